This is an optimization exercise on Yosys and OpenROAD, whose aim is small area, not a production implementation.
Where RTL was checked, it was by simulation tests only, not by an equivalence proof against the original.
The runs stand in the order in which they began. Some may have run side by side, so a run need not build on the results above it, and the first need not be the original design.
Not every run is shown, and edits may drop behaviour that the tests do not exercise.
For runs 6 and 10, only the layout was checked, not whether the RTL still works.

==> design/flow/design.v <==
module dwt_mul_step (
    input  [31:0] a,
    input  [31:0] b,
    input         hi,         
    input  [23:0] acc,        
    input         stk,        
    output [23:0] acc_nxt,
    output        stk_nxt,
    output [31:0] result      
);
    wire [23:0] ma = {|a[30:23], a[22:0]};
    wire [23:0] mb = {|b[30:23], b[22:0]};
    wire [11:0] mbh = hi ? mb[23:12] : mb[11:0];
    wire [23:0] addend = hi ? acc : 24'd0;
    wire [35:0] s = ma * mbh + addend;    
    assign acc_nxt = s[35:12];
    assign stk_nxt = |s[11:0];
    wire        norm   = s[35];
    wire [22:0] mraw   = norm ? s[34:12] : s[33:11];
    wire        guard  = norm ? s[11] : s[10];
    wire        sticky = stk | (|s[9:0]) | (norm & s[10]);
    wire [22:0] mant   = mraw + {22'd0, guard & sticky};
    wire        exc    = (&a[30:23]) | (&b[30:23]);
    wire        sign   = a[31] ^ b[31];
    wire [8:0]  expo   = {1'b0, a[30:23]} + {1'b0, b[30:23]} - 9'd127 + {8'd0, norm};
    wire        zero   = (mant == 23'd0);
    assign result = exc  ? 32'd0 :
                    zero ? {sign, 31'd0} :
                    expo[8] ? (expo[7] ? {sign, 31'd0} : {sign, 8'hff, 23'd0}) :
                    {sign, expo[7:0], mant};
endmodule
module dwt_fadd (
    input  [31:0] x,
    input  [31:0] y,
    output [31:0] z
);
    wire        swap = x[30:0] < y[30:0];
    wire [31:0] A = swap ? y : x;
    wire [31:0] B = swap ? x : y;
    wire        exc = (&x[30:23]) | (&y[30:23]);
    wire        sub = x[31] ^ y[31];
    wire [7:0]  ea = A[30:23];
    wire [7:0]  eb = B[30:23];
    wire [23:0] sa = {|ea, A[22:0]};
    wire [23:0] sb = {|eb, B[22:0]};
    wire [7:0]  d = ea - eb;
    wire [23:0] sbs = sb >> d;
    wire [24:0] S = sa + sbs;
    wire [30:0] radd = S[24] ? {ea + 8'd1, S[23:1]} : {ea, S[22:0]};
    wire [23:0] D = sa - sbs;
    reg  [4:0]  lz;
    integer i;
    always @* begin
        lz = 5'd24;
        for (i = 0; i < 24; i = i + 1)
            if (D[i]) lz = 5'd23 - i[4:0];
    end
    wire [23:0] Dn = D << lz;
    wire [30:0] rsub = (sbs == 24'd0) ? {ea, sa[22:0]} : {ea - {3'd0, lz}, Dn[22:0]};
    assign z = exc ? 32'd0 : {A[31], sub ? rsub : radd};
endmodule
module dwt_pe #(parameter DATA_WIDTH = 32)
(
    input clk,
    input rst,
    input[DATA_WIDTH-1:0] transform1,
    input[DATA_WIDTH-1:0] transform2,
    input[DATA_WIDTH-1:0] transform3,
    input[DATA_WIDTH-1:0] transform4,
    input[DATA_WIDTH-1:0] transform5,
    input[DATA_WIDTH-1:0] transform6,
    input[DATA_WIDTH-1:0] data_in1,
    input[DATA_WIDTH-1:0] data_in2,
    input[DATA_WIDTH-1:0] data_in3,
    input[DATA_WIDTH-1:0] data_in4,
    input[DATA_WIDTH-1:0] data_in5,
    input[DATA_WIDTH-1:0] data_in6,
    output reg [DATA_WIDTH-1:0] data_out
);
    reg [3:0] cnt;
    reg [31:0] U, V, W;
    reg [23:0] acc;
    reg        stk;
    reg [31:0] ta, db;
    always @* begin
        case (cnt[3:1])
            3'd0: begin ta = transform1; db = data_in1; end
            3'd1: begin ta = transform2; db = data_in2; end
            3'd2: begin ta = transform3; db = data_in3; end
            3'd3: begin ta = transform4; db = data_in4; end
            3'd4: begin ta = transform5; db = data_in5; end
            default: begin ta = transform6; db = data_in6; end
        endcase
    end
    wire [23:0] acc_nxt;
    wire        stk_nxt;
    wire [31:0] prod;
    dwt_mul_step mul (
        .a(ta), .b(db), .hi(cnt[0]), .acc(acc), .stk(stk),
        .acc_nxt(acc_nxt), .stk_nxt(stk_nxt), .result(prod)
    );
    wire [31:0] sum;
    dwt_fadd add (.x(U), .y(V), .z(sum));
    always @(posedge clk) begin
        if (rst || cnt == 4'd13) cnt <= 4'd0;
        else cnt <= cnt + 4'd1;
        acc <= acc_nxt;
        stk <= stk_nxt;
        case (cnt)
            4'd1, 4'd5, 4'd9: U <= prod;
            4'd8:             U <= W;
            4'd12:            U <= sum;
            default: ;
        endcase
        case (cnt)
            4'd3, 4'd7, 4'd11: V <= prod;
            4'd8:              V <= sum;
            4'd12:             V <= W;
            default: ;
        endcase
        if (cnt == 4'd4 || cnt == 4'd9) W <= sum;
        if (rst) data_out <= 32'd0;
        else if (cnt == 4'd13) data_out <= sum;
    end
endmodule
==> design/flow/run.sh <==
#!/bin/bash
# synth_recipe.tcl (not shown) runs the flow's synth.tcl, then flattens the netlist and writes it again
# the make line also repeats each setting of config.mk as NAME=value (left out here)
make -C /OpenROAD-flow-scripts/flow DESIGN_CONFIG=/design/flow/config.mk WORK_HOME=/design/flow/orfs CLKGATE_MAP_FILE= SYNTH_SCRIPT=/design/flow/synth_recipe.tcl finish
==> design/flow/config.mk <==
export PLATFORM = sky130hd
export DESIGN_NAME = dwt_pe
export DESIGN_NICKNAME = dwt_pe
export VERILOG_FILES = /design/flow/design.v
export SDC_FILE = /design/flow/constraint.sdc
export NUM_CORES = 4
export LEC_CHECK = 0
export CAP_MARGIN = 20
export CORE_MARGIN = 2
export CORE_UTILIZATION = 40
export PLACE_DENSITY = 0.6
export SLEW_MARGIN = 20
==> design/flow/constraint.sdc <==
create_clock -name core_clock -period 10.0 [get_ports {clk}]
set_input_delay 2.0000 -clock core_clock [delete_from_list [all_inputs] [get_ports {clk}]]
set_output_delay 2.0000 -clock core_clock [all_outputs]
set_load 0.01 [all_outputs]
==> flow_summary.json, run 1 <==
{
  "antenna_found_initial": 0,
  "ff2ff_path_depth": 45,
  "portBuffers": 417,
  "viasPerCell": 5.59,
  "syn_area_um2": 29200,
  "areaGrowthSynthToFinish_pct": 47.5,
  "critPathArrivalTime_ps": 11590,
  "io_pins": 418,
  "finalWirelength_mm": 121,
  "max-slew-margin-rel_pct": 40.7,
  "r2r_end": "V[24]",
  "yosysWarnings": 2,
  "clk_pin_slew_ps": 70,
  "setup_viol": 62,
  "syn_inst": 3628,
  "diodes": 0,
  "crit_top_cell": "fa_1",
  "insertion_delay_ps": 470,
  "clockBufferDepth": 2,
  "rsz0062_at_grt": "yes",
  "final.period_utilization_pct": 114,
  "detailroute.via_count": 31700,
  "crit_required_ps": 10210,
  "setup_ws_ps": -1380,
  "period_minus_slack_ps": 11380,
  "synth_ff_type": "edfxtp_1",
  "cts_tree": "yes",
  "hold_path.class": "reg -> reg",
  "grt_pass1_wl_mm": 183,
  "seq_area_frac_synth_pct": 14.1,
  "min_path_cells": 2,
  "overflow": 0,
  "status": "finished with violations",
  "finish.net_count": 5518,
  "hold_buffers": 0,
  "dr.first_iter.drc_count": 2560,
  "final_hold_viol_count": 0,
  "cp_slowest_cell": "or4_4",
  "ys_ff_latch": 157,
  "rows": 99,
  "drive_above_1_share_pct": 26.8,
  "wl_per_cell_um": 21.4,
  "cts-root-buf": "clkbuf_16",
  "crit_path_max_fanout": 8,
  "worst_pin_slew_ps": 887,
  "max_freq_mhz": 87.9,
  "drtPass1Iterations": 5,
  "avgSynthCellArea_um2": 8.04,
  "syn_nets": 4449,
  "post-dp-hpwl_mm": 98.4,
  "maxCapViolCount": 0,
  "hold_end": "data_out[6]",
  "r2r-start": "cnt[2]",
  "synthTopCellsByArea": "fa_1 (17%), edfxtp_1 (9.9%), ha_1 (8.1%), mux2i_1 (5.6%), nand2_1 (5.4%)",
  "hp-start": "data_out[6]",
  "die_h_um": 274,
  "final.setup_skew_ps": 19.9,
  "finalMaxSlewViolations": 0,
  "so.violations": "setup timing",
  "startpoint_type": "input port",
  "gp_congestion": 0.975,
  "track_usage_pct": 31.5,
  "grt_max_degree": 58,
  "synth_top_area_share_pct": 17.0,
  "core_um2": 72600,
  "reg2reg_slack_ps": -630,
  "synth_cell_types": 102,
  "drc": 0,
  "cts_buffers": 17,
  "cts_sinks": 157,
  "ant_nets": 0,
  "end_kind": "register",
  "cts_max_level": 4,
  "async_reset_ff_share_pct": 0,
  "dieArea_um2": 75100,
  "crit_path_max_incr_delay_ps": 600,
  "die_w_um": 274,
  "crit_type": "in -> reg",
  "n_fill_cell": 6658,
  "synth_area_leader_cell": "fa_1",
  "first_global_vias": 31500,
  "timing.hold.ws_ps": 448,
  "start_util_pct": 40.2,
  "synth-edff-count": 96
}
-- flip-flops by register name, summed over array words and instances, names as in the netlist --
register  count
stk           1
W            32
U            32
acc          24
V            32
cnt           4
data_out     32
-- how the worst max path moves through the flow --
stage / from / endpoint / depth (start not counted)
after detailed placement: transform4[26] / U[25] / 44
after floorplan: data_in4[7] / U[23] / 42
final: transform4[30] / V[24] / 42
after global placement: transform4[26] / U[25] / 44
after CTS: transform3[29] / U[25] / 45
after global routing: data_in2[28] / V[25] / 43
-- worst max-delay path: cells and delay by family --
kind	cells	cell delay, ps
buffers and inverters	9	1430
adders and majority gates	8	2800
and+or+nand+nor	12	2600
AOI/OAI and AO/OA	12	2610
muxes	1	120
-- metrics by stage --
stage	TNS, ps	cells	util, %	setup slack (ps)	area (um2)
global route	-81420	5669	59.3	-1770	43000
global placement	-112640	5584	55.7	-2300	40400
detailed placement	-118350	5584	55.7	-2470	40400
finish	-53580	5669	59.3	-1380	43000
CTS	-54130	5647	57.5	-1270	41700
floorplan	-41240	3628	-	-1380	29500
-- what timing repair did --
item / 4_1_cts / 5_1_grt
endpoints found under the hold margin: 0 / 0
setup endpoints to repair: 63 / 111
resized for setup: 113 / 283
pin swaps: 68 / 170
cloned: 3 / 3
buffers inserted: 29 / 28
-- cells by family after synthesis --
logic type	Yosys count	share of synthesized area (%)
xor gates and xnor gates	102	3.06
DFF	157	14.1
buffers and inverters	564	7.57
and+or+nand+nor	1206	19.7
AOI/OAI and AO/OA	934	21.5
adders and majority gates	435	25.0
muxes	230	9.10
-- routing by layer --
layer	GRT usage, %	wire length (um)
met1	41.1	50200
met2	53.6	57800
met3	2.99	7190
met4	12.7	5940
met5	0	0
-- synth_stat cells, types with 22 or more instances --
master / instances
xnor2_1: 68
mux4_2: 24
a211oi_1: 62
a221oi_1: 30
clkbuf_1: 161
o31ai_1: 29
nand3_1: 61
a31oi_1: 23
mux2_2: 36
xor2_1: 34
inv_1: 344
nor4_1: 22
nor2_1: 279
fa_1: 247
o21bai_1: 24
nand2_1: 423
o21ai_0: 155
a21o_1: 52
a22oi_1: 33
buf_1: 25
edfxtp_1: 96
o211ai_1: 47
or3_1: 24
nor2b_1: 83
ha_1: 188
o21a_1: 24
nand4_1: 30
a21oi_1: 255
nor3_1: 89
dfxtp_1: 61
mux2i_1: 164
and2_1: 71
nand2b_1: 34
o21ai_1: 24
-- cell usage in the layout, fill, tap and decap left out, types with 53 or more instances in the layout --
cell type,instances
fa_1,229
a21oi_1,219
inv_1,323
nor2b_1,73
edfxtp_1,96
nor3_1,73
mux2i_1,160
and2_1,64
nand2_1,397
nor2_1,257
dfxtp_1,57
nand3_1,58
clkdlybuf4s50_1,342
xnor2_1,65
ha_1,166
o21ai_0,117
buf_4,777
o21ai_1,53
-- layout make-up --
class	count	area (um2)	share of cell area [%]
Timing Repair Buffer	1265	11300	26.3
Sequential cell	157	4120	9.57
Multi-Input combinational cell	2907	24500	56.8
Clock inverter	15	180	0.419
Inverter	349	1310	3.05
Tap cell	959	1200	2.79
Clock buffer	17	425	0.989
Power of run 1 is left out: the tool's default activity adds up to more than one toggle a clock period on the data nets, which glitch-free logic cannot reach.
==> inputs of run 2 (changes only) <==
==> design/flow/design.v (replaced) <==
module dwt_mul_array (
    input  [23:0] a,
    input  [11:0] b,
    input  [23:0] c,
    output [35:0] s
);
    wire [23:0] pp [0:11];
    genvar gi;
    generate for (gi = 0; gi < 12; gi = gi + 1) begin : g_pp
        assign pp[gi] = a & {24{b[gi]}};
    end endgenerate
    wire s1;
    wire k2;
    wire s3;
    wire k4;
    wire s5;
    wire k6;
    wire s7;
    wire k8;
    wire s9;
    wire k10;
    wire s11;
    wire k12;
    wire s13;
    wire k14;
    wire s15;
    wire k16;
    wire s17;
    wire k18;
    wire s19;
    wire k20;
    wire s21;
    wire k22;
    wire s23;
    wire k24;
    wire s25;
    wire k26;
    wire s27;
    wire k28;
    wire s29;
    wire k30;
    wire s31;
    wire k32;
    wire s33;
    wire k34;
    wire s35;
    wire k36;
    wire s37;
    wire k38;
    wire s39;
    wire k40;
    wire s41;
    wire k42;
    wire s43;
    wire k44;
    wire s45;
    wire k46;
    wire s47;
    wire k48;
    wire s49;
    wire k50;
    wire s51;
    wire k52;
    wire s53;
    wire k54;
    wire s55;
    wire k56;
    wire s57;
    wire k58;
    wire s59;
    wire k60;
    wire s61;
    wire k62;
    wire s63;
    wire k64;
    wire s65;
    wire k66;
    wire s67;
    wire k68;
    wire s69;
    wire k70;
    wire s71;
    wire k72;
    wire s73;
    wire k74;
    wire s75;
    wire k76;
    wire s77;
    wire k78;
    wire s79;
    wire k80;
    wire s81;
    wire k82;
    wire s83;
    wire k84;
    wire s85;
    wire k86;
    wire s87;
    wire k88;
    wire s89;
    wire k90;
    wire s91;
    wire k92;
    wire s93;
    wire k94;
    wire s95;
    wire k96;
    wire s97;
    wire k98;
    wire s99;
    wire k100;
    wire s101;
    wire k102;
    wire s103;
    wire k104;
    wire s105;
    wire k106;
    wire s107;
    wire k108;
    wire s109;
    wire k110;
    wire s111;
    wire k112;
    wire s113;
    wire k114;
    wire s115;
    wire k116;
    wire s117;
    wire k118;
    wire s119;
    wire k120;
    wire s121;
    wire k122;
    wire s123;
    wire k124;
    wire s125;
    wire k126;
    wire s127;
    wire k128;
    wire s129;
    wire k130;
    wire s131;
    wire k132;
    wire s133;
    wire k134;
    wire s135;
    wire k136;
    wire s137;
    wire k138;
    wire s139;
    wire k140;
    wire s141;
    wire k142;
    wire s143;
    wire k144;
    wire s145;
    wire k146;
    wire s147;
    wire k148;
    wire s149;
    wire k150;
    wire s151;
    wire k152;
    wire s153;
    wire k154;
    wire s155;
    wire k156;
    wire s157;
    wire k158;
    wire s159;
    wire k160;
    wire s161;
    wire k162;
    wire s163;
    wire k164;
    wire s165;
    wire k166;
    wire s167;
    wire k168;
    wire s169;
    wire k170;
    wire s171;
    wire k172;
    wire s173;
    wire k174;
    wire s175;
    wire k176;
    wire s177;
    wire k178;
    wire s179;
    wire k180;
    wire s181;
    wire k182;
    wire s183;
    wire k184;
    wire s185;
    wire k186;
    wire s187;
    wire k188;
    wire s189;
    wire k190;
    wire s191;
    wire k192;
    wire s193;
    wire k194;
    wire s195;
    wire k196;
    wire s197;
    wire k198;
    wire s199;
    wire k200;
    wire s201;
    wire k202;
    wire s203;
    wire k204;
    wire s205;
    wire k206;
    wire s207;
    wire k208;
    wire s209;
    wire k210;
    wire s211;
    wire k212;
    wire s213;
    wire k214;
    wire s215;
    wire k216;
    wire s217;
    wire k218;
    wire s219;
    wire k220;
    wire s221;
    wire k222;
    wire s223;
    wire k224;
    wire s225;
    wire k226;
    wire s227;
    wire k228;
    wire s229;
    wire k230;
    wire s231;
    wire k232;
    wire s233;
    wire k234;
    wire s235;
    wire k236;
    wire s237;
    wire k238;
    wire s239;
    wire k240;
    wire s241;
    wire k242;
    wire s243;
    wire k244;
    wire s245;
    wire k246;
    wire s247;
    wire k248;
    wire s249;
    wire k250;
    wire s251;
    wire k252;
    wire s253;
    wire k254;
    wire s255;
    wire k256;
    wire s257;
    wire k258;
    wire s259;
    wire k260;
    wire s261;
    wire k262;
    wire s263;
    wire k264;
    wire s265;
    wire k266;
    wire s267;
    wire k268;
    wire s269;
    wire k270;
    wire s271;
    wire k272;
    wire s273;
    wire k274;
    wire s275;
    wire k276;
    wire s277;
    wire k278;
    wire s279;
    wire k280;
    wire s281;
    wire k282;
    wire s283;
    wire k284;
    wire s285;
    wire k286;
    wire s287;
    wire k288;
    wire s289;
    wire k290;
    wire s291;
    wire k292;
    wire s293;
    wire k294;
    wire s295;
    wire k296;
    wire s297;
    wire k298;
    wire s299;
    wire k300;
    wire s301;
    wire k302;
    wire s303;
    wire k304;
    wire s305;
    wire k306;
    wire s307;
    wire k308;
    wire s309;
    wire k310;
    wire s311;
    wire k312;
    wire s313;
    wire k314;
    wire s315;
    wire k316;
    wire s317;
    wire k318;
    wire s319;
    wire k320;
    wire s321;
    wire k322;
    wire s323;
    wire k324;
    wire s325;
    wire k326;
    wire s327;
    wire k328;
    wire s329;
    wire k330;
    wire s331;
    wire k332;
    wire s333;
    wire k334;
    wire s335;
    wire k336;
    wire s337;
    wire k338;
    wire s339;
    wire k340;
    wire s341;
    wire k342;
    wire s343;
    wire k344;
    wire s345;
    wire k346;
    wire s347;
    wire k348;
    wire s349;
    wire k350;
    wire s351;
    wire k352;
    wire s353;
    wire k354;
    wire s355;
    wire k356;
    wire s357;
    wire k358;
    wire s359;
    wire k360;
    wire s361;
    wire k362;
    wire s363;
    wire k364;
    wire s365;
    wire k366;
    wire s367;
    wire k368;
    wire s369;
    wire k370;
    wire s371;
    wire k372;
    wire s373;
    wire k374;
    wire s375;
    wire k376;
    wire s377;
    wire k378;
    wire s379;
    wire k380;
    wire s381;
    wire k382;
    wire s383;
    wire k384;
    wire s385;
    wire k386;
    wire s387;
    wire k388;
    wire s389;
    wire k390;
    wire s391;
    wire k392;
    wire s393;
    wire k394;
    wire s395;
    wire k396;
    wire s397;
    wire k398;
    wire s399;
    wire k400;
    wire s401;
    wire k402;
    wire s403;
    wire k404;
    wire s405;
    wire k406;
    wire s407;
    wire k408;
    wire s409;
    wire k410;
    wire s411;
    wire k412;
    wire s413;
    wire k414;
    wire s415;
    wire k416;
    wire s417;
    wire k418;
    wire s419;
    wire k420;
    wire s421;
    wire k422;
    wire s423;
    wire k424;
    wire s425;
    wire k426;
    wire s427;
    wire k428;
    wire s429;
    wire k430;
    wire s431;
    wire k432;
    wire s433;
    wire k434;
    wire s435;
    wire k436;
    wire s437;
    wire k438;
    wire s439;
    wire k440;
    wire s441;
    wire k442;
    wire s443;
    wire k444;
    wire s445;
    wire k446;
    wire s447;
    wire k448;
    wire s449;
    wire k450;
    wire s451;
    wire k452;
    wire s453;
    wire k454;
    wire s455;
    wire k456;
    wire s457;
    wire k458;
    wire s459;
    wire k460;
    wire s461;
    wire k462;
    wire s463;
    wire k464;
    wire s465;
    wire k466;
    wire s467;
    wire k468;
    wire s469;
    wire k470;
    wire s471;
    wire k472;
    wire s473;
    wire k474;
    wire s475;
    wire k476;
    wire s477;
    wire k478;
    wire s479;
    wire k480;
    wire s481;
    wire k482;
    wire s483;
    wire k484;
    wire s485;
    wire k486;
    wire s487;
    wire k488;
    wire s489;
    wire k490;
    wire s491;
    wire k492;
    wire s493;
    wire k494;
    wire s495;
    wire k496;
    wire s497;
    wire k498;
    wire s499;
    wire k500;
    wire s501;
    wire k502;
    wire s503;
    wire k504;
    wire s505;
    wire k506;
    assign s1 = pp[0][8] ^ pp[1][7];
    assign k2 = pp[0][8] & pp[1][7];
    assign s3 = pp[0][9] ^ pp[1][8] ^ pp[2][7];
    assign k4 = (pp[0][9] & pp[1][8]) | (pp[0][9] & pp[2][7]) | (pp[1][8] & pp[2][7]);
    assign s5 = pp[3][6] ^ pp[4][5];
    assign k6 = pp[3][6] & pp[4][5];
    assign s7 = pp[0][10] ^ pp[1][9] ^ pp[2][8];
    assign k8 = (pp[0][10] & pp[1][9]) | (pp[0][10] & pp[2][8]) | (pp[1][9] & pp[2][8]);
    assign s9 = pp[3][7] ^ pp[4][6] ^ pp[5][5];
    assign k10 = (pp[3][7] & pp[4][6]) | (pp[3][7] & pp[5][5]) | (pp[4][6] & pp[5][5]);
    assign s11 = pp[6][4] ^ pp[7][3];
    assign k12 = pp[6][4] & pp[7][3];
    assign s13 = pp[0][11] ^ pp[1][10] ^ pp[2][9];
    assign k14 = (pp[0][11] & pp[1][10]) | (pp[0][11] & pp[2][9]) | (pp[1][10] & pp[2][9]);
    assign s15 = pp[3][8] ^ pp[4][7] ^ pp[5][6];
    assign k16 = (pp[3][8] & pp[4][7]) | (pp[3][8] & pp[5][6]) | (pp[4][7] & pp[5][6]);
    assign s17 = pp[6][5] ^ pp[7][4] ^ pp[8][3];
    assign k18 = (pp[6][5] & pp[7][4]) | (pp[6][5] & pp[8][3]) | (pp[7][4] & pp[8][3]);
    assign s19 = pp[9][2] ^ pp[10][1];
    assign k20 = pp[9][2] & pp[10][1];
    assign s21 = pp[0][12] ^ pp[1][11] ^ pp[2][10];
    assign k22 = (pp[0][12] & pp[1][11]) | (pp[0][12] & pp[2][10]) | (pp[1][11] & pp[2][10]);
    assign s23 = pp[3][9] ^ pp[4][8] ^ pp[5][7];
    assign k24 = (pp[3][9] & pp[4][8]) | (pp[3][9] & pp[5][7]) | (pp[4][8] & pp[5][7]);
    assign s25 = pp[6][6] ^ pp[7][5] ^ pp[8][4];
    assign k26 = (pp[6][6] & pp[7][5]) | (pp[6][6] & pp[8][4]) | (pp[7][5] & pp[8][4]);
    assign s27 = pp[9][3] ^ pp[10][2] ^ pp[11][1];
    assign k28 = (pp[9][3] & pp[10][2]) | (pp[9][3] & pp[11][1]) | (pp[10][2] & pp[11][1]);
    assign s29 = pp[0][13] ^ pp[1][12] ^ pp[2][11];
    assign k30 = (pp[0][13] & pp[1][12]) | (pp[0][13] & pp[2][11]) | (pp[1][12] & pp[2][11]);
    assign s31 = pp[3][10] ^ pp[4][9] ^ pp[5][8];
    assign k32 = (pp[3][10] & pp[4][9]) | (pp[3][10] & pp[5][8]) | (pp[4][9] & pp[5][8]);
    assign s33 = pp[6][7] ^ pp[7][6] ^ pp[8][5];
    assign k34 = (pp[6][7] & pp[7][6]) | (pp[6][7] & pp[8][5]) | (pp[7][6] & pp[8][5]);
    assign s35 = pp[9][4] ^ pp[10][3] ^ pp[11][2];
    assign k36 = (pp[9][4] & pp[10][3]) | (pp[9][4] & pp[11][2]) | (pp[10][3] & pp[11][2]);
    assign s37 = pp[0][14] ^ pp[1][13] ^ pp[2][12];
    assign k38 = (pp[0][14] & pp[1][13]) | (pp[0][14] & pp[2][12]) | (pp[1][13] & pp[2][12]);
    assign s39 = pp[3][11] ^ pp[4][10] ^ pp[5][9];
    assign k40 = (pp[3][11] & pp[4][10]) | (pp[3][11] & pp[5][9]) | (pp[4][10] & pp[5][9]);
    assign s41 = pp[6][8] ^ pp[7][7] ^ pp[8][6];
    assign k42 = (pp[6][8] & pp[7][7]) | (pp[6][8] & pp[8][6]) | (pp[7][7] & pp[8][6]);
    assign s43 = pp[9][5] ^ pp[10][4] ^ pp[11][3];
    assign k44 = (pp[9][5] & pp[10][4]) | (pp[9][5] & pp[11][3]) | (pp[10][4] & pp[11][3]);
    assign s45 = pp[0][15] ^ pp[1][14] ^ pp[2][13];
    assign k46 = (pp[0][15] & pp[1][14]) | (pp[0][15] & pp[2][13]) | (pp[1][14] & pp[2][13]);
    assign s47 = pp[3][12] ^ pp[4][11] ^ pp[5][10];
    assign k48 = (pp[3][12] & pp[4][11]) | (pp[3][12] & pp[5][10]) | (pp[4][11] & pp[5][10]);
    assign s49 = pp[6][9] ^ pp[7][8] ^ pp[8][7];
    assign k50 = (pp[6][9] & pp[7][8]) | (pp[6][9] & pp[8][7]) | (pp[7][8] & pp[8][7]);
    assign s51 = pp[9][6] ^ pp[10][5] ^ pp[11][4];
    assign k52 = (pp[9][6] & pp[10][5]) | (pp[9][6] & pp[11][4]) | (pp[10][5] & pp[11][4]);
    assign s53 = pp[0][16] ^ pp[1][15] ^ pp[2][14];
    assign k54 = (pp[0][16] & pp[1][15]) | (pp[0][16] & pp[2][14]) | (pp[1][15] & pp[2][14]);
    assign s55 = pp[3][13] ^ pp[4][12] ^ pp[5][11];
    assign k56 = (pp[3][13] & pp[4][12]) | (pp[3][13] & pp[5][11]) | (pp[4][12] & pp[5][11]);
    assign s57 = pp[6][10] ^ pp[7][9] ^ pp[8][8];
    assign k58 = (pp[6][10] & pp[7][9]) | (pp[6][10] & pp[8][8]) | (pp[7][9] & pp[8][8]);
    assign s59 = pp[9][7] ^ pp[10][6] ^ pp[11][5];
    assign k60 = (pp[9][7] & pp[10][6]) | (pp[9][7] & pp[11][5]) | (pp[10][6] & pp[11][5]);
    assign s61 = pp[0][17] ^ pp[1][16] ^ pp[2][15];
    assign k62 = (pp[0][17] & pp[1][16]) | (pp[0][17] & pp[2][15]) | (pp[1][16] & pp[2][15]);
    assign s63 = pp[3][14] ^ pp[4][13] ^ pp[5][12];
    assign k64 = (pp[3][14] & pp[4][13]) | (pp[3][14] & pp[5][12]) | (pp[4][13] & pp[5][12]);
    assign s65 = pp[6][11] ^ pp[7][10] ^ pp[8][9];
    assign k66 = (pp[6][11] & pp[7][10]) | (pp[6][11] & pp[8][9]) | (pp[7][10] & pp[8][9]);
    assign s67 = pp[9][8] ^ pp[10][7] ^ pp[11][6];
    assign k68 = (pp[9][8] & pp[10][7]) | (pp[9][8] & pp[11][6]) | (pp[10][7] & pp[11][6]);
    assign s69 = pp[0][18] ^ pp[1][17] ^ pp[2][16];
    assign k70 = (pp[0][18] & pp[1][17]) | (pp[0][18] & pp[2][16]) | (pp[1][17] & pp[2][16]);
    assign s71 = pp[3][15] ^ pp[4][14] ^ pp[5][13];
    assign k72 = (pp[3][15] & pp[4][14]) | (pp[3][15] & pp[5][13]) | (pp[4][14] & pp[5][13]);
    assign s73 = pp[6][12] ^ pp[7][11] ^ pp[8][10];
    assign k74 = (pp[6][12] & pp[7][11]) | (pp[6][12] & pp[8][10]) | (pp[7][11] & pp[8][10]);
    assign s75 = pp[9][9] ^ pp[10][8] ^ pp[11][7];
    assign k76 = (pp[9][9] & pp[10][8]) | (pp[9][9] & pp[11][7]) | (pp[10][8] & pp[11][7]);
    assign s77 = pp[0][19] ^ pp[1][18] ^ pp[2][17];
    assign k78 = (pp[0][19] & pp[1][18]) | (pp[0][19] & pp[2][17]) | (pp[1][18] & pp[2][17]);
    assign s79 = pp[3][16] ^ pp[4][15] ^ pp[5][14];
    assign k80 = (pp[3][16] & pp[4][15]) | (pp[3][16] & pp[5][14]) | (pp[4][15] & pp[5][14]);
    assign s81 = pp[6][13] ^ pp[7][12] ^ pp[8][11];
    assign k82 = (pp[6][13] & pp[7][12]) | (pp[6][13] & pp[8][11]) | (pp[7][12] & pp[8][11]);
    assign s83 = pp[9][10] ^ pp[10][9] ^ pp[11][8];
    assign k84 = (pp[9][10] & pp[10][9]) | (pp[9][10] & pp[11][8]) | (pp[10][9] & pp[11][8]);
    assign s85 = pp[0][20] ^ pp[1][19] ^ pp[2][18];
    assign k86 = (pp[0][20] & pp[1][19]) | (pp[0][20] & pp[2][18]) | (pp[1][19] & pp[2][18]);
    assign s87 = pp[3][17] ^ pp[4][16] ^ pp[5][15];
    assign k88 = (pp[3][17] & pp[4][16]) | (pp[3][17] & pp[5][15]) | (pp[4][16] & pp[5][15]);
    assign s89 = pp[6][14] ^ pp[7][13] ^ pp[8][12];
    assign k90 = (pp[6][14] & pp[7][13]) | (pp[6][14] & pp[8][12]) | (pp[7][13] & pp[8][12]);
    assign s91 = pp[9][11] ^ pp[10][10] ^ pp[11][9];
    assign k92 = (pp[9][11] & pp[10][10]) | (pp[9][11] & pp[11][9]) | (pp[10][10] & pp[11][9]);
    assign s93 = pp[0][21] ^ pp[1][20] ^ pp[2][19];
    assign k94 = (pp[0][21] & pp[1][20]) | (pp[0][21] & pp[2][19]) | (pp[1][20] & pp[2][19]);
    assign s95 = pp[3][18] ^ pp[4][17] ^ pp[5][16];
    assign k96 = (pp[3][18] & pp[4][17]) | (pp[3][18] & pp[5][16]) | (pp[4][17] & pp[5][16]);
    assign s97 = pp[6][15] ^ pp[7][14] ^ pp[8][13];
    assign k98 = (pp[6][15] & pp[7][14]) | (pp[6][15] & pp[8][13]) | (pp[7][14] & pp[8][13]);
    assign s99 = pp[9][12] ^ pp[10][11] ^ pp[11][10];
    assign k100 = (pp[9][12] & pp[10][11]) | (pp[9][12] & pp[11][10]) | (pp[10][11] & pp[11][10]);
    assign s101 = pp[0][22] ^ pp[1][21] ^ pp[2][20];
    assign k102 = (pp[0][22] & pp[1][21]) | (pp[0][22] & pp[2][20]) | (pp[1][21] & pp[2][20]);
    assign s103 = pp[3][19] ^ pp[4][18] ^ pp[5][17];
    assign k104 = (pp[3][19] & pp[4][18]) | (pp[3][19] & pp[5][17]) | (pp[4][18] & pp[5][17]);
    assign s105 = pp[6][16] ^ pp[7][15] ^ pp[8][14];
    assign k106 = (pp[6][16] & pp[7][15]) | (pp[6][16] & pp[8][14]) | (pp[7][15] & pp[8][14]);
    assign s107 = pp[9][13] ^ pp[10][12] ^ pp[11][11];
    assign k108 = (pp[9][13] & pp[10][12]) | (pp[9][13] & pp[11][11]) | (pp[10][12] & pp[11][11]);
    assign s109 = pp[0][23] ^ pp[1][22] ^ pp[2][21];
    assign k110 = (pp[0][23] & pp[1][22]) | (pp[0][23] & pp[2][21]) | (pp[1][22] & pp[2][21]);
    assign s111 = pp[3][20] ^ pp[4][19] ^ pp[5][18];
    assign k112 = (pp[3][20] & pp[4][19]) | (pp[3][20] & pp[5][18]) | (pp[4][19] & pp[5][18]);
    assign s113 = pp[6][17] ^ pp[7][16] ^ pp[8][15];
    assign k114 = (pp[6][17] & pp[7][16]) | (pp[6][17] & pp[8][15]) | (pp[7][16] & pp[8][15]);
    assign s115 = pp[9][14] ^ pp[10][13] ^ pp[11][12];
    assign k116 = (pp[9][14] & pp[10][13]) | (pp[9][14] & pp[11][12]) | (pp[10][13] & pp[11][12]);
    assign s117 = pp[1][23] ^ pp[2][22] ^ pp[3][21];
    assign k118 = (pp[1][23] & pp[2][22]) | (pp[1][23] & pp[3][21]) | (pp[2][22] & pp[3][21]);
    assign s119 = pp[4][20] ^ pp[5][19] ^ pp[6][18];
    assign k120 = (pp[4][20] & pp[5][19]) | (pp[4][20] & pp[6][18]) | (pp[5][19] & pp[6][18]);
    assign s121 = pp[7][17] ^ pp[8][16] ^ pp[9][15];
    assign k122 = (pp[7][17] & pp[8][16]) | (pp[7][17] & pp[9][15]) | (pp[8][16] & pp[9][15]);
    assign s123 = pp[2][23] ^ pp[3][22] ^ pp[4][21];
    assign k124 = (pp[2][23] & pp[3][22]) | (pp[2][23] & pp[4][21]) | (pp[3][22] & pp[4][21]);
    assign s125 = pp[5][20] ^ pp[6][19] ^ pp[7][18];
    assign k126 = (pp[5][20] & pp[6][19]) | (pp[5][20] & pp[7][18]) | (pp[6][19] & pp[7][18]);
    assign s127 = pp[3][23] ^ pp[4][22] ^ pp[5][21];
    assign k128 = (pp[3][23] & pp[4][22]) | (pp[3][23] & pp[5][21]) | (pp[4][22] & pp[5][21]);
    assign s129 = pp[0][5] ^ pp[1][4];
    assign k130 = pp[0][5] & pp[1][4];
    assign s131 = pp[0][6] ^ pp[1][5] ^ pp[2][4];
    assign k132 = (pp[0][6] & pp[1][5]) | (pp[0][6] & pp[2][4]) | (pp[1][5] & pp[2][4]);
    assign s133 = pp[3][3] ^ pp[4][2];
    assign k134 = pp[3][3] & pp[4][2];
    assign s135 = pp[0][7] ^ pp[1][6] ^ pp[2][5];
    assign k136 = (pp[0][7] & pp[1][6]) | (pp[0][7] & pp[2][5]) | (pp[1][6] & pp[2][5]);
    assign s137 = pp[3][4] ^ pp[4][3] ^ pp[5][2];
    assign k138 = (pp[3][4] & pp[4][3]) | (pp[3][4] & pp[5][2]) | (pp[4][3] & pp[5][2]);
    assign s139 = pp[6][1] ^ pp[7][0];
    assign k140 = pp[6][1] & pp[7][0];
    assign s141 = pp[2][6] ^ pp[3][5] ^ pp[4][4];
    assign k142 = (pp[2][6] & pp[3][5]) | (pp[2][6] & pp[4][4]) | (pp[3][5] & pp[4][4]);
    assign s143 = pp[5][3] ^ pp[6][2] ^ pp[7][1];
    assign k144 = (pp[5][3] & pp[6][2]) | (pp[5][3] & pp[7][1]) | (pp[6][2] & pp[7][1]);
    assign s145 = pp[8][0] ^ c[8] ^ s1;
    assign k146 = (pp[8][0] & c[8]) | (pp[8][0] & s1) | (c[8] & s1);
    assign s147 = pp[5][4] ^ pp[6][3] ^ pp[7][2];
    assign k148 = (pp[5][4] & pp[6][3]) | (pp[5][4] & pp[7][2]) | (pp[6][3] & pp[7][2]);
    assign s149 = pp[8][1] ^ pp[9][0] ^ c[9];
    assign k150 = (pp[8][1] & pp[9][0]) | (pp[8][1] & c[9]) | (pp[9][0] & c[9]);
    assign s151 = k2 ^ s3 ^ s5;
    assign k152 = (k2 & s3) | (k2 & s5) | (s3 & s5);
    assign s153 = pp[8][2] ^ pp[9][1] ^ pp[10][0];
    assign k154 = (pp[8][2] & pp[9][1]) | (pp[8][2] & pp[10][0]) | (pp[9][1] & pp[10][0]);
    assign s155 = c[10] ^ k4 ^ k6;
    assign k156 = (c[10] & k4) | (c[10] & k6) | (k4 & k6);
    assign s157 = s7 ^ s9 ^ s11;
    assign k158 = (s7 & s9) | (s7 & s11) | (s9 & s11);
    assign s159 = pp[11][0] ^ c[11] ^ k8;
    assign k160 = (pp[11][0] & c[11]) | (pp[11][0] & k8) | (c[11] & k8);
    assign s161 = k10 ^ k12 ^ s13;
    assign k162 = (k10 & k12) | (k10 & s13) | (k12 & s13);
    assign s163 = s15 ^ s17 ^ s19;
    assign k164 = (s15 & s17) | (s15 & s19) | (s17 & s19);
    assign s165 = c[12] ^ k14 ^ k16;
    assign k166 = (c[12] & k14) | (c[12] & k16) | (k14 & k16);
    assign s167 = k18 ^ k20 ^ s21;
    assign k168 = (k18 & k20) | (k18 & s21) | (k20 & s21);
    assign s169 = s23 ^ s25 ^ s27;
    assign k170 = (s23 & s25) | (s23 & s27) | (s25 & s27);
    assign s171 = c[13] ^ k22 ^ k24;
    assign k172 = (c[13] & k22) | (c[13] & k24) | (k22 & k24);
    assign s173 = k26 ^ k28 ^ s29;
    assign k174 = (k26 & k28) | (k26 & s29) | (k28 & s29);
    assign s175 = s31 ^ s33 ^ s35;
    assign k176 = (s31 & s33) | (s31 & s35) | (s33 & s35);
    assign s177 = c[14] ^ k30 ^ k32;
    assign k178 = (c[14] & k30) | (c[14] & k32) | (k30 & k32);
    assign s179 = k34 ^ k36 ^ s37;
    assign k180 = (k34 & k36) | (k34 & s37) | (k36 & s37);
    assign s181 = s39 ^ s41 ^ s43;
    assign k182 = (s39 & s41) | (s39 & s43) | (s41 & s43);
    assign s183 = c[15] ^ k38 ^ k40;
    assign k184 = (c[15] & k38) | (c[15] & k40) | (k38 & k40);
    assign s185 = k42 ^ k44 ^ s45;
    assign k186 = (k42 & k44) | (k42 & s45) | (k44 & s45);
    assign s187 = s47 ^ s49 ^ s51;
    assign k188 = (s47 & s49) | (s47 & s51) | (s49 & s51);
    assign s189 = c[16] ^ k46 ^ k48;
    assign k190 = (c[16] & k46) | (c[16] & k48) | (k46 & k48);
    assign s191 = k50 ^ k52 ^ s53;
    assign k192 = (k50 & k52) | (k50 & s53) | (k52 & s53);
    assign s193 = s55 ^ s57 ^ s59;
    assign k194 = (s55 & s57) | (s55 & s59) | (s57 & s59);
    assign s195 = c[17] ^ k54 ^ k56;
    assign k196 = (c[17] & k54) | (c[17] & k56) | (k54 & k56);
    assign s197 = k58 ^ k60 ^ s61;
    assign k198 = (k58 & k60) | (k58 & s61) | (k60 & s61);
    assign s199 = s63 ^ s65 ^ s67;
    assign k200 = (s63 & s65) | (s63 & s67) | (s65 & s67);
    assign s201 = c[18] ^ k62 ^ k64;
    assign k202 = (c[18] & k62) | (c[18] & k64) | (k62 & k64);
    assign s203 = k66 ^ k68 ^ s69;
    assign k204 = (k66 & k68) | (k66 & s69) | (k68 & s69);
    assign s205 = s71 ^ s73 ^ s75;
    assign k206 = (s71 & s73) | (s71 & s75) | (s73 & s75);
    assign s207 = c[19] ^ k70 ^ k72;
    assign k208 = (c[19] & k70) | (c[19] & k72) | (k70 & k72);
    assign s209 = k74 ^ k76 ^ s77;
    assign k210 = (k74 & k76) | (k74 & s77) | (k76 & s77);
    assign s211 = s79 ^ s81 ^ s83;
    assign k212 = (s79 & s81) | (s79 & s83) | (s81 & s83);
    assign s213 = c[20] ^ k78 ^ k80;
    assign k214 = (c[20] & k78) | (c[20] & k80) | (k78 & k80);
    assign s215 = k82 ^ k84 ^ s85;
    assign k216 = (k82 & k84) | (k82 & s85) | (k84 & s85);
    assign s217 = s87 ^ s89 ^ s91;
    assign k218 = (s87 & s89) | (s87 & s91) | (s89 & s91);
    assign s219 = c[21] ^ k86 ^ k88;
    assign k220 = (c[21] & k86) | (c[21] & k88) | (k86 & k88);
    assign s221 = k90 ^ k92 ^ s93;
    assign k222 = (k90 & k92) | (k90 & s93) | (k92 & s93);
    assign s223 = s95 ^ s97 ^ s99;
    assign k224 = (s95 & s97) | (s95 & s99) | (s97 & s99);
    assign s225 = c[22] ^ k94 ^ k96;
    assign k226 = (c[22] & k94) | (c[22] & k96) | (k94 & k96);
    assign s227 = k98 ^ k100 ^ s101;
    assign k228 = (k98 & k100) | (k98 & s101) | (k100 & s101);
    assign s229 = s103 ^ s105 ^ s107;
    assign k230 = (s103 & s105) | (s103 & s107) | (s105 & s107);
    assign s231 = c[23] ^ k102 ^ k104;
    assign k232 = (c[23] & k102) | (c[23] & k104) | (k102 & k104);
    assign s233 = k106 ^ k108 ^ s109;
    assign k234 = (k106 & k108) | (k106 & s109) | (k108 & s109);
    assign s235 = s111 ^ s113 ^ s115;
    assign k236 = (s111 & s113) | (s111 & s115) | (s113 & s115);
    assign s237 = pp[10][14] ^ pp[11][13] ^ k110;
    assign k238 = (pp[10][14] & pp[11][13]) | (pp[10][14] & k110) | (pp[11][13] & k110);
    assign s239 = k112 ^ k114 ^ k116;
    assign k240 = (k112 & k114) | (k112 & k116) | (k114 & k116);
    assign s241 = s117 ^ s119 ^ s121;
    assign k242 = (s117 & s119) | (s117 & s121) | (s119 & s121);
    assign s243 = pp[8][17] ^ pp[9][16] ^ pp[10][15];
    assign k244 = (pp[8][17] & pp[9][16]) | (pp[8][17] & pp[10][15]) | (pp[9][16] & pp[10][15]);
    assign s245 = pp[11][14] ^ k118 ^ k120;
    assign k246 = (pp[11][14] & k118) | (pp[11][14] & k120) | (k118 & k120);
    assign s247 = k122 ^ s123 ^ s125;
    assign k248 = (k122 & s123) | (k122 & s125) | (s123 & s125);
    assign s249 = pp[6][20] ^ pp[7][19] ^ pp[8][18];
    assign k250 = (pp[6][20] & pp[7][19]) | (pp[6][20] & pp[8][18]) | (pp[7][19] & pp[8][18]);
    assign s251 = pp[9][17] ^ pp[10][16] ^ pp[11][15];
    assign k252 = (pp[9][17] & pp[10][16]) | (pp[9][17] & pp[11][15]) | (pp[10][16] & pp[11][15]);
    assign s253 = k124 ^ k126 ^ s127;
    assign k254 = (k124 & k126) | (k124 & s127) | (k126 & s127);
    assign s255 = pp[4][23] ^ pp[5][22] ^ pp[6][21];
    assign k256 = (pp[4][23] & pp[5][22]) | (pp[4][23] & pp[6][21]) | (pp[5][22] & pp[6][21]);
    assign s257 = pp[7][20] ^ pp[8][19] ^ pp[9][18];
    assign k258 = (pp[7][20] & pp[8][19]) | (pp[7][20] & pp[9][18]) | (pp[8][19] & pp[9][18]);
    assign s259 = pp[10][17] ^ pp[11][16] ^ k128;
    assign k260 = (pp[10][17] & pp[11][16]) | (pp[10][17] & k128) | (pp[11][16] & k128);
    assign s261 = pp[5][23] ^ pp[6][22] ^ pp[7][21];
    assign k262 = (pp[5][23] & pp[6][22]) | (pp[5][23] & pp[7][21]) | (pp[6][22] & pp[7][21]);
    assign s263 = pp[8][20] ^ pp[9][19] ^ pp[10][18];
    assign k264 = (pp[8][20] & pp[9][19]) | (pp[8][20] & pp[10][18]) | (pp[9][19] & pp[10][18]);
    assign s265 = pp[6][23] ^ pp[7][22] ^ pp[8][21];
    assign k266 = (pp[6][23] & pp[7][22]) | (pp[6][23] & pp[8][21]) | (pp[7][22] & pp[8][21]);
    assign s267 = pp[0][3] ^ pp[1][2];
    assign k268 = pp[0][3] & pp[1][2];
    assign s269 = pp[0][4] ^ pp[1][3] ^ pp[2][2];
    assign k270 = (pp[0][4] & pp[1][3]) | (pp[0][4] & pp[2][2]) | (pp[1][3] & pp[2][2]);
    assign s271 = pp[3][1] ^ pp[4][0];
    assign k272 = pp[3][1] & pp[4][0];
    assign s273 = pp[2][3] ^ pp[3][2] ^ pp[4][1];
    assign k274 = (pp[2][3] & pp[3][2]) | (pp[2][3] & pp[4][1]) | (pp[3][2] & pp[4][1]);
    assign s275 = pp[5][0] ^ c[5] ^ s129;
    assign k276 = (pp[5][0] & c[5]) | (pp[5][0] & s129) | (c[5] & s129);
    assign s277 = pp[5][1] ^ pp[6][0] ^ c[6];
    assign k278 = (pp[5][1] & pp[6][0]) | (pp[5][1] & c[6]) | (pp[6][0] & c[6]);
    assign s279 = k130 ^ s131 ^ s133;
    assign k280 = (k130 & s131) | (k130 & s133) | (s131 & s133);
    assign s281 = c[7] ^ k132 ^ k134;
    assign k282 = (c[7] & k132) | (c[7] & k134) | (k132 & k134);
    assign s283 = s135 ^ s137 ^ s139;
    assign k284 = (s135 & s137) | (s135 & s139) | (s137 & s139);
    assign s285 = k136 ^ k138 ^ k140;
    assign k286 = (k136 & k138) | (k136 & k140) | (k138 & k140);
    assign s287 = s141 ^ s143 ^ s145;
    assign k288 = (s141 & s143) | (s141 & s145) | (s143 & s145);
    assign s289 = k142 ^ k144 ^ k146;
    assign k290 = (k142 & k144) | (k142 & k146) | (k144 & k146);
    assign s291 = s147 ^ s149 ^ s151;
    assign k292 = (s147 & s149) | (s147 & s151) | (s149 & s151);
    assign s293 = k148 ^ k150 ^ k152;
    assign k294 = (k148 & k150) | (k148 & k152) | (k150 & k152);
    assign s295 = s153 ^ s155 ^ s157;
    assign k296 = (s153 & s155) | (s153 & s157) | (s155 & s157);
    assign s297 = k154 ^ k156 ^ k158;
    assign k298 = (k154 & k156) | (k154 & k158) | (k156 & k158);
    assign s299 = s159 ^ s161 ^ s163;
    assign k300 = (s159 & s161) | (s159 & s163) | (s161 & s163);
    assign s301 = k160 ^ k162 ^ k164;
    assign k302 = (k160 & k162) | (k160 & k164) | (k162 & k164);
    assign s303 = s165 ^ s167 ^ s169;
    assign k304 = (s165 & s167) | (s165 & s169) | (s167 & s169);
    assign s305 = k166 ^ k168 ^ k170;
    assign k306 = (k166 & k168) | (k166 & k170) | (k168 & k170);
    assign s307 = s171 ^ s173 ^ s175;
    assign k308 = (s171 & s173) | (s171 & s175) | (s173 & s175);
    assign s309 = k172 ^ k174 ^ k176;
    assign k310 = (k172 & k174) | (k172 & k176) | (k174 & k176);
    assign s311 = s177 ^ s179 ^ s181;
    assign k312 = (s177 & s179) | (s177 & s181) | (s179 & s181);
    assign s313 = k178 ^ k180 ^ k182;
    assign k314 = (k178 & k180) | (k178 & k182) | (k180 & k182);
    assign s315 = s183 ^ s185 ^ s187;
    assign k316 = (s183 & s185) | (s183 & s187) | (s185 & s187);
    assign s317 = k184 ^ k186 ^ k188;
    assign k318 = (k184 & k186) | (k184 & k188) | (k186 & k188);
    assign s319 = s189 ^ s191 ^ s193;
    assign k320 = (s189 & s191) | (s189 & s193) | (s191 & s193);
    assign s321 = k190 ^ k192 ^ k194;
    assign k322 = (k190 & k192) | (k190 & k194) | (k192 & k194);
    assign s323 = s195 ^ s197 ^ s199;
    assign k324 = (s195 & s197) | (s195 & s199) | (s197 & s199);
    assign s325 = k196 ^ k198 ^ k200;
    assign k326 = (k196 & k198) | (k196 & k200) | (k198 & k200);
    assign s327 = s201 ^ s203 ^ s205;
    assign k328 = (s201 & s203) | (s201 & s205) | (s203 & s205);
    assign s329 = k202 ^ k204 ^ k206;
    assign k330 = (k202 & k204) | (k202 & k206) | (k204 & k206);
    assign s331 = s207 ^ s209 ^ s211;
    assign k332 = (s207 & s209) | (s207 & s211) | (s209 & s211);
    assign s333 = k208 ^ k210 ^ k212;
    assign k334 = (k208 & k210) | (k208 & k212) | (k210 & k212);
    assign s335 = s213 ^ s215 ^ s217;
    assign k336 = (s213 & s215) | (s213 & s217) | (s215 & s217);
    assign s337 = k214 ^ k216 ^ k218;
    assign k338 = (k214 & k216) | (k214 & k218) | (k216 & k218);
    assign s339 = s219 ^ s221 ^ s223;
    assign k340 = (s219 & s221) | (s219 & s223) | (s221 & s223);
    assign s341 = k220 ^ k222 ^ k224;
    assign k342 = (k220 & k222) | (k220 & k224) | (k222 & k224);
    assign s343 = s225 ^ s227 ^ s229;
    assign k344 = (s225 & s227) | (s225 & s229) | (s227 & s229);
    assign s345 = k226 ^ k228 ^ k230;
    assign k346 = (k226 & k228) | (k226 & k230) | (k228 & k230);
    assign s347 = s231 ^ s233 ^ s235;
    assign k348 = (s231 & s233) | (s231 & s235) | (s233 & s235);
    assign s349 = k232 ^ k234 ^ k236;
    assign k350 = (k232 & k234) | (k232 & k236) | (k234 & k236);
    assign s351 = s237 ^ s239 ^ s241;
    assign k352 = (s237 & s239) | (s237 & s241) | (s239 & s241);
    assign s353 = k238 ^ k240 ^ k242;
    assign k354 = (k238 & k240) | (k238 & k242) | (k240 & k242);
    assign s355 = s243 ^ s245 ^ s247;
    assign k356 = (s243 & s245) | (s243 & s247) | (s245 & s247);
    assign s357 = k244 ^ k246 ^ k248;
    assign k358 = (k244 & k246) | (k244 & k248) | (k246 & k248);
    assign s359 = s249 ^ s251 ^ s253;
    assign k360 = (s249 & s251) | (s249 & s253) | (s251 & s253);
    assign s361 = k250 ^ k252 ^ k254;
    assign k362 = (k250 & k252) | (k250 & k254) | (k252 & k254);
    assign s363 = s255 ^ s257 ^ s259;
    assign k364 = (s255 & s257) | (s255 & s259) | (s257 & s259);
    assign s365 = pp[11][17] ^ k256 ^ k258;
    assign k366 = (pp[11][17] & k256) | (pp[11][17] & k258) | (k256 & k258);
    assign s367 = k260 ^ s261 ^ s263;
    assign k368 = (k260 & s261) | (k260 & s263) | (s261 & s263);
    assign s369 = pp[9][20] ^ pp[10][19] ^ pp[11][18];
    assign k370 = (pp[9][20] & pp[10][19]) | (pp[9][20] & pp[11][18]) | (pp[10][19] & pp[11][18]);
    assign s371 = k262 ^ k264 ^ s265;
    assign k372 = (k262 & k264) | (k262 & s265) | (k264 & s265);
    assign s373 = pp[7][23] ^ pp[8][22] ^ pp[9][21];
    assign k374 = (pp[7][23] & pp[8][22]) | (pp[7][23] & pp[9][21]) | (pp[8][22] & pp[9][21]);
    assign s375 = pp[10][20] ^ pp[11][19] ^ k266;
    assign k376 = (pp[10][20] & pp[11][19]) | (pp[10][20] & k266) | (pp[11][19] & k266);
    assign s377 = pp[8][23] ^ pp[9][22] ^ pp[10][21];
    assign k378 = (pp[8][23] & pp[9][22]) | (pp[8][23] & pp[10][21]) | (pp[9][22] & pp[10][21]);
    assign s379 = pp[0][2] ^ pp[1][1];
    assign k380 = pp[0][2] & pp[1][1];
    assign s381 = pp[2][1] ^ pp[3][0] ^ c[3];
    assign k382 = (pp[2][1] & pp[3][0]) | (pp[2][1] & c[3]) | (pp[3][0] & c[3]);
    assign s383 = c[4] ^ k268 ^ s269;
    assign k384 = (c[4] & k268) | (c[4] & s269) | (k268 & s269);
    assign s385 = k270 ^ k272 ^ s273;
    assign k386 = (k270 & k272) | (k270 & s273) | (k272 & s273);
    assign s387 = k274 ^ k276 ^ s277;
    assign k388 = (k274 & k276) | (k274 & s277) | (k276 & s277);
    assign s389 = k278 ^ k280 ^ s281;
    assign k390 = (k278 & k280) | (k278 & s281) | (k280 & s281);
    assign s391 = k282 ^ k284 ^ s285;
    assign k392 = (k282 & k284) | (k282 & s285) | (k284 & s285);
    assign s393 = k286 ^ k288 ^ s289;
    assign k394 = (k286 & k288) | (k286 & s289) | (k288 & s289);
    assign s395 = k290 ^ k292 ^ s293;
    assign k396 = (k290 & k292) | (k290 & s293) | (k292 & s293);
    assign s397 = k294 ^ k296 ^ s297;
    assign k398 = (k294 & k296) | (k294 & s297) | (k296 & s297);
    assign s399 = k298 ^ k300 ^ s301;
    assign k400 = (k298 & k300) | (k298 & s301) | (k300 & s301);
    assign s401 = k302 ^ k304 ^ s305;
    assign k402 = (k302 & k304) | (k302 & s305) | (k304 & s305);
    assign s403 = k306 ^ k308 ^ s309;
    assign k404 = (k306 & k308) | (k306 & s309) | (k308 & s309);
    assign s405 = k310 ^ k312 ^ s313;
    assign k406 = (k310 & k312) | (k310 & s313) | (k312 & s313);
    assign s407 = k314 ^ k316 ^ s317;
    assign k408 = (k314 & k316) | (k314 & s317) | (k316 & s317);
    assign s409 = k318 ^ k320 ^ s321;
    assign k410 = (k318 & k320) | (k318 & s321) | (k320 & s321);
    assign s411 = k322 ^ k324 ^ s325;
    assign k412 = (k322 & k324) | (k322 & s325) | (k324 & s325);
    assign s413 = k326 ^ k328 ^ s329;
    assign k414 = (k326 & k328) | (k326 & s329) | (k328 & s329);
    assign s415 = k330 ^ k332 ^ s333;
    assign k416 = (k330 & k332) | (k330 & s333) | (k332 & s333);
    assign s417 = k334 ^ k336 ^ s337;
    assign k418 = (k334 & k336) | (k334 & s337) | (k336 & s337);
    assign s419 = k338 ^ k340 ^ s341;
    assign k420 = (k338 & k340) | (k338 & s341) | (k340 & s341);
    assign s421 = k342 ^ k344 ^ s345;
    assign k422 = (k342 & k344) | (k342 & s345) | (k344 & s345);
    assign s423 = k346 ^ k348 ^ s349;
    assign k424 = (k346 & k348) | (k346 & s349) | (k348 & s349);
    assign s425 = k350 ^ k352 ^ s353;
    assign k426 = (k350 & k352) | (k350 & s353) | (k352 & s353);
    assign s427 = k354 ^ k356 ^ s357;
    assign k428 = (k354 & k356) | (k354 & s357) | (k356 & s357);
    assign s429 = k358 ^ k360 ^ s361;
    assign k430 = (k358 & k360) | (k358 & s361) | (k360 & s361);
    assign s431 = k362 ^ k364 ^ s365;
    assign k432 = (k362 & k364) | (k362 & s365) | (k364 & s365);
    assign s433 = k366 ^ k368 ^ s369;
    assign k434 = (k366 & k368) | (k366 & s369) | (k368 & s369);
    assign s435 = k370 ^ k372 ^ s373;
    assign k436 = (k370 & k372) | (k370 & s373) | (k372 & s373);
    assign s437 = pp[11][20] ^ k374 ^ k376;
    assign k438 = (pp[11][20] & k374) | (pp[11][20] & k376) | (k374 & k376);
    assign s439 = pp[9][23] ^ pp[10][22] ^ pp[11][21];
    assign k440 = (pp[9][23] & pp[10][22]) | (pp[9][23] & pp[11][21]) | (pp[10][22] & pp[11][21]);
    assign s441 = pp[0][1] ^ pp[1][0];
    assign k442 = pp[0][1] & pp[1][0];
    assign s443 = pp[2][0] ^ c[2] ^ s379;
    assign k444 = (pp[2][0] & c[2]) | (pp[2][0] & s379) | (c[2] & s379);
    assign s445 = s267 ^ k380 ^ s381;
    assign k446 = (s267 & k380) | (s267 & s381) | (k380 & s381);
    assign s447 = s271 ^ k382 ^ s383;
    assign k448 = (s271 & k382) | (s271 & s383) | (k382 & s383);
    assign s449 = s275 ^ k384 ^ s385;
    assign k450 = (s275 & k384) | (s275 & s385) | (k384 & s385);
    assign s451 = s279 ^ k386 ^ s387;
    assign k452 = (s279 & k386) | (s279 & s387) | (k386 & s387);
    assign s453 = s283 ^ k388 ^ s389;
    assign k454 = (s283 & k388) | (s283 & s389) | (k388 & s389);
    assign s455 = s287 ^ k390 ^ s391;
    assign k456 = (s287 & k390) | (s287 & s391) | (k390 & s391);
    assign s457 = s291 ^ k392 ^ s393;
    assign k458 = (s291 & k392) | (s291 & s393) | (k392 & s393);
    assign s459 = s295 ^ k394 ^ s395;
    assign k460 = (s295 & k394) | (s295 & s395) | (k394 & s395);
    assign s461 = s299 ^ k396 ^ s397;
    assign k462 = (s299 & k396) | (s299 & s397) | (k396 & s397);
    assign s463 = s303 ^ k398 ^ s399;
    assign k464 = (s303 & k398) | (s303 & s399) | (k398 & s399);
    assign s465 = s307 ^ k400 ^ s401;
    assign k466 = (s307 & k400) | (s307 & s401) | (k400 & s401);
    assign s467 = s311 ^ k402 ^ s403;
    assign k468 = (s311 & k402) | (s311 & s403) | (k402 & s403);
    assign s469 = s315 ^ k404 ^ s405;
    assign k470 = (s315 & k404) | (s315 & s405) | (k404 & s405);
    assign s471 = s319 ^ k406 ^ s407;
    assign k472 = (s319 & k406) | (s319 & s407) | (k406 & s407);
    assign s473 = s323 ^ k408 ^ s409;
    assign k474 = (s323 & k408) | (s323 & s409) | (k408 & s409);
    assign s475 = s327 ^ k410 ^ s411;
    assign k476 = (s327 & k410) | (s327 & s411) | (k410 & s411);
    assign s477 = s331 ^ k412 ^ s413;
    assign k478 = (s331 & k412) | (s331 & s413) | (k412 & s413);
    assign s479 = s335 ^ k414 ^ s415;
    assign k480 = (s335 & k414) | (s335 & s415) | (k414 & s415);
    assign s481 = s339 ^ k416 ^ s417;
    assign k482 = (s339 & k416) | (s339 & s417) | (k416 & s417);
    assign s483 = s343 ^ k418 ^ s419;
    assign k484 = (s343 & k418) | (s343 & s419) | (k418 & s419);
    assign s485 = s347 ^ k420 ^ s421;
    assign k486 = (s347 & k420) | (s347 & s421) | (k420 & s421);
    assign s487 = s351 ^ k422 ^ s423;
    assign k488 = (s351 & k422) | (s351 & s423) | (k422 & s423);
    assign s489 = s355 ^ k424 ^ s425;
    assign k490 = (s355 & k424) | (s355 & s425) | (k424 & s425);
    assign s491 = s359 ^ k426 ^ s427;
    assign k492 = (s359 & k426) | (s359 & s427) | (k426 & s427);
    assign s493 = s363 ^ k428 ^ s429;
    assign k494 = (s363 & k428) | (s363 & s429) | (k428 & s429);
    assign s495 = s367 ^ k430 ^ s431;
    assign k496 = (s367 & k430) | (s367 & s431) | (k430 & s431);
    assign s497 = s371 ^ k432 ^ s433;
    assign k498 = (s371 & k432) | (s371 & s433) | (k432 & s433);
    assign s499 = s375 ^ k434 ^ s435;
    assign k500 = (s375 & k434) | (s375 & s435) | (k434 & s435);
    assign s501 = s377 ^ k436 ^ s437;
    assign k502 = (s377 & k436) | (s377 & s437) | (k436 & s437);
    assign s503 = k378 ^ k438 ^ s439;
    assign k504 = (k378 & k438) | (k378 & s439) | (k438 & s439);
    assign s505 = pp[10][23] ^ pp[11][22] ^ k440;
    assign k506 = (pp[10][23] & pp[11][22]) | (pp[10][23] & k440) | (pp[11][22] & k440);
    wire [35:0] x = {1'b0, pp[11][23], k504, k502, k500, k498, k496, k494, k492, k490, k488, k486, k484, k482, k480, k478, k476, k474, k472, k470, k468, k466, k464, k462, k460, k458, k456, k454, k452, k450, k448, k446, k444, k442, c[1], pp[0][0]};
    wire [35:0] y = {1'b0, k506, s505, s503, s501, s499, s497, s495, s493, s491, s489, s487, s485, s483, s481, s479, s477, s475, s473, s471, s469, s467, s465, s463, s461, s459, s457, s455, s453, s451, s449, s447, s445, s443, s441, c[0]};
    assign s = x + y;
endmodule
module dwt_fadd (
    input  [31:0] x,
    input  [31:0] y,
    output [31:0] z
);
    wire [7:0]  ex = x[30:23];
    wire [7:0]  ey = y[30:23];
    wire        e_lt = ex < ey;
    wire        e_eq = ex == ey;
    wire        m_lt = x[22:0] < y[22:0];
    wire        rev  = e_eq & m_lt;            
    wire        swap = e_lt | rev;             
    wire        exc  = (&ex) | (&ey);
    wire        sub  = x[31] ^ y[31];
    wire [7:0]  dxy  = ex - ey;
    wire [7:0]  dyx  = ey - ex;
    wire [7:0]  d    = e_lt ? dyx : dxy;
    wire [7:0]  ea   = e_lt ? ey : ex;
    wire [23:0] sx   = {|ex, x[22:0]};
    wire [23:0] sy   = {|ey, y[22:0]};
    wire [23:0] sa   = e_lt ? sy : sx;
    wire [23:0] sb   = e_lt ? sx : sy;
    wire [23:0] sbs  = sb >> d;
    wire [24:0] S = {1'b0, sa ^ {24{sub & rev}}} + {1'b0, sbs ^ {24{sub & ~rev}}} + {24'd0, sub};
    wire [30:0] radd = S[24] ? {ea + 8'd1, S[23:1]} : {ea, S[22:0]};
    wire [23:0] D = S[23:0];
    wire        sbz = rev ? ~(|sa) : ~(|sbs);
    reg  [4:0]  lz;
    integer i;
    always @* begin
        lz = 5'd24;
        for (i = 0; i < 24; i = i + 1)
            if (D[i]) lz = 5'd23 - i[4:0];
        if (sbz) lz = 5'd0;
    end
    wire [23:0] Dn = D << lz;
    wire [30:0] rsub = {ea - {3'd0, lz}, Dn[22:0]};
    assign z = exc ? 32'd0 : {swap ? y[31] : x[31], sub ? rsub : radd};
endmodule
module dwt_pe #(parameter DATA_WIDTH = 32)
(
    input clk,
    input rst,
    input[DATA_WIDTH-1:0] transform1,
    input[DATA_WIDTH-1:0] transform2,
    input[DATA_WIDTH-1:0] transform3,
    input[DATA_WIDTH-1:0] transform4,
    input[DATA_WIDTH-1:0] transform5,
    input[DATA_WIDTH-1:0] transform6,
    input[DATA_WIDTH-1:0] data_in1,
    input[DATA_WIDTH-1:0] data_in2,
    input[DATA_WIDTH-1:0] data_in3,
    input[DATA_WIDTH-1:0] data_in4,
    input[DATA_WIDTH-1:0] data_in5,
    input[DATA_WIDTH-1:0] data_in6,
    output reg [DATA_WIDTH-1:0] data_out
);
    reg [3:0] t;
    wire hi = t[0];
    wire [5:0] ks;
    assign ks[0] = (t[3:1] == 3'd0);
    assign ks[1] = (t[3:1] == 3'd1);
    assign ks[2] = (t[3:1] == 3'd2);
    assign ks[3] = (t[3:1] == 3'd3);
    assign ks[4] = (t[3:1] == 3'd4);
    assign ks[5] = (t[3:1] == 3'd5);
    wire [31:0] ta = (transform1 & {32{ks[0]}}) | (transform2 & {32{ks[1]}}) |
                     (transform3 & {32{ks[2]}}) | (transform4 & {32{ks[3]}}) |
                     (transform5 & {32{ks[4]}}) | (transform6 & {32{ks[5]}});
    wire [31:0] db = (data_in1 & {32{ks[0]}}) | (data_in2 & {32{ks[1]}}) |
                     (data_in3 & {32{ks[2]}}) | (data_in4 & {32{ks[3]}}) |
                     (data_in5 & {32{ks[4]}}) | (data_in6 & {32{ks[5]}});
    reg  [23:0] acc;      
    reg         stk;      
    reg         g1, g0;   
    reg  [8:0]  es;       
    reg         sg, ex;   
    wire [23:0] ma = {|ta[30:23], ta[22:0]};
    wire [23:0] mb = {|db[30:23], db[22:0]};
    wire [35:0] s;
    dwt_mul_array mul (
        .a(ma), .b(hi ? mb[23:12] : mb[11:0]), .c(acc & {24{hi}}), .s(s)
    );
    always @(posedge clk) begin
        acc <= s[35:12];
        stk <= hi ? (stk | (|s[9:0])) : (|s[11:0]);
        g1  <= s[11];
        g0  <= s[10];
        es  <= {1'b0, ta[30:23]} + {1'b0, db[30:23]} - 9'd127;
        sg  <= ta[31] ^ db[31];
        ex  <= (&ta[30:23]) | (&db[30:23]);
    end
    wire        norm  = acc[23];
    wire [22:0] mraw  = norm ? acc[22:0] : {acc[21:0], g1};
    wire        rnd   = (norm ? g1 : g0) & (stk | (norm & g0));
    wire [22:0] mant;
    wire [23:0] ic;
    assign ic[0] = rnd;
    genvar gi;
    generate for (gi = 0; gi < 23; gi = gi + 1) begin : g_inc
        assign mant[gi] = mraw[gi] ^ ic[gi];
        assign ic[gi+1] = mraw[gi] & ic[gi];
    end endgenerate
    wire        zero  = rnd ? (&mraw) : ~(|mraw);
    wire [8:0]  expo  = es + {8'd0, norm};
    wire [31:0] prod  = ex   ? 32'd0 :
                        zero ? {sg, 31'd0} :
                        expo[8] ? (expo[7] ? {sg, 31'd0} : {sg, 8'hff, 23'd0}) :
                        {sg, expo[7:0], mant};
    reg  [31:0] U, V, W;
    wire [31:0] sum;
    dwt_fadd add (.x(U), .y(V), .z(sum));
    always @(posedge clk) begin
        if (rst || t == 4'd11) t <= 4'd0;
        else t <= t + 4'd1;
        case (t)
            4'd2, 4'd6, 4'd10: U <= prod;
            4'd9:              U <= W;
            4'd1:              U <= sum;
            default: ;
        endcase
        case (t)
            4'd0, 4'd4, 4'd8:  V <= prod;
            4'd9:              V <= sum;
            4'd1:              V <= W;
            default: ;
        endcase
        if (t == 4'd5 || t == 4'd10) W <= sum;
        if (rst) data_out <= 32'd0;
        else if (t == 4'd2) data_out <= sum;
    end
endmodule
==> flow_summary.json, run 2 <==
{
  "max-slew-margin-rel_pct": 39.2,
  "syn_inst": 3232,
  "drtPass1Iterations": 6,
  "synth-edff-count": 96,
  "crit_top_cell": "ha_1",
  "track_usage_pct": 28.9,
  "die_h_um": 265,
  "synthTopCellsByArea": "fa_1 (18%), edfxtp_1 (11%), ha_1 (7.3%), dfxtp_1 (5.4%), nand2_1 (4.9%)",
  "rows": 95,
  "yosysWarnings": 3,
  "ctsResizeCount": 0,
  "synth_top_family_by_area": "adder cells",
  "synth_area_leader_cell": "fa_1",
  "crit_required_ps": 10210,
  "crit_path_max_incr_delay_ps": 540,
  "drc": 0,
  "final.period_utilization_pct": 94.3,
  "period_minus_slack_ps": 9430,
  "grt_pass1_wl_mm": 159,
  "yosysMostFrequentCell": "nand2_1",
  "io_pins": 418,
  "tns_ps": 0,
  "avgSynthCellArea_um2": 8.44,
  "dr.first_iter.drc_count": 2529,
  "die_w_um": 265,
  "final_common_cell": "clkdlybuf4s50_1",
  "status": "no timing/DRC/antenna violations",
  "ff2ff_path_depth": 36,
  "mostFrequentLayoutCells": "clkdlybuf4s50_1 (417), nand2_1 (359), inv_1 (297)",
  "post-dp-hpwl_mm": 82.6,
  "finalMaxSlewViolations": 0,
  "syn_area_um2": 27300,
  "portBuffers": 417,
  "synthXorXnorAreaFrac_pct": 3.91,
  "synth_ff_type": "edfxtp_1",
  "n_fill_cell": 6555,
  "synth_mux_area_share_pct": 7.93,
  "async_reset_ff_share_pct": 0,
  "start_util_pct": 40.5,
  "r2r_end": "U[30]",
  "finalWirelength_mm": 102,
  "synth_top_area_share_pct": 18.2,
  "end_kind": "register",
  "cts_sinks": 170,
  "reg2reg_slack_ps": 570,
  "critPathArrivalTime_ps": 9640,
  "grtUsageMet1_pct": 38.4,
  "final.setup_skew_ps": 16.0,
  "setup_viol": 0,
  "first_global_vias": 26700,
  "ant_nets": 0,
  "r2r-start": "U[23]",
  "wl_per_cell_um": 22.8,
  "met3_usage_pct": 3.59,
  "cts_max_level": 4,
  "diodes": 0,
  "finish.net_count": 4387,
  "rsz0062_at_grt": "no",
  "dieArea_um2": 70300,
  "overflow": 0,
  "crit_path_max_fanout": 21,
  "hold_path.class": "reg -> reg",
  "synth_common_cells": "nand2_1 (359), inv_1 (297), fa_1 (248), nor2_1 (219), a21oi_1 (176)",
  "synth_compound_area_share_pct": 21.0,
  "gp_congestion": 0.975,
  "hold_buffers": 0,
  "use_met2_pct": 49.0,
  "crit_type": "reg -> reg",
  "cp_slowest_cell": "nor2_4",
  "synth-simple-area-share_pct": 18.4,
  "worst_pin_slew_ps": 913,
  "maxCapViolCount": 0,
  "grt_max_degree": 68,
  "startpoint": "U[23]",
  "crit_path_end": "U[30]",
  "top_usage_layer": "met2",
  "seq_area_frac_synth_pct": 16.0,
  "cts_setup_buffers": 0,
  "core_um2": 67300,
  "startpoint_type": "register",
  "drive_above_1_share_pct": 8.40,
  "cts-root-buf": "clkbuf_16",
  "ys_ff_latch": 170,
  "cts_buffers": 17,
  "clockBufferDepth": 2,
  "areaGrowthSynthToFinish_pct": 22.7,
  "detailroute.via_count": 26500,
  "viasPerCell": 5.92,
  "synth_fa_ha_area_share_pct": 25.5,
  "syn_nets": 4024,
  "antenna_found_initial": 0,
  "final_hold_viol_count": 0,
  "clk_pin_slew_ps": 80,
  "insertion_delay_ps": 450,
  "synth_cell_types": 103,
  "max_freq_mhz": 106,
  "cts_tree": "yes"
}
-- run 2: critical path, delay by kind of cell (launching register included) --
family | cells | cell delay, ps
buffers and inverters | 3 | 790
AOI/OAI and AO/OA | 15 | 3700
muxes | 2 | 510
DFF | 1 | 480
xor gates and xnor gates | 2 | 470
and+or+nand+nor | 10 | 2270
adders and majority gates | 4 | 950
-- run 2: logic make-up after synthesis --
group / after synthesis
buf+inv: 501
mux: 177
flops: 170
xor+xnor: 119
compound gates: 813
fa+ha+maj: 406
simple gates: 1046
-- run 2: worst min-delay path by stage --
stage                  from      endpoint  cells after the start
6_report       data_out[19]  data_out[19]                      2
5_1_grt        data_out[13]  data_out[13]                      2
4_1_cts        data_out[19]  data_out[19]                      2
3_5_place_dp   data_out[19]  data_out[19]                      2
3_3_place_gp   data_out[19]  data_out[19]                      2
2_1_floorplan  data_out[15]  data_out[15]                      2
-- run 2: final cells by class --
cell class	count	area, um2	area share [%]
multi-input cells	2561	21100	62.9
repair buffers	544	5160	15.4
flip-flops and latches	170	4370	13.1
inverters	301	1130	3.38
well taps	873	1090	3.27
clock buffers	17	425	1.27
clock inverters	15	214	0.640
-- run 2: stage by stage --
| stage | util, % | cell area (um2) | hold WS [ps] | std cells | setup slack [ps] |
|---|---|---|---|---|---|
| 3_5_place_dp | 48.7 | 32800 | 444 | 4448 | 274 |
| 6_report | 49.7 | 33500 | 451 | 4481 | 574 |
| 3_3_place_gp | 48.7 | 32800 | 444 | 4448 | 427 |
| 4_1_cts | 49.7 | 33400 | 454 | 4480 | 736 |
| 2_1_floorplan | - | 27300 | 474 | 3232 | 1090 |
| 5_1_grt | 49.7 | 33500 | 476 | 4481 | 32.1 |
-- run 2: per-layer routing --
metal  share of wire (%)  up-vias
li1                    -    12300
met1                  42    12900
met2                  48     1137
met3                 6.6      176
met4                 3.3        0
met5                   0        -
Power of run 2 is left out for the same reason.
==> inputs of run 3 (changes only) <==
==> design/flow/flow/run.sh (new file) <==
#!/bin/bash
# The standard layout, with the smallest buffer (buf_1) as the port
# buffers in place of the resizer's own pick (clkdlybuf4s50_1).
set -euo pipefail
export BUFFER_PORTS_ARGS="-buffer_cell sky130_fd_sc_hd__buf_1"
bash standard.sh > standard.log 2>&1
==> design/flow/standard.sh (new file) <==
#!/bin/bash
# synth_recipe.tcl (not shown) runs the flow's synth.tcl, then flattens the netlist and writes it again
# the make line also repeats each setting of config.mk as NAME=value (left out here)
make -C /OpenROAD-flow-scripts/flow DESIGN_CONFIG=/design/flow/config.mk WORK_HOME=/design/flow/orfs CLKGATE_MAP_FILE= SYNTH_SCRIPT=/design/flow/synth_recipe.tcl "${@:-finish}"
removed: design/flow/run.sh
==> flow_summary.json, run 3 <==
{
  "status": "no timing/DRC/antenna violations",
  "drtPass1Iterations": 6,
  "rsz0062_at_grt": "no",
  "top_layer_used": "met4",
  "finish.net_count": 4362,
  "yosysMostFrequentCell": "nand2_1",
  "finalMaxSlewViolations": 0,
  "grt_max_degree": 47,
  "finalWirelength_mm": 101,
  "cts-root-buf": "clkbuf_16",
  "track_usage_pct": 28.2,
  "avgSynthCellArea_um2": 8.44,
  "finalNonFillerCells": 4457,
  "dp.cells": 4424,
  "portBuffers": 417,
  "areaGrowthSynthToFinish_pct": 12.4,
  "final.period_utilization_pct": 93.5,
  "async_reset_ff_share_pct": 0,
  "final.setup_skew_ps": 17.6,
  "path_buf_inv": 3,
  "critPathArrivalTime_ps": 9570,
  "yosysWarnings": 3,
  "min_path_cells": 2,
  "r2r_end": "U[30]",
  "end_kind": "register",
  "io_pins": 418,
  "ys_ff_latch": 170,
  "crit_path_max_fanout": 20,
  "hold_path.class": "reg -> reg",
  "start_util_pct": 40.5,
  "cts_tree": "yes",
  "grt_pass1_wl_mm": 155,
  "startpoint_type": "register",
  "place_area_um2": 30000,
  "worst_pin_slew_ps": 1090,
  "ff2ff_path_depth": 36,
  "clockBufferDepth": 2,
  "detailroute.via_count": 26700,
  "rows": 95,
  "die_h_um": 265,
  "max_freq_mhz": 107,
  "viasPerCell": 6.00,
  "cp_slowest_cell": "mux4_2",
  "syn_nets": 4024,
  "drc": 0,
  "setup_viol": 0,
  "synthTopCellsByArea": "fa_1 (18%), edfxtp_1 (11%), ha_1 (7.3%), dfxtp_1 (5.4%), nand2_1 (4.9%)",
  "synth-edff-count": 96,
  "final_common_cell": "buf_1",
  "cts_max_level": 4,
  "synth_top_area_share_pct": 18.2,
  "mostFrequentLayoutCells": "buf_1 (417), nand2_1 (359), inv_1 (297)",
  "syn_area_um2": 27300,
  "synth_cell_types": 103,
  "clk_pin_slew_ps": 80,
  "met1_length_mm": 42.5,
  "syn_inst": 3232,
  "seq_area_frac_synth_pct": 16.0,
  "period_minus_slack_ps": 9350,
  "drive_above_1_share_pct": 7.76,
  "crit_family": "compound AO/OA/AOI/OAI gates",
  "insertion_delay_ps": 460,
  "post-dp-hpwl_mm": 80.7,
  "wl_per_cell_um": 22.6,
  "final_hold_viol_count": 0,
  "tns_ps": 0,
  "synth_area_leader_cell": "fa_1",
  "overflow": 0,
  "synth_ff_type": "edfxtp_1",
  "met3_length_mm": 7.59,
  "hold_end": "data_out[0]",
  "final_cell_area_um2": 30600,
  "crit_path_max_incr_delay_ps": 560,
  "reg2reg_slack_ps": 650,
  "cts_buffers": 17,
  "ant_nets": 0,
  "max-slew-margin-rel_pct": 27.4,
  "core_um2": 67300,
  "die_w_um": 265,
  "gp_congestion": 0.984,
  "hp-start": "data_out[0]",
  "maxCapViolCount": 0,
  "r2r-start": "U[23]",
  "synth_common_cells": "nand2_1 (359), inv_1 (297), fa_1 (248), nor2_1 (219), a21oi_1 (176)",
  "dr.first_iter.drc_count": 2795,
  "crit_type": "reg -> reg",
  "routed-wl-met2_mm": 46.3,
  "first_global_vias": 26500,
  "antenna_found_initial": 2,
  "cts_sinks": 170,
  "dieArea_um2": 70300,
  "crit_required_ps": 10220
}
run 3: worst max-delay path by stage:
stage | startpoint | endpoint | slack (ps) | depth (start not counted)
4_1_cts | U[23] | U[30] | 710 | 34
2_1_floorplan | U[23] | U[30] | 1090 | 38
5_1_grt | U[23] | U[30] | 40 | 36
3_3_place_gp | data_in6[14] | acc[21] | 760 | 31
3_5_place_dp | data_in6[14] | acc[21] | 650 | 29
6_report | U[23] | U[30] | 650 | 36
run 3: through the flow:
step | util (%) | setup WS [ps] | hold slack [ps]
floorplan | - | 1090 | 474
global placement | 44.6 | 758 | 443
detailed placement | 44.6 | 651 | 446
CTS | 45.5 | 710 | 461
global route | 45.5 | 40.0 | 479
finish | 45.5 | 648 | 458
run 3: area by class of cell:
| cell class | instances | area (um2) |
|---|---|---|
| Antenna cell | 1 | 2.50 |
| Clock buffer | 17 | 425 |
| Clock inverter | 15 | 204 |
| Fill cell | 6744 | 36600 |
| Inverter | 301 | 1130 |
| Multi-Input combinational cell | 2561 | 21100 |
| Sequential cell | 170 | 4370 |
| Tap cell | 873 | 1090 |
| Timing Repair Buffer | 519 | 2350 |
run 3: repair_timing:
| action | CTS | global route |
|---|---|---|
| endpoints found under the setup margin | 0 | 2 |
| hold endpoints to repair | 0 | 0 |
| hold buffers | 0 | 0 |
| setup buffers | 0 | 0 |
| gates resized for setup | 0 | 2 |
run 3: worst register-to-register path: cells and delay by family (launching register included):
family	cells	cell delay (ps)
AO/OA/AOI/OAI	15	3740
XOR/XNOR	3	480
adder cells (fa/ha/maj)	4	1210
buffers and inverters	3	480
flip-flops	1	440
multiplexers	2	800
AND/OR/NAND/NOR	9	1950
run 3: cell families after synthesis:
| logic type | after synthesis | synth area share, % |
|---|---|---|
| multiplexers | 177 | 7.93 |
| AND/OR/NAND/NOR | 1046 | 18.4 |
| buffers and inverters | 501 | 7.26 |
| AO/OA/AOI/OAI | 813 | 21.0 |
| flip-flops | 170 | 16.0 |
| adder cells (fa/ha/maj) | 406 | 25.5 |
| XOR/XNOR | 119 | 3.91 |
run 3: routing by layer:
layer  GRT usage, %  vias up
li1               -    12200
met1           38.0    13000
met2           46.3     1321
met3           3.20      199
met4           11.6        0
met5              0        -
Power of run 3 is left out for the same reason.
==> inputs of run 4 (changes only) <==
--- a/design/flow/config.mk
+++ b/design/flow/config.mk
@@ -7,6 +7,6 @@
 export LEC_CHECK = 0
 export CAP_MARGIN = 20
 export CORE_MARGIN = 2
-export CORE_UTILIZATION = 40
-export PLACE_DENSITY = 0.6
+export CORE_UTILIZATION = 60
+export PLACE_DENSITY = 0.75
 export SLEW_MARGIN = 20
==> flow_summary.json, run 4 <==
{
  "status": "no timing/DRC/antenna violations",
  "path_buf_inv": 3,
  "crit_family": "compound AO/OA/AOI/OAI gates",
  "cts_sinks": 170,
  "crit_type": "in -> reg",
  "final_hold_viol_count": 0,
  "core_um2": 45100,
  "portBuffers": 417,
  "tns_ps": 0,
  "grt_max_degree": 49,
  "end_kind": "register",
  "finish.net_count": 4355,
  "timing.hold.ws_ps": 458,
  "yosysWarnings": 3,
  "ys_ff_latch": 170,
  "finalWirelength_mm": 107,
  "finalNonFillerCells": 4180,
  "synthTopCellsByArea": "fa_1 (18%), edfxtp_1 (11%), ha_1 (7.3%), dfxtp_1 (5.4%), nand2_1 (4.9%)",
  "rows": 78,
  "cts_setup_buffers": 0,
  "async_reset_ff_share_pct": 0,
  "first_global_vias": 28100,
  "syn_nets": 4024,
  "worst_pin_slew_ps": 1140,
  "start_util_pct": 60.5,
  "crit_top_cell": "fa_1",
  "drtPass1Iterations": 11,
  "synth_top_area_share_pct": 18.2,
  "cp_slowest_cell": "a2111oi_0",
  "max-slew-margin-rel_pct": 21.9,
  "detailroute.via_count": 28500,
  "dieArea_um2": 47200,
  "drc": 0,
  "dp_slack_ps": 133,
  "cts_tree": "yes",
  "rsz0062_at_grt": "no",
  "ant_nets": 0,
  "cts-root-buf": "clkbuf_16",
  "maxCapViolCount": 0,
  "track_usage_pct": 44.6,
  "max_freq_mhz": 104,
  "hold_path.class": "reg -> reg",
  "critPathArrivalTime_ps": 10010,
  "multi_input_area_um2": 21100,
  "final.period_utilization_pct": 96.5,
  "n_fill_cell": 3752,
  "die_w_um": 217,
  "synth_area_leader_cell": "fa_1",
  "grt_pass1_wl_mm": 162,
  "synth_ff_type": "edfxtp_1",
  "syn_area_um2": 27300,
  "setup_ws_ps": 350,
  "drive_above_1_share_pct": 7.63,
  "cts_max_level": 4,
  "finalMaxSlewViolations": 0,
  "cts_buffers": 17,
  "clockBufferDepth": 2,
  "seq_area_frac_synth_pct": 16.0,
  "yosysMostFrequentCell": "nand2_1",
  "viasPerCell": 6.83,
  "setup_viol": 0,
  "io_pins": 418,
  "syn_inst": 3232,
  "startpoint_type": "input port",
  "avgSynthCellArea_um2": 8.44,
  "clk_pin_slew_ps": 70,
  "gp_congestion": 1.07,
  "antenna_found_initial": 5,
  "crit_path_max_fanout": 23,
  "overflow": 0,
  "synth_cell_types": 103,
  "crit_required_ps": 10360,
  "insertion_delay_ps": 450,
  "final_common_cell": "buf_1",
  "die_h_um": 217,
  "synth_common_cells": "nand2_1 (359), inv_1 (297), fa_1 (248), nor2_1 (219), a21oi_1 (176)",
  "register_area_um2": 4370,
  "areaGrowthSynthToFinish_pct": 10.9,
  "synth-edff-count": 96,
  "final.setup_skew_ps": 13.7,
  "period_minus_slack_ps": 9650,
  "crit_path_max_incr_delay_ps": 1000,
  "post-dp-hpwl_mm": 85.6,
  "dp.cells": 4143,
  "wl_per_cell_um": 25.5,
  "mostFrequentLayoutCells": "buf_1 (417), nand2_1 (359), inv_1 (297)",
  "dr.first_iter.drc_count": 3906
}
==> run 4: path summary, 6_finish.rpt <==
| path | startpoint | end | slack (ps) | cells past startpoint |
|---|---|---|---|---|
| max | data_in6[3] | acc[22] | 350 | 29 |
| min | data_out[21] | data_out[21] | 460 | 2 |
| max reg2reg | U[23] | V[30] | 560 | 35 |
| min reg2reg | data_out[21] | data_out[21] | 460 | 2 |
==> run 4: area by class of cell <==
class                   instances  area share [%]
well taps                     600            2.48
clock inverters                15           0.641
inverters                     301            3.74
clock buffers                  17            1.41
flip-flops and latches        170            14.5
repair buffers                512            7.61
diodes                          4          0.0331
multi-input cells            2561            69.6
==> run 4: kinds of logic (layout without fill, tap and decap cells) <==
group	Yosys count	in the layout	share of synthesized area [%]
simple gates	1046	1046	18.4
compound gates	813	813	21.0
buf+inv	501	845	7.26
fa+ha+maj	406	406	25.5
mux	177	177	7.93
flops	170	170	16.0
xor+xnor	119	119	3.91
other cells	0	4	0
==> run 4: tightest hold or removal path, stage by stage, from the launching register on <==
cell	delay, ps
dfxtp_1	310
nand2_1	50
o21ai_1	50
==> run 4: through the flow <==
step	instance area, um2	utilization (%)
6_report	30200	67.1
3_5_place_dp	29600	65.6
2_1_floorplan	27300	-
5_1_grt	30200	67.1
4_1_cts	30200	66.9
3_3_place_gp	29600	65.6
==> run 4: repair_timing <==
action,CTS,global route
endpoints found under the setup margin,0,10
endpoints found under the hold margin,0,0
resized for setup,0,5
hold buffers,0,0
==> run 4: routing by layer <==
layer | routed length [um] | part of all wire [%] | global-route usage [%]
met4 | 7460 | 7.0 | 26.1
met1 | 39300 | 37 | 56.4
met3 | 11700 | 11 | 8.29
met2 | 48200 | 45 | 71.4
met5 | 13 | 0.012 | 0
Power of run 4 is left out for the same reason.
==> inputs of run 5 (changes only) <==
--- a/design/flow/design.v
+++ b/design/flow/design.v
@@ -1049,20 +1049,20 @@
     wire [23:0] sb   = e_lt ? sx : sy;
     wire [23:0] sbs  = sb >> d;
     wire [24:0] S = {1'b0, sa ^ {24{sub & rev}}} + {1'b0, sbs ^ {24{sub & ~rev}}} + {24'd0, sub};
-    wire [30:0] radd = S[24] ? {ea + 8'd1, S[23:1]} : {ea, S[22:0]};
-    wire [23:0] D = S[23:0];
     wire        sbz = rev ? ~(|sa) : ~(|sbs);
-    reg  [4:0]  lz;
+    wire [24:0] T = {S[24] & ~sub, S[23:0]};
+    reg  [4:0]  sh;
     integer i;
     always @* begin
-        lz = 5'd24;
+        sh = 5'd25;
         for (i = 0; i < 24; i = i + 1)
-            if (D[i]) lz = 5'd23 - i[4:0];
-        if (sbz) lz = 5'd0;
+            if (S[i]) sh = 5'd24 - i[4:0];
+        if (sbz) sh = 5'd1;
+        if (~sub) sh = {4'd0, ~S[24]};
     end
-    wire [23:0] Dn = D << lz;
-    wire [30:0] rsub = {ea - {3'd0, lz}, Dn[22:0]};
-    assign z = exc ? 32'd0 : {swap ? y[31] : x[31], sub ? rsub : radd};
+    wire [24:0] N = T << sh;
+    wire [7:0]  en = ea + 8'd1 - {3'd0, sh};
+    assign z = exc ? 32'd0 : {swap ? y[31] : x[31], en, N[23:1]};
 endmodule
 module dwt_pe #(parameter DATA_WIDTH = 32)
 (
@@ -1108,12 +1108,21 @@
     dwt_mul_array mul (
         .a(ma), .b(hi ? mb[23:12] : mb[11:0]), .c(acc & {24{hi}}), .s(s)
     );
+    wire [8:0]  esum;
+    wire [8:0]  ec;
+    assign ec[0] = 1'b0;
+    genvar gi;
+    generate for (gi = 0; gi < 8; gi = gi + 1) begin : g_es
+        assign esum[gi] = ta[23+gi] ^ db[23+gi] ^ ec[gi];
+        assign ec[gi+1] = (ta[23+gi] & db[23+gi]) | (ta[23+gi] & ec[gi]) | (db[23+gi] & ec[gi]);
+    end endgenerate
+    assign esum[8] = ec[8];
     always @(posedge clk) begin
         acc <= s[35:12];
         stk <= hi ? (stk | (|s[9:0])) : (|s[11:0]);
         g1  <= s[11];
         g0  <= s[10];
-        es  <= {1'b0, ta[30:23]} + {1'b0, db[30:23]} - 9'd127;
+        es  <= esum;
         sg  <= ta[31] ^ db[31];
         ex  <= (&ta[30:23]) | (&db[30:23]);
     end
@@ -1123,13 +1132,23 @@
     wire [22:0] mant;
     wire [23:0] ic;
     assign ic[0] = rnd;
-    genvar gi;
     generate for (gi = 0; gi < 23; gi = gi + 1) begin : g_inc
         assign mant[gi] = mraw[gi] ^ ic[gi];
         assign ic[gi+1] = mraw[gi] & ic[gi];
     end endgenerate
     wire        zero  = rnd ? (&mraw) : ~(|mraw);
-    wire [8:0]  expo  = es + {8'd0, norm};
+    wire [8:0]  expo;
+    wire [9:0]  xc;
+    assign xc[0] = norm;
+    generate for (gi = 0; gi < 9; gi = gi + 1) begin : g_ex
+        if (gi == 0 || gi == 7 || gi == 8) begin : g1
+            assign expo[gi] = ~(es[gi] ^ xc[gi]);
+            assign xc[gi+1] = es[gi] | xc[gi];
+        end else begin : g0
+            assign expo[gi] = es[gi] ^ xc[gi];
+            assign xc[gi+1] = es[gi] & xc[gi];
+        end
+    end endgenerate
     wire [31:0] prod  = ex   ? 32'd0 :
                         zero ? {sg, 31'd0} :
                         expo[8] ? (expo[7] ? {sg, 31'd0} : {sg, 8'hff, 23'd0}) :
--- a/design/flow/config.mk
+++ b/design/flow/config.mk
@@ -7,6 +7,6 @@
 export LEC_CHECK = 0
 export CAP_MARGIN = 20
 export CORE_MARGIN = 2
-export CORE_UTILIZATION = 60
-export PLACE_DENSITY = 0.75
+export CORE_UTILIZATION = 40
+export PLACE_DENSITY = 0.6
 export SLEW_MARGIN = 20
==> flow_summary.json, run 5 <==
{
  "status": "no timing/DRC/antenna violations",
  "drtPass1Iterations": 6,
  "synth_area_leader_cell": "fa_1",
  "cts_tree": "yes",
  "tns_ps": 0,
  "cts_max_level": 4,
  "areaGrowthSynthToFinish_pct": 13.6,
  "avgSynthCellArea_um2": 8.46,
  "final.period_utilization_pct": 94.7,
  "portBuffers": 417,
  "detailroute.via_count": 25300,
  "dr.first_iter.drc_count": 2450,
  "reg2reg_slack_ps": 530,
  "cts_buffers": 17,
  "hp-start": "data_out[26]",
  "final_common_cell": "buf_1",
  "seq_area_frac_synth_pct": 16.6,
  "hold_end": "data_out[26]",
  "ff2ff_path_depth": 42,
  "rows": 94,
  "critPathArrivalTime_ps": 9760,
  "cts-root-buf": "clkbuf_16",
  "die_h_um": 261,
  "worst_pin_slew_ps": 1050,
  "startpoint_type": "register",
  "finalWirelength_mm": 94.0,
  "syn_nets": 3907,
  "io_pins": 418,
  "final.setup_skew_ps": 13.8,
  "crit_path_max_incr_delay_ps": 720,
  "core_um2": 65500,
  "finalMaxSlewViolations": 0,
  "crit_required_ps": 10290,
  "clk_pin_slew_ps": 70,
  "hold_path.class": "reg -> reg",
  "final_hold_viol_count": 0,
  "insertion_delay_ps": 450,
  "viasPerCell": 5.81,
  "synth-edff-count": 96,
  "dieArea_um2": 67900,
  "hold_buffers": 0,
  "track_usage_pct": 27.5,
  "yosysMostFrequentCell": "nand2_1",
  "end_kind": "register",
  "wl_per_cell_um": 21.6,
  "grt_max_degree": 63,
  "overflow": 0,
  "final_cell_area_um2": 29900,
  "place_area_um2": 29200,
  "min_path_cells": 2,
  "synthTopCellsByArea": "fa_1 (19%), edfxtp_1 (11%), ha_1 (7.3%), dfxtp_1 (5.6%), mux2i_1 (4.9%)",
  "ant_nets": 0,
  "syn_inst": 3112,
  "drive_above_1_share_pct": 8.06,
  "synth_cell_types": 98,
  "crit_top_cell": "ha_1",
  "ys_ff_latch": 170,
  "crit_path_max_fanout": 11,
  "r2r_end": "V[30]",
  "gp_congestion": 0.969,
  "mostFrequentLayoutCells": "buf_1 (417), nand2_1 (339), inv_1 (302)",
  "cts_sinks": 170,
  "synth_common_cells": "nand2_1 (339), inv_1 (302), fa_1 (255), nor2_1 (189), a21oi_1 (174)",
  "r2r-start": "U[23]",
  "setup_viol": 0,
  "antenna_found_initial": 0,
  "start_util_pct": 40.2,
  "grt_pass1_wl_mm": 145,
  "finish.net_count": 4270,
  "max_freq_mhz": 106,
  "post-dp-hpwl_mm": 76.1,
  "first_global_vias": 25000,
  "clockBufferDepth": 2,
  "max-slew-margin-rel_pct": 29.9,
  "crit_type": "reg -> reg",
  "syn_area_um2": 26300,
  "die_w_um": 261,
  "maxCapViolCount": 0,
  "period_minus_slack_ps": 9470,
  "cp_slowest_cell": "o311ai_0",
  "dp_slack_ps": 327,
  "setup_ws_ps": 527,
  "synth_top_area_share_pct": 19.4,
  "synth_ff_type": "edfxtp_1",
  "final_util_pct": 45.6,
  "yosysWarnings": 3,
  "async_reset_ff_share_pct": 0,
  "drc": 0
}
## run 5: routing by layer
metal	track usage [%]	wire length, um	vias up
li1	-	-	11700
met1	36.1	39400	12300
met2	45.5	43900	1130
met3	3.80	6410	186
met4	11.7	4280	0
met5	0	0	-
## run 5: timing repair
| item | 4_1_cts | 5_1_grt |
|---|---|---|
| endpoints found under the setup margin | 0 | 30 |
| setup buffers | 0 | 4 |
| resized for setup | 0 | 11 |
## run 5: worst max path at each step
stage / startpoint / depth (start not counted) / slack, ps / to
CTS: U[23] / 41 / 270 / V[30]
global placement: U[23] / 43 / 390 / data_out[30]
detailed placement: U[23] / 41 / 330 / V[30]
global route: U[23] / 44 / -70 / data_out[30]
floorplan: U[23] / 42 / 950 / U[30]
finish: U[23] / 42 / 530 / V[30]
## run 5: cells by family (layout without fill, tap and decap cells)
logic type               Yosys count  after routing  synth area share [%]
AO/OA/AOI/OAI                    786            786                  20.2
XOR/XNOR                         112            112                  3.78
adder cells (fa/ha/maj)          409            409                  26.7
buffers and inverters            494            870                  7.37
flip-flops                       170            170                  16.6
multiplexers                     190            190                  8.15
other                              0              1                     0
AND/OR/NAND/NOR                  951            951                  17.2
## run 5: through the flow
stage               std cells  hold slack, ps
global route             4352             482
CTS                      4348             460
global placement         4315             443
detailed placement       4316             450
finish                   4353             457
floorplan                3112             481
## run 5: cell type report
cell class                 instances  area (um2)
antenna                            1        2.50
clock inverter                    14         176
timing repair buffer             529        2480
sequential                       170        4370
tap                              864        1080
fill                            6542       35600
clock buffer                      18         439
inverter                         309        1160
multi-input combinational       2448       20200
## run 5: worst max-delay path, delay by kind of cell, from the launching register on
family,cells,cell delay (ps)
adder cells (fa/ha/maj),6,1840
AND/OR/NAND/NOR,7,1420
flip-flops,1,460
buffers and inverters,6,660
XOR/XNOR,3,580
AO/OA/AOI/OAI,20,4370
Power of run 5 is left out for the same reason.
==> inputs of run 6 (changes only) <==
--- a/design/flow/design.v
+++ b/design/flow/design.v
@@ -1023,7 +1023,189 @@
     assign k506 = (pp[10][23] & pp[11][22]) | (pp[10][23] & k440) | (pp[11][22] & k440);
     wire [35:0] x = {1'b0, pp[11][23], k504, k502, k500, k498, k496, k494, k492, k490, k488, k486, k484, k482, k480, k478, k476, k474, k472, k470, k468, k466, k464, k462, k460, k458, k456, k454, k452, k450, k448, k446, k444, k442, c[1], pp[0][0]};
     wire [35:0] y = {1'b0, k506, s505, s503, s501, s499, s497, s495, s493, s491, s489, s487, s485, s483, s481, s479, s477, s475, s473, s471, s469, s467, s465, s463, s461, s459, s457, s455, s453, s451, s449, s447, s445, s443, s441, c[0]};
-    assign s = x + y;
+    dwt_add36 cpa (.a(x), .b(y), .ci(1'b0), .s(s));
+endmodule
+module dwt_add36 (input [35:0] a, input [35:0] b, input ci, output [35:0] s);
+    wire [35:0] p = a ^ b;
+    wire [35:0] g = a & b;
+    wire G0c = g[0] | (p[0] & ci);
+    wire G1 = g[1] | (p[1] & G0c);
+    wire G2 = g[3] | (p[3] & g[2]);
+    wire P2 = p[3] & p[2];
+    wire G3 = g[5] | (p[5] & g[4]);
+    wire P3 = p[5] & p[4];
+    wire G4 = g[7] | (p[7] & g[6]);
+    wire P4 = p[7] & p[6];
+    wire G5 = g[9] | (p[9] & g[8]);
+    wire P5 = p[9] & p[8];
+    wire G6 = g[11] | (p[11] & g[10]);
+    wire P6 = p[11] & p[10];
+    wire G7 = g[13] | (p[13] & g[12]);
+    wire P7 = p[13] & p[12];
+    wire G8 = g[15] | (p[15] & g[14]);
+    wire P8 = p[15] & p[14];
+    wire G9 = g[17] | (p[17] & g[16]);
+    wire P9 = p[17] & p[16];
+    wire G10 = g[19] | (p[19] & g[18]);
+    wire P10 = p[19] & p[18];
+    wire G11 = g[21] | (p[21] & g[20]);
+    wire P11 = p[21] & p[20];
+    wire G12 = g[23] | (p[23] & g[22]);
+    wire P12 = p[23] & p[22];
+    wire G13 = g[25] | (p[25] & g[24]);
+    wire P13 = p[25] & p[24];
+    wire G14 = g[27] | (p[27] & g[26]);
+    wire P14 = p[27] & p[26];
+    wire G15 = g[29] | (p[29] & g[28]);
+    wire P15 = p[29] & p[28];
+    wire G16 = g[31] | (p[31] & g[30]);
+    wire P16 = p[31] & p[30];
+    wire G17 = g[33] | (p[33] & g[32]);
+    wire P17 = p[33] & p[32];
+    wire G18 = g[35] | (p[35] & g[34]);
+    wire P18 = p[35] & p[34];
+    wire G19 = g[2] | (p[2] & G1);
+    wire G20 = G2 | (P2 & G1);
+    wire G21 = g[6] | (p[6] & G3);
+    wire P21 = p[6] & P3;
+    wire G22 = G4 | (P4 & G3);
+    wire P22 = P4 & P3;
+    wire G23 = g[10] | (p[10] & G5);
+    wire P23 = p[10] & P5;
+    wire G24 = G6 | (P6 & G5);
+    wire P24 = P6 & P5;
+    wire G25 = g[14] | (p[14] & G7);
+    wire P25 = p[14] & P7;
+    wire G26 = G8 | (P8 & G7);
+    wire P26 = P8 & P7;
+    wire G27 = g[18] | (p[18] & G9);
+    wire P27 = p[18] & P9;
+    wire G28 = G10 | (P10 & G9);
+    wire P28 = P10 & P9;
+    wire G29 = g[22] | (p[22] & G11);
+    wire P29 = p[22] & P11;
+    wire G30 = G12 | (P12 & G11);
+    wire P30 = P12 & P11;
+    wire G31 = g[26] | (p[26] & G13);
+    wire P31 = p[26] & P13;
+    wire G32 = G14 | (P14 & G13);
+    wire P32 = P14 & P13;
+    wire G33 = g[30] | (p[30] & G15);
+    wire P33 = p[30] & P15;
+    wire G34 = G16 | (P16 & G15);
+    wire P34 = P16 & P15;
+    wire G35 = g[34] | (p[34] & G17);
+    wire P35 = p[34] & P17;
+    wire G36 = G18 | (P18 & G17);
+    wire P36 = P18 & P17;
+    wire G37 = g[4] | (p[4] & G20);
+    wire G38 = G3 | (P3 & G20);
+    wire G39 = G21 | (P21 & G20);
+    wire G40 = G22 | (P22 & G20);
+    wire G41 = g[12] | (p[12] & G24);
+    wire P41 = p[12] & P24;
+    wire G42 = G7 | (P7 & G24);
+    wire P42 = P7 & P24;
+    wire G43 = G25 | (P25 & G24);
+    wire P43 = P25 & P24;
+    wire G44 = G26 | (P26 & G24);
+    wire P44 = P26 & P24;
+    wire G45 = g[20] | (p[20] & G28);
+    wire P45 = p[20] & P28;
+    wire G46 = G11 | (P11 & G28);
+    wire P46 = P11 & P28;
+    wire G47 = G29 | (P29 & G28);
+    wire P47 = P29 & P28;
+    wire G48 = G30 | (P30 & G28);
+    wire P48 = P30 & P28;
+    wire G49 = g[28] | (p[28] & G32);
+    wire P49 = p[28] & P32;
+    wire G50 = G15 | (P15 & G32);
+    wire P50 = P15 & P32;
+    wire G51 = G33 | (P33 & G32);
+    wire P51 = P33 & P32;
+    wire G52 = G34 | (P34 & G32);
+    wire P52 = P34 & P32;
+    wire G53 = g[8] | (p[8] & G40);
+    wire G54 = G5 | (P5 & G40);
+    wire G55 = G23 | (P23 & G40);
+    wire G56 = G24 | (P24 & G40);
+    wire G57 = G41 | (P41 & G40);
+    wire G58 = G42 | (P42 & G40);
+    wire G59 = G43 | (P43 & G40);
+    wire G60 = G44 | (P44 & G40);
+    wire G61 = g[24] | (p[24] & G48);
+    wire P61 = p[24] & P48;
+    wire G62 = G13 | (P13 & G48);
+    wire P62 = P13 & P48;
+    wire G63 = G31 | (P31 & G48);
+    wire P63 = P31 & P48;
+    wire G64 = G32 | (P32 & G48);
+    wire P64 = P32 & P48;
+    wire G65 = G49 | (P49 & G48);
+    wire P65 = P49 & P48;
+    wire G66 = G50 | (P50 & G48);
+    wire P66 = P50 & P48;
+    wire G67 = G51 | (P51 & G48);
+    wire P67 = P51 & P48;
+    wire G68 = G52 | (P52 & G48);
+    wire P68 = P52 & P48;
+    wire G69 = g[16] | (p[16] & G60);
+    wire G70 = G9 | (P9 & G60);
+    wire G71 = G27 | (P27 & G60);
+    wire G72 = G28 | (P28 & G60);
+    wire G73 = G45 | (P45 & G60);
+    wire G74 = G46 | (P46 & G60);
+    wire G75 = G47 | (P47 & G60);
+    wire G76 = G48 | (P48 & G60);
+    wire G77 = G61 | (P61 & G60);
+    wire G78 = G62 | (P62 & G60);
+    wire G79 = G63 | (P63 & G60);
+    wire G80 = G64 | (P64 & G60);
+    wire G81 = G65 | (P65 & G60);
+    wire G82 = G66 | (P66 & G60);
+    wire G83 = G67 | (P67 & G60);
+    wire G84 = G68 | (P68 & G60);
+    wire G85 = g[32] | (p[32] & G84);
+    wire G86 = G17 | (P17 & G84);
+    wire G87 = G35 | (P35 & G84);
+    wire G88 = G36 | (P36 & G84);
+    assign s[0] = p[0] ^ ci;
+    assign s[1] = p[1] ^ G0c;
+    assign s[2] = p[2] ^ G1;
+    assign s[3] = p[3] ^ G19;
+    assign s[4] = p[4] ^ G20;
+    assign s[5] = p[5] ^ G37;
+    assign s[6] = p[6] ^ G38;
+    assign s[7] = p[7] ^ G39;
+    assign s[8] = p[8] ^ G40;
+    assign s[9] = p[9] ^ G53;
+    assign s[10] = p[10] ^ G54;
+    assign s[11] = p[11] ^ G55;
+    assign s[12] = p[12] ^ G56;
+    assign s[13] = p[13] ^ G57;
+    assign s[14] = p[14] ^ G58;
+    assign s[15] = p[15] ^ G59;
+    assign s[16] = p[16] ^ G60;
+    assign s[17] = p[17] ^ G69;
+    assign s[18] = p[18] ^ G70;
+    assign s[19] = p[19] ^ G71;
+    assign s[20] = p[20] ^ G72;
+    assign s[21] = p[21] ^ G73;
+    assign s[22] = p[22] ^ G74;
+    assign s[23] = p[23] ^ G75;
+    assign s[24] = p[24] ^ G76;
+    assign s[25] = p[25] ^ G77;
+    assign s[26] = p[26] ^ G78;
+    assign s[27] = p[27] ^ G79;
+    assign s[28] = p[28] ^ G80;
+    assign s[29] = p[29] ^ G81;
+    assign s[30] = p[30] ^ G82;
+    assign s[31] = p[31] ^ G83;
+    assign s[32] = p[32] ^ G84;
+    assign s[33] = p[33] ^ G85;
+    assign s[34] = p[34] ^ G86;
+    assign s[35] = p[35] ^ G87;
 endmodule
 module dwt_fadd (
     input  [31:0] x,
==> flow_summary.json, run 6 <==
{
  "post-dp-hpwl_mm": 79.5,
  "final_common_cell": "buf_1",
  "max-slew-margin-rel_pct": 25.1,
  "synth_cell_types": 101,
  "grt_pass1_wl_mm": 148,
  "gp_congestion": 0.974,
  "cp_slowest_cell": "a31oi_2",
  "overflow": 0,
  "drive_above_1_share_pct": 7.52,
  "dieArea_um2": 67300,
  "n_fill_cell": 6589,
  "period_minus_slack_ps": 9340,
  "finish.net_count": 4112,
  "first_global_vias": 24400,
  "cts_max_level": 4,
  "synth_common_cells": "nand2_1 (328), inv_1 (307), fa_1 (260), mux2i_1 (178), nor2_1 (176)",
  "syn_inst": 2967,
  "viasPerCell": 5.78,
  "setup_viol": 0,
  "mostFrequentLayoutCells": "buf_1 (417), nand2_1 (328), inv_1 (307)",
  "startpoint_type": "input port",
  "hold_path.class": "reg -> reg",
  "finalWirelength_mm": 97.4,
  "syn_area_um2": 26100,
  "cts_buffers": 17,
  "critPathArrivalTime_ps": 9670,
  "drtPass1Iterations": 6,
  "portBuffers": 417,
  "synth_ff_type": "edfxtp_1",
  "end_kind": "register",
  "yosysMostFrequentCell": "nand2_1",
  "startpoint": "data_in6[13]",
  "crit_type": "in -> reg",
  "drc": 0,
  "dp.cells": 4148,
  "grt_max_degree": 58,
  "worst_pin_slew_ps": 1120,
  "dr.first_iter.drc_count": 2156,
  "crit_top_cell": "fa_1",
  "tns_ps": 0,
  "final.setup_skew_ps": 12.5,
  "synth_top_area_share_pct": 19.9,
  "yosysWarnings": 3,
  "wl_per_cell_um": 23.3,
  "multi_input_area_um2": 20000,
  "r2r-start": "U[23]",
  "seq_area_frac_synth_pct": 16.7,
  "synth_area_leader_cell": "fa_1",
  "crit_path_max_fanout": 16,
  "hold_buffers": 0,
  "crit_required_ps": 10330,
  "final_hold_viol_count": 0,
  "ant_nets": 0,
  "detailroute.via_count": 24200,
  "clk_pin_slew_ps": 70,
  "synthTopCellsByArea": "fa_1 (20%), edfxtp_1 (11%), ha_1 (7.3%), mux2i_1 (6.8%), dfxtp_1 (5.7%)",
  "async_reset_ff_share_pct": 0,
  "track_usage_pct": 28.9,
  "clockBufferDepth": 2,
  "start_util_pct": 40.5,
  "syn_nets": 3766,
  "io_pins": 418,
  "synth-edff-count": 96,
  "avgSynthCellArea_um2": 8.80,
  "maxCapViolCount": 0,
  "hp-start": "data_out[22]",
  "core_um2": 64500,
  "rsz0062_at_grt": "no",
  "finalMaxSlewViolations": 0,
  "finalNonFillerCells": 4187,
  "final.period_utilization_pct": 93.4,
  "register_area_um2": 4370,
  "areaGrowthSynthToFinish_pct": 12.8,
  "antenna_found_initial": 8,
  "insertion_delay_ps": 440,
  "rows": 93,
  "cts_tree": "yes",
  "status": "no timing/DRC/antenna violations",
  "max_freq_mhz": 107,
  "die_w_um": 259,
  "cts-root-buf": "clkbuf_16",
  "crit_path_max_incr_delay_ps": 910,
  "cts_sinks": 170,
  "ys_ff_latch": 170,
  "die_h_um": 259
}
run 6: logic make-up after synthesis:
family / after synthesis / share of synthesized area, %
adder cells (fa/ha/maj): 413 / 27.3
flip-flops: 170 / 16.7
multiplexers: 244 / 11.0
AO/OA/AOI/OAI: 628 / 17.3
AND/OR/NAND/NOR: 915 / 16.8
buffers and inverters: 490 / 7.33
XOR/XNOR: 107 / 3.59
run 6: timing repair:
action,in CTS,in global routing
endpoints found under the setup margin,0,55
gates resized for setup,0,7
buffers inserted,0,1
run 6: critical path, delay by kind of cell:
kind	cells	cell delay [ps]
AND/OR/NAND/NOR	4	780
buffers and inverters	2	120
AO/OA/AOI/OAI	11	3350
adder cells (fa/ha/maj)	7	3240
XOR/XNOR	1	150
run 6: worst paths after layout:
kind	to	depth (start not counted)	slack, ps
worst min-delay path	data_out[22]	2	450
worst min register to register	data_out[22]	2	450
worst max register to register	U[12]	34	720
worst max-delay path	acc[21]	25	660
run 6: final cells by class:
type / instances / share of cell area [%]
timing repair buffer: 504 / 7.59
multi-input combinational: 2307 / 67.9
clock inverter: 13 / 0.472
clock buffer: 19 / 1.54
tap: 855 / 3.64
inverter: 313 / 3.99
sequential: 170 / 14.9
antenna: 6 / 0.0510
run 6: per-layer routing:
| layer | track usage, % | part of all wire, % | up-vias |
|---|---|---|---|
| li1 | - | - | 11100 |
| met1 | 36.8 | 41 | 11900 |
| met2 | 48.2 | 47 | 1045 |
| met3 | 4.03 | 6.5 | 190 |
| met4 | 14.1 | 5.2 | 2 |
| met5 | 0 | 0.011 | - |
run 6: stage by stage:
stage | setup WS [ps] | hold WS, ps | instance area [um2] | utilization, %
finish | 660 | 450 | 29400 | 45.6
detailed placement | 290 | 446 | 28800 | 44.6
global placement | 425 | 442 | 28800 | 44.6
global route | 33.5 | 477 | 29400 | 45.6
floorplan | 1060 | 474 | 26100 | -
CTS | 317 | 455 | 29400 | 45.6
Power of run 6 is left out for the same reason.
==> inputs of run 7 (changes only) <==
==> design/flow/design.v: back to that of run 5 <==
--- a/design/flow/config.mk
+++ b/design/flow/config.mk
@@ -5,6 +5,7 @@
 export SDC_FILE = /design/flow/constraint.sdc
 export NUM_CORES = 4
 export LEC_CHECK = 0
+export ABC_AREA = 1
 export CAP_MARGIN = 20
 export CORE_MARGIN = 2
 export CORE_UTILIZATION = 40
==> flow_summary.json, run 7 <==
{
  "status": "no timing/DRC/antenna violations",
  "hold_buffers": 0,
  "cts-root-buf": "clkbuf_16",
  "worst_pin_slew_ps": 873,
  "viasPerCell": 5.27,
  "portBuffers": 417,
  "r2r_end": "V[29]",
  "avgSynthCellArea_um2": 7.09,
  "reg2reg_slack_ps": 970,
  "mostFrequentLayoutCells": "nand2_1 (1004), inv_1 (536), buf_1 (417)",
  "synth_area_leader_cell": "fa_1",
  "ff2ff_path_depth": 47,
  "crit_required_ps": 10300,
  "drtPass1Iterations": 6,
  "finalWirelength_mm": 92.8,
  "gp_congestion": 0.959,
  "syn_area_um2": 25400,
  "final.setup_skew_ps": 16.5,
  "areaGrowthSynthToFinish_pct": 12.9,
  "first_global_vias": 25300,
  "cts_sinks": 170,
  "syn_nets": 4383,
  "n_fill_cell": 6596,
  "crit_path_max_fanout": 37,
  "period_minus_slack_ps": 9030,
  "startpoint_type": "register",
  "detailroute.via_count": 25400,
  "dieArea_um2": 65600,
  "ctsResizeCount": 0,
  "finish.net_count": 4746,
  "hold_path.class": "reg -> reg",
  "synth-edff-count": 96,
  "r2r-start": "U[23]",
  "track_usage_pct": 28.1,
  "cts_tree": "yes",
  "syn_inst": 3588,
  "end_kind": "register",
  "critPathArrivalTime_ps": 9330,
  "dr.first_iter.drc_count": 2058,
  "rows": 92,
  "final_hold_viol_count": 0,
  "die_h_um": 256,
  "grt_pass1_wl_mm": 144,
  "tns_ps": 0,
  "post-dp-hpwl_mm": 77.5,
  "finalMaxSlewViolations": 0,
  "min_path_cells": 2,
  "seq_area_frac_synth_pct": 17.2,
  "die_w_um": 256,
  "insertion_delay_ps": 460,
  "crit_type": "reg -> reg",
  "cts_buffers": 17,
  "synthTopCellsByArea": "fa_1 (20%), nand2_1 (15%), edfxtp_1 (11%), inv_1 (7.9%), ha_1 (7.6%)",
  "synth_cell_types": 57,
  "max_freq_mhz": 111,
  "crit_top_cell": "nand2_1",
  "clk_pin_slew_ps": 90,
  "hp-start": "data_out[6]",
  "synth_common_cells": "nand2_1 (1004), inv_1 (536), nand3_1 (332), fa_1 (255), nor2_1 (213)",
  "synth_top_area_share_pct": 20.1,
  "ant_nets": 0,
  "yosysWarnings": 3,
  "ys_ff_latch": 170,
  "clockBufferDepth": 2,
  "yosysMostFrequentCell": "nand2_1",
  "maxCapViolCount": 0,
  "start_util_pct": 40.4,
  "cts_max_level": 4,
  "hold_end": "data_out[6]",
  "cts_setup_buffers": 0,
  "rsz0062_at_grt": "no",
  "grt_max_degree": 64,
  "io_pins": 418,
  "wl_per_cell_um": 19.3,
  "final.period_utilization_pct": 90.3,
  "drc": 0,
  "core_um2": 63000,
  "antenna_found_initial": 4,
  "drive_above_1_share_pct": 3.83,
  "synth_ff_type": "edfxtp_1",
  "max-slew-margin-rel_pct": 41.7,
  "crit_path_max_incr_delay_ps": 490,
  "overflow": 0,
  "async_reset_ff_share_pct": 0,
  "setup_viol": 0,
  "final_common_cell": "nand2_1",
  "cp_slowest_cell": "inv_2"
}
==> run 7: cell types whose count changed after synthesis, moves of 56 or more <==
cell     change
a22oi_1     -82
and2_1      -62
inv_1      +229
mux2i_1    -178
nand2_1    +676
nand3_1    +278
nor2b_1     -78
xnor2_1     -56
==> run 7: cells by family after synthesis <==
logic type | share of synthesized area, %
XOR/XNOR | 3.64
adder cells (fa/ha/maj) | 27.6
AND/OR/NAND/NOR | 27.9
flip-flops | 17.2
AO/OA/AOI/OAI | 12.6
buffers and inverters | 11.1
==> run 7: worst max path at each step <==
stage                  from  endpoint  slack [ps]  cells past startpoint
6_report              U[23]     V[29]         970                     47
5_1_grt               U[23]     V[30]          60                     53
4_1_cts               V[29]     V[30]        1080                     49
3_5_place_dp   data_in1[30]   acc[22]         660                     36
3_3_place_gp   data_in1[30]   acc[21]         830                     26
2_1_floorplan  data_in1[30]   acc[22]        1850                     34
==> run 7: per-stage QoR <==
stage / instances / instance area (um2) / util (%) / setup WS [ps] / hold WS [ps]
final: 4813 / 28700 / 45.6 / 968 / 495
after global routing: 4813 / 28700 / 45.6 / 57.6 / 509
after CTS: 4809 / 28700 / 45.6 / 1080 / 493
after detailed placement: 4777 / 28100 / 44.5 / 657 / 482
after global placement: 4777 / 28100 / 44.5 / 827 / 467
after floorplan: 3588 / 25400 / - / 1850 / 443
==> run 7: worst max-delay path: cells and delay by family (launching register included) <==
kind | cells | cell delay, ps
AOI/OAI and AO/OA | 8 | 1230
xor gates and xnor gates | 2 | 450
adders and majority gates | 6 | 2040
buffers and inverters | 7 | 1160
DFF | 1 | 460
and+or+nand+nor | 24 | 3520
==> run 7: final cells by class <==
| type | instances | area, um2 | share of cell area [%] |
|---|---|---|---|
| Antenna cell | 3 | 7.51 | 0.0261 |
| Clock buffer | 17 | 425 | 1.48 |
| Clock inverter | 15 | 206 | 0.719 |
| Inverter | 566 | 2130 | 7.42 |
| Multi-Input combinational cell | 2706 | 18400 | 63.9 |
| Sequential cell | 170 | 4370 | 15.2 |
| Tap cell | 846 | 1060 | 3.69 |
| Timing Repair Buffer | 490 | 2170 | 7.56 |
==> run 7: metal layers <==
metal	track usage, %	vias up	routed length (um)
met5	0	-	0
met4	15.3	0	5480
met3	3.45	183	5450
met2	47.5	1009	43900
met1	35.0	11800	37900
li1	-	12300	-
Power of run 7 is left out for the same reason.
==> inputs of run 8 (changes only) <==
==> design/flow/flow/run.sh (replaced) <==
#!/bin/bash
# The standard layout (standard.sh) with two changes:
#  - port buffers are buf_1, the smallest buffer, instead of the resizer's
#    own pick (clkdlybuf4s50_1);
#  - synthesis maps the logic with flow/map.abc (one &nf pass with area
#    recovery) in place of ORFS's ABC script. The rest of synthesis is
#    synth_recipe.tcl and ORFS's synth.tcl unchanged, so the registers (their
#    inference, names and cells) are those of the standard synthesis.
set -euo pipefail
W=$PWD
sed "s|^source \$::env(SCRIPTS_DIR)/synth_preamble.tcl\$|&\nlset abc_args 1 $W/flow/map.abc|" \
    "$FLOW_HOME/scripts/synth.tcl" > "$W/synth_map.tcl"
grep -q "^lset abc_args 1 " "$W/synth_map.tcl"
sed "s|source \$::env(SCRIPTS_DIR)/synth.tcl|source $W/synth_map.tcl|" \
    "$W/synth_recipe.tcl" > "$W/synth_recipe_map.tcl"
grep -q "synth_map.tcl" "$W/synth_recipe_map.tcl"
sed "s|SYNTH_SCRIPT=[^ ]*|SYNTH_SCRIPT=$W/synth_recipe_map.tcl|" "$W/standard.sh" > "$W/standard_map.sh"
grep -q "synth_recipe_map.tcl" "$W/standard_map.sh"
export BUFFER_PORTS_ARGS="-buffer_cell sky130_fd_sc_hd__buf_1"
bash "$W/standard_map.sh" > "$W/standard.log" 2>&1
==> design/flow/flow/map.abc (new file) <==
&get -n
&st
&dch
&nf -p -R 20 -F 8
&put
buffer -c
topo
stime -c
upsize -c
dnsize -c
==> flow_summary.json, run 8 <==
{
  "status": "no timing/DRC/antenna violations",
  "end_kind": "register",
  "hold_end": "stk",
  "portBuffers": 417,
  "post-dp-hpwl_mm": 70.3,
  "worst_pin_slew_ps": 1110,
  "die_h_um": 248,
  "dr.first_iter.drc_count": 2317,
  "yosysWarnings": 3,
  "min_path_cells": 2,
  "clk_pin_slew_ps": 70,
  "top_usage_layer": "met2",
  "grtUsageMet1_pct": 35.1,
  "final_hold_viol_count": 0,
  "start_util_pct": 40.5,
  "r2r-start": "t[3]",
  "cp_slowest_cell": "a21oi_2",
  "mostFrequentLayoutCells": "buf_1 (416), nand2_1 (407), inv_1 (280)",
  "drtPass1Iterations": 9,
  "crit_type": "reg -> reg",
  "synth_area_leader_cell": "fa_1",
  "reg2reg_slack_ps": 790,
  "antenna_found_initial": 0,
  "met3_usage_pct": 3.36,
  "max-slew-margin-rel_pct": 25.7,
  "io_pins": 418,
  "maxCapViolCount": 0,
  "hp-start": "stk",
  "synth_common_cells": "nand2_1 (409), inv_1 (280), fa_1 (255), a21oi_1 (190), nor2_1 (165)",
  "synthTopCellsByArea": "fa_1 (21%), edfxtp_1 (12%), ha_1 (8.1%), nand2_1 (6.4%), dfxtp_1 (6.2%)",
  "period_minus_slack_ps": 9210,
  "avgSynthCellArea_um2": 8.49,
  "cts-root-buf": "clkbuf_16",
  "critPathArrivalTime_ps": 9540,
  "r2r_end": "acc[22]",
  "cts_tree": "yes",
  "ys_ff_latch": 170,
  "die_w_um": 248,
  "track_usage_pct": 27.8,
  "core_um2": 58900,
  "seq_area_frac_synth_pct": 18.3,
  "crit_path_max_incr_delay_ps": 790,
  "synth_top_area_share_pct": 21.4,
  "finish.net_count": 3974,
  "drc": 0,
  "rows": 89,
  "grt_max_degree": 65,
  "wl_per_cell_um": 21.5,
  "rsz0062_at_grt": "no",
  "syn_area_um2": 23800,
  "areaGrowthSynthToFinish_pct": 14.0,
  "synth-edff-count": 96,
  "crit_top_cell": "fa_1",
  "final_common_cell": "buf_1",
  "dieArea_um2": 61500,
  "finalMaxSlewViolations": 0,
  "crit_path_max_fanout": 32,
  "drive_above_1_share_pct": 6.80,
  "cts_buffers": 17,
  "synth_ff_type": "edfxtp_1",
  "syn_nets": 3603,
  "hold_path.class": "reg -> reg",
  "final.period_utilization_pct": 92.1,
  "overflow": 0,
  "yosysMostFrequentCell": "nand2_1",
  "syn_inst": 2808,
  "startpoint_type": "register",
  "grt_pass1_wl_mm": 132,
  "diodes": 0,
  "cts_max_level": 4,
  "max_freq_mhz": 109,
  "cts_sinks": 170,
  "first_global_vias": 23200,
  "finalWirelength_mm": 85.4,
  "ant_nets": 0,
  "synth_cell_types": 74,
  "final.setup_skew_ps": 14.5,
  "crit_required_ps": 10330,
  "gp_congestion": 1.00,
  "viasPerCell": 5.78,
  "setup_viol": 0,
  "use_met2_pct": 48.6,
  "tns_ps": 0,
  "async_reset_ff_share_pct": 0,
  "insertion_delay_ps": 460,
  "detailroute.via_count": 22900,
  "clockBufferDepth": 2,
  "n_fill_cell": 5778,
  "ff2ff_path_depth": 31
}
run 8: changes by cell type after synthesis, moves of 68 or more:
cell      before  now
nand2_1     1004  409
nand3_1      332   71
inv_1        536  280
a222oi_1       0  102
mux2i_1        0   70
a22o_1        68    0
run 8: worst max-delay path by stage:
stage	end	slack [ps]	startpoint
after detailed placement	acc[22]	510	data_in3[15]
after CTS	V[30]	540	V[23]
after global placement	acc[22]	610	data_in6[23]
after floorplan	V[30]	950	U[23]
final	acc[22]	790	t[3]
after global routing	V[30]	20	V[23]
run 8: cell families after synthesis:
logic type	share of synthesized area, %
compound gates	18.6
xor+xnor	4.44
fa+ha+maj	29.5
buf+inv	7.34
flops	18.3
mux	3.99
simple gates	17.8
run 8: timing repair:
| item | 4_1_cts | 5_1_grt |
|---|---|---|
| endpoints found under the setup margin | 0 | 68 |
| setup buffers | 0 | 2 |
| resized for setup | 0 | 14 |
| hold buffers | 0 | 0 |
run 8: layout make-up:
type | instances | area, um2 | share of cell area (%)
Clock buffer | 19 | 443 | 1.63
Clock inverter | 13 | 125 | 0.461
Inverter | 281 | 1050 | 3.88
Multi-Input combinational cell | 2194 | 17900 | 65.7
Sequential cell | 170 | 4370 | 16.1
Tap cell | 773 | 967 | 3.56
Timing Repair Buffer | 515 | 2360 | 8.67
run 8: metal layers:
| layer | wire length, um | vias up |
|---|---|---|
| li1 | - | 10600 |
| met1 | 35400 | 11200 |
| met2 | 41500 | 956 |
| met3 | 5220 | 141 |
| met4 | 3260 | 0 |
| met5 | 0 | - |
run 8: critical path, delay by kind of cell, from the launching register on:
kind / cells / cell delay, ps
compound gates: 12 / 3270
simple gates: 11 / 2110
buf+inv: 1 / 60
xor+xnor: 1 / 160
fa+ha+maj: 6 / 2900
flops: 1 / 570
run 8: per-stage QoR:
| stage | setup slack, ps | cell area (um2) | instances | util, % | hold slack [ps] |
|---|---|---|---|---|---|
| after floorplan | 950 | 23800 | 2808 | - | 436 |
| after global placement | 612 | 26500 | 3931 | 45.0 | 452 |
| after detailed placement | 511 | 26500 | 3931 | 45.0 | 456 |
| after CTS | 538 | 27100 | 3963 | 46.0 | 474 |
| after global routing | 25.0 | 27200 | 3965 | 46.1 | 506 |
| final | 794 | 27200 | 3965 | 46.1 | 471 |
Power of run 8 is left out for the same reason.
==> inputs of run 9 (changes only) <==
==> design/flow/flow/map.abc (replaced) <==
&get -n
&st
&dch
&nf -p -R 10
&put
buffer -c
topo
stime -c
upsize -c
dnsize -c
==> flow_summary.json, run 9 <==
{
  "period_minus_slack_ps": 9320,
  "maxCapViolCount": 0,
  "cts_tree": "yes",
  "drtPass1Iterations": 10,
  "final.setup_skew_ps": 15.5,
  "critPathArrivalTime_ps": 9680,
  "start_util_pct": 40.2,
  "crit_family": "compound AO/OA/AOI/OAI gates",
  "dieArea_um2": 62300,
  "syn_area_um2": 24100,
  "seq_area_frac_synth_pct": 18.1,
  "ff2ff_path_depth": 45,
  "async_reset_ff_share_pct": 0,
  "dp.cells": 3920,
  "io_pins": 418,
  "synth-edff-count": 96,
  "dr.first_iter.drc_count": 2032,
  "worst_pin_slew_ps": 977,
  "cts_buffers": 17,
  "synth_top_area_share_pct": 21.1,
  "max-slew-margin-rel_pct": 34.7,
  "drc": 0,
  "core_um2": 60000,
  "areaGrowthSynthToFinish_pct": 13.9,
  "synth_area_leader_cell": "fa_1",
  "track_usage_pct": 29.5,
  "ys_ff_latch": 170,
  "cts_max_level": 4,
  "startpoint_type": "register",
  "overflow": 0,
  "multi_input_area_um2": 18200,
  "avgSynthCellArea_um2": 8.60,
  "grt_pass1_wl_mm": 142,
  "antenna_found_initial": 1,
  "synth_ff_type": "edfxtp_1",
  "final_hold_viol_count": 0,
  "final.period_utilization_pct": 93.2,
  "mostFrequentLayoutCells": "buf_1 (416), nand2_1 (398), inv_1 (274)",
  "register_area_um2": 4370,
  "reg2reg_slack_ps": 680,
  "finalNonFillerCells": 3954,
  "hold_end": "stk",
  "syn_inst": 2806,
  "portBuffers": 417,
  "finalWirelength_mm": 92.8,
  "final_cell_area_um2": 27500,
  "max_freq_mhz": 107,
  "n_fill_cell": 5939,
  "viasPerCell": 5.84,
  "synthTopCellsByArea": "fa_1 (21%), edfxtp_1 (12%), ha_1 (8.0%), nand2_1 (6.2%), dfxtp_1 (6.1%)",
  "cts_sinks": 170,
  "crit_path_max_fanout": 37,
  "cts-root-buf": "clkbuf_16",
  "gp_congestion": 1.07,
  "wl_per_cell_um": 23.5,
  "finish.net_count": 3953,
  "insertion_delay_ps": 450,
  "hp-start": "stk",
  "rows": 90,
  "clk_pin_slew_ps": 70,
  "clockBufferDepth": 2,
  "final_common_cell": "buf_1",
  "yosysMostFrequentCell": "nand2_1",
  "cp_slowest_cell": "ha_1",
  "end_kind": "register",
  "syn_nets": 3601,
  "r2r_end": "data_out[30]",
  "detailroute.via_count": 23100,
  "status": "no timing/DRC/antenna violations",
  "first_global_vias": 23800,
  "setup_viol": 0,
  "ant_nets": 0,
  "synth_cell_types": 90,
  "crit_path_max_incr_delay_ps": 570,
  "crit_required_ps": 10360,
  "grt_max_degree": 65,
  "finalMaxSlewViolations": 0,
  "r2r-start": "V[29]",
  "synth_common_cells": "nand2_1 (398), inv_1 (274), fa_1 (255), a21oi_1 (180), ha_1 (154)",
  "die_w_um": 250,
  "die_h_um": 250,
  "hold_path.class": "reg -> reg",
  "min_path_cells": 2,
  "yosysWarnings": 3,
  "path_buf_inv": 5,
  "place_area_um2": 26700,
  "crit_type": "reg -> reg",
  "drive_above_1_share_pct": 7.57,
  "post-dp-hpwl_mm": 77.2
}
==> run 9: cell count changes in the layout (fill, tap and decap cells not counted), sizes merged, moves of 6 or more <==
cell	before	now
nand4	23	32
xor2	47	56
nor2	165	151
buf	514	505
o21ai	123	117
nor2b	21	29
mux2i	71	84
and3	17	33
a21oi	197	183
inv	291	279
nand2	409	399
==> run 9: worst max-delay path by stage <==
| stage | from | endpoint | cells after the start |
|---|---|---|---|
| after floorplan | U[23] | V[30] | 48 |
| after global placement | data_in4[1] | acc[21] | 30 |
| after detailed placement | data_in4[0] | acc[22] | 30 |
| after CTS | V[23] | data_out[30] | 48 |
| after global routing | U[28] | data_out[30] | 46 |
| final | V[29] | data_out[30] | 45 |
==> run 9: worst min-delay path, cell delays in order, from the launching register on <==
cell     delay (ps)
dfxtp_1         330
a21oi_1          70
nand2_1          50
==> run 9: kinds of logic after synthesis <==
kind of cell / Yosys count / share of synthesized area [%]
multiplexers: 107 / 4.73
AO/OA/AOI/OAI: 633 / 18.2
AND/OR/NAND/NOR: 912 / 17.7
flip-flops: 170 / 18.1
buffers and inverters: 449 / 7.45
XOR/XNOR: 126 / 4.63
adder cells (fa/ha/maj): 409 / 29.1
==> run 9: through the flow <==
stage / util [%] / TNS, ps / setup slack (ps) / hold slack (ps)
2_1_floorplan: - / 0 / 1170 / 436
3_3_place_gp: 44.5 / 0 / 486 / 456
3_5_place_dp: 44.5 / 0 / 402 / 469
4_1_cts: 45.6 / 0 / 552 / 485
5_1_grt: 45.8 / -51.7 / -38.7 / 510
6_report: 45.8 / 0 / 680 / 476
==> run 9: routing by layer <==
layer  up-vias  track usage (%)  wire length [um]
li1      10600                -                 -
met1     11400             36.6             37500
met2       955             51.2             45200
met3       165             3.40              5510
met4         0             14.0              4590
met5         -                0                 0
==> run 9: timing repair <==
item / in CTS / in global routing
hold buffers: 0 / 0
buffers inserted: 0 / 1
endpoints found under the setup margin: 0 / 15
gates resized for setup: 0 / 26
endpoints found under the hold margin: 0 / 0
==> run 9: cell type report <==
type,count,share of cell area (%)
Inverter,276,3.77
Tap cell,782,3.56
Clock buffer,18,1.60
Antenna cell,1,0.00910
Multi-Input combinational cell,2187,66.1
Clock inverter,14,0.678
Timing Repair Buffer,506,8.46
Sequential cell,170,15.9
Power of run 9 is left out for the same reason.
==> inputs of run 10 (changes only) <==
==> design/flow/design.v (replaced) <==
module dwt_mul_booth (
    input  [23:0] a,
    input  [23:0] b,
    input         hi,
    input  [23:0] c,
    output [35:0] s
);
    wire [12:0] w = hi ? b[23:11] : {b[11:0], 1'b0};
    wire [5:0] neg, one, two;
    wire [24:0] q0, q1, q2, q3, q4, q5;
    wire [24:0] ax = {1'b0, a};
    wire [24:0] a2 = {a, 1'b0};
    assign neg[0] = w[2];
    assign one[0] = w[1] ^ w[0];
    assign two[0] = (w[2] & ~w[1] & ~w[0]) | (~w[2] & w[1] & w[0]);
    assign q0 = ((ax & {25{one[0]}}) | (a2 & {25{two[0]}})) ^ {25{neg[0]}};
    assign neg[1] = w[4];
    assign one[1] = w[3] ^ w[2];
    assign two[1] = (w[4] & ~w[3] & ~w[2]) | (~w[4] & w[3] & w[2]);
    assign q1 = ((ax & {25{one[1]}}) | (a2 & {25{two[1]}})) ^ {25{neg[1]}};
    assign neg[2] = w[6];
    assign one[2] = w[5] ^ w[4];
    assign two[2] = (w[6] & ~w[5] & ~w[4]) | (~w[6] & w[5] & w[4]);
    assign q2 = ((ax & {25{one[2]}}) | (a2 & {25{two[2]}})) ^ {25{neg[2]}};
    assign neg[3] = w[8];
    assign one[3] = w[7] ^ w[6];
    assign two[3] = (w[8] & ~w[7] & ~w[6]) | (~w[8] & w[7] & w[6]);
    assign q3 = ((ax & {25{one[3]}}) | (a2 & {25{two[3]}})) ^ {25{neg[3]}};
    assign neg[4] = w[10];
    assign one[4] = w[9] ^ w[8];
    assign two[4] = (w[10] & ~w[9] & ~w[8]) | (~w[10] & w[9] & w[8]);
    assign q4 = ((ax & {25{one[4]}}) | (a2 & {25{two[4]}})) ^ {25{neg[4]}};
    assign neg[5] = w[12];
    assign one[5] = w[11] ^ w[10];
    assign two[5] = (w[12] & ~w[11] & ~w[10]) | (~w[12] & w[11] & w[10]);
    assign q5 = ((ax & {25{one[5]}}) | (a2 & {25{two[5]}})) ^ {25{neg[5]}};
    wire [23:0] r6 = a & {24{hi & b[23]}};
    wire [22:0] cg = c[22:0] & {23{hi}};
    wire cg23n = ~(hi & c[23]);
    wire t1;
    wire t2;
    wire t3;
    wire t4;
    wire t5;
    wire t6;
    wire t7;
    wire s8;
    wire k9;
    wire s10;
    wire k11;
    wire s12;
    wire k13;
    wire s14;
    wire k15;
    wire s16;
    wire k17;
    wire s18;
    wire k19;
    wire s20;
    wire k21;
    wire s22;
    wire k23;
    wire s24;
    wire k25;
    wire s26;
    wire k27;
    wire s28;
    wire k29;
    wire s30;
    wire k31;
    wire s32;
    wire k33;
    wire s34;
    wire k35;
    wire s36;
    wire k37;
    wire s38;
    wire k39;
    wire s40;
    wire k41;
    wire s42;
    wire k43;
    wire s44;
    wire k45;
    wire s46;
    wire k47;
    wire s48;
    wire k49;
    wire s50;
    wire k51;
    wire s52;
    wire k53;
    wire s54;
    wire k55;
    wire s56;
    wire k57;
    wire s58;
    wire k59;
    wire s60;
    wire k61;
    wire s62;
    wire k63;
    wire s64;
    wire k65;
    wire s66;
    wire k67;
    wire s68;
    wire k69;
    wire s70;
    wire k71;
    wire s72;
    wire k73;
    wire s74;
    wire k75;
    wire s76;
    wire k77;
    wire s78;
    wire k79;
    wire s80;
    wire k81;
    wire s82;
    wire k83;
    wire s84;
    wire k85;
    wire s86;
    wire k87;
    wire s88;
    wire k89;
    wire s90;
    wire k91;
    wire s92;
    wire k93;
    wire s94;
    wire k95;
    wire s96;
    wire k97;
    wire s98;
    wire k99;
    wire s100;
    wire k101;
    wire s102;
    wire k103;
    wire s104;
    wire k105;
    wire s106;
    wire k107;
    wire s108;
    wire k109;
    wire s110;
    wire k111;
    wire s112;
    wire k113;
    wire s114;
    wire k115;
    wire s116;
    wire k117;
    wire s118;
    wire k119;
    wire s120;
    wire k121;
    wire s122;
    wire k123;
    wire s124;
    wire k125;
    wire s126;
    wire k127;
    wire s128;
    wire k129;
    wire s130;
    wire k131;
    wire s132;
    wire k133;
    wire s134;
    wire k135;
    wire s136;
    wire k137;
    wire s138;
    wire k139;
    wire s140;
    wire k141;
    wire s142;
    wire k143;
    wire s144;
    wire k145;
    wire s146;
    wire k147;
    wire s148;
    wire k149;
    wire s150;
    wire k151;
    wire s152;
    wire k153;
    wire s154;
    wire k155;
    wire s156;
    wire k157;
    wire s158;
    wire k159;
    wire s160;
    wire k161;
    wire s162;
    wire k163;
    wire s164;
    wire k165;
    wire s166;
    wire k167;
    wire s168;
    wire k169;
    wire s170;
    wire k171;
    wire s172;
    wire k173;
    wire s174;
    wire k175;
    wire s176;
    wire k177;
    wire s178;
    wire k179;
    wire s180;
    wire k181;
    wire s182;
    wire k183;
    wire s184;
    wire k185;
    wire s186;
    wire k187;
    wire s188;
    wire k189;
    wire s190;
    wire k191;
    wire s192;
    wire k193;
    wire s194;
    wire k195;
    wire s196;
    wire k197;
    wire s198;
    wire k199;
    wire s200;
    wire k201;
    wire s202;
    wire k203;
    wire s204;
    wire k205;
    wire s206;
    wire k207;
    wire s208;
    wire k209;
    wire s210;
    wire k211;
    wire s212;
    wire k213;
    wire s214;
    wire k215;
    wire s216;
    wire k217;
    wire s218;
    wire k219;
    wire s220;
    wire k221;
    wire s222;
    wire k223;
    wire s224;
    wire k225;
    wire s226;
    wire k227;
    wire s228;
    wire k229;
    wire s230;
    wire k231;
    wire s232;
    wire k233;
    wire s234;
    wire k235;
    wire s236;
    wire k237;
    wire s238;
    wire k239;
    wire s240;
    wire k241;
    wire s242;
    wire k243;
    wire s244;
    wire k245;
    wire s246;
    wire k247;
    wire s248;
    wire k249;
    wire s250;
    wire k251;
    wire s252;
    wire k253;
    wire s254;
    wire k255;
    wire s256;
    wire k257;
    wire s258;
    wire k259;
    wire s260;
    wire k261;
    wire s262;
    wire k263;
    wire s264;
    wire k265;
    wire s266;
    wire k267;
    wire s268;
    wire k269;
    wire s270;
    wire k271;
    wire s272;
    wire k273;
    wire s274;
    wire k275;
    wire s276;
    wire k277;
    wire s278;
    wire k279;
    wire s280;
    wire k281;
    wire s282;
    wire k283;
    wire s284;
    wire k285;
    wire s286;
    wire k287;
    wire s288;
    wire k289;
    wire s290;
    wire k291;
    wire s292;
    wire k293;
    wire s294;
    wire k295;
    wire s296;
    wire k297;
    wire s298;
    wire k299;
    wire s300;
    wire k301;
    wire s302;
    wire k303;
    wire s304;
    wire k305;
    wire s306;
    wire k307;
    wire s308;
    wire k309;
    wire s310;
    wire k311;
    wire s312;
    wire k313;
    wire s314;
    wire k315;
    wire s316;
    wire k317;
    wire s318;
    wire k319;
    assign t1 = ~(q0[23]);
    assign t2 = ~(q0[24]);
    assign t3 = ~(q1[24]);
    assign t4 = ~(q2[24]);
    assign t5 = ~(q3[24]);
    assign t6 = ~(q4[24]);
    assign t7 = ~(q5[24]);
    assign s8 = q0[8] ^ q1[6];
    assign k9 = q0[8] & q1[6];
    assign s10 = q0[9] ^ q1[7];
    assign k11 = q0[9] & q1[7];
    assign s12 = q0[10] ^ q1[8] ^ q2[6];
    assign k13 = (q0[10] & q1[8]) | (q0[10] & q2[6]) | (q1[8] & q2[6]);
    assign s14 = q3[4] ^ q4[2];
    assign k15 = q3[4] & q4[2];
    assign s16 = q0[11] ^ q1[9] ^ q2[7];
    assign k17 = (q0[11] & q1[9]) | (q0[11] & q2[7]) | (q1[9] & q2[7]);
    assign s18 = q3[5] ^ q4[3];
    assign k19 = q3[5] & q4[3];
    assign s20 = q0[12] ^ q1[10] ^ q2[8];
    assign k21 = (q0[12] & q1[10]) | (q0[12] & q2[8]) | (q1[10] & q2[8]);
    assign s22 = q3[6] ^ q4[4] ^ q5[2];
    assign k23 = (q3[6] & q4[4]) | (q3[6] & q5[2]) | (q4[4] & q5[2]);
    assign s24 = q0[13] ^ q1[11] ^ q2[9];
    assign k25 = (q0[13] & q1[11]) | (q0[13] & q2[9]) | (q1[11] & q2[9]);
    assign s26 = q3[7] ^ q4[5] ^ q5[3];
    assign k27 = (q3[7] & q4[5]) | (q3[7] & q5[3]) | (q4[5] & q5[3]);
    assign s28 = q0[14] ^ q1[12] ^ q2[10];
    assign k29 = (q0[14] & q1[12]) | (q0[14] & q2[10]) | (q1[12] & q2[10]);
    assign s30 = q3[8] ^ q4[6] ^ q5[4];
    assign k31 = (q3[8] & q4[6]) | (q3[8] & q5[4]) | (q4[6] & q5[4]);
    assign s32 = q0[15] ^ q1[13] ^ q2[11];
    assign k33 = (q0[15] & q1[13]) | (q0[15] & q2[11]) | (q1[13] & q2[11]);
    assign s34 = q3[9] ^ q4[7] ^ q5[5];
    assign k35 = (q3[9] & q4[7]) | (q3[9] & q5[5]) | (q4[7] & q5[5]);
    assign s36 = q0[16] ^ q1[14] ^ q2[12];
    assign k37 = (q0[16] & q1[14]) | (q0[16] & q2[12]) | (q1[14] & q2[12]);
    assign s38 = q3[10] ^ q4[8] ^ q5[6];
    assign k39 = (q3[10] & q4[8]) | (q3[10] & q5[6]) | (q4[8] & q5[6]);
    assign s40 = q0[17] ^ q1[15] ^ q2[13];
    assign k41 = (q0[17] & q1[15]) | (q0[17] & q2[13]) | (q1[15] & q2[13]);
    assign s42 = q3[11] ^ q4[9] ^ q5[7];
    assign k43 = (q3[11] & q4[9]) | (q3[11] & q5[7]) | (q4[9] & q5[7]);
    assign s44 = q0[18] ^ q1[16] ^ q2[14];
    assign k45 = (q0[18] & q1[16]) | (q0[18] & q2[14]) | (q1[16] & q2[14]);
    assign s46 = q3[12] ^ q4[10] ^ q5[8];
    assign k47 = (q3[12] & q4[10]) | (q3[12] & q5[8]) | (q4[10] & q5[8]);
    assign s48 = q0[19] ^ q1[17] ^ q2[15];
    assign k49 = (q0[19] & q1[17]) | (q0[19] & q2[15]) | (q1[17] & q2[15]);
    assign s50 = q3[13] ^ q4[11] ^ q5[9];
    assign k51 = (q3[13] & q4[11]) | (q3[13] & q5[9]) | (q4[11] & q5[9]);
    assign s52 = q0[20] ^ q1[18] ^ q2[16];
    assign k53 = (q0[20] & q1[18]) | (q0[20] & q2[16]) | (q1[18] & q2[16]);
    assign s54 = q3[14] ^ q4[12] ^ q5[10];
    assign k55 = (q3[14] & q4[12]) | (q3[14] & q5[10]) | (q4[12] & q5[10]);
    assign s56 = q0[21] ^ q1[19] ^ q2[17];
    assign k57 = (q0[21] & q1[19]) | (q0[21] & q2[17]) | (q1[19] & q2[17]);
    assign s58 = q3[15] ^ q4[13] ^ q5[11];
    assign k59 = (q3[15] & q4[13]) | (q3[15] & q5[11]) | (q4[13] & q5[11]);
    assign s60 = q0[22] ^ q1[20] ^ q2[18];
    assign k61 = (q0[22] & q1[20]) | (q0[22] & q2[18]) | (q1[20] & q2[18]);
    assign s62 = q3[16] ^ q4[14] ^ q5[12];
    assign k63 = (q3[16] & q4[14]) | (q3[16] & q5[12]) | (q4[14] & q5[12]);
    assign s64 = q1[21] ^ q2[19] ^ q3[17];
    assign k65 = (q1[21] & q2[19]) | (q1[21] & q3[17]) | (q2[19] & q3[17]);
    assign s66 = q4[15] ^ q5[13] ^ r6[11];
    assign k67 = (q4[15] & q5[13]) | (q4[15] & r6[11]) | (q5[13] & r6[11]);
    assign s68 = q1[22] ^ q2[20] ^ q3[18];
    assign k69 = (q1[22] & q2[20]) | (q1[22] & q3[18]) | (q2[20] & q3[18]);
    assign s70 = q4[16] ^ q5[14] ^ r6[12];
    assign k71 = (q4[16] & q5[14]) | (q4[16] & r6[12]) | (q5[14] & r6[12]);
    assign s72 = (~neg[0]) ^ q1[23] ^ q2[21];
    assign k73 = ((~neg[0]) & q1[23]) | ((~neg[0]) & q2[21]) | (q1[23] & q2[21]);
    assign s74 = q3[19] ^ q4[17] ^ q5[15];
    assign k75 = (q3[19] & q4[17]) | (q3[19] & q5[15]) | (q4[17] & q5[15]);
    assign s76 = q2[22] ^ q3[20] ^ q4[18];
    assign k77 = (q2[22] & q3[20]) | (q2[22] & q4[18]) | (q3[20] & q4[18]);
    assign s78 = (~neg[1]) ^ q2[23] ^ q3[21];
    assign k79 = ((~neg[1]) & q2[23]) | ((~neg[1]) & q3[21]) | (q2[23] & q3[21]);
    assign s80 = q0[4] ^ q1[2];
    assign k81 = q0[4] & q1[2];
    assign s82 = q0[5] ^ q1[3];
    assign k83 = q0[5] & q1[3];
    assign s84 = q0[6] ^ q1[4] ^ q2[2];
    assign k85 = (q0[6] & q1[4]) | (q0[6] & q2[2]) | (q1[4] & q2[2]);
    assign s86 = q3[0] ^ neg[3];
    assign k87 = q3[0] & neg[3];
    assign s88 = q0[7] ^ q1[5] ^ q2[3];
    assign k89 = (q0[7] & q1[5]) | (q0[7] & q2[3]) | (q1[5] & q2[3]);
    assign s90 = q3[1] ^ cg[7];
    assign k91 = q3[1] & cg[7];
    assign s92 = q2[4] ^ q3[2] ^ q4[0];
    assign k93 = (q2[4] & q3[2]) | (q2[4] & q4[0]) | (q3[2] & q4[0]);
    assign s94 = neg[4] ^ cg[8] ^ s8;
    assign k95 = (neg[4] & cg[8]) | (neg[4] & s8) | (cg[8] & s8);
    assign s96 = q2[5] ^ q3[3] ^ q4[1];
    assign k97 = (q2[5] & q3[3]) | (q2[5] & q4[1]) | (q3[3] & q4[1]);
    assign s98 = cg[9] ^ k9 ^ s10;
    assign k99 = (cg[9] & k9) | (cg[9] & s10) | (k9 & s10);
    assign s100 = q5[0] ^ neg[5] ^ cg[10];
    assign k101 = (q5[0] & neg[5]) | (q5[0] & cg[10]) | (neg[5] & cg[10]);
    assign s102 = k11 ^ s12 ^ s14;
    assign k103 = (k11 & s12) | (k11 & s14) | (s12 & s14);
    assign s104 = q5[1] ^ cg[11] ^ k13;
    assign k105 = (q5[1] & cg[11]) | (q5[1] & k13) | (cg[11] & k13);
    assign s106 = k15 ^ s16 ^ s18;
    assign k107 = (k15 & s16) | (k15 & s18) | (s16 & s18);
    assign s108 = r6[0] ^ cg[12] ^ k17;
    assign k109 = (r6[0] & cg[12]) | (r6[0] & k17) | (cg[12] & k17);
    assign s110 = k19 ^ s20 ^ s22;
    assign k111 = (k19 & s20) | (k19 & s22) | (s20 & s22);
    assign s112 = r6[1] ^ cg[13] ^ k21;
    assign k113 = (r6[1] & cg[13]) | (r6[1] & k21) | (cg[13] & k21);
    assign s114 = k23 ^ s24 ^ s26;
    assign k115 = (k23 & s24) | (k23 & s26) | (s24 & s26);
    assign s116 = r6[2] ^ cg[14] ^ k25;
    assign k117 = (r6[2] & cg[14]) | (r6[2] & k25) | (cg[14] & k25);
    assign s118 = k27 ^ s28 ^ s30;
    assign k119 = (k27 & s28) | (k27 & s30) | (s28 & s30);
    assign s120 = r6[3] ^ cg[15] ^ k29;
    assign k121 = (r6[3] & cg[15]) | (r6[3] & k29) | (cg[15] & k29);
    assign s122 = k31 ^ s32 ^ s34;
    assign k123 = (k31 & s32) | (k31 & s34) | (s32 & s34);
    assign s124 = r6[4] ^ cg[16] ^ k33;
    assign k125 = (r6[4] & cg[16]) | (r6[4] & k33) | (cg[16] & k33);
    assign s126 = k35 ^ s36 ^ s38;
    assign k127 = (k35 & s36) | (k35 & s38) | (s36 & s38);
    assign s128 = r6[5] ^ cg[17] ^ k37;
    assign k129 = (r6[5] & cg[17]) | (r6[5] & k37) | (cg[17] & k37);
    assign s130 = k39 ^ s40 ^ s42;
    assign k131 = (k39 & s40) | (k39 & s42) | (s40 & s42);
    assign s132 = r6[6] ^ cg[18] ^ k41;
    assign k133 = (r6[6] & cg[18]) | (r6[6] & k41) | (cg[18] & k41);
    assign s134 = k43 ^ s44 ^ s46;
    assign k135 = (k43 & s44) | (k43 & s46) | (s44 & s46);
    assign s136 = r6[7] ^ cg[19] ^ k45;
    assign k137 = (r6[7] & cg[19]) | (r6[7] & k45) | (cg[19] & k45);
    assign s138 = k47 ^ s48 ^ s50;
    assign k139 = (k47 & s48) | (k47 & s50) | (s48 & s50);
    assign s140 = r6[8] ^ cg[20] ^ k49;
    assign k141 = (r6[8] & cg[20]) | (r6[8] & k49) | (cg[20] & k49);
    assign s142 = k51 ^ s52 ^ s54;
    assign k143 = (k51 & s52) | (k51 & s54) | (s52 & s54);
    assign s144 = r6[9] ^ cg[21] ^ k53;
    assign k145 = (r6[9] & cg[21]) | (r6[9] & k53) | (cg[21] & k53);
    assign s146 = k55 ^ s56 ^ s58;
    assign k147 = (k55 & s56) | (k55 & s58) | (s56 & s58);
    assign s148 = r6[10] ^ cg[22] ^ k57;
    assign k149 = (r6[10] & cg[22]) | (r6[10] & k57) | (cg[22] & k57);
    assign s150 = k59 ^ s60 ^ s62;
    assign k151 = (k59 & s60) | (k59 & s62) | (s60 & s62);
    assign s152 = cg23n ^ t1 ^ k61;
    assign k153 = (cg23n & t1) | (cg23n & k61) | (t1 & k61);
    assign s154 = k63 ^ s64 ^ s66;
    assign k155 = (k63 & s64) | (k63 & s66) | (s64 & s66);
    assign s156 = q0[23] ^ t2 ^ k65;
    assign k157 = (q0[23] & t2) | (q0[23] & k65) | (t2 & k65);
    assign s158 = k67 ^ s68 ^ s70;
    assign k159 = (k67 & s68) | (k67 & s70) | (s68 & s70);
    assign s160 = r6[13] ^ q0[24] ^ k69;
    assign k161 = (r6[13] & q0[24]) | (r6[13] & k69) | (q0[24] & k69);
    assign s162 = k71 ^ s72 ^ s74;
    assign k163 = (k71 & s72) | (k71 & s74) | (s72 & s74);
    assign s164 = q5[16] ^ r6[14] ^ t3;
    assign k165 = (q5[16] & r6[14]) | (q5[16] & t3) | (r6[14] & t3);
    assign s166 = k73 ^ k75 ^ s76;
    assign k167 = (k73 & k75) | (k73 & s76) | (k75 & s76);
    assign s168 = q4[19] ^ q5[17] ^ r6[15];
    assign k169 = (q4[19] & q5[17]) | (q4[19] & r6[15]) | (q5[17] & r6[15]);
    assign s170 = q1[24] ^ k77 ^ s78;
    assign k171 = (q1[24] & k77) | (q1[24] & s78) | (k77 & s78);
    assign s172 = q3[22] ^ q4[20] ^ q5[18];
    assign k173 = (q3[22] & q4[20]) | (q3[22] & q5[18]) | (q4[20] & q5[18]);
    assign s174 = r6[16] ^ t4 ^ k79;
    assign k175 = (r6[16] & t4) | (r6[16] & k79) | (t4 & k79);
    assign s176 = (~neg[2]) ^ q3[23] ^ q4[21];
    assign k177 = ((~neg[2]) & q3[23]) | ((~neg[2]) & q4[21]) | (q3[23] & q4[21]);
    assign s178 = q5[19] ^ r6[17] ^ q2[24];
    assign k179 = (q5[19] & r6[17]) | (q5[19] & q2[24]) | (r6[17] & q2[24]);
    assign s180 = q4[22] ^ q5[20] ^ r6[18];
    assign k181 = (q4[22] & q5[20]) | (q4[22] & r6[18]) | (q5[20] & r6[18]);
    assign s182 = (~neg[3]) ^ q4[23] ^ q5[21];
    assign k183 = ((~neg[3]) & q4[23]) | ((~neg[3]) & q5[21]) | (q4[23] & q5[21]);
    assign s184 = q0[2] ^ q1[0];
    assign k185 = q0[2] & q1[0];
    assign s186 = q0[3] ^ q1[1];
    assign k187 = q0[3] & q1[1];
    assign s188 = q2[0] ^ neg[2] ^ cg[4];
    assign k189 = (q2[0] & neg[2]) | (q2[0] & cg[4]) | (neg[2] & cg[4]);
    assign s190 = q2[1] ^ cg[5] ^ k81;
    assign k191 = (q2[1] & cg[5]) | (q2[1] & k81) | (cg[5] & k81);
    assign s192 = cg[6] ^ k83 ^ s84;
    assign k193 = (cg[6] & k83) | (cg[6] & s84) | (k83 & s84);
    assign s194 = k85 ^ k87 ^ s88;
    assign k195 = (k85 & k87) | (k85 & s88) | (k87 & s88);
    assign s196 = k89 ^ k91 ^ s92;
    assign k197 = (k89 & k91) | (k89 & s92) | (k91 & s92);
    assign s198 = k93 ^ k95 ^ s96;
    assign k199 = (k93 & k95) | (k93 & s96) | (k95 & s96);
    assign s200 = k97 ^ k99 ^ s100;
    assign k201 = (k97 & k99) | (k97 & s100) | (k99 & s100);
    assign s202 = k101 ^ k103 ^ s104;
    assign k203 = (k101 & k103) | (k101 & s104) | (k103 & s104);
    assign s204 = k105 ^ k107 ^ s108;
    assign k205 = (k105 & k107) | (k105 & s108) | (k107 & s108);
    assign s206 = k109 ^ k111 ^ s112;
    assign k207 = (k109 & k111) | (k109 & s112) | (k111 & s112);
    assign s208 = k113 ^ k115 ^ s116;
    assign k209 = (k113 & k115) | (k113 & s116) | (k115 & s116);
    assign s210 = k117 ^ k119 ^ s120;
    assign k211 = (k117 & k119) | (k117 & s120) | (k119 & s120);
    assign s212 = k121 ^ k123 ^ s124;
    assign k213 = (k121 & k123) | (k121 & s124) | (k123 & s124);
    assign s214 = k125 ^ k127 ^ s128;
    assign k215 = (k125 & k127) | (k125 & s128) | (k127 & s128);
    assign s216 = k129 ^ k131 ^ s132;
    assign k217 = (k129 & k131) | (k129 & s132) | (k131 & s132);
    assign s218 = k133 ^ k135 ^ s136;
    assign k219 = (k133 & k135) | (k133 & s136) | (k135 & s136);
    assign s220 = k137 ^ k139 ^ s140;
    assign k221 = (k137 & k139) | (k137 & s140) | (k139 & s140);
    assign s222 = k141 ^ k143 ^ s144;
    assign k223 = (k141 & k143) | (k141 & s144) | (k143 & s144);
    assign s224 = k145 ^ k147 ^ s148;
    assign k225 = (k145 & k147) | (k145 & s148) | (k147 & s148);
    assign s226 = k149 ^ k151 ^ s152;
    assign k227 = (k149 & k151) | (k149 & s152) | (k151 & s152);
    assign s228 = k153 ^ k155 ^ s156;
    assign k229 = (k153 & k155) | (k153 & s156) | (k155 & s156);
    assign s230 = k157 ^ k159 ^ s160;
    assign k231 = (k157 & k159) | (k157 & s160) | (k159 & s160);
    assign s232 = k161 ^ k163 ^ s164;
    assign k233 = (k161 & k163) | (k161 & s164) | (k163 & s164);
    assign s234 = k165 ^ k167 ^ s168;
    assign k235 = (k165 & k167) | (k165 & s168) | (k167 & s168);
    assign s236 = k169 ^ k171 ^ s172;
    assign k237 = (k169 & k171) | (k169 & s172) | (k171 & s172);
    assign s238 = k173 ^ k175 ^ s176;
    assign k239 = (k173 & k175) | (k173 & s176) | (k175 & s176);
    assign s240 = t5 ^ k177 ^ k179;
    assign k241 = (t5 & k177) | (t5 & k179) | (k177 & k179);
    assign s242 = r6[19] ^ q3[24] ^ k181;
    assign k243 = (r6[19] & q3[24]) | (r6[19] & k181) | (q3[24] & k181);
    assign s244 = q5[22] ^ r6[20] ^ t6;
    assign k245 = (q5[22] & r6[20]) | (q5[22] & t6) | (r6[20] & t6);
    assign s246 = (~neg[4]) ^ q5[23] ^ r6[21];
    assign k247 = ((~neg[4]) & q5[23]) | ((~neg[4]) & r6[21]) | (q5[23] & r6[21]);
    assign s248 = q0[0] ^ neg[0];
    assign k249 = q0[0] & neg[0];
    assign s250 = q0[1] ^ cg[1];
    assign k251 = q0[1] & cg[1];
    assign s252 = neg[1] ^ cg[2] ^ s184;
    assign k253 = (neg[1] & cg[2]) | (neg[1] & s184) | (cg[2] & s184);
    assign s254 = cg[3] ^ k185 ^ s186;
    assign k255 = (cg[3] & k185) | (cg[3] & s186) | (k185 & s186);
    assign s256 = s80 ^ k187 ^ s188;
    assign k257 = (s80 & k187) | (s80 & s188) | (k187 & s188);
    assign s258 = s82 ^ k189 ^ s190;
    assign k259 = (s82 & k189) | (s82 & s190) | (k189 & s190);
    assign s260 = s86 ^ k191 ^ s192;
    assign k261 = (s86 & k191) | (s86 & s192) | (k191 & s192);
    assign s262 = s90 ^ k193 ^ s194;
    assign k263 = (s90 & k193) | (s90 & s194) | (k193 & s194);
    assign s264 = s94 ^ k195 ^ s196;
    assign k265 = (s94 & k195) | (s94 & s196) | (k195 & s196);
    assign s266 = s98 ^ k197 ^ s198;
    assign k267 = (s98 & k197) | (s98 & s198) | (k197 & s198);
    assign s268 = s102 ^ k199 ^ s200;
    assign k269 = (s102 & k199) | (s102 & s200) | (k199 & s200);
    assign s270 = s106 ^ k201 ^ s202;
    assign k271 = (s106 & k201) | (s106 & s202) | (k201 & s202);
    assign s272 = s110 ^ k203 ^ s204;
    assign k273 = (s110 & k203) | (s110 & s204) | (k203 & s204);
    assign s274 = s114 ^ k205 ^ s206;
    assign k275 = (s114 & k205) | (s114 & s206) | (k205 & s206);
    assign s276 = s118 ^ k207 ^ s208;
    assign k277 = (s118 & k207) | (s118 & s208) | (k207 & s208);
    assign s278 = s122 ^ k209 ^ s210;
    assign k279 = (s122 & k209) | (s122 & s210) | (k209 & s210);
    assign s280 = s126 ^ k211 ^ s212;
    assign k281 = (s126 & k211) | (s126 & s212) | (k211 & s212);
    assign s282 = s130 ^ k213 ^ s214;
    assign k283 = (s130 & k213) | (s130 & s214) | (k213 & s214);
    assign s284 = s134 ^ k215 ^ s216;
    assign k285 = (s134 & k215) | (s134 & s216) | (k215 & s216);
    assign s286 = s138 ^ k217 ^ s218;
    assign k287 = (s138 & k217) | (s138 & s218) | (k217 & s218);
    assign s288 = s142 ^ k219 ^ s220;
    assign k289 = (s142 & k219) | (s142 & s220) | (k219 & s220);
    assign s290 = s146 ^ k221 ^ s222;
    assign k291 = (s146 & k221) | (s146 & s222) | (k221 & s222);
    assign s292 = s150 ^ k223 ^ s224;
    assign k293 = (s150 & k223) | (s150 & s224) | (k223 & s224);
    assign s294 = s154 ^ k225 ^ s226;
    assign k295 = (s154 & k225) | (s154 & s226) | (k225 & s226);
    assign s296 = s158 ^ k227 ^ s228;
    assign k297 = (s158 & k227) | (s158 & s228) | (k227 & s228);
    assign s298 = s162 ^ k229 ^ s230;
    assign k299 = (s162 & k229) | (s162 & s230) | (k229 & s230);
    assign s300 = s166 ^ k231 ^ s232;
    assign k301 = (s166 & k231) | (s166 & s232) | (k231 & s232);
    assign s302 = s170 ^ k233 ^ s234;
    assign k303 = (s170 & k233) | (s170 & s234) | (k233 & s234);
    assign s304 = s174 ^ k235 ^ s236;
    assign k305 = (s174 & k235) | (s174 & s236) | (k235 & s236);
    assign s306 = s178 ^ k237 ^ s238;
    assign k307 = (s178 & k237) | (s178 & s238) | (k237 & s238);
    assign s308 = s180 ^ k239 ^ s240;
    assign k309 = (s180 & k239) | (s180 & s240) | (k239 & s240);
    assign s310 = s182 ^ k241 ^ s242;
    assign k311 = (s182 & k241) | (s182 & s242) | (k241 & s242);
    assign s312 = k183 ^ k243 ^ s244;
    assign k313 = (k183 & k243) | (k183 & s244) | (k243 & s244);
    assign s314 = q4[24] ^ k245 ^ s246;
    assign k315 = (q4[24] & k245) | (q4[24] & s246) | (k245 & s246);
    assign s316 = r6[22] ^ t7 ^ k247;
    assign k317 = (r6[22] & t7) | (r6[22] & k247) | (t7 & k247);
    assign s318 = (~neg[5]) ^ r6[23] ^ q5[24];
    assign k319 = ((~neg[5]) & r6[23]) | ((~neg[5]) & q5[24]) | (r6[23] & q5[24]);
    wire [35:0] x = {k317, k315, k313, k311, k309, k307, k305, k303, k301, k299, k297, k295, k293, k291, k289, k287, k285, k283, k281, k279, k277, k275, k273, k271, k269, k267, k265, k263, k261, k259, k257, k255, k253, k251, k249, cg[0]};
    wire [35:0] y = {s318, s316, s314, s312, s310, s308, s306, s304, s302, s300, s298, s296, s294, s292, s290, s288, s286, s284, s282, s280, s278, s276, s274, s272, s270, s268, s266, s264, s262, s260, s258, s256, s254, s252, s250, s248};
    assign s = x + y;
endmodule
module dwt_fadd (
    input  [31:0] x,
    input  [31:0] y,
    output [31:0] z
);
    wire [7:0]  ex = x[30:23];
    wire [7:0]  ey = y[30:23];
    wire        e_lt = ex < ey;
    wire        e_eq = ex == ey;
    wire        m_lt = x[22:0] < y[22:0];
    wire        rev  = e_eq & m_lt;            
    wire        swap = e_lt | rev;             
    wire        exc  = (&ex) | (&ey);
    wire        sub  = x[31] ^ y[31];
    wire [7:0]  dxy  = ex - ey;
    wire [7:0]  dyx  = ey - ex;
    wire [7:0]  d    = e_lt ? dyx : dxy;
    wire [7:0]  ea   = e_lt ? ey : ex;
    wire [23:0] sx   = {|ex, x[22:0]};
    wire [23:0] sy   = {|ey, y[22:0]};
    wire [23:0] sa   = e_lt ? sy : sx;
    wire [23:0] sb   = e_lt ? sx : sy;
    wire [23:0] sbs  = sb >> d;
    wire [24:0] S = {1'b0, sa ^ {24{sub & rev}}} + {1'b0, sbs ^ {24{sub & ~rev}}} + {24'd0, sub};
    wire        sbz = rev ? ~(|sa) : ~(|sbs);
    wire [24:0] T = {S[24] & ~sub, S[23:0]};
    reg  [4:0]  sh;
    integer i;
    always @* begin
        sh = 5'd25;
        for (i = 0; i < 24; i = i + 1)
            if (S[i]) sh = 5'd24 - i[4:0];
        if (sbz) sh = 5'd1;
        if (~sub) sh = {4'd0, ~S[24]};
    end
    wire [24:0] N = T << sh;
    wire [7:0]  en = ea + 8'd1 - {3'd0, sh};
    assign z = exc ? 32'd0 : {swap ? y[31] : x[31], en, N[23:1]};
endmodule
module dwt_pe #(parameter DATA_WIDTH = 32)
(
    input clk,
    input rst,
    input[DATA_WIDTH-1:0] transform1,
    input[DATA_WIDTH-1:0] transform2,
    input[DATA_WIDTH-1:0] transform3,
    input[DATA_WIDTH-1:0] transform4,
    input[DATA_WIDTH-1:0] transform5,
    input[DATA_WIDTH-1:0] transform6,
    input[DATA_WIDTH-1:0] data_in1,
    input[DATA_WIDTH-1:0] data_in2,
    input[DATA_WIDTH-1:0] data_in3,
    input[DATA_WIDTH-1:0] data_in4,
    input[DATA_WIDTH-1:0] data_in5,
    input[DATA_WIDTH-1:0] data_in6,
    output reg [DATA_WIDTH-1:0] data_out
);
    reg [3:0] t;
    wire hi = t[0];
    wire [5:0] ks;
    assign ks[0] = (t[3:1] == 3'd0);
    assign ks[1] = (t[3:1] == 3'd1);
    assign ks[2] = (t[3:1] == 3'd2);
    assign ks[3] = (t[3:1] == 3'd3);
    assign ks[4] = (t[3:1] == 3'd4);
    assign ks[5] = (t[3:1] == 3'd5);
    wire [31:0] ta = (transform1 & {32{ks[0]}}) | (transform2 & {32{ks[1]}}) |
                     (transform3 & {32{ks[2]}}) | (transform4 & {32{ks[3]}}) |
                     (transform5 & {32{ks[4]}}) | (transform6 & {32{ks[5]}});
    wire [31:0] db = (data_in1 & {32{ks[0]}}) | (data_in2 & {32{ks[1]}}) |
                     (data_in3 & {32{ks[2]}}) | (data_in4 & {32{ks[3]}}) |
                     (data_in5 & {32{ks[4]}}) | (data_in6 & {32{ks[5]}});
    reg  [23:0] acc;      
    reg         stk;      
    reg         g1, g0;   
    reg  [8:0]  es;       
    reg         sg, ex;   
    wire [23:0] ma = {|ta[30:23], ta[22:0]};
    wire [23:0] mb = {|db[30:23], db[22:0]};
    wire [35:0] s;
    dwt_mul_booth mul (.a(ma), .b(mb), .hi(hi), .c(acc), .s(s));
    wire [8:0]  esum;
    wire [8:0]  ec;
    assign ec[0] = 1'b0;
    genvar gi;
    generate for (gi = 0; gi < 8; gi = gi + 1) begin : g_es
        assign esum[gi] = ta[23+gi] ^ db[23+gi] ^ ec[gi];
        assign ec[gi+1] = (ta[23+gi] & db[23+gi]) | (ta[23+gi] & ec[gi]) | (db[23+gi] & ec[gi]);
    end endgenerate
    assign esum[8] = ec[8];
    always @(posedge clk) begin
        acc <= s[35:12];
        stk <= hi ? (stk | (|s[9:0])) : (|s[11:0]);
        g1  <= s[11];
        g0  <= s[10];
        es  <= esum;
        sg  <= ta[31] ^ db[31];
        ex  <= (&ta[30:23]) | (&db[30:23]);
    end
    wire        norm  = acc[23];
    wire [22:0] mraw  = norm ? acc[22:0] : {acc[21:0], g1};
    wire        rnd   = (norm ? g1 : g0) & (stk | (norm & g0));
    wire [22:0] mant;
    wire [23:0] ic;
    assign ic[0] = rnd;
    generate for (gi = 0; gi < 23; gi = gi + 1) begin : g_inc
        assign mant[gi] = mraw[gi] ^ ic[gi];
        assign ic[gi+1] = mraw[gi] & ic[gi];
    end endgenerate
    wire        zero  = rnd ? (&mraw) : ~(|mraw);
    wire [8:0]  expo;
    wire [9:0]  xc;
    assign xc[0] = norm;
    generate for (gi = 0; gi < 9; gi = gi + 1) begin : g_ex
        if (gi == 0 || gi == 7 || gi == 8) begin : g1
            assign expo[gi] = ~(es[gi] ^ xc[gi]);
            assign xc[gi+1] = es[gi] | xc[gi];
        end else begin : g0
            assign expo[gi] = es[gi] ^ xc[gi];
            assign xc[gi+1] = es[gi] & xc[gi];
        end
    end endgenerate
    wire [31:0] prod  = ex   ? 32'd0 :
                        zero ? {sg, 31'd0} :
                        expo[8] ? (expo[7] ? {sg, 31'd0} : {sg, 8'hff, 23'd0}) :
                        {sg, expo[7:0], mant};
    reg  [31:0] U, V, W;
    wire [31:0] sum;
    dwt_fadd add (.x(U), .y(V), .z(sum));
    always @(posedge clk) begin
        if (rst || t == 4'd11) t <= 4'd0;
        else t <= t + 4'd1;
        case (t)
            4'd2, 4'd6, 4'd10: U <= prod;
            4'd9:              U <= W;
            4'd1:              U <= sum;
            default: ;
        endcase
        case (t)
            4'd0, 4'd4, 4'd8:  V <= prod;
            4'd9:              V <= sum;
            4'd1:              V <= W;
            default: ;
        endcase
        if (t == 4'd5 || t == 4'd10) W <= sum;
        if (rst) data_out <= 32'd0;
        else if (t == 4'd2) data_out <= sum;
    end
endmodule
==> design/flow/flow/run.sh (replaced) <==
#!/bin/bash
# The standard layout (standard.sh) with three changes:
#  - port buffers are buf_1, the smallest buffer, instead of the resizer's
#    own pick (clkdlybuf4s50_1);
#  - synthesis extracts full adders (extract_fa) before the quick abc pass of
#    yosys's fine step rather than after it, so the explicit full adders of
#    the RTL map to fa_1 cells without inverters between them;
#  - the final technology mapping uses flow/map.abc (one &nf pass with area
#    recovery) in place of ORFS's ABC script.
# The rest of synthesis is synth_recipe.tcl and ORFS's synth.tcl unchanged, so
# the registers (their inference, names and cells) are the standard ones.
set -euo pipefail
W=$PWD
sed -e "s|^source \$::env(SCRIPTS_DIR)/synth_preamble.tcl\$|&\nlset abc_args 1 $W/flow/map.abc|" \
    -e 's|^  synth -top $::env(DESIGN_NAME) -run fine: {\*}$synth_full_args$|  synth -top $::env(DESIGN_NAME) -run fine:check -noabc {*}$synth_full_args\n  extract_fa\n  techmap -map $::env(ADDER_MAP_FILE)\n  techmap\n  opt -fast\n  abc -fast\n  opt -fast\n  synth -top $::env(DESIGN_NAME) -run check: {*}$synth_full_args|' \
    "$FLOW_HOME/scripts/synth.tcl" > "$W/synth_map.tcl"
grep -q "^lset abc_args 1 " "$W/synth_map.tcl"
grep -q "^  extract_fa$" "$W/synth_map.tcl"
sed "s|source \$::env(SCRIPTS_DIR)/synth.tcl|source $W/synth_map.tcl|" \
    "$W/synth_recipe.tcl" > "$W/synth_recipe_map.tcl"
grep -q "synth_map.tcl" "$W/synth_recipe_map.tcl"
sed "s|SYNTH_SCRIPT=[^ ]*|SYNTH_SCRIPT=$W/synth_recipe_map.tcl|" "$W/standard.sh" > "$W/standard_map.sh"
grep -q "synth_recipe_map.tcl" "$W/standard_map.sh"
export BUFFER_PORTS_ARGS="-buffer_cell sky130_fd_sc_hd__buf_1"
bash "$W/standard_map.sh" > "$W/standard.log" 2>&1
==> design/flow/flow/map.abc (replaced) <==
&get -n
&st
&dch
&nf -p -R 20 -F 8
&put
buffer -c
topo
stime -c
upsize -c
dnsize -c
==> flow_summary.json, run 10 <==
{
  "status": "no timing/DRC/antenna violations",
  "hold_path.class": "reg -> reg",
  "r2r_end": "V[29]",
  "syn_area_um2": 23000,
  "cp_slowest_cell": "fa_1",
  "dieArea_um2": 59300,
  "insertion_delay_ps": 460,
  "synth_common_cells": "nand2_1 (278), xnor2_1 (203), nor2_1 (201), ha_1 (164), fa_1 (156)",
  "cts_sinks": 170,
  "syn_inst": 2680,
  "synth_fa_ha_area_share_pct": 22.5,
  "maxCapViolCount": 0,
  "synth_ff_type": "edfxtp_1",
  "synthXorXnorAreaFrac_pct": 10.4,
  "portBuffers": 417,
  "path_buf_inv": 3,
  "io_pins": 418,
  "drc": 0,
  "r2r-start": "V[23]",
  "async_reset_ff_share_pct": 0,
  "yosysMostFrequentCell": "nand2_1",
  "crit_cells": 45,
  "finalWirelength_mm": 94.2,
  "core_um2": 56600,
  "crit_path_max_incr_delay_ps": 480,
  "final.period_utilization_pct": 95.7,
  "yosysWarnings": 2,
  "dp_slack_ps": 296,
  "synth-simple-area-share_pct": 15.8,
  "crit_type": "reg -> reg",
  "synth_area_leader_cell": "fa_1",
  "synth_compound_area_share_pct": 21.4,
  "startpoint_type": "register",
  "grt_pass1_wl_mm": 140,
  "max-slew-margin-rel_pct": 31.3,
  "first_global_vias": 23000,
  "crit_required_ps": 10220,
  "antenna_found_initial": 8,
  "startpoint": "V[23]",
  "crit_path_max_fanout": 22,
  "max_freq_mhz": 105,
  "synth-edff-count": 96,
  "end_kind": "register",
  "critPathArrivalTime_ps": 9780,
  "drive_above_1_share_pct": 8.98,
  "syn_nets": 3386,
  "areaGrowthSynthToFinish_pct": 16.3,
  "clockBufferDepth": 2,
  "finish.net_count": 3778,
  "final_hold_viol_count": 0,
  "die_w_um": 244,
  "setup_ws_ps": 432,
  "rows": 87,
  "avgSynthCellArea_um2": 8.57,
  "wl_per_cell_um": 24.5,
  "crit_top_cell": "nand2_1",
  "hp-start": "data_out[3]",
  "cts_max_level": 4,
  "overflow": 0,
  "worst_pin_slew_ps": 1030,
  "ant_nets": 0,
  "start_util_pct": 40.6,
  "cts_tree": "yes",
  "track_usage_pct": 30.7,
  "seq_area_frac_synth_pct": 19.0,
  "synth_cell_types": 75,
  "ys_ff_latch": 170,
  "crit_path_end": "V[29]",
  "die_h_um": 244,
  "setup_viol": 0,
  "hold_buffers": 0,
  "period_minus_slack_ps": 9570,
  "synth_top_area_share_pct": 13.6,
  "gp_congestion": 1.05,
  "dr.first_iter.drc_count": 2291,
  "grt_max_degree": 68,
  "reg2reg_slack_ps": 430,
  "cts-root-buf": "clkbuf_16",
  "final.setup_skew_ps": 17.5,
  "detailroute.via_count": 23200,
  "finalMaxSlewViolations": 0,
  "clk_pin_slew_ps": 80,
  "viasPerCell": 6.05,
  "final_common_cell": "buf_1",
  "ff2ff_path_depth": 45,
  "synthTopCellsByArea": "fa_1 (14%), edfxtp_1 (13%), ha_1 (8.9%), xnor2_1 (7.7%), dfxtp_1 (6.5%)",
  "crit_family": "compound AO/OA/AOI/OAI gates",
  "synth_top_family_by_area": "adder cells",
  "drtPass1Iterations": 9,
  "cts_buffers": 17,
  "synth_mux_area_share_pct": 5.59,
  "post-dp-hpwl_mm": 76.8,
  "mostFrequentLayoutCells": "buf_1 (416), nand2_1 (276), xnor2_1 (200)"
}
==> run 10: timing repair <==
item                       in CTS  in global routing
setup endpoints to repair       0                103
gates resized for setup         0                 31
setup buffers                   0                 13
==> run 10: worst reg2reg max path, delay by kind of cell (launching register included) <==
kind                       cells  cell delay (ps)
buffers and inverters          3              420
and+or+nand+nor               14             2110
adders and majority gates      6             2160
xor gates and xnor gates       3              600
DFF                            1              470
AOI/OAI and AO/OA             19             3560
==> run 10: layer usage <==
metal	global-route usage, %	vias up	wire length (um)
met5	0	-	68
met1	37.2	11300	37400
met3	4.21	204	6050
met2	53.3	1110	45600
met4	15.2	10	5110
li1	-	10600	-
==> run 10: worst min-delay path by stage <==
| stage | slack (ps) | cells past startpoint | to |
|---|---|---|---|
| 2_1_floorplan | 480 | 2 | stk |
| 3_3_place_gp | 480 | 2 | data_out[20] |
| 3_5_place_dp | 480 | 2 | data_out[2] |
| 4_1_cts | 490 | 2 | data_out[2] |
| 5_1_grt | 510 | 2 | data_out[17] |
| 6_report | 490 | 2 | data_out[3] |
==> run 10: through the flow <==
step           utilization, %  cells  area (um2)  setup TNS (ps)  hold slack, ps
5_1_grt                  47.2   3842       26700            -107             508
6_report                 47.2   3844       26700               0             491
3_3_place_gp             45.7   3793       25900               0             481
2_1_floorplan               -   2680       23000               0             481
3_5_place_dp             45.7   3793       25900               0             479
4_1_cts                  46.7   3825       26500               0             492
==> run 10: logic make-up (layout without fill, tap and decap cells) <==
| kind of cell | after synthesis | after routing |
|---|---|---|
| simple gates | 792 | 792 |
| buf+inv | 307 | 712 |
| mux | 126 | 126 |
| other cells | 0 | 3 |
| compound gates | 692 | 692 |
| flops | 170 | 170 |
| fa+ha+maj | 320 | 320 |
| xor+xnor | 273 | 273 |
==> run 10: area by class of cell <==
cell class / count / area (um2)
Clock buffer: 18 / 450
Fill cell: 5620 / 29900
Antenna cell: 3 / 7.51
Sequential cell: 170 / 4370
Multi-Input combinational cell: 2203 / 17600
Clock inverter: 14 / 151
Tap cell: 756 / 946
Timing Repair Buffer: 568 / 2780
Inverter: 112 / 420
Power of run 10 is left out for the same reason.
==> inputs of run 11 (changes only) <==
==> design/flow/design.v: back to that of run 5 <==
==> flow_summary.json, run 11 <==
{
  "grt_max_degree": 81,
  "synth_common_cells": "nor2_1 (441), nand2_1 (258), fa_1 (255), ha_1 (157), a21oi_1 (152)",
  "avgSynthCellArea_um2": 8.67,
  "viasPerCell": 5.97,
  "startpoint": "U[23]",
  "detailroute.via_count": 22900,
  "wl_per_cell_um": 22.6,
  "crit_top_cell": "fa_1",
  "ys_ff_latch": 170,
  "clockBufferDepth": 2,
  "areaGrowthSynthToFinish_pct": 14.8,
  "synth_cell_types": 81,
  "finalMaxSlewViolations": 0,
  "end_kind": "register",
  "final_hold_viol_count": 0,
  "yosysWarnings": 3,
  "r2r_end": "U[30]",
  "drc": 0,
  "hold_end": "data_out[29]",
  "rows": 88,
  "path_buf_inv": 4,
  "overflow": 0,
  "seq_area_frac_synth_pct": 18.7,
  "place_area_um2": 26000,
  "finalWirelength_mm": 86.8,
  "critPathArrivalTime_ps": 9710,
  "cts_tree": "yes",
  "finish.net_count": 3849,
  "hold_path.class": "reg -> reg",
  "hp-start": "data_out[29]",
  "setup_viol": 0,
  "rsz0062_at_grt": "no",
  "ant_nets": 0,
  "crit_path_max_incr_delay_ps": 490,
  "track_usage_pct": 28.3,
  "ff2ff_path_depth": 45,
  "antenna_found_initial": 9,
  "cts_sinks": 170,
  "crit_type": "reg -> reg",
  "period_minus_slack_ps": 9400,
  "setup_ws_ps": 602,
  "cts_buffers": 17,
  "dr.first_iter.drc_count": 2441,
  "dp_slack_ps": 395,
  "startpoint_type": "register",
  "maxCapViolCount": 0,
  "max-slew-margin-rel_pct": 30.3,
  "post-dp-hpwl_mm": 70.5,
  "register_area_um2": 4360,
  "async_reset_ff_share_pct": 0,
  "syn_nets": 3482,
  "crit_required_ps": 10310,
  "n_fill_cell": 5609,
  "first_global_vias": 22700,
  "final.period_utilization_pct": 94.0,
  "drtPass1Iterations": 14,
  "portBuffers": 417,
  "insertion_delay_ps": 440,
  "crit_family": "compound AO/OA/AOI/OAI gates",
  "tns_ps": 0,
  "drive_above_1_share_pct": 7.21,
  "io_pins": 418,
  "synth_ff_type": "edfxtp_1",
  "die_w_um": 245,
  "synth_top_area_share_pct": 21.9,
  "multi_input_area_um2": 18000,
  "status": "no timing/DRC/antenna violations",
  "gp_congestion": 0.963,
  "min_path_cells": 2,
  "final.setup_skew_ps": 11.2,
  "clk_pin_slew_ps": 80,
  "dieArea_um2": 60100,
  "mostFrequentLayoutCells": "nor2_1 (440), buf_1 (417), nand2_1 (258)",
  "crit_path_max_fanout": 20,
  "cts-root-buf": "clkbuf_16",
  "r2r-start": "U[23]",
  "finalNonFillerCells": 3838,
  "final_cell_area_um2": 26700,
  "grt_pass1_wl_mm": 132,
  "cp_slowest_cell": "fa_1",
  "start_util_pct": 40.4,
  "final_common_cell": "nor2_1",
  "dp.cells": 3788,
  "syn_inst": 2684,
  "hold_buffers": 0,
  "worst_pin_slew_ps": 1040,
  "synth-edff-count": 96,
  "die_h_um": 245,
  "reg2reg_slack_ps": 600,
  "synth_area_leader_cell": "fa_1",
  "cts_max_level": 4,
  "synthTopCellsByArea": "fa_1 (22%), edfxtp_1 (12%), ha_1 (8.4%), nor2_1 (7.1%), dfxtp_1 (6.4%)",
  "yosysMostFrequentCell": "nor2_1",
  "max_freq_mhz": 106,
  "core_um2": 57600,
  "syn_area_um2": 23300
}
## run 11: what timing repair did
item	in CTS	in global routing
gates resized for setup	0	18
buffers inserted	0	5
endpoints found under the setup margin	0	56
## run 11: cell families (layout without fill, tap and decap cells)
group                      after synthesis  after routing  share of synthesized area [%]
DFF                                    170            170                           18.7
adders and majority gates              412            412                           30.4
muxes                                   85             85                           3.79
other                                    0              9                              0
xor gates and xnor gates               122            122                           4.62
and+or+nand+nor                       1004           1004                           19.2
AOI/OAI and AO/OA                      622            622                           18.7
buffers and inverters                  269            649                           4.60
## run 11: worst max-delay path by stage
stage | to | cells past startpoint
final | U[30] | 45
after global routing | U[30] | 45
after CTS | U[30] | 44
after detailed placement | U[30] | 45
after global placement | acc[21] | 30
after floorplan | U[30] | 46
## run 11: worst register-to-register path, delay by kind of cell, from the launching register on
| family | cells | cell delay, ps |
|---|---|---|
| fa+ha+maj | 7 | 2550 |
| buf+inv | 4 | 510 |
| compound gates | 24 | 4540 |
| simple gates | 8 | 830 |
| flops | 1 | 420 |
| xor+xnor | 2 | 430 |
## run 11: cell type report
type                       instances  share of cell area (%)
clock inverter                    14                   0.501
inverter                          86                    1.21
timing repair buffer             531                    9.46
clock buffer                      18                    1.61
multi-input combinational       2245                    67.2
tap                              765                    3.58
antenna                            9                  0.0843
sequential                       170                    16.3
## run 11: per-layer routing
| layer | track usage (%) | share of wire (%) | vias to the layer above |
|---|---|---|---|
| li1 | - | - | 10400 |
| met1 | 38.4 | 42 | 11200 |
| met2 | 45.9 | 46 | 1129 |
| met3 | 3.66 | 7.5 | 158 |
| met4 | 10.9 | 4.1 | 0 |
| met5 | 0 | 0 | - |
## run 11: per-stage QoR
stage / utilization, % / hold WS [ps]
2_1_floorplan: - / 486
3_3_place_gp: 45.1 / 480
3_5_place_dp: 45.1 / 479
4_1_cts: 46.1 / 492
5_1_grt: 46.4 / 518
6_report: 46.4 / 492
Power of run 11 is left out for the same reason.
==> inputs of run 12 (changes only) <==
--- a/design/flow/config.mk
+++ b/design/flow/config.mk
@@ -6,8 +6,8 @@
 export NUM_CORES = 4
 export LEC_CHECK = 0
 export ABC_AREA = 1
-export CAP_MARGIN = 20
+export CAP_MARGIN = 0
 export CORE_MARGIN = 2
 export CORE_UTILIZATION = 40
 export PLACE_DENSITY = 0.6
-export SLEW_MARGIN = 20
+export SLEW_MARGIN = 0
==> flow_summary.json, run 12 <==
{
  "status": "no timing/DRC/antenna violations",
  "areaGrowthSynthToFinish_pct": 14.8,
  "dp.cells": 3788,
  "rsz0062_at_grt": "no",
  "synth_ff_type": "edfxtp_1",
  "dieArea_um2": 60100,
  "hold_path.class": "reg -> reg",
  "final_util_pct": 46.4,
  "crit_required_ps": 10300,
  "synth_common_cells": "nor2_1 (441), nand2_1 (258), fa_1 (255), ha_1 (157), a21oi_1 (152)",
  "grt_max_degree": 81,
  "finish.net_count": 3850,
  "end_kind": "register",
  "cts_tree": "yes",
  "grt_pass1_wl_mm": 132,
  "rows": 88,
  "wl_per_cell_um": 22.6,
  "finalMaxSlewViolations": 0,
  "worst_pin_slew_ps": 1170,
  "period_minus_slack_ps": 9420,
  "n_fill_cell": 5605,
  "crit_type": "reg -> reg",
  "syn_inst": 2684,
  "cts_buffers": 17,
  "synth-edff-count": 96,
  "finalNonFillerCells": 3839,
  "final_hold_viol_count": 0,
  "dr.first_iter.drc_count": 2357,
  "ant_nets": 0,
  "yosysMostFrequentCell": "nor2_1",
  "detailroute.via_count": 22900,
  "io_pins": 418,
  "syn_nets": 3482,
  "avgSynthCellArea_um2": 8.67,
  "register_area_um2": 4360,
  "maxCapViolCount": 0,
  "startpoint_type": "register",
  "max-slew-margin-rel_pct": 21.9,
  "async_reset_ff_share_pct": 0,
  "seq_area_frac_synth_pct": 18.7,
  "multi_input_area_um2": 18000,
  "ys_ff_latch": 170,
  "core_um2": 57600,
  "tns_ps": 0,
  "synth_area_leader_cell": "fa_1",
  "mostFrequentLayoutCells": "nor2_1 (440), buf_1 (417), nand2_1 (258)",
  "final_common_cell": "nor2_1",
  "cp_slowest_cell": "fa_1",
  "final.period_utilization_pct": 94.2,
  "setup_viol": 0,
  "finalWirelength_mm": 86.8,
  "first_global_vias": 22700,
  "max_freq_mhz": 106,
  "yosysWarnings": 3,
  "die_h_um": 245,
  "drive_above_1_share_pct": 7.28,
  "syn_area_um2": 23300,
  "final.setup_skew_ps": 10.8,
  "clk_pin_slew_ps": 70,
  "drtPass1Iterations": 11,
  "start_util_pct": 40.4,
  "synth_top_area_share_pct": 21.9,
  "critPathArrivalTime_ps": 9730,
  "crit_path_max_fanout": 20,
  "cts_sinks": 170,
  "gp_congestion": 0.963,
  "drc": 0,
  "overflow": 0,
  "crit_top_cell": "fa_1",
  "cts_max_level": 4,
  "track_usage_pct": 28.3,
  "insertion_delay_ps": 440,
  "crit_path_max_incr_delay_ps": 480,
  "synth_cell_types": 81,
  "die_w_um": 245,
  "viasPerCell": 5.97,
  "clockBufferDepth": 2,
  "hold_buffers": 0,
  "synthTopCellsByArea": "fa_1 (22%), edfxtp_1 (12%), ha_1 (8.4%), nor2_1 (7.1%), dfxtp_1 (6.4%)",
  "antenna_found_initial": 9,
  "timing.hold.ws_ps": 493,
  "cts-root-buf": "clkbuf_16",
  "portBuffers": 417,
  "post-dp-hpwl_mm": 70.5
}
-- run 12: cell counts after synthesis --
Identical to the previous run, type by type.
-- run 12: critical path, delay by kind of cell (launching register included) --
family                     cells  cell delay, ps
DFF                            1             390
xor gates and xnor gates       2             430
buffers and inverters          4             510
and+or+nand+nor                8             870
AOI/OAI and AO/OA             24            4550
adders and majority gates      7            2540
-- run 12: routing by layer --
metal | vias to the layer above | share of wire (%) | track usage, % | routed length (um)
met5 | - | 0 | 0 | 0
met4 | 0 | 4.1 | 10.9 | 3570
met3 | 156 | 7.1 | 3.66 | 6140
met2 | 1125 | 47 | 45.9 | 40400
met1 | 11300 | 42 | 38.4 | 36700
li1 | 10400 | - | - | -
-- run 12: cell families (layout without fill, tap and decap cells) --
kind of cell               Yosys count  after routing  share of synthesized area (%)
other                                0              9                              0
adders and majority gates          412            412                           30.4
DFF                                170            170                           18.7
xor gates and xnor gates           122            122                           4.62
AOI/OAI and AO/OA                  622            622                           18.7
buffers and inverters              269            650                           4.60
muxes                               85             85                           3.79
and+or+nand+nor                   1004           1004                           19.2
-- run 12: stage by stage --
step	worst slack (ps)	instance area (um2)
final	577	26700
after global placement	430	26000
after floorplan	914	23300
after CTS	349	26500
after detailed placement	395	26000
after global routing	3.31	26700
-- run 12: final cells by class --
cell class                      instances  area share [%]
Timing Repair Buffer                  532            9.48
Clock buffer                           18            1.61
Sequential cell                       170            16.3
Clock inverter                         14           0.501
Inverter                               86            1.21
Tap cell                              765            3.58
Antenna cell                            9          0.0842
Multi-Input combinational cell       2245            67.2
-- run 12: path summary, 6_finish.rpt --
check        cells after the start         start      endpoint  slack (ps)
max                             45         U[23]         U[30]         580
min                              2  data_out[29]  data_out[29]         490
max reg2reg                     45         U[23]         U[30]         580
min reg2reg                      2  data_out[29]  data_out[29]         490
-- run 12: repair_timing --
item / in CTS / in global routing
setup buffers: 0 / 6
setup endpoints to repair: 0 / 58
resized for setup: 0 / 19
Power of run 12 is left out for the same reason.
==> inputs of run 13 (changes only) <==
--- a/design/flow/config.mk
+++ b/design/flow/config.mk
@@ -6,8 +6,10 @@
 export NUM_CORES = 4
 export LEC_CHECK = 0
 export ABC_AREA = 1
-export CAP_MARGIN = 0
+export CAP_MARGIN = 20
 export CORE_MARGIN = 2
 export CORE_UTILIZATION = 40
+export CTS_BUF_LIST = sky130_fd_sc_hd__clkbuf_8
+export CTS_CLUSTER_SIZE = 12
 export PLACE_DENSITY = 0.6
-export SLEW_MARGIN = 0
+export SLEW_MARGIN = 20
==> flow_summary.json, run 13 <==
{
  "track_usage_pct": 28.2,
  "drc": 0,
  "period_minus_slack_ps": 9360,
  "crit_type": "reg -> reg",
  "cts_sinks": 170,
  "die_w_um": 245,
  "ant_nets": 0,
  "cp_slowest_cell": "mux2_2",
  "syn_inst": 2684,
  "dieArea_um2": 60100,
  "crit_path_max_incr_delay_ps": 520,
  "cts-root-buf": "clkbuf_8",
  "finalWirelength_mm": 86.8,
  "clockBufferDepth": 2,
  "synth_top_area_share_pct": 21.9,
  "drive_above_1_share_pct": 7.43,
  "hold_path.class": "reg -> reg",
  "finalNonFillerCells": 3844,
  "grt_pass1_wl_mm": 132,
  "synth_ff_type": "edfxtp_1",
  "rows": 88,
  "maxCapViolCount": 0,
  "detailroute.via_count": 22900,
  "end_kind": "register",
  "insertion_delay_ps": 470,
  "setup_viol": 0,
  "crit_required_ps": 10340,
  "synth_common_cells": "nor2_1 (441), nand2_1 (258), fa_1 (255), ha_1 (157), a21oi_1 (152)",
  "synth-edff-count": 96,
  "areaGrowthSynthToFinish_pct": 14.1,
  "antenna_found_initial": 9,
  "status": "no timing/DRC/antenna violations",
  "core_um2": 57600,
  "cts_buffers": 17,
  "post-dp-hpwl_mm": 70.5,
  "cts_max_level": 4,
  "finish.net_count": 3855,
  "yosysMostFrequentCell": "nor2_1",
  "drtPass1Iterations": 14,
  "startpoint_type": "register",
  "ys_ff_latch": 170,
  "synth_area_leader_cell": "fa_1",
  "portBuffers": 417,
  "setup_ws_ps": 644,
  "grt_max_degree": 81,
  "overflow": 0,
  "final_common_cell": "nor2_1",
  "synth_cell_types": 81,
  "seq_area_frac_synth_pct": 18.7,
  "n_fill_cell": 5641,
  "max_freq_mhz": 107,
  "first_global_vias": 22600,
  "avgSynthCellArea_um2": 8.67,
  "viasPerCell": 5.95,
  "gp_congestion": 0.963,
  "cts_tree": "yes",
  "wl_per_cell_um": 22.6,
  "die_h_um": 245,
  "worst_pin_slew_ps": 1020,
  "syn_area_um2": 23300,
  "synthTopCellsByArea": "fa_1 (22%), edfxtp_1 (12%), ha_1 (8.4%), nor2_1 (7.1%), dfxtp_1 (6.4%)",
  "dp_slack_ps": 395,
  "final_hold_viol_count": 0,
  "dp.cells": 3788,
  "tns_ps": 0,
  "max-slew-margin-rel_pct": 31.5,
  "mostFrequentLayoutCells": "nor2_1 (440), buf_1 (417), nand2_1 (258)",
  "critPathArrivalTime_ps": 9700,
  "async_reset_ff_share_pct": 0,
  "final.period_utilization_pct": 93.6,
  "syn_nets": 3482,
  "dr.first_iter.drc_count": 2436,
  "final.setup_skew_ps": 21.5,
  "finalMaxSlewViolations": 0,
  "start_util_pct": 40.4,
  "io_pins": 418,
  "crit_path_max_fanout": 23,
  "yosysWarnings": 3,
  "clk_pin_slew_ps": 110
}
run 13: cell type report:
class / instances / area (um2) / share of cell area, %
antenna: 9 / 22.5 / 0.0848
clock buffer: 17 / 234 / 0.881
clock inverter: 15 / 138 / 0.518
inverter: 86 / 323 / 1.22
multi-input combinational: 2245 / 18000 / 67.6
sequential: 170 / 4360 / 16.4
tap: 765 / 957 / 3.60
timing repair buffer: 537 / 2560 / 9.63
run 13: path summary, 6_finish.rpt:
| kind | from | to | slack, ps | cells past startpoint |
|---|---|---|---|---|
| worst max register to register | V[28] | U[30] | 640 | 43 |
| worst min register to register | data_out[29] | data_out[29] | 500 | 2 |
| worst min-delay path | data_out[29] | data_out[29] | 500 | 2 |
| worst max-delay path | V[28] | U[30] | 640 | 43 |
run 13: repair_timing:
| action | in CTS | in global routing |
|---|---|---|
| buffers inserted | 0 | 11 |
| hold buffers | 0 | 0 |
| endpoints found under the setup margin | 0 | 57 |
| gates resized for setup | 0 | 18 |
run 13: metrics by stage:
| stage | area (um2) | hold slack (ps) | utilization [%] |
|---|---|---|---|
| finish | 26600 | 496 | 46.1 |
| detailed placement | 26000 | 479 | 45.1 |
| global placement | 26000 | 480 | 45.1 |
| global route | 26600 | 522 | 46.1 |
| CTS | 26300 | 496 | 45.7 |
| floorplan | 23300 | 486 | - |
run 13: worst max-delay path: cells and delay by family (launching register included):
| family | cells | cell delay, ps |
|---|---|---|
| xor gates and xnor gates | 2 | 430 |
| muxes | 3 | 950 |
| AOI/OAI and AO/OA | 20 | 3740 |
| buffers and inverters | 3 | 410 |
| adders and majority gates | 6 | 2140 |
| and+or+nand+nor | 9 | 1090 |
| DFF | 1 | 450 |
run 13: kinds of logic (layout without fill, tap and decap cells):
logic type,after synthesis,after routing,share of synthesized area (%)
AOI/OAI and AO/OA,622,622,18.7
xor gates and xnor gates,122,122,4.62
adders and majority gates,412,412,30.4
buffers and inverters,269,655,4.60
DFF,170,170,18.7
muxes,85,85,3.79
other,0,9,0
and+or+nand+nor,1004,1004,19.2
run 13: routing by layer:
metal	part of all wire (%)	vias up	global-route usage, %
li1	-	10400	-
met2	47	1116	46.0
met4	4.1	0	10.6
met5	0	-	0
met1	42	11200	38.3
met3	7.3	159	3.63
Power of run 13 is left out for the same reason.
==> inputs of run 14 (changes only) <==
==> design/flow/flow/map.abc (replaced) <==
&get -n
&st
&dch
&nf -p -R 50
&put
buffer -c
topo
stime -c
upsize -c
dnsize -c
--- a/design/flow/config.mk
+++ b/design/flow/config.mk
@@ -9,7 +9,5 @@
 export CAP_MARGIN = 20
 export CORE_MARGIN = 2
 export CORE_UTILIZATION = 40
-export CTS_BUF_LIST = sky130_fd_sc_hd__clkbuf_8
-export CTS_CLUSTER_SIZE = 12
 export PLACE_DENSITY = 0.6
 export SLEW_MARGIN = 20
==> flow_summary.json, run 14 <==
{
  "dr.first_iter.drc_count": 2471,
  "gp_congestion": 0.973,
  "wl_per_cell_um": 22.1,
  "end_kind": "register",
  "cts-root-buf": "clkbuf_16",
  "hold_buffers": 0,
  "final_util_pct": 46.3,
  "dieArea_um2": 59800,
  "final_cell_area_um2": 26600,
  "yosysWarnings": 3,
  "insertion_delay_ps": 420,
  "finalNonFillerCells": 3813,
  "grt_pass1_wl_mm": 128,
  "die_h_um": 244,
  "crit_family": "compound AO/OA/AOI/OAI gates",
  "final.setup_skew_ps": 10.8,
  "detailroute.via_count": 22300,
  "first_global_vias": 22200,
  "drc": 0,
  "crit_required_ps": 10310,
  "crit_path_max_incr_delay_ps": 890,
  "dp.cells": 3768,
  "cts_sinks": 170,
  "max_freq_mhz": 106,
  "crit_path_max_fanout": 4,
  "critPathArrivalTime_ps": 9770,
  "startpoint": "data_in2[2]",
  "syn_area_um2": 23100,
  "path_buf_inv": 1,
  "core_um2": 57500,
  "maxCapViolCount": 0,
  "io_pins": 418,
  "ant_nets": 0,
  "final.period_utilization_pct": 94.6,
  "portBuffers": 417,
  "status": "no timing/DRC/antenna violations",
  "post-dp-hpwl_mm": 68.8,
  "setup_viol": 0,
  "cp_slowest_cell": "a222oi_1",
  "finalMaxSlewViolations": 0,
  "mostFrequentLayoutCells": "nor2_1 (504), buf_1 (417), fa_1 (255)",
  "place_area_um2": 25800,
  "grt_max_degree": 76,
  "antenna_found_initial": 8,
  "setup_ws_ps": 536,
  "synth_cell_types": 68,
  "rows": 88,
  "synth_ff_type": "edfxtp_1",
  "crit_type": "in -> reg",
  "clk_pin_slew_ps": 70,
  "areaGrowthSynthToFinish_pct": 15.0,
  "startpoint_type": "input port",
  "hold_path.class": "reg -> reg",
  "worst_pin_slew_ps": 1110,
  "rsz0062_at_grt": "yes",
  "avgSynthCellArea_um2": 8.70,
  "finalWirelength_mm": 84.4,
  "finish.net_count": 3827,
  "die_w_um": 244,
  "start_util_pct": 40.2,
  "synth-edff-count": 96,
  "syn_nets": 3455,
  "final_common_cell": "nor2_1",
  "seq_area_frac_synth_pct": 18.9,
  "syn_inst": 2657,
  "cts_buffers": 17,
  "ys_ff_latch": 170,
  "async_reset_ff_share_pct": 0,
  "dp_slack_ps": 70.5,
  "overflow": 0,
  "cts_max_level": 4,
  "cts_tree": "yes",
  "viasPerCell": 5.85,
  "hp-start": "data_out[30]",
  "drive_above_1_share_pct": 7.00,
  "synthTopCellsByArea": "fa_1 (22%), edfxtp_1 (12%), ha_1 (8.5%), nor2_1 (8.2%), dfxtp_1 (6.4%)",
  "r2r-start": "U[23]",
  "clockBufferDepth": 2,
  "synth_top_area_share_pct": 22.1,
  "period_minus_slack_ps": 9460,
  "drtPass1Iterations": 15,
  "synth_area_leader_cell": "fa_1",
  "yosysMostFrequentCell": "nor2_1",
  "track_usage_pct": 27.6,
  "max-slew-margin-rel_pct": 26.1,
  "final_hold_viol_count": 0,
  "synth_common_cells": "nor2_1 (507), fa_1 (255), nand2_1 (206), a21oi_1 (174), ha_1 (157)"
}
[run 14: worst paths after layout]
kind | end | slack (ps) | depth (start not counted)
max | acc[21] | 540 | 26
min | data_out[30] | 490 | 2
max reg2reg | U[30] | 650 | 47
min reg2reg | data_out[30] | 490 | 2
[run 14: per-layer routing]
| metal | vias to the layer above | GRT usage (%) | routed length (um) |
|---|---|---|---|
| li1 | 10200 | - | - |
| met1 | 10900 | 35.7 | 34500 |
| met2 | 1011 | 46.1 | 39800 |
| met3 | 162 | 3.44 | 5630 |
| met4 | 2 | 12.7 | 4470 |
| met5 | - | 0 | 14 |
[run 14: repair_timing]
item,CTS,global route
setup endpoints to repair,0,94
resized for setup,0,26
buffers inserted,0,6
[run 14: cells by family after synthesis]
kind of cell | Yosys count | share of synthesized area, %
flip-flops | 170 | 18.9
XOR/XNOR | 127 | 4.81
AO/OA/AOI/OAI | 564 | 17.0
buffers and inverters | 258 | 4.40
adder cells (fa/ha/maj) | 412 | 30.6
AND/OR/NAND/NOR | 1003 | 18.9
multiplexers | 123 | 5.49
[run 14: cell type report]
class / instances / area [um2]
Sequential cell: 170 / 4360
Antenna cell: 6 / 15.0
Inverter: 80 / 300
Tap cell: 765 / 957
Clock inverter: 14 / 136
Multi-Input combinational cell: 2229 / 17900
Timing Repair Buffer: 531 / 2480
Fill cell: 5668 / 30900
Clock buffer: 18 / 429
[run 14: stage by stage]
| step | setup TNS [ps] | hold WS (ps) |
|---|---|---|
| after global placement | 0 | 479 |
| after global routing | -423 | 513 |
| after floorplan | 0 | 481 |
| after detailed placement | 0 | 488 |
| final | 0 | 495 |
| after CTS | 0 | 495 |
[run 14: worst reg2reg max path, delay by kind of cell (launching register included)]
kind	cells	cell delay (ps)
and+or+nand+nor	11	1020
DFF	1	440
muxes	3	550
buffers and inverters	3	520
AOI/OAI and AO/OA	20	3770
xor gates and xnor gates	3	470
adders and majority gates	7	2450
Power of run 14 is left out for the same reason.
==> inputs of run 15 (changes only) <==
==> design/flow/flow/map.abc (replaced) <==
&get -n
&st
&dch
&nf -p -R 20 -F 8
&put
topo
stime -c
upsize -c
dnsize -c
==> flow_summary.json, run 15 <==
{
  "ff2ff_path_depth": 43,
  "worst_pin_slew_ps": 1180,
  "r2r-start": "U[23]",
  "syn_inst": 2501,
  "avgSynthCellArea_um2": 9.00,
  "synth-edff-count": 96,
  "antenna_found_initial": 4,
  "yosysMostFrequentCell": "nor2_1",
  "syn_nets": 3299,
  "post-dp-hpwl_mm": 66.4,
  "crit_required_ps": 10350,
  "max_freq_mhz": 107,
  "async_reset_ff_share_pct": 0,
  "final.period_utilization_pct": 93.6,
  "startpoint_type": "register",
  "n_fill_cell": 5340,
  "overflow": 0,
  "ant_nets": 0,
  "max-slew-margin-rel_pct": 21.6,
  "synth_common_cells": "nor2_1 (442), nand2_1 (257), fa_1 (255), ha_1 (157), a21oi_1 (154)",
  "final_common_cell": "nor2_1",
  "cts_max_level": 4,
  "crit_cells": 43,
  "finalMaxSlewViolations": 0,
  "register_area_um2": 4360,
  "crit_family": "compound AO/OA/AOI/OAI gates",
  "path_buf_inv": 4,
  "hold_path.class": "reg -> reg",
  "synth_ff_type": "edfxtp_1",
  "core_um2": 55400,
  "crit_path_end": "data_out[30]",
  "setup_viol": 0,
  "end_kind": "register",
  "startpoint": "U[23]",
  "ys_ff_latch": 170,
  "rows": 86,
  "clk_pin_slew_ps": 70,
  "clockBufferDepth": 2,
  "cts_tree": "yes",
  "synthTopCellsByArea": "fa_1 (23%), edfxtp_1 (13%), ha_1 (8.7%), nor2_1 (7.4%), dfxtp_1 (6.6%)",
  "tns_ps": 0,
  "drtPass1Iterations": 10,
  "areaGrowthSynthToFinish_pct": 18.2,
  "synth_top_area_share_pct": 22.7,
  "die_h_um": 241,
  "yosysWarnings": 3,
  "drc": 0,
  "final.setup_skew_ps": 10.6,
  "seq_area_frac_synth_pct": 19.4,
  "rsz0062_at_grt": "no",
  "synth_cell_types": 75,
  "die_w_um": 241,
  "status": "no timing/DRC/antenna violations",
  "crit_path_max_fanout": 124,
  "crit_type": "reg -> reg",
  "r2r_end": "data_out[30]",
  "crit_path_max_incr_delay_ps": 520,
  "maxCapViolCount": 0,
  "multi_input_area_um2": 18200,
  "dp_slack_ps": 366,
  "cts-root-buf": "clkbuf_16",
  "io_pins": 418,
  "wl_per_cell_um": 21.9,
  "reg2reg_slack_ps": 640,
  "critPathArrivalTime_ps": 9710,
  "period_minus_slack_ps": 9360,
  "gp_congestion": 1.01,
  "portBuffers": 417,
  "finish.net_count": 3814,
  "cts_sinks": 170,
  "track_usage_pct": 28.2,
  "setup_ws_ps": 641,
  "cp_slowest_cell": "mux2_2",
  "insertion_delay_ps": 440,
  "final_cell_area_um2": 26600,
  "detailroute.via_count": 22800,
  "drive_above_1_share_pct": 6.60,
  "final_hold_viol_count": 0,
  "start_util_pct": 40.6,
  "synth_area_leader_cell": "fa_1",
  "mostFrequentLayoutCells": "nor2_1 (440), buf_1 (416), nand2_1 (254)",
  "place_area_um2": 25900,
  "dieArea_um2": 58200,
  "crit_top_cell": "nor2_1",
  "first_global_vias": 22800,
  "finalWirelength_mm": 82.9,
  "dr.first_iter.drc_count": 2433,
  "syn_area_um2": 22500,
  "grt_max_degree": 125,
  "final_util_pct": 48.0,
  "hold_buffers": 0,
  "viasPerCell": 6.04,
  "grt_pass1_wl_mm": 127,
  "cts_buffers": 17
}
## run 15: cell count changes after synthesis, sizes merged, moves of 41 or more
cell    before  now
mux2i      105   60
nand2      206  258
clkinv       1   85
nor2       507  442
clkbuf     146    0
inv         79    1
o21ai       95  136
## run 15: worst register-to-register path, delay by kind of cell (launching register included)
| family | cells | cell delay, ps |
|---|---|---|
| compound gates | 19 | 3660 |
| xor+xnor | 2 | 530 |
| simple gates | 9 | 1320 |
| mux | 3 | 890 |
| flops | 1 | 420 |
| buf+inv | 4 | 570 |
| fa+ha+maj | 6 | 1930 |
## run 15: layout make-up
type	count	share of cell area (%)
Timing Repair Buffer	495	8.23
Antenna cell	4	0.0376
Clock inverter	13	0.517
Clock buffer	19	1.75
Inverter	86	1.26
Multi-Input combinational cell	2246	68.3
Sequential cell	170	16.4
Tap cell	748	3.52
## run 15: logic make-up (layout without fill, tap and decap cells)
kind of cell	count (synthesis)	after routing	share of synthesized area [%]
compound gates	622	622	19.1
xor+xnor	122	123	4.83
fa+ha+maj	412	412	31.4
buf+inv	86	613	1.43
flops	170	170	19.4
mux	85	85	3.95
other cells	0	4	0
simple gates	1004	1004	19.9
## run 15: worst min-delay path by stage
stage | from | endpoint | slack [ps] | cells after the start
after floorplan | sg | U[31] | 490 | 2
after global placement | data_out[20] | data_out[20] | 480 | 2
after detailed placement | data_out[24] | data_out[24] | 480 | 2
after CTS | data_out[24] | data_out[24] | 490 | 2
after global routing | data_out[20] | data_out[20] | 520 | 2
final | data_out[27] | data_out[27] | 500 | 2
## run 15: through the flow
stage,instances,hold slack [ps]
after global routing,3781,520
final,3781,495
after detailed placement,3740,478
after global placement,3740,480
after CTS,3772,494
after floorplan,2501,486
## run 15: per-layer routing
layer,track usage (%),up-vias,share of wire [%]
met5,0,-,0
met4,12.0,0,4.6
met3,4.44,194,7.2
met2,47.2,1112,47
met1,36.3,11200,41
li1,-,10300,-
## run 15: what timing repair did
item                                    in CTS  in global routing
endpoints found under the setup margin       0                 33
resized for setup                            0                  9
setup buffers                                0                  4
Power of run 15 is left out for the same reason.
==> inputs of run 16 (changes only) <==
==> design/flow/flow/map.abc (replaced) <==
&get -n
&st
&dch
&nf -p -R 20 -F 8
&put
==> flow_summary.json, run 16 <==
{
  "path_buf_inv": 6,
  "cts_buffers": 17,
  "end_kind": "register",
  "final_util_pct": 48.5,
  "ant_nets": 0,
  "synth_common_cells": "nor2_1 (442), nand2_1 (258), fa_1 (255), ha_1 (157), a21oi_1 (155)",
  "grt_max_degree": 117,
  "hold_end": "data_out[30]",
  "syn_inst": 2501,
  "detailroute.via_count": 22600,
  "async_reset_ff_share_pct": 0,
  "die_h_um": 241,
  "portBuffers": 417,
  "crit_family": "compound AO/OA/AOI/OAI gates",
  "overflow": 0,
  "syn_nets": 3299,
  "synthXorXnorAreaFrac_pct": 4.77,
  "rsz0062_at_grt": "no",
  "ff2ff_path_depth": 45,
  "max_freq_mhz": 108,
  "period_minus_slack_ps": 9230,
  "avgSynthCellArea_um2": 8.96,
  "crit_path_max_incr_delay_ps": 490,
  "core_um2": 55200,
  "synth_top_family_by_area": "adder cells",
  "final.setup_skew_ps": 9.29,
  "viasPerCell": 5.91,
  "status": "no timing/DRC/antenna violations",
  "yosysWarnings": 3,
  "crit_required_ps": 10320,
  "final.period_utilization_pct": 92.3,
  "cts_sinks": 170,
  "syn_area_um2": 22400,
  "drive_above_1_share_pct": 6.95,
  "io_pins": 418,
  "r2r-start": "U[23]",
  "final_hold_viol_count": 0,
  "crit_type": "reg -> reg",
  "insertion_delay_ps": 460,
  "worst_pin_slew_ps": 1110,
  "final_common_cell": "nor2_1",
  "synth_fa_ha_area_share_pct": 31.6,
  "grt_pass1_wl_mm": 129,
  "synth_ff_type": "edfxtp_1",
  "synth_mux_area_share_pct": 3.94,
  "hold_path.class": "reg -> reg",
  "wl_per_cell_um": 22.1,
  "place_area_um2": 26100,
  "start_util_pct": 40.6,
  "synth-simple-area-share_pct": 19.9,
  "cp_slowest_cell": "mux2_1",
  "areaGrowthSynthToFinish_pct": 19.5,
  "antenna_found_initial": 2,
  "crit_path_max_fanout": 13,
  "cts_max_level": 4,
  "cts-root-buf": "clkbuf_16",
  "clk_pin_slew_ps": 70,
  "synth_top_area_share_pct": 22.8,
  "drc": 0,
  "r2r_end": "U[30]",
  "reg2reg_slack_ps": 770,
  "dr.first_iter.drc_count": 2192,
  "gp_congestion": 1.01,
  "maxCapViolCount": 0,
  "synth_cell_types": 60,
  "post-dp-hpwl_mm": 67.8,
  "cts_tree": "yes",
  "max-slew-margin-rel_pct": 25.8,
  "critPathArrivalTime_ps": 9560,
  "track_usage_pct": 28.9,
  "first_global_vias": 22700,
  "synth_compound_area_share_pct": 18.9,
  "setup_viol": 0,
  "synthTopCellsByArea": "fa_1 (23%), edfxtp_1 (13%), ha_1 (8.8%), nor2_1 (7.4%), dfxtp_1 (6.6%)",
  "n_fill_cell": 5367,
  "die_w_um": 241,
  "drtPass1Iterations": 10,
  "seq_area_frac_synth_pct": 19.5,
  "synth_area_leader_cell": "fa_1",
  "clockBufferDepth": 2,
  "rows": 86,
  "final_cell_area_um2": 26800,
  "min_path_cells": 2,
  "hold_buffers": 0,
  "finalMaxSlewViolations": 0,
  "startpoint_type": "register",
  "hp-start": "data_out[30]",
  "yosysMostFrequentCell": "nor2_1",
  "finish.net_count": 3850,
  "mostFrequentLayoutCells": "nor2_1 (441), buf_1 (416), nand2_1 (253)",
  "synth-edff-count": 96,
  "dieArea_um2": 57900,
  "ys_ff_latch": 170,
  "finalWirelength_mm": 84.2
}
-- run 16: cell types whose count changed in the layout (fill, tap and decap cells not counted), moves of 3 or more --
cell,before,now
a211oi_1,15,20
a211oi_2,9,4
buf_4,75,110
clkbuf_16,18,21
mux2_1,12,23
mux2_2,12,0
o21ai_0,108,112
-- run 16: kinds of logic after synthesis --
family	count (synthesis)
compound gates	622
xor+xnor	122
fa+ha+maj	412
buf+inv	86
flops	170
mux	85
simple gates	1004
-- run 16: how the worst max path moves through the flow --
stage / slack, ps / cells past startpoint / endpoint / startpoint
6_report: 770 / 45 / U[30] / U[23]
3_5_place_dp: 530 / 27 / acc[21] / data_in3[1]
3_3_place_gp: 600 / 27 / acc[21] / data_in3[1]
4_1_cts: 800 / 42 / U[30] / V[29]
2_1_floorplan: -690 / 37 / U[29] / V[27]
5_1_grt: 20 / 43 / U[30] / V[29]
-- run 16: final cells by class --
| type | count | area [um2] | share of cell area, % |
|---|---|---|---|
| clock inverters | 11 | 93.8 | 0.351 |
| inverters | 86 | 330 | 1.23 |
| multi-input cells | 2245 | 18000 | 67.4 |
| clock buffers | 21 | 514 | 1.92 |
| flip-flops and latches | 170 | 4370 | 16.3 |
| repair buffers | 532 | 2490 | 9.30 |
| well taps | 748 | 936 | 3.50 |
| diodes | 3 | 7.51 | 0.0281 |
-- run 16: worst reg2reg max path: cells and delay by family (launching register included) --
| family | cells | cell delay, ps |
|---|---|---|
| AO/OA/AOI/OAI | 21 | 3660 |
| XOR/XNOR | 2 | 630 |
| flip-flops | 1 | 400 |
| AND/OR/NAND/NOR | 7 | 860 |
| buffers and inverters | 6 | 870 |
| multiplexers | 3 | 910 |
| adder cells (fa/ha/maj) | 6 | 1810 |
-- run 16: timing repair --
item                       in CTS  in global routing
setup buffers                   0                  3
gates resized for setup         0                  4
setup endpoints to repair       0                  8
-- run 16: metrics by stage --
stage / setup WS, ps / setup TNS (ps) / hold WS [ps] / std cells
global route: 19.8 / 0 / 503 / 3815
detailed placement: 527 / 0 / 478 / 3777
CTS: 804 / 0 / 494 / 3809
finish: 765 / 0 / 493 / 3816
floorplan: -689 / -13350 / 486 / 2501
global placement: 597 / 0 / 478 / 3777
-- run 16: layer usage --
layer,global-route usage (%),vias to the layer above,routed length [um]
met5,0,-,0
met4,10.8,0,2980
met3,3.88,151,5370
met2,48.6,1015,40400
met1,37.9,11000,35400
li1,-,10400,-
Power of run 16 is left out for the same reason.
==> inputs of run 17 (changes only) <==
--- a/design/flow/design.v
+++ b/design/flow/design.v
@@ -1035,21 +1035,21 @@
     wire        e_lt = ex < ey;
     wire        e_eq = ex == ey;
     wire        m_lt = x[22:0] < y[22:0];
-    wire        rev  = e_eq & m_lt;            
-    wire        swap = e_lt | rev;             
+    wire        swap = e_lt | (e_eq & m_lt);   
     wire        exc  = (&ex) | (&ey);
     wire        sub  = x[31] ^ y[31];
     wire [7:0]  dxy  = ex - ey;
     wire [7:0]  dyx  = ey - ex;
     wire [7:0]  d    = e_lt ? dyx : dxy;
     wire [7:0]  ea   = e_lt ? ey : ex;
+    wire [7:0]  ea1  = ea + 8'd1;
     wire [23:0] sx   = {|ex, x[22:0]};
     wire [23:0] sy   = {|ey, y[22:0]};
-    wire [23:0] sa   = e_lt ? sy : sx;
-    wire [23:0] sb   = e_lt ? sx : sy;
+    wire [23:0] sa   = swap ? sy : sx;
+    wire [23:0] sb   = swap ? sx : sy;
     wire [23:0] sbs  = sb >> d;
-    wire [24:0] S = {1'b0, sa ^ {24{sub & rev}}} + {1'b0, sbs ^ {24{sub & ~rev}}} + {24'd0, sub};
-    wire        sbz = rev ? ~(|sa) : ~(|sbs);
+    wire [24:0] S = {1'b0, sa} + {1'b0, sbs ^ {24{sub}}} + {24'd0, sub};
+    wire        sbz = ~(|sbs);
     wire [24:0] T = {S[24] & ~sub, S[23:0]};
     reg  [4:0]  sh;
     integer i;
@@ -1061,7 +1061,7 @@
         if (~sub) sh = {4'd0, ~S[24]};
     end
     wire [24:0] N = T << sh;
-    wire [7:0]  en = ea + 8'd1 - {3'd0, sh};
+    wire [7:0]  en = ea1 - {3'd0, sh};
     assign z = exc ? 32'd0 : {swap ? y[31] : x[31], en, N[23:1]};
 endmodule
 module dwt_pe #(parameter DATA_WIDTH = 32)
==> design/flow/flow/map.abc (replaced) <==
&get -n
&st
&dch
&nf -p -R 20 -F 8
&put
buffer -c
topo
stime -c
upsize -c
dnsize -c
--- a/design/flow/config.mk
+++ b/design/flow/config.mk
@@ -9,5 +9,7 @@
 export CAP_MARGIN = 20
 export CORE_MARGIN = 2
 export CORE_UTILIZATION = 40
+export CTS_BUF_LIST = sky130_fd_sc_hd__clkbuf_8
+export CTS_CLUSTER_SIZE = 12
 export PLACE_DENSITY = 0.6
 export SLEW_MARGIN = 20
==> flow_summary.json, run 17 <==
{
  "drive_above_1_share_pct": 9.02,
  "hold_end": "data_out[29]",
  "crit_required_ps": 10240,
  "final_common_cell": "nor2_1",
  "cts_tree": "yes",
  "crit_path_max_incr_delay_ps": 460,
  "io_pins": 418,
  "finalWirelength_mm": 90.1,
  "first_global_vias": 23100,
  "reg2reg_slack_ps": 510,
  "cts_max_level": 4,
  "final_cell_area_um2": 26800,
  "hold_buffers": 0,
  "synthTopCellsByArea": "fa_1 (22%), edfxtp_1 (12%), ha_1 (8.6%), nor2_1 (7.0%), dfxtp_1 (6.4%)",
  "ys_ff_latch": 170,
  "status": "no timing/DRC/antenna violations",
  "grt_max_degree": 57,
  "top_usage_layer": "met2",
  "dieArea_um2": 59800,
  "setup_ws_ps": 513,
  "antenna_found_initial": 2,
  "post-dp-hpwl_mm": 72.4,
  "cts-root-buf": "clkbuf_8",
  "finalNonFillerCells": 3838,
  "core_um2": 57500,
  "worst_pin_slew_ps": 1040,
  "startpoint_type": "register",
  "hold_path.class": "reg -> reg",
  "max_freq_mhz": 105,
  "die_w_um": 245,
  "wl_per_cell_um": 23.5,
  "overflow": 0,
  "viasPerCell": 5.97,
  "cp_slowest_cell": "edfxtp_1",
  "crit_type": "reg -> reg",
  "clockBufferDepth": 2,
  "syn_nets": 3469,
  "portBuffers": 417,
  "synth_cell_types": 86,
  "r2r-start": "V[23]",
  "cts_sinks": 170,
  "cts_buffers": 17,
  "end_kind": "register",
  "synth_ff_type": "edfxtp_1",
  "dr.first_iter.drc_count": 2306,
  "finalMaxSlewViolations": 0,
  "areaGrowthSynthToFinish_pct": 15.7,
  "drc": 0,
  "start_util_pct": 40.3,
  "clk_pin_slew_ps": 110,
  "critPathArrivalTime_ps": 9730,
  "hp-start": "data_out[29]",
  "avgSynthCellArea_um2": 8.67,
  "final.setup_skew_ps": 26.4,
  "crit_path_max_fanout": 14,
  "timing.hold.ws_ps": 496,
  "setup_viol": 0,
  "syn_inst": 2669,
  "async_reset_ff_share_pct": 0,
  "use_met2_pct": 47.4,
  "syn_area_um2": 23100,
  "rows": 88,
  "r2r_end": "U[30]",
  "mostFrequentLayoutCells": "nor2_1 (431), buf_1 (417), fa_1 (254)",
  "insertion_delay_ps": 480,
  "min_path_cells": 2,
  "synth_common_cells": "nor2_1 (432), fa_1 (255), nand2_1 (224), a21oi_1 (182), ha_1 (159)",
  "finish.net_count": 3858,
  "yosysWarnings": 3,
  "gp_congestion": 1.04,
  "yosysMostFrequentCell": "nor2_1",
  "grtUsageMet1_pct": 39.8,
  "synth-edff-count": 96,
  "max-slew-margin-rel_pct": 29.9,
  "place_area_um2": 25900,
  "final_hold_viol_count": 0,
  "detailroute.via_count": 22900,
  "track_usage_pct": 29.6,
  "final.period_utilization_pct": 94.9,
  "ff2ff_path_depth": 45,
  "grt_pass1_wl_mm": 136,
  "maxCapViolCount": 0,
  "seq_area_frac_synth_pct": 18.9,
  "period_minus_slack_ps": 9490,
  "synth_area_leader_cell": "fa_1",
  "die_h_um": 245,
  "met3_usage_pct": 3.88,
  "drtPass1Iterations": 10,
  "dp_slack_ps": 189,
  "dp.cells": 3787,
  "synth_top_area_share_pct": 22.1,
  "ant_nets": 0
}
==> run 17: cell count changes after synthesis, sizes merged, moves of 32 or more <==
cell    before  now
a211oi      24   60
buf          0   39
clkbuf       0  141
clkinv      86    0
inv          0   85
nand2      258  226
==> run 17: worst max path at each step <==
| stage | start | to | slack [ps] | cells past startpoint |
|---|---|---|---|---|
| floorplan | V[26] | U[30] | 820 | 43 |
| global placement | U[26] | U[30] | 300 | 44 |
| detailed placement | U[26] | U[29] | 190 | 43 |
| CTS | U[26] | U[29] | 120 | 43 |
| global route | U[23] | U[30] | -20 | 46 |
| finish | V[23] | U[30] | 510 | 45 |
==> run 17: cell type report <==
cell class / count / area (um2)
fill: 5662 / 30700
clock buffer: 17 / 234
clock inverter: 15 / 194
tap: 765 / 957
timing repair buffer: 550 / 2730
antenna: 2 / 5.00
inverter: 85 / 319
multi-input combinational: 2234 / 18000
sequential: 170 / 4370
==> run 17: timing repair <==
action | CTS | global route
buffers inserted | 0 | 13
resized for setup | 0 | 52
setup endpoints to repair | 0 | 111
==> run 17: routing by layer <==
| layer | share of wire (%) | routed length [um] | vias up |
|---|---|---|---|
| li1 | - | - | 10400 |
| met1 | 43 | 38300 | 11300 |
| met2 | 46 | 41200 | 1058 |
| met3 | 6.9 | 6240 | 145 |
| met4 | 4.8 | 4370 | 2 |
| met5 | 0.014 | 13 | - |
==> run 17: logic make-up after synthesis <==
family	Yosys count	share of synthesized area [%]
AO/OA/AOI/OAI	684	20.5
multiplexers	65	2.91
XOR/XNOR	92	3.48
flip-flops	170	18.9
adder cells (fa/ha/maj)	414	30.7
buffers and inverters	265	4.61
AND/OR/NAND/NOR	979	18.9
==> run 17: metrics by stage <==
step,TNS [ps],util (%)
5_1_grt,-30.8,46.6
3_5_place_dp,0,45.1
2_1_floorplan,0,-
6_report,0,46.6
3_3_place_gp,0,45.1
4_1_cts,0,45.9
==> run 17: critical path, delay by kind of cell, from the launching register on <==
kind	cells	cell delay [ps]
DFF	1	460
AOI/OAI and AO/OA	18	3410
adders and majority gates	5	1660
and+or+nand+nor	13	2320
xor gates and xnor gates	2	390
buffers and inverters	7	990
Power of run 17 is left out for the same reason.
==> inputs of run 18 (changes only) <==
--- a/design/flow/config.mk
+++ b/design/flow/config.mk
@@ -9,7 +9,5 @@
 export CAP_MARGIN = 20
 export CORE_MARGIN = 2
 export CORE_UTILIZATION = 40
-export CTS_BUF_LIST = sky130_fd_sc_hd__clkbuf_8
-export CTS_CLUSTER_SIZE = 12
 export PLACE_DENSITY = 0.6
 export SLEW_MARGIN = 20
==> flow_summary.json, run 18 <==
{
  "setup_viol": 0,
  "r2r_end": "U[30]",
  "yosysWarnings": 3,
  "gp_congestion": 1.04,
  "finalWirelength_mm": 89.6,
  "dieArea_um2": 59800,
  "min_path_cells": 2,
  "hp-start": "data_out[29]",
  "cts_max_level": 4,
  "final.setup_skew_ps": 17.7,
  "cts_sinks": 170,
  "async_reset_ff_share_pct": 0,
  "hold_buffers": 0,
  "die_h_um": 245,
  "synth_top_family_by_area": "adder cells",
  "maxCapViolCount": 0,
  "die_w_um": 245,
  "yosysMostFrequentCell": "nor2_1",
  "synthTopCellsByArea": "fa_1 (22%), edfxtp_1 (12%), ha_1 (8.6%), nor2_1 (7.0%), dfxtp_1 (6.4%)",
  "hold_path.class": "reg -> reg",
  "ys_ff_latch": 170,
  "synth_cell_types": 86,
  "setup_ws_ps": 516,
  "synth_area_leader_cell": "fa_1",
  "first_global_vias": 23100,
  "synthXorXnorAreaFrac_pct": 3.48,
  "dp_slack_ps": 189,
  "syn_nets": 3469,
  "core_um2": 57500,
  "max-slew-margin-rel_pct": 30.9,
  "timing.hold.ws_ps": 491,
  "final_hold_viol_count": 0,
  "drc": 0,
  "startpoint_type": "register",
  "end_kind": "register",
  "crit_path_max_incr_delay_ps": 470,
  "wl_per_cell_um": 23.4,
  "clockBufferDepth": 2,
  "drive_above_1_share_pct": 8.80,
  "cp_slowest_cell": "edfxtp_1",
  "synth_mux_area_share_pct": 2.91,
  "overflow": 0,
  "grt_max_degree": 57,
  "dr.first_iter.drc_count": 2382,
  "hold_end": "data_out[29]",
  "synth_top_area_share_pct": 22.1,
  "synth_fa_ha_area_share_pct": 30.7,
  "status": "no timing/DRC/antenna violations",
  "cts-root-buf": "clkbuf_16",
  "critPathArrivalTime_ps": 9680,
  "crit_path_max_fanout": 19,
  "track_usage_pct": 29.6,
  "portBuffers": 417,
  "syn_inst": 2669,
  "finish.net_count": 3854,
  "final_common_cell": "nor2_1",
  "clk_pin_slew_ps": 80,
  "max_freq_mhz": 105,
  "syn_area_um2": 23100,
  "finalMaxSlewViolations": 0,
  "mostFrequentLayoutCells": "nor2_1 (431), buf_1 (417), fa_1 (254)",
  "seq_area_frac_synth_pct": 18.9,
  "cts_tree": "yes",
  "worst_pin_slew_ps": 1020,
  "antenna_found_initial": 2,
  "ant_nets": 0,
  "grt_pass1_wl_mm": 136,
  "crit_required_ps": 10190,
  "ff2ff_path_depth": 45,
  "final.period_utilization_pct": 94.8,
  "synth-edff-count": 96,
  "tns_ps": 0,
  "start_util_pct": 40.3,
  "avgSynthCellArea_um2": 8.67,
  "rsz0062_at_grt": "no",
  "synth_common_cells": "nor2_1 (432), fa_1 (255), nand2_1 (224), a21oi_1 (182), ha_1 (159)",
  "crit_type": "reg -> reg",
  "r2r-start": "V[25]",
  "insertion_delay_ps": 440,
  "drtPass1Iterations": 10,
  "areaGrowthSynthToFinish_pct": 16.1,
  "viasPerCell": 5.96,
  "detailroute.via_count": 22900,
  "synth-simple-area-share_pct": 18.9,
  "synth_compound_area_share_pct": 20.5,
  "post-dp-hpwl_mm": 72.4,
  "synth_ff_type": "edfxtp_1",
  "period_minus_slack_ps": 9480,
  "cts_buffers": 17,
  "reg2reg_slack_ps": 520,
  "rows": 88,
  "io_pins": 418
}
## run 18: cell counts after synthesis
No cell type changed its count.
## run 18: area by class of cell
| cell class | instances | area, um2 |
|---|---|---|
| clock buffer | 17 | 425 |
| multi-input combinational | 2234 | 17900 |
| timing repair buffer | 546 | 2660 |
| tap | 765 | 957 |
| sequential | 170 | 4370 |
| inverter | 85 | 319 |
| fill | 5652 | 30600 |
| clock inverter | 15 | 194 |
| antenna | 3 | 7.51 |
## run 18: logic make-up (layout without fill, tap and decap cells)
kind of cell | after synthesis | count (layout)
flip-flops | 170 | 170
buffers and inverters | 265 | 663
XOR/XNOR | 92 | 92
other | 0 | 3
adder cells (fa/ha/maj) | 414 | 414
AND/OR/NAND/NOR | 979 | 979
multiplexers | 65 | 65
AO/OA/AOI/OAI | 684 | 684
## run 18: critical path, delay by kind of cell, from the launching register on
| kind | cells | cell delay (ps) |
|---|---|---|
| buffers and inverters | 7 | 1040 |
| AO/OA/AOI/OAI | 20 | 3840 |
| adder cells (fa/ha/maj) | 4 | 1440 |
| XOR/XNOR | 2 | 390 |
| flip-flops | 1 | 470 |
| AND/OR/NAND/NOR | 12 | 2070 |
## run 18: repair_timing
action	4_1_cts	5_1_grt
setup buffers	0	11
endpoints found under the hold margin	0	0
resized for setup	0	48
endpoints found under the setup margin	0	110
## run 18: metrics by stage
stage               area [um2]  utilization [%]  instances
floorplan                23100                -       2669
CTS                      26600             46.2       3819
global route             26900             46.7       3833
detailed placement       25900             45.1       3787
finish                   26900             46.7       3835
global placement         25900             45.1       3787
## run 18: worst max path at each step
stage,start,endpoint,slack (ps),depth (start not counted)
2_1_floorplan,V[26],U[30],820,43
3_3_place_gp,U[26],U[30],300,44
3_5_place_dp,U[26],U[29],190,43
4_1_cts,U[26],U[29],120,43
5_1_grt,U[25],U[30],6,44
6_report,V[25],U[30],520,45
## run 18: layer usage
layer | GRT usage [%] | part of all wire, % | up-vias
li1 | - | - | 10400
met1 | 39.8 | 43 | 11300
met2 | 47.5 | 46 | 1016
met3 | 3.78 | 6.4 | 145
met4 | 13.6 | 4.8 | 2
met5 | 0 | 0.015 | -
Power of run 18 is left out for the same reason.
==> inputs of run 19 (changes only) <==
==> design/flow/flow/map.abc (replaced) <==
&get -n
&st
&dch
&nf -p -R 50
&put
buffer -c
topo
stime -c
upsize -c
dnsize -c
==> flow_summary.json, run 19 <==
{
  "synth_top_area_share_pct": 22.3,
  "setup_viol": 0,
  "viasPerCell": 5.84,
  "max-slew-margin-rel_pct": 29.9,
  "cts_sinks": 170,
  "insertion_delay_ps": 450,
  "clockBufferDepth": 2,
  "first_global_vias": 22500,
  "max_freq_mhz": 107,
  "syn_area_um2": 22900,
  "die_h_um": 243,
  "cts-root-buf": "clkbuf_16",
  "synth-edff-count": 96,
  "place_area_um2": 25600,
  "crit_required_ps": 10160,
  "overflow": 0,
  "final.setup_skew_ps": 23.6,
  "period_minus_slack_ps": 9340,
  "hold_path.class": "reg -> reg",
  "async_reset_ff_share_pct": 0,
  "final.period_utilization_pct": 93.4,
  "hold_buffers": 0,
  "areaGrowthSynthToFinish_pct": 15.6,
  "mostFrequentLayoutCells": "nor2_1 (478), buf_1 (417), fa_1 (254)",
  "drive_above_1_share_pct": 9.41,
  "portBuffers": 417,
  "status": "no timing/DRC/antenna violations",
  "drtPass1Iterations": 9,
  "synth_common_cells": "nor2_1 (479), fa_1 (255), nand2_1 (212), a21oi_1 (173), ha_1 (159)",
  "yosysWarnings": 3,
  "detailroute.via_count": 22000,
  "cts_buffers": 17,
  "cts_tree": "yes",
  "yosysMostFrequentCell": "nor2_1",
  "final_util_pct": 46.8,
  "synth_area_leader_cell": "fa_1",
  "grt_pass1_wl_mm": 130,
  "final_hold_viol_count": 0,
  "avgSynthCellArea_um2": 8.82,
  "finalMaxSlewViolations": 0,
  "dr.first_iter.drc_count": 2234,
  "syn_nets": 3395,
  "startpoint_type": "register",
  "critPathArrivalTime_ps": 9500,
  "maxCapViolCount": 0,
  "finalWirelength_mm": 84.6,
  "rows": 87,
  "cp_slowest_cell": "a211oi_1",
  "antenna_found_initial": 8,
  "gp_congestion": 0.997,
  "crit_path_max_fanout": 33,
  "post-dp-hpwl_mm": 69.5,
  "cts_max_level": 4,
  "ant_nets": 0,
  "io_pins": 418,
  "clk_pin_slew_ps": 80,
  "synthTopCellsByArea": "fa_1 (22%), edfxtp_1 (13%), ha_1 (8.7%), nor2_1 (7.9%), dfxtp_1 (6.5%)",
  "crit_top_cell": "nand3_1",
  "drc": 0,
  "dieArea_um2": 59200,
  "syn_inst": 2595,
  "synth_cell_types": 79,
  "finish.net_count": 3785,
  "final_common_cell": "nor2_1",
  "die_w_um": 243,
  "wl_per_cell_um": 22.5,
  "track_usage_pct": 28.3,
  "end_kind": "register",
  "ys_ff_latch": 170,
  "synth_ff_type": "edfxtp_1",
  "grt_max_degree": 58,
  "crit_type": "reg -> reg",
  "start_util_pct": 40.5,
  "worst_pin_slew_ps": 1050,
  "seq_area_frac_synth_pct": 19.1,
  "crit_path_max_incr_delay_ps": 440,
  "final_cell_area_um2": 26500,
  "core_um2": 56500
}
-- run 19: critical path, delay by kind of cell (launching register included) --
kind | cells | cell delay, ps
XOR/XNOR | 2 | 200
flip-flops | 1 | 420
AO/OA/AOI/OAI | 19 | 3760
AND/OR/NAND/NOR | 14 | 1600
buffers and inverters | 4 | 660
multiplexers | 4 | 1120
adder cells (fa/ha/maj) | 3 | 1230
-- run 19: what timing repair did --
item	4_1_cts	5_1_grt
resized for setup	0	29
buffers inserted	0	12
endpoints found under the hold margin	0	0
endpoints found under the setup margin	0	108
-- run 19: metal layers --
metal	vias to the layer above	track usage, %	part of all wire, %
met1	10800	37.5	43
met4	0	14.1	5.1
met3	156	5.13	7.3
met2	1030	44.4	45
li1	10000	-	-
met5	-	0	0
-- run 19: layout make-up --
class | count | area [um2]
sequential | 170 | 4370
tap | 756 | 946
fill | 5490 | 30000
antenna | 8 | 20.0
clock buffer | 17 | 425
clock inverter | 15 | 176
inverter | 81 | 307
multi-input combinational | 2174 | 17600
timing repair buffer | 541 | 2580
-- run 19: worst paths after layout --
kind,start,to,slack (ps),depth (start not counted)
min reg2reg,data_out[12],data_out[12],500,2
max,U[27],U[16],660,46
max reg2reg,U[27],U[16],660,46
min,data_out[12],data_out[12],500,2
-- run 19: cells by family (layout without fill, tap and decap cells) --
| group | count (synthesis) | after routing | share of synthesized area (%) |
|---|---|---|---|
| compound gates | 586 | 586 | 17.7 |
| flops | 170 | 170 | 19.1 |
| fa+ha+maj | 414 | 414 | 31.0 |
| mux | 116 | 116 | 5.27 |
| xor+xnor | 98 | 98 | 3.75 |
| simple gates | 960 | 960 | 18.5 |
| other cells | 0 | 8 | 0 |
| buf+inv | 251 | 654 | 4.71 |
-- run 19: through the flow --
stage | instances | TNS (ps) | setup slack, ps | hold slack, ps
global route | 3762 | -56.2 | -22.5 | 520
floorplan | 2595 | 0 | 711 | 486
finish | 3762 | 0 | 660 | 497
global placement | 3708 | 0 | 341 | 480
CTS | 3740 | 0 | 108 | 497
detailed placement | 3708 | 0 | 161 | 478
Power of run 19 is left out for the same reason.
==> inputs of run 20 (changes only) <==
--- a/design/flow/flow/run.sh
+++ b/design/flow/flow/run.sh
@@ -6,7 +6,9 @@
 #    yosys's fine step rather than after it, so the explicit full adders of
 #    the RTL map to fa_1 cells without inverters between them;
 #  - the final technology mapping uses flow/map.abc (one &nf pass with area
-#    recovery) in place of ORFS's ABC script.
+#    recovery) in place of ORFS's ABC script;
+#  - after global routing, ORFS's own power recovery (RECOVER_POWER, which
+#    downsizes gates on paths with positive slack) runs on 100% of those paths.
 # The rest of synthesis is synth_recipe.tcl and ORFS's synth.tcl unchanged, so
 # the registers (their inference, names and cells) are the standard ones.
 set -euo pipefail
@@ -22,4 +24,5 @@
 sed "s|SYNTH_SCRIPT=[^ ]*|SYNTH_SCRIPT=$W/synth_recipe_map.tcl|" "$W/standard.sh" > "$W/standard_map.sh"
 grep -q "synth_recipe_map.tcl" "$W/standard_map.sh"
 export BUFFER_PORTS_ARGS="-buffer_cell sky130_fd_sc_hd__buf_1"
+export RECOVER_POWER=100
 bash "$W/standard_map.sh" > "$W/standard.log" 2>&1
==> flow_summary.json, run 20 <==
{
  "finalMaxSlewViolations": 143,
  "cts_sinks": 170,
  "clk_pin_slew_ps": 90,
  "reg2reg_slack_ps": 680,
  "yosysWarnings": 3,
  "synth_compound_area_share_pct": 17.7,
  "dr.first_iter.drc_count": 2178,
  "final.period_utilization_pct": 93.2,
  "first_global_vias": 22500,
  "cp_slowest_cell": "fa_2",
  "rows": 87,
  "crit_required_ps": 10160,
  "crit_path_max_incr_delay_ps": 430,
  "die_w_um": 243,
  "avgSynthCellArea_um2": 8.82,
  "startpoint_type": "register",
  "synthXorXnorAreaFrac_pct": 3.75,
  "synth-simple-area-share_pct": 18.5,
  "syn_nets": 3395,
  "crit_path_max_fanout": 33,
  "n_fill_cell": 5492,
  "dieArea_um2": 59200,
  "max_freq_mhz": 107,
  "synth_cell_types": 79,
  "startpoint": "U[27]",
  "hold_path.class": "reg -> reg",
  "antenna_found_initial": 8,
  "crit_path_end": "U[16]",
  "synth_ff_type": "edfxtp_1",
  "yosysMostFrequentCell": "nor2_1",
  "cts_tree": "yes",
  "drive_above_1_share_pct": 9.21,
  "register_area_um2": 4360,
  "final_hold_viol_count": 0,
  "insertion_delay_ps": 450,
  "ant_nets": 0,
  "synth_top_family_by_area": "adder cells",
  "ys_ff_latch": 170,
  "cts_buffers": 17,
  "setup_viol": 0,
  "synth_area_leader_cell": "fa_1",
  "synth_common_cells": "nor2_1 (479), fa_1 (255), nand2_1 (212), a21oi_1 (173), ha_1 (159)",
  "drtPass1Iterations": 13,
  "synth-edff-count": 96,
  "syn_area_um2": 22900,
  "critPathArrivalTime_ps": 9480,
  "cts_max_level": 4,
  "end_kind": "register",
  "portBuffers": 417,
  "final_util_pct": 46.8,
  "r2r_end": "U[16]",
  "finalWirelength_mm": 84.6,
  "finish.net_count": 3785,
  "max-slew-margin-rel_pct": -47.2,
  "grt_pass1_wl_mm": 130,
  "r2r-start": "U[27]",
  "die_h_um": 243,
  "multi_input_area_um2": 17600,
  "areaGrowthSynthToFinish_pct": 15.5,
  "maxCapViolCount": 4,
  "detailroute.via_count": 21900,
  "hold_buffers": 0,
  "overflow": 0,
  "clockBufferDepth": 2,
  "drc": 0,
  "async_reset_ff_share_pct": 0,
  "crit_top_cell": "nand3_1",
  "crit_type": "reg -> reg",
  "core_um2": 56500,
  "synth_top_area_share_pct": 22.3,
  "synth_mux_area_share_pct": 5.27,
  "start_util_pct": 40.5,
  "cts-root-buf": "clkbuf_16",
  "mostFrequentLayoutCells": "nor2_1 (478), buf_1 (417), fa_1 (254)",
  "wl_per_cell_um": 22.5,
  "synth_fa_ha_area_share_pct": 31.0,
  "track_usage_pct": 28.3,
  "final.setup_skew_ps": 21.9,
  "io_pins": 418,
  "status": "finished with violations",
  "so.violations": "capacitance limit, slew limit",
  "synthTopCellsByArea": "fa_1 (22%), edfxtp_1 (13%), ha_1 (8.7%), nor2_1 (7.9%), dfxtp_1 (6.5%)",
  "final_common_cell": "nor2_1",
  "seq_area_frac_synth_pct": 19.1,
  "worst_pin_slew_ps": 2210,
  "period_minus_slack_ps": 9320,
  "dp.cells": 3708,
  "syn_inst": 2595,
  "grt_max_degree": 58,
  "finalNonFillerCells": 3762,
  "post-dp-hpwl_mm": 69.5,
  "gp_congestion": 0.997,
  "ff2ff_path_depth": 46,
  "viasPerCell": 5.82
}
## run 20: cells by family (layout without fill, tap and decap cells)
| kind of cell | after synthesis | in the layout |
|---|---|---|
| XOR/XNOR | 98 | 98 |
| buffers and inverters | 251 | 654 |
| other | 0 | 8 |
| AO/OA/AOI/OAI | 586 | 586 |
| adder cells (fa/ha/maj) | 414 | 414 |
| AND/OR/NAND/NOR | 960 | 960 |
| multiplexers | 116 | 116 |
| flip-flops | 170 | 170 |
## run 20: area by class of cell
class / count / area share (%)
multi-input combinational: 2174 / 66.7
sequential: 170 / 16.5
clock buffer: 17 / 1.61
antenna: 8 / 0.0757
tap: 756 / 3.58
inverter: 81 / 1.16
clock inverter: 15 / 0.667
timing repair buffer: 541 / 9.70
## run 20: critical path, delay by kind of cell, from the launching register on
kind | cells | cell delay, ps
AOI/OAI and AO/OA | 19 | 3710
xor gates and xnor gates | 2 | 200
adders and majority gates | 3 | 1230
buffers and inverters | 4 | 660
DFF | 1 | 410
muxes | 4 | 1130
and+or+nand+nor | 14 | 1630
## run 20: worst min path at each step
stage / slack (ps) / end / from / depth (start not counted)
after global placement: 480 / data_out[4] / data_out[4] / 2
after floorplan: 490 / U[31] / sg / 2
after global routing: 520 / data_out[28] / data_out[28] / 2
after detailed placement: 480 / data_out[12] / data_out[12] / 2
after CTS: 500 / data_out[8] / data_out[8] / 2
final: 500 / data_out[8] / data_out[8] / 2
## run 20: per-stage QoR
stage,TNS [ps],area (um2),hold slack (ps),setup slack [ps]
after CTS,0,26200,497,108
after detailed placement,0,25600,478,161
after floorplan,0,22900,486,711
final,0,26400,496,681
after global placement,0,25600,480,341
after global routing,-56.2,26400,520,-22.5
## run 20: timing repair
action / 4_1_cts / 5_1_grt
setup endpoints to repair: 0 / 108
setup buffers: 0 / 12
gates resized for setup: 0 / 29
## run 20: routing by layer
metal	vias up	global-route usage, %	wire length, um
met2	1035	44.4	37900
met3	153	5.13	6330
met5	-	0	0
li1	10000	-	-
met1	10700	37.5	36000
met4	0	14.1	4320
Power of run 20 is left out for the same reason.
==> inputs of run 21 (changes only) <==
--- a/design/flow/flow/run.sh
+++ b/design/flow/flow/run.sh
@@ -8,7 +8,7 @@
 #  - the final technology mapping uses flow/map.abc (one &nf pass with area
 #    recovery) in place of ORFS's ABC script;
 #  - after global routing, ORFS's own power recovery (RECOVER_POWER, which
-#    downsizes gates on paths with positive slack) runs on 100% of those paths.
+#    downsizes gates on paths with positive slack) runs on 50% of those paths.
 # The rest of synthesis is synth_recipe.tcl and ORFS's synth.tcl unchanged, so
 # the registers (their inference, names and cells) are the standard ones.
 set -euo pipefail
@@ -24,5 +24,5 @@
 sed "s|SYNTH_SCRIPT=[^ ]*|SYNTH_SCRIPT=$W/synth_recipe_map.tcl|" "$W/standard.sh" > "$W/standard_map.sh"
 grep -q "synth_recipe_map.tcl" "$W/standard_map.sh"
 export BUFFER_PORTS_ARGS="-buffer_cell sky130_fd_sc_hd__buf_1"
-export RECOVER_POWER=100
+export RECOVER_POWER=50
 bash "$W/standard_map.sh" > "$W/standard.log" 2>&1
==> flow_summary.json, run 21 <==
{
  "status": "finished with violations",
  "so.violations": "capacitance limit, slew limit",
  "avgSynthCellArea_um2": 8.82,
  "rows": 87,
  "synthTopCellsByArea": "fa_1 (22%), edfxtp_1 (13%), ha_1 (8.7%), nor2_1 (7.9%), dfxtp_1 (6.5%)",
  "die_w_um": 243,
  "startpoint_type": "register",
  "final_cell_area_um2": 26400,
  "dieArea_um2": 59200,
  "crit_required_ps": 10160,
  "final.period_utilization_pct": 93.2,
  "top_usage_layer": "met2",
  "crit_path_max_fanout": 33,
  "multi_input_area_um2": 17600,
  "insertion_delay_ps": 450,
  "n_fill_cell": 5492,
  "synth_common_cells": "nor2_1 (479), fa_1 (255), nand2_1 (212), a21oi_1 (173), ha_1 (159)",
  "crit_path_max_incr_delay_ps": 430,
  "worst_pin_slew_ps": 2210,
  "synth_cell_types": 79,
  "ant_nets": 0,
  "reg2reg_slack_ps": 680,
  "start_util_pct": 40.5,
  "max_freq_mhz": 107,
  "synth_ff_type": "edfxtp_1",
  "startpoint": "U[27]",
  "hold_path.class": "reg -> reg",
  "finalWirelength_mm": 84.6,
  "yosysMostFrequentCell": "nor2_1",
  "cts_max_level": 4,
  "syn_area_um2": 22900,
  "track_usage_pct": 28.3,
  "io_pins": 418,
  "path_buf_inv": 4,
  "use_met2_pct": 44.4,
  "yosysWarnings": 3,
  "antenna_found_initial": 8,
  "setup_viol": 0,
  "overflow": 0,
  "cts_tree": "yes",
  "cts-root-buf": "clkbuf_16",
  "cts_sinks": 170,
  "r2r-start": "U[27]",
  "clk_pin_slew_ps": 90,
  "die_h_um": 243,
  "grt_max_degree": 58,
  "drc": 0,
  "synth_area_leader_cell": "fa_1",
  "timing.hold.ws_ps": 496,
  "dp_slack_ps": 161,
  "portBuffers": 417,
  "maxCapViolCount": 4,
  "final_common_cell": "nor2_1",
  "wl_per_cell_um": 22.5,
  "clockBufferDepth": 2,
  "place_area_um2": 25600,
  "seq_area_frac_synth_pct": 19.1,
  "end_kind": "register",
  "register_area_um2": 4360,
  "finalMaxSlewViolations": 143,
  "grtUsageMet1_pct": 37.5,
  "cp_slowest_cell": "fa_2",
  "cts_buffers": 17,
  "r2r_end": "U[16]",
  "drtPass1Iterations": 13,
  "crit_top_cell": "nand3_1",
  "crit_path_end": "U[16]",
  "critPathArrivalTime_ps": 9480,
  "syn_inst": 2595,
  "ys_ff_latch": 170,
  "gp_congestion": 0.997,
  "areaGrowthSynthToFinish_pct": 15.5,
  "finish.net_count": 3785,
  "synth_top_area_share_pct": 22.3,
  "synth-edff-count": 96,
  "first_global_vias": 22500,
  "viasPerCell": 5.82,
  "met3_usage_pct": 5.13,
  "dr.first_iter.drc_count": 2178,
  "mostFrequentLayoutCells": "nor2_1 (478), buf_1 (417), fa_1 (254)",
  "final_hold_viol_count": 0,
  "syn_nets": 3395,
  "core_um2": 56500,
  "final_util_pct": 46.8,
  "async_reset_ff_share_pct": 0,
  "crit_type": "reg -> reg",
  "post-dp-hpwl_mm": 69.5,
  "hold_buffers": 0,
  "ff2ff_path_depth": 46,
  "period_minus_slack_ps": 9320,
  "grt_pass1_wl_mm": 130,
  "final.setup_skew_ps": 21.9,
  "detailroute.via_count": 21900,
  "drive_above_1_share_pct": 9.21,
  "max-slew-margin-rel_pct": -47.2,
  "setup_ws_ps": 681,
  "crit_cells": 46,
  "crit_family": "compound AO/OA/AOI/OAI gates"
}
-- run 21: cell counts after synthesis --
Identical to the previous run, type by type.
-- run 21: per-layer routing --
metal | up-vias | wire, um
li1 | 10000 | -
met1 | 10700 | 36000
met2 | 1035 | 37900
met3 | 153 | 6330
met4 | 0 | 4320
met5 | - | 0
-- run 21: stage by stage --
stage	setup TNS, ps	std cells
final	0	3762
after global routing	-56.2	3762
after CTS	0	3740
after detailed placement	0	3708
after global placement	0	3708
after floorplan	0	2595
-- run 21: repair_timing --
| action | in CTS | in global routing |
|---|---|---|
| buffers inserted | 0 | 12 |
| setup endpoints to repair | 0 | 108 |
| gates resized for setup | 0 | 29 |
-- run 21: worst min-delay path by stage --
stage,startpoint,to,slack (ps),cells past startpoint
after floorplan,sg,U[31],490,2
after global placement,data_out[4],data_out[4],480,2
after detailed placement,data_out[12],data_out[12],480,2
after CTS,data_out[8],data_out[8],500,2
after global routing,data_out[28],data_out[28],520,2
final,data_out[8],data_out[8],500,2
-- run 21: kinds of logic after synthesis --
group | after synthesis | synth area share [%]
buf+inv | 251 | 4.71
simple gates | 960 | 18.5
mux | 116 | 5.27
fa+ha+maj | 414 | 31.0
xor+xnor | 98 | 3.75
compound gates | 586 | 17.7
flops | 170 | 19.1
-- run 21: worst reg2reg max path, delay by kind of cell, from the launching register on --
family	cells	cell delay (ps)
buffers and inverters	4	660
AO/OA/AOI/OAI	19	3730
multiplexers	4	1140
XOR/XNOR	2	200
adder cells (fa/ha/maj)	3	1230
AND/OR/NAND/NOR	14	1650
flip-flops	1	410
-- run 21: cell type report --
class	count	area share (%)
inverters	81	1.16
clock buffers	17	1.61
clock inverters	15	0.667
repair buffers	541	9.70
flip-flops and latches	170	16.5
diodes	8	0.0757
well taps	756	3.58
multi-input cells	2174	66.7
Power of run 21 is left out for the same reason.
==> inputs of run 22 (changes only) <==
==> design/flow/design.v (replaced) <==
module dwt_mul_booth (
    input  [23:0] a,
    input  [23:0] b,
    input         hi,
    input  [23:0] c,
    output [35:0] s
);
    wire [12:0] w = hi ? b[23:11] : {b[11:0], 1'b0};
    wire [5:0] neg, one, two;
    wire [24:0] q0, q1, q2, q3, q4, q5;
    wire [24:0] ax = {1'b0, a};
    wire [24:0] a2 = {a, 1'b0};
    assign neg[0] = w[2];
    assign one[0] = w[1] ^ w[0];
    assign two[0] = (w[2] & ~w[1] & ~w[0]) | (~w[2] & w[1] & w[0]);
    assign q0 = ((ax & {25{one[0]}}) | (a2 & {25{two[0]}})) ^ {25{neg[0]}};
    assign neg[1] = w[4];
    assign one[1] = w[3] ^ w[2];
    assign two[1] = (w[4] & ~w[3] & ~w[2]) | (~w[4] & w[3] & w[2]);
    assign q1 = ((ax & {25{one[1]}}) | (a2 & {25{two[1]}})) ^ {25{neg[1]}};
    assign neg[2] = w[6];
    assign one[2] = w[5] ^ w[4];
    assign two[2] = (w[6] & ~w[5] & ~w[4]) | (~w[6] & w[5] & w[4]);
    assign q2 = ((ax & {25{one[2]}}) | (a2 & {25{two[2]}})) ^ {25{neg[2]}};
    assign neg[3] = w[8];
    assign one[3] = w[7] ^ w[6];
    assign two[3] = (w[8] & ~w[7] & ~w[6]) | (~w[8] & w[7] & w[6]);
    assign q3 = ((ax & {25{one[3]}}) | (a2 & {25{two[3]}})) ^ {25{neg[3]}};
    assign neg[4] = w[10];
    assign one[4] = w[9] ^ w[8];
    assign two[4] = (w[10] & ~w[9] & ~w[8]) | (~w[10] & w[9] & w[8]);
    assign q4 = ((ax & {25{one[4]}}) | (a2 & {25{two[4]}})) ^ {25{neg[4]}};
    assign neg[5] = w[12];
    assign one[5] = w[11] ^ w[10];
    assign two[5] = (w[12] & ~w[11] & ~w[10]) | (~w[12] & w[11] & w[10]);
    assign q5 = ((ax & {25{one[5]}}) | (a2 & {25{two[5]}})) ^ {25{neg[5]}};
    wire [23:0] r6 = a & {24{hi & b[23]}};
    wire [22:0] cg = c[22:0] & {23{hi}};
    wire cg23n = ~(hi & c[23]);
    wire t1;
    wire t2;
    wire t3;
    wire t4;
    wire t5;
    wire t6;
    wire t7;
    wire s8;
    wire k9;
    wire s10;
    wire k11;
    wire s12;
    wire k13;
    wire s14;
    wire k15;
    wire s16;
    wire k17;
    wire s18;
    wire k19;
    wire s20;
    wire k21;
    wire s22;
    wire k23;
    wire s24;
    wire k25;
    wire s26;
    wire k27;
    wire s28;
    wire k29;
    wire s30;
    wire k31;
    wire s32;
    wire k33;
    wire s34;
    wire k35;
    wire s36;
    wire k37;
    wire s38;
    wire k39;
    wire s40;
    wire k41;
    wire s42;
    wire k43;
    wire s44;
    wire k45;
    wire s46;
    wire k47;
    wire s48;
    wire k49;
    wire s50;
    wire k51;
    wire s52;
    wire k53;
    wire s54;
    wire k55;
    wire s56;
    wire k57;
    wire s58;
    wire k59;
    wire s60;
    wire k61;
    wire s62;
    wire k63;
    wire s64;
    wire k65;
    wire s66;
    wire k67;
    wire s68;
    wire k69;
    wire s70;
    wire k71;
    wire s72;
    wire k73;
    wire s74;
    wire k75;
    wire s76;
    wire k77;
    wire s78;
    wire k79;
    wire s80;
    wire k81;
    wire s82;
    wire k83;
    wire s84;
    wire k85;
    wire s86;
    wire k87;
    wire s88;
    wire k89;
    wire s90;
    wire k91;
    wire s92;
    wire k93;
    wire s94;
    wire k95;
    wire s96;
    wire k97;
    wire s98;
    wire k99;
    wire s100;
    wire k101;
    wire s102;
    wire k103;
    wire s104;
    wire k105;
    wire s106;
    wire k107;
    wire s108;
    wire k109;
    wire s110;
    wire k111;
    wire s112;
    wire k113;
    wire s114;
    wire k115;
    wire s116;
    wire k117;
    wire s118;
    wire k119;
    wire s120;
    wire k121;
    wire s122;
    wire k123;
    wire s124;
    wire k125;
    wire s126;
    wire k127;
    wire s128;
    wire k129;
    wire s130;
    wire k131;
    wire s132;
    wire k133;
    wire s134;
    wire k135;
    wire s136;
    wire k137;
    wire s138;
    wire k139;
    wire s140;
    wire k141;
    wire s142;
    wire k143;
    wire s144;
    wire k145;
    wire s146;
    wire k147;
    wire s148;
    wire k149;
    wire s150;
    wire k151;
    wire s152;
    wire k153;
    wire s154;
    wire k155;
    wire s156;
    wire k157;
    wire s158;
    wire k159;
    wire s160;
    wire k161;
    wire s162;
    wire k163;
    wire s164;
    wire k165;
    wire s166;
    wire k167;
    wire s168;
    wire k169;
    wire s170;
    wire k171;
    wire s172;
    wire k173;
    wire s174;
    wire k175;
    wire s176;
    wire k177;
    wire s178;
    wire k179;
    wire s180;
    wire k181;
    wire s182;
    wire k183;
    wire s184;
    wire k185;
    wire s186;
    wire k187;
    wire s188;
    wire k189;
    wire s190;
    wire k191;
    wire s192;
    wire k193;
    wire s194;
    wire k195;
    wire s196;
    wire k197;
    wire s198;
    wire k199;
    wire s200;
    wire k201;
    wire s202;
    wire k203;
    wire s204;
    wire k205;
    wire s206;
    wire k207;
    wire s208;
    wire k209;
    wire s210;
    wire k211;
    wire s212;
    wire k213;
    wire s214;
    wire k215;
    wire s216;
    wire k217;
    wire s218;
    wire k219;
    wire s220;
    wire k221;
    wire s222;
    wire k223;
    wire s224;
    wire k225;
    wire s226;
    wire k227;
    wire s228;
    wire k229;
    wire s230;
    wire k231;
    wire s232;
    wire k233;
    wire s234;
    wire k235;
    wire s236;
    wire k237;
    wire s238;
    wire k239;
    wire s240;
    wire k241;
    wire s242;
    wire k243;
    wire s244;
    wire k245;
    wire s246;
    wire k247;
    wire s248;
    wire k249;
    wire s250;
    wire k251;
    wire s252;
    wire k253;
    wire s254;
    wire k255;
    wire s256;
    wire k257;
    wire s258;
    wire k259;
    wire s260;
    wire k261;
    wire s262;
    wire k263;
    wire s264;
    wire k265;
    wire s266;
    wire k267;
    wire s268;
    wire k269;
    wire s270;
    wire k271;
    wire s272;
    wire k273;
    wire s274;
    wire k275;
    wire s276;
    wire k277;
    wire s278;
    wire k279;
    wire s280;
    wire k281;
    wire s282;
    wire k283;
    wire s284;
    wire k285;
    wire s286;
    wire k287;
    wire s288;
    wire k289;
    wire s290;
    wire k291;
    wire s292;
    wire k293;
    wire s294;
    wire k295;
    wire s296;
    wire k297;
    wire s298;
    wire k299;
    wire s300;
    wire k301;
    wire s302;
    wire k303;
    wire s304;
    wire k305;
    wire s306;
    wire k307;
    wire s308;
    wire k309;
    wire s310;
    wire k311;
    wire s312;
    wire k313;
    wire s314;
    wire k315;
    wire s316;
    wire k317;
    wire s318;
    wire k319;
    assign t1 = ~(q0[23]);
    assign t2 = ~(q0[24]);
    assign t3 = ~(q1[24]);
    assign t4 = ~(q2[24]);
    assign t5 = ~(q3[24]);
    assign t6 = ~(q4[24]);
    assign t7 = ~(q5[24]);
    assign s8 = q0[8] ^ q1[6];
    assign k9 = q0[8] & q1[6];
    assign s10 = q0[9] ^ q1[7];
    assign k11 = q0[9] & q1[7];
    assign s12 = q0[10] ^ q1[8] ^ q2[6];
    assign k13 = (q0[10] & q1[8]) | (q0[10] & q2[6]) | (q1[8] & q2[6]);
    assign s14 = q3[4] ^ q4[2];
    assign k15 = q3[4] & q4[2];
    assign s16 = q0[11] ^ q1[9] ^ q2[7];
    assign k17 = (q0[11] & q1[9]) | (q0[11] & q2[7]) | (q1[9] & q2[7]);
    assign s18 = q3[5] ^ q4[3];
    assign k19 = q3[5] & q4[3];
    assign s20 = q0[12] ^ q1[10] ^ q2[8];
    assign k21 = (q0[12] & q1[10]) | (q0[12] & q2[8]) | (q1[10] & q2[8]);
    assign s22 = q3[6] ^ q4[4] ^ q5[2];
    assign k23 = (q3[6] & q4[4]) | (q3[6] & q5[2]) | (q4[4] & q5[2]);
    assign s24 = q0[13] ^ q1[11] ^ q2[9];
    assign k25 = (q0[13] & q1[11]) | (q0[13] & q2[9]) | (q1[11] & q2[9]);
    assign s26 = q3[7] ^ q4[5] ^ q5[3];
    assign k27 = (q3[7] & q4[5]) | (q3[7] & q5[3]) | (q4[5] & q5[3]);
    assign s28 = q0[14] ^ q1[12] ^ q2[10];
    assign k29 = (q0[14] & q1[12]) | (q0[14] & q2[10]) | (q1[12] & q2[10]);
    assign s30 = q3[8] ^ q4[6] ^ q5[4];
    assign k31 = (q3[8] & q4[6]) | (q3[8] & q5[4]) | (q4[6] & q5[4]);
    assign s32 = q0[15] ^ q1[13] ^ q2[11];
    assign k33 = (q0[15] & q1[13]) | (q0[15] & q2[11]) | (q1[13] & q2[11]);
    assign s34 = q3[9] ^ q4[7] ^ q5[5];
    assign k35 = (q3[9] & q4[7]) | (q3[9] & q5[5]) | (q4[7] & q5[5]);
    assign s36 = q0[16] ^ q1[14] ^ q2[12];
    assign k37 = (q0[16] & q1[14]) | (q0[16] & q2[12]) | (q1[14] & q2[12]);
    assign s38 = q3[10] ^ q4[8] ^ q5[6];
    assign k39 = (q3[10] & q4[8]) | (q3[10] & q5[6]) | (q4[8] & q5[6]);
    assign s40 = q0[17] ^ q1[15] ^ q2[13];
    assign k41 = (q0[17] & q1[15]) | (q0[17] & q2[13]) | (q1[15] & q2[13]);
    assign s42 = q3[11] ^ q4[9] ^ q5[7];
    assign k43 = (q3[11] & q4[9]) | (q3[11] & q5[7]) | (q4[9] & q5[7]);
    assign s44 = q0[18] ^ q1[16] ^ q2[14];
    assign k45 = (q0[18] & q1[16]) | (q0[18] & q2[14]) | (q1[16] & q2[14]);
    assign s46 = q3[12] ^ q4[10] ^ q5[8];
    assign k47 = (q3[12] & q4[10]) | (q3[12] & q5[8]) | (q4[10] & q5[8]);
    assign s48 = q0[19] ^ q1[17] ^ q2[15];
    assign k49 = (q0[19] & q1[17]) | (q0[19] & q2[15]) | (q1[17] & q2[15]);
    assign s50 = q3[13] ^ q4[11] ^ q5[9];
    assign k51 = (q3[13] & q4[11]) | (q3[13] & q5[9]) | (q4[11] & q5[9]);
    assign s52 = q0[20] ^ q1[18] ^ q2[16];
    assign k53 = (q0[20] & q1[18]) | (q0[20] & q2[16]) | (q1[18] & q2[16]);
    assign s54 = q3[14] ^ q4[12] ^ q5[10];
    assign k55 = (q3[14] & q4[12]) | (q3[14] & q5[10]) | (q4[12] & q5[10]);
    assign s56 = q0[21] ^ q1[19] ^ q2[17];
    assign k57 = (q0[21] & q1[19]) | (q0[21] & q2[17]) | (q1[19] & q2[17]);
    assign s58 = q3[15] ^ q4[13] ^ q5[11];
    assign k59 = (q3[15] & q4[13]) | (q3[15] & q5[11]) | (q4[13] & q5[11]);
    assign s60 = q0[22] ^ q1[20] ^ q2[18];
    assign k61 = (q0[22] & q1[20]) | (q0[22] & q2[18]) | (q1[20] & q2[18]);
    assign s62 = q3[16] ^ q4[14] ^ q5[12];
    assign k63 = (q3[16] & q4[14]) | (q3[16] & q5[12]) | (q4[14] & q5[12]);
    assign s64 = q1[21] ^ q2[19] ^ q3[17];
    assign k65 = (q1[21] & q2[19]) | (q1[21] & q3[17]) | (q2[19] & q3[17]);
    assign s66 = q4[15] ^ q5[13] ^ r6[11];
    assign k67 = (q4[15] & q5[13]) | (q4[15] & r6[11]) | (q5[13] & r6[11]);
    assign s68 = q1[22] ^ q2[20] ^ q3[18];
    assign k69 = (q1[22] & q2[20]) | (q1[22] & q3[18]) | (q2[20] & q3[18]);
    assign s70 = q4[16] ^ q5[14] ^ r6[12];
    assign k71 = (q4[16] & q5[14]) | (q4[16] & r6[12]) | (q5[14] & r6[12]);
    assign s72 = (~neg[0]) ^ q1[23] ^ q2[21];
    assign k73 = ((~neg[0]) & q1[23]) | ((~neg[0]) & q2[21]) | (q1[23] & q2[21]);
    assign s74 = q3[19] ^ q4[17] ^ q5[15];
    assign k75 = (q3[19] & q4[17]) | (q3[19] & q5[15]) | (q4[17] & q5[15]);
    assign s76 = q2[22] ^ q3[20] ^ q4[18];
    assign k77 = (q2[22] & q3[20]) | (q2[22] & q4[18]) | (q3[20] & q4[18]);
    assign s78 = (~neg[1]) ^ q2[23] ^ q3[21];
    assign k79 = ((~neg[1]) & q2[23]) | ((~neg[1]) & q3[21]) | (q2[23] & q3[21]);
    assign s80 = q0[4] ^ q1[2];
    assign k81 = q0[4] & q1[2];
    assign s82 = q0[5] ^ q1[3];
    assign k83 = q0[5] & q1[3];
    assign s84 = q0[6] ^ q1[4] ^ q2[2];
    assign k85 = (q0[6] & q1[4]) | (q0[6] & q2[2]) | (q1[4] & q2[2]);
    assign s86 = q3[0] ^ neg[3];
    assign k87 = q3[0] & neg[3];
    assign s88 = q0[7] ^ q1[5] ^ q2[3];
    assign k89 = (q0[7] & q1[5]) | (q0[7] & q2[3]) | (q1[5] & q2[3]);
    assign s90 = q3[1] ^ cg[7];
    assign k91 = q3[1] & cg[7];
    assign s92 = q2[4] ^ q3[2] ^ q4[0];
    assign k93 = (q2[4] & q3[2]) | (q2[4] & q4[0]) | (q3[2] & q4[0]);
    assign s94 = neg[4] ^ cg[8] ^ s8;
    assign k95 = (neg[4] & cg[8]) | (neg[4] & s8) | (cg[8] & s8);
    assign s96 = q2[5] ^ q3[3] ^ q4[1];
    assign k97 = (q2[5] & q3[3]) | (q2[5] & q4[1]) | (q3[3] & q4[1]);
    assign s98 = cg[9] ^ k9 ^ s10;
    assign k99 = (cg[9] & k9) | (cg[9] & s10) | (k9 & s10);
    assign s100 = q5[0] ^ neg[5] ^ cg[10];
    assign k101 = (q5[0] & neg[5]) | (q5[0] & cg[10]) | (neg[5] & cg[10]);
    assign s102 = k11 ^ s12 ^ s14;
    assign k103 = (k11 & s12) | (k11 & s14) | (s12 & s14);
    assign s104 = q5[1] ^ cg[11] ^ k13;
    assign k105 = (q5[1] & cg[11]) | (q5[1] & k13) | (cg[11] & k13);
    assign s106 = k15 ^ s16 ^ s18;
    assign k107 = (k15 & s16) | (k15 & s18) | (s16 & s18);
    assign s108 = r6[0] ^ cg[12] ^ k17;
    assign k109 = (r6[0] & cg[12]) | (r6[0] & k17) | (cg[12] & k17);
    assign s110 = k19 ^ s20 ^ s22;
    assign k111 = (k19 & s20) | (k19 & s22) | (s20 & s22);
    assign s112 = r6[1] ^ cg[13] ^ k21;
    assign k113 = (r6[1] & cg[13]) | (r6[1] & k21) | (cg[13] & k21);
    assign s114 = k23 ^ s24 ^ s26;
    assign k115 = (k23 & s24) | (k23 & s26) | (s24 & s26);
    assign s116 = r6[2] ^ cg[14] ^ k25;
    assign k117 = (r6[2] & cg[14]) | (r6[2] & k25) | (cg[14] & k25);
    assign s118 = k27 ^ s28 ^ s30;
    assign k119 = (k27 & s28) | (k27 & s30) | (s28 & s30);
    assign s120 = r6[3] ^ cg[15] ^ k29;
    assign k121 = (r6[3] & cg[15]) | (r6[3] & k29) | (cg[15] & k29);
    assign s122 = k31 ^ s32 ^ s34;
    assign k123 = (k31 & s32) | (k31 & s34) | (s32 & s34);
    assign s124 = r6[4] ^ cg[16] ^ k33;
    assign k125 = (r6[4] & cg[16]) | (r6[4] & k33) | (cg[16] & k33);
    assign s126 = k35 ^ s36 ^ s38;
    assign k127 = (k35 & s36) | (k35 & s38) | (s36 & s38);
    assign s128 = r6[5] ^ cg[17] ^ k37;
    assign k129 = (r6[5] & cg[17]) | (r6[5] & k37) | (cg[17] & k37);
    assign s130 = k39 ^ s40 ^ s42;
    assign k131 = (k39 & s40) | (k39 & s42) | (s40 & s42);
    assign s132 = r6[6] ^ cg[18] ^ k41;
    assign k133 = (r6[6] & cg[18]) | (r6[6] & k41) | (cg[18] & k41);
    assign s134 = k43 ^ s44 ^ s46;
    assign k135 = (k43 & s44) | (k43 & s46) | (s44 & s46);
    assign s136 = r6[7] ^ cg[19] ^ k45;
    assign k137 = (r6[7] & cg[19]) | (r6[7] & k45) | (cg[19] & k45);
    assign s138 = k47 ^ s48 ^ s50;
    assign k139 = (k47 & s48) | (k47 & s50) | (s48 & s50);
    assign s140 = r6[8] ^ cg[20] ^ k49;
    assign k141 = (r6[8] & cg[20]) | (r6[8] & k49) | (cg[20] & k49);
    assign s142 = k51 ^ s52 ^ s54;
    assign k143 = (k51 & s52) | (k51 & s54) | (s52 & s54);
    assign s144 = r6[9] ^ cg[21] ^ k53;
    assign k145 = (r6[9] & cg[21]) | (r6[9] & k53) | (cg[21] & k53);
    assign s146 = k55 ^ s56 ^ s58;
    assign k147 = (k55 & s56) | (k55 & s58) | (s56 & s58);
    assign s148 = r6[10] ^ cg[22] ^ k57;
    assign k149 = (r6[10] & cg[22]) | (r6[10] & k57) | (cg[22] & k57);
    assign s150 = k59 ^ s60 ^ s62;
    assign k151 = (k59 & s60) | (k59 & s62) | (s60 & s62);
    assign s152 = cg23n ^ t1 ^ k61;
    assign k153 = (cg23n & t1) | (cg23n & k61) | (t1 & k61);
    assign s154 = k63 ^ s64 ^ s66;
    assign k155 = (k63 & s64) | (k63 & s66) | (s64 & s66);
    assign s156 = q0[23] ^ t2 ^ k65;
    assign k157 = (q0[23] & t2) | (q0[23] & k65) | (t2 & k65);
    assign s158 = k67 ^ s68 ^ s70;
    assign k159 = (k67 & s68) | (k67 & s70) | (s68 & s70);
    assign s160 = r6[13] ^ q0[24] ^ k69;
    assign k161 = (r6[13] & q0[24]) | (r6[13] & k69) | (q0[24] & k69);
    assign s162 = k71 ^ s72 ^ s74;
    assign k163 = (k71 & s72) | (k71 & s74) | (s72 & s74);
    assign s164 = q5[16] ^ r6[14] ^ t3;
    assign k165 = (q5[16] & r6[14]) | (q5[16] & t3) | (r6[14] & t3);
    assign s166 = k73 ^ k75 ^ s76;
    assign k167 = (k73 & k75) | (k73 & s76) | (k75 & s76);
    assign s168 = q4[19] ^ q5[17] ^ r6[15];
    assign k169 = (q4[19] & q5[17]) | (q4[19] & r6[15]) | (q5[17] & r6[15]);
    assign s170 = q1[24] ^ k77 ^ s78;
    assign k171 = (q1[24] & k77) | (q1[24] & s78) | (k77 & s78);
    assign s172 = q3[22] ^ q4[20] ^ q5[18];
    assign k173 = (q3[22] & q4[20]) | (q3[22] & q5[18]) | (q4[20] & q5[18]);
    assign s174 = r6[16] ^ t4 ^ k79;
    assign k175 = (r6[16] & t4) | (r6[16] & k79) | (t4 & k79);
    assign s176 = (~neg[2]) ^ q3[23] ^ q4[21];
    assign k177 = ((~neg[2]) & q3[23]) | ((~neg[2]) & q4[21]) | (q3[23] & q4[21]);
    assign s178 = q5[19] ^ r6[17] ^ q2[24];
    assign k179 = (q5[19] & r6[17]) | (q5[19] & q2[24]) | (r6[17] & q2[24]);
    assign s180 = q4[22] ^ q5[20] ^ r6[18];
    assign k181 = (q4[22] & q5[20]) | (q4[22] & r6[18]) | (q5[20] & r6[18]);
    assign s182 = (~neg[3]) ^ q4[23] ^ q5[21];
    assign k183 = ((~neg[3]) & q4[23]) | ((~neg[3]) & q5[21]) | (q4[23] & q5[21]);
    assign s184 = q0[2] ^ q1[0];
    assign k185 = q0[2] & q1[0];
    assign s186 = q0[3] ^ q1[1];
    assign k187 = q0[3] & q1[1];
    assign s188 = q2[0] ^ neg[2] ^ cg[4];
    assign k189 = (q2[0] & neg[2]) | (q2[0] & cg[4]) | (neg[2] & cg[4]);
    assign s190 = q2[1] ^ cg[5] ^ k81;
    assign k191 = (q2[1] & cg[5]) | (q2[1] & k81) | (cg[5] & k81);
    assign s192 = cg[6] ^ k83 ^ s84;
    assign k193 = (cg[6] & k83) | (cg[6] & s84) | (k83 & s84);
    assign s194 = k85 ^ k87 ^ s88;
    assign k195 = (k85 & k87) | (k85 & s88) | (k87 & s88);
    assign s196 = k89 ^ k91 ^ s92;
    assign k197 = (k89 & k91) | (k89 & s92) | (k91 & s92);
    assign s198 = k93 ^ k95 ^ s96;
    assign k199 = (k93 & k95) | (k93 & s96) | (k95 & s96);
    assign s200 = k97 ^ k99 ^ s100;
    assign k201 = (k97 & k99) | (k97 & s100) | (k99 & s100);
    assign s202 = k101 ^ k103 ^ s104;
    assign k203 = (k101 & k103) | (k101 & s104) | (k103 & s104);
    assign s204 = k105 ^ k107 ^ s108;
    assign k205 = (k105 & k107) | (k105 & s108) | (k107 & s108);
    assign s206 = k109 ^ k111 ^ s112;
    assign k207 = (k109 & k111) | (k109 & s112) | (k111 & s112);
    assign s208 = k113 ^ k115 ^ s116;
    assign k209 = (k113 & k115) | (k113 & s116) | (k115 & s116);
    assign s210 = k117 ^ k119 ^ s120;
    assign k211 = (k117 & k119) | (k117 & s120) | (k119 & s120);
    assign s212 = k121 ^ k123 ^ s124;
    assign k213 = (k121 & k123) | (k121 & s124) | (k123 & s124);
    assign s214 = k125 ^ k127 ^ s128;
    assign k215 = (k125 & k127) | (k125 & s128) | (k127 & s128);
    assign s216 = k129 ^ k131 ^ s132;
    assign k217 = (k129 & k131) | (k129 & s132) | (k131 & s132);
    assign s218 = k133 ^ k135 ^ s136;
    assign k219 = (k133 & k135) | (k133 & s136) | (k135 & s136);
    assign s220 = k137 ^ k139 ^ s140;
    assign k221 = (k137 & k139) | (k137 & s140) | (k139 & s140);
    assign s222 = k141 ^ k143 ^ s144;
    assign k223 = (k141 & k143) | (k141 & s144) | (k143 & s144);
    assign s224 = k145 ^ k147 ^ s148;
    assign k225 = (k145 & k147) | (k145 & s148) | (k147 & s148);
    assign s226 = k149 ^ k151 ^ s152;
    assign k227 = (k149 & k151) | (k149 & s152) | (k151 & s152);
    assign s228 = k153 ^ k155 ^ s156;
    assign k229 = (k153 & k155) | (k153 & s156) | (k155 & s156);
    assign s230 = k157 ^ k159 ^ s160;
    assign k231 = (k157 & k159) | (k157 & s160) | (k159 & s160);
    assign s232 = k161 ^ k163 ^ s164;
    assign k233 = (k161 & k163) | (k161 & s164) | (k163 & s164);
    assign s234 = k165 ^ k167 ^ s168;
    assign k235 = (k165 & k167) | (k165 & s168) | (k167 & s168);
    assign s236 = k169 ^ k171 ^ s172;
    assign k237 = (k169 & k171) | (k169 & s172) | (k171 & s172);
    assign s238 = k173 ^ k175 ^ s176;
    assign k239 = (k173 & k175) | (k173 & s176) | (k175 & s176);
    assign s240 = t5 ^ k177 ^ k179;
    assign k241 = (t5 & k177) | (t5 & k179) | (k177 & k179);
    assign s242 = r6[19] ^ q3[24] ^ k181;
    assign k243 = (r6[19] & q3[24]) | (r6[19] & k181) | (q3[24] & k181);
    assign s244 = q5[22] ^ r6[20] ^ t6;
    assign k245 = (q5[22] & r6[20]) | (q5[22] & t6) | (r6[20] & t6);
    assign s246 = (~neg[4]) ^ q5[23] ^ r6[21];
    assign k247 = ((~neg[4]) & q5[23]) | ((~neg[4]) & r6[21]) | (q5[23] & r6[21]);
    assign s248 = q0[0] ^ neg[0];
    assign k249 = q0[0] & neg[0];
    assign s250 = q0[1] ^ cg[1];
    assign k251 = q0[1] & cg[1];
    assign s252 = neg[1] ^ cg[2] ^ s184;
    assign k253 = (neg[1] & cg[2]) | (neg[1] & s184) | (cg[2] & s184);
    assign s254 = cg[3] ^ k185 ^ s186;
    assign k255 = (cg[3] & k185) | (cg[3] & s186) | (k185 & s186);
    assign s256 = s80 ^ k187 ^ s188;
    assign k257 = (s80 & k187) | (s80 & s188) | (k187 & s188);
    assign s258 = s82 ^ k189 ^ s190;
    assign k259 = (s82 & k189) | (s82 & s190) | (k189 & s190);
    assign s260 = s86 ^ k191 ^ s192;
    assign k261 = (s86 & k191) | (s86 & s192) | (k191 & s192);
    assign s262 = s90 ^ k193 ^ s194;
    assign k263 = (s90 & k193) | (s90 & s194) | (k193 & s194);
    assign s264 = s94 ^ k195 ^ s196;
    assign k265 = (s94 & k195) | (s94 & s196) | (k195 & s196);
    assign s266 = s98 ^ k197 ^ s198;
    assign k267 = (s98 & k197) | (s98 & s198) | (k197 & s198);
    assign s268 = s102 ^ k199 ^ s200;
    assign k269 = (s102 & k199) | (s102 & s200) | (k199 & s200);
    assign s270 = s106 ^ k201 ^ s202;
    assign k271 = (s106 & k201) | (s106 & s202) | (k201 & s202);
    assign s272 = s110 ^ k203 ^ s204;
    assign k273 = (s110 & k203) | (s110 & s204) | (k203 & s204);
    assign s274 = s114 ^ k205 ^ s206;
    assign k275 = (s114 & k205) | (s114 & s206) | (k205 & s206);
    assign s276 = s118 ^ k207 ^ s208;
    assign k277 = (s118 & k207) | (s118 & s208) | (k207 & s208);
    assign s278 = s122 ^ k209 ^ s210;
    assign k279 = (s122 & k209) | (s122 & s210) | (k209 & s210);
    assign s280 = s126 ^ k211 ^ s212;
    assign k281 = (s126 & k211) | (s126 & s212) | (k211 & s212);
    assign s282 = s130 ^ k213 ^ s214;
    assign k283 = (s130 & k213) | (s130 & s214) | (k213 & s214);
    assign s284 = s134 ^ k215 ^ s216;
    assign k285 = (s134 & k215) | (s134 & s216) | (k215 & s216);
    assign s286 = s138 ^ k217 ^ s218;
    assign k287 = (s138 & k217) | (s138 & s218) | (k217 & s218);
    assign s288 = s142 ^ k219 ^ s220;
    assign k289 = (s142 & k219) | (s142 & s220) | (k219 & s220);
    assign s290 = s146 ^ k221 ^ s222;
    assign k291 = (s146 & k221) | (s146 & s222) | (k221 & s222);
    assign s292 = s150 ^ k223 ^ s224;
    assign k293 = (s150 & k223) | (s150 & s224) | (k223 & s224);
    assign s294 = s154 ^ k225 ^ s226;
    assign k295 = (s154 & k225) | (s154 & s226) | (k225 & s226);
    assign s296 = s158 ^ k227 ^ s228;
    assign k297 = (s158 & k227) | (s158 & s228) | (k227 & s228);
    assign s298 = s162 ^ k229 ^ s230;
    assign k299 = (s162 & k229) | (s162 & s230) | (k229 & s230);
    assign s300 = s166 ^ k231 ^ s232;
    assign k301 = (s166 & k231) | (s166 & s232) | (k231 & s232);
    assign s302 = s170 ^ k233 ^ s234;
    assign k303 = (s170 & k233) | (s170 & s234) | (k233 & s234);
    assign s304 = s174 ^ k235 ^ s236;
    assign k305 = (s174 & k235) | (s174 & s236) | (k235 & s236);
    assign s306 = s178 ^ k237 ^ s238;
    assign k307 = (s178 & k237) | (s178 & s238) | (k237 & s238);
    assign s308 = s180 ^ k239 ^ s240;
    assign k309 = (s180 & k239) | (s180 & s240) | (k239 & s240);
    assign s310 = s182 ^ k241 ^ s242;
    assign k311 = (s182 & k241) | (s182 & s242) | (k241 & s242);
    assign s312 = k183 ^ k243 ^ s244;
    assign k313 = (k183 & k243) | (k183 & s244) | (k243 & s244);
    assign s314 = q4[24] ^ k245 ^ s246;
    assign k315 = (q4[24] & k245) | (q4[24] & s246) | (k245 & s246);
    assign s316 = r6[22] ^ t7 ^ k247;
    assign k317 = (r6[22] & t7) | (r6[22] & k247) | (t7 & k247);
    assign s318 = (~neg[5]) ^ r6[23] ^ q5[24];
    assign k319 = ((~neg[5]) & r6[23]) | ((~neg[5]) & q5[24]) | (r6[23] & q5[24]);
    wire [35:0] x = {k317, k315, k313, k311, k309, k307, k305, k303, k301, k299, k297, k295, k293, k291, k289, k287, k285, k283, k281, k279, k277, k275, k273, k271, k269, k267, k265, k263, k261, k259, k257, k255, k253, k251, k249, cg[0]};
    wire [35:0] y = {s318, s316, s314, s312, s310, s308, s306, s304, s302, s300, s298, s296, s294, s292, s290, s288, s286, s284, s282, s280, s278, s276, s274, s272, s270, s268, s266, s264, s262, s260, s258, s256, s254, s252, s250, s248};
    assign s = x + y;
endmodule
module dwt_fadd (
    input  [31:0] x,
    input  [31:0] y,
    output [31:0] z
);
    wire [7:0]  ex = x[30:23];
    wire [7:0]  ey = y[30:23];
    wire        e_lt = ex < ey;
    wire        e_eq = ex == ey;
    wire        m_lt = x[22:0] < y[22:0];
    wire        swap = e_lt | (e_eq & m_lt);   
    wire        exc  = (&ex) | (&ey);
    wire        sub  = x[31] ^ y[31];
    wire [7:0]  dxy  = ex - ey;
    wire [7:0]  dyx  = ey - ex;
    wire [7:0]  d    = e_lt ? dyx : dxy;
    wire [7:0]  ea   = e_lt ? ey : ex;
    wire [7:0]  ea1  = ea + 8'd1;
    wire [23:0] sx   = {|ex, x[22:0]};
    wire [23:0] sy   = {|ey, y[22:0]};
    wire [23:0] sa   = swap ? sy : sx;
    wire [23:0] sb   = swap ? sx : sy;
    wire [23:0] sbs  = sb >> d;
    wire [24:0] S = {1'b0, sa} + {1'b0, sbs ^ {24{sub}}} + {24'd0, sub};
    wire        sbz = ~(|sbs);
    wire [24:0] T = {S[24] & ~sub, S[23:0]};
    reg  [4:0]  sh;
    integer i;
    always @* begin
        sh = 5'd25;
        for (i = 0; i < 24; i = i + 1)
            if (S[i]) sh = 5'd24 - i[4:0];
        if (sbz) sh = 5'd1;
        if (~sub) sh = {4'd0, ~S[24]};
    end
    wire [24:0] N = T << sh;
    wire [7:0]  en = ea1 - {3'd0, sh};
    assign z = exc ? 32'd0 : {swap ? y[31] : x[31], en, N[23:1]};
endmodule
module dwt_pe #(parameter DATA_WIDTH = 32)
(
    input clk,
    input rst,
    input[DATA_WIDTH-1:0] transform1,
    input[DATA_WIDTH-1:0] transform2,
    input[DATA_WIDTH-1:0] transform3,
    input[DATA_WIDTH-1:0] transform4,
    input[DATA_WIDTH-1:0] transform5,
    input[DATA_WIDTH-1:0] transform6,
    input[DATA_WIDTH-1:0] data_in1,
    input[DATA_WIDTH-1:0] data_in2,
    input[DATA_WIDTH-1:0] data_in3,
    input[DATA_WIDTH-1:0] data_in4,
    input[DATA_WIDTH-1:0] data_in5,
    input[DATA_WIDTH-1:0] data_in6,
    output reg [DATA_WIDTH-1:0] data_out
);
    reg [3:0] t;
    wire hi = t[0];
    wire [5:0] ks;
    assign ks[0] = (t[3:1] == 3'd0);
    assign ks[1] = (t[3:1] == 3'd1);
    assign ks[2] = (t[3:1] == 3'd2);
    assign ks[3] = (t[3:1] == 3'd3);
    assign ks[4] = (t[3:1] == 3'd4);
    assign ks[5] = (t[3:1] == 3'd5);
    wire [31:0] ta = (transform1 & {32{ks[0]}}) | (transform2 & {32{ks[1]}}) |
                     (transform3 & {32{ks[2]}}) | (transform4 & {32{ks[3]}}) |
                     (transform5 & {32{ks[4]}}) | (transform6 & {32{ks[5]}});
    wire [31:0] db = (data_in1 & {32{ks[0]}}) | (data_in2 & {32{ks[1]}}) |
                     (data_in3 & {32{ks[2]}}) | (data_in4 & {32{ks[3]}}) |
                     (data_in5 & {32{ks[4]}}) | (data_in6 & {32{ks[5]}});
    reg  [23:0] acc;      
    reg         stk;      
    reg         g1, g0;   
    reg  [8:0]  es;       
    reg         sg, ex;   
    wire [23:0] ma = {|ta[30:23], ta[22:0]};
    wire [23:0] mb = {|db[30:23], db[22:0]};
    wire [35:0] s;
    dwt_mul_booth mul (.a(ma), .b(mb), .hi(hi), .c(acc), .s(s));
    wire [8:0]  esum;
    wire [8:0]  ec;
    assign ec[0] = 1'b0;
    genvar gi;
    generate for (gi = 0; gi < 8; gi = gi + 1) begin : g_es
        assign esum[gi] = ta[23+gi] ^ db[23+gi] ^ ec[gi];
        assign ec[gi+1] = (ta[23+gi] & db[23+gi]) | (ta[23+gi] & ec[gi]) | (db[23+gi] & ec[gi]);
    end endgenerate
    assign esum[8] = ec[8];
    always @(posedge clk) begin
        acc <= s[35:12];
        stk <= hi ? (stk | (|s[9:0])) : (|s[11:0]);
        g1  <= s[11];
        g0  <= s[10];
        es  <= esum;
        sg  <= ta[31] ^ db[31];
        ex  <= (&ta[30:23]) | (&db[30:23]);
    end
    wire        norm  = acc[23];
    wire [22:0] mraw  = norm ? acc[22:0] : {acc[21:0], g1};
    wire        rnd   = (norm ? g1 : g0) & (stk | (norm & g0));
    wire [22:0] mant;
    wire [23:0] ic;
    assign ic[0] = rnd;
    generate for (gi = 0; gi < 23; gi = gi + 1) begin : g_inc
        assign mant[gi] = mraw[gi] ^ ic[gi];
        assign ic[gi+1] = mraw[gi] & ic[gi];
    end endgenerate
    wire        zero  = rnd ? (&mraw) : ~(|mraw);
    wire [8:0]  expo;
    wire [9:0]  xc;
    assign xc[0] = norm;
    generate for (gi = 0; gi < 9; gi = gi + 1) begin : g_ex
        if (gi == 0 || gi == 7 || gi == 8) begin : g1
            assign expo[gi] = ~(es[gi] ^ xc[gi]);
            assign xc[gi+1] = es[gi] | xc[gi];
        end else begin : g0
            assign expo[gi] = es[gi] ^ xc[gi];
            assign xc[gi+1] = es[gi] & xc[gi];
        end
    end endgenerate
    wire [31:0] prod  = ex   ? 32'd0 :
                        zero ? {sg, 31'd0} :
                        expo[8] ? (expo[7] ? {sg, 31'd0} : {sg, 8'hff, 23'd0}) :
                        {sg, expo[7:0], mant};
    reg  [31:0] U, V, W;
    wire [31:0] sum;
    dwt_fadd add (.x(U), .y(V), .z(sum));
    always @(posedge clk) begin
        if (rst || t == 4'd11) t <= 4'd0;
        else t <= t + 4'd1;
        case (t)
            4'd2, 4'd6, 4'd10: U <= prod;
            4'd9:              U <= W;
            4'd1:              U <= sum;
            default: ;
        endcase
        case (t)
            4'd0, 4'd4, 4'd8:  V <= prod;
            4'd9:              V <= sum;
            4'd1:              V <= W;
            default: ;
        endcase
        if (t == 4'd5 || t == 4'd10) W <= sum;
        if (rst) data_out <= 32'd0;
        else if (t == 4'd2) data_out <= sum;
    end
endmodule
--- a/design/flow/flow/run.sh
+++ b/design/flow/flow/run.sh
@@ -6,9 +6,7 @@
 #    yosys's fine step rather than after it, so the explicit full adders of
 #    the RTL map to fa_1 cells without inverters between them;
 #  - the final technology mapping uses flow/map.abc (one &nf pass with area
-#    recovery) in place of ORFS's ABC script;
-#  - after global routing, ORFS's own power recovery (RECOVER_POWER, which
-#    downsizes gates on paths with positive slack) runs on 50% of those paths.
+#    recovery) in place of ORFS's ABC script.
 # The rest of synthesis is synth_recipe.tcl and ORFS's synth.tcl unchanged, so
 # the registers (their inference, names and cells) are the standard ones.
 set -euo pipefail
@@ -24,5 +22,4 @@
 sed "s|SYNTH_SCRIPT=[^ ]*|SYNTH_SCRIPT=$W/synth_recipe_map.tcl|" "$W/standard.sh" > "$W/standard_map.sh"
 grep -q "synth_recipe_map.tcl" "$W/standard_map.sh"
 export BUFFER_PORTS_ARGS="-buffer_cell sky130_fd_sc_hd__buf_1"
-export RECOVER_POWER=50
 bash "$W/standard_map.sh" > "$W/standard.log" 2>&1
==> flow_summary.json, run 22 <==
{
  "synthTopCellsByArea": "fa_1 (14%), edfxtp_1 (13%), ha_1 (9.2%), xnor2_1 (7.6%), dfxtp_1 (6.6%)",
  "async_reset_ff_share_pct": 0,
  "seq_area_frac_synth_pct": 19.5,
  "max-slew-margin-rel_pct": 34.7,
  "hold_path.class": "reg -> reg",
  "syn_inst": 2603,
  "cts_sinks": 170,
  "setup_viol": 0,
  "dr.first_iter.drc_count": 2397,
  "cp_slowest_cell": "edfxtp_1",
  "crit_type": "reg -> reg",
  "tns_ps": 0,
  "synth_common_cells": "nand2_1 (249), nor2_1 (208), xnor2_1 (195), a21oi_1 (167), ha_1 (164)",
  "gp_congestion": 0.973,
  "first_global_vias": 21600,
  "ant_nets": 0,
  "syn_area_um2": 22400,
  "maxCapViolCount": 0,
  "dieArea_um2": 57900,
  "final.period_utilization_pct": 94.9,
  "cts_tree": "yes",
  "grt_pass1_wl_mm": 125,
  "synth-edff-count": 96,
  "finalWirelength_mm": 83.0,
  "crit_required_ps": 10200,
  "crit_path_max_fanout": 19,
  "rows": 86,
  "final_hold_viol_count": 0,
  "period_minus_slack_ps": 9490,
  "synth_cell_types": 68,
  "startpoint_type": "register",
  "finalMaxSlewViolations": 0,
  "yosysWarnings": 2,
  "portBuffers": 417,
  "synth_ff_type": "edfxtp_1",
  "drtPass1Iterations": 9,
  "syn_nets": 3309,
  "final.setup_skew_ps": 20.8,
  "drc": 0,
  "core_um2": 55200,
  "finish.net_count": 3698,
  "viasPerCell": 5.97,
  "status": "no timing/DRC/antenna violations",
  "wl_per_cell_um": 22.1,
  "worst_pin_slew_ps": 970,
  "track_usage_pct": 27.8,
  "insertion_delay_ps": 460,
  "start_util_pct": 40.6,
  "ys_ff_latch": 170,
  "crit_path_max_incr_delay_ps": 520,
  "areaGrowthSynthToFinish_pct": 17.7,
  "synth_area_leader_cell": "fa_1",
  "avgSynthCellArea_um2": 8.61,
  "die_w_um": 241,
  "drive_above_1_share_pct": 10.8,
  "clockBufferDepth": 2,
  "critPathArrivalTime_ps": 9680,
  "rsz0062_at_grt": "yes",
  "end_kind": "register",
  "mostFrequentLayoutCells": "buf_1 (416), nand2_1 (245), nor2_1 (201)",
  "clk_pin_slew_ps": 90,
  "cts-root-buf": "clkbuf_16",
  "grt_max_degree": 65,
  "final_common_cell": "buf_1",
  "max_freq_mhz": 105,
  "antenna_found_initial": 1,
  "detailroute.via_count": 22400,
  "cts_buffers": 17,
  "overflow": 0,
  "post-dp-hpwl_mm": 65.6,
  "die_h_um": 241,
  "io_pins": 418,
  "cts_max_level": 4,
  "synth_top_area_share_pct": 13.9,
  "yosysMostFrequentCell": "nand2_1"
}
## run 22: logic make-up after synthesis
kind of cell | share of synthesized area (%)
adder cells (fa/ha/maj) | 23.1
flip-flops | 19.5
multiplexers | 5.15
AND/OR/NAND/NOR | 14.6
XOR/XNOR | 10.0
buffers and inverters | 5.56
AO/OA/AOI/OAI | 22.1
## run 22: per-layer routing
layer,vias to the layer above,share of wire [%],GRT usage (%)
met3,159,5.9,3.34
met1,10900,42,35.8
met4,0,4.9,13.0
met2,1037,47,46.6
li1,10300,-,-
met5,-,0,0
## run 22: final cells by class
| type | instances | area [um2] |
|---|---|---|
| Antenna cell | 4 | 10.0 |
| Clock buffer | 17 | 425 |
| Clock inverter | 15 | 189 |
| Fill cell | 5390 | 28800 |
| Inverter | 110 | 418 |
| Multi-Input combinational cell | 2136 | 17300 |
| Sequential cell | 170 | 4370 |
| Tap cell | 748 | 936 |
| Timing Repair Buffer | 557 | 2740 |
## run 22: repair_timing
| item | in CTS | in global routing |
|---|---|---|
| buffers inserted | 0 | 42 |
| hold buffers | 0 | 0 |
| setup endpoints to repair | 0 | 117 |
| gates resized for setup | 0 | 70 |
## run 22: critical path, delay by kind of cell, from the launching register on
| family | cells | cell delay (ps) |
|---|---|---|
| AO/OA/AOI/OAI | 19 | 3560 |
| AND/OR/NAND/NOR | 20 | 2510 |
| adder cells (fa/ha/maj) | 4 | 1280 |
| flip-flops | 1 | 520 |
| multiplexers | 1 | 230 |
| buffers and inverters | 4 | 740 |
| XOR/XNOR | 2 | 360 |
## run 22: worst paths after layout
check                           start     to  slack [ps]  cells after the start
worst max-delay path            V[26]  V[30]         510                     50
worst min-delay path              stk    stk         480                      2
worst max register to register  V[26]  V[30]         510                     50
worst min register to register    stk    stk         480                      2
## run 22: stage by stage
stage	instances	instance area (um2)	worst slack, ps	util [%]	hold WS [ps]
detailed placement	3671	25000	53.9	45.2	469
CTS	3703	25600	23.3	46.4	485
global route	3754	26400	-76.9	47.8	514
floorplan	2603	22400	663	-	436
global placement	3671	25000	242	45.2	460
finish	3757	26400	513	47.8	480
Power of run 22 is left out for the same reason.

## static timing again, ports no longer ideal
Ports are ideal in the flow. The routed layouts listed here were re-timed in OpenROAD. Step 1, drivers: a clkbuf_16 drives clk and a buf_2 each remaining input, both assumed. Step 2 times the ports against the registers' clock, not the clock port: input delays grow and output delays shrink by t, the midpoint of the rising clock arrivals with the driver on. Slacks: no drivers / after step 1 / after step 2; pairs: no drivers / after step 1.
run | shift t [ns] | slack for setup (ns) | hold slack, ns | worst slew at a driven data input, ns
run 1 | 0.509 | -1.381 / -1.368 / -1.877 | 0.448 / 0.448 / 0.448 | 0.08
run 2 | 0.495 | 0.574 / 0.574 / 0.246 | 0.451 / 0.451 / 0.451 | 0.09
run 3 | 0.509 | 0.648 / 0.648 / 0.648 | 0.458 / 0.458 / 0.458 | 0.10
run 4 | 0.493 | 0.350 / 0.385 / -0.109 | 0.458 / 0.458 / 0.458 | 0.22
run 5 | 0.500 | 0.527 / 0.527 / 0.484 | 0.457 / 0.457 / 0.457 | 0.10
run 6 | 0.494 | 0.660 / 0.692 / 0.197 | 0.450 / 0.450 / 0.450 | 0.11
run 7 | 0.502 | 0.968 / 0.968 / 0.721 | 0.495 / 0.495 / 0.495 | 0.14
run 8 | 0.502 | 0.794 / 0.794 / 0.436 | 0.471 / 0.471 / 0.471 | 0.09
run 9 | 0.498 | 0.680 / 0.680 / 0.252 | 0.476 / 0.476 / 0.476 | 0.12
run 10 | 0.510 | 0.432 / 0.432 / 0.432 | 0.491 / 0.491 / 0.491 | 0.12
run 11 | 0.484 | 0.602 / 0.602 / 0.389 | 0.492 / 0.492 / 0.492 | 0.22
run 12 | 0.485 | 0.577 / 0.577 / 0.373 | 0.493 / 0.493 / 0.493 | 0.21
run 13 | 0.502 | 0.644 / 0.644 / 0.369 | 0.496 / 0.496 / 0.496 | 0.21
run 14 | 0.472 | 0.536 / 0.563 / 0.091 | 0.495 / 0.495 / 0.495 | 0.18
run 15 | 0.491 | 0.641 / 0.641 / 0.410 | 0.495 / 0.495 / 0.495 | 0.09
run 16 | 0.499 | 0.765 / 0.765 / 0.493 | 0.493 / 0.493 / 0.493 | 0.10
run 17 | 0.516 | 0.513 / 0.513 / 0.513 | 0.496 / 0.496 / 0.496 | 0.08
run 18 | 0.484 | 0.516 / 0.516 / 0.516 | 0.491 / 0.491 / 0.491 | 0.08
run 19 | 0.478 | 0.660 / 0.660 / 0.541 | 0.497 / 0.497 / 0.497 | 0.23
run 20 | 0.479 | 0.681 / 0.681 / 0.450 | 0.496 / 0.496 / 0.496 | 0.23
run 21 | 0.479 | 0.681 / 0.681 / 0.450 | 0.496 / 0.496 / 0.496 | 0.23
run 22 | 0.502 | 0.513 / 0.513 / 0.187 | 0.480 / 0.480 / 0.480 | 0.16
Met with ideal ports but missed after step 2: setup timing in run 4. For run 1, which loses most, drivers alone change the setup slack by +0.013 ns; drivers and shift together by -0.496 ns.
